Background: an optimization exercise with open tools, aiming at small area, a short achievable clock period and few clock cycles. Do not read the settings as production practice. Only simulation tests tie the RTL to the original design; equivalence was not proved. Runs are listed by start time; runs that overlapped did not see each other's results, and the first one shown may already differ from the original design. Some runs may be left out. An edit can pass the tests and still lose a function that they never use. Power and IR drop assume default switching activity.

[config.mk]
export PLATFORM = sky130hd
export DESIGN_NAME = top_module
export DESIGN_NICKNAME = top_module
export VERILOG_FILES = /design/flow/design.v
export SDC_FILE = /design/flow/constraint.sdc
export NUM_CORES = 4
export LEC_CHECK = 0
export CAP_MARGIN = 20
export CORE_MARGIN = 2
export CORE_UTILIZATION = 40
export SLEW_MARGIN = 20
export SYNTH_MEMORY_MAX_BITS = 16384
[constraint.sdc]
create_clock -name core_clock -period 12.0 [get_ports {clk}]
set_input_delay 2.4000 -clock core_clock [delete_from_list [all_inputs] [get_ports {clk}]]
set_output_delay 2.4000 -clock core_clock [all_outputs]
set_load 0.01 [all_outputs]
[design.v]
`timescale 1ns / 1ps
module Dff(in,out,clk,en,rst);
	input in,clk,en,rst;
	output out;
	reg out;
	always@(posedge clk or negedge rst)
		if(!rst) out<=0;
		else if(en)
			out <= in;
endmodule
module reg16(in,out,clk,en,rst);
	input clk,en,rst;
	input[15:0] in;
	output[15:0] out;
	genvar i;
	generate
		for(i=0;i<16;i=i+1)
		begin
			Dff inter(in[i],out[i],clk,en,rst);
		end
	endgenerate
endmodule
module demux(in,sel,out);
	input[2:0] sel;
	input in;
	output[7:0] out;
	not N1(not0,sel[0]),
		 N2(not1,sel[1]),
		 N3(not2,sel[2]);
	and A1(out[0],in,not2,not1,not0),
		 A2(out[1],in,not2,not1,sel[0]),
		 A3(out[2],in,not2,sel[1],not0),
		 A4(out[3],in,not2,sel[1],sel[0]),
		 A5(out[4],in,sel[2],not1,not0),
		 A6(out[5],in,sel[2],not1,sel[0]),
		 A7(out[6],in,sel[2],sel[1],not0),
		 A8(out[7],in,sel[2],sel[1],sel[0]);
endmodule
module tristate16(in,out,en);
	input[15:0] in;
	output[15:0] out;
	input en;
	reg[15:0] out;
	always@(in or en)
		begin
			if(en)
				out=in;
			else
				out=16'b0;
		end
endmodule
module regbank(in,RPA,WPA,rdR,wR,out,clk,rst);
	input[15:0] in;
	output[15:0] out;
	input rdR,wR,clk,rst;
	input[2:0] RPA,WPA;
	wire[7:0] we,en;
	wire[15:0] o0,o1,o2,o3,o4,o5,o6,o7;
	wire[15:0] out0,out1,out2,out3,out4,out5,out6,out7;
	demux DMux1(wR,WPA,we),
			DMux2(rdR,RPA,en);
	reg16 R0(in,out0,clk,we[0],rst),
			R1(in,out1,clk,we[1],rst),
			R2(in,out2,clk,we[2],rst),
			R3(in,out3,clk,we[3],rst),
			R4(in,out4,clk,we[4],rst),
			R5(in,out5,clk,we[5],rst),
			R6(in,out6,clk,we[6],rst),
			R7(in,out7,clk,we[7],rst);
	tristate16 T1(out0,o0,en[0]),
				  T2(out1,o1,en[1]),
				  T3(out2,o2,en[2]),
				  T4(out3,o3,en[3]),
				  T5(out4,o4,en[4]),
				  T6(out5,o5,en[5]),
				  T7(out6,o6,en[6]),
				  T8(out7,o7,en[7]);
	assign out = o0|o1|o2|o3|o4|o5|o6|o7;
endmodule
module adder(a,b,inp,outcar,sum);
	input a,b,inp;
	output outcar,sum;
	wire w1,w2,w3,w4,w5;
	and A1(w1,a,inp),
		 A2(w2,a,b),
		 A3(w3,b,inp);
	or O1(w4,w1,w2),
	   O2(outcar,w4,w3);
	xor X1(w5,a,b),
		 X2(sum,inp,w5);
endmodule
module adder16(X,Y,inp,out,car,ovflow);
	input[15:0] X,Y;
	input inp;
	output car,ovflow;
	output[15:0] out;
	wire[15:0] carry;
	genvar i;
	generate
		for(i=0;i<16;i=i+1)
		begin
			if(i==0) adder A(X[i],Y[i],inp,carry[0],out[i]);
			else adder B(X[i],Y[i],carry[i-1],carry[i],out[i]);
		end
	endgenerate
	buf B1(car,carry[15]);
	xor X1(ovflow,carry[15],carry[14]);
endmodule
module compY(Y,Z);
	input[15:0] Y;
   output[15:0] Z;
   genvar i;
   generate
		for(i=0;i<16;i=i+1)
			begin  
				not N1(Z[i],Y[i]);
			end
   endgenerate
endmodule
module andXY(X,Y,Z);
	input[15:0] X,Y;
   output[15:0] Z;
   genvar i;
   generate
		for(i=0;i<16;i=i+1)
			begin  
				and A1(Z[i],Y[i],X[i]);
			end
   endgenerate
endmodule
module orXY(X,Y,Z);
	input[15:0] X,Y;
   output[15:0] Z;
   genvar i;
   generate
		for(i=0;i<16;i=i+1)
			begin  
				or O1(Z[i],Y[i],X[i]);
			end
   endgenerate
endmodule
module decoder3(x,y,z,out);
	input x,y,z;
	output[7:0] out;
	wire notx,noty,notz;
	and D1(out[0],notx,noty,notz),
		 D2(out[1],notx,noty,z),
		 D3(out[2],notx,y,notz),
		 D4(out[3],notx,y,z),
		 D5(out[4],x,noty,notz),
		 D6(out[5],x,noty,z),
		 D7(out[6],x,y,notz),
		 D8(out[7],x,y,z);
	not N1(notx,x),
		 N2(noty,y),
		 N3(notz,z);
endmodule
module ALU(X,Y,Z,fnsel,Sin,Zin,Vin,Cin);
	input[15:0] X,Y;
	output[15:0] Z;
	output Sin,Zin,Vin,Cin;
	input[2:0] fnsel;
	wire[7:0] func;
	wire[15:0] outadd,outsub,outcomp1,outcomp,outand,outor,negY;
	decoder3 Decode(fnsel[2],fnsel[1],fnsel[0],func);
	adder16 add(X,Y,1'b0,outadd,car1,ovf1);
	compY comp1(Y,negY);
	adder16 sub(X,negY,1'b1,outsub,car2,ovf2);
	compY comp2(X,outcomp1);
	adder16 compadd(outcomp1,16'b0000000000000001,1'b0,outcomp,car3,ovf3);
	andXY and1(X,Y,outand);
	orXY or1(X,Y,outor);
	or O1(adden,func[0],func[7]),
		O2(suben,func[1],func[4]);
	wire[15:0] z1,z2,z3,z4,z5,z6;
	tristate16 T1(outadd,z1,adden),
				  T2(outsub,z2,suben),
				  T3(outand,z3,func[2]),
				  T4(outor,z4,func[3]),
				  T5(X,z5,func[6]),
				  T6(outcomp,z6,func[5]);
	assign Z = z1|z2|z3|z4|z5|z6;
	buf B1(Sin,Z[15]);
	or A1(notz,Z[0],Z[1],Z[2],Z[3],Z[4],Z[5],Z[6],Z[7],Z[8],Z[9],Z[10],Z[11],Z[12],Z[13],Z[14],Z[15]);
	not N1(Zin,notz);
	and A2(temp_car1,car1,adden);
	and A3(temp_car2,car2,suben);
	and A4(temp_car3,car3,func[5]);
	or O3(Cin,temp_car1,temp_car2,temp_car3);
	and A5(temp_ovf1,ovf1,adden);
	and A6(temp_ovf2,ovf2,suben);
	and A7(temp_ovf3,ovf3,func[5]);
	or O4(Vin,temp_ovf1,temp_ovf2,temp_ovf3);
endmodule
module decoder2(sel1,sel2,out);
	input sel1,sel2;
	output[3:0] out;
	not N1(not1,sel1),
		 N2(not2,sel2);
	and A1(out[0],not1,not2),
		 A2(out[1],not1,sel2),
		 A3(out[2],sel1,not2),
		 A4(out[3],sel1,sel2);
endmodule
module MUX2(A,B,D,E,C,sel1,sel2);
	input A,B,D,E;
	input sel1,sel2;
	output C;
	wire[3:0] out;
	decoder2 D1(sel1,sel2,out);
	and A1(w1,A,out[0]),
	    A2(w2,B,out[1]),
		 A3(w3,D,out[2]),
		 A4(w4,E,out[3]);
	or O1(C,w1,w2,w3,w4);
endmodule
module CPUdatapath(
						 clk,rst,ldbuf,ldflags,ldPC,ld2,ldtemp,ldMAR,ldMDR,ldIR,
						 TPC,Tr2,Ttemp,TMAR,TMDR2X,TMDR,
						 add,transx,rdR,wR,rMDRi,rMDRX,sel1,
						 Sout,Vout,Zout,Cout,IRout,
						 address,datain,dataout
						 );
	input clk,rst,ldbuf,ldflags,ldPC,TPC,ld2,Tr2,add,
			transx,rdR,wR,ldtemp,Ttemp,ldMAR,
			TMAR,ldMDR,rMDRi,rMDRX,TMDR2X,TMDR,ldIR;
	input[1:0] sel1;
	wire[15:0] X,bufout,Z,tempPC,temp2,tmp,
				  tempMAR,MDRin,MDRout;
	wire[15:0] x1,x2,x3,x4,x5,m1,m2;
	wire[2:0] fnsel,RPA;
	wire Sin,Zin,Vin,Cin;
	output[15:0] IRout;
	output Sout,Vout,Zout,Cout;
	output[15:0] address;
	output[15:0] datain;
	input[15:0] dataout;
	MUX2 M1(IRout[14],1'b1,1'b1,1'b0,fnsel[2],add,transx),
		  M2(IRout[13],1'b1,1'b1,1'b0,fnsel[1],add,transx),
		  M3(IRout[12],1'b0,1'b1,1'b0,fnsel[0],add,transx);
	reg16 buffer(X,bufout,clk,ldbuf,rst);
	ALU alu(X,bufout,Z,fnsel,Sin,Zin,Vin,Cin);
	Dff sign(Sin,Sout,clk,ldflags,rst),
		 zero(Zin,Zout,clk,ldflags,rst),
		 overflow(Vin,Vout,clk,ldflags,rst),
		 carry(Cin,Cout,clk,ldflags,rst);
	reg16 PC(Z,tempPC,clk,ldPC,rst);
	tristate16 tpc(tempPC,x1,TPC);
	reg16 two(16'b0000000000000001,temp2,clk,ld2,rst);
	tristate16 ttwo(temp2,x2,Tr2);
	MUX2 M4(IRout[5],IRout[8],IRout[2],1'b0,RPA[2],sel1[1],sel1[0]),
		  M5(IRout[4],IRout[7],IRout[1],1'b0,RPA[1],sel1[1],sel1[0]),
		  M6(IRout[3],IRout[6],IRout[0],1'b0,RPA[0],sel1[1],sel1[0]);
	regbank registers(Z,RPA,IRout[2:0],rdR,wR,x3,clk,rst);
	reg16 temp(Z,tmp,clk,ldtemp,rst);
	tristate16 ttemp(tmp,x4,Ttemp);
	reg16 MAR(Z,tempMAR,clk,ldMAR,rst);
	tristate16 tmar(tempMAR,address,TMAR);
	reg16 IR(dataout,IRout,clk,ldIR,rst);
	reg16 MDR(MDRin,MDRout,clk,ldMDR,rst);
	tristate16 T1(Z,m1,rMDRi);
   tristate16 T2(dataout,m2,rMDRX);
	tristate16 T3(MDRout,x5,TMDR2X);
	tristate16 T4(MDRout,datain,TMDR);
	assign X = x1|x2|x3|x4|x5;
	assign MDRin = m1|m2;
endmodule
`timescale 1ns / 1ps
module CPUcontroller(
						 clk,rst,ldbuf,ldflags,ldPC,ld2,ldtemp,ldMAR,ldMDR,ldIR,
						 TPC,Tr2,Ttemp,TMAR,TMDR2X,TMDR,
						 add,transx,rdR,wR,rMDRi,rMDRX,sel1,
						 Sout,Vout,Zout,Cout,IRout,
						 rd,wr,MFC,dataout
							);
	input rst,clk;
	input[15:0] dataout;
	output ldbuf,ldflags,ldPC,ld2,ldtemp,ldMAR,ldMDR,ldIR,
			TPC,Tr2,Ttemp,TMAR,TMDR2X,TMDR,
			add,transx,rdR,wR,rd,wr,rMDRi,rMDRX;
	reg  ld2,
			TPC,Tr2,Ttemp,TMAR,TMDR2X,TMDR,
			add,transx,rdR,rd,wr,rMDRi,rMDRX;		
	output[1:0]	sel1;
	reg[1:0] sel1;
	reg ldbuf_comp,ldflags_comp,ldPC_comp,ldtemp_comp,ldMAR_comp,ldMDR_comp,ldIR_comp,wR_comp;
	input Sout,Vout,Zout,Cout,MFC;
	input[15:0] IRout;
	reg[8:0] state;
	reg[8:0] next_state;
	reg D_cond;
	parameter A01 = 9'b000010001;
	parameter A02 = 9'b000010010;
	parameter A03 = 9'b000010011;
	parameter A04 = 9'b000010100;
	parameter B01 = 9'b000100001;
	parameter B02 = 9'b000100010;
	parameter B03 = 9'b000100011;
	parameter B04 = 9'b000100100;
	parameter B05 = 9'b000100101;
	parameter C01 = 9'b000110001;
	parameter D01 = 9'b001000001;
	parameter D02 = 9'b001000010;
	parameter D03 = 9'b001000011;
	parameter D04 = 9'b001000100;
	parameter D05 = 9'b001000101;
	parameter D06 = 9'b001000110;
	parameter D07 = 9'b001000111;
	parameter D08 = 9'b001001000;
	parameter D09 = 9'b001001001;
	parameter D10 = 9'b001001010;
	parameter D11 = 9'b001001011;
	parameter D12 = 9'b001001100;
	parameter E01 = 9'b001010001;
	parameter E02 = 9'b001010010;
	parameter E03 = 9'b001010011;
	parameter E04 = 9'b001010100;
	parameter E05 = 9'b001010101;
	parameter E06 = 9'b001010110;
	parameter E07 = 9'b001010111;
	parameter E08 = 9'b001011000;
	parameter E09 = 9'b001011001;
	parameter E10 = 9'b001011010;
	parameter E11 = 9'b001011011;
	parameter E12 = 9'b001011100;
	parameter E13 = 9'b001011101;
	parameter E14 = 9'b001011110;
	parameter E15 = 9'b001011111;
	parameter F01 = 9'b001100001;
	parameter F02 = 9'b001100010;
	parameter F03 = 9'b001100011;
	parameter F04 = 9'b001100100;
	parameter F05 = 9'b001100101;
	parameter F06 = 9'b001100110;
	parameter G01 = 9'b001110001;
	parameter G02 = 9'b001110010;
	parameter H01 = 9'b010000001;
	parameter H02 = 9'b010000010;
	parameter H03 = 9'b010000011;
	parameter H04 = 9'b010000100;
	parameter H05 = 9'b010000101;
	parameter H06 = 9'b010000110;
	parameter H07 = 9'b010000111;
	parameter H08 = 9'b010001000;
	parameter H09 = 9'b010001001;
	parameter H10 = 9'b010001010;
	parameter H11 = 9'b010001011;
	parameter H12 = 9'b010001100;
	parameter H13 = 9'b010001101;
	parameter I01 = 9'b010010001;
	parameter I02 = 9'b010010010;
	parameter I03 = 9'b010010011;
	parameter I04 = 9'b010010100;
	parameter I05 = 9'b010010101;
	parameter I06 = 9'b010010110;
	parameter I07 = 9'b010010111;
	parameter I08 = 9'b010011000;
	parameter I09 = 9'b010011001;
	parameter I10 = 9'b010011010;
	parameter I11 = 9'b010011011;
	parameter I12 = 9'b010011100;
	parameter I13 = 9'b010011101;
	parameter I14 = 9'b010011110;
	parameter I15 = 9'b010011111;
	parameter I16 = 9'b010010000;
	parameter J01 = 9'b010100001;
	parameter J02 = 9'b010100010;
	parameter J03 = 9'b010100011;
	parameter J04 = 9'b010100100;
	parameter J05 = 9'b010100101;
	parameter J06 = 9'b010100110;
	parameter K01 = 9'b010110001;
	parameter K02 = 9'b010110010;
	parameter L01 = 9'b011000001;
	parameter L02 = 9'b011000010;
	parameter L03 = 9'b011000011;
	parameter L04 = 9'b011000100;
	parameter L05 = 9'b011000101;
	parameter L06 = 9'b011000110;
	parameter L07 = 9'b011000111;
	parameter L08 = 9'b011001000;
	parameter L09 = 9'b011001001;
	parameter L10 = 9'b011001010;
	parameter L11 = 9'b011001011;
	parameter L12 = 9'b011001100;
	parameter L13 = 9'b011001101;
	parameter M01 = 9'b011010001;
	parameter M02 = 9'b011010010;
	parameter M03 = 9'b011010011;
	parameter M04 = 9'b011010100;
	parameter M05 = 9'b011010101;
	parameter M06 = 9'b011010110;
	parameter M07 = 9'b011010111;
	parameter M08 = 9'b011011000;
	parameter M09 = 9'b011011001;
	parameter M10 = 9'b011011010;
	parameter M11 = 9'b011011011;
	parameter M12 = 9'b011011100;
	parameter M13 = 9'b011011101;
	parameter M14 = 9'b011011110;
	parameter M15 = 9'b011011111;
	parameter M16 = 9'b011010000;
	parameter N01 = 9'b011100001;
	parameter O01 = 9'b011110001;
	parameter O02 = 9'b011110010;
	parameter O03 = 9'b011110011;
	parameter O04 = 9'b011110100;
	parameter O05 = 9'b011110101;
	parameter O06 = 9'b011110110;
	parameter P01 = 9'b100000001;
	parameter P02 = 9'b100000010;
	parameter P03 = 9'b100000011;
	parameter P04 = 9'b100000100;
	parameter P05 = 9'b100000101;
	parameter P06 = 9'b100000110;
	parameter P07 = 9'b100000111;
	parameter Q01 = 9'b100010001;
	parameter R01 = 9'b100100001;
	parameter R02 = 9'b100100010;
	parameter R03 = 9'b100100011;
	parameter R04 = 9'b100100100;
	parameter R05 = 9'b100100101;
	parameter R06 = 9'b100100110;
	parameter R07 = 9'b100100111;
	parameter R08 = 9'b100101000;
	parameter R09 = 9'b100101001;
	parameter R10 = 9'b100101010;
	parameter R11 = 9'b100101011;
	parameter S01 = 9'b100110001;
	parameter S02 = 9'b100110010;
	parameter S03 = 9'b100110011;
	parameter S04 = 9'b100110100;
	parameter S05 = 9'b100110101;
	parameter S06 = 9'b100110110;
	parameter S07 = 9'b100110111;
	parameter S08 = 9'b100111000;
	parameter S09 = 9'b100111001;
	parameter S10 = 9'b100111010;
	parameter S11 = 9'b100111011;
	parameter S12 = 9'b100111100;
	parameter S13 = 9'b100111101;
	parameter S14 = 9'b100111110;
	parameter start=9'b000000000;
	parameter end_state=9'b111111111;   
	always@(posedge clk or negedge rst)
	begin
		if(!rst)
			state<= start;
		else 
			state <= next_state;
	end
	assign ldbuf = ldbuf_comp;
	assign ldflags = ldflags_comp;
	assign ldPC = ldPC_comp;
	assign ldtemp = ldtemp_comp;
	assign ldMAR = ldMAR_comp;
	assign ldMDR = ldMDR_comp;
	assign ldIR = ldIR_comp;
	assign wR = wR_comp;
	always@(*)
	begin
		case({IRout[13:12],IRout[10:9]})
			4'b0000:
						D_cond = 1;
			4'b0001:
						D_cond = Zout;
			4'b0010:
						D_cond = !Zout;
			4'b0100:
						D_cond = Cout;
			4'b0101:
						D_cond = !Cout;
			4'b0110:
						D_cond = Vout;
			4'b1000:
						D_cond = !Vout;
			4'b1001:
						D_cond = Sout;
			4'b1010:
						D_cond = !Sout;
			default:
						D_cond = 1'b0;
		endcase
	end
	always@(*)
	begin
		next_state = end_state;
		case(state)	
			start:
						next_state = A01;
			A01:		next_state = A02;
			A02:		next_state = A03;
			A03:		begin
							if(!MFC) next_state = A03;
							else next_state = A04;
						end
			A04:
						begin
							next_state = end_state;
							case(dataout[15:9])
								7'b0111000:
									next_state=B01;
								7'b0111001:
									next_state=C01;
								7'b0111010:
									next_state=D01;
								7'b0111011:			
									next_state=E01;
								7'b1000000:
									next_state=F01;
								7'b1000001:
									next_state=G01;
								7'b1000010:
									next_state=H01;
								7'b1000011:
									next_state=I01;
								7'b1001000:
									next_state=F01;
								7'b1001001:
									next_state=G01;
								7'b1001010:
									next_state=H01;
								7'b1001011:
									next_state=I01;
								7'b1010000:
									next_state=F01;
								7'b1010001:
									next_state=G01;
								7'b1010010:
									next_state=H01;
								7'b1010011:
									next_state=I01;
								7'b1011000:
									next_state=F01;
								7'b1011001:
									next_state=G01;
								7'b1011010:
									next_state=H01;
								7'b1011011:
									next_state=I01;
								7'b1100000:
									next_state=J01;
								7'b1100001:
									next_state=K01;
								7'b1100010:
									next_state=L01;
								7'b1100011:
									next_state=M01;
								7'b1101000:
									next_state=N01;
								7'b1101001:
									next_state=N01;
								7'b1101010:
									next_state=N01;
								7'b1101011:
									next_state=N01;
								7'b1101100:
									next_state=N01;
								7'b1101101:
									next_state=N01;
								7'b1101110:
									next_state=N01;
								7'b1101111:
									next_state=N01;
								7'b0100100:
									next_state=O01;
								7'b0100101:
									next_state=O01;
								7'b0100110:
									next_state=O01;
								7'b0101100:
									next_state=O01;
								7'b0101101:
									next_state=O01;
								7'b0101110:
									next_state=O01;
								7'b0110100:
									next_state=O01;
								7'b0110101:
									next_state=O01;
								7'b0110110:
									next_state=O01;
								7'b0010100:
									next_state=P01;
								7'b0010101:
									next_state=P01;
								7'b0010110:
									next_state=P01;
								7'b0010111:
									next_state=P01;
								7'b0011100:
									next_state=Q01;
								7'b0011101:
									next_state=Q01;
								7'b0011110:
									next_state=Q01;
								7'b0011111:
									next_state=Q01;
								7'b0000000:
									next_state=R01;
								7'b0000001:
									next_state=R01;
								7'b0000010:
									next_state=R01;
								7'b0000011:
									next_state=R01;
								7'b0000100:
									next_state=R01;
								7'b0000101:
									next_state=R01;
								7'b0000110:
									next_state=R01;
								7'b0000111:
									next_state=R01;
								7'b0001000:
									next_state=S01;
								7'b0001001:
									next_state=S01;
								7'b0001010:
									next_state=S01;
								7'b0001011:
									next_state=S01;
								7'b0001100:
									next_state=S01;
								7'b0001101:
									next_state=S01;
								7'b0001110:
									next_state=S01;
								7'b0001111:
									next_state=S01;
						endcase
					end
			B01:	next_state=B02;
			B02:	next_state=B03;
			B03:	
				begin
					if(!MFC) next_state = B03;
					else next_state = B04;
				end
			B04:	next_state=B05;
			B05:	next_state=end_state;
			C01:	next_state=end_state;
			D01:	next_state=D02;
			D02:	next_state=D03;
			D03:	
				begin
					if(!MFC) next_state = D03;
					else next_state = D04;
				end
			D04:	next_state=D05;
			D05:	next_state=D06;
			D06:	next_state=D07;
			D07:	next_state=D08;
			D08:	next_state=D09;
			D09:	next_state=D10;
			D10:	
				begin
					if(!MFC) next_state = D10;
					else next_state = D11;
				end
			D11:	next_state=D12;
			D12:	next_state=end_state;
			E01:	next_state=E02;
			E02:	next_state=E03;
			E03:	
				begin
					if(!MFC) next_state = E03;
					else next_state = E04;
				end
			E04:	next_state=E05;
			E05:	next_state=E06;
			E06:	next_state=E07;
			E07:	next_state=E08;
			E08:	next_state=E09;
			E09:	next_state=E10;
			E10:	
				begin
					if(!MFC) next_state = E10;
					else next_state = E11;
				end
			E11:	next_state=E12;
			E12:	next_state=E13;
			E13:	
				begin
					if(!MFC) next_state = E13;
					else next_state = E14;
				end
			E14:	next_state=E15;
			E15:	next_state=end_state;
			F01:	next_state=F02;
			F02:	next_state=F03;
			F03:	
				begin
					if(!MFC) next_state = F03;
					else next_state = F04;
				end
			F04:	next_state=F05;
			F05:	next_state=F06;
			F06:	next_state=end_state;
			G01:	next_state=G02;
			G02:	next_state=end_state;
			H01:	next_state=H02;
			H02:	next_state=H03;
			H03:	
				begin
					if(!MFC) next_state = H03;
					else next_state = H04;
				end
			H04:	next_state=H05;
			H05:	next_state=H06;
			H06:	next_state=H07;
			H07:	next_state=H08;
			H08:	next_state=H09;
			H09:	next_state=H10;
			H10:	
				begin
					if(!MFC) next_state = H10;
					else next_state = H11;
				end
			H11:	next_state=H12;
			H12:	next_state=H13;
			H13:	next_state=end_state;
			I01:	next_state=I02;
			I02:	next_state=I03;
			I03:	
				begin
					if(!MFC) next_state = I03;
					else next_state = I04;
				end
			I04:	next_state=I05;
			I05:	next_state=I06;
			I06:	next_state=I07;
			I07:	next_state=I08;
			I08:	next_state=I09;
			I09:	next_state=I10;
			I10:	
				begin
					if(!MFC) next_state = I10;
					else next_state = I11;
				end
			I11:	next_state=I12;
			I12:	next_state=I13;
			I13:	
				begin
					if(!MFC) next_state = I13;
					else next_state = I14;
				end
			I14:	next_state=I15;
			I15:	next_state=I16;
			I16:	next_state=end_state;
			J01:	next_state=J02;
			J02:	next_state=J03;
			J03:	
				begin
					if(!MFC) next_state = J03;
					else next_state = J04;
				end
			J04:	next_state=J05;
			J05:	next_state=J06;
			J06:	next_state=end_state;
			K01:	next_state=K02;
			K02:	next_state=end_state;
			L01:	next_state=L02;
			L02:	next_state=L03;
			L03:	
				begin
					if(!MFC) next_state = L03;
					else next_state = L04;
				end
			L04:	next_state=L05;
			L05:	next_state=L06;
			L06:	next_state=L07;
			L07:	next_state=L08;
			L08:	next_state=L09;
			L09:	next_state=L10;
			L10:	
				begin
					if(!MFC) next_state = L10;
					else next_state = L11;
				end
			L11:	next_state=L12;
			L12:	next_state=L13;
			L13:	next_state=end_state;
			M01:	next_state=M02;
			M02:	next_state=M03;
			M03:	
				begin
					if(!MFC) next_state = M03;
					else next_state = M04;
				end
			M04:	next_state=M05;
			M05:	next_state=M06;
			M06:	next_state=M07;
			M07:	next_state=M08;
			M08:	next_state=M09;
			M09:	next_state=M10;
			M10:	
				begin
					if(!MFC) next_state = M10;
					else next_state = M11;
				end
			M11:	next_state=M12;
			M12:	next_state=M13;
			M13:	
				begin
					if(!MFC) next_state = M13;
					else next_state = M14;
				end
			M14:	next_state=M15;
			M15:	next_state=M16;
			M16:	next_state=end_state;
			N01:	next_state=end_state;
			O01:	next_state=O02;
			O02:	next_state=O03;
			O03:	
				begin
					if(!MFC) next_state = O03;
					else next_state = O04;
				end
			O04:	
				begin
					if(!D_cond)	next_state=end_state;
					else	next_state=O05;
				end
			O05:	next_state=O06;
			O06:	next_state=end_state;
			P01:	next_state=P02;
			P02:	next_state=P03;
			P03:	
				begin
					if(!MFC) next_state = P03;
					else next_state = P04;
				end
			P04:	next_state=P05;
			P05:	next_state=P06;
			P06:	next_state=P07;
			P07:	next_state=end_state;
			Q01:	next_state=end_state;
			R01:	next_state=R02;
			R02:	next_state=R03;
			R03:	
				begin
					if(!MFC) next_state = R03;
					else next_state = R04;
				end
			R04:	next_state=R05;
			R05:	next_state=R06;
			R06:	next_state=R07;
			R07:	next_state=R08;
			R08:	next_state=R09;
			R09:	next_state=R10;
			R10:	next_state=R11;
			R11:	
				begin
					if(!MFC) next_state = R11;
					else next_state = end_state;
				end
			S01:	next_state=S02;
			S02:	next_state=S03;
			S03:	
				begin
					if(!MFC) next_state = S03;
					else next_state = S04;
				end
			S04:	next_state=S05;
			S05:	next_state=S06;
			S06:	next_state=S07;
			S07:	next_state=S08;
			S08:	next_state=S09;
			S09:	next_state=S10;
			S10:	
				begin
					if(!MFC) next_state = S10;
					else next_state = S11;
				end
			S11:	next_state=S12;
			S12:	next_state=S13;
			S13:	next_state=S14;
			S14:	
				begin
					if(!MFC) next_state = S14;
					else next_state = end_state;
				end
			end_state:
				next_state=start;
		endcase
	end
	always@(*)
	begin
		rdR = 0;
		wR_comp = 0;
		rd = 0;
		wr = 0;
		rMDRi = 0;
		rMDRX = 0;
		TPC = 0;
		Ttemp = 0;
		TMAR = 0;
		TMDR2X = 0;
		TMDR = 0;
		ldIR_comp = 0;
		transx = 0;
		ldMAR_comp = 0;
		ldbuf_comp = 0;
		Tr2 = 0;
		add = 0;
		ldPC_comp = 0;
		ldflags_comp = 0;
		ld2 = 0;
		ldtemp_comp = 0;
		ldMDR_comp = 0;
		sel1 = 2'b00;
		case(state)
			A01:
					begin
						ld2 = 1;
						TPC = 1;
						transx = 1;
						ldMAR_comp = 1;
						ldbuf_comp = 1;
					end
			A02: 
					begin
						Tr2 = 1;
						add = 1;
						TMAR = 1;
						ldPC_comp = 1;
					end
			A03:
					begin
						TMAR = 1;
						rd = 1;
					end
			A04:
					begin
						ldIR_comp=1;                                                                                                                                                                                                                                                                                                                                                                                                                                                                                                                                                                                                                                                                                                      
					end
			B01:
					begin			
						TPC = 1;
						transx = 1;
						ldMAR_comp = 1;
						ldbuf_comp = 1;
					end
			B02: 
					begin
						Tr2 = 1;
						add = 1;
						TMAR = 1;
						ldPC_comp = 1;
					end
			B03:
					begin
						TMAR = 1;
						rd = 1;
					end
			B04:
					begin
						rMDRX = 1;
						ldMDR_comp = 1;
					end
			B05:
					begin
						TMDR2X = 1;
						transx = 1;
						wR_comp = 1;
					end
			C01:
					begin
						sel1 = 2'b01;
						rdR = 1;
						transx = 1;
						wR_comp = 1;
					end
			D01:
					begin
						TPC = 1;
						transx = 1;
						ldMAR_comp = 1;
						ldbuf_comp = 1;
					end
			D02: 
					begin
						Tr2 = 1;
						add = 1;
						TMAR = 1;
						ldPC_comp = 1;
					end
			D03:
					begin
						TMAR = 1;
						rd = 1;
					end
			D04:
					begin
						rMDRX = 1;
						ldMDR_comp = 1;
					end
			D05:
					begin
						TMDR2X = 1;
						transx = 1;
						ldtemp_comp = 1;
					end
			D06:
					begin
						sel1 = 2'b01;
						rdR = 1;
						ldbuf_comp = 1;					
					end
			D07:
					begin
						sel1 = 2'b00;
						rdR = 1;
						add = 1;
						rMDRi = 1;
						ldMDR_comp = 1;
					end
			D08:
					begin
						Ttemp = 1;
						ldbuf_comp = 1;
					end
			D09:
					begin
						TMDR2X = 1;
						add = 1;
						TMAR = 1;
						ldMAR_comp = 1;			
					end
			D10:
					begin
						TMAR = 1;
						rd = 1;
					end
			D11:
					begin
						rMDRX = 1;
						ldMDR_comp = 1;
					end
			D12:
					begin
						TMDR2X = 1;
						transx = 1;
						wR_comp = 1;
					end
			E01:
					begin
						TPC = 1;
						transx = 1;
						ldMAR_comp = 1;
						ldbuf_comp = 1;
					end
			E02: 
					begin
						Tr2 = 1;
						add = 1;
						TMAR = 1;
						ldPC_comp = 1;
					end
			E03:
					begin
					   TMAR = 1;
						rd = 1;
					end
			E04:
					begin
						rMDRX = 1;
						ldMDR_comp = 1;
					end
			E05:
					begin
						TMDR2X = 1;
						transx = 1;
						ldtemp_comp = 1;
					end
			E06:
					begin
						sel1 = 2'b01;
						rdR = 1;
						ldbuf_comp = 1;					
					end
			E07:
					begin
						sel1 = 2'b00;
						rdR = 1;
						add = 1;
						rMDRi = 1;
						ldMDR_comp = 1;
					end
			E08:
					begin
						Ttemp = 1;
						ldbuf_comp = 1;
					end
			E09:
					begin
						TMDR2X = 1;
						add = 1;
						ldMAR_comp = 1;			
					end
			E10:
					begin
						TMAR = 1;
						rd = 1;
					end
			E11:
					begin
						rMDRX = 1;
						ldMDR_comp = 1;
					end	
			E12:
					begin
						TMDR2X = 1;
						transx = 1;
						TMAR = 1;
						ldMAR_comp = 1;
					end
			E13:
					begin
						TMAR = 1;
						rd = 1;
					end
			E14:
					begin
						rMDRX = 1;
						ldMDR_comp = 1;
					end
			E15:
					begin
						TMDR2X = 1;
						transx = 1;
						wR_comp = 1;
					end
			F01:
					begin			
						TPC = 1;
						transx = 1;
						ldMAR_comp = 1;
						ldbuf_comp = 1;
					end
			F02: 
					begin
						Tr2 = 1;
						add = 1;
						TMAR = 1;
						ldPC_comp = 1;
					end
			F03:
					begin
						TMAR = 1;
						rd = 1;
					end
			F04:
					begin
						rMDRX = 1;
						ldMDR_comp = 1;
					end
			F05:
					begin
						TMDR2X = 1;
						ldbuf_comp = 1;
					end
			F06:
					begin
						sel1 = 2'b10;
						rdR = 1;
						ldflags_comp = 1;
						wR_comp = 1;
					end
			G01:
					begin
						sel1 = 2'b01;
						rdR = 1;
						ldbuf_comp = 1;
					end
			G02:
					begin
						sel1 = 2'b10;
						rdR = 1;
						wR_comp = 1;
						ldflags_comp = 1;
					end
			H01:
					begin			
						TPC = 1;
						transx = 1;
						ldMAR_comp = 1;
						ldbuf_comp = 1;
					end
			H02: 
					begin
						Tr2 = 1;
						add = 1;
						TMAR = 1;
						ldPC_comp = 1;
					end
			H03:
					begin
						TMAR = 1;
						rd = 1;
					end
			H04:
					begin
						rMDRX = 1;
						ldMDR_comp = 1;
					end
			H05:
					begin
						TMDR2X = 1;
						transx = 1;
						ldtemp_comp = 1;
					end 
			H06:
					begin
						sel1 = 2'b00;
						rdR = 1;
						ldbuf_comp = 1;
					end
			H07:
					begin
						sel1 = 2'b01;
						rdR = 1;
						add = 1;
						rMDRi = 1;
						ldMDR_comp = 1;
					end
			H08:
					begin
						Ttemp = 1;
						ldbuf_comp = 1;
					end
			H09:
					begin
						TMDR2X = 1;
						add = 1;
						TMAR = 1;
						ldMAR_comp = 1;
					end
			H10:
					begin
						TMAR = 1;
						rd = 1;
					end
			H11:
					begin
						rMDRX = 1;
						ldMDR_comp = 1;
					end
			H12: 
					begin
						TMDR2X = 1;
						ldbuf_comp = 1;
					end
			H13: 
					begin
						sel1 = 2'b10;
						rdR = 1;
						wR_comp = 1;
						ldflags_comp = 1;
					end
			I01:
					begin			
						TPC = 1;
						transx = 1;
						ldMAR_comp = 1;
						ldbuf_comp = 1;
					end
			I02: 
					begin
						Tr2 = 1;
						add = 1;
						TMAR = 1;
						ldPC_comp = 1;
					end
			I03:
					begin
						TMAR = 1;
						rd = 1;
					end
			I04:
					begin
						rMDRX = 1;
						ldMDR_comp = 1;
					end
			I05:
					begin
						TMDR2X = 1;
						transx = 1;
						ldtemp_comp = 1;
					end 
			I06:
					begin
						sel1 = 2'b00;
						rdR = 1;
						ldbuf_comp = 1;
					end
			I07:
					begin
						sel1 = 2'b01;
						rdR = 1;
						add = 1;
						rMDRi = 1;
						ldMDR_comp = 1;
					end
			I08:
					begin
						Ttemp = 1;
						ldbuf_comp = 1;
					end
			I09:
					begin
						TMDR2X = 1;
						add = 1;
						TMAR = 1;
						ldMAR_comp = 1;
					end
			I10:
					begin
						TMAR = 1;
						rd = 1;
					end
			I11:
					begin
						rMDRX = 1;
						ldMDR_comp = 1;
					end
			I12:	
					begin
						TMDR2X = 1;
						transx = 1;
						TMAR = 1;
						ldMAR_comp = 1;
					end
			I13:
					begin
						TMAR = 1;
						rd = 1;
					end
			I14:
					begin
						rMDRX = 1;
						ldMDR_comp = 1;
					end
			I15: 
					begin
						TMDR2X = 1;
						ldbuf_comp = 1;
					end
			I16: 
					begin	
						sel1 = 2'b10;
						rdR = 1;
						wR_comp = 1;
						ldflags_comp = 1;
					end
			J01:
					begin			
						TPC = 1;
						transx = 1;
						ldMAR_comp = 1;
						ldbuf_comp = 1;
					end
			J02: 
					begin
						Tr2 = 1;
						add = 1;
						TMAR = 1;
						ldPC_comp = 1;
					end
			J03:
					begin
						TMAR = 1;
						rd = 1;
					end
			J04:
					begin
						rMDRX = 1;
						ldMDR_comp = 1;
					end
			J05:
					begin
						TMDR2X = 1;
						ldbuf_comp = 1;
					end
			J06:
					begin
						sel1 = 2'b10;
						rdR = 1;
						ldflags_comp = 1;
					end
			K01:
					begin
						sel1 = 2'b01;
						rdR = 1;
						ldbuf_comp = 1;
					end
			K02:
					begin
						sel1 = 2'b10;
						rdR = 1;
						ldflags_comp = 1;
					end
			L01:
					begin			
						TPC = 1;
						transx = 1;
						ldMAR_comp = 1;
						ldbuf_comp = 1;
					end
			L02: 
					begin
						Tr2 = 1;
						add = 1;
						TMAR = 1;
						ldPC_comp = 1;
					end
			L03:
					begin
						TMAR = 1;
						rd = 1;
					end
			L04:
					begin
						rMDRX = 1;
						ldMDR_comp = 1;
					end
			L05:
					begin
						TMDR2X = 1;
						transx = 1;
						ldtemp_comp = 1;
					end 
			L06:
					begin
						sel1 = 2'b00;
						rdR = 1;
						ldbuf_comp = 1;
					end
			L07:
					begin
						sel1 = 2'b01;
						rdR = 1;
						add = 1;
						rMDRi = 1;
						ldMDR_comp = 1;
					end
			L08:
					begin
						Ttemp = 1;
						ldbuf_comp = 1;
					end
			L09:
					begin
						TMDR2X = 1;
						add = 1;
						TMAR = 1;
						ldMAR_comp = 1;
					end
			L10:
					begin
						TMAR = 1;
						rd = 1;
					end
			L11:
					begin
						rMDRX = 1;
						ldMDR_comp = 1;
					end
			L12: 
					begin
						TMDR2X = 1;
						ldbuf_comp = 1;
					end
			L13: 
					begin
						sel1 = 2'b10;
						rdR = 1;
						ldflags_comp = 1;
					end
			M01:
					begin			
						TPC = 1;
						transx = 1;
						ldMAR_comp = 1;
						ldbuf_comp = 1;
					end
			M02: 
					begin
						Tr2 = 1;
						add = 1;
						TMAR = 1;
						ldPC_comp = 1;
					end
			M03:
					begin
						TMAR = 1;
						rd = 1;
					end
			M04:
					begin
						rMDRX = 1;
						ldMDR_comp = 1;
					end
			M05:
					begin
						TMDR2X = 1;
						transx = 1;
						ldtemp_comp = 1;
					end 
			M06:
					begin
						sel1 = 2'b00;
						rdR = 1;
						ldbuf_comp = 1;
					end
			M07:
					begin
						sel1 = 2'b01;
						rdR = 1;
						add = 1;
						rMDRi = 1;
						ldMDR_comp = 1;
					end
			M08:
					begin
						Ttemp = 1;
						ldbuf_comp = 1;
					end
			M09:
					begin
						TMDR2X = 1;
						add = 1;
						TMAR = 1;
						ldMAR_comp = 1;
					end
			M10:
					begin
						TMAR = 1;
						rd = 1;
					end
			M11:
					begin
						rMDRX = 1;
						ldMDR_comp = 1;
					end
			M12:	
					begin
						TMDR2X = 1;
						transx = 1;
						TMAR = 1;
						ldMAR_comp = 1;
					end
			M13:
					begin
						TMAR = 1;
						rd = 1;
					end
			M14:
					begin
						rMDRX = 1;
						ldMDR_comp = 1;
					end
			M15: 
					begin
						TMDR2X = 1;
						ldbuf_comp = 1;
					end
			M16: 
					begin	
						sel1 = 2'b10;
						rdR = 1;
						ldflags_comp = 1;
					end		
			N01:
					begin
						sel1 = 2'b10;
						rdR = 1;
						wR_comp=1;
					end
			O01:
					begin			
						TPC = 1;
						transx = 1;
						ldMAR_comp = 1;
						ldbuf_comp = 1;
					end
			O02: 
					begin
						Tr2 = 1;
						add = 1;
						TMAR = 1;
						ldPC_comp = 1;
					end
			O03:
					begin
						TMAR = 1;
						rd = 1;
					end
			O04:
					begin
						rMDRX = 1;
						ldMDR_comp = 1;
					end
			O05:
					begin
						TMDR2X = 1;
						ldbuf_comp = 1;
					end
			O06: 
					begin
						TPC = 1;
						add = 1;
						ldPC_comp = 1;
					end
			P01:
					begin			
						TPC = 1;
						transx = 1;
						ldMAR_comp = 1;
						ldbuf_comp = 1;
					end
			P02: 
					begin
						Tr2 = 1;
						add = 1;
						TMAR = 1;
						ldPC_comp = 1;
					end
			P03:
					begin
						TMAR = 1;
						rd = 1;
					end
			P04:
					begin
						rMDRX = 1;
						ldMDR_comp = 1;
					end
			P05:
					begin
						TPC = 1;
						transx = 1;
						wR_comp = 1;
					end
			P06: 
					begin
						TMDR2X = 1;
						ldbuf_comp = 1;
					end
			P07: 
					begin
						TPC = 1;
						add = 1;
						ldPC_comp = 1;
					end
			Q01:
				begin
					sel1 = 2'b10;
					rdR = 1;
					transx = 1;
					ldPC_comp = 1;
				end
			R01:
					begin			
						TPC = 1;
						transx = 1;
						ldMAR_comp = 1;
						ldbuf_comp = 1;
					end
			R02: 
					begin
						Tr2 = 1;
						add = 1;
						TMAR = 1;
						ldPC_comp = 1;
					end
			R03:
					begin
						TMAR = 1;
						rd = 1;
					end
			R04:
					begin
						rMDRX = 1;
						ldMDR_comp = 1;
					end
			R05: 
					begin
						TMDR2X = 1;
						transx = 1;
						ldtemp_comp = 1;
					end
			R06:
					begin
						sel1 = 2'b01;
						rdR = 1;
						ldbuf_comp = 1;
					end
			R07:
					begin
						sel1 = 2'b00;
						rdR = 1;
						add = 1;
						rMDRi = 1;
						ldMDR_comp = 1;
					end
			R08:
					begin
						Ttemp = 1;
						ldbuf_comp = 1;
					end
			R09:
					begin
						TMDR2X = 1;
						add = 1;
						ldMAR_comp = 1;
					end
			R10:
					begin
						sel1 = 2'b10;
						rdR = 1;
						transx = 1;
						rMDRi = 1;
						TMAR = 1;
						ldMDR_comp = 1;
						TMDR = 1;
					end
			R11:
					begin
						TMAR = 1;
						TMDR = 1;
						wr = 1;
					end
		  S01:
					begin			
						TPC = 1;
						transx = 1;
						ldMAR_comp = 1;
						ldbuf_comp = 1;
					end
			S02: 
					begin
						Tr2 = 1;
						add = 1;
						TMAR = 1;
						ldPC_comp = 1;
					end
			S03:
					begin
						TMAR = 1;
						rd = 1;
					end
			S04:
					begin
						rMDRX = 1;
						ldMDR_comp = 1;
					end
			S05: 
					begin
						TMDR2X = 1;
						transx = 1;
						ldtemp_comp = 1;
					end
			S06:
					begin
						sel1 = 2'b01;
						rdR = 1;
						ldbuf_comp = 1;
					end
			S07:
					begin
						sel1 = 2'b00;
						rdR = 1;
						add = 1;
						rMDRi = 1;
						ldMDR_comp = 1;
					end
			S08:
					begin
						Ttemp = 1;
						ldbuf_comp = 1;
					end
			S09:
					begin
						TMDR2X = 1;
						add = 1;
						TMAR = 1;
						ldMAR_comp = 1;
					end
			S10:
					begin
						TMAR = 1;
						rd = 1;
					end
			S11:
					begin
						rMDRX = 1;
						ldMDR_comp = 1;
					end
			S12: 
					begin
						TMDR2X = 1;
						transx = 1;
						ldMAR_comp = 1;
					end
			S13: 
					begin
						sel1 = 2'b10;
						rdR = 1;
						transx = 1;
						rMDRi = 1;
						TMAR = 1;
						TMDR = 1;
						ldMDR_comp = 1;
					end
			S14:
					begin
						TMAR = 1;
						TMDR = 1;
						wr = 1;
					end
		endcase
	end
endmodule
`timescale 1ns / 1ps
module top_module(clk,rst,mem_addr,mem_wdata,mem_rdata,mem_rd,mem_wr,mem_ready
    );
	 input clk,rst;
	 output[15:0] mem_addr,mem_wdata;
	 input[15:0] mem_rdata;
	 output mem_rd,mem_wr;
	 input mem_ready;
	 wire[15:0] IRout;
	 wire[1:0] sel1;
	 wire[15:0] address,datain,dataout;
	 CPUcontroller control(
						 clk,rst,ldbuf,ldflags,ldPC,ld2,ldtemp,ldMAR,ldMDR,ldIR,
						 TPC,Tr2,Ttemp,TMAR,TMDR2X,TMDR,
						 add,transx,rdR,wR,rMDRi,rMDRX,sel1,
						 Sout,Vout,Zout,Cout,IRout,
						 rd,wr,MFC,dataout
							);
	 CPUdatapath datapath(
						 clk,rst,ldbuf,ldflags,ldPC,ld2,ldtemp,ldMAR,ldMDR,ldIR,
						 TPC,Tr2,Ttemp,TMAR,TMDR2X,TMDR,
						 add,transx,rdR,wR,rMDRi,rMDRX,sel1,
						 Sout,Vout,Zout,Cout,IRout,
						 address,datain,dataout
						 );
	assign mem_addr = address;
	assign mem_wdata = datain;
	assign mem_rd = rd;
	assign mem_wr = wr;
	assign dataout = mem_rdata;
	assign MFC = mem_ready;
endmodule
[run.sh]
#!/bin/bash
# synth_recipe.tcl (not shown) runs the flow's synth.tcl, then flattens the netlist and writes it again
# the make line also repeats each setting of config.mk as NAME=value (left out here)
make -C /OpenROAD-flow-scripts/flow DESIGN_CONFIG=/design/flow/config.mk WORK_HOME=/design/flow/orfs CLKGATE_MAP_FILE= SYNTH_SCRIPT=/design/flow/synth_recipe.tcl finish
==> run_summary.xml, run 1 <==
<?xml version="1.0" encoding="UTF-8"?>
<metrics>
  <group name="pwr">
    <metric name="power_switching_share" unit="%">41.8</metric>
    <metric name="power.share.combinational" unit="%">39.6</metric>
    <metric name="internal_power" unit="mW">1.89</metric>
    <metric name="p_sw" unit="mW">1.36</metric>
    <metric name="power.static_leakage" unit="nW">8.01</metric>
    <metric name="power_frac_clock" unit="%">23.7</metric>
    <metric name="power_frac_seq" unit="%">36.7</metric>
    <metric name="ir_drop" unit="mV">0.137</metric>
    <metric name="cellPowerDensity" unit="nW/um^2">177</metric>
  </group>
  <group name="synth">
    <metric name="post-synth-top-count-cell" unit="">nor2_1</metric>
    <metric name="synthesis.area" unit="um^2">16100</metric>
    <metric name="syn_nets" unit="">1991</metric>
    <metric name="synth_ff_type" unit="">dfrtp_1</metric>
    <metric name="post_synth_mux_area_share" unit="%">6.56</metric>
    <metric name="yosys.area_share.simple" unit="%">18.8</metric>
    <metric name="synth_compound_area_share" unit="%">23.6</metric>
    <metric name="post_synth_top_area_cell" unit="">dfrtp_1</metric>
    <metric name="synth.yosys.warnings" unit="">54</metric>
    <metric name="synth_xor_xnor_area_share" unit="%">0.326</metric>
    <metric name="synthDominantCellAreaShare" unit="%">36.6</metric>
    <metric name="synth_top_family_by_area" unit="">compound AO/OA/AOI/OAI gates</metric>
    <metric name="synth_seq_area_share" unit="%">36.6</metric>
    <metric name="post_synth_inst_count" unit="">1888</metric>
    <metric name="synth.distinct_cells" unit="">96</metric>
    <metric name="most_area_consuming_cells_after_synthesis" unit="">dfrtp_1 (37%), a21oi_1 (7.7%), nor2_1 (6.1%)</metric>
    <metric name="synth_adder_area_share" unit="%">7.91</metric>
    <metric name="synth_enable_flop_cells" unit="">0</metric>
    <metric name="postSynthAreaPerCell" unit="um^2">8.54</metric>
    <metric name="synthTopCellsByCount" unit="">nor2_1 (262), a21oi_1 (249), dfrtp_1 (236)</metric>
    <metric name="synth.ff_latch_count" unit="">236</metric>
    <metric name="synth-async-reset-ratio" unit="%">100</metric>
  </group>
  <group name="worst_setup_path">
    <metric name="startpoint_type_of_the_worst_setup_path" unit="">register</metric>
    <metric name="worstPathArrival" unit="ps">11810</metric>
    <metric name="worstSetupEndpoint" unit="">datapath.MAR.genblk1[15].inter.out</metric>
    <metric name="timing.critical_path.required" unit="ps">12370</metric>
    <metric name="cp_num_cells" unit="">34</metric>
    <metric name="rr_worst_depth" unit="">34</metric>
    <metric name="regToRegSetupSlack" unit="ps">560</metric>
    <metric name="crit_path_frequent_cell" unit="">fa_1</metric>
    <metric name="crit_path_max_incr_delay" unit="ps">490</metric>
    <metric name="critical_path.reg2reg.endpoint" unit="">datapath.MAR.genblk1[15].inter.out</metric>
    <metric name="crit-reg2reg-launch" unit="">control.state[1]</metric>
    <metric name="timing.critical_path.buf_inv" unit="">4</metric>
    <metric name="critical_path.top_delay_family" unit="">adder cells</metric>
    <metric name="critical_path.startpoint" unit="">control.state[1]</metric>
    <metric name="criticalPathCategory" unit="">reg -&gt; reg</metric>
    <metric name="worst_setup_path_end_kind" unit="">register</metric>
    <metric name="critical-path-slowest-cell" unit="">fa_1</metric>
    <metric name="worstPathMaxFanout" unit="">12</metric>
  </group>
  <group name="timing">
    <metric name="slew_viol_final" unit="">0</metric>
    <metric name="final_period_minus_worst_setup_slack" unit="ps">11440</metric>
    <metric name="rsz_0062_raised_after_global_routing" unit="">false</metric>
    <metric name="max_clock_freq" unit="GHz">0.0874</metric>
    <metric name="report.final.hold_viol_count" unit="">0</metric>
    <metric name="clock_skew" unit="ps">31.8</metric>
    <metric name="slew_headroom" unit="%">26.5</metric>
    <metric name="pin_slew_with_the_least_headroom_to_its_limit" unit="ps">1100</metric>
    <metric name="final-setup-viol-count" unit="">0</metric>
    <metric name="finalSetupTns" unit="ps">0</metric>
    <metric name="final_period_utilization" unit="%">95.3</metric>
  </group>
  <group name="layout">
    <metric name="drive_gt1_share" unit="%">12.5</metric>
    <metric name="layout_stage_area_growth_over_the_synthesis_result" unit="%">14.2</metric>
    <metric name="design.final.nets" unit="">2017</metric>
    <metric name="layout.cells.non_filler" unit="">2458</metric>
    <metric name="antennaDiodeCount" unit="">0</metric>
    <metric name="n_fill_cell" unit="">3858</metric>
  </group>
  <group name="global_route">
    <metric name="first_global_vias" unit="">14658</metric>
    <metric name="grt_pass1_wl" unit="mm">94.3</metric>
    <metric name="global_route.usage.total" unit="%">29.7</metric>
    <metric name="gr-usage-met1" unit="%">41.0</metric>
    <metric name="globalRouteMet2Util" unit="%">46.4</metric>
    <metric name="grt.overflow.total" unit="">0</metric>
    <metric name="pin_count_of_the_biggest_net_entering_global_routing" unit="">123</metric>
    <metric name="grt_busiest_layer" unit="">met2</metric>
    <metric name="gr-usage-met3" unit="%">3.98</metric>
    <metric name="number_of_antenna_violations_at_the_first_check_in_global_routing" unit="">2</metric>
  </group>
  <group name="job">
    <metric name="drv.max_cap_violation_count" unit="">0</metric>
  </group>
  <group name="clocking">
    <metric name="numCtsBuffers" unit="">26</metric>
    <metric name="cts.sink_count" unit="">236</metric>
    <metric name="post_cts.repair.setup_buffers" unit="">0</metric>
    <metric name="cts_root_buf" unit="">clkbuf_16</metric>
    <metric name="postCtsResizedCells" unit="">0</metric>
    <metric name="clock_pin_slew_reported_for_the_worst_setup_and_hold_paths_after_clock_tree_synthesis" unit="ps">70</metric>
    <metric name="cts_buffer_depth" unit="">3</metric>
    <metric name="hold_fix_buffers_at_cts" unit="">0</metric>
    <metric name="cts_max_level" unit="">1</metric>
    <metric name="tritoncts" unit="">done</metric>
    <metric name="clk_latency" unit="ps">560</metric>
  </group>
  <group name="route">
    <metric name="drt-vias-per-instance" unit="">6.18</metric>
    <metric name="wl" unit="mm">62.1</metric>
    <metric name="routed_wl_per_cell" unit="um">25.3</metric>
    <metric name="vias" unit="">15181</metric>
    <metric name="drtIter0Drc" unit="">1621</metric>
    <metric name="drtPass1Iterations" unit="">8</metric>
    <metric name="drcViolationCount" unit="">0</metric>
    <metric name="route.antenna.remaining_nets" unit="">0</metric>
  </group>
  <group name="floorplanning">
    <metric name="floorplan.initialDensity" unit="%">40.6</metric>
    <metric name="die_span_x" unit="um">205</metric>
    <metric name="fp-row-count" unit="">73</metric>
    <metric name="io-pin-count" unit="">53</metric>
    <metric name="core_area" unit="um^2">39700</metric>
    <metric name="die_height" unit="um">205</metric>
    <metric name="die_area" unit="um^2">41900</metric>
  </group>
  <group name="hold_path">
    <metric name="worst_hold_path_type" unit="">reg -&gt; reg</metric>
    <metric name="worstHoldStart" unit="">datapath.two.genblk1[0].inter.out</metric>
  </group>
  <group name="place">
    <metric name="dpl.hpwl" unit="mm">44.4</metric>
    <metric name="place.port_buffers" unit="">52</metric>
    <metric name="gpl.final_weighted_congestion" unit="">0.990</metric>
    <metric name="placedCellCount" unit="">2411</metric>
  </group>
  <group name="status">
    <metric name="run_status" unit="">complete, no violations</metric>
  </group>
</metrics>
## worst min path at each step
| stage | depth (start not counted) | end | slack, ps |
|---|---|---|---|
| 6_report | 1 | datapath.two.genblk1[0].inter.out | 490 |
| 5_1_grt | 1 | datapath.two.genblk1[0].inter.out | 490 |
| 4_1_cts | 1 | datapath.two.genblk1[0].inter.out | 490 |
| 3_5_place_dp | 1 | datapath.two.genblk1[0].inter.out | 470 |
| 3_3_place_gp | 1 | datapath.two.genblk1[0].inter.out | 470 |
| 2_1_floorplan | 1 | datapath.two.genblk1[0].inter.out | 440 |
## power by group through the flow
| stage | logic (mW) | clock network (mW) | registers [mW] |
|---|---|---|---|
| floorplan | 0.812 | 0 | 1.13 |
| CTS | 1.27 | 0.786 | 1.19 |
| finish | 1.29 | 0.770 | 1.19 |
| global placement | 1.25 | 0 | 1.20 |
| detailed placement | 1.26 | 0 | 1.20 |
| global route | 1.39 | 0.815 | 1.22 |
## per-stage QoR
step	utilization [%]	cell area, um^2	total power, mW	setup slack, ps	hold slack [ps]
floorplan	-	16100	1.94	1250	443
global placement	44.2	17600	2.44	592	473
detailed placement	44.2	17600	2.46	304	475
CTS	46.2	18400	3.24	251	490
global route	46.3	18400	3.43	21.0	490
finish	46.3	18400	3.25	564	493
## logic make-up after synthesis
kind of cell	Yosys count
flip-flops	236
adder cells (fa/ha/maj)	84
XOR/XNOR	6
buffers and inverters	245
AND/OR/NAND/NOR	629
AO/OA/AOI/OAI	589
multiplexers	99
## routing by layer
layer,up-vias,wire length (um)
li1,6792,-
met1,7478,26400
met4,2,3070
met2,750,28000
met3,159,4640
met5,-,11
## layout make-up
type,instances,area [um^2],area share [%]
Tap cell,525,657,3.57
Timing Repair Buffer,155,1300,7.06
Clock buffer,34,731,3.97
Inverter,88,330,1.79
Sequential cell,236,5910,32.1
Multi-Input combinational cell,1407,9390,51.0
Clock inverter,13,93.8,0.510
## cells in the final DEF (no fill, tap or decap), types with 51 or more instances in the layout
cell type        instances
inv_1                   88
nor2_1                 258
dfrtp_1                234
clkdlybuf4s50_1         51
mux2i_1                 72
a21oi_1                247
nand2_1                124
ha_1                    53
o21ai_0                 94
buf_4                  103
Testbench counts, summed over its fixed seeds: cycles 29,645.
==> inputs of run 2 (changes only) <==
==> design.v (replaced) <==
`timescale 1ns / 1ps
module top_module(clk,rst,mem_addr,mem_wdata,mem_rdata,mem_rd,mem_wr,mem_ready);
  input clk,rst;
  output [15:0] mem_addr,mem_wdata;
  input  [15:0] mem_rdata;
  output mem_rd,mem_wr;
  input  mem_ready;
  reg sF, sW, sD1, sD2, sSW, sJR;
  reg xp;                        
  reg [15:0] PC;
  reg [15:0] IR, MDR;
  reg fS, fZ, fV, fC;
  reg [15:0] R0,R1,R2,R3,R4,R5,R6,R7;
  reg [7:0] vld;                 
  function [9:0] dec;            
    input [6:0] op;
    reg alu;
    begin
      alu = op[6] & ~op[2] & (~op[5] | (op[4:3] == 2'b00));
      dec[9] = (op[6:2] == 5'b00111);
      dec[8] = (op[6:2] == 5'b00101);
      dec[7] = ((op[6:2] == 5'b01001) | (op[6:2] == 5'b01011) | (op[6:2] == 5'b01101)) & (op[1:0] != 2'b11);
      dec[6] = (op[6:3] == 4'b1101);
      dec[5] = alu;
      dec[4] = (op[6:1] == 6'b011101);
      dec[3] = (op == 7'b0111001);
      dec[2] = (op == 7'b0111000);
      dec[1] = (op[6:4] == 3'b000);
      dec[0] = (op[6:1] == 6'b011101 & op[0]) | (alu & (op[1:0] == 2'b11)) | (op[6:4] == 3'b000 & op[3]);
    end
  endfunction
  wire [6:0] op = IR[15:9];
  wire [2:0] rb = IR[8:6], rx = IR[5:3], rd = IR[2:0];
  wire [9:0] di = dec(op);
  wire i_jr = di[9], i_jal = di[8], i_jcc = di[7], i_neg = di[6], i_alu = di[5],
       i_ld = di[4], i_mov = di[3], i_ldi = di[2], i_st = di[1], i_ind = di[0];
  wire [1:0] mode = op[1:0];
  wire [2:0] fn = op[5:3];
  wire i_mem = i_ld | (i_alu & mode[1]) | i_st;
  wire [9:0] dn = dec(mem_rdata[15:9]);
  wire n_jr = dn[9];
  wire n_two = dn[8] | dn[7] | dn[4] | dn[2] | dn[1] | (dn[5] & (mem_rdata[10:9] != 2'b01));
  wire n_x1 = dn[3] | dn[6] | (dn[5] & (mem_rdata[10:9] == 2'b01));
  reg cond;
  always @(*) begin
    case ({op[4:3], op[1:0]})
      4'b0000: cond = 1'b1;
      4'b0001: cond = fZ;
      4'b0010: cond = ~fZ;
      4'b0100: cond = fC;
      4'b0101: cond = ~fC;
      4'b0110: cond = fV;
      4'b1000: cond = ~fV;
      4'b1001: cond = fS;
      4'b1010: cond = ~fS;
      default: cond = 1'b0;
    endcase
  end
  wire p_d = sSW | sJR | (xp & i_neg);
  wire [2:0] pidx = p_d ? rd : rb;
  wire [2:0] qidx = sW ? rx : rd;
  wire [7:0] pdec = (8'b1 << pidx) & vld;
  wire [7:0] qdec = (8'b1 << qidx) & vld;
  wire [15:0] P = ({16{pdec[0]}} & R0) | ({16{pdec[1]}} & R1) | ({16{pdec[2]}} & R2) | ({16{pdec[3]}} & R3) |
                  ({16{pdec[4]}} & R4) | ({16{pdec[5]}} & R5) | ({16{pdec[6]}} & R6) | ({16{pdec[7]}} & R7);
  wire [15:0] Q = ({16{qdec[0]}} & R0) | ({16{qdec[1]}} & R1) | ({16{qdec[2]}} & R2) | ({16{qdec[3]}} & R3) |
                  ({16{qdec[4]}} & R4) | ({16{qdec[5]}} & R5) | ({16{qdec[6]}} & R6) | ({16{qdec[7]}} & R7);
  wire a_en = i_alu;                               
  wire b_mdr = ~(i_mov | i_neg | (i_alu & mode == 2'b01));
  wire sub = i_neg | (i_alu & (fn == 3'b001 | fn == 3'b100));
  wire f_and = i_alu & (fn == 3'b010);
  wire f_or  = i_alu & (fn == 3'b011);
  wire [15:0] A = a_en ? Q : 16'd0;
  wire [15:0] B = b_mdr ? MDR : P;
  wire [15:0] Bx = B ^ {16{sub}};
  wire [16:0] sum = {1'b0, A} + {1'b0, Bx} + {16'd0, sub};
  wire ovf = (A[15] == Bx[15]) & (sum[15] != A[15]);
  wire [15:0] res = f_and ? (A & B) : f_or ? (A | B) : sum[15:0];
  wire arith = ~(f_and | f_or);
  wire x_wr = xp & (i_ldi | i_mov | i_ld | i_neg | i_jal | (i_alu & fn != 3'b100));
  wire x_fl = xp & i_alu;
  wire ea  = sW & i_mem;
  wire br  = sW & (i_jal | i_jcc);
  wire [15:0] X = ea ? P : br ? PC : 16'd0;
  wire [15:0] Y = ea ? Q : 16'd0;
  wire [15:0] cs = X ^ Y ^ mem_rdata;
  wire [15:0] cc = (X & Y) | (X & mem_rdata) | (Y & mem_rdata);
  wire [15:0] adr = cs + {cc[14:0], br};
  wire [15:0] inc = PC + 16'd1;
  assign mem_rd = sF | sW | sD1 | sD2;
  assign mem_wr = sSW;
  assign mem_addr = (sF | sW) ? PC : MDR;
  assign mem_wdata = P;
  wire done = mem_ready;
  always @(posedge clk or negedge rst) begin
    if (!rst) begin
      sF <= 1'b1; sW <= 1'b0; sD1 <= 1'b0; sD2 <= 1'b0; sSW <= 1'b0; sJR <= 1'b0;
      xp <= 1'b0;
      PC <= 16'd0;
      fS <= 1'b0; fZ <= 1'b0; fV <= 1'b0; fC <= 1'b0;
      vld <= 8'd0;
    end else begin
      xp <= 1'b0;
      if (x_fl) begin
        fS <= res[15]; fZ <= (res == 16'd0);
        fC <= arith & sum[16]; fV <= arith & ovf;
      end
      if (x_wr) vld[rd] <= 1'b1;
      if (sF) begin
        if (done) begin
          PC <= inc;
          sF <= ~(n_two | n_jr);
          xp <= n_x1;
          sW <= n_two;
          sJR <= n_jr;
        end
      end
      if (sW & done) begin
        sW <= 1'b0;
        PC <= ((i_jcc & cond) | i_jal) ? adr : inc;
        if (i_mem) begin
          if (i_ind) sD1 <= 1'b1;
          else if (i_st) sSW <= 1'b1;
          else sD2 <= 1'b1;
        end else begin
          sF <= 1'b1;
          xp <= ~i_jcc;
        end
      end
      if (sD1 & done) begin
        sD1 <= 1'b0;
        if (i_st) sSW <= 1'b1; else sD2 <= 1'b1;
      end
      if (sD2 & done) begin
        sD2 <= 1'b0; sF <= 1'b1; xp <= 1'b1;
      end
      if (sSW & done) begin
        sSW <= 1'b0; sF <= 1'b1;
      end
      if (sJR) begin
        sJR <= 1'b0; sF <= 1'b1; PC <= P;
      end
    end
  end
  always @(posedge clk) begin
    if (sF & done) IR <= mem_rdata;
    if (sW & done & i_jal) MDR <= inc;
    else if ((sW | sD1 | sD2) & done) MDR <= adr;
  end
  wire [15:0] wdat = res;
  always @(posedge clk) begin
    if (x_wr) begin
      case (rd)
        3'd0: R0 <= wdat; 3'd1: R1 <= wdat; 3'd2: R2 <= wdat; 3'd3: R3 <= wdat;
        3'd4: R4 <= wdat; 3'd5: R5 <= wdat; 3'd6: R6 <= wdat; default: R7 <= wdat;
      endcase
    end
  end
endmodule
==> run_summary.xml, run 2 <==
<?xml version="1.0" encoding="UTF-8"?>
<metrics>
  <group name="floorplanning">
    <metric name="floorplan.initialDensity" unit="%">40.6</metric>
    <metric name="die_height" unit="um">183</metric>
    <metric name="die_area" unit="um^2">33400</metric>
    <metric name="io-pin-count" unit="">53</metric>
    <metric name="core_area" unit="um^2">31500</metric>
    <metric name="fp-row-count" unit="">65</metric>
    <metric name="die_span_x" unit="um">183</metric>
  </group>
  <group name="synth">
    <metric name="synth_seq_area_share" unit="%">44.5</metric>
    <metric name="post_synth_inst_count" unit="">1267</metric>
    <metric name="most_area_consuming_cells_after_synthesis" unit="">edfxtp_1 (38%), dfrtp_1 (6.7%), a22oi_1 (4.5%)</metric>
    <metric name="synth_enable_flop_cells" unit="">160</metric>
    <metric name="synthDominantCellAreaShare" unit="%">37.6</metric>
    <metric name="synth_ff_type" unit="">edfxtp_1</metric>
    <metric name="synth.ff_latch_count" unit="">195</metric>
    <metric name="post_synth_top_area_cell" unit="">edfxtp_1</metric>
    <metric name="synth.distinct_cells" unit="">85</metric>
    <metric name="syn_nets" unit="">1341</metric>
    <metric name="postSynthAreaPerCell" unit="um^2">10.1</metric>
    <metric name="synthesis.area" unit="um^2">12800</metric>
    <metric name="synth.yosys.warnings" unit="">1</metric>
    <metric name="synth-async-reset-ratio" unit="%">17.9</metric>
    <metric name="post-synth-top-count-cell" unit="">edfxtp_1</metric>
    <metric name="synthTopCellsByCount" unit="">edfxtp_1 (160), nand2_1 (100), nor2_1 (98)</metric>
  </group>
  <group name="timing">
    <metric name="slew_viol_final" unit="">0</metric>
    <metric name="finalSetupTns" unit="ps">0</metric>
    <metric name="rsz_0062_raised_after_global_routing" unit="">false</metric>
    <metric name="final_period_minus_worst_setup_slack" unit="ps">7060</metric>
    <metric name="final_period_utilization" unit="%">58.8</metric>
    <metric name="clock_skew" unit="ps">17.8</metric>
    <metric name="slew_headroom" unit="%">25.5</metric>
    <metric name="max_clock_freq" unit="GHz">0.142</metric>
    <metric name="final-setup-viol-count" unit="">0</metric>
    <metric name="pin_slew_with_the_least_headroom_to_its_limit" unit="ps">1110</metric>
    <metric name="timing.final.ws_setup" unit="ps">4940</metric>
    <metric name="report.final.hold_viol_count" unit="">0</metric>
    <metric name="finalHoldWorstSlack" unit="ps">516</metric>
  </group>
  <group name="hold_path">
    <metric name="worst_hold_path_type" unit="">reg -&gt; reg</metric>
  </group>
  <group name="clocking">
    <metric name="cts_root_buf" unit="">clkbuf_16</metric>
    <metric name="tritoncts" unit="">done</metric>
    <metric name="hold_fix_buffers_at_cts" unit="">0</metric>
    <metric name="clk_latency" unit="ps">460</metric>
    <metric name="post_cts.repair.setup_buffers" unit="">0</metric>
    <metric name="cts.sink_count" unit="">195</metric>
    <metric name="cts_buffer_depth" unit="">2</metric>
    <metric name="numCtsBuffers" unit="">17</metric>
    <metric name="clock_pin_slew_reported_for_the_worst_setup_and_hold_paths_after_clock_tree_synthesis" unit="ps">80</metric>
    <metric name="postCtsResizedCells" unit="">0</metric>
    <metric name="cts_max_level" unit="">4</metric>
  </group>
  <group name="global_route">
    <metric name="number_of_antenna_violations_at_the_first_check_in_global_routing" unit="">0</metric>
    <metric name="grt_pass1_wl" unit="mm">67.8</metric>
    <metric name="first_global_vias" unit="">10653</metric>
    <metric name="pin_count_of_the_biggest_net_entering_global_routing" unit="">42</metric>
    <metric name="grt.overflow.total" unit="">0</metric>
    <metric name="global_route.usage.total" unit="%">27.4</metric>
  </group>
  <group name="pwr">
    <metric name="power_frac_seq" unit="%">42.6</metric>
    <metric name="p_sw" unit="mW">0.770</metric>
    <metric name="internal_power" unit="mW">1.36</metric>
    <metric name="power_frac_clock" unit="%">30.3</metric>
    <metric name="power" unit="mW">2.13</metric>
    <metric name="ir_drop" unit="mV">0.0981</metric>
    <metric name="power.share.combinational" unit="%">27.1</metric>
    <metric name="power.static_leakage" unit="nW">5.18</metric>
    <metric name="power_switching_share" unit="%">36.2</metric>
    <metric name="cellPowerDensity" unit="nW/um^2">147</metric>
  </group>
  <group name="layout">
    <metric name="multiInputGateArea" unit="um^2">6660</metric>
    <metric name="n_fill_cell" unit="">2901</metric>
    <metric name="most-common-layout-cells" unit="">edfxtp_1 (160), nand2_1 (100), nor2_1 (97)</metric>
    <metric name="layout.cells.non_filler" unit="">1715</metric>
    <metric name="layout_stage_area_growth_over_the_synthesis_result" unit="%">13.3</metric>
    <metric name="mostFrequentLayoutCell" unit="">edfxtp_1</metric>
    <metric name="layout.core_utilization" unit="%">45.9</metric>
    <metric name="final-seq-area" unit="um^2">5680</metric>
    <metric name="antennaDiodeCount" unit="">0</metric>
    <metric name="drive_gt1_share" unit="%">9.67</metric>
    <metric name="final_cell_area" unit="um^2">14500</metric>
    <metric name="design.final.nets" unit="">1374</metric>
  </group>
  <group name="worst_setup_path">
    <metric name="critical_path.startpoint" unit="">IR[13]</metric>
    <metric name="worstPathArrival" unit="ps">4660</metric>
    <metric name="regToRegSetupSlack" unit="ps">5050</metric>
    <metric name="timing.critical_path.required" unit="ps">9600</metric>
    <metric name="worstSetupEndpoint" unit="">mem_wdata[12]</metric>
    <metric name="critical_path.reg2reg.endpoint" unit="">fZ</metric>
    <metric name="worst_setup_path_end_kind" unit="">output port</metric>
    <metric name="crit-reg2reg-launch" unit="">IR[13]</metric>
    <metric name="startpoint_type_of_the_worst_setup_path" unit="">register</metric>
    <metric name="rr_worst_depth" unit="">22</metric>
    <metric name="worstPathMaxFanout" unit="">17</metric>
    <metric name="criticalPathCategory" unit="">reg -&gt; out</metric>
  </group>
  <group name="place">
    <metric name="place.port_buffers" unit="">52</metric>
    <metric name="placedCellCount" unit="">1682</metric>
    <metric name="dpl.hpwl" unit="mm">32.2</metric>
    <metric name="post_detailed_placement_cell_area" unit="um^2">13800</metric>
    <metric name="post-place-ws" unit="ps">5190</metric>
    <metric name="gpl.final_weighted_congestion" unit="">0.945</metric>
  </group>
  <group name="status">
    <metric name="run_status" unit="">complete, no violations</metric>
  </group>
  <group name="route">
    <metric name="wl" unit="mm">45.2</metric>
    <metric name="drtIter0Drc" unit="">1621</metric>
    <metric name="drcViolationCount" unit="">0</metric>
    <metric name="drtPass1Iterations" unit="">9</metric>
    <metric name="routed_wl_per_cell" unit="um">26.3</metric>
    <metric name="route.antenna.remaining_nets" unit="">0</metric>
    <metric name="vias" unit="">11078</metric>
    <metric name="drt-vias-per-instance" unit="">6.46</metric>
  </group>
  <group name="job">
    <metric name="drv.max_cap_violation_count" unit="">0</metric>
  </group>
</metrics>
run 2: worst min-delay path by stage:
stage | start | end | slack, ps | depth (start not counted)
CTS | fC | fC | 520 | 2
finish | fC | fC | 520 | 2
global route | fC | fC | 560 | 2
detailed placement | fC | fC | 500 | 2
floorplan | fC | fC | 460 | 2
global placement | fC | fC | 490 | 2
run 2: worst max-delay path, stage by stage, from the launching register on:
cell             delay [ps]
edfxtp_1                610
nand4b_2                360
o21ai_2                 720
mux2_2                  550
a2111o_1                530
nor3_1                  820
inv_1                   100
clkdlybuf4s50_1         510
run 2: power groups by stage:
stage / clock network, mW / registers [mW] / logic [mW]
floorplan: 0 / 0.863 / 0.377
global placement: 0 / 0.915 / 0.564
detailed placement: 0 / 0.916 / 0.567
CTS: 0.648 / 0.901 / 0.571
global route: 0.671 / 0.912 / 0.623
finish: 0.644 / 0.905 / 0.577
run 2: routing by layer:
metal	part of all wire [%]	vias to the layer above	GRT usage (%)
met5	0	-	0
met4	4.5	0	11.3
met3	8.3	151	5.11
met2	45	641	43.0
met1	42	5364	37.4
li1	-	4922	-
run 2: cell families (layout without fill, tap and decap cells):
| kind of cell | count (synthesis) | count (layout) | synth area share [%] |
|---|---|---|---|
| adder cells (fa/ha/maj) | 64 | 64 | 7.11 |
| flip-flops | 195 | 195 | 44.5 |
| multiplexers | 50 | 50 | 4.20 |
| XOR/XNOR | 58 | 58 | 3.98 |
| AO/OA/AOI/OAI | 400 | 400 | 21.6 |
| AND/OR/NAND/NOR | 378 | 378 | 14.7 |
| buffers and inverters | 122 | 168 | 3.86 |
run 2: layout make-up:
cell class / count / share of cell area [%]
clock buffer: 17 / 2.94
timing repair buffer: 82 / 5.18
sequential: 195 / 39.3
inverter: 54 / 1.40
multi-input combinational: 950 / 46.1
clock inverter: 15 / 1.61
tap: 402 / 3.48
Testbench counts for the RTL of run 2, summed over its fixed seeds: cycles 7,535.
==> inputs of run 3 (changes only) <==
--- a/design.v
+++ b/design.v
@@ -58,5 +58,3 @@
   end
-  wire p_d = sSW | sJR | (xp & i_neg);
-  wire [2:0] pidx = p_d ? rd : rb;
-  wire [2:0] qidx = sW ? rx : rd;
+  reg [2:0] pidx, qidx;           
   wire [7:0] pdec = (8'b1 << pidx) & vld;
@@ -101,2 +99,3 @@
       vld <= 8'd0;
+      pidx <= 3'd0; qidx <= 3'd0;
     end else begin
@@ -108,2 +107,9 @@
       if (x_wr) vld[rd] <= 1'b1;
+      if (sF & done) begin
+        pidx <= (dn[6] | n_jr) ? mem_rdata[2:0] : mem_rdata[8:6];
+        qidx <= n_two ? mem_rdata[5:3] : mem_rdata[2:0];
+      end
+      if (sW & done) begin
+        pidx <= rd; qidx <= rd;
+      end
       if (sF) begin
==> run_summary.xml, run 3 <==
<?xml version="1.0" encoding="UTF-8"?>
<metrics>
  <group name="worst_setup_path">
    <metric name="critical_path.top_delay_family" unit="">simple AND/OR/NAND/NOR gates</metric>
    <metric name="critical-path-slowest-cell" unit="">and4_1</metric>
    <metric name="worstPathMaxFanout" unit="">16</metric>
    <metric name="timing.critical_path.required" unit="ps">12340</metric>
    <metric name="timing.critical_path.buf_inv" unit="">0</metric>
    <metric name="cp_num_cells" unit="">16</metric>
    <metric name="criticalPathCategory" unit="">reg -&gt; reg</metric>
    <metric name="rr_worst_depth" unit="">16</metric>
    <metric name="worst_setup_path_end_kind" unit="">register</metric>
    <metric name="worstPathArrival" unit="ps">6410</metric>
    <metric name="crit_path_max_incr_delay" unit="ps">890</metric>
    <metric name="cells_traversed_along_the_worst_timing_path" unit="">and4_1 -&gt; a22o_1 -&gt; a221oi_1 -&gt; and3_1 -&gt; a21o_1 -&gt; xor2_1 -&gt; fa_1 -&gt; a21o_1 -&gt; a221oi_1 -&gt; xor2_1 -&gt; o221ai_1 -&gt; or4_4 -&gt; nor3_2 -&gt; or4b_1 -&gt; or3_1 -&gt; o41ai_2</metric>
    <metric name="startpoint_type_of_the_worst_setup_path" unit="">register</metric>
  </group>
  <group name="place">
    <metric name="gpl.final_weighted_congestion" unit="">0.896</metric>
    <metric name="dpl.hpwl" unit="mm">26.4</metric>
    <metric name="post_detailed_placement_cell_area" unit="um^2">13100</metric>
    <metric name="place.port_buffers" unit="">52</metric>
  </group>
  <group name="hold_path">
    <metric name="worst_hold_path_type" unit="">reg -&gt; reg</metric>
    <metric name="min_delay_path_depth" unit="">1</metric>
  </group>
  <group name="layout">
    <metric name="final_cell_area" unit="um^2">13800</metric>
    <metric name="mostFrequentLayoutCell" unit="">edfxtp_1</metric>
    <metric name="drive_gt1_share" unit="%">8.72</metric>
    <metric name="antennaDiodeCount" unit="">0</metric>
    <metric name="layout_stage_area_growth_over_the_synthesis_result" unit="%">12.7</metric>
    <metric name="design.final.nets" unit="">1254</metric>
    <metric name="n_fill_cell" unit="">2758</metric>
    <metric name="most-common-layout-cells" unit="">edfxtp_1 (154), a22oi_1 (107), nor2_1 (88)</metric>
  </group>
  <group name="pwr">
    <metric name="power_frac_clock" unit="%">28.9</metric>
    <metric name="ir_drop" unit="mV">0.101</metric>
    <metric name="power_switching_share" unit="%">36.1</metric>
    <metric name="power.static_leakage" unit="nW">5.08</metric>
    <metric name="power_frac_seq" unit="%">43.4</metric>
    <metric name="internal_power" unit="mW">1.38</metric>
    <metric name="power.share.combinational" unit="%">27.8</metric>
    <metric name="p_sw" unit="mW">0.777</metric>
    <metric name="power" unit="mW">2.16</metric>
    <metric name="cellPowerDensity" unit="nW/um^2">157</metric>
  </group>
  <group name="floorplanning">
    <metric name="fp-row-count" unit="">63</metric>
    <metric name="die_span_x" unit="um">179</metric>
    <metric name="io-pin-count" unit="">53</metric>
    <metric name="die_height" unit="um">179</metric>
    <metric name="core_area" unit="um^2">29900</metric>
    <metric name="die_area" unit="um^2">32000</metric>
    <metric name="floorplan.initialDensity" unit="%">40.9</metric>
  </group>
  <group name="synth">
    <metric name="synthesis.area" unit="um^2">12200</metric>
    <metric name="synth.yosys.warnings" unit="">1</metric>
    <metric name="synthDominantCellAreaShare" unit="%">37.9</metric>
    <metric name="synth_ff_type" unit="">edfxtp_1</metric>
    <metric name="synth_enable_flop_cells" unit="">154</metric>
    <metric name="post_synth_inst_count" unit="">1164</metric>
    <metric name="most_area_consuming_cells_after_synthesis" unit="">edfxtp_1 (38%), dfrtp_1 (8.2%), a22oi_1 (6.6%)</metric>
    <metric name="postSynthAreaPerCell" unit="um^2">10.5</metric>
    <metric name="synth.ff_latch_count" unit="">195</metric>
    <metric name="post-synth-top-count-cell" unit="">edfxtp_1</metric>
    <metric name="synth-async-reset-ratio" unit="%">21.0</metric>
    <metric name="synth_seq_area_share" unit="%">46.3</metric>
    <metric name="synth.distinct_cells" unit="">70</metric>
    <metric name="syn_nets" unit="">1238</metric>
    <metric name="post_synth_top_area_cell" unit="">edfxtp_1</metric>
    <metric name="synthTopCellsByCount" unit="">edfxtp_1 (154), a22oi_1 (107), nor2_1 (88)</metric>
  </group>
  <group name="timing">
    <metric name="slew_headroom" unit="%">23.4</metric>
    <metric name="final-setup-viol-count" unit="">0</metric>
    <metric name="rsz_0062_raised_after_global_routing" unit="">false</metric>
    <metric name="clock_skew" unit="ps">15.9</metric>
    <metric name="slew_viol_final" unit="">0</metric>
    <metric name="finalSetupTns" unit="ps">0</metric>
    <metric name="final_period_minus_worst_setup_slack" unit="ps">6080</metric>
    <metric name="report.final.hold_viol_count" unit="">0</metric>
    <metric name="max_clock_freq" unit="GHz">0.165</metric>
    <metric name="final_period_utilization" unit="%">50.6</metric>
    <metric name="pin_slew_with_the_least_headroom_to_its_limit" unit="ps">1150</metric>
  </group>
  <group name="global_route">
    <metric name="global_route.usage.total" unit="%">24.2</metric>
    <metric name="pin_count_of_the_biggest_net_entering_global_routing" unit="">42</metric>
    <metric name="first_global_vias" unit="">9387</metric>
    <metric name="grt.overflow.total" unit="">0</metric>
    <metric name="grt_pass1_wl" unit="mm">57.4</metric>
    <metric name="number_of_antenna_violations_at_the_first_check_in_global_routing" unit="">0</metric>
  </group>
  <group name="route">
    <metric name="drcViolationCount" unit="">0</metric>
    <metric name="drt-vias-per-instance" unit="">6.23</metric>
    <metric name="vias" unit="">9868</metric>
    <metric name="routed_wl_per_cell" unit="um">24.2</metric>
    <metric name="route.antenna.remaining_nets" unit="">0</metric>
    <metric name="drtPass1Iterations" unit="">5</metric>
    <metric name="wl" unit="mm">38.3</metric>
    <metric name="drtIter0Drc" unit="">1020</metric>
  </group>
  <group name="clocking">
    <metric name="post_cts.repair.setup_buffers" unit="">0</metric>
    <metric name="numCtsBuffers" unit="">17</metric>
    <metric name="cts_buffer_depth" unit="">2</metric>
    <metric name="hold_fix_buffers_at_cts" unit="">0</metric>
    <metric name="tritoncts" unit="">done</metric>
    <metric name="cts.sink_count" unit="">195</metric>
    <metric name="postCtsResizedCells" unit="">0</metric>
    <metric name="clock_pin_slew_reported_for_the_worst_setup_and_hold_paths_after_clock_tree_synthesis" unit="ps">90</metric>
    <metric name="clk_latency" unit="ps">450</metric>
    <metric name="cts_root_buf" unit="">clkbuf_16</metric>
    <metric name="cts_max_level" unit="">4</metric>
  </group>
  <group name="job">
    <metric name="drv.max_cap_violation_count" unit="">0</metric>
  </group>
  <group name="status">
    <metric name="run_status" unit="">complete, no violations</metric>
  </group>
</metrics>
-- run 3: changes by cell type in the layout (fill, tap and decap cells not counted), sizes merged, moves of 15 or more --
| cell | before | now |
|---|---|---|
| nand3 | 54 | 18 |
| a21oi | 80 | 46 |
| a222oi | 18 | 0 |
| inv | 64 | 49 |
| a22oi | 77 | 107 |
| o21ai | 78 | 55 |
-- run 3: power by group through the flow --
stage	clock network (mW)	registers (mW)	logic, mW
2_1_floorplan	0	0.869	0.433
3_3_place_gp	0	0.945	0.582
3_5_place_dp	0	0.948	0.588
4_1_cts	0.626	0.933	0.591
5_1_grt	0.654	0.947	0.650
6_report	0.622	0.935	0.598
-- run 3: path summary, 6_finish.rpt --
kind | from | to | slack (ps)
worst min register to register | vld[5] | vld[5] | 500
min in group asynchronous | rst | PC[2] | 1940
worst max-delay path | pidx[2] | fZ | 5920
max in group asynchronous | rst | fZ | 9590
worst min-delay path | vld[5] | vld[5] | 500
worst max register to register | pidx[2] | fZ | 5920
-- run 3: metrics by stage --
| stage | hold WS [ps] | instances | setup WS, ps | utilization [%] |
|---|---|---|---|---|
| after CTS | 512 | 1581 | 5980 | 46.0 |
| after floorplan | 434 | 1164 | 6760 | - |
| final | 504 | 1583 | 5920 | 46.1 |
| after global routing | 527 | 1583 | 5730 | 46.1 |
| after detailed placement | 488 | 1549 | 5870 | 43.9 |
| after global placement | 486 | 1549 | 5940 | 43.9 |
-- run 3: kinds of logic after synthesis --
| logic type | after synthesis | share of synthesized area (%) |
|---|---|---|
| xor gates and xnor gates | 54 | 3.87 |
| DFF | 195 | 46.3 |
| and+or+nand+nor | 332 | 14.0 |
| buffers and inverters | 117 | 4.02 |
| adders and majority gates | 65 | 7.50 |
| muxes | 35 | 3.11 |
| AOI/OAI and AO/OA | 366 | 21.3 |
-- run 3: layout make-up --
class / instances / area (um^2) / area share, %
repair buffers: 75 / 696 / 5.05
clock inverters: 15 / 214 / 1.55
multi-input cells: 852 / 6150 / 44.7
inverters: 39 / 146 / 1.06
clock buffers: 17 / 425 / 3.09
flip-flops and latches: 195 / 5650 / 41.0
well taps: 390 / 488 / 3.54
-- run 3: metal layers --
metal,GRT usage [%],part of all wire (%),routed length [um],up-vias
met4,8.74,2.5,972,0
met3,2.86,6.3,2430,69
li1,-,-,-,4483
met2,39.5,47,18000,438
met5,0,0,0,-
met1,33.2,44,16900,4878
Testbench counts for the RTL of run 3, summed over its fixed seeds: cycles 7,535.
==> inputs of run 4 (changes only) <==
--- a/config.mk
+++ b/config.mk
@@ -10,2 +10,3 @@
 export CORE_UTILIZATION = 40
+export SETUP_SLACK_MARGIN = 5
 export SLEW_MARGIN = 20
==> run_summary.xml, run 4 <==
<?xml version="1.0" encoding="UTF-8"?>
<metrics>
  <group name="status">
    <metric name="run_status" unit="">complete, no violations</metric>
  </group>
  <group name="route">
    <metric name="wl" unit="mm">38.3</metric>
    <metric name="drcViolationCount" unit="">0</metric>
    <metric name="routed_wl_per_cell" unit="um">24.2</metric>
    <metric name="route.antenna.remaining_nets" unit="">0</metric>
    <metric name="drt-vias-per-instance" unit="">6.23</metric>
    <metric name="drtIter0Drc" unit="">1020</metric>
    <metric name="vias" unit="">9868</metric>
    <metric name="drtPass1Iterations" unit="">5</metric>
  </group>
  <group name="synth">
    <metric name="synth-async-reset-ratio" unit="%">21.0</metric>
    <metric name="synth.yosys.warnings" unit="">1</metric>
    <metric name="post-synth-top-count-cell" unit="">edfxtp_1</metric>
    <metric name="post_synth_top_area_cell" unit="">edfxtp_1</metric>
    <metric name="most_area_consuming_cells_after_synthesis" unit="">edfxtp_1 (38%), dfrtp_1 (8.2%), a22oi_1 (6.6%)</metric>
    <metric name="synth.ff_latch_count" unit="">195</metric>
    <metric name="postSynthAreaPerCell" unit="um^2">10.5</metric>
    <metric name="synth_ff_type" unit="">edfxtp_1</metric>
    <metric name="syn_nets" unit="">1238</metric>
    <metric name="synthTopCellsByCount" unit="">edfxtp_1 (154), a22oi_1 (107), nor2_1 (88)</metric>
    <metric name="synth_enable_flop_cells" unit="">154</metric>
    <metric name="synthDominantCellAreaShare" unit="%">37.9</metric>
    <metric name="synth_seq_area_share" unit="%">46.3</metric>
    <metric name="post_synth_inst_count" unit="">1164</metric>
    <metric name="synthesis.area" unit="um^2">12200</metric>
    <metric name="synth.distinct_cells" unit="">70</metric>
  </group>
  <group name="layout">
    <metric name="layout_stage_area_growth_over_the_synthesis_result" unit="%">12.7</metric>
    <metric name="n_fill_cell" unit="">2758</metric>
    <metric name="most-common-layout-cells" unit="">edfxtp_1 (154), a22oi_1 (107), nor2_1 (88)</metric>
    <metric name="layout.cells.non_filler" unit="">1583</metric>
    <metric name="mostFrequentLayoutCell" unit="">edfxtp_1</metric>
    <metric name="final-seq-area" unit="um^2">5650</metric>
    <metric name="multiInputGateArea" unit="um^2">6150</metric>
    <metric name="drive_gt1_share" unit="%">8.72</metric>
    <metric name="layout.core_utilization" unit="%">46.1</metric>
    <metric name="design.final.nets" unit="">1254</metric>
    <metric name="antennaDiodeCount" unit="">0</metric>
  </group>
  <group name="timing">
    <metric name="slew_headroom" unit="%">23.4</metric>
    <metric name="final-setup-viol-count" unit="">0</metric>
    <metric name="final_period_minus_worst_setup_slack" unit="ps">6080</metric>
    <metric name="clock_skew" unit="ps">15.9</metric>
    <metric name="final_period_utilization" unit="%">50.6</metric>
    <metric name="pin_slew_with_the_least_headroom_to_its_limit" unit="ps">1150</metric>
    <metric name="rsz_0062_raised_after_global_routing" unit="">false</metric>
    <metric name="max_clock_freq" unit="GHz">0.165</metric>
    <metric name="timing.final.ws_setup" unit="ps">5920</metric>
    <metric name="finalSetupTns" unit="ps">0</metric>
    <metric name="slew_viol_final" unit="">0</metric>
    <metric name="report.final.hold_viol_count" unit="">0</metric>
  </group>
  <group name="global_route">
    <metric name="pin_count_of_the_biggest_net_entering_global_routing" unit="">42</metric>
    <metric name="number_of_antenna_violations_at_the_first_check_in_global_routing" unit="">0</metric>
    <metric name="grt.overflow.total" unit="">0</metric>
    <metric name="first_global_vias" unit="">9387</metric>
    <metric name="grt_pass1_wl" unit="mm">57.4</metric>
    <metric name="global_route.usage.total" unit="%">24.2</metric>
  </group>
  <group name="place">
    <metric name="place.port_buffers" unit="">52</metric>
    <metric name="dpl.hpwl" unit="mm">26.4</metric>
    <metric name="gpl.final_weighted_congestion" unit="">0.896</metric>
    <metric name="post-place-ws" unit="ps">5870</metric>
    <metric name="placedCellCount" unit="">1549</metric>
  </group>
  <group name="hold_path">
    <metric name="worst_hold_path_type" unit="">reg -&gt; reg</metric>
    <metric name="worstHoldEndpoint" unit="">vld[5]</metric>
    <metric name="worstHoldStart" unit="">vld[5]</metric>
    <metric name="min_delay_path_depth" unit="">1</metric>
  </group>
  <group name="worst_setup_path">
    <metric name="timing.critical_path.required" unit="ps">12340</metric>
    <metric name="startpoint_type_of_the_worst_setup_path" unit="">register</metric>
    <metric name="regToRegSetupSlack" unit="ps">5920</metric>
    <metric name="crit-reg2reg-launch" unit="">pidx[2]</metric>
    <metric name="worstPathArrival" unit="ps">6410</metric>
    <metric name="worst_setup_path_end_kind" unit="">register</metric>
    <metric name="worstPathMaxFanout" unit="">16</metric>
    <metric name="criticalPathCategory" unit="">reg -&gt; reg</metric>
    <metric name="critical_path.reg2reg.endpoint" unit="">fZ</metric>
    <metric name="rr_worst_depth" unit="">16</metric>
  </group>
  <group name="pwr">
    <metric name="cellPowerDensity" unit="nW/um^2">157</metric>
    <metric name="ir_drop" unit="mV">0.101</metric>
    <metric name="power.static_leakage" unit="nW">5.08</metric>
  </group>
  <group name="clocking">
    <metric name="cts_max_level" unit="">4</metric>
    <metric name="cts_buffer_depth" unit="">2</metric>
    <metric name="clk_latency" unit="ps">450</metric>
    <metric name="clock_pin_slew_reported_for_the_worst_setup_and_hold_paths_after_clock_tree_synthesis" unit="ps">90</metric>
    <metric name="tritoncts" unit="">done</metric>
    <metric name="postCtsResizedCells" unit="">0</metric>
    <metric name="cts.sink_count" unit="">195</metric>
    <metric name="cts_root_buf" unit="">clkbuf_16</metric>
    <metric name="post_cts.repair.setup_buffers" unit="">0</metric>
    <metric name="hold_fix_buffers_at_cts" unit="">0</metric>
    <metric name="numCtsBuffers" unit="">17</metric>
  </group>
  <group name="floorplanning">
    <metric name="die_height" unit="um">179</metric>
    <metric name="fp-row-count" unit="">63</metric>
    <metric name="die_span_x" unit="um">179</metric>
    <metric name="die_area" unit="um^2">32000</metric>
    <metric name="io-pin-count" unit="">53</metric>
    <metric name="floorplan.initialDensity" unit="%">40.9</metric>
    <metric name="core_area" unit="um^2">29900</metric>
  </group>
  <group name="job">
    <metric name="drv.max_cap_violation_count" unit="">0</metric>
  </group>
</metrics>
[run 4: cell counts in the layout (fill, tap and decap cells not counted)]
No cell type changed its count.
[run 4: cell type report]
type	instances	area share (%)
Clock buffer	17	3.09
Multi-Input combinational cell	852	44.7
Sequential cell	195	41.0
Tap cell	390	3.54
Clock inverter	15	1.55
Inverter	39	1.06
Timing Repair Buffer	75	5.05
[run 4: report_power, final]
part	internal [mW]	switching, mW	total, mW
clock	0.295	0.327	0.622
combinational	0.262	0.337	0.598
sequential	0.821	0.113	0.935
[run 4: through the flow]
| step | area [um^2] | hold WS [ps] | power [mW] |
|---|---|---|---|
| after detailed placement | 13100 | 488 | 1.54 |
| after global routing | 13800 | 527 | 2.25 |
| after global placement | 13100 | 486 | 1.53 |
| after CTS | 13700 | 512 | 2.15 |
| after floorplan | 12200 | 434 | 1.30 |
| final | 13800 | 504 | 2.16 |
[run 4: kinds of logic (layout without fill, tap and decap cells)]
group	Yosys count	after routing	synth area share, %
adders and majority gates	65	65	7.50
DFF	195	195	46.3
muxes	35	35	3.11
AOI/OAI and AO/OA	366	366	21.3
buffers and inverters	117	146	4.02
xor gates and xnor gates	54	54	3.87
and+or+nand+nor	332	332	14.0
[run 4: worst max-delay path by stage]
stage / slack [ps] / from / end
5_1_grt: 5730 / pidx[2] / fZ
2_1_floorplan: 6760 / mem_rdata[1] / PC[13]
6_report: 5920 / pidx[2] / fZ
3_3_place_gp: 5940 / mem_rdata[1] / PC[13]
3_5_place_dp: 5870 / mem_rdata[1] / PC[13]
4_1_cts: 5980 / pidx[2] / fZ
[run 4: critical path, stage by stage (launching register included)]
cell and delay (ps):
dfrtp_1 560, and4_1 890, a22o_1 250, a221oi_1 50, and3_1 320, a21o_1 240, xor2_1 170, fa_1 490
a21o_1 200, a221oi_1 480, xor2_1 190, o221ai_1 370, or4_4 650, nor3_2 100, or4b_1 450, or3_1 340
o41ai_2 210
[run 4: layer usage]
metal	part of all wire, %	vias up	track usage (%)
met4	2.5	0	8.74
met3	6.3	69	2.86
li1	-	4483	-
met1	44	4878	33.2
met5	0	-	0
met2	47	438	39.5
==> inputs of run 5 (changes only) <==
--- a/design.v
+++ b/design.v
@@ -7,3 +7,4 @@
   input  mem_ready;
-  reg sF, sW, sD1, sD2, sSW, sJR;
+  reg sF, sW, sD1, sD2, sSW, sJR, sJ2;
+  reg pinc;                      
   reg xp;                        
@@ -79,13 +80,16 @@
   wire x_fl = xp & i_alu;
+  wire skip = sW & i_jcc & ~cond;                
   wire ea  = sW & i_mem;
-  wire br  = sW & (i_jal | i_jcc);
-  wire [15:0] X = ea ? P : br ? PC : 16'd0;
+  wire xp_ = ea | sJR;                            
+  wire rm  = ea | sJ2 | (sW & i_jcc & cond);
+  wire cin = ~xp_;
+  wire [15:0] X = xp_ ? P : PC;
   wire [15:0] Y = ea ? Q : 16'd0;
-  wire [15:0] cs = X ^ Y ^ mem_rdata;
-  wire [15:0] cc = (X & Y) | (X & mem_rdata) | (Y & mem_rdata);
-  wire [15:0] adr = cs + {cc[14:0], br};
-  wire [15:0] inc = PC + 16'd1;
-  assign mem_rd = sF | sW | sD1 | sD2;
+  wire [15:0] M = mem_rdata & {16{rm}};
+  wire [15:0] cs = X ^ Y ^ M;
+  wire [15:0] cc = (X & Y) | (X & M) | (Y & M);
+  wire [15:0] adr = cs + {cc[14:0], cin};
+  assign mem_rd = sF | (sW & ~skip) | sD1 | sD2 | sJ2;
   assign mem_wr = sSW;
-  assign mem_addr = (sF | sW) ? PC : MDR;
+  assign mem_addr = (sF | sW | sJ2) ? PC : MDR;
   assign mem_wdata = P;
@@ -94,4 +98,4 @@
     if (!rst) begin
-      sF <= 1'b1; sW <= 1'b0; sD1 <= 1'b0; sD2 <= 1'b0; sSW <= 1'b0; sJR <= 1'b0;
-      xp <= 1'b0;
+      sF <= 1'b1; sW <= 1'b0; sD1 <= 1'b0; sD2 <= 1'b0; sSW <= 1'b0; sJR <= 1'b0; sJ2 <= 1'b0;
+      xp <= 1'b0; pinc <= 1'b0;
       PC <= 16'd0;
@@ -102,2 +106,3 @@
       xp <= 1'b0;
+      pinc <= 1'b0;
       if (x_fl) begin
@@ -107,2 +112,3 @@
       if (x_wr) vld[rd] <= 1'b1;
+      if (pinc) PC <= adr;                        
       if (sF & done) begin
@@ -110,19 +116,13 @@
         qidx <= n_two ? mem_rdata[5:3] : mem_rdata[2:0];
+        PC <= adr;
+        sF <= ~(n_two | n_jr);
+        xp <= n_x1;
+        sW <= n_two;
+        sJR <= n_jr;
       end
-      if (sW & done) begin
+      if (sW & (done | skip)) begin
         pidx <= rd; qidx <= rd;
-      end
-      if (sF) begin
-        if (done) begin
-          PC <= inc;
-          sF <= ~(n_two | n_jr);
-          xp <= n_x1;
-          sW <= n_two;
-          sJR <= n_jr;
-        end
-      end
-      if (sW & done) begin
         sW <= 1'b0;
-        PC <= ((i_jcc & cond) | i_jal) ? adr : inc;
         if (i_mem) begin
+          pinc <= 1'b1;
           if (i_ind) sD1 <= 1'b1;
@@ -130,3 +130,6 @@
           else sD2 <= 1'b1;
+        end else if (i_jal) begin
+          sJ2 <= 1'b1;                            
         end else begin
+          PC <= adr;
           sF <= 1'b1;
@@ -134,2 +137,5 @@
         end
+      end
+      if (sJ2 & done) begin
+        PC <= adr; sJ2 <= 1'b0; sF <= 1'b1; xp <= 1'b1;
       end
@@ -146,3 +152,3 @@
       if (sJR) begin
-        sJR <= 1'b0; sF <= 1'b1; PC <= P;
+        sJR <= 1'b0; sF <= 1'b1; PC <= adr;
       end
@@ -152,4 +158,4 @@
     if (sF & done) IR <= mem_rdata;
-    if (sW & done & i_jal) MDR <= inc;
-    else if ((sW | sD1 | sD2) & done) MDR <= adr;
+    if (sW & done & (i_mem | i_jal)) MDR <= adr;
+    else if ((sW | sD1 | sD2) & done) MDR <= mem_rdata;
   end
--- a/config.mk
+++ b/config.mk
@@ -10,3 +10,2 @@
 export CORE_UTILIZATION = 40
-export SETUP_SLACK_MARGIN = 5
 export SLEW_MARGIN = 20
==> run_summary.xml, run 5 <==
<?xml version="1.0" encoding="UTF-8"?>
<metrics>
  <group name="synth">
    <metric name="post_synth_inst_count" unit="">1134</metric>
    <metric name="synth_enable_flop_cells" unit="">154</metric>
    <metric name="synth-async-reset-ratio" unit="%">21.8</metric>
    <metric name="post_synth_top_area_cell" unit="">edfxtp_1</metric>
    <metric name="synthDominantCellAreaShare" unit="%">38.1</metric>
    <metric name="synth.ff_latch_count" unit="">197</metric>
    <metric name="synth_ff_type" unit="">edfxtp_1</metric>
    <metric name="post-synth-top-count-cell" unit="">edfxtp_1</metric>
    <metric name="postSynthAreaPerCell" unit="um^2">10.7</metric>
    <metric name="synthTopCellsByCount" unit="">edfxtp_1 (154), a22oi_1 (118), nand2_1 (117)</metric>
    <metric name="synth_xor_xnor_area_share" unit="%">2.75</metric>
    <metric name="yosys.area_share.simple" unit="%">13.9</metric>
    <metric name="syn_nets" unit="">1208</metric>
    <metric name="post_synth_mux_area_share" unit="%">6.70</metric>
    <metric name="synth_seq_area_share" unit="%">47.0</metric>
    <metric name="synth_top_family_by_area" unit="">compound AO/OA/AOI/OAI gates</metric>
    <metric name="most_area_consuming_cells_after_synthesis" unit="">edfxtp_1 (38%), dfrtp_1 (8.7%), a22oi_1 (7.3%)</metric>
    <metric name="synthesis.area" unit="um^2">12100</metric>
    <metric name="synth.distinct_cells" unit="">78</metric>
    <metric name="synth.yosys.warnings" unit="">1</metric>
    <metric name="synth_adder_area_share" unit="%">7.22</metric>
    <metric name="synth_compound_area_share" unit="%">18.4</metric>
  </group>
  <group name="timing">
    <metric name="final-setup-viol-count" unit="">0</metric>
    <metric name="max_clock_freq" unit="GHz">0.161</metric>
    <metric name="slew_viol_final" unit="">0</metric>
    <metric name="finalHoldWorstSlack" unit="ps">484</metric>
    <metric name="slew_headroom" unit="%">25.1</metric>
    <metric name="report.final.hold_viol_count" unit="">0</metric>
    <metric name="final_period_minus_worst_setup_slack" unit="ps">6230</metric>
    <metric name="finalSetupTns" unit="ps">0</metric>
    <metric name="pin_slew_with_the_least_headroom_to_its_limit" unit="ps">1120</metric>
    <metric name="final_period_utilization" unit="%">51.9</metric>
    <metric name="clock_skew" unit="ps">14.9</metric>
    <metric name="rsz_0062_raised_after_global_routing" unit="">false</metric>
  </group>
  <group name="hold_path">
    <metric name="worstHoldEndpoint" unit="">vld[3]</metric>
    <metric name="min_delay_path_depth" unit="">1</metric>
    <metric name="worst_hold_path_type" unit="">reg -&gt; reg</metric>
    <metric name="worstHoldStart" unit="">vld[3]</metric>
  </group>
  <group name="worst_setup_path">
    <metric name="rr_worst_depth" unit="">22</metric>
    <metric name="crit-reg2reg-launch" unit="">IR[12]</metric>
    <metric name="crit_path_max_incr_delay" unit="ps">920</metric>
    <metric name="cells_traversed_along_the_worst_timing_path" unit="">o21ai_0 -&gt; a21oi_1 -&gt; o21bai_1 -&gt; and2_1 -&gt; buf_4 -&gt; or2_2 -&gt; mux2i_1 -&gt; fa_1 -&gt; inv_1 -&gt; ha_1 -&gt; inv_1 -&gt; fa_1 -&gt; nor2b_1 -&gt; o21ai_0 -&gt; a21oi_1 -&gt; o21ai_0 -&gt; a21boi_0 -&gt; o2111ai_1 -&gt; nand3_1 -&gt; a41oi_1 -&gt; xnor2_1 -&gt; mux2_2</metric>
    <metric name="startpoint_type_of_the_worst_setup_path" unit="">register</metric>
    <metric name="critical-path-slowest-cell" unit="">edfxtp_1</metric>
    <metric name="crit_path_frequent_cell" unit="">o21ai_0</metric>
    <metric name="timing.critical_path.required" unit="ps">12200</metric>
    <metric name="regToRegSetupSlack" unit="ps">5770</metric>
    <metric name="worst_setup_path_end_kind" unit="">register</metric>
    <metric name="critical_path.reg2reg.endpoint" unit="">MDR[14]</metric>
    <metric name="worstPathMaxFanout" unit="">25</metric>
    <metric name="criticalPathCategory" unit="">reg -&gt; reg</metric>
    <metric name="worstPathArrival" unit="ps">6430</metric>
  </group>
  <group name="layout">
    <metric name="layout.cells.non_filler" unit="">1572</metric>
    <metric name="n_fill_cell" unit="">2738</metric>
    <metric name="antennaDiodeCount" unit="">0</metric>
    <metric name="layout_stage_area_growth_over_the_synthesis_result" unit="%">13.3</metric>
    <metric name="most-common-layout-cells" unit="">edfxtp_1 (154), a22oi_1 (118), nand2_1 (117)</metric>
    <metric name="drive_gt1_share" unit="%">12.3</metric>
    <metric name="design.final.nets" unit="">1243</metric>
    <metric name="mostFrequentLayoutCell" unit="">edfxtp_1</metric>
  </group>
  <group name="clocking">
    <metric name="cts.sink_count" unit="">197</metric>
    <metric name="post_cts.repair.setup_buffers" unit="">0</metric>
    <metric name="cts_max_level" unit="">4</metric>
    <metric name="cts_root_buf" unit="">clkbuf_16</metric>
    <metric name="clk_latency" unit="ps">450</metric>
    <metric name="clock_pin_slew_reported_for_the_worst_setup_and_hold_paths_after_clock_tree_synthesis" unit="ps">80</metric>
    <metric name="postCtsResizedCells" unit="">0</metric>
    <metric name="tritoncts" unit="">done</metric>
    <metric name="numCtsBuffers" unit="">17</metric>
    <metric name="cts_buffer_depth" unit="">2</metric>
    <metric name="hold_fix_buffers_at_cts" unit="">0</metric>
  </group>
  <group name="floorplanning">
    <metric name="floorplan.initialDensity" unit="%">40.8</metric>
    <metric name="die_area" unit="um^2">31700</metric>
    <metric name="fp-row-count" unit="">63</metric>
    <metric name="io-pin-count" unit="">53</metric>
    <metric name="core_area" unit="um^2">29700</metric>
    <metric name="die_height" unit="um">178</metric>
    <metric name="die_span_x" unit="um">178</metric>
  </group>
  <group name="job">
    <metric name="drv.max_cap_violation_count" unit="">0</metric>
  </group>
  <group name="route">
    <metric name="drcViolationCount" unit="">0</metric>
    <metric name="route.layer.met1.wl" unit="mm">17.0</metric>
    <metric name="highest-signal-layer" unit="">met4</metric>
    <metric name="route.antenna.remaining_nets" unit="">0</metric>
    <metric name="routed_wl_per_cell" unit="um">24.0</metric>
    <metric name="drt-vias-per-instance" unit="">6.13</metric>
    <metric name="drtPass1Iterations" unit="">6</metric>
    <metric name="wl" unit="mm">37.8</metric>
    <metric name="drtIter0Drc" unit="">1102</metric>
    <metric name="vias" unit="">9632</metric>
    <metric name="routed-wl-met2" unit="mm">17.5</metric>
    <metric name="met3_length" unit="mm">2.40</metric>
  </group>
  <group name="place">
    <metric name="gpl.final_weighted_congestion" unit="">0.954</metric>
    <metric name="place.port_buffers" unit="">52</metric>
    <metric name="placedCellCount" unit="">1540</metric>
    <metric name="dpl.hpwl" unit="mm">26.2</metric>
  </group>
  <group name="global_route">
    <metric name="first_global_vias" unit="">9232</metric>
    <metric name="pin_count_of_the_biggest_net_entering_global_routing" unit="">44</metric>
    <metric name="number_of_antenna_violations_at_the_first_check_in_global_routing" unit="">0</metric>
    <metric name="grt_pass1_wl" unit="mm">57.2</metric>
    <metric name="grt.overflow.total" unit="">0</metric>
    <metric name="global_route.usage.total" unit="%">24.3</metric>
  </group>
  <group name="pwr">
    <metric name="power.static_leakage" unit="nW">5.27</metric>
    <metric name="cellPowerDensity" unit="nW/um^2">206</metric>
    <metric name="ir_drop" unit="mV">0.0906</metric>
  </group>
  <group name="status">
    <metric name="run_status" unit="">complete, no violations</metric>
  </group>
</metrics>
-- run 5: cell count changes after synthesis, sizes merged, moves of 11 or more --
cell | previous run | this run
a21oi | 46 | 34
a22o | 24 | 7
a22oi | 107 | 118
clkbuf | 60 | 46
inv | 39 | 64
mux2 | 24 | 49
mux2i | 11 | 26
nand2 | 88 | 117
nor2 | 88 | 60
o21a | 16 | 4
o22ai | 16 | 3
xor2 | 27 | 8
-- run 5: cell type report --
type,count,area (um^2),share of cell area [%]
flip-flops and latches,197,5700,41.5
clock inverters,14,141,1.03
repair buffers,75,688,5.01
clock buffers,18,429,3.12
inverters,64,240,1.75
multi-input cells,814,6050,44.0
well taps,390,488,3.55
-- run 5: per-layer routing --
layer  vias up  global-route usage (%)
met5         -                       0
met4         0                    7.65
met3        66                    2.64
met2       445                    39.6
met1      4758                    33.9
li1       4363                       -
-- run 5: worst max path at each step --
stage	start	end	cells after the start	slack (ps)
floorplan	mem_rdata[0]	MDR[14]	16	6610
global placement	mem_rdata[0]	MDR[14]	17	5570
detailed placement	mem_rdata[0]	MDR[14]	17	5460
CTS	IR[12]	MDR[14]	22	5820
global route	IR[12]	MDR[14]	22	5340
finish	IR[12]	MDR[14]	22	5770
-- run 5: cells by family after synthesis --
| kind of cell | Yosys count |
|---|---|
| AND/OR/NAND/NOR | 326 |
| AO/OA/AOI/OAI | 314 |
| flip-flops | 197 |
| buffers and inverters | 123 |
| multiplexers | 75 |
| adder cells (fa/ha/maj) | 61 |
| XOR/XNOR | 38 |
-- run 5: stage by stage --
| step | utilization [%] | worst slack, ps | area [um^2] | total power, mW |
|---|---|---|---|---|
| 2_1_floorplan | - | 6610 | 12100 | 1.80 |
| 3_3_place_gp | 44.3 | 5570 | 13200 | 2.26 |
| 3_5_place_dp | 44.3 | 5460 | 13200 | 2.27 |
| 4_1_cts | 46.2 | 5820 | 13700 | 2.82 |
| 5_1_grt | 46.2 | 5340 | 13700 | 3.00 |
| 6_report | 46.2 | 5770 | 13700 | 2.84 |
-- run 5: critical path, delay by kind of cell, from the launching register on --
family          cells  cell delay [ps]
buf+inv             3              340
compound gates      9             2010
flops               1              920
xor+xnor            1              170
mux                 2              530
fa+ha+maj           3             1050
simple gates        4              960
-- run 5: power by group --
group          total, mW  leakage [nW]  switching [mW]  internal (mW)
combinational       1.25          3.06           0.712          0.537
sequential          1.03          1.94           0.115          0.910
clock              0.561         0.268           0.286          0.276
total               2.84          5.27            1.11           1.72
Testbench counts for the RTL of run 5, summed over its fixed seeds: cycles 7,362.
==> inputs of run 6 (changes only) <==
--- a/design.v
+++ b/design.v
@@ -7,4 +7,3 @@
   input  mem_ready;
-  reg sF, sW, sD1, sD2, sSW, sJR, sJ2;
-  reg pinc;                      
+  reg sF, sW, sE, sB, sD1, sD2, sSW, sJR;
   reg xp;                        
@@ -59,5 +58,5 @@
   end
-  reg [2:0] pidx, qidx;           
-  wire [7:0] pdec = (8'b1 << pidx) & vld;
-  wire [7:0] qdec = (8'b1 << qidx) & vld;
+  reg [7:0] psel, qsel;           
+  wire [7:0] pdec = psel;
+  wire [7:0] qdec = qsel;
   wire [15:0] P = ({16{pdec[0]}} & R0) | ({16{pdec[1]}} & R1) | ({16{pdec[2]}} & R2) | ({16{pdec[3]}} & R3) |
@@ -66,4 +65,5 @@
                   ({16{qdec[4]}} & R4) | ({16{qdec[5]}} & R5) | ({16{qdec[6]}} & R6) | ({16{qdec[7]}} & R7);
+  wire xb  = sB & i_jal;                           
   wire a_en = i_alu;                               
-  wire b_mdr = ~(i_mov | i_neg | (i_alu & mode == 2'b01));
+  wire b_mdr = ~(i_mov | i_neg | i_jal | (i_alu & mode == 2'b01));
   wire sub = i_neg | (i_alu & (fn == 3'b001 | fn == 3'b100));
@@ -71,3 +71,3 @@
   wire f_or  = i_alu & (fn == 3'b011);
-  wire [15:0] A = a_en ? Q : 16'd0;
+  wire [15:0] A = (a_en ? Q : 16'd0) | (xb ? PC : 16'd0);
   wire [15:0] B = b_mdr ? MDR : P;
@@ -78,24 +78,27 @@
   wire arith = ~(f_and | f_or);
-  wire x_wr = xp & (i_ldi | i_mov | i_ld | i_neg | i_jal | (i_alu & fn != 3'b100));
+  wire [15:0] hs = A ^ Bx;
+  wire [15:0] kc = {A[14:0] | Bx[14:0], sub};
+  wire zsum = ~|(hs ^ kc);
+  wire zr = f_and ? ~|(A & B) : f_or ? ~|(A | B) : zsum;
+  wire x_wr = (xp & (i_ldi | i_mov | i_ld | i_neg | (i_alu & fn != 3'b100))) | xb;
   wire x_fl = xp & i_alu;
   wire skip = sW & i_jcc & ~cond;                
-  wire ea  = sW & i_mem;
-  wire xp_ = ea | sJR;                            
-  wire rm  = ea | sJ2 | (sW & i_jcc & cond);
-  wire cin = ~xp_;
-  wire [15:0] X = xp_ ? P : PC;
-  wire [15:0] Y = ea ? Q : 16'd0;
-  wire [15:0] M = mem_rdata & {16{rm}};
-  wire [15:0] cs = X ^ Y ^ M;
-  wire [15:0] cc = (X & Y) | (X & M) | (Y & M);
+  wire xr  = sE | sJR;                            
+  wire [15:0] X = xr ? P : PC;
+  wire [15:0] Y = sE ? Q : 16'd0;
+  wire [15:0] Z = (sE | sB) ? MDR : 16'd0;
+  wire cin = sF | sW;
+  wire [15:0] cs = X ^ Y ^ Z;
+  wire [15:0] cc = (X & Y) | (X & Z) | (Y & Z);
   wire [15:0] adr = cs + {cc[14:0], cin};
-  assign mem_rd = sF | (sW & ~skip) | sD1 | sD2 | sJ2;
+  assign mem_rd = sF | (sW & ~skip) | sD1 | sD2;
   assign mem_wr = sSW;
-  assign mem_addr = (sF | sW | sJ2) ? PC : MDR;
+  assign mem_addr = (sF | sW) ? PC : MDR;
   assign mem_wdata = P;
   wire done = mem_ready;
+  wire [7:0] vldn = vld | ({7'd0, x_wr} << rd);
   always @(posedge clk or negedge rst) begin
     if (!rst) begin
-      sF <= 1'b1; sW <= 1'b0; sD1 <= 1'b0; sD2 <= 1'b0; sSW <= 1'b0; sJR <= 1'b0; sJ2 <= 1'b0;
-      xp <= 1'b0; pinc <= 1'b0;
+      sF <= 1'b1; sW <= 1'b0; sE <= 1'b0; sB <= 1'b0; sD1 <= 1'b0; sD2 <= 1'b0; sSW <= 1'b0; sJR <= 1'b0;
+      xp <= 1'b0;
       PC <= 16'd0;
@@ -103,15 +106,13 @@
       vld <= 8'd0;
-      pidx <= 3'd0; qidx <= 3'd0;
+      psel <= 8'd0; qsel <= 8'd0;
     end else begin
       xp <= 1'b0;
-      pinc <= 1'b0;
       if (x_fl) begin
-        fS <= res[15]; fZ <= (res == 16'd0);
+        fS <= res[15]; fZ <= zr;
         fC <= arith & sum[16]; fV <= arith & ovf;
       end
-      if (x_wr) vld[rd] <= 1'b1;
-      if (pinc) PC <= adr;                        
+      vld <= vldn;
       if (sF & done) begin
-        pidx <= (dn[6] | n_jr) ? mem_rdata[2:0] : mem_rdata[8:6];
-        qidx <= n_two ? mem_rdata[5:3] : mem_rdata[2:0];
+        psel <= (8'b1 << ((dn[6] | n_jr) ? mem_rdata[2:0] : mem_rdata[8:6])) & vldn;
+        qsel <= (8'b1 << (n_two ? mem_rdata[5:3] : mem_rdata[2:0])) & vldn;
         PC <= adr;
@@ -123,13 +124,7 @@
       if (sW & (done | skip)) begin
-        pidx <= rd; qidx <= rd;
+        PC <= adr;
         sW <= 1'b0;
-        if (i_mem) begin
-          pinc <= 1'b1;
-          if (i_ind) sD1 <= 1'b1;
-          else if (i_st) sSW <= 1'b1;
-          else sD2 <= 1'b1;
-        end else if (i_jal) begin
-          sJ2 <= 1'b1;                            
-        end else begin
-          PC <= adr;
+        if (i_mem) sE <= 1'b1;
+        else if (i_jal | (i_jcc & cond)) sB <= 1'b1;
+        else begin
           sF <= 1'b1;
@@ -137,5 +132,17 @@
         end
+        if (~i_mem) begin
+          psel <= i_jal ? 8'd0 : (8'b1 << rd) & vldn;
+          qsel <= (8'b1 << rd) & vldn;
+        end
       end
-      if (sJ2 & done) begin
-        PC <= adr; sJ2 <= 1'b0; sF <= 1'b1; xp <= 1'b1;
+      if (sE) begin
+        sE <= 1'b0;
+        if (i_ind) sD1 <= 1'b1;
+        else if (i_st) sSW <= 1'b1;
+        else sD2 <= 1'b1;
+        psel <= (8'b1 << rd) & vldn;
+        qsel <= (8'b1 << rd) & vldn;
+      end
+      if (sB) begin
+        PC <= adr; sB <= 1'b0; sF <= 1'b1;
       end
@@ -158,3 +165,3 @@
     if (sF & done) IR <= mem_rdata;
-    if (sW & done & (i_mem | i_jal)) MDR <= adr;
+    if (sE) MDR <= adr;
     else if ((sW | sD1 | sD2) & done) MDR <= mem_rdata;
==> run_summary.xml, run 6 <==
<?xml version="1.0" encoding="UTF-8"?>
<metrics>
  <group name="status">
    <metric name="run_status" unit="">complete, no violations</metric>
  </group>
  <group name="global_route">
    <metric name="grt_pass1_wl" unit="mm">64.1</metric>
    <metric name="grt.overflow.total" unit="">0</metric>
    <metric name="gr-usage-met1" unit="%">38.8</metric>
    <metric name="grt_busiest_layer" unit="">met1</metric>
    <metric name="pin_count_of_the_biggest_net_entering_global_routing" unit="">54</metric>
    <metric name="number_of_antenna_violations_at_the_first_check_in_global_routing" unit="">0</metric>
    <metric name="first_global_vias" unit="">9803</metric>
    <metric name="globalRouteMet2Util" unit="%">36.9</metric>
    <metric name="gr-usage-met3" unit="%">4.08</metric>
    <metric name="global_route.usage.total" unit="%">25.5</metric>
  </group>
  <group name="worst_setup_path">
    <metric name="critical_path.startpoint" unit="">IR[12]</metric>
    <metric name="crit-reg2reg-launch" unit="">IR[12]</metric>
    <metric name="rr_worst_depth" unit="">15</metric>
    <metric name="startpoint_type_of_the_worst_setup_path" unit="">register</metric>
    <metric name="criticalPathCategory" unit="">reg -&gt; reg</metric>
    <metric name="critical_path.reg2reg.endpoint" unit="">R0[11]</metric>
    <metric name="regToRegSetupSlack" unit="ps">6430</metric>
    <metric name="worst_setup_path_end_kind" unit="">register</metric>
    <metric name="worstSetupEndpoint" unit="">R0[11]</metric>
    <metric name="worstPathArrival" unit="ps">5770</metric>
    <metric name="timing.critical_path.required" unit="ps">12200</metric>
    <metric name="worstPathMaxFanout" unit="">32</metric>
  </group>
  <group name="clocking">
    <metric name="clock_pin_slew_reported_for_the_worst_setup_and_hold_paths_after_clock_tree_synthesis" unit="ps">60</metric>
    <metric name="tritoncts" unit="">done</metric>
    <metric name="post_cts.repair.setup_buffers" unit="">0</metric>
    <metric name="cts_buffer_depth" unit="">3</metric>
    <metric name="cts_root_buf" unit="">clkbuf_16</metric>
    <metric name="hold_fix_buffers_at_cts" unit="">0</metric>
    <metric name="postCtsResizedCells" unit="">0</metric>
    <metric name="clk_latency" unit="ps">550</metric>
    <metric name="cts_max_level" unit="">1</metric>
    <metric name="numCtsBuffers" unit="">23</metric>
    <metric name="cts.sink_count" unit="">207</metric>
  </group>
  <group name="synth">
    <metric name="post_synth_inst_count" unit="">1204</metric>
    <metric name="yosys.area_share.simple" unit="%">14.1</metric>
    <metric name="synth_enable_flop_cells" unit="">154</metric>
    <metric name="synth.ff_latch_count" unit="">207</metric>
    <metric name="synthesis.area" unit="um^2">12900</metric>
    <metric name="post_synth_mux_area_share" unit="%">6.68</metric>
    <metric name="synth_seq_area_share" unit="%">46.1</metric>
    <metric name="synthTopCellsByCount" unit="">edfxtp_1 (154), a22oi_1 (143), nand2_1 (69)</metric>
    <metric name="synth-async-reset-ratio" unit="%">25.6</metric>
    <metric name="synth_ff_type" unit="">edfxtp_1</metric>
    <metric name="synth_compound_area_share" unit="%">19.1</metric>
    <metric name="post_synth_top_area_cell" unit="">edfxtp_1</metric>
    <metric name="synth.distinct_cells" unit="">85</metric>
    <metric name="most_area_consuming_cells_after_synthesis" unit="">edfxtp_1 (36%), dfrtp_1 (10%), a22oi_1 (8.3%)</metric>
    <metric name="post-synth-top-count-cell" unit="">edfxtp_1</metric>
    <metric name="postSynthAreaPerCell" unit="um^2">10.7</metric>
    <metric name="synthDominantCellAreaShare" unit="%">35.8</metric>
    <metric name="synth.yosys.warnings" unit="">1</metric>
    <metric name="synth_top_family_by_area" unit="">compound AO/OA/AOI/OAI gates</metric>
    <metric name="synth_adder_area_share" unit="%">6.39</metric>
    <metric name="syn_nets" unit="">1278</metric>
    <metric name="synth_xor_xnor_area_share" unit="%">3.73</metric>
  </group>
  <group name="floorplanning">
    <metric name="io-pin-count" unit="">53</metric>
    <metric name="die_span_x" unit="um">184</metric>
    <metric name="die_height" unit="um">184</metric>
    <metric name="die_area" unit="um^2">33800</metric>
    <metric name="core_area" unit="um^2">31700</metric>
    <metric name="fp-row-count" unit="">65</metric>
    <metric name="floorplan.initialDensity" unit="%">40.7</metric>
  </group>
  <group name="route">
    <metric name="drtIter0Drc" unit="">1510</metric>
    <metric name="routed_wl_per_cell" unit="um">26.3</metric>
    <metric name="drtPass1Iterations" unit="">6</metric>
    <metric name="route.antenna.remaining_nets" unit="">0</metric>
    <metric name="wl" unit="mm">43.3</metric>
    <metric name="drcViolationCount" unit="">0</metric>
    <metric name="vias" unit="">10502</metric>
    <metric name="drt-vias-per-instance" unit="">6.37</metric>
  </group>
  <group name="pwr">
    <metric name="power.static_leakage" unit="nW">5.36</metric>
    <metric name="ir_drop" unit="mV">0.130</metric>
    <metric name="cellPowerDensity" unit="nW/um^2">219</metric>
  </group>
  <group name="place">
    <metric name="place.port_buffers" unit="">52</metric>
    <metric name="placedCellCount" unit="">1606</metric>
    <metric name="dpl.hpwl" unit="mm">31.5</metric>
    <metric name="gpl.final_weighted_congestion" unit="">0.954</metric>
  </group>
  <group name="layout">
    <metric name="layout_stage_area_growth_over_the_synthesis_result" unit="%">12.8</metric>
    <metric name="drive_gt1_share" unit="%">12.8</metric>
    <metric name="mostFrequentLayoutCell" unit="">edfxtp_1</metric>
    <metric name="antennaDiodeCount" unit="">0</metric>
    <metric name="most-common-layout-cells" unit="">edfxtp_1 (154), a22oi_1 (143), nand2_1 (69)</metric>
    <metric name="design.final.nets" unit="">1304</metric>
    <metric name="layout.cells.non_filler" unit="">1649</metric>
    <metric name="final-seq-area" unit="um^2">5950</metric>
    <metric name="n_fill_cell" unit="">2912</metric>
    <metric name="multiInputGateArea" unit="um^2">6480</metric>
  </group>
  <group name="timing">
    <metric name="final_period_utilization" unit="%">46.4</metric>
    <metric name="final-setup-viol-count" unit="">0</metric>
    <metric name="rsz_0062_raised_after_global_routing" unit="">false</metric>
    <metric name="clock_skew" unit="ps">29.1</metric>
    <metric name="finalSetupTns" unit="ps">0</metric>
    <metric name="report.final.hold_viol_count" unit="">0</metric>
    <metric name="slew_viol_final" unit="">0</metric>
    <metric name="max_clock_freq" unit="GHz">0.179</metric>
    <metric name="final_period_minus_worst_setup_slack" unit="ps">5570</metric>
    <metric name="pin_slew_with_the_least_headroom_to_its_limit" unit="ps">1170</metric>
    <metric name="slew_headroom" unit="%">21.3</metric>
  </group>
  <group name="hold_path">
    <metric name="worst_hold_path_type" unit="">reg -&gt; reg</metric>
  </group>
  <group name="job">
    <metric name="drv.max_cap_violation_count" unit="">0</metric>
  </group>
</metrics>
run 6: changes by cell type in the layout (fill, tap and decap cells not counted), sizes merged, moves of 9 or more:
cell	change
inv	-17
nand4	+26
nor2b	+10
a21oi	+22
clkbuf	+9
nand2	-47
xnor2	+13
nor4	+12
dfrtp	+10
a22oi	+25
and2	+11
a32oi	+16
run 6: power breakdown:
part | switching [mW] | internal, mW
sequential | 0.0976 | 0.956
combinational | 0.894 | 0.546
clock | 0.300 | 0.400
total | 1.29 | 1.90
run 6: worst min-delay path by stage:
stage                   to  cells past startpoint    from
finish                  sE                      1      sE
global placement        sE                      1      sE
floorplan           vld[7]                      1  vld[7]
detailed placement      sE                      1      sE
global route            sE                      1      sE
CTS                     sE                      1      sE
run 6: cell families after synthesis:
family | count (synthesis)
adders and majority gates | 56
DFF | 207
and+or+nand+nor | 330
muxes | 78
xor gates and xnor gates | 55
buffers and inverters | 127
AOI/OAI and AO/OA | 351
run 6: area by class of cell:
cell class	instances	share of cell area (%)
Inverter	51	1.31
Timing Repair Buffer	77	4.88
Sequential cell	207	40.8
Tap cell	402	3.45
Clock buffer	27	4.05
Clock inverter	15	1.02
Multi-Input combinational cell	870	44.5
run 6: critical path, stage by stage (launching register included):
cell and delay (ps):
edfxtp_1 320, buf_4 360, nand4b_2 250, o32a_1 580, nand2_4 350, mux2i_1 490, xnor2_1 160, ha_1 360
nor4b_1 160, o31ai_1 300, a211oi_1 140, a211oi_2 320, nor2b_1 310, o21ai_0 150, xnor2_1 140, o21ai_0 820
run 6: through the flow:
step           util, %  setup WS [ps]  hold slack [ps]  total power [mW]  cell area, um^2
6_report          46.0           6430              438              3.19            14600
5_1_grt           46.0           6130              453              3.34            14600
4_1_cts           45.9           6510              439              3.17            14600
3_5_place_dp      43.6           6610              428              2.47            13800
3_3_place_gp      43.6           6650              419              2.47            13800
2_1_floorplan        -           7150              449              1.91            12900
run 6: routing by layer:
| metal | vias up | share of wire (%) |
|---|---|---|
| met4 | 0 | 3.4 |
| li1 | 4669 | - |
| met2 | 658 | 42 |
| met1 | 5070 | 44 |
| met3 | 105 | 10 |
| met5 | - | 0 |
Testbench counts for the RTL of run 6, summed over its fixed seeds: cycles 7,855.
==> inputs of run 7 (changes only) <==
==> flow/run.sh (new file) <==
#!/bin/bash
# Layout flow: the standard flow, with timing repair aimed below the period
# (repair_timing's setup margin); the constraints are the standard flow's, unchanged.
bash standard.sh SETUP_SLACK_MARGIN=7.5 finish > standard.log 2>&1
==> standard.sh (new file) <==
#!/bin/bash
# synth_recipe.tcl (not shown) runs the flow's synth.tcl, then flattens the netlist and writes it again
# the make line also repeats each setting of config.mk as NAME=value (left out here)
make -C /OpenROAD-flow-scripts/flow DESIGN_CONFIG=/design/flow/config.mk WORK_HOME=/design/flow/orfs CLKGATE_MAP_FILE= SYNTH_SCRIPT=/design/flow/synth_recipe.tcl "${@:-finish}"
removed: run.sh
==> run_summary.xml, run 7 <==
<?xml version="1.0" encoding="UTF-8"?>
<metrics>
  <group name="route">
    <metric name="drtIter0Drc" unit="">1364</metric>
    <metric name="wl" unit="mm">45.9</metric>
    <metric name="vias" unit="">11151</metric>
    <metric name="drcViolationCount" unit="">0</metric>
    <metric name="drt-vias-per-instance" unit="">6.36</metric>
    <metric name="route.antenna.remaining_nets" unit="">0</metric>
    <metric name="routed_wl_per_cell" unit="um">26.2</metric>
    <metric name="drtPass1Iterations" unit="">8</metric>
  </group>
  <group name="synth">
    <metric name="synth_enable_flop_cells" unit="">154</metric>
    <metric name="post_synth_inst_count" unit="">1204</metric>
    <metric name="synth.ff_latch_count" unit="">207</metric>
    <metric name="post-synth-top-count-cell" unit="">edfxtp_1</metric>
    <metric name="syn_nets" unit="">1278</metric>
    <metric name="synth.distinct_cells" unit="">85</metric>
    <metric name="postSynthAreaPerCell" unit="um^2">10.7</metric>
    <metric name="synth_ff_type" unit="">edfxtp_1</metric>
    <metric name="synth_seq_area_share" unit="%">46.1</metric>
    <metric name="synth.yosys.warnings" unit="">1</metric>
    <metric name="synthTopCellsByCount" unit="">edfxtp_1 (154), a22oi_1 (143), nand2_1 (69)</metric>
    <metric name="post_synth_top_area_cell" unit="">edfxtp_1</metric>
    <metric name="most_area_consuming_cells_after_synthesis" unit="">edfxtp_1 (36%), dfrtp_1 (10%), a22oi_1 (8.3%)</metric>
    <metric name="synth-async-reset-ratio" unit="%">25.6</metric>
    <metric name="synthDominantCellAreaShare" unit="%">35.8</metric>
    <metric name="synthesis.area" unit="um^2">12900</metric>
  </group>
  <group name="floorplanning">
    <metric name="die_height" unit="um">184</metric>
    <metric name="die_span_x" unit="um">184</metric>
    <metric name="fp-row-count" unit="">65</metric>
    <metric name="io-pin-count" unit="">53</metric>
    <metric name="die_area" unit="um^2">33800</metric>
    <metric name="core_area" unit="um^2">31700</metric>
    <metric name="floorplan.initialDensity" unit="%">40.7</metric>
  </group>
  <group name="worst_setup_path">
    <metric name="timing.critical_path.required" unit="ps">9600</metric>
    <metric name="cells_traversed_along_the_worst_timing_path" unit="">buf_12 -&gt; inv_2 -&gt; o21ai_0 -&gt; nor4b_2 -&gt; and3_4 -&gt; o21ai_2 -&gt; buf_2</metric>
    <metric name="startpoint_type_of_the_worst_setup_path" unit="">register</metric>
    <metric name="criticalPathCategory" unit="">reg -&gt; out</metric>
    <metric name="worst_setup_path_end_kind" unit="">output port</metric>
    <metric name="crit_path_max_incr_delay" unit="ps">460</metric>
    <metric name="worstPathMaxFanout" unit="">9</metric>
    <metric name="worstPathArrival" unit="ps">2320</metric>
    <metric name="critical-path-slowest-cell" unit="">nor4b_2</metric>
  </group>
  <group name="global_route">
    <metric name="first_global_vias" unit="">10529</metric>
    <metric name="grt_pass1_wl" unit="mm">66.4</metric>
    <metric name="global_route.usage.total" unit="%">26.4</metric>
    <metric name="grt.overflow.total" unit="">0</metric>
    <metric name="pin_count_of_the_biggest_net_entering_global_routing" unit="">54</metric>
    <metric name="number_of_antenna_violations_at_the_first_check_in_global_routing" unit="">0</metric>
  </group>
  <group name="layout">
    <metric name="layout.core_utilization" unit="%">50.8</metric>
    <metric name="most-common-layout-cells" unit="">edfxtp_1 (154), a22oi_1 (134), buf_4 (101)</metric>
    <metric name="layout_stage_area_growth_over_the_synthesis_result" unit="%">24.6</metric>
    <metric name="drive_gt1_share" unit="%">26.0</metric>
    <metric name="mostFrequentLayoutCell" unit="">edfxtp_1</metric>
    <metric name="antennaDiodeCount" unit="">0</metric>
    <metric name="design.final.nets" unit="">1407</metric>
    <metric name="layout.cells.non_filler" unit="">1754</metric>
  </group>
  <group name="timing">
    <metric name="slew_viol_final" unit="">0</metric>
    <metric name="report.final.hold_viol_count" unit="">0</metric>
    <metric name="final_period_utilization" unit="%">39.3</metric>
    <metric name="max_clock_freq" unit="GHz">0.212</metric>
    <metric name="rsz_0062_raised_after_global_routing" unit="">true</metric>
    <metric name="clock_skew" unit="ps">24.8</metric>
    <metric name="pin_slew_with_the_least_headroom_to_its_limit" unit="ps">1180</metric>
    <metric name="final_period_minus_worst_setup_slack" unit="ps">4720</metric>
    <metric name="final-setup-viol-count" unit="">0</metric>
    <metric name="finalSetupTns" unit="ps">0</metric>
    <metric name="slew_headroom" unit="%">21.6</metric>
  </group>
  <group name="hold_path">
    <metric name="worst_hold_path_type" unit="">reg -&gt; reg</metric>
  </group>
  <group name="pwr">
    <metric name="ir_drop" unit="mV">0.117</metric>
    <metric name="cellPowerDensity" unit="nW/um^2">218</metric>
    <metric name="power.static_leakage" unit="nW">6.18</metric>
  </group>
  <group name="clocking">
    <metric name="clk_latency" unit="ps">560</metric>
    <metric name="clock_pin_slew_reported_for_the_worst_setup_and_hold_paths_after_clock_tree_synthesis" unit="ps">60</metric>
    <metric name="tritoncts" unit="">done</metric>
    <metric name="cts.sink_count" unit="">207</metric>
    <metric name="numCtsBuffers" unit="">25</metric>
    <metric name="cts_buffer_depth" unit="">3</metric>
    <metric name="cts_max_level" unit="">1</metric>
    <metric name="cts_root_buf" unit="">clkbuf_16</metric>
  </group>
  <group name="place">
    <metric name="gpl.final_weighted_congestion" unit="">0.937</metric>
    <metric name="place.port_buffers" unit="">52</metric>
    <metric name="placedCellCount" unit="">1606</metric>
    <metric name="dpl.hpwl" unit="mm">30.7</metric>
  </group>
  <group name="status">
    <metric name="run_status" unit="">complete, no violations</metric>
  </group>
  <group name="job">
    <metric name="drv.max_cap_violation_count" unit="">0</metric>
  </group>
</metrics>
[run 7: cell types whose count changed in the layout (fill, tap and decap cells not counted), moves of 11 or more]
| cell | delta |
|---|---|
| dfrtp_1 | -11 |
| dlygate4sd2_1 | +25 |
| buf_12 | +11 |
| clkdlybuf4s50_1 | -33 |
| buf_6 | +11 |
| buf_4 | +77 |
[run 7: report_power, final]
part | leakage, nW | switching, mW | internal (mW)
sequential | 2.07 | 0.0881 | 0.956
combinational | 3.67 | 0.992 | 0.675
clock | 0.432 | 0.317 | 0.474
total | 6.18 | 1.40 | 2.11
[run 7: logic make-up (layout without fill, tap and decap cells)]
kind of cell,after synthesis,count (layout),synth area share (%)
buffers and inverters,127,275,3.87
xor gates and xnor gates,55,55,3.73
muxes,78,78,6.68
AOI/OAI and AO/OA,351,351,19.1
adders and majority gates,56,56,6.39
and+or+nand+nor,330,330,14.1
DFF,207,207,46.1
[run 7: final timing paths]
| kind | from | endpoint | cells past startpoint | slack (ps) |
|---|---|---|---|---|
| min reg2reg | vld[7] | vld[7] | 1 | 490 |
| min | vld[7] | vld[7] | 1 | 490 |
| max reg2reg | psel[3] | MDR[14] | 19 | 7490 |
| max in group asynchronous | rst | psel[3] | 2 | 9370 |
| max | IR[12] | mem_rd | 7 | 7280 |
| min in group asynchronous | rst | fS | 2 | 1980 |
[run 7: layout make-up]
cell class	instances	area (um^2)
Fill cell	2785	15600
Multi-Input combinational cell	870	6930
Sequential cell	207	5970
Timing Repair Buffer	178	1630
Clock buffer	38	778
Tap cell	402	503
Inverter	51	195
Clock inverter	8	96.3
[run 7: repair_timing]
item	in CTS	in global routing
hold buffers	0	0
resized for setup	111	66
pin swaps	29	26
cloned	1	0
setup buffers	68	33
endpoints found under the setup margin	145	115
[run 7: through the flow]
stage | worst slack (ps) | cell area [um^2] | power, mW | hold slack, ps
global route | 7250 | 16100 | 3.64 | 507
detailed placement | 6570 | 13800 | 2.47 | 471
finish | 7280 | 16100 | 3.50 | 489
floorplan | 7510 | 12900 | 1.91 | 449
global placement | 6650 | 13800 | 2.47 | 474
CTS | 7380 | 15500 | 3.38 | 486
[run 7: critical path: cells and delay by family (launching register included)]
kind | cells | cell delay, ps
AND/OR/NAND/NOR | 2 | 740
buffers and inverters | 3 | 430
flip-flops | 1 | 420
AO/OA/AOI/OAI | 2 | 200
[run 7: per-layer routing]
metal / share of wire (%) / global-route usage [%] / vias up / wire (um)
met4: 5.6 / 12.7 / 0 / 2570
met5: 0 / 0 / - / 0
li1: - / - / 4871 / -
met1: 41 / 37.3 / 5517 / 18900
met3: 9.8 / 4.62 / 122 / 4500
met2: 44 / 39.4 / 641 / 20000
==> inputs of run 8 (changes only) <==
==> flow/run.sh (replaced) <==
#!/bin/bash
# Layout flow: the standard flow, with timing repair aimed below the period
# (repair_timing's setup margin) and plain buffers on the ports; the constraints
# are the standard flow's, unchanged.
bash standard.sh SETUP_SLACK_MARGIN=7.5 "BUFFER_PORTS_ARGS=-buffer_cell sky130_fd_sc_hd__buf_2" finish > standard.log 2>&1
--- a/config.mk
+++ b/config.mk
@@ -9,3 +9,4 @@
 export CORE_MARGIN = 2
-export CORE_UTILIZATION = 40
+export CORE_UTILIZATION = 55
+export CTS_BUF_LIST = sky130_fd_sc_hd__clkbuf_4 sky130_fd_sc_hd__clkbuf_8
 export SLEW_MARGIN = 20
==> run_summary.xml, run 8 <==
<?xml version="1.0" encoding="UTF-8"?>
<metrics>
  <group name="status">
    <metric name="run_status" unit="">complete, no violations</metric>
  </group>
  <group name="pwr">
    <metric name="power_frac_clock" unit="%">20.7</metric>
    <metric name="power.static_leakage" unit="nW">6.06</metric>
    <metric name="power_switching_share" unit="%">40.3</metric>
    <metric name="power_frac_seq" unit="%">31.3</metric>
    <metric name="internal_power" unit="mW">1.97</metric>
    <metric name="cellPowerDensity" unit="nW/um^2">212</metric>
    <metric name="p_sw" unit="mW">1.33</metric>
    <metric name="ir_drop" unit="mV">0.156</metric>
    <metric name="power.share.combinational" unit="%">48.0</metric>
  </group>
  <group name="global_route">
    <metric name="pin_count_of_the_biggest_net_entering_global_routing" unit="">54</metric>
    <metric name="first_global_vias" unit="">10210</metric>
    <metric name="global_route.usage.total" unit="%">34.3</metric>
    <metric name="grt.overflow.total" unit="">0</metric>
    <metric name="number_of_antenna_violations_at_the_first_check_in_global_routing" unit="">0</metric>
    <metric name="grt_pass1_wl" unit="mm">62.5</metric>
  </group>
  <group name="clocking">
    <metric name="cts.sink_count" unit="">207</metric>
    <metric name="hold_fix_buffers_at_cts" unit="">0</metric>
    <metric name="clk_latency" unit="ps">540</metric>
    <metric name="cts_max_level" unit="">2</metric>
    <metric name="cts_root_buf" unit="">clkbuf_8</metric>
    <metric name="tritoncts" unit="">done</metric>
    <metric name="clock_pin_slew_reported_for_the_worst_setup_and_hold_paths_after_clock_tree_synthesis" unit="ps">60</metric>
    <metric name="cts_buffer_depth" unit="">3</metric>
    <metric name="numCtsBuffers" unit="">37</metric>
  </group>
  <group name="place">
    <metric name="place.port_buffers" unit="">52</metric>
    <metric name="gpl.final_weighted_congestion" unit="">0.900</metric>
    <metric name="post_detailed_placement_cell_area" unit="um^2">13500</metric>
    <metric name="dpl.hpwl" unit="mm">29.0</metric>
  </group>
  <group name="synth">
    <metric name="synthDominantCellAreaShare" unit="%">35.8</metric>
    <metric name="synth.yosys.warnings" unit="">1</metric>
    <metric name="synthTopCellsByCount" unit="">edfxtp_1 (154), a22oi_1 (143), nand2_1 (69)</metric>
    <metric name="synth_ff_type" unit="">edfxtp_1</metric>
    <metric name="post_synth_inst_count" unit="">1204</metric>
    <metric name="synth-async-reset-ratio" unit="%">25.6</metric>
    <metric name="most_area_consuming_cells_after_synthesis" unit="">edfxtp_1 (36%), dfrtp_1 (10%), a22oi_1 (8.3%)</metric>
    <metric name="post-synth-top-count-cell" unit="">edfxtp_1</metric>
    <metric name="synth_seq_area_share" unit="%">46.1</metric>
    <metric name="post_synth_top_area_cell" unit="">edfxtp_1</metric>
    <metric name="synth_enable_flop_cells" unit="">154</metric>
    <metric name="synthesis.area" unit="um^2">12900</metric>
    <metric name="synth.ff_latch_count" unit="">207</metric>
    <metric name="postSynthAreaPerCell" unit="um^2">10.7</metric>
    <metric name="syn_nets" unit="">1278</metric>
    <metric name="synth.distinct_cells" unit="">85</metric>
  </group>
  <group name="timing">
    <metric name="slew_viol_final" unit="">0</metric>
    <metric name="finalSetupTns" unit="ps">0</metric>
    <metric name="final_period_utilization" unit="%">37.9</metric>
    <metric name="slew_headroom" unit="%">20.2</metric>
    <metric name="pin_slew_with_the_least_headroom_to_its_limit" unit="ps">1200</metric>
    <metric name="clock_skew" unit="ps">25.0</metric>
    <metric name="report.final.hold_viol_count" unit="">0</metric>
    <metric name="rsz_0062_raised_after_global_routing" unit="">true</metric>
    <metric name="final-setup-viol-count" unit="">0</metric>
    <metric name="max_clock_freq" unit="GHz">0.220</metric>
    <metric name="final_period_minus_worst_setup_slack" unit="ps">4550</metric>
  </group>
  <group name="floorplanning">
    <metric name="die_span_x" unit="um">157</metric>
    <metric name="die_height" unit="um">157</metric>
    <metric name="floorplan.initialDensity" unit="%">55.6</metric>
    <metric name="io-pin-count" unit="">53</metric>
    <metric name="core_area" unit="um^2">23300</metric>
    <metric name="die_area" unit="um^2">24700</metric>
    <metric name="fp-row-count" unit="">56</metric>
  </group>
  <group name="layout">
    <metric name="n_fill_cell" unit="">1852</metric>
    <metric name="final-seq-area" unit="um^2">5970</metric>
    <metric name="multiInputGateArea" unit="um^2">6900</metric>
    <metric name="antennaDiodeCount" unit="">0</metric>
    <metric name="design.final.nets" unit="">1413</metric>
    <metric name="layout_stage_area_growth_over_the_synthesis_result" unit="%">20.5</metric>
    <metric name="most-common-layout-cells" unit="">edfxtp_1 (154), a22oi_1 (134), buf_4 (99)</metric>
    <metric name="drive_gt1_share" unit="%">29.5</metric>
    <metric name="final_cell_area" unit="um^2">15600</metric>
    <metric name="mostFrequentLayoutCell" unit="">edfxtp_1</metric>
  </group>
  <group name="route">
    <metric name="routed_wl_per_cell" unit="um">26.1</metric>
    <metric name="route.antenna.remaining_nets" unit="">0</metric>
    <metric name="drcViolationCount" unit="">0</metric>
    <metric name="drtPass1Iterations" unit="">7</metric>
    <metric name="drt-vias-per-instance" unit="">6.60</metric>
    <metric name="vias" unit="">11135</metric>
    <metric name="drtIter0Drc" unit="">1286</metric>
    <metric name="wl" unit="mm">44.0</metric>
  </group>
  <group name="worst_setup_path">
    <metric name="criticalPathCategory" unit="">reg -&gt; reg</metric>
    <metric name="worstPathMaxFanout" unit="">8</metric>
    <metric name="critical-path-slowest-cell" unit="">dfrtp_2</metric>
    <metric name="startpoint_type_of_the_worst_setup_path" unit="">register</metric>
    <metric name="crit_path_frequent_cell" unit="">a21oi_2</metric>
    <metric name="worstPathArrival" unit="ps">4850</metric>
    <metric name="crit_path_max_incr_delay" unit="ps">440</metric>
    <metric name="worst_setup_path_end_kind" unit="">register</metric>
    <metric name="cells_traversed_along_the_worst_timing_path" unit="">buf_8 -&gt; a22oi_2 -&gt; nand4_1 -&gt; mux2_4 -&gt; fa_1 -&gt; ha_2 -&gt; fa_2 -&gt; a21o_1 -&gt; a21oi_2 -&gt; o21bai_1 -&gt; a21oi_2 -&gt; o21bai_1 -&gt; a21oi_2 -&gt; o21ai_2 -&gt; a2111o_1 -&gt; a31oi_2 -&gt; xnor2_1 -&gt; mux2_2</metric>
    <metric name="timing.critical_path.required" unit="ps">12300</metric>
  </group>
  <group name="job">
    <metric name="drv.max_cap_violation_count" unit="">0</metric>
  </group>
  <group name="hold_path">
    <metric name="worst_hold_path_type" unit="">reg -&gt; reg</metric>
  </group>
</metrics>
run 8: cell counts after synthesis:
No cell type changed its count.
run 8: layer usage:
metal | share of wire, % | GRT usage, %
met5 | 0.12 | 0
met2 | 45 | 52.2
met4 | 4.4 | 14.9
met3 | 10 | 6.69
met1 | 41 | 47.9
run 8: layout make-up:
| type | instances | share of cell area (%) |
|---|---|---|
| clock buffers | 54 | 4.29 |
| clock inverters | 14 | 0.675 |
| inverters | 51 | 1.23 |
| multi-input cells | 873 | 44.3 |
| flip-flops and latches | 207 | 38.3 |
| well taps | 319 | 2.56 |
| repair buffers | 169 | 8.58 |
run 8: per-stage QoR:
stage | setup WS [ps] | hold slack (ps) | total power, mW | instances | utilization (%)
after floorplan | 7510 | 449 | 1.91 | 1204 | -
after global placement | 6920 | 467 | 2.36 | 1525 | 58.0
after detailed placement | 6860 | 471 | 2.37 | 1525 | 58.0
after CTS | 7440 | 485 | 3.16 | 1639 | 63.8
after global routing | 7320 | 508 | 3.45 | 1687 | 66.9
final | 7450 | 488 | 3.30 | 1687 | 66.9
run 8: critical path: cells and delay by family, from the launching register on:
kind            cells  cell delay (ps)
buf+inv             1              150
mux                 2              580
compound gates     10             1790
xor+xnor            1              110
flops               1              440
simple gates        1              200
fa+ha+maj           3             1010
run 8: path summary, 6_finish.rpt:
| kind | slack (ps) | depth (start not counted) | start | endpoint |
|---|---|---|---|---|
| worst max-delay path | 7450 | 18 | psel[3] | MDR[14] |
| worst min-delay path | 490 | 1 | vld[7] | vld[7] |
| worst max register to register | 7450 | 18 | psel[3] | MDR[14] |
| worst min register to register | 490 | 1 | vld[7] | vld[7] |
| max in group asynchronous | 9360 | 2 | rst | qsel[5] |
| min in group asynchronous | 2000 | 2 | rst | PC[1] |
run 8: repair_timing:
| item | CTS | global route |
|---|---|---|
| setup endpoints to repair | 138 | 110 |
| pin swaps | 18 | 38 |
| resized for setup | 48 | 70 |
| gates cloned | 1 | 3 |
| buffers inserted | 45 | 45 |
run 8: power groups by stage:
stage               sequential [mW]  combinational [mW]  clock (mW)
finish                         1.03                1.59       0.685
global route                   1.04                1.68       0.722
CTS                            1.03                1.44       0.692
detailed placement             1.05                1.32           0
floorplan                      1.00               0.904           0
global placement               1.05                1.31           0
run 8: cells by family (layout without fill, tap and decap cells):
| group | after synthesis | count (layout) | synth area share [%] |
|---|---|---|---|
| AO/OA/AOI/OAI | 351 | 353 | 19.1 |
| XOR/XNOR | 55 | 55 | 3.73 |
| adder cells (fa/ha/maj) | 56 | 56 | 6.39 |
| buffers and inverters | 127 | 288 | 3.87 |
| flip-flops | 207 | 207 | 46.1 |
| multiplexers | 78 | 78 | 6.68 |
| AND/OR/NAND/NOR | 330 | 331 | 14.1 |
==> inputs of run 9 (changes only) <==
==> flow/run.sh (replaced) <==
#!/bin/bash
# Layout flow: the standard flow, with timing repair aimed below the period
# (repair_timing's setup margin) and plain buffers on the ports; the constraints
# are the standard flow's, unchanged.
bash standard.sh SETUP_SLACK_MARGIN=6.5 "BUFFER_PORTS_ARGS=-buffer_cell sky130_fd_sc_hd__buf_2" finish > standard.log 2>&1
==> run_summary.xml, run 9 <==
<?xml version="1.0" encoding="UTF-8"?>
<metrics>
  <group name="synth">
    <metric name="synth_top_family_by_area" unit="">compound AO/OA/AOI/OAI gates</metric>
    <metric name="synth.yosys.warnings" unit="">1</metric>
    <metric name="postSynthAreaPerCell" unit="um^2">10.7</metric>
    <metric name="synth_xor_xnor_area_share" unit="%">3.73</metric>
    <metric name="synth-async-reset-ratio" unit="%">25.6</metric>
    <metric name="synth_adder_area_share" unit="%">6.39</metric>
    <metric name="synthDominantCellAreaShare" unit="%">35.8</metric>
    <metric name="post_synth_inst_count" unit="">1204</metric>
    <metric name="synth_enable_flop_cells" unit="">154</metric>
    <metric name="synth_compound_area_share" unit="%">19.1</metric>
    <metric name="post-synth-top-count-cell" unit="">edfxtp_1</metric>
    <metric name="synth_seq_area_share" unit="%">46.1</metric>
    <metric name="post_synth_top_area_cell" unit="">edfxtp_1</metric>
    <metric name="synth_ff_type" unit="">edfxtp_1</metric>
    <metric name="synthTopCellsByCount" unit="">edfxtp_1 (154), a22oi_1 (143), nand2_1 (69)</metric>
    <metric name="syn_nets" unit="">1278</metric>
    <metric name="synth.distinct_cells" unit="">85</metric>
    <metric name="post_synth_mux_area_share" unit="%">6.68</metric>
    <metric name="most_area_consuming_cells_after_synthesis" unit="">edfxtp_1 (36%), dfrtp_1 (10%), a22oi_1 (8.3%)</metric>
    <metric name="synth.ff_latch_count" unit="">207</metric>
    <metric name="synthesis.area" unit="um^2">12900</metric>
    <metric name="yosys.area_share.simple" unit="%">14.1</metric>
  </group>
  <group name="layout">
    <metric name="n_fill_cell" unit="">1982</metric>
    <metric name="most-common-layout-cells" unit="">edfxtp_1 (154), a22oi_1 (143), nand2_1 (69)</metric>
    <metric name="antennaDiodeCount" unit="">0</metric>
    <metric name="drive_gt1_share" unit="%">19.2</metric>
    <metric name="final-seq-area" unit="um^2">5960</metric>
    <metric name="multiInputGateArea" unit="um^2">6500</metric>
    <metric name="design.final.nets" unit="">1314</metric>
    <metric name="layout_stage_area_growth_over_the_synthesis_result" unit="%">10.2</metric>
    <metric name="mostFrequentLayoutCell" unit="">edfxtp_1</metric>
  </group>
  <group name="route">
    <metric name="drt-vias-per-instance" unit="">6.71</metric>
    <metric name="drtIter0Drc" unit="">1288</metric>
    <metric name="drtPass1Iterations" unit="">5</metric>
    <metric name="route.antenna.remaining_nets" unit="">0</metric>
    <metric name="wl" unit="mm">42.0</metric>
    <metric name="routed_wl_per_cell" unit="um">26.5</metric>
    <metric name="vias" unit="">10647</metric>
    <metric name="drcViolationCount" unit="">0</metric>
  </group>
  <group name="hold_path">
    <metric name="worstHoldStart" unit="">fV</metric>
    <metric name="worst_hold_path_type" unit="">reg -&gt; reg</metric>
    <metric name="min_delay_path_depth" unit="">2</metric>
    <metric name="worstHoldEndpoint" unit="">fV</metric>
  </group>
  <group name="worst_setup_path">
    <metric name="timing.critical_path.buf_inv" unit="">0</metric>
    <metric name="crit_path_max_incr_delay" unit="ps">700</metric>
    <metric name="critical_path.reg2reg.endpoint" unit="">MDR[14]</metric>
    <metric name="regToRegSetupSlack" unit="ps">6780</metric>
    <metric name="rr_worst_depth" unit="">17</metric>
    <metric name="startpoint_type_of_the_worst_setup_path" unit="">register</metric>
    <metric name="critical_path.top_delay_family" unit="">compound AO/OA/AOI/OAI gates</metric>
    <metric name="worstPathArrival" unit="ps">5500</metric>
    <metric name="criticalPathCategory" unit="">reg -&gt; reg</metric>
    <metric name="crit-reg2reg-launch" unit="">psel[1]</metric>
    <metric name="timing.critical_path.required" unit="ps">12280</metric>
    <metric name="critical-path-slowest-cell" unit="">dfrtp_1</metric>
    <metric name="worstPathMaxFanout" unit="">17</metric>
    <metric name="worst_setup_path_end_kind" unit="">register</metric>
    <metric name="cells_traversed_along_the_worst_timing_path" unit="">a22oi_1 -&gt; nand4_1 -&gt; mux2_2 -&gt; fa_1 -&gt; ha_1 -&gt; fa_1 -&gt; a21o_1 -&gt; a21oi_1 -&gt; o21bai_1 -&gt; a21oi_1 -&gt; o21bai_1 -&gt; a21oi_2 -&gt; o21ai_0 -&gt; a2111o_1 -&gt; a31oi_1 -&gt; xnor2_1 -&gt; mux2_2</metric>
  </group>
  <group name="timing">
    <metric name="timing.final.ws_setup" unit="ps">6780</metric>
    <metric name="final_period_minus_worst_setup_slack" unit="ps">5220</metric>
    <metric name="slew_headroom" unit="%">20.3</metric>
    <metric name="rsz_0062_raised_after_global_routing" unit="">false</metric>
    <metric name="final_period_utilization" unit="%">43.5</metric>
    <metric name="clock_skew" unit="ps">20.7</metric>
    <metric name="finalSetupTns" unit="ps">0</metric>
    <metric name="pin_slew_with_the_least_headroom_to_its_limit" unit="ps">1180</metric>
    <metric name="max_clock_freq" unit="GHz">0.192</metric>
    <metric name="report.final.hold_viol_count" unit="">0</metric>
    <metric name="final-setup-viol-count" unit="">0</metric>
    <metric name="slew_viol_final" unit="">0</metric>
  </group>
  <group name="place">
    <metric name="dpl.hpwl" unit="mm">29.5</metric>
    <metric name="place.port_buffers" unit="">52</metric>
    <metric name="gpl.final_weighted_congestion" unit="">0.939</metric>
    <metric name="post-place-ws" unit="ps">6790</metric>
  </group>
  <group name="clocking">
    <metric name="cts_max_level" unit="">2</metric>
    <metric name="postCtsResizedCells" unit="">0</metric>
    <metric name="cts_buffer_depth" unit="">3</metric>
    <metric name="numCtsBuffers" unit="">37</metric>
    <metric name="clk_latency" unit="ps">530</metric>
    <metric name="tritoncts" unit="">done</metric>
    <metric name="cts_root_buf" unit="">clkbuf_8</metric>
    <metric name="cts.sink_count" unit="">207</metric>
    <metric name="hold_fix_buffers_at_cts" unit="">0</metric>
    <metric name="post_cts.repair.setup_buffers" unit="">0</metric>
    <metric name="clock_pin_slew_reported_for_the_worst_setup_and_hold_paths_after_clock_tree_synthesis" unit="ps">60</metric>
  </group>
  <group name="floorplanning">
    <metric name="core_area" unit="um^2">23300</metric>
    <metric name="fp-row-count" unit="">56</metric>
    <metric name="io-pin-count" unit="">53</metric>
    <metric name="die_area" unit="um^2">24700</metric>
    <metric name="die_height" unit="um">157</metric>
    <metric name="floorplan.initialDensity" unit="%">55.6</metric>
    <metric name="die_span_x" unit="um">157</metric>
  </group>
  <group name="pwr">
    <metric name="internal_power" unit="mW">1.84</metric>
    <metric name="ir_drop" unit="mV">0.131</metric>
    <metric name="cellPowerDensity" unit="nW/um^2">217</metric>
    <metric name="power_frac_clock" unit="%">22.5</metric>
    <metric name="power" unit="mW">3.09</metric>
    <metric name="power.static_leakage" unit="nW">5.42</metric>
    <metric name="power_switching_share" unit="%">40.4</metric>
    <metric name="power_frac_seq" unit="%">34.2</metric>
    <metric name="power.share.combinational" unit="%">43.4</metric>
    <metric name="p_sw" unit="mW">1.25</metric>
  </group>
  <group name="status">
    <metric name="run_status" unit="">complete, no violations</metric>
  </group>
  <group name="global_route">
    <metric name="pin_count_of_the_biggest_net_entering_global_routing" unit="">54</metric>
    <metric name="grt_pass1_wl" unit="mm">62.3</metric>
    <metric name="first_global_vias" unit="">10215</metric>
    <metric name="global_route.usage.total" unit="%">34.0</metric>
    <metric name="grt.overflow.total" unit="">0</metric>
    <metric name="number_of_antenna_violations_at_the_first_check_in_global_routing" unit="">0</metric>
  </group>
  <group name="job">
    <metric name="drv.max_cap_violation_count" unit="">0</metric>
  </group>
</metrics>
-- run 9: cell counts after synthesis --
No cell type changed its count.
-- run 9: worst max-delay path by stage --
stage / start / to / slack, ps / depth (start not counted)
2_1_floorplan: sJR / MDR[14] / 7150 / 18
3_3_place_gp: psel[2] / MDR[15] / 6910 / 17
3_5_place_dp: psel[7] / MDR[14] / 6790 / 18
4_1_cts: psel[2] / MDR[14] / 6810 / 17
5_1_grt: IR[12] / R6[9] / 6590 / 15
6_report: psel[1] / MDR[14] / 6780 / 17
-- run 9: tightest hold or removal path: stages, from the launching register on --
cell and delay (ps):
dfrtp_1 370, nand2_1 60, o41ai_1 50
-- run 9: power groups by stage --
stage / registers [mW] / logic [mW] / clock network (mW)
6_report: 1.05 / 1.34 / 0.693
5_1_grt: 1.06 / 1.43 / 0.732
4_1_cts: 1.05 / 1.31 / 0.701
3_5_place_dp: 1.06 / 1.31 / 0
3_3_place_gp: 1.06 / 1.30 / 0
2_1_floorplan: 1.00 / 0.901 / 0
-- run 9: area by class of cell --
type | instances | share of cell area, %
timing repair buffer | 73 | 2.93
clock buffer | 56 | 4.66
clock inverter | 11 | 0.782
multi-input combinational | 870 | 45.6
inverter | 51 | 1.34
tap | 319 | 2.80
sequential | 207 | 41.8
-- run 9: layer usage --
layer | vias up | GRT usage (%) | part of all wire (%)
li1 | 4692 | - | -
met1 | 5251 | 49.5 | 43
met2 | 616 | 51.6 | 45
met4 | 0 | 11.7 | 3.4
met5 | - | 0 | 0
met3 | 88 | 5.78 | 9.4
-- run 9: stage by stage --
stage	std cells	area, um^2	hold WS [ps]	util (%)
floorplan	1204	12900	449	-
global placement	1520	13400	483	57.8
detailed placement	1520	13400	485	57.8
global route	1587	14200	524	61.2
CTS	1587	14200	497	61.1
finish	1587	14200	506	61.2
-- run 9: logic make-up after synthesis --
| group | after synthesis |
|---|---|
| xor gates and xnor gates | 55 |
| adders and majority gates | 56 |
| AOI/OAI and AO/OA | 351 |
| muxes | 78 |
| DFF | 207 |
| buffers and inverters | 127 |
| and+or+nand+nor | 330 |
==> inputs of run 10 (changes only) <==
--- a/design.v
+++ b/design.v
@@ -7,3 +7,4 @@
   input  mem_ready;
-  reg sF, sW, sE, sB, sD1, sD2, sSW, sJR;
+  reg sF, sW, sJ, sD1, sD2, sSW, sJR, sJ2;    
+  reg pinc;                      
   reg xp;                        
@@ -65,5 +66,4 @@
                   ({16{qdec[4]}} & R4) | ({16{qdec[5]}} & R5) | ({16{qdec[6]}} & R6) | ({16{qdec[7]}} & R7);
-  wire xb  = sB & i_jal;                           
   wire a_en = i_alu;                               
-  wire b_mdr = ~(i_mov | i_neg | i_jal | (i_alu & mode == 2'b01));
+  wire b_mdr = ~(i_mov | i_neg | (i_alu & mode == 2'b01));
   wire sub = i_neg | (i_alu & (fn == 3'b001 | fn == 3'b100));
@@ -71,3 +71,3 @@
   wire f_or  = i_alu & (fn == 3'b011);
-  wire [15:0] A = (a_en ? Q : 16'd0) | (xb ? PC : 16'd0);
+  wire [15:0] A = a_en ? Q : 16'd0;
   wire [15:0] B = b_mdr ? MDR : P;
@@ -82,16 +82,17 @@
   wire zr = f_and ? ~|(A & B) : f_or ? ~|(A | B) : zsum;
-  wire x_wr = (xp & (i_ldi | i_mov | i_ld | i_neg | (i_alu & fn != 3'b100))) | xb;
+  wire x_wr = xp & (i_ldi | i_mov | i_ld | i_neg | i_jal | (i_alu & fn != 3'b100));
   wire x_fl = xp & i_alu;
-  wire skip = sW & i_jcc & ~cond;                
-  wire xr  = sE | sJR;                            
-  wire [15:0] X = xr ? P : PC;
-  wire [15:0] Y = sE ? Q : 16'd0;
-  wire [15:0] Z = (sE | sB) ? MDR : 16'd0;
-  wire cin = sF | sW;
-  wire [15:0] cs = X ^ Y ^ Z;
-  wire [15:0] cc = (X & Y) | (X & Z) | (Y & Z);
+  wire ea  = sW & i_mem;
+  wire xp_ = ea | sJR;                            
+  wire rm  = ea | sJ2 | (sJ & cond);
+  wire cin = ~xp_;
+  wire [15:0] X = xp_ ? P : PC;
+  wire [15:0] Y = ea ? Q : 16'd0;
+  wire [15:0] M = mem_rdata & {16{rm}};
+  wire [15:0] cs = X ^ Y ^ M;
+  wire [15:0] cc = (X & Y) | (X & M) | (Y & M);
   wire [15:0] adr = cs + {cc[14:0], cin};
-  assign mem_rd = sF | (sW & ~skip) | sD1 | sD2;
+  assign mem_rd = sF | sW | (sJ & cond) | sD1 | sD2 | sJ2;    
   assign mem_wr = sSW;
-  assign mem_addr = (sF | sW) ? PC : MDR;
+  assign mem_addr = (sF | sW | sJ | sJ2) ? PC : MDR;
   assign mem_wdata = P;
@@ -101,4 +102,4 @@
     if (!rst) begin
-      sF <= 1'b1; sW <= 1'b0; sE <= 1'b0; sB <= 1'b0; sD1 <= 1'b0; sD2 <= 1'b0; sSW <= 1'b0; sJR <= 1'b0;
-      xp <= 1'b0;
+      sF <= 1'b1; sW <= 1'b0; sJ <= 1'b0; sD1 <= 1'b0; sD2 <= 1'b0; sSW <= 1'b0; sJR <= 1'b0; sJ2 <= 1'b0;
+      xp <= 1'b0; pinc <= 1'b0;
       PC <= 16'd0;
@@ -109,2 +110,3 @@
       xp <= 1'b0;
+      pinc <= 1'b0;
       if (x_fl) begin
@@ -114,2 +116,3 @@
       vld <= vldn;
+      if (pinc) PC <= adr;                        
       if (sF & done) begin
@@ -120,29 +123,28 @@
         xp <= n_x1;
-        sW <= n_two;
+        sW <= n_two & ~dn[7];
+        sJ <= dn[7];
         sJR <= n_jr;
       end
-      if (sW & (done | skip)) begin
-        PC <= adr;
+      if (sJ & (done | ~cond)) begin
+        PC <= adr; sJ <= 1'b0; sF <= 1'b1;
+      end
+      if (sW & done) begin
+        psel <= (8'b1 << rd) & vldn;
+        qsel <= (8'b1 << rd) & vldn;
         sW <= 1'b0;
-        if (i_mem) sE <= 1'b1;
-        else if (i_jal | (i_jcc & cond)) sB <= 1'b1;
-        else begin
+        if (i_mem) begin
+          pinc <= 1'b1;
+          if (i_ind) sD1 <= 1'b1;
+          else if (i_st) sSW <= 1'b1;
+          else sD2 <= 1'b1;
+        end else if (i_jal) begin
+          sJ2 <= 1'b1;                            
+        end else begin
+          PC <= adr;
           sF <= 1'b1;
-          xp <= ~i_jcc;
-        end
-        if (~i_mem) begin
-          psel <= i_jal ? 8'd0 : (8'b1 << rd) & vldn;
-          qsel <= (8'b1 << rd) & vldn;
+          xp <= 1'b1;
         end
       end
-      if (sE) begin
-        sE <= 1'b0;
-        if (i_ind) sD1 <= 1'b1;
-        else if (i_st) sSW <= 1'b1;
-        else sD2 <= 1'b1;
-        psel <= (8'b1 << rd) & vldn;
-        qsel <= (8'b1 << rd) & vldn;
-      end
-      if (sB) begin
-        PC <= adr; sB <= 1'b0; sF <= 1'b1;
+      if (sJ2 & done) begin
+        PC <= adr; sJ2 <= 1'b0; sF <= 1'b1; xp <= 1'b1;
       end
@@ -165,3 +167,3 @@
     if (sF & done) IR <= mem_rdata;
-    if (sE) MDR <= adr;
+    if (sW & done & (i_mem | i_jal)) MDR <= adr;
     else if ((sW | sD1 | sD2) & done) MDR <= mem_rdata;
==> flow/run.sh (replaced) <==
#!/bin/bash
# Layout flow: the standard flow, with timing repair aimed below the period
# (repair_timing's setup margin) and plain buffers on the ports; the constraints
# are the standard flow's, unchanged.
bash standard.sh SETUP_SLACK_MARGIN=7.5 "BUFFER_PORTS_ARGS=-buffer_cell sky130_fd_sc_hd__buf_2" finish > standard.log 2>&1
--- a/config.mk
+++ b/config.mk
@@ -10,3 +10,5 @@
 export CORE_UTILIZATION = 55
-export CTS_BUF_LIST = sky130_fd_sc_hd__clkbuf_4 sky130_fd_sc_hd__clkbuf_8
+export CTS_BUF_LIST = sky130_fd_sc_hd__clkbuf_8
+export CTS_CLUSTER_DIAMETER = 60
+export CTS_CLUSTER_SIZE = 14
 export SLEW_MARGIN = 20
==> run_summary.xml, run 10 <==
<?xml version="1.0" encoding="UTF-8"?>
<metrics>
  <group name="status">
    <metric name="run_status" unit="">complete, no violations</metric>
  </group>
  <group name="global_route">
    <metric name="grt.overflow.total" unit="">0</metric>
    <metric name="number_of_antenna_violations_at_the_first_check_in_global_routing" unit="">1</metric>
    <metric name="grt_pass1_wl" unit="mm">61.9</metric>
    <metric name="global_route.usage.total" unit="%">34.8</metric>
    <metric name="pin_count_of_the_biggest_net_entering_global_routing" unit="">55</metric>
    <metric name="first_global_vias" unit="">10106</metric>
  </group>
  <group name="layout">
    <metric name="layout.core_utilization" unit="%">67.1</metric>
    <metric name="final_cell_area" unit="um^2">15100</metric>
    <metric name="n_fill_cell" unit="">1797</metric>
    <metric name="final-seq-area" unit="um^2">5990</metric>
    <metric name="drive_gt1_share" unit="%">27.6</metric>
    <metric name="most-common-layout-cells" unit="">edfxtp_1 (154), a22oi_1 (127), buf_4 (112)</metric>
    <metric name="multiInputGateArea" unit="um^2">6580</metric>
    <metric name="design.final.nets" unit="">1398</metric>
    <metric name="antennaDiodeCount" unit="">0</metric>
    <metric name="mostFrequentLayoutCell" unit="">edfxtp_1</metric>
    <metric name="layout_stage_area_growth_over_the_synthesis_result" unit="%">20.8</metric>
  </group>
  <group name="pwr">
    <metric name="power_frac_clock" unit="%">18.3</metric>
    <metric name="p_sw" unit="mW">1.02</metric>
    <metric name="ir_drop" unit="mV">0.128</metric>
    <metric name="internal_power" unit="mW">1.60</metric>
    <metric name="power_switching_share" unit="%">39.0</metric>
    <metric name="cellPowerDensity" unit="nW/um^2">174</metric>
    <metric name="power.static_leakage" unit="nW">6.21</metric>
    <metric name="power_frac_seq" unit="%">35.9</metric>
    <metric name="power.share.combinational" unit="%">45.7</metric>
  </group>
  <group name="clocking">
    <metric name="cts_root_buf" unit="">clkbuf_8</metric>
    <metric name="tritoncts" unit="">done</metric>
    <metric name="hold_fix_buffers_at_cts" unit="">0</metric>
    <metric name="clk_latency" unit="ps">570</metric>
    <metric name="clock_pin_slew_reported_for_the_worst_setup_and_hold_paths_after_clock_tree_synthesis" unit="ps">100</metric>
    <metric name="cts_buffer_depth" unit="">3</metric>
    <metric name="numCtsBuffers" unit="">22</metric>
    <metric name="cts_max_level" unit="">1</metric>
    <metric name="cts.sink_count" unit="">208</metric>
  </group>
  <group name="route">
    <metric name="drtPass1Iterations" unit="">5</metric>
    <metric name="highest-signal-layer" unit="">met4</metric>
    <metric name="vias" unit="">10399</metric>
    <metric name="drtIter0Drc" unit="">955</metric>
    <metric name="wl" unit="mm">42.3</metric>
    <metric name="routed_wl_per_cell" unit="um">26.2</metric>
    <metric name="route.antenna.remaining_nets" unit="">0</metric>
    <metric name="routed-wl-met2" unit="mm">18.7</metric>
    <metric name="met3_length" unit="mm">4.00</metric>
    <metric name="drcViolationCount" unit="">0</metric>
    <metric name="route.layer.met1.wl" unit="mm">17.7</metric>
    <metric name="drt-vias-per-instance" unit="">6.44</metric>
  </group>
  <group name="worst_setup_path">
    <metric name="startpoint_type_of_the_worst_setup_path" unit="">input port</metric>
    <metric name="cells_traversed_along_the_worst_timing_path" unit="">buf_12 -&gt; nand2_4 -&gt; fa_1 -&gt; inv_1 -&gt; ha_2 -&gt; inv_2 -&gt; fa_2 -&gt; nor2b_2 -&gt; o21ai_2 -&gt; a21boi_2 -&gt; o21ai_2 -&gt; a21oi_2 -&gt; a31oi_4 -&gt; o21ai_2 -&gt; buf_4 -&gt; buf_6 -&gt; xor2_2 -&gt; mux2_2</metric>
    <metric name="worstPathArrival" unit="ps">5130</metric>
    <metric name="timing.critical_path.required" unit="ps">12330</metric>
    <metric name="worst_setup_path_end_kind" unit="">register</metric>
    <metric name="critical_path.top_delay_family" unit="">adder cells</metric>
    <metric name="timing.critical_path.buf_inv" unit="">5</metric>
    <metric name="worstPathMaxFanout" unit="">2</metric>
    <metric name="critical-path-slowest-cell" unit="">fa_1</metric>
    <metric name="rr_worst_depth" unit="">23</metric>
    <metric name="critical_path.reg2reg.endpoint" unit="">MDR[12]</metric>
    <metric name="crit-reg2reg-launch" unit="">IR[13]</metric>
    <metric name="crit_path_frequent_cell" unit="">o21ai_2</metric>
    <metric name="regToRegSetupSlack" unit="ps">7280</metric>
    <metric name="criticalPathCategory" unit="">in -&gt; reg</metric>
    <metric name="crit_path_max_incr_delay" unit="ps">440</metric>
  </group>
  <group name="timing">
    <metric name="final-setup-viol-count" unit="">0</metric>
    <metric name="report.final.hold_viol_count" unit="">0</metric>
    <metric name="max_clock_freq" unit="GHz">0.209</metric>
    <metric name="pin_slew_with_the_least_headroom_to_its_limit" unit="ps">1090</metric>
    <metric name="slew_viol_final" unit="">0</metric>
    <metric name="rsz_0062_raised_after_global_routing" unit="">true</metric>
    <metric name="clock_skew" unit="ps">21.6</metric>
    <metric name="final_period_minus_worst_setup_slack" unit="ps">4790</metric>
    <metric name="final_period_utilization" unit="%">39.9</metric>
    <metric name="finalSetupTns" unit="ps">0</metric>
    <metric name="slew_headroom" unit="%">27.4</metric>
  </group>
  <group name="floorplanning">
    <metric name="die_height" unit="um">155</metric>
    <metric name="floorplan.initialDensity" unit="%">55.6</metric>
    <metric name="io-pin-count" unit="">53</metric>
    <metric name="die_area" unit="um^2">23900</metric>
    <metric name="fp-row-count" unit="">55</metric>
    <metric name="core_area" unit="um^2">22400</metric>
    <metric name="die_span_x" unit="um">155</metric>
  </group>
  <group name="job">
    <metric name="drv.max_cap_violation_count" unit="">0</metric>
  </group>
  <group name="synth">
    <metric name="synthesis.area" unit="um^2">12500</metric>
    <metric name="synth.yosys.warnings" unit="">1</metric>
    <metric name="synthDominantCellAreaShare" unit="%">37.1</metric>
    <metric name="synth.distinct_cells" unit="">66</metric>
    <metric name="postSynthAreaPerCell" unit="um^2">10.6</metric>
    <metric name="syn_nets" unit="">1260</metric>
    <metric name="synth.ff_latch_count" unit="">208</metric>
    <metric name="synth-async-reset-ratio" unit="%">26.0</metric>
    <metric name="synth_enable_flop_cells" unit="">154</metric>
    <metric name="most_area_consuming_cells_after_synthesis" unit="">edfxtp_1 (37%), dfrtp_1 (11%), a22oi_1 (7.6%)</metric>
    <metric name="synth_ff_type" unit="">edfxtp_1</metric>
    <metric name="post_synth_top_area_cell" unit="">edfxtp_1</metric>
    <metric name="synth_seq_area_share" unit="%">48.0</metric>
    <metric name="synthTopCellsByCount" unit="">edfxtp_1 (154), a22oi_1 (127), nand2_1 (110)</metric>
    <metric name="post_synth_inst_count" unit="">1179</metric>
    <metric name="post-synth-top-count-cell" unit="">edfxtp_1</metric>
  </group>
  <group name="place">
    <metric name="gpl.final_weighted_congestion" unit="">0.922</metric>
    <metric name="dpl.hpwl" unit="mm">28.4</metric>
    <metric name="post_detailed_placement_cell_area" unit="um^2">13200</metric>
    <metric name="place.port_buffers" unit="">52</metric>
  </group>
  <group name="hold_path">
    <metric name="min_delay_path_depth" unit="">2</metric>
    <metric name="worst_hold_path_type" unit="">reg -&gt; reg</metric>
    <metric name="worstHoldStart" unit="">vld[5]</metric>
    <metric name="worstHoldEndpoint" unit="">vld[5]</metric>
  </group>
</metrics>
-- run 10: cell count changes after synthesis, moves of 8 or more --
| cell | delta |
|---|---|
| mux2i_1 | +20 |
| a22oi_1 | -16 |
| inv_1 | +38 |
| nand3_1 | +8 |
| or2_2 | -12 |
| and2_1 | -21 |
| clkbuf_1 | -11 |
| nor2b_1 | -10 |
| xor2_1 | +10 |
| mux2_2 | -13 |
| a32oi_1 | -16 |
| nand2_1 | +41 |
| o21ai_0 | -15 |
-- run 10: how the worst max path moves through the flow --
stage,from,endpoint,slack (ps),cells after the start
floorplan,mem_rdata[0],MDR[14],6800,16
global placement,mem_rdata[0],MDR[14],6370,17
detailed placement,mem_rdata[0],MDR[14],6300,17
CTS,mem_rdata[0],MDR[14],7190,17
global route,mem_rdata[0],MDR[14],7110,17
finish,mem_rdata[0],MDR[12],7210,18
-- run 10: metrics by stage --
stage | power, mW | worst slack, ps | instances | hold slack (ps)
4_1_cts | 2.48 | 7190 | 1578 | 462
2_1_floorplan | 1.55 | 6800 | 1179 | 422
3_3_place_gp | 1.88 | 6370 | 1487 | 433
6_report | 2.62 | 7210 | 1616 | 460
5_1_grt | 2.73 | 7110 | 1616 | 478
3_5_place_dp | 1.89 | 6300 | 1487 | 441
-- run 10: final cells by class --
class | instances | share of cell area, %
Multi-Input combinational cell | 821 | 43.7
Sequential cell | 208 | 39.8
Clock inverter | 16 | 0.898
Inverter | 88 | 2.19
Clock buffer | 22 | 2.01
Tap cell | 285 | 2.37
Timing Repair Buffer | 176 | 9.03
-- run 10: kinds of logic (layout without fill, tap and decap cells) --
kind of cell             count (synthesis)  in the layout  synth area share (%)
XOR/XNOR                                58             58                  4.08
buffers and inverters                  150            302                  4.61
flip-flops                             208            208                  48.0
adder cells (fa/ha/maj)                 62             62                  7.25
multiplexers                            85             85                  7.27
AND/OR/NAND/NOR                        309            309                  12.1
AO/OA/AOI/OAI                          307            307                  16.7
-- run 10: metal layers --
metal	track usage (%)	vias up
met1	49.6	5124
li1	-	4643
met3	7.28	94
met5	0	-
met4	14.8	0
met2	52.1	538
-- run 10: worst reg2reg max path, delay by kind of cell (launching register included) --
| family | cells | cell delay, ps |
|---|---|---|
| compound gates | 7 | 970 |
| buf+inv | 6 | 880 |
| mux | 2 | 510 |
| xor+xnor | 1 | 60 |
| simple gates | 5 | 700 |
| flops | 1 | 510 |
| fa+ha+maj | 2 | 830 |
-- run 10: what timing repair did --
| action | CTS | global route |
|---|---|---|
| gates cloned | 2 | 0 |
| gates resized for setup | 77 | 84 |
| setup endpoints to repair | 175 | 135 |
| hold endpoints to repair | 0 | 0 |
| pin swaps | 44 | 40 |
| setup buffers | 51 | 37 |
-- run 10: power groups by stage --
stage                     Sequential (mW)  Combinational [mW]  Clock [mW]
after detailed placement            0.959               0.928           0
after global routing                0.949                1.27       0.511
after global placement              0.958               0.923           0
final                               0.941                1.20       0.480
after CTS                           0.939                1.06       0.484
after floorplan                     0.922               0.626           0
Testbench counts for the RTL of run 10, summed over its fixed seeds: cycles 7,362.
==> inputs of run 11 (changes only) <==
--- a/design.v
+++ b/design.v
@@ -7,4 +7,3 @@
   input  mem_ready;
-  reg sF, sW, sJ, sD1, sD2, sSW, sJR, sJ2;    
-  reg pinc;                      
+  reg sF, sW, sJ, sE, sB, sD1, sD2, sSW, sJR;     
   reg xp;                        
@@ -66,4 +65,5 @@
                   ({16{qdec[4]}} & R4) | ({16{qdec[5]}} & R5) | ({16{qdec[6]}} & R6) | ({16{qdec[7]}} & R7);
+  wire xb  = sB & i_jal;                           
   wire a_en = i_alu;                               
-  wire b_mdr = ~(i_mov | i_neg | (i_alu & mode == 2'b01));
+  wire b_mdr = ~(i_mov | i_neg | i_jal | (i_alu & mode == 2'b01));
   wire sub = i_neg | (i_alu & (fn == 3'b001 | fn == 3'b100));
@@ -71,3 +71,3 @@
   wire f_or  = i_alu & (fn == 3'b011);
-  wire [15:0] A = a_en ? Q : 16'd0;
+  wire [15:0] A = (a_en ? Q : 16'd0) | (xb ? PC : 16'd0);
   wire [15:0] B = b_mdr ? MDR : P;
@@ -82,17 +82,15 @@
   wire zr = f_and ? ~|(A & B) : f_or ? ~|(A | B) : zsum;
-  wire x_wr = xp & (i_ldi | i_mov | i_ld | i_neg | i_jal | (i_alu & fn != 3'b100));
+  wire x_wr = (xp & (i_ldi | i_mov | i_ld | i_neg | (i_alu & fn != 3'b100))) | xb;
   wire x_fl = xp & i_alu;
-  wire ea  = sW & i_mem;
-  wire xp_ = ea | sJR;                            
-  wire rm  = ea | sJ2 | (sJ & cond);
-  wire cin = ~xp_;
-  wire [15:0] X = xp_ ? P : PC;
-  wire [15:0] Y = ea ? Q : 16'd0;
-  wire [15:0] M = mem_rdata & {16{rm}};
-  wire [15:0] cs = X ^ Y ^ M;
-  wire [15:0] cc = (X & Y) | (X & M) | (Y & M);
+  wire xr  = sE | sJR;                            
+  wire [15:0] X = xr ? P : PC;
+  wire [15:0] Y = sE ? Q : 16'd0;
+  wire [15:0] Z = (sE | sB) ? MDR : 16'd0;
+  wire cin = sF | sW | sJ;
+  wire [15:0] cs = X ^ Y ^ Z;
+  wire [15:0] cc = (X & Y) | (X & Z) | (Y & Z);
   wire [15:0] adr = cs + {cc[14:0], cin};
-  assign mem_rd = sF | sW | (sJ & cond) | sD1 | sD2 | sJ2;    
+  assign mem_rd = sF | sW | (sJ & cond) | sD1 | sD2;    
   assign mem_wr = sSW;
-  assign mem_addr = (sF | sW | sJ | sJ2) ? PC : MDR;
+  assign mem_addr = (sF | sW | sJ) ? PC : MDR;
   assign mem_wdata = P;
@@ -102,4 +100,4 @@
     if (!rst) begin
-      sF <= 1'b1; sW <= 1'b0; sJ <= 1'b0; sD1 <= 1'b0; sD2 <= 1'b0; sSW <= 1'b0; sJR <= 1'b0; sJ2 <= 1'b0;
-      xp <= 1'b0; pinc <= 1'b0;
+      sF <= 1'b1; sW <= 1'b0; sJ <= 1'b0; sE <= 1'b0; sB <= 1'b0; sD1 <= 1'b0; sD2 <= 1'b0; sSW <= 1'b0; sJR <= 1'b0;
+      xp <= 1'b0;
       PC <= 16'd0;
@@ -110,3 +108,2 @@
       xp <= 1'b0;
-      pinc <= 1'b0;
       if (x_fl) begin
@@ -116,3 +113,2 @@
       vld <= vldn;
-      if (pinc) PC <= adr;                        
       if (sF & done) begin
@@ -128,17 +124,13 @@
       if (sJ & (done | ~cond)) begin
-        PC <= adr; sJ <= 1'b0; sF <= 1'b1;
+        PC <= adr;
+        sJ <= 1'b0;
+        sB <= cond;
+        sF <= ~cond;
       end
       if (sW & done) begin
-        psel <= (8'b1 << rd) & vldn;
-        qsel <= (8'b1 << rd) & vldn;
+        PC <= adr;
         sW <= 1'b0;
-        if (i_mem) begin
-          pinc <= 1'b1;
-          if (i_ind) sD1 <= 1'b1;
-          else if (i_st) sSW <= 1'b1;
-          else sD2 <= 1'b1;
-        end else if (i_jal) begin
-          sJ2 <= 1'b1;                            
-        end else begin
-          PC <= adr;
+        if (i_mem) sE <= 1'b1;
+        else if (i_jal) sB <= 1'b1;
+        else begin
           sF <= 1'b1;
@@ -146,5 +138,17 @@
         end
+        if (~i_mem) begin
+          psel <= i_jal ? 8'd0 : (8'b1 << rd) & vldn;
+          qsel <= (8'b1 << rd) & vldn;
+        end
       end
-      if (sJ2 & done) begin
-        PC <= adr; sJ2 <= 1'b0; sF <= 1'b1; xp <= 1'b1;
+      if (sE) begin
+        sE <= 1'b0;
+        if (i_ind) sD1 <= 1'b1;
+        else if (i_st) sSW <= 1'b1;
+        else sD2 <= 1'b1;
+        psel <= (8'b1 << rd) & vldn;
+        qsel <= (8'b1 << rd) & vldn;
+      end
+      if (sB) begin
+        PC <= adr; sB <= 1'b0; sF <= 1'b1;
       end
@@ -167,4 +171,4 @@
     if (sF & done) IR <= mem_rdata;
-    if (sW & done & (i_mem | i_jal)) MDR <= adr;
-    else if ((sW | sD1 | sD2) & done) MDR <= mem_rdata;
+    if (sE) MDR <= adr;
+    else if ((sW | sJ | sD1 | sD2) & done) MDR <= mem_rdata;
   end
==> run_summary.xml, run 11 <==
<?xml version="1.0" encoding="UTF-8"?>
<metrics>
  <group name="worst_setup_path">
    <metric name="crit_path_max_incr_delay" unit="ps">430</metric>
    <metric name="cells_traversed_along_the_worst_timing_path" unit="">buf_6 -&gt; clkinv_4 -&gt; nor3_2 -&gt; a211oi_2 -&gt; a31oi_1 -&gt; o22a_1 -&gt; inv_2 -&gt; nand2_2 -&gt; nand2_1 -&gt; buf_2</metric>
    <metric name="startpoint_type_of_the_worst_setup_path" unit="">register</metric>
    <metric name="rr_worst_depth" unit="">16</metric>
    <metric name="worstPathArrival" unit="ps">2190</metric>
    <metric name="timing.critical_path.required" unit="ps">9600</metric>
    <metric name="crit-reg2reg-launch" unit="">IR[12]</metric>
    <metric name="criticalPathCategory" unit="">reg -&gt; out</metric>
    <metric name="critical-path-slowest-cell" unit="">edfxtp_1</metric>
    <metric name="critical_path.reg2reg.endpoint" unit="">R3[12]</metric>
    <metric name="worst_setup_path_end_kind" unit="">output port</metric>
    <metric name="worstPathMaxFanout" unit="">4</metric>
    <metric name="regToRegSetupSlack" unit="ps">7610</metric>
  </group>
  <group name="synth">
    <metric name="synth_ff_type" unit="">edfxtp_1</metric>
    <metric name="post-synth-top-count-cell" unit="">edfxtp_1</metric>
    <metric name="postSynthAreaPerCell" unit="um^2">10.7</metric>
    <metric name="synth.ff_latch_count" unit="">208</metric>
    <metric name="synthTopCellsByCount" unit="">edfxtp_1 (154), a22oi_1 (140), nand2_1 (78)</metric>
    <metric name="synthesis.area" unit="um^2">13000</metric>
    <metric name="synth_seq_area_share" unit="%">45.8</metric>
    <metric name="syn_nets" unit="">1296</metric>
    <metric name="synthDominantCellAreaShare" unit="%">35.5</metric>
    <metric name="post_synth_top_area_cell" unit="">edfxtp_1</metric>
    <metric name="synth.yosys.warnings" unit="">1</metric>
    <metric name="most_area_consuming_cells_after_synthesis" unit="">edfxtp_1 (35%), dfrtp_1 (10%), a22oi_1 (8.1%)</metric>
    <metric name="synth_enable_flop_cells" unit="">154</metric>
    <metric name="synth-async-reset-ratio" unit="%">26.0</metric>
    <metric name="post_synth_inst_count" unit="">1222</metric>
    <metric name="synth.distinct_cells" unit="">81</metric>
  </group>
  <group name="route">
    <metric name="routed_wl_per_cell" unit="um">27.5</metric>
    <metric name="drcViolationCount" unit="">0</metric>
    <metric name="wl" unit="mm">45.3</metric>
    <metric name="drtPass1Iterations" unit="">6</metric>
    <metric name="route.antenna.remaining_nets" unit="">0</metric>
    <metric name="drtIter0Drc" unit="">1357</metric>
    <metric name="drt-vias-per-instance" unit="">6.80</metric>
    <metric name="vias" unit="">11187</metric>
  </group>
  <group name="timing">
    <metric name="slew_headroom" unit="%">24.1</metric>
    <metric name="pin_slew_with_the_least_headroom_to_its_limit" unit="ps">1130</metric>
    <metric name="clock_skew" unit="ps">25.6</metric>
    <metric name="finalHoldWorstSlack" unit="ps">494</metric>
    <metric name="max_clock_freq" unit="GHz">0.218</metric>
    <metric name="slew_viol_final" unit="">0</metric>
    <metric name="final_period_minus_worst_setup_slack" unit="ps">4590</metric>
    <metric name="rsz_0062_raised_after_global_routing" unit="">true</metric>
    <metric name="final-setup-viol-count" unit="">0</metric>
    <metric name="finalSetupTns" unit="ps">0</metric>
    <metric name="final_period_utilization" unit="%">38.2</metric>
    <metric name="report.final.hold_viol_count" unit="">0</metric>
    <metric name="timing.final.ws_setup" unit="ps">7410</metric>
  </group>
  <group name="global_route">
    <metric name="globalRouteMet2Util" unit="%">50.8</metric>
    <metric name="global_route.usage.total" unit="%">35.6</metric>
    <metric name="gr-usage-met3" unit="%">6.71</metric>
    <metric name="grt.overflow.total" unit="">0</metric>
    <metric name="first_global_vias" unit="">10056</metric>
    <metric name="gr-usage-met1" unit="%">54.7</metric>
    <metric name="number_of_antenna_violations_at_the_first_check_in_global_routing" unit="">0</metric>
    <metric name="pin_count_of_the_biggest_net_entering_global_routing" unit="">55</metric>
    <metric name="grt_pass1_wl" unit="mm">64.4</metric>
    <metric name="grt_busiest_layer" unit="">met1</metric>
  </group>
  <group name="hold_path">
    <metric name="min_delay_path_depth" unit="">1</metric>
    <metric name="worstHoldStart" unit="">vld[7]</metric>
    <metric name="worst_hold_path_type" unit="">reg -&gt; reg</metric>
    <metric name="worstHoldEndpoint" unit="">vld[7]</metric>
  </group>
  <group name="layout">
    <metric name="design.final.nets" unit="">1387</metric>
    <metric name="mostFrequentLayoutCell" unit="">edfxtp_1</metric>
    <metric name="antennaDiodeCount" unit="">0</metric>
    <metric name="multiInputGateArea" unit="um^2">6930</metric>
    <metric name="drive_gt1_share" unit="%">24.8</metric>
    <metric name="most-common-layout-cells" unit="">edfxtp_1 (154), a22oi_1 (137), nand2_1 (77)</metric>
    <metric name="layout_stage_area_growth_over_the_synthesis_result" unit="%">15.5</metric>
    <metric name="n_fill_cell" unit="">1934</metric>
    <metric name="final_cell_area" unit="um^2">15100</metric>
    <metric name="final-seq-area" unit="um^2">6000</metric>
  </group>
  <group name="floorplanning">
    <metric name="die_area" unit="um^2">25000</metric>
    <metric name="floorplan.initialDensity" unit="%">55.7</metric>
    <metric name="core_area" unit="um^2">23400</metric>
    <metric name="fp-row-count" unit="">56</metric>
    <metric name="die_span_x" unit="um">158</metric>
    <metric name="io-pin-count" unit="">53</metric>
    <metric name="die_height" unit="um">158</metric>
  </group>
  <group name="place">
    <metric name="post-place-ws" unit="ps">6330</metric>
    <metric name="gpl.final_weighted_congestion" unit="">0.968</metric>
    <metric name="dpl.hpwl" unit="mm">30.9</metric>
    <metric name="post_detailed_placement_cell_area" unit="um^2">13600</metric>
    <metric name="place.port_buffers" unit="">52</metric>
  </group>
  <group name="clocking">
    <metric name="cts_root_buf" unit="">clkbuf_8</metric>
    <metric name="numCtsBuffers" unit="">22</metric>
    <metric name="clk_latency" unit="ps">570</metric>
    <metric name="hold_fix_buffers_at_cts" unit="">0</metric>
    <metric name="cts_max_level" unit="">1</metric>
    <metric name="cts.sink_count" unit="">208</metric>
    <metric name="cts_buffer_depth" unit="">3</metric>
    <metric name="tritoncts" unit="">done</metric>
    <metric name="clock_pin_slew_reported_for_the_worst_setup_and_hold_paths_after_clock_tree_synthesis" unit="ps">90</metric>
  </group>
  <group name="pwr">
    <metric name="ir_drop" unit="mV">0.121</metric>
    <metric name="power.static_leakage" unit="nW">5.87</metric>
    <metric name="cellPowerDensity" unit="nW/um^2">173</metric>
  </group>
  <group name="status">
    <metric name="run_status" unit="">complete, no violations</metric>
  </group>
  <group name="job">
    <metric name="drv.max_cap_violation_count" unit="">0</metric>
  </group>
</metrics>
[run 11: cell types whose count changed in the layout (fill, tap and decap cells not counted), moves of 15 or more]
cell and delta:
nand2_1 -28, mux2_2 +24, and2_1 +28, buf_4 -36, inv_1 -25, mux2_4 -18
a32oi_1 +15, o22ai_1 +18
[run 11: kinds of logic after synthesis]
logic type | synth area share (%)
mux | 6.62
buf+inv | 4.21
flops | 45.8
simple gates | 13.8
compound gates | 19.3
xor+xnor | 3.49
fa+ha+maj | 6.79
[run 11: per-stage QoR]
stage / cells / utilization, % / total power, mW
final: 1646 / 64.4 / 2.61
after global routing: 1646 / 64.4 / 2.71
after global placement: 1537 / 58.0 / 1.95
after CTS: 1623 / 62.3 / 2.51
after detailed placement: 1537 / 58.0 / 1.95
after floorplan: 1222 / - / 1.59
[run 11: power by group]
part           internal [mW]  switching (mW)  leakage (nW)
Combinational          0.452           0.702          3.53
Clock                  0.209           0.275         0.245
Sequential             0.891          0.0774          2.10
Total                   1.55            1.05          5.87
[run 11: worst max-delay path by stage]
stage          startpoint       to  depth (start not counted)
6_report           IR[12]   mem_rd                         10
5_1_grt            IR[12]   mem_rd                         10
4_1_cts            IR[12]   mem_rd                         10
3_5_place_dp       IR[12]   R4[15]                         13
3_3_place_gp       IR[12]   R1[15]                         14
2_1_floorplan     psel[2]  MDR[15]                         18
[run 11: worst max-delay path: cells and delay by family (launching register included)]
family	cells	cell delay, ps
DFF	1	430
AOI/OAI and AO/OA	3	480
buffers and inverters	4	400
and+or+nand+nor	3	310
[run 11: what timing repair did]
item | in CTS | in global routing
setup endpoints to repair | 140 | 101
resized for setup | 50 | 70
cloned | 0 | 2
buffers inserted | 48 | 21
pin swaps | 20 | 25
[run 11: metal layers]
metal	part of all wire [%]	wire length [um]	vias to the layer above
met5	0	0	-
met4	3.8	1740	0
met3	12	5310	102
met2	42	19300	735
met1	42	19000	5477
li1	-	-	4873
[run 11: final cells by class]
class	instances	share of cell area [%]
Clock buffer	23	2.10
Clock inverter	15	0.864
Tap cell	319	2.65
Inverter	64	1.63
Multi-Input combinational cell	872	46.0
Sequential cell	208	39.8
Timing Repair Buffer	145	6.90
Testbench counts for the RTL of run 11, summed over its fixed seeds: cycles 7,855.
==> inputs of run 12 (changes only) <==
--- a/design.v
+++ b/design.v
@@ -7,3 +7,4 @@
   input  mem_ready;
-  reg sF, sW, sJ, sE, sB, sD1, sD2, sSW, sJR;     
+  reg sF, sW, sJ, sD1, sD2, sSW, sJR, sJ2;    
+  reg pinc;                      
   reg xp;                        
@@ -65,5 +66,4 @@
                   ({16{qdec[4]}} & R4) | ({16{qdec[5]}} & R5) | ({16{qdec[6]}} & R6) | ({16{qdec[7]}} & R7);
-  wire xb  = sB & i_jal;                           
   wire a_en = i_alu;                               
-  wire b_mdr = ~(i_mov | i_neg | i_jal | (i_alu & mode == 2'b01));
+  wire b_mdr = ~(i_mov | i_neg | (i_alu & mode == 2'b01));
   wire sub = i_neg | (i_alu & (fn == 3'b001 | fn == 3'b100));
@@ -71,3 +71,3 @@
   wire f_or  = i_alu & (fn == 3'b011);
-  wire [15:0] A = (a_en ? Q : 16'd0) | (xb ? PC : 16'd0);
+  wire [15:0] A = a_en ? Q : 16'd0;
   wire [15:0] B = b_mdr ? MDR : P;
@@ -78,19 +78,18 @@
   wire arith = ~(f_and | f_or);
-  wire [15:0] hs = A ^ Bx;
-  wire [15:0] kc = {A[14:0] | Bx[14:0], sub};
-  wire zsum = ~|(hs ^ kc);
-  wire zr = f_and ? ~|(A & B) : f_or ? ~|(A | B) : zsum;
-  wire x_wr = (xp & (i_ldi | i_mov | i_ld | i_neg | (i_alu & fn != 3'b100))) | xb;
+  wire zr = ~|res;
+  wire x_wr = xp & (i_ldi | i_mov | i_ld | i_neg | i_jal | (i_alu & fn != 3'b100));
   wire x_fl = xp & i_alu;
-  wire xr  = sE | sJR;                            
-  wire [15:0] X = xr ? P : PC;
-  wire [15:0] Y = sE ? Q : 16'd0;
-  wire [15:0] Z = (sE | sB) ? MDR : 16'd0;
-  wire cin = sF | sW | sJ;
-  wire [15:0] cs = X ^ Y ^ Z;
-  wire [15:0] cc = (X & Y) | (X & Z) | (Y & Z);
+  wire ea  = sW & i_mem;
+  wire xp_ = ea | sJR;                            
+  wire rm  = ea | sJ2 | (sJ & cond);
+  wire cin = ~xp_;
+  wire [15:0] X = xp_ ? P : PC;
+  wire [15:0] Y = ea ? Q : 16'd0;
+  wire [15:0] M = mem_rdata & {16{rm}};
+  wire [15:0] cs = X ^ Y ^ M;
+  wire [15:0] cc = (X & Y) | (X & M) | (Y & M);
   wire [15:0] adr = cs + {cc[14:0], cin};
-  assign mem_rd = sF | sW | (sJ & cond) | sD1 | sD2;    
+  assign mem_rd = sF | sW | (sJ & cond) | sD1 | sD2 | sJ2;    
   assign mem_wr = sSW;
-  assign mem_addr = (sF | sW | sJ) ? PC : MDR;
+  assign mem_addr = (sF | sW | sJ | sJ2) ? PC : MDR;
   assign mem_wdata = P;
@@ -100,4 +99,4 @@
     if (!rst) begin
-      sF <= 1'b1; sW <= 1'b0; sJ <= 1'b0; sE <= 1'b0; sB <= 1'b0; sD1 <= 1'b0; sD2 <= 1'b0; sSW <= 1'b0; sJR <= 1'b0;
-      xp <= 1'b0;
+      sF <= 1'b1; sW <= 1'b0; sJ <= 1'b0; sD1 <= 1'b0; sD2 <= 1'b0; sSW <= 1'b0; sJR <= 1'b0; sJ2 <= 1'b0;
+      xp <= 1'b0; pinc <= 1'b0;
       PC <= 16'd0;
@@ -108,2 +107,3 @@
       xp <= 1'b0;
+      pinc <= 1'b0;
       if (x_fl) begin
@@ -113,2 +113,3 @@
       vld <= vldn;
+      if (pinc) PC <= adr;                        
       if (sF & done) begin
@@ -124,13 +125,17 @@
       if (sJ & (done | ~cond)) begin
-        PC <= adr;
-        sJ <= 1'b0;
-        sB <= cond;
-        sF <= ~cond;
+        PC <= adr; sJ <= 1'b0; sF <= 1'b1;
       end
       if (sW & done) begin
-        PC <= adr;
+        psel <= (8'b1 << rd) & vldn;
+        qsel <= (8'b1 << rd) & vldn;
         sW <= 1'b0;
-        if (i_mem) sE <= 1'b1;
-        else if (i_jal) sB <= 1'b1;
-        else begin
+        if (i_mem) begin
+          pinc <= 1'b1;
+          if (i_ind) sD1 <= 1'b1;
+          else if (i_st) sSW <= 1'b1;
+          else sD2 <= 1'b1;
+        end else if (i_jal) begin
+          sJ2 <= 1'b1;                            
+        end else begin
+          PC <= adr;
           sF <= 1'b1;
@@ -138,17 +143,5 @@
         end
-        if (~i_mem) begin
-          psel <= i_jal ? 8'd0 : (8'b1 << rd) & vldn;
-          qsel <= (8'b1 << rd) & vldn;
-        end
       end
-      if (sE) begin
-        sE <= 1'b0;
-        if (i_ind) sD1 <= 1'b1;
-        else if (i_st) sSW <= 1'b1;
-        else sD2 <= 1'b1;
-        psel <= (8'b1 << rd) & vldn;
-        qsel <= (8'b1 << rd) & vldn;
-      end
-      if (sB) begin
-        PC <= adr; sB <= 1'b0; sF <= 1'b1;
+      if (sJ2 & done) begin
+        PC <= adr; sJ2 <= 1'b0; sF <= 1'b1; xp <= 1'b1;
       end
@@ -171,4 +164,4 @@
     if (sF & done) IR <= mem_rdata;
-    if (sE) MDR <= adr;
-    else if ((sW | sJ | sD1 | sD2) & done) MDR <= mem_rdata;
+    if (sW & done & (i_mem | i_jal)) MDR <= adr;
+    else if ((sW | sD1 | sD2) & done) MDR <= mem_rdata;
   end
--- a/config.mk
+++ b/config.mk
@@ -9,3 +9,3 @@
 export CORE_MARGIN = 2
-export CORE_UTILIZATION = 55
+export CORE_UTILIZATION = 70
 export CTS_BUF_LIST = sky130_fd_sc_hd__clkbuf_8
==> run_summary.xml, run 12 <==
<?xml version="1.0" encoding="UTF-8"?>
<metrics>
  <group name="status">
    <metric name="run_status" unit="">complete, no violations</metric>
  </group>
  <group name="place">
    <metric name="place.port_buffers" unit="">52</metric>
    <metric name="gpl.final_weighted_congestion" unit="">0.944</metric>
    <metric name="dpl.hpwl" unit="mm">24.4</metric>
  </group>
  <group name="worst_setup_path">
    <metric name="timing.critical_path.buf_inv" unit="">2</metric>
    <metric name="rr_worst_depth" unit="">19</metric>
    <metric name="worstPathArrival" unit="ps">6070</metric>
    <metric name="timing.critical_path.required" unit="ps">12460</metric>
    <metric name="startpoint_type_of_the_worst_setup_path" unit="">register</metric>
    <metric name="criticalPathCategory" unit="">reg -&gt; reg</metric>
    <metric name="crit_path_max_incr_delay" unit="ps">560</metric>
    <metric name="cells_traversed_along_the_worst_timing_path" unit="">buf_6 -&gt; a21bo_4 -&gt; a2111oi_2 -&gt; nor2_1 -&gt; o21a_1 -&gt; nor2_2 -&gt; inv_1 -&gt; fa_2 -&gt; a211oi_2 -&gt; o21bai_1 -&gt; a31o_2 -&gt; a21oi_2 -&gt; xnor2_1 -&gt; mux2_4 -&gt; or4_1 -&gt; or4b_4 -&gt; or4_1 -&gt; or4b_4 -&gt; o31ai_2</metric>
    <metric name="critical-path-slowest-cell" unit="">a2111oi_2</metric>
    <metric name="worstPathMaxFanout" unit="">4</metric>
    <metric name="worst_setup_path_end_kind" unit="">register</metric>
    <metric name="critical_path.top_delay_family" unit="">simple AND/OR/NAND/NOR gates</metric>
    <metric name="cp_num_cells" unit="">19</metric>
  </group>
  <group name="timing">
    <metric name="pin_slew_with_the_least_headroom_to_its_limit" unit="ps">1100</metric>
    <metric name="final_period_minus_worst_setup_slack" unit="ps">5610</metric>
    <metric name="final_period_utilization" unit="%">46.7</metric>
    <metric name="clock_skew" unit="ps">14.6</metric>
    <metric name="rsz_0062_raised_after_global_routing" unit="">true</metric>
    <metric name="max_clock_freq" unit="GHz">0.178</metric>
    <metric name="final-setup-viol-count" unit="">0</metric>
    <metric name="finalSetupTns" unit="ps">0</metric>
    <metric name="report.final.hold_viol_count" unit="">0</metric>
    <metric name="slew_viol_final" unit="">0</metric>
    <metric name="slew_headroom" unit="%">26.8</metric>
  </group>
  <group name="synth">
    <metric name="synthDominantCellAreaShare" unit="%">37.8</metric>
    <metric name="synth_seq_area_share" unit="%">48.9</metric>
    <metric name="synthesis.area" unit="um^2">12200</metric>
    <metric name="post-synth-top-count-cell" unit="">edfxtp_1</metric>
    <metric name="synthTopCellsByCount" unit="">edfxtp_1 (154), nand2_1 (141), a22oi_1 (128)</metric>
    <metric name="synth_ff_type" unit="">edfxtp_1</metric>
    <metric name="post_synth_inst_count" unit="">1174</metric>
    <metric name="post_synth_mux_area_share" unit="%">5.80</metric>
    <metric name="syn_nets" unit="">1240</metric>
    <metric name="yosys.area_share.simple" unit="%">14.2</metric>
    <metric name="synth-async-reset-ratio" unit="%">26.0</metric>
    <metric name="synth_adder_area_share" unit="%">6.84</metric>
    <metric name="synth.yosys.warnings" unit="">1</metric>
    <metric name="synth.distinct_cells" unit="">71</metric>
    <metric name="synth.ff_latch_count" unit="">208</metric>
    <metric name="synth_top_family_by_area" unit="">compound AO/OA/AOI/OAI gates</metric>
    <metric name="postSynthAreaPerCell" unit="um^2">10.4</metric>
    <metric name="synth_compound_area_share" unit="%">17.5</metric>
    <metric name="most_area_consuming_cells_after_synthesis" unit="">edfxtp_1 (38%), dfrtp_1 (11%), a22oi_1 (7.9%)</metric>
    <metric name="synth_enable_flop_cells" unit="">154</metric>
    <metric name="post_synth_top_area_cell" unit="">edfxtp_1</metric>
    <metric name="synth_xor_xnor_area_share" unit="%">2.51</metric>
  </group>
  <group name="clocking">
    <metric name="cts_buffer_depth" unit="">3</metric>
    <metric name="cts_max_level" unit="">1</metric>
    <metric name="hold_fix_buffers_at_cts" unit="">0</metric>
    <metric name="tritoncts" unit="">done</metric>
    <metric name="cts_root_buf" unit="">clkbuf_8</metric>
    <metric name="numCtsBuffers" unit="">19</metric>
    <metric name="clock_pin_slew_reported_for_the_worst_setup_and_hold_paths_after_clock_tree_synthesis" unit="ps">100</metric>
    <metric name="cts.sink_count" unit="">208</metric>
    <metric name="clk_latency" unit="ps">550</metric>
  </group>
  <group name="layout">
    <metric name="most-common-layout-cells" unit="">edfxtp_1 (154), nand2_1 (137), a22oi_1 (127)</metric>
    <metric name="layout_stage_area_growth_over_the_synthesis_result" unit="%">16.4</metric>
    <metric name="mostFrequentLayoutCell" unit="">edfxtp_1</metric>
    <metric name="antennaDiodeCount" unit="">0</metric>
    <metric name="layout.core_utilization" unit="%">82.9</metric>
    <metric name="final-seq-area" unit="um^2">6000</metric>
    <metric name="n_fill_cell" unit="">972</metric>
    <metric name="design.final.nets" unit="">1334</metric>
    <metric name="drive_gt1_share" unit="%">24.4</metric>
    <metric name="multiInputGateArea" unit="um^2">6260</metric>
  </group>
  <group name="hold_path">
    <metric name="min_delay_path_depth" unit="">2</metric>
    <metric name="worst_hold_path_type" unit="">reg -&gt; reg</metric>
  </group>
  <group name="route">
    <metric name="drt-vias-per-instance" unit="">7.19</metric>
    <metric name="routed_wl_per_cell" unit="um">25.9</metric>
    <metric name="wl" unit="mm">39.1</metric>
    <metric name="route.antenna.remaining_nets" unit="">0</metric>
    <metric name="drcViolationCount" unit="">0</metric>
    <metric name="vias" unit="">10825</metric>
    <metric name="drtIter0Drc" unit="">1521</metric>
    <metric name="drtPass1Iterations" unit="">6</metric>
  </group>
  <group name="pwr">
    <metric name="cellPowerDensity" unit="nW/um^2">151</metric>
    <metric name="ir_drop" unit="mV">0.141</metric>
    <metric name="power.static_leakage" unit="nW">5.76</metric>
    <metric name="power" unit="mW">2.15</metric>
  </group>
  <group name="global_route">
    <metric name="first_global_vias" unit="">10166</metric>
    <metric name="number_of_antenna_violations_at_the_first_check_in_global_routing" unit="">0</metric>
    <metric name="global_route.usage.total" unit="%">41.0</metric>
    <metric name="pin_count_of_the_biggest_net_entering_global_routing" unit="">55</metric>
    <metric name="grt.overflow.total" unit="">0</metric>
    <metric name="grt_pass1_wl" unit="mm">57.0</metric>
  </group>
  <group name="floorplanning">
    <metric name="core_area" unit="um^2">17200</metric>
    <metric name="floorplan.initialDensity" unit="%">71.2</metric>
    <metric name="fp-row-count" unit="">48</metric>
    <metric name="die_area" unit="um^2">18500</metric>
    <metric name="die_height" unit="um">136</metric>
    <metric name="io-pin-count" unit="">53</metric>
    <metric name="die_span_x" unit="um">136</metric>
  </group>
  <group name="job">
    <metric name="drv.max_cap_violation_count" unit="">0</metric>
  </group>
</metrics>
[run 12: changes by cell type after synthesis, sizes merged, moves of 11 or more]
cell	delta
nor4	-11
and2	-26
xnor2	-13
o21ai	+15
mux2	-17
o22ai	-15
nand2	+64
a32oi	-12
a22oi	-13
[run 12: what timing repair did]
action	CTS	global route
endpoints found under the setup margin	126	93
buffers inserted	44	26
resized for setup	88	51
gates cloned	1	1
pin swaps	40	17
[run 12: tightest hold or removal path, cell delays in order, from the launching register on]
cell and delay [ps]:
dfrtp_1 340, nor2_1 50, inv_1 40
[run 12: final cells by class]
class	instances	area share, %
clock buffers	20	1.93
multi-input cells	826	44.0
repair buffers	142	7.63
flip-flops and latches	208	42.1
inverters	71	1.87
clock inverters	14	0.466
well taps	225	1.98
[run 12: final timing paths]
path                        start       to  slack, ps
hold reg to reg            vld[2]   vld[2]        460
min in group asynchronous     rst  qsel[1]       1990
max in group asynchronous     rst       sJ       9440
setup / recovery           IR[15]       fZ       6390
hold / removal             vld[2]   vld[2]        460
setup reg to reg           IR[15]       fZ       6390
[run 12: cells by family (layout without fill, tap and decap cells)]
kind of cell | Yosys count | count (layout)
buf+inv | 141 | 247
mux | 66 | 66
compound gates | 311 | 312
fa+ha+maj | 59 | 59
flops | 208 | 208
xor+xnor | 35 | 35
simple gates | 354 | 354
[run 12: per-layer routing]
metal | share of wire (%) | global-route usage, %
met5 | 0 | 0
met4 | 7.1 | 23.4
met3 | 13 | 9.21
met2 | 45 | 62.2
met1 | 35 | 54.7
[run 12: where the power goes]
group | total (mW) | switching (mW) | internal (mW)
logic | 0.811 | 0.480 | 0.331
registers | 0.932 | 0.0726 | 0.859
clock network | 0.404 | 0.247 | 0.158
[run 12: stage by stage]
stage | instance area, um^2 | worst slack (ps) | hold WS, ps | instances
finish | 14200 | 6390 | 461 | 1506
global route | 14200 | 6240 | 477 | 1506
CTS | 13800 | 6540 | 457 | 1479
detailed placement | 12800 | 5860 | 435 | 1400
global placement | 12800 | 6060 | 430 | 1400
floorplan | 12400 | 6620 | 416 | 1174
Testbench counts for the RTL of run 12, summed over its fixed seeds: cycles 7,362.
==> inputs of run 13 (changes only) <==
==> flow/run.sh (replaced) <==
#!/bin/bash
# Layout flow: the standard flow, with timing repair aimed below the period
# (repair_timing's setup margin) and plain buffers on the ports; the constraints
# are the standard flow's, unchanged.
bash standard.sh SETUP_SLACK_MARGIN=7.0 "BUFFER_PORTS_ARGS=-buffer_cell sky130_fd_sc_hd__buf_2" finish > standard.log 2>&1
--- a/config.mk
+++ b/config.mk
@@ -9,3 +9,3 @@
 export CORE_MARGIN = 2
-export CORE_UTILIZATION = 70
+export CORE_UTILIZATION = 55
 export CTS_BUF_LIST = sky130_fd_sc_hd__clkbuf_8
==> run_summary.xml, run 13 <==
<?xml version="1.0" encoding="UTF-8"?>
<metrics>
  <group name="layout">
    <metric name="mostFrequentLayoutCell" unit="">edfxtp_1</metric>
    <metric name="n_fill_cell" unit="">1774</metric>
    <metric name="most-common-layout-cells" unit="">edfxtp_1 (154), nand2_1 (137), a22oi_1 (128)</metric>
    <metric name="layout_stage_area_growth_over_the_synthesis_result" unit="%">14.2</metric>
    <metric name="drive_gt1_share" unit="%">22.5</metric>
    <metric name="antennaDiodeCount" unit="">0</metric>
    <metric name="design.final.nets" unit="">1321</metric>
  </group>
  <group name="synth">
    <metric name="synth_ff_type" unit="">edfxtp_1</metric>
    <metric name="post_synth_inst_count" unit="">1174</metric>
    <metric name="syn_nets" unit="">1240</metric>
    <metric name="synth.ff_latch_count" unit="">208</metric>
    <metric name="post_synth_top_area_cell" unit="">edfxtp_1</metric>
    <metric name="synthDominantCellAreaShare" unit="%">37.8</metric>
    <metric name="postSynthAreaPerCell" unit="um^2">10.4</metric>
    <metric name="synth-async-reset-ratio" unit="%">26.0</metric>
    <metric name="synthesis.area" unit="um^2">12200</metric>
    <metric name="synth.yosys.warnings" unit="">1</metric>
    <metric name="synth_seq_area_share" unit="%">48.9</metric>
    <metric name="post-synth-top-count-cell" unit="">edfxtp_1</metric>
    <metric name="synthTopCellsByCount" unit="">edfxtp_1 (154), nand2_1 (141), a22oi_1 (128)</metric>
    <metric name="synth_enable_flop_cells" unit="">154</metric>
    <metric name="most_area_consuming_cells_after_synthesis" unit="">edfxtp_1 (38%), dfrtp_1 (11%), a22oi_1 (7.9%)</metric>
    <metric name="synth.distinct_cells" unit="">71</metric>
  </group>
  <group name="worst_setup_path">
    <metric name="worst_setup_path_end_kind" unit="">register</metric>
    <metric name="cells_traversed_along_the_worst_timing_path" unit="">a22oi_1 -&gt; nand4_1 -&gt; o211ai_1 -&gt; nor2_1 -&gt; nor2_2 -&gt; inv_1 -&gt; fa_2 -&gt; a211oi_2 -&gt; o21bai_1 -&gt; a31o_2 -&gt; a21oi_2 -&gt; xnor2_1 -&gt; mux2_4 -&gt; or4_1 -&gt; or4b_1 -&gt; or4_1 -&gt; or4b_4 -&gt; o31ai_2</metric>
    <metric name="worstPathMaxFanout" unit="">17</metric>
    <metric name="startpoint_type_of_the_worst_setup_path" unit="">register</metric>
    <metric name="criticalPathCategory" unit="">reg -&gt; reg</metric>
    <metric name="critical-path-slowest-cell" unit="">dfrtp_2</metric>
    <metric name="timing.critical_path.required" unit="ps">12470</metric>
    <metric name="worstPathArrival" unit="ps">6010</metric>
    <metric name="crit_path_max_incr_delay" unit="ps">610</metric>
    <metric name="crit_path_frequent_cell" unit="">or4_1</metric>
  </group>
  <group name="clocking">
    <metric name="cts_max_level" unit="">1</metric>
    <metric name="clock_pin_slew_reported_for_the_worst_setup_and_hold_paths_after_clock_tree_synthesis" unit="ps">90</metric>
    <metric name="tritoncts" unit="">done</metric>
    <metric name="clk_latency" unit="ps">580</metric>
    <metric name="numCtsBuffers" unit="">21</metric>
    <metric name="cts.sink_count" unit="">208</metric>
    <metric name="cts_buffer_depth" unit="">3</metric>
    <metric name="hold_fix_buffers_at_cts" unit="">0</metric>
    <metric name="cts_root_buf" unit="">clkbuf_8</metric>
  </group>
  <group name="floorplanning">
    <metric name="core_area" unit="um^2">21800</metric>
    <metric name="die_span_x" unit="um">153</metric>
    <metric name="die_height" unit="um">153</metric>
    <metric name="floorplan.initialDensity" unit="%">56.1</metric>
    <metric name="fp-row-count" unit="">54</metric>
    <metric name="io-pin-count" unit="">53</metric>
    <metric name="die_area" unit="um^2">23500</metric>
  </group>
  <group name="timing">
    <metric name="final-setup-viol-count" unit="">0</metric>
    <metric name="report.final.hold_viol_count" unit="">0</metric>
    <metric name="slew_viol_final" unit="">0</metric>
    <metric name="clock_skew" unit="ps">41.7</metric>
    <metric name="max_clock_freq" unit="GHz">0.181</metric>
    <metric name="slew_headroom" unit="%">24.2</metric>
    <metric name="final_period_utilization" unit="%">46.2</metric>
    <metric name="finalSetupTns" unit="ps">0</metric>
    <metric name="rsz_0062_raised_after_global_routing" unit="">true</metric>
    <metric name="pin_slew_with_the_least_headroom_to_its_limit" unit="ps">1130</metric>
    <metric name="timing.final.ws_setup" unit="ps">6460</metric>
    <metric name="final_period_minus_worst_setup_slack" unit="ps">5540</metric>
  </group>
  <group name="place">
    <metric name="place.port_buffers" unit="">52</metric>
    <metric name="dpl.hpwl" unit="mm">25.8</metric>
    <metric name="post-place-ws" unit="ps">5860</metric>
    <metric name="gpl.final_weighted_congestion" unit="">0.906</metric>
  </group>
  <group name="route">
    <metric name="vias" unit="">10084</metric>
    <metric name="route.antenna.remaining_nets" unit="">0</metric>
    <metric name="drtIter0Drc" unit="">1204</metric>
    <metric name="drtPass1Iterations" unit="">5</metric>
    <metric name="drcViolationCount" unit="">0</metric>
    <metric name="wl" unit="mm">38.6</metric>
    <metric name="routed_wl_per_cell" unit="um">25.0</metric>
    <metric name="drt-vias-per-instance" unit="">6.51</metric>
  </group>
  <group name="pwr">
    <metric name="ir_drop" unit="mV">0.102</metric>
    <metric name="power.static_leakage" unit="nW">5.62</metric>
    <metric name="cellPowerDensity" unit="nW/um^2">151</metric>
  </group>
  <group name="global_route">
    <metric name="first_global_vias" unit="">9812</metric>
    <metric name="number_of_antenna_violations_at_the_first_check_in_global_routing" unit="">0</metric>
    <metric name="grt.overflow.total" unit="">0</metric>
    <metric name="pin_count_of_the_biggest_net_entering_global_routing" unit="">55</metric>
    <metric name="grt_pass1_wl" unit="mm">58.2</metric>
    <metric name="global_route.usage.total" unit="%">32.3</metric>
  </group>
  <group name="job">
    <metric name="drv.max_cap_violation_count" unit="">0</metric>
  </group>
  <group name="hold_path">
    <metric name="worst_hold_path_type" unit="">reg -&gt; reg</metric>
  </group>
  <group name="status">
    <metric name="run_status" unit="">complete, no violations</metric>
  </group>
</metrics>
run 13: per-layer routing:
metal / GRT usage, % / routed length [um] / vias to the layer above
li1: - / - / 4538
met1: 45.5 / 15800 / 4887
met2: 49.6 / 17400 / 566
met3: 6.35 / 3680 / 93
met4: 13.1 / 1730 / 0
met5: 0 / 0 / -
run 13: critical path: cells and delay by family, from the launching register on:
kind | cells | cell delay [ps]
compound gates | 7 | 1480
xor+xnor | 1 | 80
fa+ha+maj | 1 | 400
buf+inv | 1 | 90
flops | 1 | 610
mux | 1 | 280
simple gates | 7 | 2500
run 13: what timing repair did:
item,4_1_cts,5_1_grt
setup buffers,37,13
gates resized for setup,40,32
gates cloned,0,0
setup endpoints to repair,63,45
pin swaps,33,18
run 13: through the flow:
stage               area (um^2)  std cells  util (%)  hold WS [ps]  power (mW)
global placement          12900       1460      59.2           436        1.61
CTS                       13700       1535      63.0           468        2.08
global route              14000       1548      64.0           477        2.20
floorplan                 12400       1174         -           416        1.37
detailed placement        12900       1462      59.3           436        1.62
finish                    14000       1548      64.0           469        2.10
run 13: kinds of logic after synthesis:
logic type                 Yosys count  synth area share, %
buffers and inverters              141                 4.37
DFF                                208                 48.9
AOI/OAI and AO/OA                  311                 17.5
adders and majority gates           59                 6.84
xor gates and xnor gates            35                 2.51
and+or+nand+nor                    354                 14.2
muxes                               66                 5.80
run 13: path summary, 6_finish.rpt:
path,start,end,slack (ps),cells past startpoint
max in group asynchronous,rst,PC[14],9450,2
min,vld[7],vld[7],470,1
max reg2reg,qsel[0],fZ,6460,18
min reg2reg,vld[7],vld[7],470,1
min in group asynchronous,rst,psel[6],1980,2
max,qsel[0],fZ,6460,18
run 13: where the power goes:
part / switching (mW) / leakage (nW) / internal (mW)
logic: 0.464 / 3.30 / 0.288
registers: 0.0587 / 2.10 / 0.859
clock network: 0.265 / 0.215 / 0.170
total: 0.787 / 5.62 / 1.32
run 13: cell type report:
type | count | area, um^2 | area share (%)
clock buffers | 21 | 289 | 2.07
clock inverters | 15 | 86.3 | 0.618
inverters | 71 | 270 | 1.93
multi-input cells | 825 | 6100 | 43.6
flip-flops and latches | 208 | 5990 | 42.9
well taps | 280 | 350 | 2.51
repair buffers | 128 | 890 | 6.37
==> inputs of run 14 (changes only) <==
--- a/design.v
+++ b/design.v
@@ -78,3 +78,6 @@
   wire arith = ~(f_and | f_or);
-  wire zr = ~|res;
+  wire [15:0] hs = A ^ Bx;
+  wire [15:0] kc = {A[14:0] | Bx[14:0], sub};
+  wire zsum = ~|(hs ^ kc);
+  wire zr = f_and ? ~|(A & B) : f_or ? ~|(A | B) : zsum;
   wire x_wr = xp & (i_ldi | i_mov | i_ld | i_neg | i_jal | (i_alu & fn != 3'b100));
==> flow/run.sh (replaced) <==
#!/bin/bash
# Layout flow: the standard flow, with timing repair aimed below the period
# (repair_timing's setup margin) and plain buffers on the ports; the constraints
# are the standard flow's, unchanged.
bash standard.sh SETUP_SLACK_MARGIN=7.5 "BUFFER_PORTS_ARGS=-buffer_cell sky130_fd_sc_hd__buf_2" finish > standard.log 2>&1
--- a/config.mk
+++ b/config.mk
@@ -7,2 +7,3 @@
 export LEC_CHECK = 0
+export ABC_AREA = 1
 export CAP_MARGIN = 20
==> run_summary.xml, run 14 <==
<?xml version="1.0" encoding="UTF-8"?>
<metrics>
  <group name="route">
    <metric name="met3_length" unit="mm">5.02</metric>
    <metric name="routed-wl-met2" unit="mm">19.7</metric>
    <metric name="drt-vias-per-instance" unit="">5.94</metric>
    <metric name="vias" unit="">11973</metric>
    <metric name="drtIter0Drc" unit="">1501</metric>
    <metric name="drcViolationCount" unit="">0</metric>
    <metric name="routed_wl_per_cell" unit="um">22.5</metric>
    <metric name="wl" unit="mm">45.4</metric>
    <metric name="highest-signal-layer" unit="">met4</metric>
    <metric name="route.antenna.remaining_nets" unit="">0</metric>
    <metric name="route.layer.met1.wl" unit="mm">19.0</metric>
    <metric name="drtPass1Iterations" unit="">7</metric>
  </group>
  <group name="synth">
    <metric name="synth.ff_latch_count" unit="">208</metric>
    <metric name="synth-async-reset-ratio" unit="%">26.0</metric>
    <metric name="post_synth_mux_area_share" unit="%">0.828</metric>
    <metric name="yosys.area_share.simple" unit="%">23.8</metric>
    <metric name="synth_top_family_by_area" unit="">simple AND/OR/NAND/NOR gates</metric>
    <metric name="synthesis.area" unit="um^2">13100</metric>
    <metric name="syn_nets" unit="">1661</metric>
    <metric name="post-synth-top-count-cell" unit="">nand2_1</metric>
    <metric name="synth_compound_area_share" unit="%">12.0</metric>
    <metric name="synth_adder_area_share" unit="%">6.87</metric>
    <metric name="most_area_consuming_cells_after_synthesis" unit="">edfxtp_1 (35%), nand2_1 (13%), dfrtp_1 (10%)</metric>
    <metric name="synth.distinct_cells" unit="">56</metric>
    <metric name="synthTopCellsByCount" unit="">nand2_1 (472), inv_1 (184), edfxtp_1 (154)</metric>
    <metric name="post_synth_top_area_cell" unit="">edfxtp_1</metric>
    <metric name="postSynthAreaPerCell" unit="um^2">8.32</metric>
    <metric name="synth_ff_type" unit="">edfxtp_1</metric>
    <metric name="synth_seq_area_share" unit="%">45.5</metric>
    <metric name="synth.yosys.warnings" unit="">1</metric>
    <metric name="post_synth_inst_count" unit="">1580</metric>
    <metric name="synthDominantCellAreaShare" unit="%">35.2</metric>
    <metric name="synth_xor_xnor_area_share" unit="%">3.67</metric>
    <metric name="synth_enable_flop_cells" unit="">154</metric>
  </group>
  <group name="worst_setup_path">
    <metric name="worst_setup_path_end_kind" unit="">output port</metric>
    <metric name="startpoint_type_of_the_worst_setup_path" unit="">register</metric>
    <metric name="worstPathMaxFanout" unit="">3</metric>
    <metric name="worstPathArrival" unit="ps">2220</metric>
    <metric name="criticalPathCategory" unit="">reg -&gt; out</metric>
    <metric name="timing.critical_path.required" unit="ps">9600</metric>
  </group>
  <group name="layout">
    <metric name="most-common-layout-cells" unit="">nand2_1 (455), inv_1 (180), edfxtp_1 (154)</metric>
    <metric name="layout.core_utilization" unit="%">65.0</metric>
    <metric name="layout.cells.non_filler" unit="">2016</metric>
    <metric name="drive_gt1_share" unit="%">18.2</metric>
    <metric name="antennaDiodeCount" unit="">0</metric>
    <metric name="design.final.nets" unit="">1761</metric>
    <metric name="final_cell_area" unit="um^2">15300</metric>
    <metric name="n_fill_cell" unit="">2008</metric>
    <metric name="layout_stage_area_growth_over_the_synthesis_result" unit="%">16.1</metric>
    <metric name="mostFrequentLayoutCell" unit="">nand2_1</metric>
  </group>
  <group name="global_route">
    <metric name="first_global_vias" unit="">10937</metric>
    <metric name="number_of_antenna_violations_at_the_first_check_in_global_routing" unit="">0</metric>
    <metric name="grt_pass1_wl" unit="mm">66.2</metric>
    <metric name="grt.overflow.total" unit="">0</metric>
    <metric name="pin_count_of_the_biggest_net_entering_global_routing" unit="">55</metric>
    <metric name="global_route.usage.total" unit="%">36.2</metric>
  </group>
  <group name="hold_path">
    <metric name="worst_hold_path_type" unit="">reg -&gt; reg</metric>
  </group>
  <group name="timing">
    <metric name="clock_skew" unit="ps">41.4</metric>
    <metric name="slew_viol_final" unit="">0</metric>
    <metric name="report.final.hold_viol_count" unit="">0</metric>
    <metric name="max_clock_freq" unit="GHz">0.216</metric>
    <metric name="timing.final.ws_setup" unit="ps">7380</metric>
    <metric name="slew_headroom" unit="%">27.0</metric>
    <metric name="final-setup-viol-count" unit="">0</metric>
    <metric name="pin_slew_with_the_least_headroom_to_its_limit" unit="ps">1090</metric>
    <metric name="final_period_utilization" unit="%">38.5</metric>
    <metric name="rsz_0062_raised_after_global_routing" unit="">true</metric>
    <metric name="finalSetupTns" unit="ps">0</metric>
    <metric name="final_period_minus_worst_setup_slack" unit="ps">4620</metric>
  </group>
  <group name="floorplanning">
    <metric name="die_span_x" unit="um">159</metric>
    <metric name="die_height" unit="um">159</metric>
    <metric name="floorplan.initialDensity" unit="%">56.0</metric>
    <metric name="die_area" unit="um^2">25100</metric>
    <metric name="io-pin-count" unit="">53</metric>
    <metric name="fp-row-count" unit="">56</metric>
    <metric name="core_area" unit="um^2">23500</metric>
  </group>
  <group name="status">
    <metric name="run_status" unit="">complete, no violations</metric>
  </group>
  <group name="clocking">
    <metric name="cts_buffer_depth" unit="">3</metric>
    <metric name="cts_root_buf" unit="">clkbuf_8</metric>
    <metric name="cts_max_level" unit="">1</metric>
    <metric name="clock_pin_slew_reported_for_the_worst_setup_and_hold_paths_after_clock_tree_synthesis" unit="ps">90</metric>
    <metric name="hold_fix_buffers_at_cts" unit="">0</metric>
    <metric name="clk_latency" unit="ps">610</metric>
    <metric name="numCtsBuffers" unit="">23</metric>
    <metric name="cts.sink_count" unit="">208</metric>
    <metric name="tritoncts" unit="">done</metric>
  </group>
  <group name="place">
    <metric name="place.port_buffers" unit="">52</metric>
    <metric name="dpl.hpwl" unit="mm">31.9</metric>
    <metric name="post_detailed_placement_cell_area" unit="um^2">13900</metric>
    <metric name="post-place-ws" unit="ps">6950</metric>
    <metric name="gpl.final_weighted_congestion" unit="">0.966</metric>
    <metric name="placedCellCount" unit="">1922</metric>
  </group>
  <group name="pwr">
    <metric name="cellPowerDensity" unit="nW/um^2">259</metric>
    <metric name="ir_drop" unit="mV">0.242</metric>
    <metric name="power.static_leakage" unit="nW">6.83</metric>
  </group>
  <group name="job">
    <metric name="drv.max_cap_violation_count" unit="">0</metric>
  </group>
</metrics>
==> run 14: worst max-delay path, cell delays in order (launching register included) <==
cell,delay (ps)
edfxtp_1,490
inv_2,140
nand2_2,80
o22ai_2,170
a21oi_2,60
o31ai_4,330
nand2_1,130
nand3_1,100
buf_2,130
==> run 14: path summary, 6_finish.rpt <==
kind,startpoint,end,slack (ps),cells after the start
max,IR[13],mem_rd,7380,8
min,vld[4],vld[4],490,1
max reg2reg,IR[13],MDR[13],7610,23
min reg2reg,vld[4],vld[4],490,1
max in group asynchronous,rst,psel[6],9420,2
min in group asynchronous,rst,qsel[7],1950,2
==> run 14: area by class of cell <==
| cell class | instances | area (um^2) | area share [%] |
|---|---|---|---|
| multi-input combinational | 1126 | 6650 | 43.6 |
| clock inverter | 19 | 176 | 1.16 |
| sequential | 208 | 6000 | 39.3 |
| tap | 319 | 399 | 2.62 |
| timing repair buffer | 126 | 970 | 6.35 |
| clock buffer | 23 | 317 | 2.07 |
| inverter | 195 | 747 | 4.89 |
==> run 14: where the power goes <==
part	internal, mW	switching [mW]	total [mW]
registers	1.03	0.145	1.17
logic	0.799	1.46	2.25
clock network	0.235	0.293	0.528
==> run 14: routing by layer <==
metal / vias up / global-route usage [%]
li1: 5478 / -
met1: 5688 / 54.2
met2: 697 / 54.6
met3: 110 / 4.90
met4: 0 / 11.6
met5: - / 0
==> run 14: what timing repair did <==
action / 4_1_cts / 5_1_grt
gates resized for setup: 54 / 77
setup buffers: 29 / 21
gates cloned: 0 / 2
pin swaps: 11 / 28
setup endpoints to repair: 109 / 80
==> run 14: logic make-up after synthesis <==
logic type / Yosys count
flops: 208
compound gates: 267
mux: 10
xor+xnor: 55
simple gates: 731
fa+ha+maj: 62
buf+inv: 247
==> run 14: per-stage QoR <==
stage | hold slack, ps | power (mW)
global placement | 461 | 3.09
global route | 505 | 4.18
floorplan | 449 | 2.42
detailed placement | 468 | 3.11
CTS | 492 | 3.76
finish | 491 | 3.96
Testbench counts for the RTL of run 14, summed over its fixed seeds: cycles 7,362.
==> inputs of run 15 (changes only) <==
--- a/config.mk
+++ b/config.mk
@@ -7,6 +7,5 @@
 export LEC_CHECK = 0
-export ABC_AREA = 1
 export CAP_MARGIN = 20
 export CORE_MARGIN = 2
-export CORE_UTILIZATION = 55
+export CORE_UTILIZATION = 70
 export CTS_BUF_LIST = sky130_fd_sc_hd__clkbuf_8
==> run_summary.xml, run 15 <==
<?xml version="1.0" encoding="UTF-8"?>
<metrics>
  <group name="synth">
    <metric name="yosys.area_share.simple" unit="%">12.1</metric>
    <metric name="post_synth_inst_count" unit="">1179</metric>
    <metric name="synthDominantCellAreaShare" unit="%">37.1</metric>
    <metric name="synthTopCellsByCount" unit="">edfxtp_1 (154), a22oi_1 (127), nand2_1 (110)</metric>
    <metric name="post-synth-top-count-cell" unit="">edfxtp_1</metric>
    <metric name="synth_ff_type" unit="">edfxtp_1</metric>
    <metric name="synth_top_family_by_area" unit="">compound AO/OA/AOI/OAI gates</metric>
    <metric name="most_area_consuming_cells_after_synthesis" unit="">edfxtp_1 (37%), dfrtp_1 (11%), a22oi_1 (7.6%)</metric>
    <metric name="post_synth_mux_area_share" unit="%">7.27</metric>
    <metric name="synth-async-reset-ratio" unit="%">26.0</metric>
    <metric name="synth.yosys.warnings" unit="">1</metric>
    <metric name="synth_enable_flop_cells" unit="">154</metric>
    <metric name="post_synth_top_area_cell" unit="">edfxtp_1</metric>
    <metric name="synthesis.area" unit="um^2">12500</metric>
    <metric name="synth_compound_area_share" unit="%">16.7</metric>
    <metric name="postSynthAreaPerCell" unit="um^2">10.6</metric>
    <metric name="synth.distinct_cells" unit="">66</metric>
    <metric name="synth.ff_latch_count" unit="">208</metric>
    <metric name="synth_adder_area_share" unit="%">7.25</metric>
    <metric name="synth_xor_xnor_area_share" unit="%">4.08</metric>
    <metric name="syn_nets" unit="">1260</metric>
    <metric name="synth_seq_area_share" unit="%">48.0</metric>
  </group>
  <group name="clocking">
    <metric name="cts_max_level" unit="">1</metric>
    <metric name="cts.sink_count" unit="">208</metric>
    <metric name="cts_buffer_depth" unit="">3</metric>
    <metric name="clk_latency" unit="ps">560</metric>
    <metric name="hold_fix_buffers_at_cts" unit="">0</metric>
    <metric name="clock_pin_slew_reported_for_the_worst_setup_and_hold_paths_after_clock_tree_synthesis" unit="ps">100</metric>
    <metric name="cts_root_buf" unit="">clkbuf_8</metric>
    <metric name="numCtsBuffers" unit="">20</metric>
    <metric name="tritoncts" unit="">done</metric>
  </group>
  <group name="route">
    <metric name="drt-vias-per-instance" unit="">7.13</metric>
    <metric name="routed_wl_per_cell" unit="um">27.6</metric>
    <metric name="drtIter0Drc" unit="">1868</metric>
    <metric name="vias" unit="">10926</metric>
    <metric name="drcViolationCount" unit="">0</metric>
    <metric name="route.antenna.remaining_nets" unit="">0</metric>
    <metric name="drtPass1Iterations" unit="">6</metric>
    <metric name="wl" unit="mm">42.2</metric>
  </group>
  <group name="worst_setup_path">
    <metric name="timing.critical_path.required" unit="ps">12320</metric>
    <metric name="timing.critical_path.buf_inv" unit="">3</metric>
    <metric name="criticalPathCategory" unit="">in -&gt; reg</metric>
    <metric name="worstPathMaxFanout" unit="">2</metric>
    <metric name="worst_setup_path_end_kind" unit="">register</metric>
    <metric name="critical_path.top_delay_family" unit="">compound AO/OA/AOI/OAI gates</metric>
    <metric name="crit_path_max_incr_delay" unit="ps">440</metric>
    <metric name="crit_path_frequent_cell" unit="">o21ai_2</metric>
    <metric name="startpoint_type_of_the_worst_setup_path" unit="">input port</metric>
    <metric name="critical-path-slowest-cell" unit="">fa_1</metric>
    <metric name="worstPathArrival" unit="ps">5150</metric>
    <metric name="cells_traversed_along_the_worst_timing_path" unit="">buf_8 -&gt; nand2_4 -&gt; fa_1 -&gt; inv_1 -&gt; ha_2 -&gt; inv_2 -&gt; fa_2 -&gt; nor2b_2 -&gt; o21ai_2 -&gt; a21boi_2 -&gt; o21ai_2 -&gt; a21oi_2 -&gt; a31oi_2 -&gt; o21ai_2 -&gt; a31oi_1 -&gt; xnor2_1 -&gt; mux2_4</metric>
  </group>
  <group name="place">
    <metric name="place.port_buffers" unit="">52</metric>
    <metric name="gpl.final_weighted_congestion" unit="">0.964</metric>
    <metric name="dpl.hpwl" unit="mm">26.4</metric>
    <metric name="placedCellCount" unit="">1420</metric>
    <metric name="post_detailed_placement_cell_area" unit="um^2">13100</metric>
    <metric name="post-place-ws" unit="ps">6380</metric>
  </group>
  <group name="status">
    <metric name="run_status" unit="">complete, no violations</metric>
  </group>
  <group name="timing">
    <metric name="slew_viol_final" unit="">0</metric>
    <metric name="finalSetupTns" unit="ps">0</metric>
    <metric name="report.final.hold_viol_count" unit="">0</metric>
    <metric name="finalHoldWorstSlack" unit="ps">464</metric>
    <metric name="clock_skew" unit="ps">39.9</metric>
    <metric name="pin_slew_with_the_least_headroom_to_its_limit" unit="ps">1100</metric>
    <metric name="final_period_utilization" unit="%">40.3</metric>
    <metric name="max_clock_freq" unit="GHz">0.207</metric>
    <metric name="timing.final.ws_setup" unit="ps">7160</metric>
    <metric name="slew_headroom" unit="%">26.9</metric>
    <metric name="final-setup-viol-count" unit="">0</metric>
    <metric name="rsz_0062_raised_after_global_routing" unit="">true</metric>
    <metric name="final_period_minus_worst_setup_slack" unit="ps">4840</metric>
  </group>
  <group name="pwr">
    <metric name="power.static_leakage" unit="nW">6.06</metric>
    <metric name="cellPowerDensity" unit="nW/um^2">173</metric>
    <metric name="power" unit="mW">2.53</metric>
    <metric name="internal_power" unit="mW">1.52</metric>
    <metric name="p_sw" unit="mW">1.01</metric>
    <metric name="power_frac_clock" unit="%">16.8</metric>
    <metric name="power.share.combinational" unit="%">45.8</metric>
    <metric name="ir_drop" unit="mV">0.136</metric>
    <metric name="power_frac_seq" unit="%">37.4</metric>
    <metric name="power_switching_share" unit="%">40.0</metric>
  </group>
  <group name="layout">
    <metric name="design.final.nets" unit="">1371</metric>
    <metric name="final_cell_area" unit="um^2">14600</metric>
    <metric name="layout.cells.non_filler" unit="">1532</metric>
    <metric name="layout.core_utilization" unit="%">84.3</metric>
    <metric name="n_fill_cell" unit="">955</metric>
    <metric name="most-common-layout-cells" unit="">edfxtp_1 (154), a22oi_1 (127), nand2_1 (107)</metric>
    <metric name="mostFrequentLayoutCell" unit="">edfxtp_1</metric>
    <metric name="drive_gt1_share" unit="%">25.5</metric>
    <metric name="final-seq-area" unit="um^2">5980</metric>
    <metric name="multiInputGateArea" unit="um^2">6510</metric>
    <metric name="layout_stage_area_growth_over_the_synthesis_result" unit="%">17.4</metric>
  </group>
  <group name="floorplanning">
    <metric name="fp-row-count" unit="">48</metric>
    <metric name="die_span_x" unit="um">137</metric>
    <metric name="io-pin-count" unit="">53</metric>
    <metric name="die_area" unit="um^2">18900</metric>
    <metric name="floorplan.initialDensity" unit="%">71.8</metric>
    <metric name="core_area" unit="um^2">17400</metric>
    <metric name="die_height" unit="um">137</metric>
  </group>
  <group name="hold_path">
    <metric name="worst_hold_path_type" unit="">reg -&gt; reg</metric>
  </group>
  <group name="global_route">
    <metric name="number_of_antenna_violations_at_the_first_check_in_global_routing" unit="">1</metric>
    <metric name="first_global_vias" unit="">10032</metric>
    <metric name="pin_count_of_the_biggest_net_entering_global_routing" unit="">55</metric>
    <metric name="grt_pass1_wl" unit="mm">58.4</metric>
    <metric name="grt.overflow.total" unit="">0</metric>
    <metric name="global_route.usage.total" unit="%">42.7</metric>
  </group>
  <group name="job">
    <metric name="drv.max_cap_violation_count" unit="">0</metric>
  </group>
</metrics>
-- run 15: worst paths after layout --
| check | to | depth (start not counted) | slack, ps | startpoint |
|---|---|---|---|---|
| max in group asynchronous | psel[0] | 2 | 9340 | rst |
| hold reg to reg | vld[6] | 2 | 460 | vld[6] |
| min in group asynchronous | fV | 2 | 2010 | rst |
| setup reg to reg | MDR[14] | 24 | 7180 | IR[12] |
| hold / removal | vld[6] | 2 | 460 | vld[6] |
| setup / recovery | MDR[14] | 17 | 7160 | mem_rdata[0] |
-- run 15: final cells by class --
type / instances / share of cell area [%]
Clock inverter: 15 / 0.547
Sequential cell: 208 / 40.9
Inverter: 88 / 2.26
Clock buffer: 21 / 1.98
Timing Repair Buffer: 151 / 7.86
Multi-Input combinational cell: 821 / 44.5
Antenna cell: 3 / 0.0513
Tap cell: 225 / 1.92
-- run 15: what timing repair did --
| item | CTS | global route |
|---|---|---|
| gates resized for setup | 58 | 84 |
| buffers inserted | 34 | 37 |
| gates cloned | 1 | 0 |
| setup endpoints to repair | 156 | 131 |
| pin swaps | 35 | 54 |
-- run 15: kinds of logic after synthesis --
logic type	Yosys count
AND/OR/NAND/NOR	309
AO/OA/AOI/OAI	307
flip-flops	208
buffers and inverters	150
multiplexers	85
adder cells (fa/ha/maj)	62
XOR/XNOR	58
-- run 15: worst min-delay path: stages (launching register included) --
cell and delay [ps]:
dfrtp_1 330, nor2_1 60, inv_1 50
-- run 15: power groups by stage --
stage / clock (mW) / combinational (mW) / sequential, mW
2_1_floorplan: 0 / 0.626 / 0.922
3_3_place_gp: 0 / 0.890 / 0.959
3_5_place_dp: 0 / 0.909 / 0.960
4_1_cts: 0.422 / 0.983 / 0.942
5_1_grt: 0.451 / 1.21 / 0.952
6_report: 0.426 / 1.16 / 0.948
-- run 15: per-layer routing --
metal	routed length, um	part of all wire (%)	GRT usage [%]	vias to the layer above
li1	-	-	-	4602
met1	14500	34	58.4	5161
met2	18400	44	62.0	955
met3	6620	16	13.0	206
met4	2650	6.3	21.6	2
met5	13	0.031	0	-
==> inputs of run 16 (changes only) <==
==> flow/run.sh (replaced) <==
#!/bin/bash
# Layout flow: the standard flow, with timing repair aimed below the period
# (repair_timing's setup margin) and plain buffers on the ports; the constraints
# are the standard flow's, unchanged.
bash standard.sh SETUP_SLACK_MARGIN=8.0 "BUFFER_PORTS_ARGS=-buffer_cell sky130_fd_sc_hd__buf_2" finish > standard.log 2>&1
--- a/config.mk
+++ b/config.mk
@@ -7,5 +7,6 @@
 export LEC_CHECK = 0
+export ABC_AREA = 1
 export CAP_MARGIN = 20
 export CORE_MARGIN = 2
-export CORE_UTILIZATION = 70
+export CORE_UTILIZATION = 55
 export CTS_BUF_LIST = sky130_fd_sc_hd__clkbuf_8
==> run_summary.xml, run 16 <==
<?xml version="1.0" encoding="UTF-8"?>
<metrics>
  <group name="layout">
    <metric name="layout.cells.non_filler" unit="">2080</metric>
    <metric name="most-common-layout-cells" unit="">nand2_1 (424), inv_1 (167), edfxtp_1 (154)</metric>
    <metric name="mostFrequentLayoutCell" unit="">nand2_1</metric>
    <metric name="antennaDiodeCount" unit="">0</metric>
    <metric name="layout.core_utilization" unit="%">71.5</metric>
    <metric name="layout_stage_area_growth_over_the_synthesis_result" unit="%">27.7</metric>
    <metric name="final_cell_area" unit="um^2">16800</metric>
    <metric name="n_fill_cell" unit="">1836</metric>
    <metric name="design.final.nets" unit="">1826</metric>
    <metric name="drive_gt1_share" unit="%">28.2</metric>
  </group>
  <group name="worst_setup_path">
    <metric name="regToRegSetupSlack" unit="ps">7760</metric>
    <metric name="critical_path.startpoint" unit="">psel[3]</metric>
    <metric name="crit-reg2reg-launch" unit="">IR[14]</metric>
    <metric name="crit_path_max_incr_delay" unit="ps">540</metric>
    <metric name="worstSetupEndpoint" unit="">mem_wdata[3]</metric>
    <metric name="startpoint_type_of_the_worst_setup_path" unit="">register</metric>
    <metric name="worst_setup_path_end_kind" unit="">output port</metric>
    <metric name="criticalPathCategory" unit="">reg -&gt; out</metric>
    <metric name="timing.critical_path.required" unit="ps">9600</metric>
    <metric name="crit_path_frequent_cell" unit="">buf_6</metric>
    <metric name="worstPathMaxFanout" unit="">7</metric>
    <metric name="rr_worst_depth" unit="">22</metric>
    <metric name="worstPathArrival" unit="ps">2100</metric>
    <metric name="critical_path.reg2reg.endpoint" unit="">MDR[14]</metric>
    <metric name="cells_traversed_along_the_worst_timing_path" unit="">buf_4 -&gt; buf_6 -&gt; a221oi_4 -&gt; nand2_2 -&gt; buf_6</metric>
    <metric name="critical-path-slowest-cell" unit="">dfrtp_2</metric>
  </group>
  <group name="place">
    <metric name="placedCellCount" unit="">1923</metric>
    <metric name="place.port_buffers" unit="">52</metric>
    <metric name="dpl.hpwl" unit="mm">31.9</metric>
    <metric name="gpl.final_weighted_congestion" unit="">0.949</metric>
    <metric name="post_detailed_placement_cell_area" unit="um^2">13900</metric>
  </group>
  <group name="floorplanning">
    <metric name="die_span_x" unit="um">159</metric>
    <metric name="io-pin-count" unit="">53</metric>
    <metric name="floorplan.initialDensity" unit="%">56.0</metric>
    <metric name="die_height" unit="um">159</metric>
    <metric name="core_area" unit="um^2">23500</metric>
    <metric name="die_area" unit="um^2">25100</metric>
    <metric name="fp-row-count" unit="">56</metric>
  </group>
  <group name="route">
    <metric name="drtIter0Drc" unit="">1450</metric>
    <metric name="routed_wl_per_cell" unit="um">23.2</metric>
    <metric name="route.antenna.remaining_nets" unit="">0</metric>
    <metric name="vias" unit="">12472</metric>
    <metric name="drtPass1Iterations" unit="">6</metric>
    <metric name="drcViolationCount" unit="">0</metric>
    <metric name="drt-vias-per-instance" unit="">6.00</metric>
    <metric name="wl" unit="mm">48.3</metric>
  </group>
  <group name="synth">
    <metric name="postSynthAreaPerCell" unit="um^2">8.32</metric>
    <metric name="synthTopCellsByCount" unit="">nand2_1 (472), inv_1 (184), edfxtp_1 (154)</metric>
    <metric name="post_synth_inst_count" unit="">1580</metric>
    <metric name="post_synth_top_area_cell" unit="">edfxtp_1</metric>
    <metric name="synth_ff_type" unit="">edfxtp_1</metric>
    <metric name="synth_seq_area_share" unit="%">45.5</metric>
    <metric name="synthesis.area" unit="um^2">13100</metric>
    <metric name="syn_nets" unit="">1661</metric>
    <metric name="synth-async-reset-ratio" unit="%">26.0</metric>
    <metric name="synthDominantCellAreaShare" unit="%">35.2</metric>
    <metric name="post-synth-top-count-cell" unit="">nand2_1</metric>
    <metric name="most_area_consuming_cells_after_synthesis" unit="">edfxtp_1 (35%), nand2_1 (13%), dfrtp_1 (10%)</metric>
    <metric name="synth.yosys.warnings" unit="">1</metric>
    <metric name="synth_enable_flop_cells" unit="">154</metric>
    <metric name="synth.distinct_cells" unit="">56</metric>
    <metric name="synth.ff_latch_count" unit="">208</metric>
  </group>
  <group name="timing">
    <metric name="final_period_minus_worst_setup_slack" unit="ps">4500</metric>
    <metric name="final-setup-viol-count" unit="">0</metric>
    <metric name="slew_viol_final" unit="">0</metric>
    <metric name="finalHoldWorstSlack" unit="ps">487</metric>
    <metric name="rsz_0062_raised_after_global_routing" unit="">true</metric>
    <metric name="final_period_utilization" unit="%">37.5</metric>
    <metric name="slew_headroom" unit="%">21.7</metric>
    <metric name="report.final.hold_viol_count" unit="">0</metric>
    <metric name="finalSetupTns" unit="ps">0</metric>
    <metric name="clock_skew" unit="ps">56.7</metric>
    <metric name="max_clock_freq" unit="GHz">0.222</metric>
    <metric name="pin_slew_with_the_least_headroom_to_its_limit" unit="ps">1170</metric>
  </group>
  <group name="clocking">
    <metric name="cts_root_buf" unit="">clkbuf_8</metric>
    <metric name="clock_pin_slew_reported_for_the_worst_setup_and_hold_paths_after_clock_tree_synthesis" unit="ps">90</metric>
    <metric name="hold_fix_buffers_at_cts" unit="">0</metric>
    <metric name="clk_latency" unit="ps">600</metric>
    <metric name="cts_max_level" unit="">1</metric>
    <metric name="cts.sink_count" unit="">208</metric>
    <metric name="numCtsBuffers" unit="">23</metric>
    <metric name="tritoncts" unit="">done</metric>
    <metric name="cts_buffer_depth" unit="">3</metric>
  </group>
  <group name="global_route">
    <metric name="gr-usage-met1" unit="%">54.2</metric>
    <metric name="globalRouteMet2Util" unit="%">56.8</metric>
    <metric name="gr-usage-met3" unit="%">6.37</metric>
    <metric name="number_of_antenna_violations_at_the_first_check_in_global_routing" unit="">1</metric>
    <metric name="global_route.usage.total" unit="%">37.5</metric>
    <metric name="first_global_vias" unit="">11562</metric>
    <metric name="grt_pass1_wl" unit="mm">69.1</metric>
    <metric name="grt.overflow.total" unit="">0</metric>
    <metric name="grt_busiest_layer" unit="">met2</metric>
    <metric name="pin_count_of_the_biggest_net_entering_global_routing" unit="">55</metric>
  </group>
  <group name="job">
    <metric name="drv.max_cap_violation_count" unit="">0</metric>
  </group>
  <group name="pwr">
    <metric name="cellPowerDensity" unit="nW/um^2">269</metric>
    <metric name="power.static_leakage" unit="nW">7.40</metric>
    <metric name="ir_drop" unit="mV">0.209</metric>
  </group>
  <group name="hold_path">
    <metric name="worst_hold_path_type" unit="">reg -&gt; reg</metric>
    <metric name="worstHoldStart" unit="">vld[7]</metric>
  </group>
  <group name="status">
    <metric name="run_status" unit="">complete, no violations</metric>
  </group>
</metrics>
run 16: through the flow:
stage / power (mW) / setup slack, ps
3_5_place_dp: 3.11 / 6730
3_3_place_gp: 3.09 / 6950
6_report: 4.52 / 7500
2_1_floorplan: 2.42 / 7320
5_1_grt: 4.73 / 7440
4_1_cts: 4.07 / 7530
run 16: cells by family (layout without fill, tap and decap cells):
| group | after synthesis | after routing | share of synthesized area, % |
|---|---|---|---|
| DFF | 208 | 208 | 45.5 |
| buffers and inverters | 247 | 427 | 7.34 |
| adders and majority gates | 62 | 62 | 6.87 |
| muxes | 10 | 10 | 0.828 |
| and+or+nand+nor | 731 | 732 | 23.8 |
| xor gates and xnor gates | 55 | 55 | 3.67 |
| AOI/OAI and AO/OA | 267 | 267 | 12.0 |
run 16: how the worst min path moves through the flow:
stage,cells past startpoint,slack (ps),end
final,1,490,vld[7]
after global routing,1,490,vld[7]
after CTS,1,490,vld[7]
after detailed placement,1,470,vld[7]
after global placement,2,460,PC[15]
after floorplan,1,450,vld[0]
run 16: area by class of cell:
| cell class | count | area (um^2) | share of cell area (%) |
|---|---|---|---|
| multi-input combinational | 1126 | 7420 | 44.2 |
| sequential | 208 | 6000 | 35.7 |
| timing repair buffer | 191 | 1740 | 10.3 |
| inverter | 195 | 751 | 4.47 |
| tap | 319 | 399 | 2.38 |
| clock buffer | 24 | 330 | 1.97 |
| clock inverter | 17 | 155 | 0.924 |
run 16: per-layer routing:
metal | wire, um | vias to the layer above
met5 | 0 | -
met1 | 19600 | 5991
met4 | 2160 | 0
li1 | - | 5586
met2 | 21000 | 755
met3 | 5590 | 140
run 16: worst max-delay path, delay by kind of cell (launching register included):
kind	cells	cell delay, ps
AO/OA/AOI/OAI	1	320
buffers and inverters	3	460
flip-flops	1	540
AND/OR/NAND/NOR	1	170
run 16: report_power, final:
part | internal (mW) | switching [mW] | total [mW]
Sequential | 1.03 | 0.137 | 1.16
Combinational | 1.14 | 1.69 | 2.83
Clock | 0.238 | 0.287 | 0.525
run 16: repair_timing:
action                     CTS  global route
setup endpoints to repair  187           165
setup buffers               71            41
resized for setup          188           176
gates cloned                 3             1
pin swaps                   60            78
==> inputs of run 17 (changes only) <==
==> flow/run.sh (replaced) <==
#!/bin/bash
# Layout flow: the standard flow, with timing repair aimed below the period
# (repair_timing's setup margin) and plain buffers on the ports; the constraints
# are the standard flow's, unchanged.
bash standard.sh SETUP_SLACK_MARGIN=7.5 "BUFFER_PORTS_ARGS=-buffer_cell sky130_fd_sc_hd__buf_2" finish > standard.log 2>&1
--- a/config.mk
+++ b/config.mk
@@ -10,3 +10,3 @@
 export CORE_MARGIN = 2
-export CORE_UTILIZATION = 55
+export CORE_UTILIZATION = 70
 export CTS_BUF_LIST = sky130_fd_sc_hd__clkbuf_8
==> run_summary.xml, run 17 <==
<?xml version="1.0" encoding="UTF-8"?>
<metrics>
  <group name="global_route">
    <metric name="pin_count_of_the_biggest_net_entering_global_routing" unit="">55</metric>
    <metric name="gr-usage-met3" unit="%">10.5</metric>
    <metric name="first_global_vias" unit="">11245</metric>
    <metric name="gr-usage-met1" unit="%">59.3</metric>
    <metric name="grt_pass1_wl" unit="mm">63.4</metric>
    <metric name="grt.overflow.total" unit="">0</metric>
    <metric name="grt_busiest_layer" unit="">met2</metric>
    <metric name="number_of_antenna_violations_at_the_first_check_in_global_routing" unit="">0</metric>
    <metric name="global_route.usage.total" unit="%">42.7</metric>
    <metric name="globalRouteMet2Util" unit="%">64.2</metric>
  </group>
  <group name="synth">
    <metric name="most_area_consuming_cells_after_synthesis" unit="">edfxtp_1 (35%), nand2_1 (13%), dfrtp_1 (10%)</metric>
    <metric name="synth.yosys.warnings" unit="">1</metric>
    <metric name="synthDominantCellAreaShare" unit="%">35.2</metric>
    <metric name="syn_nets" unit="">1661</metric>
    <metric name="synth.distinct_cells" unit="">56</metric>
    <metric name="synth_ff_type" unit="">edfxtp_1</metric>
    <metric name="synthTopCellsByCount" unit="">nand2_1 (472), inv_1 (184), edfxtp_1 (154)</metric>
    <metric name="post-synth-top-count-cell" unit="">nand2_1</metric>
    <metric name="postSynthAreaPerCell" unit="um^2">8.32</metric>
    <metric name="synth_enable_flop_cells" unit="">154</metric>
    <metric name="post_synth_top_area_cell" unit="">edfxtp_1</metric>
    <metric name="post_synth_inst_count" unit="">1580</metric>
    <metric name="synth.ff_latch_count" unit="">208</metric>
    <metric name="synth_seq_area_share" unit="%">45.5</metric>
    <metric name="synthesis.area" unit="um^2">13100</metric>
    <metric name="synth-async-reset-ratio" unit="%">26.0</metric>
  </group>
  <group name="timing">
    <metric name="pin_slew_with_the_least_headroom_to_its_limit" unit="ps">1130</metric>
    <metric name="final_period_minus_worst_setup_slack" unit="ps">4570</metric>
    <metric name="finalSetupTns" unit="ps">0</metric>
    <metric name="rsz_0062_raised_after_global_routing" unit="">true</metric>
    <metric name="clock_skew" unit="ps">61.9</metric>
    <metric name="final-setup-viol-count" unit="">0</metric>
    <metric name="slew_viol_final" unit="">0</metric>
    <metric name="slew_headroom" unit="%">23.7</metric>
    <metric name="final_period_utilization" unit="%">38.1</metric>
    <metric name="max_clock_freq" unit="GHz">0.219</metric>
    <metric name="report.final.hold_viol_count" unit="">0</metric>
  </group>
  <group name="layout">
    <metric name="antennaDiodeCount" unit="">0</metric>
    <metric name="layout_stage_area_growth_over_the_synthesis_result" unit="%">14.4</metric>
    <metric name="mostFrequentLayoutCell" unit="">nand2_1</metric>
    <metric name="drive_gt1_share" unit="%">16.6</metric>
    <metric name="layout.cells.non_filler" unit="">1922</metric>
    <metric name="layout.core_utilization" unit="%">80.9</metric>
    <metric name="most-common-layout-cells" unit="">nand2_1 (461), inv_1 (191), edfxtp_1 (154)</metric>
    <metric name="n_fill_cell" unit="">1206</metric>
    <metric name="design.final.nets" unit="">1755</metric>
  </group>
  <group name="route">
    <metric name="drtIter0Drc" unit="">1853</metric>
    <metric name="routed_wl_per_cell" unit="um">23.1</metric>
    <metric name="drtPass1Iterations" unit="">7</metric>
    <metric name="wl" unit="mm">44.4</metric>
    <metric name="drcViolationCount" unit="">0</metric>
    <metric name="drt-vias-per-instance" unit="">6.41</metric>
    <metric name="vias" unit="">12323</metric>
    <metric name="route.antenna.remaining_nets" unit="">0</metric>
  </group>
  <group name="worst_setup_path">
    <metric name="worst_setup_path_end_kind" unit="">output port</metric>
    <metric name="startpoint_type_of_the_worst_setup_path" unit="">register</metric>
    <metric name="rr_worst_depth" unit="">13</metric>
    <metric name="criticalPathCategory" unit="">reg -&gt; out</metric>
    <metric name="timing.critical_path.required" unit="ps">9600</metric>
    <metric name="worstPathMaxFanout" unit="">8</metric>
    <metric name="worstPathArrival" unit="ps">2170</metric>
  </group>
  <group name="clocking">
    <metric name="tritoncts" unit="">done</metric>
    <metric name="numCtsBuffers" unit="">20</metric>
    <metric name="cts.sink_count" unit="">208</metric>
    <metric name="clock_pin_slew_reported_for_the_worst_setup_and_hold_paths_after_clock_tree_synthesis" unit="ps">90</metric>
    <metric name="cts_max_level" unit="">1</metric>
    <metric name="clk_latency" unit="ps">590</metric>
    <metric name="cts_buffer_depth" unit="">3</metric>
    <metric name="cts_root_buf" unit="">clkbuf_8</metric>
  </group>
  <group name="floorplanning">
    <metric name="floorplan.initialDensity" unit="%">70.7</metric>
    <metric name="io-pin-count" unit="">53</metric>
    <metric name="core_area" unit="um^2">18600</metric>
    <metric name="die_area" unit="um^2">19900</metric>
    <metric name="die_span_x" unit="um">141</metric>
    <metric name="die_height" unit="um">141</metric>
    <metric name="fp-row-count" unit="">50</metric>
  </group>
  <group name="pwr">
    <metric name="cellPowerDensity" unit="nW/um^2">258</metric>
    <metric name="power.static_leakage" unit="nW">6.77</metric>
    <metric name="ir_drop" unit="mV">0.209</metric>
    <metric name="power" unit="mW">3.88</metric>
  </group>
  <group name="hold_path">
    <metric name="min_delay_path_depth" unit="">1</metric>
    <metric name="worst_hold_path_type" unit="">reg -&gt; reg</metric>
  </group>
  <group name="place">
    <metric name="gpl.final_weighted_congestion" unit="">1.03</metric>
    <metric name="dpl.hpwl" unit="mm">29.4</metric>
    <metric name="placedCellCount" unit="">1828</metric>
    <metric name="place.port_buffers" unit="">52</metric>
  </group>
  <group name="job">
    <metric name="drv.max_cap_violation_count" unit="">0</metric>
  </group>
  <group name="status">
    <metric name="run_status" unit="">complete, no violations</metric>
  </group>
</metrics>
run 17: final timing paths:
check,from,end,slack [ps]
max,psel[7],mem_wdata[9],7430
min,vld[6],vld[6],490
max reg2reg,qsel[5],R1[3],7560
min reg2reg,vld[6],vld[6],490
max in group asynchronous,rst,sW,9460
min in group asynchronous,rst,psel[6],1960
run 17: through the flow:
step                hold slack (ps)  cell area (um^2)  setup WS [ps]
global route                    511             15000           7340
finish                          493             15000           7430
floorplan                       449             13200           7320
CTS                             485             14400           7360
global placement                460             13700           6990
detailed placement              464             13700           6890
run 17: layout make-up:
cell class | count | area (um^2) | area share (%)
Multi-Input combinational cell | 1127 | 6650 | 44.2
Sequential cell | 208 | 6010 | 40.0
Timing Repair Buffer | 122 | 968 | 6.44
Inverter | 195 | 739 | 4.92
Tap cell | 234 | 293 | 1.95
Clock buffer | 21 | 289 | 1.92
Clock inverter | 15 | 87.6 | 0.583
run 17: repair_timing:
item / 4_1_cts / 5_1_grt
hold buffers: 0 / 0
pin swaps: 10 / 22
gates cloned: 1 / 1
setup endpoints to repair: 96 / 89
resized for setup: 51 / 51
setup buffers: 17 / 39
run 17: critical path: stages (launching register included):
cell     delay, ps
dfrtp_4        570
buf_12         180
nand2_2         50
nand4_1        140
nor4_4         310
buf_4          190
inv_2           40
buf_6          110
run 17: report_power, final:
group	leakage (nW)	internal, mW	switching (mW)
Sequential	2.06	1.03	0.149
Clock	0.230	0.170	0.262
Combinational	4.48	0.800	1.47
run 17: cells by family after synthesis:
kind of cell    count (synthesis)  synth area share [%]
compound gates                267                  12.0
fa+ha+maj                      62                  6.87
buf+inv                       247                  7.34
flops                         208                  45.5
mux                            10                 0.828
xor+xnor                       55                  3.67
simple gates                  731                  23.8
run 17: metal layers:
layer | routed length, um | vias up | part of all wire [%]
met5 | 0 | - | 0
met4 | 2600 | 0 | 5.9
met3 | 6950 | 176 | 16
met2 | 19200 | 1016 | 43
met1 | 15600 | 5669 | 35
li1 | - | 5462 | -
==> inputs of run 18 (changes only) <==
--- a/design.v
+++ b/design.v
@@ -107,3 +107,2 @@
       vld <= 8'd0;
-      psel <= 8'd0; qsel <= 8'd0;
     end else begin
@@ -118,4 +117,2 @@
       if (sF & done) begin
-        psel <= (8'b1 << ((dn[6] | n_jr) ? mem_rdata[2:0] : mem_rdata[8:6])) & vldn;
-        qsel <= (8'b1 << (n_two ? mem_rdata[5:3] : mem_rdata[2:0])) & vldn;
         PC <= adr;
@@ -131,4 +128,2 @@
       if (sW & done) begin
-        psel <= (8'b1 << rd) & vldn;
-        qsel <= (8'b1 << rd) & vldn;
         sW <= 1'b0;
@@ -166,2 +161,9 @@
   always @(posedge clk) begin
+    if (sF & done) begin
+      psel <= (8'b1 << ((dn[6] | n_jr) ? mem_rdata[2:0] : mem_rdata[8:6])) & vldn;
+      qsel <= (8'b1 << (n_two ? mem_rdata[5:3] : mem_rdata[2:0])) & vldn;
+    end else if (sW & done) begin
+      psel <= (8'b1 << rd) & vldn;
+      qsel <= (8'b1 << rd) & vldn;
+    end
     if (sF & done) IR <= mem_rdata;
==> flow/run.sh (replaced) <==
#!/bin/bash
# Layout flow: the standard flow, with timing repair aimed below the period
# (repair_timing's setup margin) and plain buffers on the ports; the constraints
# are the standard flow's, unchanged.
bash standard.sh SETUP_SLACK_MARGIN=7.25 "BUFFER_PORTS_ARGS=-buffer_cell sky130_fd_sc_hd__buf_2" finish > standard.log 2>&1
==> run_summary.xml, run 18 <==
<?xml version="1.0" encoding="UTF-8"?>
<metrics>
  <group name="pwr">
    <metric name="power_frac_clock" unit="%">12.0</metric>
    <metric name="power.static_leakage" unit="nW">6.58</metric>
    <metric name="internal_power" unit="mW">1.86</metric>
    <metric name="cellPowerDensity" unit="nW/um^2">245</metric>
    <metric name="power_switching_share" unit="%">47.2</metric>
    <metric name="power.share.combinational" unit="%">55.6</metric>
    <metric name="power" unit="mW">3.52</metric>
    <metric name="ir_drop" unit="mV">0.168</metric>
    <metric name="power_frac_seq" unit="%">32.4</metric>
    <metric name="p_sw" unit="mW">1.66</metric>
  </group>
  <group name="place">
    <metric name="post-place-ws" unit="ps">6800</metric>
    <metric name="dpl.hpwl" unit="mm">29.0</metric>
    <metric name="place.port_buffers" unit="">52</metric>
    <metric name="gpl.final_weighted_congestion" unit="">0.993</metric>
  </group>
  <group name="synth">
    <metric name="synth_ff_type" unit="">edfxtp_1</metric>
    <metric name="synthDominantCellAreaShare" unit="%">39.0</metric>
    <metric name="synth.ff_latch_count" unit="">208</metric>
    <metric name="synth_enable_flop_cells" unit="">170</metric>
    <metric name="post_synth_top_area_cell" unit="">edfxtp_1</metric>
    <metric name="post-synth-top-count-cell" unit="">nand2_1</metric>
    <metric name="postSynthAreaPerCell" unit="um^2">8.32</metric>
    <metric name="synth_seq_area_share" unit="%">46.3</metric>
    <metric name="synthTopCellsByCount" unit="">nand2_1 (495), inv_1 (203), edfxtp_1 (170)</metric>
    <metric name="synthesis.area" unit="um^2">13100</metric>
    <metric name="synth-async-reset-ratio" unit="%">18.3</metric>
    <metric name="most_area_consuming_cells_after_synthesis" unit="">edfxtp_1 (39%), nand2_1 (14%), dfrtp_1 (7.1%)</metric>
    <metric name="syn_nets" unit="">1653</metric>
    <metric name="synth.yosys.warnings" unit="">1</metric>
    <metric name="post_synth_inst_count" unit="">1572</metric>
    <metric name="synth.distinct_cells" unit="">54</metric>
  </group>
  <group name="worst_setup_path">
    <metric name="startpoint_type_of_the_worst_setup_path" unit="">register</metric>
    <metric name="crit-reg2reg-launch" unit="">IR[13]</metric>
    <metric name="timing.critical_path.required" unit="ps">9600</metric>
    <metric name="regToRegSetupSlack" unit="ps">7450</metric>
    <metric name="worst_setup_path_end_kind" unit="">output port</metric>
    <metric name="worstPathArrival" unit="ps">2280</metric>
    <metric name="worstPathMaxFanout" unit="">5</metric>
    <metric name="critical_path.reg2reg.endpoint" unit="">MDR[15]</metric>
    <metric name="rr_worst_depth" unit="">21</metric>
    <metric name="criticalPathCategory" unit="">reg -&gt; out</metric>
  </group>
  <group name="clocking">
    <metric name="clk_latency" unit="ps">570</metric>
    <metric name="cts_buffer_depth" unit="">3</metric>
    <metric name="cts_max_level" unit="">1</metric>
    <metric name="cts.sink_count" unit="">208</metric>
    <metric name="cts_root_buf" unit="">clkbuf_8</metric>
    <metric name="clock_pin_slew_reported_for_the_worst_setup_and_hold_paths_after_clock_tree_synthesis" unit="ps">100</metric>
    <metric name="tritoncts" unit="">done</metric>
    <metric name="numCtsBuffers" unit="">20</metric>
    <metric name="hold_fix_buffers_at_cts" unit="">0</metric>
  </group>
  <group name="layout">
    <metric name="most-common-layout-cells" unit="">nand2_1 (493), inv_1 (213), edfxtp_1 (170)</metric>
    <metric name="n_fill_cell" unit="">1259</metric>
    <metric name="drive_gt1_share" unit="%">11.7</metric>
    <metric name="antennaDiodeCount" unit="">0</metric>
    <metric name="layout_stage_area_growth_over_the_synthesis_result" unit="%">9.88</metric>
    <metric name="design.final.nets" unit="">1729</metric>
    <metric name="mostFrequentLayoutCell" unit="">nand2_1</metric>
    <metric name="layout.core_utilization" unit="%">79.2</metric>
  </group>
  <group name="floorplanning">
    <metric name="core_area" unit="um^2">18100</metric>
    <metric name="fp-row-count" unit="">49</metric>
    <metric name="io-pin-count" unit="">53</metric>
    <metric name="die_area" unit="um^2">19800</metric>
    <metric name="floorplan.initialDensity" unit="%">72.1</metric>
    <metric name="die_span_x" unit="um">141</metric>
    <metric name="die_height" unit="um">141</metric>
  </group>
  <group name="route">
    <metric name="routed-wl-met2" unit="mm">18.0</metric>
    <metric name="route.antenna.remaining_nets" unit="">0</metric>
    <metric name="drcViolationCount" unit="">0</metric>
    <metric name="met3_length" unit="mm">6.09</metric>
    <metric name="routed_wl_per_cell" unit="um">21.6</metric>
    <metric name="drt-vias-per-instance" unit="">6.30</metric>
    <metric name="highest-signal-layer" unit="">met4</metric>
    <metric name="route.layer.met1.wl" unit="mm">14.9</metric>
    <metric name="drtPass1Iterations" unit="">6</metric>
    <metric name="vias" unit="">11912</metric>
    <metric name="drtIter0Drc" unit="">2032</metric>
    <metric name="wl" unit="mm">40.8</metric>
  </group>
  <group name="global_route">
    <metric name="pin_count_of_the_biggest_net_entering_global_routing" unit="">39</metric>
    <metric name="global_route.usage.total" unit="%">41.1</metric>
    <metric name="grt_pass1_wl" unit="mm">61.8</metric>
    <metric name="first_global_vias" unit="">11180</metric>
    <metric name="number_of_antenna_violations_at_the_first_check_in_global_routing" unit="">0</metric>
    <metric name="grt.overflow.total" unit="">0</metric>
  </group>
  <group name="timing">
    <metric name="slew_headroom" unit="%">19.3</metric>
    <metric name="pin_slew_with_the_least_headroom_to_its_limit" unit="ps">1200</metric>
    <metric name="final_period_utilization" unit="%">39.0</metric>
    <metric name="timing.final.ws_setup" unit="ps">7320</metric>
    <metric name="rsz_0062_raised_after_global_routing" unit="">true</metric>
    <metric name="report.final.hold_viol_count" unit="">0</metric>
    <metric name="final_period_minus_worst_setup_slack" unit="ps">4680</metric>
    <metric name="clock_skew" unit="ps">51.7</metric>
    <metric name="finalHoldWorstSlack" unit="ps">471</metric>
    <metric name="slew_viol_final" unit="">0</metric>
    <metric name="final-setup-viol-count" unit="">0</metric>
    <metric name="max_clock_freq" unit="GHz">0.214</metric>
    <metric name="finalSetupTns" unit="ps">0</metric>
  </group>
  <group name="hold_path">
    <metric name="min_delay_path_depth" unit="">1</metric>
    <metric name="worstHoldStart" unit="">sJR</metric>
    <metric name="worstHoldEndpoint" unit="">sJR</metric>
    <metric name="worst_hold_path_type" unit="">reg -&gt; reg</metric>
  </group>
  <group name="status">
    <metric name="run_status" unit="">complete, no violations</metric>
  </group>
  <group name="job">
    <metric name="drv.max_cap_violation_count" unit="">0</metric>
  </group>
</metrics>
[run 18: cell count changes after synthesis, moves of 5 or more]
cell / before / now
dfrtp_1: 53 / 37
nor2_1: 92 / 72
xnor2_1: 21 / 16
nand2_2: 13 / 8
xor2_1: 34 / 39
nor3_1: 16 / 24
a21oi_1: 79 / 69
inv_1: 184 / 203
nand2_1: 472 / 495
nand3_1: 70 / 64
edfxtp_1: 154 / 170
[run 18: repair_timing]
action | in CTS | in global routing
resized for setup | 14 | 9
hold endpoints to repair | 0 | 0
pin swaps | 1 | 3
setup endpoints to repair | 75 | 68
setup buffers | 15 | 21
[run 18: logic make-up (layout without fill, tap and decap cells)]
group                    Yosys count  count (layout)  synth area share (%)
XOR/XNOR                          55              55                  3.68
flip-flops                       208             208                  46.3
adder cells (fa/ha/maj)           62              62                  6.91
multiplexers                      12              12                 0.995
buffers and inverters            260             350                  7.64
AO/OA/AOI/OAI                    252             252                  11.3
AND/OR/NAND/NOR                  723             723                  23.2
[run 18: how the worst max path moves through the flow]
stage | startpoint | endpoint | slack [ps]
finish | IR[13] | mem_rd | 7320
global route | mem_rdata[1] | MDR[15] | 7200
CTS | psel[1] | mem_wdata[1] | 7250
detailed placement | IR[12] | R3[8] | 6800
global placement | IR[12] | R1[8] | 6900
floorplan | mem_rdata[0] | MDR[14] | 7260
[run 18: worst max-delay path, cell delays in order (launching register included)]
cell and delay [ps]:
edfxtp_1 500, inv_2 170, nand2_1 110, o22ai_1 180, a21oi_1 90, o31ai_4 330
nand2_1 150, nand3_1 90, buf_2 130
[run 18: power by group through the flow]
stage	clock network [mW]	logic (mW)	registers (mW)
final	0.423	1.96	1.14
after CTS	0.420	1.80	1.18
after global placement	0	1.67	1.22
after floorplan	0	1.27	1.10
after global routing	0.447	2.11	1.15
after detailed placement	0	1.71	1.22
[run 18: stage by stage]
step	area (um^2)	cells
2_1_floorplan	13100	1572
3_3_place_gp	13600	1819
3_5_place_dp	13600	1819
4_1_cts	14200	1870
5_1_grt	14400	1891
6_report	14400	1891
[run 18: area by class of cell]
type                            count  area (um^2)  share of cell area [%]
Inverter                          212          803                    5.59
Clock inverter                     16         93.8                   0.653
Sequential cell                   208         6060                    42.1
Multi-Input combinational cell   1104         6160                    42.9
Clock buffer                       20          275                    1.92
Timing Repair Buffer              102          698                    4.86
Tap cell                          229          287                    1.99
[run 18: per-layer routing]
layer  GRT usage (%)  vias up
met2            62.8      970
met5               0        -
met1            58.5     5444
li1                -     5373
met3            8.08      125
met4            17.0        0
Testbench counts for the RTL of run 18, summed over its fixed seeds: cycles 7,362.
==> inputs of run 19 (changes only) <==
==> flow/run.sh (replaced) <==
#!/bin/bash
# Layout flow: the standard flow, with timing repair aimed below the period
# (repair_timing's setup margin) and plain buffers on the ports; the constraints
# are the standard flow's, unchanged.
bash standard.sh SETUP_SLACK_MARGIN=7.5 "BUFFER_PORTS_ARGS=-buffer_cell sky130_fd_sc_hd__buf_2" finish > standard.log 2>&1
--- a/config.mk
+++ b/config.mk
@@ -13,3 +13,3 @@
 export CTS_CLUSTER_DIAMETER = 60
-export CTS_CLUSTER_SIZE = 14
+export CTS_CLUSTER_SIZE = 18
 export SLEW_MARGIN = 20
==> run_summary.xml, run 19 <==
<?xml version="1.0" encoding="UTF-8"?>
<metrics>
  <group name="clocking">
    <metric name="tritoncts" unit="">done</metric>
    <metric name="cts.sink_count" unit="">208</metric>
    <metric name="cts_buffer_depth" unit="">3</metric>
    <metric name="clock_pin_slew_reported_for_the_worst_setup_and_hold_paths_after_clock_tree_synthesis" unit="ps">100</metric>
    <metric name="clk_latency" unit="ps">560</metric>
    <metric name="numCtsBuffers" unit="">17</metric>
    <metric name="hold_fix_buffers_at_cts" unit="">0</metric>
    <metric name="cts_root_buf" unit="">clkbuf_8</metric>
    <metric name="cts_max_level" unit="">1</metric>
  </group>
  <group name="timing">
    <metric name="finalSetupTns" unit="ps">0</metric>
    <metric name="report.final.hold_viol_count" unit="">0</metric>
    <metric name="final-setup-viol-count" unit="">0</metric>
    <metric name="pin_slew_with_the_least_headroom_to_its_limit" unit="ps">1260</metric>
    <metric name="final_period_utilization" unit="%">37.9</metric>
    <metric name="final_period_minus_worst_setup_slack" unit="ps">4550</metric>
    <metric name="clock_skew" unit="ps">37.4</metric>
    <metric name="slew_viol_final" unit="">0</metric>
    <metric name="rsz_0062_raised_after_global_routing" unit="">true</metric>
    <metric name="slew_headroom" unit="%">15.1</metric>
    <metric name="max_clock_freq" unit="GHz">0.220</metric>
  </group>
  <group name="synth">
    <metric name="synth.distinct_cells" unit="">54</metric>
    <metric name="post-synth-top-count-cell" unit="">nand2_1</metric>
    <metric name="synth_enable_flop_cells" unit="">170</metric>
    <metric name="synth_ff_type" unit="">edfxtp_1</metric>
    <metric name="post_synth_inst_count" unit="">1572</metric>
    <metric name="syn_nets" unit="">1653</metric>
    <metric name="synthesis.area" unit="um^2">13100</metric>
    <metric name="synthTopCellsByCount" unit="">nand2_1 (495), inv_1 (203), edfxtp_1 (170)</metric>
    <metric name="post_synth_top_area_cell" unit="">edfxtp_1</metric>
    <metric name="postSynthAreaPerCell" unit="um^2">8.32</metric>
    <metric name="synthDominantCellAreaShare" unit="%">39.0</metric>
    <metric name="synth.ff_latch_count" unit="">208</metric>
    <metric name="synth.yosys.warnings" unit="">1</metric>
    <metric name="synth_seq_area_share" unit="%">46.3</metric>
    <metric name="synth-async-reset-ratio" unit="%">18.3</metric>
    <metric name="most_area_consuming_cells_after_synthesis" unit="">edfxtp_1 (39%), nand2_1 (14%), dfrtp_1 (7.1%)</metric>
  </group>
  <group name="layout">
    <metric name="n_fill_cell" unit="">1129</metric>
    <metric name="most-common-layout-cells" unit="">nand2_1 (481), inv_1 (204), edfxtp_1 (170)</metric>
    <metric name="mostFrequentLayoutCell" unit="">nand2_1</metric>
    <metric name="drive_gt1_share" unit="%">15.5</metric>
    <metric name="design.final.nets" unit="">1750</metric>
    <metric name="layout_stage_area_growth_over_the_synthesis_result" unit="%">13.7</metric>
    <metric name="final_cell_area" unit="um^2">14900</metric>
  </group>
  <group name="hold_path">
    <metric name="worstHoldEndpoint" unit="">vld[0]</metric>
    <metric name="worstHoldStart" unit="">vld[0]</metric>
    <metric name="worst_hold_path_type" unit="">reg -&gt; reg</metric>
    <metric name="min_delay_path_depth" unit="">1</metric>
  </group>
  <group name="pwr">
    <metric name="internal_power" unit="mW">1.93</metric>
    <metric name="ir_drop" unit="mV">0.233</metric>
    <metric name="power.static_leakage" unit="nW">6.75</metric>
    <metric name="power_frac_clock" unit="%">10.5</metric>
    <metric name="power_switching_share" unit="%">47.7</metric>
    <metric name="p_sw" unit="mW">1.76</metric>
    <metric name="cellPowerDensity" unit="nW/um^2">248</metric>
    <metric name="power.share.combinational" unit="%">58.7</metric>
    <metric name="power_frac_seq" unit="%">30.8</metric>
  </group>
  <group name="worst_setup_path">
    <metric name="worst_setup_path_end_kind" unit="">output port</metric>
    <metric name="criticalPathCategory" unit="">reg -&gt; out</metric>
    <metric name="startpoint_type_of_the_worst_setup_path" unit="">register</metric>
    <metric name="cells_traversed_along_the_worst_timing_path" unit="">buf_6 -&gt; clkbuf_16 -&gt; nand2_1 -&gt; nand4_1 -&gt; nor3_2 -&gt; inv_1 -&gt; buf_2</metric>
    <metric name="rr_worst_depth" unit="">17</metric>
    <metric name="worstPathMaxFanout" unit="">7</metric>
    <metric name="regToRegSetupSlack" unit="ps">7490</metric>
    <metric name="crit-reg2reg-launch" unit="">psel[4]</metric>
    <metric name="critical_path.reg2reg.endpoint" unit="">R5[5]</metric>
    <metric name="worstPathArrival" unit="ps">2150</metric>
    <metric name="critical-path-slowest-cell" unit="">edfxtp_1</metric>
    <metric name="crit_path_max_incr_delay" unit="ps">480</metric>
    <metric name="timing.critical_path.required" unit="ps">9600</metric>
  </group>
  <group name="place">
    <metric name="place.port_buffers" unit="">52</metric>
    <metric name="gpl.final_weighted_congestion" unit="">0.998</metric>
    <metric name="post_detailed_placement_cell_area" unit="um^2">13600</metric>
    <metric name="dpl.hpwl" unit="mm">28.7</metric>
  </group>
  <group name="floorplanning">
    <metric name="fp-row-count" unit="">49</metric>
    <metric name="die_area" unit="um^2">19800</metric>
    <metric name="die_span_x" unit="um">141</metric>
    <metric name="io-pin-count" unit="">53</metric>
    <metric name="floorplan.initialDensity" unit="%">72.1</metric>
    <metric name="die_height" unit="um">141</metric>
    <metric name="core_area" unit="um^2">18100</metric>
  </group>
  <group name="route">
    <metric name="drtIter0Drc" unit="">1995</metric>
    <metric name="routed-wl-met2" unit="mm">18.7</metric>
    <metric name="met3_length" unit="mm">7.27</metric>
    <metric name="highest-signal-layer" unit="">met4</metric>
    <metric name="drcViolationCount" unit="">0</metric>
    <metric name="wl" unit="mm">43.4</metric>
    <metric name="routed_wl_per_cell" unit="um">22.7</metric>
    <metric name="route.layer.met1.wl" unit="mm">15.1</metric>
    <metric name="drt-vias-per-instance" unit="">6.47</metric>
    <metric name="drtPass1Iterations" unit="">9</metric>
    <metric name="vias" unit="">12352</metric>
    <metric name="route.antenna.remaining_nets" unit="">0</metric>
  </group>
  <group name="global_route">
    <metric name="first_global_vias" unit="">11298</metric>
    <metric name="grt_pass1_wl" unit="mm">63.4</metric>
    <metric name="number_of_antenna_violations_at_the_first_check_in_global_routing" unit="">1</metric>
    <metric name="grt.overflow.total" unit="">0</metric>
    <metric name="global_route.usage.total" unit="%">42.3</metric>
    <metric name="pin_count_of_the_biggest_net_entering_global_routing" unit="">39</metric>
  </group>
  <group name="status">
    <metric name="run_status" unit="">complete, no violations</metric>
  </group>
  <group name="job">
    <metric name="drv.max_cap_violation_count" unit="">0</metric>
  </group>
</metrics>
## run 19: cells by family (layout without fill, tap and decap cells)
| kind of cell | count (synthesis) | in the layout | synth area share, % |
|---|---|---|---|
| compound gates | 252 | 252 | 11.3 |
| xor+xnor | 55 | 55 | 3.68 |
| fa+ha+maj | 62 | 62 | 6.91 |
| buf+inv | 260 | 367 | 7.64 |
| flops | 208 | 208 | 46.3 |
| mux | 12 | 12 | 0.995 |
| other cells | 0 | 1 | 0 |
| simple gates | 723 | 724 | 23.2 |
## run 19: final cells by class
cell class                      instances  area [um^2]  area share [%]
Antenna cell                            1         2.50          0.0168
Tap cell                              229          287            1.93
Clock inverter                         13         77.6           0.521
Clock buffer                           17          234            1.57
Timing Repair Buffer                  125          978            6.58
Inverter                              212          800            5.37
Sequential cell                       208         6060            40.7
Multi-Input combinational cell       1105         6440            43.3
## run 19: metrics by stage
step | cells | power [mW] | hold WS, ps | worst slack (ps) | utilization, %
floorplan | 1572 | 2.39 | 431 | 7290 | -
global placement | 1819 | 2.92 | 463 | 6830 | 75.0
detailed placement | 1819 | 2.96 | 457 | 6730 | 75.1
CTS | 1877 | 3.44 | 472 | 7500 | 79.4
global route | 1909 | 3.86 | 502 | 7430 | 82.0
finish | 1910 | 3.69 | 488 | 7450 | 82.0
## run 19: what timing repair did
item | CTS | global route
endpoints found under the setup margin | 145 | 80
gates cloned | 1 | 1
buffers inserted | 27 | 31
gates resized for setup | 42 | 52
pin swaps | 10 | 28
## run 19: worst max-delay path, delay by kind of cell (launching register included)
family / cells / cell delay (ps)
flip-flops: 1 / 480
AND/OR/NAND/NOR: 3 / 510
buffers and inverters: 4 / 610
## run 19: power by group through the flow
stage                     Combinational, mW  Sequential [mW]  Clock [mW]
after floorplan                        1.29             1.10           0
after detailed placement               1.75             1.21           0
after global placement                 1.71             1.21           0
after CTS                              1.91             1.15       0.379
final                                  2.17             1.14       0.388
after global routing                   2.31             1.14       0.406
## run 19: worst max path at each step
stage                             from       endpoint  cells past startpoint
after floorplan           mem_rdata[0]        MDR[14]                     17
after global placement          IR[12]          R1[8]                     20
after detailed placement        IR[12]          R1[8]                     20
after CTS                 mem_rdata[1]        MDR[15]                     16
after global routing           psel[7]  mem_wdata[12]                      7
final                          psel[7]  mem_wdata[12]                      7
## run 19: per-layer routing
layer | vias up | GRT usage (%)
li1 | 5403 | -
met1 | 5638 | 58.9
met2 | 1121 | 63.7
met3 | 190 | 11.4
met4 | 0 | 17.2
met5 | - | 0
==> inputs of run 20 (changes only) <==
==> flow/run.sh (replaced) <==
#!/bin/bash
# Layout flow: the standard flow, with timing repair aimed below the period
# (repair_timing's setup margin) and plain buffers on the ports; the constraints
# are the standard flow's, unchanged.
bash standard.sh SETUP_SLACK_MARGIN=7.0 "BUFFER_PORTS_ARGS=-buffer_cell sky130_fd_sc_hd__buf_2" finish > standard.log 2>&1
--- a/config.mk
+++ b/config.mk
@@ -13,3 +13,3 @@
 export CTS_CLUSTER_DIAMETER = 60
-export CTS_CLUSTER_SIZE = 18
+export CTS_CLUSTER_SIZE = 14
 export SLEW_MARGIN = 20
==> run_summary.xml, run 20 <==
<?xml version="1.0" encoding="UTF-8"?>
<metrics>
  <group name="route">
    <metric name="drcViolationCount" unit="">0</metric>
    <metric name="route.antenna.remaining_nets" unit="">0</metric>
    <metric name="met3_length" unit="mm">6.43</metric>
    <metric name="drtPass1Iterations" unit="">7</metric>
    <metric name="routed-wl-met2" unit="mm">17.6</metric>
    <metric name="vias" unit="">11866</metric>
    <metric name="drt-vias-per-instance" unit="">6.37</metric>
    <metric name="route.layer.met1.wl" unit="mm">14.6</metric>
    <metric name="highest-signal-layer" unit="">met4</metric>
    <metric name="routed_wl_per_cell" unit="um">21.8</metric>
    <metric name="drtIter0Drc" unit="">1766</metric>
    <metric name="wl" unit="mm">40.6</metric>
  </group>
  <group name="worst_setup_path">
    <metric name="worstPathArrival" unit="ps">2630</metric>
    <metric name="worst_setup_path_end_kind" unit="">output port</metric>
    <metric name="criticalPathCategory" unit="">reg -&gt; out</metric>
    <metric name="critical_path.reg2reg.endpoint" unit="">MDR[15]</metric>
    <metric name="crit-reg2reg-launch" unit="">qsel[3]</metric>
    <metric name="worstPathMaxFanout" unit="">13</metric>
    <metric name="regToRegSetupSlack" unit="ps">7290</metric>
    <metric name="rr_worst_depth" unit="">19</metric>
    <metric name="timing.critical_path.required" unit="ps">9600</metric>
    <metric name="startpoint_type_of_the_worst_setup_path" unit="">register</metric>
  </group>
  <group name="synth">
    <metric name="synthTopCellsByCount" unit="">nand2_1 (495), inv_1 (203), edfxtp_1 (170)</metric>
    <metric name="syn_nets" unit="">1653</metric>
    <metric name="synth.ff_latch_count" unit="">208</metric>
    <metric name="synth_seq_area_share" unit="%">46.3</metric>
    <metric name="post_synth_inst_count" unit="">1572</metric>
    <metric name="postSynthAreaPerCell" unit="um^2">8.32</metric>
    <metric name="synth.yosys.warnings" unit="">1</metric>
    <metric name="synthDominantCellAreaShare" unit="%">39.0</metric>
    <metric name="post_synth_top_area_cell" unit="">edfxtp_1</metric>
    <metric name="synthesis.area" unit="um^2">13100</metric>
    <metric name="most_area_consuming_cells_after_synthesis" unit="">edfxtp_1 (39%), nand2_1 (14%), dfrtp_1 (7.1%)</metric>
    <metric name="synth_ff_type" unit="">edfxtp_1</metric>
    <metric name="synth.distinct_cells" unit="">54</metric>
    <metric name="post-synth-top-count-cell" unit="">nand2_1</metric>
    <metric name="synth-async-reset-ratio" unit="%">18.3</metric>
    <metric name="synth_enable_flop_cells" unit="">170</metric>
  </group>
  <group name="floorplanning">
    <metric name="floorplan.initialDensity" unit="%">72.1</metric>
    <metric name="io-pin-count" unit="">53</metric>
    <metric name="die_area" unit="um^2">19800</metric>
    <metric name="core_area" unit="um^2">18100</metric>
    <metric name="fp-row-count" unit="">49</metric>
    <metric name="die_span_x" unit="um">141</metric>
    <metric name="die_height" unit="um">141</metric>
  </group>
  <group name="pwr">
    <metric name="cellPowerDensity" unit="nW/um^2">246</metric>
    <metric name="power.static_leakage" unit="nW">6.43</metric>
    <metric name="ir_drop" unit="mV">0.186</metric>
  </group>
  <group name="place">
    <metric name="gpl.final_weighted_congestion" unit="">1.03</metric>
    <metric name="post_detailed_placement_cell_area" unit="um^2">13500</metric>
    <metric name="dpl.hpwl" unit="mm">28.9</metric>
    <metric name="place.port_buffers" unit="">52</metric>
    <metric name="placedCellCount" unit="">1819</metric>
  </group>
  <group name="layout">
    <metric name="n_fill_cell" unit="">1308</metric>
    <metric name="layout.core_utilization" unit="%">77.7</metric>
    <metric name="design.final.nets" unit="">1701</metric>
    <metric name="drive_gt1_share" unit="%">9.61</metric>
    <metric name="most-common-layout-cells" unit="">nand2_1 (494), inv_1 (213), edfxtp_1 (170)</metric>
    <metric name="multiInputGateArea" unit="um^2">6120</metric>
    <metric name="mostFrequentLayoutCell" unit="">nand2_1</metric>
    <metric name="final_cell_area" unit="um^2">14100</metric>
    <metric name="layout_stage_area_growth_over_the_synthesis_result" unit="%">7.74</metric>
    <metric name="layout.cells.non_filler" unit="">1863</metric>
    <metric name="antennaDiodeCount" unit="">0</metric>
    <metric name="final-seq-area" unit="um^2">6060</metric>
  </group>
  <group name="clocking">
    <metric name="cts_root_buf" unit="">clkbuf_8</metric>
    <metric name="cts_buffer_depth" unit="">3</metric>
    <metric name="hold_fix_buffers_at_cts" unit="">0</metric>
    <metric name="cts.sink_count" unit="">208</metric>
    <metric name="clk_latency" unit="ps">580</metric>
    <metric name="numCtsBuffers" unit="">20</metric>
    <metric name="cts_max_level" unit="">1</metric>
    <metric name="tritoncts" unit="">done</metric>
    <metric name="clock_pin_slew_reported_for_the_worst_setup_and_hold_paths_after_clock_tree_synthesis" unit="ps">80</metric>
  </group>
  <group name="timing">
    <metric name="final-setup-viol-count" unit="">0</metric>
    <metric name="clock_skew" unit="ps">42.7</metric>
    <metric name="final_period_utilization" unit="%">41.9</metric>
    <metric name="pin_slew_with_the_least_headroom_to_its_limit" unit="ps">1130</metric>
    <metric name="final_period_minus_worst_setup_slack" unit="ps">5030</metric>
    <metric name="slew_viol_final" unit="">0</metric>
    <metric name="finalSetupTns" unit="ps">0</metric>
    <metric name="rsz_0062_raised_after_global_routing" unit="">true</metric>
    <metric name="max_clock_freq" unit="GHz">0.199</metric>
    <metric name="report.final.hold_viol_count" unit="">0</metric>
    <metric name="slew_headroom" unit="%">23.6</metric>
  </group>
  <group name="global_route">
    <metric name="pin_count_of_the_biggest_net_entering_global_routing" unit="">39</metric>
    <metric name="first_global_vias" unit="">11094</metric>
    <metric name="number_of_antenna_violations_at_the_first_check_in_global_routing" unit="">0</metric>
    <metric name="global_route.usage.total" unit="%">41.0</metric>
    <metric name="grt.overflow.total" unit="">0</metric>
    <metric name="grt_pass1_wl" unit="mm">61.5</metric>
  </group>
  <group name="status">
    <metric name="run_status" unit="">complete, no violations</metric>
  </group>
  <group name="hold_path">
    <metric name="worstHoldEndpoint" unit="">sJR</metric>
    <metric name="min_delay_path_depth" unit="">1</metric>
    <metric name="worst_hold_path_type" unit="">reg -&gt; reg</metric>
    <metric name="worstHoldStart" unit="">sJR</metric>
  </group>
  <group name="job">
    <metric name="drv.max_cap_violation_count" unit="">0</metric>
  </group>
</metrics>
run 20: cell types whose count changed in the layout (fill, tap and decap cells not counted), moves of 9 or more:
cell / before / now
o21ai_0: 91 / 105
nand2_2: 19 / 9
buf_4: 61 / 19
inv_1: 204 / 213
nand2_1: 481 / 494
run 20: layout make-up:
type	count	share of cell area, %
sequential	208	43.0
inverter	212	5.65
clock inverter	16	0.861
timing repair buffer	74	3.12
multi-input combinational	1104	43.4
clock buffer	20	1.95
tap	229	2.03
run 20: logic make-up (layout without fill, tap and decap cells):
group | Yosys count | in the layout | share of synthesized area (%)
and+or+nand+nor | 723 | 723 | 23.2
DFF | 208 | 208 | 46.3
buffers and inverters | 260 | 322 | 7.64
xor gates and xnor gates | 55 | 55 | 3.68
adders and majority gates | 62 | 62 | 6.91
muxes | 12 | 12 | 0.995
AOI/OAI and AO/OA | 252 | 252 | 11.3
run 20: how the worst max path moves through the flow:
stage | slack, ps | end | cells after the start | from
final | 6970 | mem_wdata[6] | 5 | psel[0]
after global placement | 6640 | MDR[15] | 16 | mem_rdata[2]
after CTS | 7000 | mem_wdata[3] | 5 | psel[0]
after global routing | 6920 | MDR[15] | 16 | mem_rdata[1]
after detailed placement | 6570 | MDR[15] | 16 | mem_rdata[1]
after floorplan | 7020 | MDR[15] | 15 | mem_rdata[2]
run 20: what timing repair did:
| item | in CTS | in global routing |
|---|---|---|
| pin swaps | 0 | 1 |
| buffers inserted | 0 | 7 |
| endpoints found under the setup margin | 39 | 41 |
| gates resized for setup | 6 | 9 |
run 20: critical path: stages (launching register included):
cell and delay (ps):
edfxtp_1 850, inv_1 260, o21ai_0 300, a21oi_1 90
nand4_1 350, buf_2 210
run 20: power by group:
group / leakage (nW) / switching, mW / internal [mW]
combinational: 4.16 / 1.23 / 0.595
clock: 0.233 / 0.261 / 0.184
sequential: 2.04 / 0.158 / 1.04
run 20: stage by stage:
| step | power [mW] | hold slack, ps | setup slack (ps) |
|---|---|---|---|
| floorplan | 2.35 | 431 | 7020 |
| global placement | 2.88 | 450 | 6640 |
| detailed placement | 2.92 | 459 | 6570 |
| CTS | 3.36 | 472 | 7000 |
| global route | 3.64 | 509 | 6920 |
| finish | 3.47 | 467 | 6970 |
run 20: routing by layer:
layer,GRT usage [%],vias up
li1,-,5314
met1,57.3,5391
met2,63.8,986
met3,9.85,175
met4,14.3,0
met5,0,-
==> inputs of run 21 (changes only) <==
--- a/design.v
+++ b/design.v
@@ -60,2 +60,3 @@
   reg [7:0] psel, qsel;           
+  reg pm;                         
   wire [7:0] pdec = psel;
@@ -63,3 +64,4 @@
   wire [15:0] P = ({16{pdec[0]}} & R0) | ({16{pdec[1]}} & R1) | ({16{pdec[2]}} & R2) | ({16{pdec[3]}} & R3) |
-                  ({16{pdec[4]}} & R4) | ({16{pdec[5]}} & R5) | ({16{pdec[6]}} & R6) | ({16{pdec[7]}} & R7);
+                  ({16{pdec[4]}} & R4) | ({16{pdec[5]}} & R5) | ({16{pdec[6]}} & R6) | ({16{pdec[7]}} & R7) |
+                  ({16{pm}} & MDR);
   wire [15:0] Q = ({16{qdec[0]}} & R0) | ({16{qdec[1]}} & R1) | ({16{qdec[2]}} & R2) | ({16{qdec[3]}} & R3) |
@@ -67,3 +69,2 @@
   wire a_en = i_alu;                               
-  wire b_mdr = ~(i_mov | i_neg | (i_alu & mode == 2'b01));
   wire sub = i_neg | (i_alu & (fn == 3'b001 | fn == 3'b100));
@@ -72,3 +73,3 @@
   wire [15:0] A = a_en ? Q : 16'd0;
-  wire [15:0] B = b_mdr ? MDR : P;
+  wire [15:0] B = P;
   wire [15:0] Bx = B ^ {16{sub}};
@@ -164,5 +165,7 @@
       qsel <= (8'b1 << (n_two ? mem_rdata[5:3] : mem_rdata[2:0])) & vldn;
+      pm <= 1'b0;
     end else if (sW & done) begin
-      psel <= (8'b1 << rd) & vldn;
+      psel <= (8'b1 << rd) & vldn & {8{i_st}};     
       qsel <= (8'b1 << rd) & vldn;
+      pm <= ~i_st;
     end
==> flow/run.sh (replaced) <==
#!/bin/bash
# Layout flow: the standard flow, with timing repair aimed below the period
# (repair_timing's setup margin) and plain buffers on the ports; the constraints
# are the standard flow's, unchanged.
bash standard.sh SETUP_SLACK_MARGIN=7.25 "BUFFER_PORTS_ARGS=-buffer_cell sky130_fd_sc_hd__buf_2" finish > standard.log 2>&1
==> run_summary.xml, run 21 <==
<?xml version="1.0" encoding="UTF-8"?>
<metrics>
  <group name="clocking">
    <metric name="hold_fix_buffers_at_cts" unit="">0</metric>
    <metric name="clock_pin_slew_reported_for_the_worst_setup_and_hold_paths_after_clock_tree_synthesis" unit="ps">90</metric>
    <metric name="tritoncts" unit="">done</metric>
    <metric name="cts_root_buf" unit="">clkbuf_8</metric>
    <metric name="cts_max_level" unit="">1</metric>
    <metric name="cts.sink_count" unit="">209</metric>
    <metric name="cts_buffer_depth" unit="">3</metric>
    <metric name="numCtsBuffers" unit="">19</metric>
    <metric name="clk_latency" unit="ps">550</metric>
  </group>
  <group name="route">
    <metric name="drtIter0Drc" unit="">1655</metric>
    <metric name="wl" unit="mm">41.5</metric>
    <metric name="drt-vias-per-instance" unit="">6.39</metric>
    <metric name="drtPass1Iterations" unit="">9</metric>
    <metric name="vias" unit="">11891</metric>
    <metric name="route.antenna.remaining_nets" unit="">0</metric>
    <metric name="routed_wl_per_cell" unit="um">22.3</metric>
    <metric name="drcViolationCount" unit="">0</metric>
  </group>
  <group name="floorplanning">
    <metric name="die_area" unit="um^2">20100</metric>
    <metric name="die_height" unit="um">142</metric>
    <metric name="die_span_x" unit="um">142</metric>
    <metric name="core_area" unit="um^2">18600</metric>
    <metric name="io-pin-count" unit="">53</metric>
    <metric name="floorplan.initialDensity" unit="%">71.3</metric>
    <metric name="fp-row-count" unit="">50</metric>
  </group>
  <group name="synth">
    <metric name="post-synth-top-count-cell" unit="">nand2_1</metric>
    <metric name="synth_seq_area_share" unit="%">45.7</metric>
    <metric name="postSynthAreaPerCell" unit="um^2">8.46</metric>
    <metric name="syn_nets" unit="">1651</metric>
    <metric name="synth.distinct_cells" unit="">59</metric>
    <metric name="synth.yosys.warnings" unit="">1</metric>
    <metric name="synth.ff_latch_count" unit="">209</metric>
    <metric name="post_synth_inst_count" unit="">1570</metric>
    <metric name="synthDominantCellAreaShare" unit="%">38.4</metric>
    <metric name="post_synth_top_area_cell" unit="">edfxtp_1</metric>
    <metric name="synth_ff_type" unit="">edfxtp_1</metric>
    <metric name="synth-async-reset-ratio" unit="%">18.2</metric>
    <metric name="synthesis.area" unit="um^2">13300</metric>
    <metric name="synthTopCellsByCount" unit="">nand2_1 (510), edfxtp_1 (170), inv_1 (162)</metric>
    <metric name="synth_enable_flop_cells" unit="">170</metric>
    <metric name="most_area_consuming_cells_after_synthesis" unit="">edfxtp_1 (38%), nand2_1 (14%), dfrtp_1 (7.0%)</metric>
  </group>
  <group name="global_route">
    <metric name="grt_pass1_wl" unit="mm">61.8</metric>
    <metric name="number_of_antenna_violations_at_the_first_check_in_global_routing" unit="">0</metric>
    <metric name="global_route.usage.total" unit="%">41.3</metric>
    <metric name="grt.overflow.total" unit="">0</metric>
    <metric name="pin_count_of_the_biggest_net_entering_global_routing" unit="">39</metric>
    <metric name="first_global_vias" unit="">11080</metric>
  </group>
  <group name="layout">
    <metric name="final_cell_area" unit="um^2">14200</metric>
    <metric name="drive_gt1_share" unit="%">12.7</metric>
    <metric name="design.final.nets" unit="">1702</metric>
    <metric name="final-seq-area" unit="um^2">6080</metric>
    <metric name="antennaDiodeCount" unit="">0</metric>
    <metric name="n_fill_cell" unit="">1344</metric>
    <metric name="layout.core_utilization" unit="%">76.4</metric>
    <metric name="layout.cells.non_filler" unit="">1862</metric>
    <metric name="multiInputGateArea" unit="um^2">6290</metric>
    <metric name="most-common-layout-cells" unit="">nand2_1 (509), edfxtp_1 (170), inv_1 (167)</metric>
    <metric name="mostFrequentLayoutCell" unit="">nand2_1</metric>
    <metric name="layout_stage_area_growth_over_the_synthesis_result" unit="%">7.25</metric>
  </group>
  <group name="pwr">
    <metric name="ir_drop" unit="mV">0.204</metric>
    <metric name="power" unit="mW">3.75</metric>
    <metric name="cellPowerDensity" unit="nW/um^2">263</metric>
    <metric name="power.static_leakage" unit="nW">6.42</metric>
  </group>
  <group name="worst_setup_path">
    <metric name="criticalPathCategory" unit="">reg -&gt; out</metric>
    <metric name="cells_traversed_along_the_worst_timing_path" unit="">buf_4 -&gt; nand2_1 -&gt; nand2_1 -&gt; a21oi_1 -&gt; nand4_1 -&gt; nor2_1 -&gt; inv_1 -&gt; buf_2</metric>
    <metric name="crit_path_max_incr_delay" unit="ps">550</metric>
    <metric name="startpoint_type_of_the_worst_setup_path" unit="">register</metric>
    <metric name="worstPathArrival" unit="ps">2280</metric>
    <metric name="critical_path.reg2reg.endpoint" unit="">MDR[12]</metric>
    <metric name="critical_path.top_delay_family" unit="">simple AND/OR/NAND/NOR gates</metric>
    <metric name="worst_setup_path_end_kind" unit="">output port</metric>
    <metric name="worstPathMaxFanout" unit="">12</metric>
    <metric name="critical-path-slowest-cell" unit="">nor2_1</metric>
    <metric name="regToRegSetupSlack" unit="ps">7520</metric>
    <metric name="timing.critical_path.buf_inv" unit="">3</metric>
    <metric name="cp_num_cells" unit="">8</metric>
    <metric name="crit_path_frequent_cell" unit="">nand2_1</metric>
    <metric name="crit-reg2reg-launch" unit="">IR[13]</metric>
    <metric name="timing.critical_path.required" unit="ps">9600</metric>
    <metric name="rr_worst_depth" unit="">20</metric>
  </group>
  <group name="timing">
    <metric name="pin_slew_with_the_least_headroom_to_its_limit" unit="ps">1190</metric>
    <metric name="finalSetupTns" unit="ps">0</metric>
    <metric name="slew_viol_final" unit="">0</metric>
    <metric name="slew_headroom" unit="%">20.1</metric>
    <metric name="final_period_minus_worst_setup_slack" unit="ps">4680</metric>
    <metric name="clock_skew" unit="ps">33.1</metric>
    <metric name="rsz_0062_raised_after_global_routing" unit="">true</metric>
    <metric name="final_period_utilization" unit="%">39.0</metric>
    <metric name="final-setup-viol-count" unit="">0</metric>
    <metric name="timing.final.ws_setup" unit="ps">7320</metric>
    <metric name="report.final.hold_viol_count" unit="">0</metric>
    <metric name="max_clock_freq" unit="GHz">0.214</metric>
    <metric name="finalHoldWorstSlack" unit="ps">504</metric>
  </group>
  <group name="place">
    <metric name="post_detailed_placement_cell_area" unit="um^2">13600</metric>
    <metric name="dpl.hpwl" unit="mm">29.6</metric>
    <metric name="post-place-ws" unit="ps">6410</metric>
    <metric name="place.port_buffers" unit="">52</metric>
    <metric name="gpl.final_weighted_congestion" unit="">0.983</metric>
    <metric name="placedCellCount" unit="">1808</metric>
  </group>
  <group name="hold_path">
    <metric name="min_delay_path_depth" unit="">1</metric>
    <metric name="worst_hold_path_type" unit="">reg -&gt; reg</metric>
    <metric name="worstHoldStart" unit="">sJR</metric>
    <metric name="worstHoldEndpoint" unit="">sJR</metric>
  </group>
  <group name="status">
    <metric name="run_status" unit="">complete, no violations</metric>
  </group>
  <group name="job">
    <metric name="drv.max_cap_violation_count" unit="">0</metric>
  </group>
</metrics>
==> run 21: what timing repair did <==
item,4_1_cts,5_1_grt
endpoints found under the setup margin,44,36
cloned,0,0
gates resized for setup,6,15
setup buffers,17,8
pin swaps,0,1
hold endpoints to repair,0,0
==> run 21: area by class of cell <==
type | instances | area share [%]
multi-input combinational | 1127 | 44.1
sequential | 209 | 42.7
inverter | 174 | 4.68
timing repair buffer | 90 | 4.25
tap | 234 | 2.05
clock buffer | 20 | 1.93
clock inverter | 8 | 0.290
==> run 21: per-layer routing <==
| metal | global-route usage, % | vias up | wire length [um] |
|---|---|---|---|
| met5 | 0 | - | 0 |
| met4 | 16.0 | 0 | 1900 |
| met3 | 8.37 | 147 | 5910 |
| met2 | 63.7 | 953 | 18200 |
| met1 | 58.4 | 5473 | 15400 |
| li1 | - | 5318 | - |
==> run 21: cells by family (layout without fill, tap and decap cells) <==
| family | Yosys count | after routing | synth area share [%] |
|---|---|---|---|
| flip-flops | 209 | 209 | 45.7 |
| adder cells (fa/ha/maj) | 62 | 62 | 6.80 |
| XOR/XNOR | 47 | 47 | 3.10 |
| multiplexers | 15 | 15 | 1.27 |
| AO/OA/AOI/OAI | 213 | 213 | 9.44 |
| buffers and inverters | 234 | 292 | 7.74 |
| AND/OR/NAND/NOR | 790 | 790 | 25.9 |
==> run 21: how the worst max path moves through the flow <==
| stage | endpoint | slack (ps) | from |
|---|---|---|---|
| 6_report | mem_wdata[14] | 7320 | psel[2] |
| 5_1_grt | MDR[11] | 7210 | IR[12] |
| 4_1_cts | MDR[12] | 7260 | IR[12] |
| 3_5_place_dp | PC[4] | 6410 | mem_ready |
| 3_3_place_gp | PC[4] | 6580 | mem_ready |
| 2_1_floorplan | MDR[12] | 7220 | mem_rdata[0] |
==> run 21: power by group <==
part	leakage, nW	internal, mW	switching (mW)
clock	0.178	0.155	0.247
sequential	2.03	1.08	0.151
combinational	4.21	0.689	1.42
total	6.42	1.93	1.82
Testbench counts for the RTL of run 21, summed over its fixed seeds: cycles 7,362.
==> inputs of run 22 (changes only) <==
--- a/design.v
+++ b/design.v
@@ -60,3 +60,2 @@
   reg [7:0] psel, qsel;           
-  reg pm;                         
   wire [7:0] pdec = psel;
@@ -64,4 +63,3 @@
   wire [15:0] P = ({16{pdec[0]}} & R0) | ({16{pdec[1]}} & R1) | ({16{pdec[2]}} & R2) | ({16{pdec[3]}} & R3) |
-                  ({16{pdec[4]}} & R4) | ({16{pdec[5]}} & R5) | ({16{pdec[6]}} & R6) | ({16{pdec[7]}} & R7) |
-                  ({16{pm}} & MDR);
+                  ({16{pdec[4]}} & R4) | ({16{pdec[5]}} & R5) | ({16{pdec[6]}} & R6) | ({16{pdec[7]}} & R7);
   wire [15:0] Q = ({16{qdec[0]}} & R0) | ({16{qdec[1]}} & R1) | ({16{qdec[2]}} & R2) | ({16{qdec[3]}} & R3) |
@@ -69,2 +67,3 @@
   wire a_en = i_alu;                               
+  wire b_mdr = ~(i_mov | i_neg | (i_alu & mode == 2'b01));
   wire sub = i_neg | (i_alu & (fn == 3'b001 | fn == 3'b100));
@@ -73,3 +72,3 @@
   wire [15:0] A = a_en ? Q : 16'd0;
-  wire [15:0] B = P;
+  wire [15:0] B = b_mdr ? MDR : P;
   wire [15:0] Bx = B ^ {16{sub}};
@@ -165,7 +164,5 @@
       qsel <= (8'b1 << (n_two ? mem_rdata[5:3] : mem_rdata[2:0])) & vldn;
-      pm <= 1'b0;
     end else if (sW & done) begin
-      psel <= (8'b1 << rd) & vldn & {8{i_st}};     
+      psel <= (8'b1 << rd) & vldn;
       qsel <= (8'b1 << rd) & vldn;
-      pm <= ~i_st;
     end
--- a/config.mk
+++ b/config.mk
@@ -13,3 +13,3 @@
 export CTS_CLUSTER_DIAMETER = 60
-export CTS_CLUSTER_SIZE = 14
+export CTS_CLUSTER_SIZE = 10
 export SLEW_MARGIN = 20
==> run_summary.xml, run 22 <==
<?xml version="1.0" encoding="UTF-8"?>
<metrics>
  <group name="layout">
    <metric name="antennaDiodeCount" unit="">0</metric>
    <metric name="n_fill_cell" unit="">1234</metric>
    <metric name="design.final.nets" unit="">1735</metric>
    <metric name="final-seq-area" unit="um^2">6060</metric>
    <metric name="layout_stage_area_growth_over_the_synthesis_result" unit="%">10.4</metric>
    <metric name="multiInputGateArea" unit="um^2">6160</metric>
    <metric name="most-common-layout-cells" unit="">nand2_1 (493), inv_1 (220), edfxtp_1 (170)</metric>
    <metric name="mostFrequentLayoutCell" unit="">nand2_1</metric>
    <metric name="layout.cells.non_filler" unit="">1902</metric>
    <metric name="drive_gt1_share" unit="%">11.9</metric>
  </group>
  <group name="pwr">
    <metric name="power" unit="mW">3.55</metric>
    <metric name="cellPowerDensity" unit="nW/um^2">246</metric>
    <metric name="ir_drop" unit="mV">0.161</metric>
    <metric name="power.static_leakage" unit="nW">6.65</metric>
  </group>
  <group name="clocking">
    <metric name="numCtsBuffers" unit="">25</metric>
    <metric name="clock_pin_slew_reported_for_the_worst_setup_and_hold_paths_after_clock_tree_synthesis" unit="ps">70</metric>
    <metric name="hold_fix_buffers_at_cts" unit="">0</metric>
    <metric name="cts_buffer_depth" unit="">3</metric>
    <metric name="cts_root_buf" unit="">clkbuf_8</metric>
    <metric name="clk_latency" unit="ps">580</metric>
    <metric name="cts_max_level" unit="">1</metric>
    <metric name="cts.sink_count" unit="">208</metric>
    <metric name="tritoncts" unit="">done</metric>
  </group>
  <group name="floorplanning">
    <metric name="core_area" unit="um^2">18100</metric>
    <metric name="io-pin-count" unit="">53</metric>
    <metric name="floorplan.initialDensity" unit="%">72.1</metric>
    <metric name="die_area" unit="um^2">19800</metric>
    <metric name="die_span_x" unit="um">141</metric>
    <metric name="fp-row-count" unit="">49</metric>
    <metric name="die_height" unit="um">141</metric>
  </group>
  <group name="job">
    <metric name="drv.max_cap_violation_count" unit="">0</metric>
  </group>
  <group name="timing">
    <metric name="slew_viol_final" unit="">0</metric>
    <metric name="finalHoldWorstSlack" unit="ps">473</metric>
    <metric name="slew_headroom" unit="%">24.2</metric>
    <metric name="finalSetupTns" unit="ps">0</metric>
    <metric name="pin_slew_with_the_least_headroom_to_its_limit" unit="ps">1120</metric>
    <metric name="final-setup-viol-count" unit="">0</metric>
    <metric name="rsz_0062_raised_after_global_routing" unit="">true</metric>
    <metric name="max_clock_freq" unit="GHz">0.212</metric>
    <metric name="final_period_utilization" unit="%">39.4</metric>
    <metric name="final_period_minus_worst_setup_slack" unit="ps">4730</metric>
    <metric name="report.final.hold_viol_count" unit="">0</metric>
    <metric name="clock_skew" unit="ps">37.1</metric>
  </group>
  <group name="synth">
    <metric name="synth-async-reset-ratio" unit="%">18.3</metric>
    <metric name="synth_seq_area_share" unit="%">46.3</metric>
    <metric name="synth_enable_flop_cells" unit="">170</metric>
    <metric name="synthDominantCellAreaShare" unit="%">39.0</metric>
    <metric name="synth_compound_area_share" unit="%">11.3</metric>
    <metric name="syn_nets" unit="">1653</metric>
    <metric name="synth_adder_area_share" unit="%">6.91</metric>
    <metric name="synthesis.area" unit="um^2">13100</metric>
    <metric name="synth.ff_latch_count" unit="">208</metric>
    <metric name="synth.yosys.warnings" unit="">1</metric>
    <metric name="yosys.area_share.simple" unit="%">23.2</metric>
    <metric name="post_synth_inst_count" unit="">1572</metric>
    <metric name="synth_top_family_by_area" unit="">simple AND/OR/NAND/NOR gates</metric>
    <metric name="post-synth-top-count-cell" unit="">nand2_1</metric>
    <metric name="synth.distinct_cells" unit="">54</metric>
    <metric name="postSynthAreaPerCell" unit="um^2">8.32</metric>
    <metric name="synth_xor_xnor_area_share" unit="%">3.68</metric>
    <metric name="post_synth_top_area_cell" unit="">edfxtp_1</metric>
    <metric name="post_synth_mux_area_share" unit="%">0.995</metric>
    <metric name="most_area_consuming_cells_after_synthesis" unit="">edfxtp_1 (39%), nand2_1 (14%), dfrtp_1 (7.1%)</metric>
    <metric name="synth_ff_type" unit="">edfxtp_1</metric>
    <metric name="synthTopCellsByCount" unit="">nand2_1 (495), inv_1 (203), edfxtp_1 (170)</metric>
  </group>
  <group name="worst_setup_path">
    <metric name="critical-path-slowest-cell" unit="">nand4_1</metric>
    <metric name="worstPathArrival" unit="ps">2330</metric>
    <metric name="crit_path_max_incr_delay" unit="ps">420</metric>
    <metric name="startpoint_type_of_the_worst_setup_path" unit="">register</metric>
    <metric name="rr_worst_depth" unit="">20</metric>
    <metric name="criticalPathCategory" unit="">reg -&gt; out</metric>
    <metric name="cells_traversed_along_the_worst_timing_path" unit="">buf_4 -&gt; inv_1 -&gt; o21ai_0 -&gt; a21oi_1 -&gt; nand4_1 -&gt; buf_2</metric>
    <metric name="worst_setup_path_end_kind" unit="">output port</metric>
    <metric name="timing.critical_path.required" unit="ps">9600</metric>
    <metric name="worstPathMaxFanout" unit="">9</metric>
  </group>
  <group name="global_route">
    <metric name="pin_count_of_the_biggest_net_entering_global_routing" unit="">39</metric>
    <metric name="first_global_vias" unit="">11284</metric>
    <metric name="global_route.usage.total" unit="%">41.3</metric>
    <metric name="grt_pass1_wl" unit="mm">62.1</metric>
    <metric name="grt.overflow.total" unit="">0</metric>
    <metric name="number_of_antenna_violations_at_the_first_check_in_global_routing" unit="">0</metric>
  </group>
  <group name="hold_path">
    <metric name="worst_hold_path_type" unit="">reg -&gt; reg</metric>
    <metric name="min_delay_path_depth" unit="">1</metric>
  </group>
  <group name="route">
    <metric name="drtIter0Drc" unit="">2026</metric>
    <metric name="wl" unit="mm">41.0</metric>
    <metric name="vias" unit="">11983</metric>
    <metric name="route.antenna.remaining_nets" unit="">0</metric>
    <metric name="drt-vias-per-instance" unit="">6.30</metric>
    <metric name="routed_wl_per_cell" unit="um">21.6</metric>
    <metric name="drtPass1Iterations" unit="">6</metric>
    <metric name="drcViolationCount" unit="">0</metric>
  </group>
  <group name="place">
    <metric name="place.port_buffers" unit="">52</metric>
    <metric name="dpl.hpwl" unit="mm">29.0</metric>
    <metric name="gpl.final_weighted_congestion" unit="">0.993</metric>
    <metric name="placedCellCount" unit="">1819</metric>
  </group>
  <group name="status">
    <metric name="run_status" unit="">complete, no violations</metric>
  </group>
</metrics>
-- run 22: cell types whose count changed after synthesis, moves of 10 or more --
cell and delta:
a22o_1 +11, nand4_1 -14, buf_2 -10, inv_1 +41
o21ai_0 +37, nand2_1 -15, buf_6 -11, clkbuf_1 +19
nand3_1 -10, nor2_1 -17
-- run 22: cell type report --
cell class / count / share of cell area, %
Sequential cell: 208 / 41.9
Timing Repair Buffer: 103 / 4.80
Inverter: 212 / 5.56
Clock buffer: 25 / 2.38
Tap cell: 229 / 1.98
Multi-Input combinational cell: 1104 / 42.7
Clock inverter: 21 / 0.667
-- run 22: kinds of logic after synthesis --
family          count (synthesis)
compound gates                252
xor+xnor                       55
fa+ha+maj                      62
buf+inv                       260
flops                         208
mux                            12
simple gates                  723
-- run 22: path summary, 6_finish.rpt --
path                         start      endpoint  slack, ps
min in group asynchronous      rst        vld[0]       1970
setup reg to reg           qsel[5]        R0[10]       7480
max in group asynchronous      rst        PC[10]       9400
setup / recovery           psel[0]  mem_wdata[6]       7270
hold reg to reg                sJR           sJR        470
hold / removal                 sJR           sJR        470
-- run 22: per-stage QoR --
stage               utilization, %  instance area, um^2  worst slack, ps
floorplan                        -                13100             7260
global placement              74.8                13600             6900
detailed placement            74.8                13600             6800
CTS                           78.6                14300             7270
global route                  79.6                14400             7200
finish                        79.6                14400             7270
-- run 22: per-layer routing --
metal,part of all wire [%],GRT usage (%)
met1,37,58.2
met2,44,63.9
met3,15,8.39
met4,4.6,16.0
met5,0,0
-- run 22: report_power, final --
group | total [mW] | switching (mW) | internal (mW)
sequential | 1.14 | 0.0980 | 1.04
combinational | 1.95 | 1.30 | 0.649
clock | 0.461 | 0.264 | 0.197
total | 3.55 | 1.66 | 1.89
-- run 22: critical path, delay by kind of cell, from the launching register on --
family                 cells  cell delay [ps]
and+or+nand+nor            1              420
AOI/OAI and AO/OA          2              270
buffers and inverters      3              660
DFF                        1              400
-- run 22: timing repair --
item,in CTS,in global routing
gates resized for setup,15,7
pin swaps,1,2
buffers inserted,18,19
setup endpoints to repair,73,63
Testbench counts for the RTL of run 22, summed over its fixed seeds: cycles 7,362.
==> inputs of run 23 (changes only) <==
--- a/design.v
+++ b/design.v
@@ -60,2 +60,3 @@
   reg [7:0] psel, qsel;           
+  reg pm;                         
   wire [7:0] pdec = psel;
@@ -63,3 +64,4 @@
   wire [15:0] P = ({16{pdec[0]}} & R0) | ({16{pdec[1]}} & R1) | ({16{pdec[2]}} & R2) | ({16{pdec[3]}} & R3) |
-                  ({16{pdec[4]}} & R4) | ({16{pdec[5]}} & R5) | ({16{pdec[6]}} & R6) | ({16{pdec[7]}} & R7);
+                  ({16{pdec[4]}} & R4) | ({16{pdec[5]}} & R5) | ({16{pdec[6]}} & R6) | ({16{pdec[7]}} & R7) |
+                  ({16{pm}} & MDR);
   wire [15:0] Q = ({16{qdec[0]}} & R0) | ({16{qdec[1]}} & R1) | ({16{qdec[2]}} & R2) | ({16{qdec[3]}} & R3) |
@@ -67,3 +69,2 @@
   wire a_en = i_alu;                               
-  wire b_mdr = ~(i_mov | i_neg | (i_alu & mode == 2'b01));
   wire sub = i_neg | (i_alu & (fn == 3'b001 | fn == 3'b100));
@@ -72,3 +73,3 @@
   wire [15:0] A = a_en ? Q : 16'd0;
-  wire [15:0] B = b_mdr ? MDR : P;
+  wire [15:0] B = P;
   wire [15:0] Bx = B ^ {16{sub}};
@@ -164,5 +165,7 @@
       qsel <= (8'b1 << (n_two ? mem_rdata[5:3] : mem_rdata[2:0])) & vldn;
+      pm <= 1'b0;
     end else if (sW & done) begin
-      psel <= (8'b1 << rd) & vldn;
+      psel <= (8'b1 << rd) & vldn & {8{i_st}};     
       qsel <= (8'b1 << rd) & vldn;
+      pm <= ~i_st;
     end
--- a/config.mk
+++ b/config.mk
@@ -10,6 +10,6 @@
 export CORE_MARGIN = 2
-export CORE_UTILIZATION = 70
+export CORE_UTILIZATION = 75
 export CTS_BUF_LIST = sky130_fd_sc_hd__clkbuf_8
 export CTS_CLUSTER_DIAMETER = 60
-export CTS_CLUSTER_SIZE = 10
+export CTS_CLUSTER_SIZE = 14
 export SLEW_MARGIN = 20
==> run_summary.xml, run 23 <==
<?xml version="1.0" encoding="UTF-8"?>
<metrics>
  <group name="global_route">
    <metric name="global_route.usage.total" unit="%">44.5</metric>
    <metric name="pin_count_of_the_biggest_net_entering_global_routing" unit="">39</metric>
    <metric name="grt_busiest_layer" unit="">met2</metric>
    <metric name="gr-usage-met1" unit="%">59.4</metric>
    <metric name="first_global_vias" unit="">11240</metric>
    <metric name="grt_pass1_wl" unit="mm">61.3</metric>
    <metric name="globalRouteMet2Util" unit="%">67.6</metric>
    <metric name="grt.overflow.total" unit="">0</metric>
    <metric name="gr-usage-met3" unit="%">11.7</metric>
    <metric name="number_of_antenna_violations_at_the_first_check_in_global_routing" unit="">0</metric>
  </group>
  <group name="worst_setup_path">
    <metric name="worstPathMaxFanout" unit="">11</metric>
    <metric name="cells_traversed_along_the_worst_timing_path" unit="">buf_12 -&gt; nand2_1 -&gt; nand2_1 -&gt; a21oi_1 -&gt; nand4_1 -&gt; nor2_1 -&gt; inv_1 -&gt; buf_2</metric>
    <metric name="critical-path-slowest-cell" unit="">edfxtp_1</metric>
    <metric name="crit_path_frequent_cell" unit="">nand2_1</metric>
    <metric name="timing.critical_path.required" unit="ps">9600</metric>
    <metric name="worst_setup_path_end_kind" unit="">output port</metric>
    <metric name="worstPathArrival" unit="ps">2290</metric>
    <metric name="startpoint_type_of_the_worst_setup_path" unit="">register</metric>
    <metric name="crit_path_max_incr_delay" unit="ps">430</metric>
    <metric name="criticalPathCategory" unit="">reg -&gt; out</metric>
  </group>
  <group name="place">
    <metric name="dpl.hpwl" unit="mm">29.1</metric>
    <metric name="place.port_buffers" unit="">52</metric>
    <metric name="post_detailed_placement_cell_area" unit="um^2">13600</metric>
    <metric name="gpl.final_weighted_congestion" unit="">0.995</metric>
  </group>
  <group name="timing">
    <metric name="finalSetupTns" unit="ps">0</metric>
    <metric name="pin_slew_with_the_least_headroom_to_its_limit" unit="ps">1170</metric>
    <metric name="report.final.hold_viol_count" unit="">0</metric>
    <metric name="clock_skew" unit="ps">31.3</metric>
    <metric name="max_clock_freq" unit="GHz">0.213</metric>
    <metric name="final_period_utilization" unit="%">39.1</metric>
    <metric name="slew_headroom" unit="%">21.1</metric>
    <metric name="final-setup-viol-count" unit="">0</metric>
    <metric name="slew_viol_final" unit="">0</metric>
    <metric name="rsz_0062_raised_after_global_routing" unit="">true</metric>
    <metric name="final_period_minus_worst_setup_slack" unit="ps">4690</metric>
  </group>
  <group name="pwr">
    <metric name="power.static_leakage" unit="nW">6.44</metric>
    <metric name="cellPowerDensity" unit="nW/um^2">266</metric>
    <metric name="ir_drop" unit="mV">0.171</metric>
  </group>
  <group name="layout">
    <metric name="drive_gt1_share" unit="%">12.5</metric>
    <metric name="n_fill_cell" unit="">1100</metric>
    <metric name="final-seq-area" unit="um^2">6080</metric>
    <metric name="antennaDiodeCount" unit="">0</metric>
    <metric name="mostFrequentLayoutCell" unit="">nand2_1</metric>
    <metric name="design.final.nets" unit="">1696</metric>
    <metric name="final_cell_area" unit="um^2">14300</metric>
    <metric name="most-common-layout-cells" unit="">nand2_1 (508), inv_1 (173), edfxtp_1 (170)</metric>
    <metric name="layout_stage_area_growth_over_the_synthesis_result" unit="%">7.38</metric>
    <metric name="multiInputGateArea" unit="um^2">6300</metric>
  </group>
  <group name="clocking">
    <metric name="cts.sink_count" unit="">209</metric>
    <metric name="clock_pin_slew_reported_for_the_worst_setup_and_hold_paths_after_clock_tree_synthesis" unit="ps">90</metric>
    <metric name="cts_root_buf" unit="">clkbuf_8</metric>
    <metric name="cts_max_level" unit="">1</metric>
    <metric name="clk_latency" unit="ps">550</metric>
    <metric name="hold_fix_buffers_at_cts" unit="">0</metric>
    <metric name="tritoncts" unit="">done</metric>
    <metric name="cts_buffer_depth" unit="">3</metric>
    <metric name="numCtsBuffers" unit="">20</metric>
  </group>
  <group name="job">
    <metric name="drv.max_cap_violation_count" unit="">0</metric>
  </group>
  <group name="route">
    <metric name="routed_wl_per_cell" unit="um">22.2</metric>
    <metric name="drtIter0Drc" unit="">1763</metric>
    <metric name="drcViolationCount" unit="">0</metric>
    <metric name="wl" unit="mm">41.2</metric>
    <metric name="vias" unit="">12087</metric>
    <metric name="route.antenna.remaining_nets" unit="">0</metric>
    <metric name="drtPass1Iterations" unit="">6</metric>
    <metric name="drt-vias-per-instance" unit="">6.52</metric>
  </group>
  <group name="synth">
    <metric name="post_synth_inst_count" unit="">1570</metric>
    <metric name="most_area_consuming_cells_after_synthesis" unit="">edfxtp_1 (38%), nand2_1 (14%), dfrtp_1 (7.0%)</metric>
    <metric name="postSynthAreaPerCell" unit="um^2">8.46</metric>
    <metric name="post-synth-top-count-cell" unit="">nand2_1</metric>
    <metric name="synth_enable_flop_cells" unit="">170</metric>
    <metric name="synth.ff_latch_count" unit="">209</metric>
    <metric name="synthTopCellsByCount" unit="">nand2_1 (510), edfxtp_1 (170), inv_1 (162)</metric>
    <metric name="synth_ff_type" unit="">edfxtp_1</metric>
    <metric name="synth_seq_area_share" unit="%">45.7</metric>
    <metric name="synthDominantCellAreaShare" unit="%">38.4</metric>
    <metric name="synth.distinct_cells" unit="">59</metric>
    <metric name="post_synth_top_area_cell" unit="">edfxtp_1</metric>
    <metric name="synth-async-reset-ratio" unit="%">18.2</metric>
    <metric name="synthesis.area" unit="um^2">13300</metric>
    <metric name="syn_nets" unit="">1651</metric>
    <metric name="synth.yosys.warnings" unit="">1</metric>
  </group>
  <group name="status">
    <metric name="run_status" unit="">complete, no violations</metric>
  </group>
  <group name="floorplanning">
    <metric name="die_height" unit="um">137</metric>
    <metric name="core_area" unit="um^2">17300</metric>
    <metric name="die_area" unit="um^2">18800</metric>
    <metric name="io-pin-count" unit="">53</metric>
    <metric name="die_span_x" unit="um">137</metric>
    <metric name="fp-row-count" unit="">48</metric>
    <metric name="floorplan.initialDensity" unit="%">76.8</metric>
  </group>
  <group name="hold_path">
    <metric name="worst_hold_path_type" unit="">reg -&gt; reg</metric>
  </group>
</metrics>
-- run 23: cell type report --
cell class                 instances  area share [%]
tap                              225            1.97
multi-input combinational       1127            44.2
inverter                         174            4.68
sequential                       209            42.6
clock buffer                      20            1.93
clock inverter                    16           0.649
timing repair buffer              83            3.98
-- run 23: worst paths after layout --
kind	start	endpoint	slack (ps)	cells past startpoint
min reg2reg	vld[3]	vld[3]	500	1
max	psel[1]	mem_wdata[4]	7310	8
max in group asynchronous	rst	vld[2]	9400	1
min	vld[3]	vld[3]	500	1
max reg2reg	IR[12]	MDR[13]	7440	25
min in group asynchronous	rst	fC	2000	1
-- run 23: power by group --
group	internal, mW	switching, mW
Clock	0.164	0.258
Sequential	1.09	0.150
Combinational	0.687	1.45
Total	1.94	1.86
-- run 23: metrics by stage --
step | hold WS (ps) | cells | setup slack [ps] | power (mW) | utilization (%)
2_1_floorplan | 435 | 1570 | 7220 | 2.60 | -
3_3_place_gp | 463 | 1797 | 6530 | 3.12 | 78.4
3_5_place_dp | 468 | 1797 | 6440 | 3.18 | 78.4
4_1_cts | 488 | 1848 | 7260 | 3.64 | 81.7
5_1_grt | 504 | 1854 | 7250 | 3.97 | 82.5
6_report | 497 | 1854 | 7310 | 3.79 | 82.5
-- run 23: metal layers --
metal | wire length [um] | part of all wire [%]
met2 | 17900 | 43
met5 | 0 | 0
met1 | 14100 | 34
met4 | 2660 | 6.4
met3 | 6570 | 16
-- run 23: kinds of logic after synthesis --
family / Yosys count / synth area share, %
multiplexers: 15 / 1.27
flip-flops: 209 / 45.7
adder cells (fa/ha/maj): 62 / 6.80
XOR/XNOR: 47 / 3.10
buffers and inverters: 234 / 7.74
AND/OR/NAND/NOR: 790 / 25.9
AO/OA/AOI/OAI: 213 / 9.44
-- run 23: critical path: cells and delay by family, from the launching register on --
family          cells  cell delay [ps]
flops               1              430
simple gates        4              650
buf+inv             3              540
compound gates      1              130
-- run 23: what timing repair did --
item	CTS	global route
resized for setup	9	14
setup buffers	15	6
pin swaps	0	3
endpoints found under the setup margin	46	36
Testbench counts for the RTL of run 23, summed over its fixed seeds: cycles 7,362.
==> inputs of run 24 (changes only) <==
--- a/config.mk
+++ b/config.mk
@@ -10,6 +10,6 @@
 export CORE_MARGIN = 2
-export CORE_UTILIZATION = 75
+export CORE_UTILIZATION = 70
 export CTS_BUF_LIST = sky130_fd_sc_hd__clkbuf_8
 export CTS_CLUSTER_DIAMETER = 60
-export CTS_CLUSTER_SIZE = 14
+export CTS_CLUSTER_SIZE = 10
 export SLEW_MARGIN = 20
==> run_summary.xml, run 24 <==
<?xml version="1.0" encoding="UTF-8"?>
<metrics>
  <group name="place">
    <metric name="post-place-ws" unit="ps">6410</metric>
    <metric name="dpl.hpwl" unit="mm">29.6</metric>
    <metric name="place.port_buffers" unit="">52</metric>
    <metric name="gpl.final_weighted_congestion" unit="">0.983</metric>
  </group>
  <group name="worst_setup_path">
    <metric name="crit_path_frequent_cell" unit="">nand2_1</metric>
    <metric name="crit-reg2reg-launch" unit="">IR[13]</metric>
    <metric name="criticalPathCategory" unit="">reg -&gt; out</metric>
    <metric name="critical-path-slowest-cell" unit="">edfxtp_1</metric>
    <metric name="worstPathArrival" unit="ps">2310</metric>
    <metric name="crit_path_max_incr_delay" unit="ps">520</metric>
    <metric name="timing.critical_path.required" unit="ps">9600</metric>
    <metric name="critical_path.reg2reg.endpoint" unit="">MDR[12]</metric>
    <metric name="critical_path.top_delay_family" unit="">simple AND/OR/NAND/NOR gates</metric>
    <metric name="rr_worst_depth" unit="">20</metric>
    <metric name="regToRegSetupSlack" unit="ps">7500</metric>
    <metric name="startpoint_type_of_the_worst_setup_path" unit="">register</metric>
    <metric name="worstPathMaxFanout" unit="">4</metric>
    <metric name="timing.critical_path.buf_inv" unit="">1</metric>
    <metric name="cells_traversed_along_the_worst_timing_path" unit="">nand2_1 -&gt; nand2_1 -&gt; a221oi_1 -&gt; nand4_1 -&gt; buf_2</metric>
    <metric name="worst_setup_path_end_kind" unit="">output port</metric>
  </group>
  <group name="route">
    <metric name="routed_wl_per_cell" unit="um">22.2</metric>
    <metric name="route.antenna.remaining_nets" unit="">0</metric>
    <metric name="drt-vias-per-instance" unit="">6.33</metric>
    <metric name="highest-signal-layer" unit="">met4</metric>
    <metric name="route.layer.met1.wl" unit="mm">15.2</metric>
    <metric name="met3_length" unit="mm">6.12</metric>
    <metric name="drcViolationCount" unit="">0</metric>
    <metric name="drtIter0Drc" unit="">1817</metric>
    <metric name="routed-wl-met2" unit="mm">18.1</metric>
    <metric name="drtPass1Iterations" unit="">8</metric>
    <metric name="vias" unit="">11870</metric>
    <metric name="wl" unit="mm">41.7</metric>
  </group>
  <group name="clocking">
    <metric name="cts_max_level" unit="">1</metric>
    <metric name="tritoncts" unit="">done</metric>
    <metric name="clk_latency" unit="ps">580</metric>
    <metric name="cts_buffer_depth" unit="">3</metric>
    <metric name="cts.sink_count" unit="">209</metric>
    <metric name="numCtsBuffers" unit="">25</metric>
    <metric name="clock_pin_slew_reported_for_the_worst_setup_and_hold_paths_after_clock_tree_synthesis" unit="ps">70</metric>
    <metric name="cts_root_buf" unit="">clkbuf_8</metric>
  </group>
  <group name="synth">
    <metric name="synth.ff_latch_count" unit="">209</metric>
    <metric name="synthesis.area" unit="um^2">13300</metric>
    <metric name="synth_ff_type" unit="">edfxtp_1</metric>
    <metric name="syn_nets" unit="">1651</metric>
    <metric name="synth.distinct_cells" unit="">59</metric>
    <metric name="most_area_consuming_cells_after_synthesis" unit="">edfxtp_1 (38%), nand2_1 (14%), dfrtp_1 (7.0%)</metric>
    <metric name="synthDominantCellAreaShare" unit="%">38.4</metric>
    <metric name="synth_seq_area_share" unit="%">45.7</metric>
    <metric name="post_synth_top_area_cell" unit="">edfxtp_1</metric>
    <metric name="synth.yosys.warnings" unit="">1</metric>
    <metric name="post_synth_inst_count" unit="">1570</metric>
    <metric name="postSynthAreaPerCell" unit="um^2">8.46</metric>
    <metric name="synth-async-reset-ratio" unit="%">18.2</metric>
    <metric name="post-synth-top-count-cell" unit="">nand2_1</metric>
    <metric name="synth_enable_flop_cells" unit="">170</metric>
    <metric name="synthTopCellsByCount" unit="">nand2_1 (510), edfxtp_1 (170), inv_1 (162)</metric>
  </group>
  <group name="hold_path">
    <metric name="worstHoldEndpoint" unit="">sJR</metric>
    <metric name="min_delay_path_depth" unit="">1</metric>
    <metric name="worstHoldStart" unit="">sJR</metric>
    <metric name="worst_hold_path_type" unit="">reg -&gt; reg</metric>
  </group>
  <group name="global_route">
    <metric name="global_route.usage.total" unit="%">41.7</metric>
    <metric name="grt.overflow.total" unit="">0</metric>
    <metric name="pin_count_of_the_biggest_net_entering_global_routing" unit="">39</metric>
    <metric name="number_of_antenna_violations_at_the_first_check_in_global_routing" unit="">0</metric>
    <metric name="grt_pass1_wl" unit="mm">62.5</metric>
    <metric name="first_global_vias" unit="">11206</metric>
  </group>
  <group name="timing">
    <metric name="max_clock_freq" unit="GHz">0.212</metric>
    <metric name="finalHoldWorstSlack" unit="ps">500</metric>
    <metric name="report.final.hold_viol_count" unit="">0</metric>
    <metric name="slew_headroom" unit="%">20.8</metric>
    <metric name="final-setup-viol-count" unit="">0</metric>
    <metric name="final_period_utilization" unit="%">39.2</metric>
    <metric name="clock_skew" unit="ps">17.9</metric>
    <metric name="finalSetupTns" unit="ps">0</metric>
    <metric name="final_period_minus_worst_setup_slack" unit="ps">4710</metric>
    <metric name="timing.final.ws_setup" unit="ps">7290</metric>
    <metric name="rsz_0062_raised_after_global_routing" unit="">false</metric>
    <metric name="pin_slew_with_the_least_headroom_to_its_limit" unit="ps">1180</metric>
    <metric name="slew_viol_final" unit="">0</metric>
  </group>
  <group name="floorplanning">
    <metric name="die_height" unit="um">142</metric>
    <metric name="die_span_x" unit="um">142</metric>
    <metric name="fp-row-count" unit="">50</metric>
    <metric name="core_area" unit="um^2">18600</metric>
    <metric name="floorplan.initialDensity" unit="%">71.3</metric>
    <metric name="io-pin-count" unit="">53</metric>
    <metric name="die_area" unit="um^2">20100</metric>
  </group>
  <group name="layout">
    <metric name="drive_gt1_share" unit="%">12.9</metric>
    <metric name="n_fill_cell" unit="">1336</metric>
    <metric name="mostFrequentLayoutCell" unit="">nand2_1</metric>
    <metric name="antennaDiodeCount" unit="">0</metric>
    <metric name="design.final.nets" unit="">1704</metric>
    <metric name="most-common-layout-cells" unit="">nand2_1 (509), inv_1 (180), edfxtp_1 (170)</metric>
    <metric name="layout_stage_area_growth_over_the_synthesis_result" unit="%">8.10</metric>
  </group>
  <group name="pwr">
    <metric name="power.static_leakage" unit="nW">6.51</metric>
    <metric name="cellPowerDensity" unit="nW/um^2">266</metric>
    <metric name="ir_drop" unit="mV">0.192</metric>
  </group>
  <group name="job">
    <metric name="drv.max_cap_violation_count" unit="">0</metric>
  </group>
  <group name="status">
    <metric name="run_status" unit="">complete, no violations</metric>
  </group>
</metrics>
run 24: kinds of logic after synthesis:
| logic type | count (synthesis) | synth area share, % |
|---|---|---|
| AO/OA/AOI/OAI | 213 | 9.44 |
| AND/OR/NAND/NOR | 790 | 25.9 |
| adder cells (fa/ha/maj) | 62 | 6.80 |
| multiplexers | 15 | 1.27 |
| buffers and inverters | 234 | 7.74 |
| flip-flops | 209 | 45.7 |
| XOR/XNOR | 47 | 3.10 |
run 24: area by class of cell:
| cell class | instances | area (um^2) | area share, % |
|---|---|---|---|
| multi-input cells | 1127 | 6290 | 43.8 |
| flip-flops and latches | 209 | 6080 | 42.3 |
| inverters | 174 | 669 | 4.66 |
| repair buffers | 86 | 591 | 4.11 |
| clock buffers | 25 | 344 | 2.40 |
| well taps | 234 | 293 | 2.04 |
| clock inverters | 21 | 93.8 | 0.653 |
run 24: worst max-delay path by stage:
| stage | cells after the start | startpoint | slack (ps) | to |
|---|---|---|---|---|
| after detailed placement | 9 | mem_ready | 6410 | PC[4] |
| after global routing | 8 | psel[2] | 7230 | mem_wdata[2] |
| final | 5 | psel[4] | 7290 | mem_wdata[15] |
| after CTS | 5 | pm | 7270 | mem_wdata[7] |
| after floorplan | 14 | mem_rdata[0] | 7220 | MDR[12] |
| after global placement | 9 | mem_ready | 6580 | PC[4] |
run 24: worst reg2reg max path, delay by kind of cell, from the launching register on:
| kind | cells | cell delay, ps |
|---|---|---|
| compound gates | 5 | 880 |
| simple gates | 9 | 1570 |
| flops | 1 | 440 |
| xor+xnor | 1 | 180 |
| buf+inv | 2 | 140 |
| fa+ha+maj | 3 | 1040 |
run 24: metal layers:
| metal | vias up | global-route usage (%) |
|---|---|---|
| met1 | 5449 | 59.1 |
| met5 | - | 0 |
| li1 | 5348 | - |
| met2 | 913 | 63.9 |
| met4 | 0 | 18.7 |
| met3 | 160 | 7.56 |
run 24: what timing repair did:
item / CTS / global route
hold buffers: 0 / 0
setup buffers: 18 / 4
pin swaps: 0 / 1
endpoints found under the setup margin: 47 / 36
resized for setup: 6 / 18
run 24: power by group:
part | switching, mW | leakage (nW) | total, mW | internal (mW)
combinational | 1.43 | 4.20 | 2.12 | 0.687
clock | 0.267 | 0.282 | 0.463 | 0.196
sequential | 0.151 | 2.03 | 1.24 | 1.09
total | 1.85 | 6.51 | 3.82 | 1.97
run 24: through the flow:
| stage | area, um^2 | power, mW | std cells | util, % |
|---|---|---|---|---|
| after floorplan | 13300 | 2.60 | 1570 | - |
| after global placement | 13600 | 3.13 | 1808 | 72.9 |
| after detailed placement | 13600 | 3.20 | 1808 | 72.9 |
| after CTS | 14300 | 3.71 | 1872 | 76.6 |
| after global routing | 14400 | 4.02 | 1876 | 77.0 |
| final | 14400 | 3.82 | 1876 | 77.0 |
==> inputs of run 25 (changes only) <==
==> flow/run.sh (replaced) <==
#!/bin/bash
# Layout flow: the standard flow, with timing repair aimed below the period
# (repair_timing's setup margin) and plain buffers on the ports; the constraints
# are the standard flow's, unchanged.
bash standard.sh SETUP_SLACK_MARGIN=7.35 "BUFFER_PORTS_ARGS=-buffer_cell sky130_fd_sc_hd__buf_2" finish > standard.log 2>&1
--- a/config.mk
+++ b/config.mk
@@ -13,3 +13,3 @@
 export CTS_CLUSTER_DIAMETER = 60
-export CTS_CLUSTER_SIZE = 10
+export CTS_CLUSTER_SIZE = 14
 export SLEW_MARGIN = 20
==> run_summary.xml, run 25 <==
<?xml version="1.0" encoding="UTF-8"?>
<metrics>
  <group name="status">
    <metric name="run_status" unit="">complete, no violations</metric>
  </group>
  <group name="floorplanning">
    <metric name="floorplan.initialDensity" unit="%">71.3</metric>
    <metric name="core_area" unit="um^2">18600</metric>
    <metric name="io-pin-count" unit="">53</metric>
    <metric name="fp-row-count" unit="">50</metric>
    <metric name="die_area" unit="um^2">20100</metric>
    <metric name="die_span_x" unit="um">142</metric>
    <metric name="die_height" unit="um">142</metric>
  </group>
  <group name="worst_setup_path">
    <metric name="rr_worst_depth" unit="">22</metric>
    <metric name="critical-path-slowest-cell" unit="">edfxtp_1</metric>
    <metric name="crit_path_max_incr_delay" unit="ps">450</metric>
    <metric name="timing.critical_path.required" unit="ps">9600</metric>
    <metric name="worstPathMaxFanout" unit="">7</metric>
    <metric name="crit-reg2reg-launch" unit="">IR[12]</metric>
    <metric name="timing.critical_path.buf_inv" unit="">4</metric>
    <metric name="startpoint_type_of_the_worst_setup_path" unit="">register</metric>
    <metric name="cells_traversed_along_the_worst_timing_path" unit="">buf_4 -&gt; clkbuf_16 -&gt; a21oi_1 -&gt; nand4_1 -&gt; nor2_2 -&gt; inv_1 -&gt; buf_2</metric>
    <metric name="critical_path.reg2reg.endpoint" unit="">MDR[12]</metric>
    <metric name="worstSetupEndpoint" unit="">mem_wdata[3]</metric>
    <metric name="criticalPathCategory" unit="">reg -&gt; out</metric>
    <metric name="regToRegSetupSlack" unit="ps">7540</metric>
    <metric name="worst_setup_path_end_kind" unit="">output port</metric>
    <metric name="worstPathArrival" unit="ps">2390</metric>
    <metric name="cp_num_cells" unit="">7</metric>
    <metric name="critical_path.top_delay_family" unit="">buffers and inverters</metric>
    <metric name="critical_path.startpoint" unit="">psel[0]</metric>
  </group>
  <group name="layout">
    <metric name="most-common-layout-cells" unit="">nand2_1 (507), inv_1 (173), edfxtp_1 (170)</metric>
    <metric name="drive_gt1_share" unit="%">13.7</metric>
    <metric name="final-seq-area" unit="um^2">6080</metric>
    <metric name="design.final.nets" unit="">1713</metric>
    <metric name="n_fill_cell" unit="">1302</metric>
    <metric name="multiInputGateArea" unit="um^2">6350</metric>
    <metric name="antennaDiodeCount" unit="">0</metric>
    <metric name="mostFrequentLayoutCell" unit="">nand2_1</metric>
    <metric name="layout_stage_area_growth_over_the_synthesis_result" unit="%">9.05</metric>
  </group>
  <group name="clocking">
    <metric name="tritoncts" unit="">done</metric>
    <metric name="hold_fix_buffers_at_cts" unit="">0</metric>
    <metric name="cts_root_buf" unit="">clkbuf_8</metric>
    <metric name="cts.sink_count" unit="">209</metric>
    <metric name="cts_buffer_depth" unit="">3</metric>
    <metric name="clock_pin_slew_reported_for_the_worst_setup_and_hold_paths_after_clock_tree_synthesis" unit="ps">90</metric>
    <metric name="numCtsBuffers" unit="">20</metric>
    <metric name="clk_latency" unit="ps">570</metric>
    <metric name="cts_max_level" unit="">1</metric>
  </group>
  <group name="job">
    <metric name="drv.max_cap_violation_count" unit="">0</metric>
  </group>
  <group name="timing">
    <metric name="slew_headroom" unit="%">15.2</metric>
    <metric name="pin_slew_with_the_least_headroom_to_its_limit" unit="ps">1260</metric>
    <metric name="rsz_0062_raised_after_global_routing" unit="">true</metric>
    <metric name="final_period_minus_worst_setup_slack" unit="ps">4790</metric>
    <metric name="finalHoldWorstSlack" unit="ps">496</metric>
    <metric name="max_clock_freq" unit="GHz">0.209</metric>
    <metric name="slew_viol_final" unit="">0</metric>
    <metric name="finalSetupTns" unit="ps">0</metric>
    <metric name="final-setup-viol-count" unit="">0</metric>
    <metric name="report.final.hold_viol_count" unit="">0</metric>
    <metric name="timing.final.ws_setup" unit="ps">7210</metric>
    <metric name="final_period_utilization" unit="%">39.9</metric>
    <metric name="clock_skew" unit="ps">27.7</metric>
  </group>
  <group name="route">
    <metric name="drtPass1Iterations" unit="">6</metric>
    <metric name="route.antenna.remaining_nets" unit="">0</metric>
    <metric name="vias" unit="">11853</metric>
    <metric name="drt-vias-per-instance" unit="">6.30</metric>
    <metric name="wl" unit="mm">41.3</metric>
    <metric name="routed_wl_per_cell" unit="um">22.0</metric>
    <metric name="drtIter0Drc" unit="">1792</metric>
    <metric name="drcViolationCount" unit="">0</metric>
  </group>
  <group name="synth">
    <metric name="synthTopCellsByCount" unit="">nand2_1 (510), edfxtp_1 (170), inv_1 (162)</metric>
    <metric name="post_synth_inst_count" unit="">1570</metric>
    <metric name="synth_enable_flop_cells" unit="">170</metric>
    <metric name="synth-async-reset-ratio" unit="%">18.2</metric>
    <metric name="synth.distinct_cells" unit="">59</metric>
    <metric name="synth.ff_latch_count" unit="">209</metric>
    <metric name="post-synth-top-count-cell" unit="">nand2_1</metric>
    <metric name="post_synth_top_area_cell" unit="">edfxtp_1</metric>
    <metric name="synth.yosys.warnings" unit="">1</metric>
    <metric name="most_area_consuming_cells_after_synthesis" unit="">edfxtp_1 (38%), nand2_1 (14%), dfrtp_1 (7.0%)</metric>
    <metric name="syn_nets" unit="">1651</metric>
    <metric name="postSynthAreaPerCell" unit="um^2">8.46</metric>
    <metric name="synthDominantCellAreaShare" unit="%">38.4</metric>
    <metric name="synth_ff_type" unit="">edfxtp_1</metric>
    <metric name="synth_seq_area_share" unit="%">45.7</metric>
    <metric name="synthesis.area" unit="um^2">13300</metric>
  </group>
  <group name="global_route">
    <metric name="pin_count_of_the_biggest_net_entering_global_routing" unit="">39</metric>
    <metric name="number_of_antenna_violations_at_the_first_check_in_global_routing" unit="">0</metric>
    <metric name="first_global_vias" unit="">10951</metric>
    <metric name="grt.overflow.total" unit="">0</metric>
    <metric name="grt_pass1_wl" unit="mm">61.7</metric>
    <metric name="global_route.usage.total" unit="%">41.2</metric>
  </group>
  <group name="place">
    <metric name="gpl.final_weighted_congestion" unit="">0.976</metric>
    <metric name="post-place-ws" unit="ps">6420</metric>
    <metric name="place.port_buffers" unit="">52</metric>
    <metric name="dpl.hpwl" unit="mm">29.0</metric>
  </group>
  <group name="pwr">
    <metric name="cellPowerDensity" unit="nW/um^2">263</metric>
    <metric name="ir_drop" unit="mV">0.230</metric>
    <metric name="power.static_leakage" unit="nW">6.56</metric>
  </group>
  <group name="hold_path">
    <metric name="worst_hold_path_type" unit="">reg -&gt; reg</metric>
  </group>
</metrics>
==> run 25: worst reg2reg max path, cell delays in order, from the launching register on <==
cell,delay [ps]
edfxtp_1,500
buf_4,190
nand2_1,90
inv_1,60
nand4_1,210
nand3_2,130
nand2_2,160
nand2_4,220
nand2_1,200
o21ai_0,180
fa_1,520
inv_1,40
ha_2,180
fa_2,350
nand3_2,80
nand3_2,110
a21boi_4,230
o21ai_2,110
a31oi_2,230
o21ai_1,120
xor2_1,190
nand2_1,80
nand2_1,60
==> run 25: layout make-up <==
class	instances	share of cell area, %
Multi-Input combinational cell	1127	43.9
Sequential cell	209	42.0
Timing Repair Buffer	100	5.04
Inverter	174	4.60
Tap cell	234	2.02
Clock buffer	20	1.90
Clock inverter	16	0.631
==> run 25: how the worst min path moves through the flow <==
| stage | from | endpoint | slack, ps | cells past startpoint |
|---|---|---|---|---|
| after floorplan | sJR | sJR | 440 | 1 |
| after global placement | sJR | sJR | 460 | 1 |
| after detailed placement | vld[3] | vld[3] | 470 | 1 |
| after CTS | vld[3] | vld[3] | 490 | 1 |
| after global routing | vld[3] | vld[3] | 500 | 1 |
| final | sJR | sJR | 500 | 1 |
==> run 25: routing by layer <==
metal | part of all wire (%) | GRT usage [%] | wire [um] | vias to the layer above
met5 | 0 | 0 | 0 | -
met4 | 4.4 | 15.7 | 1810 | 0
met3 | 14 | 6.01 | 5960 | 144
met2 | 45 | 63.4 | 18400 | 921
met1 | 37 | 60.0 | 15100 | 5431
li1 | - | - | - | 5357
==> run 25: metrics by stage <==
stage                     util, %  instances  area (um^2)  power (mW)
after global placement       72.9       1806        13600        3.15
final                        77.7       1880        14500        3.81
after detailed placement     72.9       1806        13600        3.20
after floorplan                 -       1570        13300        2.61
after global routing         77.7       1880        14500        4.02
after CTS                    76.6       1868        14300        3.67
==> run 25: timing repair <==
action,4_1_cts,5_1_grt
buffers inserted,26,11
gates cloned,0,1
gates resized for setup,11,19
pin swaps,1,3
endpoints found under the setup margin,51,46
==> run 25: power breakdown <==
| part | internal, mW | total [mW] | switching (mW) | leakage [nW] |
|---|---|---|---|---|
| clock network | 0.163 | 0.422 | 0.258 | 0.228 |
| logic | 0.724 | 2.15 | 1.43 | 4.30 |
| registers | 1.09 | 1.24 | 0.150 | 2.03 |
==> run 25: cells by family (layout without fill, tap and decap cells) <==
kind of cell               after synthesis  in the layout  share of synthesized area, %
AOI/OAI and AO/OA                      213            213                          9.44
xor gates and xnor gates                47             47                          3.10
adders and majority gates               62             62                          6.80
muxes                                   15             15                          1.27
buffers and inverters                  234            310                          7.74
and+or+nand+nor                        790            790                          25.9
DFF                                    209            209                          45.7

==> separate check: timing with driven ports <==
No port has a modelled driver above. Below, the same layouts with a new extraction and two added sets of constraints.
Step 1 sets driving cells, clkbuf_16 on the clock port and buf_2 on the other inputs (assumed; they add their load-dependent delay and slew).
Step 2 adds t to the input delays and takes it off the output delays; t is the mean of the earliest and latest rising clock arrival at the registers after step 1. Input paths then give back, and output paths get back, about the clock's delay inside the block.
a / b / c = ideal / step 1 / step 2; a / b = the first two.
run	shift t [ns]	slack for setup (ns)	hold slack, ns	cell pins on the clock port's net
run 1	0.590	0.564 / 0.564 / 0.564	0.493 / 0.493 / 0.493	1
run 2	0.506	4.943 / 4.891 / 5.048	0.516 / 0.516 / 0.516	1
run 3	0.491	5.924 / 5.924 / 5.885	0.504 / 0.504 / 0.504	1
run 4	0.491	5.924 / 5.924 / 5.885	0.504 / 0.504 / 0.504	1
run 5	0.494	5.772 / 5.772 / 5.467	0.484 / 0.484 / 0.484	1
run 6	0.577	6.426 / 6.426 / 6.426	0.438 / 0.438 / 0.438	1
run 7	0.593	7.282 / 7.232 / 7.092	0.489 / 0.489 / 0.489	1
run 8	0.577	7.448 / 7.402 / 7.128	0.488 / 0.488 / 0.488	1
run 9	0.570	6.780 / 6.780 / 6.780	0.506 / 0.506 / 0.506	1
run 10	0.612	7.209 / 7.198 / 6.586	0.460 / 0.460 / 0.460	1
run 11	0.601	7.411 / 7.363 / 7.105	0.494 / 0.494 / 0.494	1
run 12	0.587	6.390 / 6.390 / 6.190	0.461 / 0.461 / 0.461	1
run 13	0.605	6.461 / 6.461 / 6.327	0.469 / 0.469 / 0.469	1
run 14	0.632	7.378 / 7.332 / 7.042	0.491 / 0.491 / 0.491	1
run 15	0.579	7.163 / 7.156 / 6.577	0.464 / 0.464 / 0.464	1
run 16	0.622	7.501 / 7.455 / 6.999	0.487 / 0.487 / 0.487	1
run 17	0.607	7.425 / 7.378 / 6.916	0.493 / 0.493 / 0.493	1
run 18	0.591	7.317 / 7.274 / 6.812	0.471 / 0.471 / 0.471	1
run 19	0.585	7.454 / 7.414 / 7.002	0.488 / 0.488 / 0.488	1
run 20	0.603	6.972 / 6.930 / 6.630	0.467 / 0.467 / 0.467	1
run 21	0.579	7.324 / 7.280 / 6.895	0.504 / 0.504 / 0.504	1
run 22	0.605	7.273 / 7.228 / 6.810	0.473 / 0.473 / 0.473	1
run 23	0.579	7.308 / 7.264 / 6.839	0.497 / 0.497 / 0.497	1
run 24	0.611	7.293 / 7.249 / 6.851	0.500 / 0.500 / 0.500	1
run 25	0.598	7.212 / 7.169 / 6.880	0.496 / 0.496 / 0.496	1
After both steps setup and hold are still met in every run listed. For run 10, which loses most, drivers alone change the setup slack by -0.011 ns; drivers and shift together by -0.623 ns.
